Source: an optimization exercise on an open RTL-to-GDS flow (aim: small area, a short achievable clock period and few clock cycles per item). Production flows keep margins and buffers that such runs may drop.
At most, simulation tests tie the RTL to the original design; equivalence was not proved.
Order is by start time. A run may have started before the one above it ended, and the first run may already hold edits.
Not every run is shown, and edits may drop behaviour that the tests do not exercise.
Function not checked in runs 3 to 6, 8, 13 and 18 to 20: the RTL went through the layout flow alone.
No activity file was given, so power comes from the tool's default toggle rates.

## flow/run.sh

```bash
#!/bin/bash
# synth_recipe.tcl (not shown) runs the flow's synth.tcl, then flattens the netlist and writes it again
# the make line also repeats each setting of config.mk as NAME=value (left out here)
make -C /OpenROAD-flow-scripts/flow DESIGN_CONFIG=/design/flow/config.mk WORK_HOME=/design/flow/orfs CLKGATE_MAP_FILE= SYNTH_SCRIPT=/design/flow/synth_recipe.tcl finish
```

## flow/config.mk

```make
export PLATFORM = sky130hd
export DESIGN_NAME = conv_128_8_16_1
export DESIGN_NICKNAME = conv_128_8_16_1
export VERILOG_FILES = /design/flow/design.v
export SDC_FILE = /design/flow/constraint.sdc
export NUM_CORES = 4
export LEC_CHECK = 0
export CAP_MARGIN = 20
export CORE_MARGIN = 2
export CORE_UTILIZATION = 40
export SLEW_MARGIN = 20
```

## flow/constraint.sdc

```tcl
create_clock -name core_clock -period 10.0 [get_ports {clk}]
set_input_delay 2.0000 -clock core_clock [delete_from_list [all_inputs] [get_ports {clk}]]
set_output_delay 2.0000 -clock core_clock [all_outputs]
set_load 0.01 [all_outputs]
```

## flow/design.v

```verilog
module conv_128_8_16_1(clk, reset, x_data, x_valid, x_ready, y_data, y_valid, y_ready);
  input clk, reset, x_valid, y_ready;
  input signed [15:0] x_data;
  output logic x_ready, y_valid;
  output logic signed [15:0] y_data;
  localparam int F0 = 95, F1 = 191, F2 = 158, F3 = -47, F4 = -234, F5 = -41, F6 = 10, F7 = 82;
  logic signed [15:0] xr;         
  logic               vr;
  logic [6:0]         idx;        
  logic signed [15:0] acc0, acc1, acc2, acc3, acc4, acc5, acc6;
  logic signed [15:0] y1;         
  logic               v1;
  function automatic logic signed [15:0] satmul(input logic signed [15:0] x,
                                                input logic signed [15:0] lo16,
                                                input int f);
    logic hi, lo;
    if (f > 0) begin
      hi = x > (32767 / f);
      lo = x < -(32768 / f);
    end else begin
      hi = x < -(32767 / -f);
      lo = x > (32768 / -f);
    end
    if (hi)      satmul = 16'sh7fff;
    else if (lo) satmul = 16'sh8000;
    else         satmul = lo16;
  endfunction
  function automatic logic signed [15:0] satadd(input logic signed [15:0] a,
                                                input logic signed [15:0] b);
    logic signed [16:0] s;
    s = {a[15], a} + {b[15], b};
    if (s[16] != s[15]) satadd = s[16] ? 16'sh8000 : 16'sh7fff;
    else                satadd = s[15:0];
  endfunction
  wire signed [15:0] m0 = (xr <<< 7) - (xr <<< 5) - xr;                  
  wire signed [15:0] m1 = (xr <<< 8) - (xr <<< 6) - xr;                  
  wire signed [15:0] m2 = (xr <<< 7) + (xr <<< 5) - (xr <<< 1);          
  wire signed [15:0] m3 = xr + (xr <<< 4) - (xr <<< 6);                  
  wire signed [15:0] m4 = (xr <<< 5) - (xr <<< 8) - (xr <<< 3) - (xr <<< 1);  
  wire signed [15:0] m5 = -(xr <<< 5) - (xr <<< 3) - xr;                 
  wire signed [15:0] m6 = (xr <<< 3) + (xr <<< 1);                       
  wire signed [15:0] m7 = (xr <<< 6) + (xr <<< 4) + (xr <<< 1);          
  wire signed [15:0] p0 = satmul(xr, m0, F0);
  wire signed [15:0] p1 = satmul(xr, m1, F1);
  wire signed [15:0] p2 = satmul(xr, m2, F2);
  wire signed [15:0] p3 = satmul(xr, m3, F3);
  wire signed [15:0] p4 = satmul(xr, m4, F4);
  wire signed [15:0] p5 = satmul(xr, m5, F5);
  wire signed [15:0] p6 = satmul(xr, m6, F6);
  wire signed [15:0] p7 = satmul(xr, m7, F7);
  wire signed [15:0] s7 = satadd(acc6, p7);
  wire signed [15:0] res = s7[15] ? 16'sd0 : s7;    
  wire adv  = vr & (~v1 | (idx < 7));    
  wire push = adv & (idx >= 7);          
  wire y0_free = ~y_valid | y_ready;
  always_ff @(posedge clk) begin
    if (x_ready) xr <= x_data;
    if (adv) begin
      acc0 <= p0;
      acc1 <= satadd(acc0, p1);
      acc2 <= satadd(acc1, p2);
      acc3 <= satadd(acc2, p3);
      acc4 <= satadd(acc3, p4);
      acc5 <= satadd(acc4, p5);
      acc6 <= satadd(acc5, p6);
    end
    if (~v1) y1 <= res;
    if (y0_free) y_data <= v1 ? y1 : res;
  end
  logic vr_n, v1_n;
  always_comb begin
    vr_n = x_ready ? x_valid : (vr & ~adv);
    v1_n = y0_free ? 1'b0 : (v1 | push);
  end
  always_ff @(posedge clk) begin
    if (reset) begin
      vr      <= 1'b0;
      v1      <= 1'b0;
      y_valid <= 1'b0;
      idx     <= 7'd0;
      x_ready <= 1'b1;
    end else begin
      vr      <= vr_n;
      v1      <= v1_n;
      y_valid <= y0_free ? (v1 | push) : 1'b1;
      if (adv) idx <= idx + 7'd1;
      x_ready <= ~vr_n | ~v1_n | (idx_n < 7);
    end
  end
  wire [6:0] idx_n = adv ? idx + 7'd1 : idx;
endmodule
```

==> results of run 1 <==
## worst max-delay path: cells and delay by family, from the launching register on
family,cells,cell delay (ns)
AO/OA/AOI/OAI,11,2.82
adder cells (fa/ha/maj),4,1.88
buffers and inverters,2,1.08
flip-flops,1,0.80
AND/OR/NAND/NOR,3,0.52
## final cells by class
class	instances	share of cell area, %
sequential	171	22.2
inverter	189	3.24
timing repair buffer	56	2.36
multi-input combinational	1859	65.4
tap	672	3.84
clock buffer	17	1.94
clock inverter	15	0.944
## stage by stage
step                cells  power [uW]
global route         2979        6040
floorplan            2284        3980
detailed placement   2946        4810
finish               2979        5550
global placement     2946        4730
CTS                  2978        5550
## power groups by stage
stage | Sequential, uW | Clock [uW] | Combinational [uW]
floorplan | 1220 | 0 | 2770
global placement | 1240 | 0 | 3490
detailed placement | 1240 | 0 | 3560
CTS | 1230 | 731 | 3590
global route | 1240 | 757 | 4040
finish | 1220 | 710 | 3620
## cells in the final DEF, fill, tap and decap left out, types with 37 or more instances in the layout
cell type,count
sky130_fd_sc_hd__nand3_1,43
sky130_fd_sc_hd__xnor2_1,107
sky130_fd_sc_hd__ha_1,264
sky130_fd_sc_hd__clkdlybuf4s50_1,37
sky130_fd_sc_hd__a21oi_1,221
sky130_fd_sc_hd__nand2_1,133
sky130_fd_sc_hd__nor3_1,38
sky130_fd_sc_hd__o21a_1,55
sky130_fd_sc_hd__o21ai_0,217
sky130_fd_sc_hd__nor2_1,120
sky130_fd_sc_hd__a21o_1,67
sky130_fd_sc_hd__fa_1,69
sky130_fd_sc_hd__inv_1,186
sky130_fd_sc_hd__xor2_1,66
sky130_fd_sc_hd__edfxtp_1,144
## layer usage
| layer | track usage [%] | wire length [um] | up-vias | part of all wire, % |
|---|---|---|---|---|
| met4 | 6.13 | 1070 | 0 | 1.9 |
| met1 | 28.4 | 25600 | 8261 | 46 |
| li1 | - | - | 8402 | - |
| met5 | 0 | 0 | - | 0 |
| met3 | 3.02 | 2280 | 70 | 4.1 |
| met2 | 35.7 | 26400 | 398 | 48 |
## cell families (layout without fill, tap and decap cells)
logic type	after synthesis	in the layout	share of synthesized area, %
XOR/XNOR	173	173	7.52
flip-flops	171	171	24.1
buffers and inverters	254	277	4.87
AND/OR/NAND/NOR	481	481	11.6
adder cells (fa/ha/maj)	357	357	24.4
AO/OA/AOI/OAI	832	832	26.7
multiplexers	16	16	0.807
## final timing paths
| path | from | to | cells past startpoint |
|---|---|---|---|
| max reg2reg | xr[0] | acc5[8] | 20 |
| min reg2reg | y1[11] | y1[11] | 2 |
| min | y1[11] | y1[11] | 2 |
| max | xr[0] | acc5[8] | 20 |
==> load_flow_metrics.sql, run 1 <==
INSERT INTO impl_metrics (metric_group, metric, value, unit) VALUES
('cells_and_area', 'design.final.nets', '2647', ''),
('clock_network', 'cts_tree', 'yes', ''),
('clock_network', 'cts.htree.levels', '4', ''),
('die', 'start_util', '40.3', '%'),
('routing', 'via_count', '17100', ''),
('setup_path', 'timing.critical_path.cells', 'clkinv_1 -> fa_1 -> ha_1 -> ha_1 -> inv_1 -> a21oi_1 -> o21a_1 -> or2_2 -> a21o_1 -> a2111o_1 -> o211ai_1 -> ha_1 -> nand2_1 -> o21ai_0 -> a21oi_1 -> o211ai_1 -> o221ai_1 -> nor2_1 -> a21oi_1 -> o21a_1', ''),
('routing', 'drt_first_pass_iters', '7', ''),
('timing', 'final_hold_viol_count', '0', ''),
('cells_and_area', 'fill_cells', '4903', ''),
('logic_synthesis', 'synth.top_cell.area_share', '21.4', '%'),
('die', 'boundaryPins', '38', ''),
('global_route', 'wire_length_of_the_first_global_routing_pass', '88.7', 'mm'),
('routing', 'drt_drc_violations_left', '0', ''),
('logic_synthesis', 'cell_types_with_the_highest_counts_after_synthesis', 'sky130_fd_sc_hd__ha_1 (264), sky130_fd_sc_hd__a21oi_1 (221), sky130_fd_sc_hd__o21ai_0 (217), sky130_fd_sc_hd__inv_1 (187), sky130_fd_sc_hd__edfxtp_1 (144)', ''),
('power_and_ir_drop', 'seq_power_share', '22.0', '%'),
('logic_synthesis', 'sequential_area_share_after_synthesis', '24.1', '%'),
('logic_synthesis', 'synthesis.nets', '2637', ''),
('setup_path', 'critical_path.startpoint_type', 'flip-flop', ''),
('setup_path', 'timing.critical_path.slowest_stage_cell', 'sky130_fd_sc_hd__clkinv_1', ''),
('routing', 'wl_per_cell', '18.6', 'um'),
('timing', 'timing.fmax', '0.138', 'GHz'),
('power_and_ir_drop', 'p_switching', '2580', 'uW'),
('placement', 'pre_cts_ws', '2.89', 'ns'),
('logic_synthesis', 'synth_cell_type_count', '87', ''),
('power_and_ir_drop', 'power_per_cell_area', '254', 'nW/um^2'),
('setup_path', 'critPathKind', 'reg2reg', ''),
('setup_path', 'worstPathMaxFanout', '18', ''),
('placement', 'finalWeightedCongestion', '0.946', ''),
('cells_and_area', 'area_delta_synth_final', '8.53', '%'),
('power_and_ir_drop', 'power.share.combinational', '65.2', '%'),
('power_and_ir_drop', 'static_leakage', '0.00896', 'uW'),
('timing', 'final_min_period_over_clock_period', '72.4', '%'),
('logic_synthesis', 'number_of_synthesized_register_bits', '171', ''),
('power_and_ir_drop', 'clkPwrFrac', '12.8', '%'),
('power_and_ir_drop', 'max-vdd-ir-drop', '0.124', 'mV'),
('timing', 'report.final.slew_viol_count', '0', ''),
('cells_and_area', 'antenna-diode-count', '0', ''),
('cells_and_area', 'multi_input_area', '14300', 'sq um'),
('routing', 'detail_route.vias_per_cell', '5.75', ''),
('clock_network', 'clk_transition_reported_paths', '0.08', 'ns'),
('die', 'die-height', '228', 'um'),
('timing', 'timing_worst_slew_pin_value', '1.09', 'ns'),
('outcome', 'run_status', 'no timing/DRC/antenna violations', ''),
('timing', 'finalClockSkew', '0.0195', 'ns'),
('setup_path', 'worstSetupEndpointType', 'flip-flop', ''),
('logic_synthesis', 'synthesis.area', '20200', 'sq um'),
('logic_synthesis', 'yosys-top-cells-area', 'sky130_fd_sc_hd__edfxtp_1 (21%), sky130_fd_sc_hd__ha_1 (16%), sky130_fd_sc_hd__fa_1 (6.9%)', ''),
('timing', 'timing.setup.tns', '0', 'ns'),
('timing', 'final.min_clock_period', '7.24', 'ns'),
('clock_network', 'clock_sink_count', '171', ''),
('logic_synthesis', 'synth_top_area_cell', 'sky130_fd_sc_hd__edfxtp_1', ''),
('die', 'dieArea', '52200', 'sq um'),
('logic_synthesis', 'syn-mean-instance-area', '8.83', 'sq um'),
('setup_path', 'rrSetupSlack', '2.76', 'ns'),
('global_route', 'grt-ovfl-total', '0', ''),
('logic_synthesis', 'synth.most_common_cell', 'sky130_fd_sc_hd__ha_1', ''),
('placement', 'detailedPlacementHpwl', '42.2', 'mm'),
('min_path', 'worstHoldPathType', 'reg2reg', ''),
('clock_network', 'post_cts.resized_instances', '0', ''),
('placement', 'port_buffers', '37', ''),
('cells_and_area', 'share_of_final_layout_standard_cells_stronger_than_drive_strength_1', '4.77', '%'),
('cells_and_area', 'sequential_cell_area', '4860', 'sq um'),
('routing', 'drt-initial-drc-count', '1359', ''),
('clock_network', 'cts-root-to-sink-buffers', '2', ''),
('run', 'drv_cap', '0', ''),
('cells_and_area', 'final_cell_area', '21900', 'sq um'),
('placement', 'dpl_cell_area', '21200', 'sq um'),
('timing', 'worst_hold_slack', '0.452', 'ns'),
('timing', 'layout_setup_ws', '2.76', 'ns'),
('clock_network', 'root_buffer', 'sky130_fd_sc_hd__clkbuf_16', ''),
('setup_path', 'cp_slowest_stage_delay', '0.99', 'ns');
Testbench counts, summed over its fixed seeds: cycles 8,208, items 7,744.
==> run 2, diff against run 1 <==
--- a/flow/config.mk
+++ b/flow/config.mk
@@ -6,6 +6,8 @@
 export NUM_CORES = 4
 export LEC_CHECK = 0
+export ABC_CLOCK_PERIOD_IN_PS = 3000
 export CAP_MARGIN = 20
 export CORE_MARGIN = 2
 export CORE_UTILIZATION = 40
+export SETUP_SLACK_MARGIN = 5
 export SLEW_MARGIN = 20
==> load_flow_metrics.sql, run 2 <==
INSERT INTO impl_metrics (metric_group, metric, value, unit) VALUES
('logic_synthesis', 'number_of_synthesized_register_bits', '171', ''),
('logic_synthesis', 'synthFlopType', 'sky130_fd_sc_hd__edfxtp_1', ''),
('routing', 'drt-initial-drc-count', '1417', ''),
('logic_synthesis', 'yosys-top-cells-area', 'sky130_fd_sc_hd__edfxtp_1 (21%), sky130_fd_sc_hd__ha_1 (16%), sky130_fd_sc_hd__fa_1 (6.9%)', ''),
('routing', 'drt_drc_violations_left', '0', ''),
('global_route', 'largest_net_degree_at_the_start_of_global_routing', '68', ''),
('clock_network', 'cts_made_buffers', '17', ''),
('placement', 'detailedPlacementHpwl', '42.5', 'mm'),
('global_route', 'wire_length_of_the_first_global_routing_pass', '95.7', 'mm'),
('die', 'die-height', '228', 'um'),
('logic_synthesis', 'synth_edf_count', '144', ''),
('setup_path', 'worstSetupEndpointType', 'flip-flop', ''),
('setup_path', 'critical_path.startpoint_type', 'flip-flop', ''),
('placement', 'dpl_cell_area', '21600', 'sq um'),
('global_route', 'grt-ovfl-total', '0', ''),
('clock_network', 'clk_transition_reported_paths', '0.08', 'ns'),
('logic_synthesis', 'synthesis.area', '20200', 'sq um'),
('logic_synthesis', 'synthesis.yosys.warnings', '1', ''),
('logic_synthesis', 'syn-instance-count', '2284', ''),
('setup_path', 'worstPathMaxFanout', '7', ''),
('cells_and_area', 'antenna-diode-count', '0', ''),
('timing', 'timing.fmax', '0.197', 'GHz'),
('cells_and_area', 'area_delta_synth_final', '26.7', '%'),
('outcome', 'run_status', 'no timing/DRC/antenna violations', ''),
('timing', 'report.final.slew_viol_count', '0', ''),
('timing', 'final.min_clock_period', '5.07', 'ns'),
('routing', 'drt_first_pass_iters', '5', ''),
('logic_synthesis', 'synthesis.nets', '2637', ''),
('clock_network', 'root_buffer', 'sky130_fd_sc_hd__clkbuf_16', ''),
('power_and_ir_drop', 'max-vdd-ir-drop', '0.143', 'mV'),
('logic_synthesis', 'syn-mean-instance-area', '8.83', 'sq um'),
('timing', 'worst_slew_margin_rel', '36.7', '%'),
('routing', 'antenna_violating_nets_post_route', '0', ''),
('logic_synthesis', 'sequential_area_share_after_synthesis', '24.1', '%'),
('cells_and_area', 'final_cell_area', '25500', 'sq um'),
('clock_network', 'cts.htree.levels', '4', ''),
('timing', 'finalClockSkew', '0.0211', 'ns'),
('cells_and_area', 'final_cell_mix', 'sky130_fd_sc_hd__ha_1 (214), sky130_fd_sc_hd__buf_4 (168), sky130_fd_sc_hd__inv_1 (166), sky130_fd_sc_hd__o21ai_0 (160), sky130_fd_sc_hd__a21oi_1 (160)', ''),
('routing', 'wl_per_cell', '19.7', 'um'),
('cells_and_area', 'design.final.nets', '2849', ''),
('timing', 'final_hold_viol_count', '0', ''),
('clock_network', 'cts-root-to-sink-buffers', '2', ''),
('setup_path', 'crit_arrival', '5.34', 'ns'),
('cells_and_area', 'share_of_final_layout_standard_cells_stronger_than_drive_strength_1', '23.4', '%'),
('power_and_ir_drop', 'power_per_cell_area', '259', 'nW/um^2'),
('placement', 'port_buffers', '37', ''),
('cells_and_area', 'mostFrequentLayoutCell', 'sky130_fd_sc_hd__ha_1', ''),
('timing', 'final_min_period_over_clock_period', '50.7', '%'),
('placement', 'finalWeightedCongestion', '0.938', ''),
('clock_network', 'cts-hold-fix-buffers', '0', ''),
('timing', 'timing_worst_slew_pin_value', '0.950', 'ns'),
('global_route', 'vias_in_the_first_global_route', '17800', ''),
('die', 'start_util', '40.3', '%'),
('clock_network', 'clock_sink_count', '171', ''),
('die', 'dieArea', '52200', 'sq um'),
('timing', 'timing.setup.tns', '0', 'ns'),
('die', 'boundaryPins', '38', ''),
('die', 'floorplan.die.width', '228', 'um'),
('die', 'core.rowCount', '82', ''),
('routing', 'via_count', '18500', ''),
('power_and_ir_drop', 'static_leakage', '0.0103', 'uW'),
('logic_synthesis', 'postSynth.asyncResetShare', '0', '%'),
('min_path', 'worstHoldPathType', 'reg2reg', ''),
('clock_network', 'cts_tree', 'yes', ''),
('global_route', 'track_usage', '23.1', '%'),
('logic_synthesis', 'synth.top_cell.area_share', '21.4', '%'),
('logic_synthesis', 'synth_top_area_cell', 'sky130_fd_sc_hd__edfxtp_1', ''),
('global_route', 'antenna_found_initial', '0', ''),
('setup_path', 'worst-endpoint-required', '10.26', 'ns'),
('routing', 'detail_route.vias_per_cell', '5.82', ''),
('clock_network', 'clock_insertion_delay_worst_skew', '0.51', 'ns'),
('die', 'core_area', '50000', 'sq um'),
('logic_synthesis', 'synth.most_common_cell', 'sky130_fd_sc_hd__ha_1', ''),
('run', 'drv_cap', '0', ''),
('setup_path', 'critPathKind', 'reg2reg', ''),
('logic_synthesis', 'synth_cell_type_count', '87', ''),
('routing', 'totalWireLength', '62.6', 'mm'),
('logic_synthesis', 'cell_types_with_the_highest_counts_after_synthesis', 'sky130_fd_sc_hd__ha_1 (264), sky130_fd_sc_hd__a21oi_1 (221), sky130_fd_sc_hd__o21ai_0 (217), sky130_fd_sc_hd__inv_1 (187), sky130_fd_sc_hd__edfxtp_1 (144)', ''),
('timing', 'grt_setup_unrepaired', 'yes', ''),
('setup_path', 'rrSetupSlack', '4.93', 'ns'),
('timing', 'finalSetupViolations', '0', '');
## run 2: critical path, stage by stage (launching register included)
cell,delay [ns]
sky130_fd_sc_hd__edfxtp_1,0.38
sky130_fd_sc_hd__buf_12,0.11
sky130_fd_sc_hd__clkinvlp_4,0.13
sky130_fd_sc_hd__buf_12,0.16
sky130_fd_sc_hd__fa_2,0.60
sky130_fd_sc_hd__ha_4,0.22
sky130_fd_sc_hd__ha_4,0.21
sky130_fd_sc_hd__inv_4,0.06
sky130_fd_sc_hd__a21oi_2,0.04
sky130_fd_sc_hd__o21a_1,0.20
sky130_fd_sc_hd__or2_4,0.23
sky130_fd_sc_hd__a21o_1,0.20
sky130_fd_sc_hd__a2111o_1,0.36
sky130_fd_sc_hd__o211ai_1,0.18
sky130_fd_sc_hd__ha_2,0.37
sky130_fd_sc_hd__a21oi_2,0.14
sky130_fd_sc_hd__o21bai_1,0.07
sky130_fd_sc_hd__a21o_1,0.20
sky130_fd_sc_hd__a221o_1,0.34
sky130_fd_sc_hd__o21ai_4,0.18
sky130_fd_sc_hd__buf_12,0.15
sky130_fd_sc_hd__nand3_4,0.10
sky130_fd_sc_hd__a21o_1,0.19
## run 2: path summary, 6_finish.rpt
kind,start,endpoint,cells after the start
worst max-delay path,xr[5],acc5[12],22
worst min-delay path,y1[12],y1[12],2
worst max register to register,xr[5],acc5[12],22
worst min register to register,y1[12],y1[12],2
## run 2: cell families after synthesis
family / after synthesis / share of synthesized area [%]
xor+xnor: 173 / 7.52
fa+ha+maj: 357 / 24.4
buf+inv: 254 / 4.87
flops: 171 / 24.1
compound gates: 832 / 26.7
simple gates: 481 / 11.6
mux: 16 / 0.807
## run 2: routing by layer
| layer | vias to the layer above | part of all wire [%] | GRT usage (%) | wire [um] |
|---|---|---|---|---|
| met1 | 8952 | 43 | 29.3 | 26800 |
| met5 | - | 0 | 0 | 0 |
| met2 | 558 | 48 | 38.9 | 30300 |
| met3 | 159 | 5.0 | 3.62 | 3130 |
| met4 | 0 | 3.8 | 9.76 | 2360 |
| li1 | 8831 | - | - | - |
## run 2: area by class of cell
cell class	count	area, sq um
fill	4551	24400
multi-input combinational	1866	16100
sequential	171	4860
timing repair buffer	251	2400
tap	672	841
inverter	189	743
clock buffer	17	425
clock inverter	15	196
## run 2: through the flow
stage	utilization (%)	hold WS, ns	power (uW)	std cells	worst slack, ns
finish	51.1	0.450	6620	3181	4.93
global route	51.1	0.473	7100	3181	4.75
CTS	48.2	0.454	6090	3102	4.99
detailed placement	43.3	0.433	4950	2944	3.14
global placement	43.3	0.431	4880	2944	3.42
floorplan	-	0.419	4160	2284	4.42
## run 2: where the power goes
| part | internal [uW] | switching [uW] | total (uW) |
|---|---|---|---|
| Sequential | 1130 | 98.9 | 1230 |
| Combinational | 2130 | 2570 | 4700 |
| Clock | 338 | 353 | 691 |
| Total | 3600 | 3020 | 6620 |
## run 2: what timing repair did
item	CTS	global route
gates resized for setup	156	204
gates cloned	9	3
setup buffers	117	76
endpoints found under the setup margin	126	120
pin swaps	58	112
==> run 3, diff against run 2 <==
==> flow/design.v (replaced) <==
module conv_128_8_16_1(clk, reset, x_data, x_valid, x_ready, y_data, y_valid, y_ready);
  input clk, reset, x_valid, y_ready;
  input signed [15:0] x_data;
  output logic x_ready, y_valid;
  output logic signed [15:0] y_data;
  localparam int NT = 8;
  function automatic int th(input int k);
    case (k)
      0: th = 344;  1: th = 171;  2: th = 207;  3: th = 697;
      4: th = 140;  5: th = 799;  6: th = 3276; default: th = 399;
    endcase
  endfunction
  localparam logic [NT-1:0] NEG = 8'b00111000;    
  logic signed [15:0] xr;         
  logic               vr;
  logic signed [15:0] xp;         
  logic signed [16:0] x3p, x5p;
  logic [NT-1:0]      hip, lop;   
  logic               vp;
  logic [6:0]         idx;        
  logic signed [15:0] acc0, acc1, acc2, acc3, acc4, acc5, acc6;
  logic signed [15:0] y1;         
  logic               v1;
  logic               run;        
  wire signed [16:0] x1r = {xr[15], xr};
  logic [NT-1:0] hi_n, lo_n;
  always_comb
    for (int k = 0; k < NT; k++) begin
      hi_n[k] = NEG[k] ? (xr < -th(k)) : (xr > th(k));
      lo_n[k] = NEG[k] ? (xr > th(k)) : (xr < -th(k));
    end
  always_ff @(posedge clk) begin
    if (x_ready) xr <= x_data;
    if (run) begin
      xp  <= xr;
      x3p <= x1r + (x1r <<< 1);
      x5p <= x1r + (x1r <<< 2);
      hip <= hi_n;
      lop <= lo_n;
    end
  end
  wire signed [16:0] x1 = {xp[15], xp};
  function automatic logic signed [15:0] tap(input logic signed [15:0] a,
                                             input logic signed [16:0] u,
                                             input logic signed [16:0] w,
                                             input logic signed [16:0] v,
                                             input logic hi, input logic lo);
    logic signed [16:0] ug, wg, vg, s;
    ug = hi ? 17'sh07fff : lo ? 17'sh18000 : u;
    wg = (hi | lo) ? 17'sh0 : w;
    vg = (hi | lo) ? 17'sh0 : v;
    s = {a[15], a} + ug + wg - vg;
    if (s[16] != s[15]) tap = s[16] ? 16'sh8000 : 16'sh7fff;
    else                tap = s[15:0];
  endfunction
  localparam logic signed [16:0] Z = 17'sh0;
  wire signed [15:0] n0 = tap(16'sh0, x3p <<< 5, Z,        x1,        hip[0], lop[0]);  
  wire signed [15:0] n1 = tap(acc0,  x3p <<< 6, Z,         x1,        hip[1], lop[1]);  
  wire signed [15:0] n2 = tap(acc1,  x5p <<< 5, Z,         x1 <<< 1,  hip[2], lop[2]);  
  wire signed [15:0] n3 = tap(acc2,  x1,        Z,         x3p <<< 4, hip[3], lop[3]);  
  wire signed [15:0] n4 = tap(acc3,  x3p <<< 1, x1 <<< 4,  x1 <<< 8,  hip[4], lop[4]);  
  wire signed [15:0] n5 = tap(acc4,  Z,         -x1,       x5p <<< 3, hip[5], lop[5]);  
  wire signed [15:0] n6 = tap(acc5,  x5p <<< 1, Z,         Z,         hip[6], lop[6]);  
  wire signed [15:0] n7 = tap(acc6,  x5p <<< 4, x1 <<< 1,  Z,         hip[7], lop[7]);  
  wire signed [15:0] res = n7[15] ? 16'sd0 : n7;    
  wire adv  = vp & run;                  
  wire push = adv & (idx >= 7);          
  wire y0_free = ~y_valid | y_ready;
  always_ff @(posedge clk) begin
    if (adv) begin
      acc0 <= n0;
      acc1 <= n1;
      acc2 <= n2;
      acc3 <= n3;
      acc4 <= n4;
      acc5 <= n5;
      acc6 <= n6;
    end
    if (~v1) y1 <= res;
    if (y0_free) y_data <= v1 ? y1 : res;
  end
  logic vr_n, vp_n, v1_n, run_n;
  logic [6:0] idx_n;
  always_comb begin
    vr_n  = run ? x_valid : vr;
    vp_n  = run ? vr : vp;
    v1_n  = y0_free ? 1'b0 : (v1 | push);
    idx_n = adv ? idx + 7'd1 : idx;
    run_n = ~(v1_n & vp_n & (idx_n >= 7));
  end
  always_ff @(posedge clk) begin
    if (reset) begin
      vr      <= 1'b0;
      vp      <= 1'b0;
      v1      <= 1'b0;
      y_valid <= 1'b0;
      idx     <= 7'd0;
      run     <= 1'b1;
      x_ready <= 1'b1;
    end else begin
      vr      <= vr_n;
      vp      <= vp_n;
      v1      <= v1_n;
      y_valid <= y0_free ? (v1 | push) : 1'b1;
      idx     <= idx_n;
      run     <= run_n;
      x_ready <= run_n;
    end
  end
endmodule
--- a/flow/config.mk
+++ b/flow/config.mk
@@ -6,5 +6,4 @@
 export NUM_CORES = 4
 export LEC_CHECK = 0
-export ABC_CLOCK_PERIOD_IN_PS = 3000
 export CAP_MARGIN = 20
 export CORE_MARGIN = 2
==> load_flow_metrics.sql, run 3 <==
INSERT INTO impl_metrics (metric_group, metric, value, unit) VALUES
('clock_network', 'clk_transition_reported_paths', '0.06', 'ns'),
('global_route', 'vias_in_the_first_global_route', '15400', ''),
('setup_path', 'worst-endpoint-required', '10.34', 'ns'),
('routing', 'drt_first_pass_iters', '5', ''),
('setup_path', 'worstSetupEndpointType', 'flip-flop', ''),
('placement', 'finalWeightedCongestion', '0.873', ''),
('setup_path', 'cp_common_cell', 'sky130_fd_sc_hd__and3_1', ''),
('logic_synthesis', 'synthSimpleGateAreaFrac', '11.8', '%'),
('die', 'dieArea', '53800', 'sq um'),
('power_and_ir_drop', 'max-vdd-ir-drop', '0.199', 'mV'),
('global_route', 'track_usage', '20.3', '%'),
('logic_synthesis', 'synth_top_family_by_area', 'adder cells', ''),
('min_path', 'min-delay-start', 'y1[13]', ''),
('logic_synthesis', 'synth_edf_count', '205', ''),
('cells_and_area', 'share_of_final_layout_standard_cells_stronger_than_drive_strength_1', '5.89', '%'),
('clock_network', 'clock_sink_count', '233', ''),
('logic_synthesis', 'syn-mean-instance-area', '9.35', 'sq um'),
('routing', 'drt-initial-drc-count', '1152', ''),
('min_path', 'hold_depth', '2', ''),
('cells_and_area', 'area_delta_synth_final', '10.6', '%'),
('timing', 'worst_slew_margin_rel', '35.7', '%'),
('power_and_ir_drop', 'static_leakage', '0.00979', 'uW'),
('timing', 'worst_hold_slack', '0.471', 'ns'),
('power_and_ir_drop', 'power.share.combinational', '60.1', '%'),
('timing', 'final_hold_viol_count', '0', ''),
('logic_synthesis', 'postSynth.asyncResetShare', '0', '%'),
('setup_path', 'timing.critical_path.cells', 'or2b_2 -> or4_4 -> or3_2 -> nand3_1 -> fa_1 -> inv_1 -> ha_1 -> and3_1 -> and3_1 -> a32oi_1 -> a21oi_1 -> mux2i_1 -> o2111ai_4 -> nor2_4 -> buf_12 -> o21ai_0', ''),
('cells_and_area', 'final_cell_mix', 'sky130_fd_sc_hd__inv_1 (307), sky130_fd_sc_hd__ha_1 (226), sky130_fd_sc_hd__a21oi_1 (219), sky130_fd_sc_hd__edfxtp_1 (205), sky130_fd_sc_hd__nand2_1 (148)', ''),
('min_path', 'worstHoldPathType', 'reg2reg', ''),
('placement', 'port_buffers', '37', ''),
('die', 'core_area', '51400', 'sq um'),
('logic_synthesis', 'yosys-mux-area-fraction', '0.144', '%'),
('power_and_ir_drop', 'power_per_cell_area', '308', 'nW/um^2'),
('outcome', 'run_status', 'no timing/DRC/antenna violations', ''),
('logic_synthesis', 'number_of_synthesized_register_bits', '233', ''),
('logic_synthesis', 'sequential_area_share_after_synthesis', '32.3', '%'),
('clock_network', 'clock_insertion_delay_worst_skew', '0.59', 'ns'),
('timing', 'grt_setup_unrepaired', 'no', ''),
('power_and_ir_drop', 'post_route_total_power', '7080', 'uW'),
('power_and_ir_drop', 'seq_power_share', '25.2', '%'),
('timing', 'report.final.slew_viol_count', '0', ''),
('routing', 'detail_route.vias_per_cell', '5.31', ''),
('setup_path', 'reg2reg_from', 'xp[2]', ''),
('setup_path', 'critical_path.startpoint_type', 'flip-flop', ''),
('setup_path', 'crit_arrival', '5.09', 'ns'),
('min_path', 'worstHoldEndpoint', 'y1[13]', ''),
('clock_network', 'cts_tree', 'yes', ''),
('setup_path', 'critPathKind', 'reg2reg', ''),
('power_and_ir_drop', 'clkPwrFrac', '14.7', '%'),
('timing', 'finalSetupViolations', '0', ''),
('global_route', 'antenna_found_initial', '2', ''),
('global_route', 'grt-ovfl-total', '0', ''),
('global_route', 'largest_net_degree_at_the_start_of_global_routing', '74', ''),
('cells_and_area', 'fill_cells', '4977', ''),
('logic_synthesis', 'yosys.area_share.adder', '23.6', '%'),
('setup_path', 'cp_slowest_stage_delay', '0.68', 'ns'),
('setup_path', 'worstSetupStartpoint', 'xp[2]', ''),
('logic_synthesis', 'synth.most_common_cell', 'sky130_fd_sc_hd__inv_1', ''),
('cells_and_area', 'sequential_cell_area', '6720', 'sq um'),
('timing', 'timing.setup.tns', '0', 'ns'),
('logic_synthesis', 'synthesis.nets', '2559', ''),
('timing', 'finalClockSkew', '0.0362', 'ns'),
('routing', 'totalWireLength', '54.0', 'mm'),
('run', 'drv_cap', '0', ''),
('clock_network', 'cts-root-to-sink-buffers', '3', ''),
('setup_path', 'rrSetupSlack', '5.25', 'ns'),
('logic_synthesis', 'post_synthesis_compound_gate_area_fraction', '16.3', '%'),
('die', 'core.rowCount', '83', ''),
('power_and_ir_drop', 'cell_internal_pwr', '4060', 'uW'),
('logic_synthesis', 'synth_xor_area_share', '8.50', '%'),
('setup_path', 'capture_instance_of_the_worst_register_to_register_path', 'acc5[3]', ''),
('cells_and_area', 'design.final.nets', '2589', ''),
('clock_network', 'cts_made_buffers', '29', ''),
('power_and_ir_drop', 'swShare', '42.7', '%'),
('logic_synthesis', 'synth_cell_type_count', '80', ''),
('logic_synthesis', 'cell_types_with_the_highest_counts_after_synthesis', 'sky130_fd_sc_hd__inv_1 (309), sky130_fd_sc_hd__ha_1 (226), sky130_fd_sc_hd__a21oi_1 (219), sky130_fd_sc_hd__edfxtp_1 (205), sky130_fd_sc_hd__nand2_1 (148)', ''),
('timing', 'timing_worst_slew_pin_value', '0.965', 'ns'),
('routing', 'antenna_violating_nets_post_route', '0', ''),
('logic_synthesis', 'synthesis.area', '20800', 'sq um'),
('setup_path', 'timing.critical_path.slowest_stage_cell', 'sky130_fd_sc_hd__edfxtp_1', ''),
('logic_synthesis', 'yosys-top-cells-area', 'sky130_fd_sc_hd__edfxtp_1 (30%), sky130_fd_sc_hd__ha_1 (14%), sky130_fd_sc_hd__fa_1 (8.7%)', ''),
('setup_path', 'worstPathMaxFanout', '12', ''),
('setup_path', 'cp_top_family', 'simple AND/OR/NAND/NOR gates', ''),
('routing', 'via_count', '15700', ''),
('setup_path', 'rr_worst_depth', '16', ''),
('die', 'floorplan.die.width', '232', 'um'),
('cells_and_area', 'multi_input_area', '12600', 'sq um'),
('die', 'die-height', '232', 'um'),
('power_and_ir_drop', 'p_switching', '3020', 'uW'),
('logic_synthesis', 'syn-instance-count', '2223', ''),
('logic_synthesis', 'synthFlopType', 'sky130_fd_sc_hd__edfxtp_1', ''),
('die', 'start_util', '40.5', '%'),
('global_route', 'wire_length_of_the_first_global_routing_pass', '85.5', 'mm'),
('routing', 'drt_drc_violations_left', '0', ''),
('logic_synthesis', 'synthesis.yosys.warnings', '1', ''),
('die', 'boundaryPins', '38', ''),
('routing', 'wl_per_cell', '18.3', 'um'),
('timing', 'timing.fmax', '0.210', 'GHz'),
('cells_and_area', 'mostFrequentLayoutCell', 'sky130_fd_sc_hd__inv_1', ''),
('clock_network', 'root_buffer', 'sky130_fd_sc_hd__clkbuf_16', ''),
('logic_synthesis', 'synth_top_area_cell', 'sky130_fd_sc_hd__edfxtp_1', ''),
('placement', 'detailedPlacementHpwl', '40.5', 'mm'),
('timing', 'final.min_clock_period', '4.75', 'ns'),
('logic_synthesis', 'synth.top_cell.area_share', '29.6', '%'),
('timing', 'final_min_period_over_clock_period', '47.5', '%'),
('clock_network', 'cts-hold-fix-buffers', '0', ''),
('setup_path', 'critPathBufInv', '2', ''),
('clock_network', 'cts.htree.levels', '1', '');
run 3: cell types whose count changed after synthesis, sizes merged, moves of 21 or more:
cell / before / now
ha: 264 / 226
o21ai: 234 / 131
and2: 16 / 41
a211oi: 35 / 9
xnor2: 107 / 131
fa: 69 / 90
o21a: 55 / 19
inv: 187 / 310
edfxtp: 144 / 205
run 3: logic make-up after synthesis:
family	Yosys count
simple gates	503
buf+inv	383
flops	233
fa+ha+maj	343
mux	3
xor+xnor	200
compound gates	558
run 3: cell type report:
cell class,count,area share (%)
tap,680,3.70
antenna,3,0.0327
multi-input combinational,1607,55.0
clock inverter,18,0.718
sequential,233,29.2
timing repair buffer,69,2.85
clock buffer,35,3.34
inverter,313,5.13
run 3: metrics by stage:
stage                     util [%]  cells  area (sq um)  setup slack, ns
final                         44.7   2958         23000             5.25
after global routing          44.7   2955         23000             5.02
after CTS                     44.4   2942         22800             5.01
after detailed placement      42.3   2878         21700             4.39
after global placement        42.3   2878         21700             4.49
after floorplan                  -   2223         20800             5.20
run 3: worst min-delay path: stages, from the launching register on:
cell                      delay [ns]
sky130_fd_sc_hd__dfxtp_1        0.30
sky130_fd_sc_hd__nand2_1        0.04
sky130_fd_sc_hd__o21ai_0        0.08
run 3: how the worst max path moves through the flow:
stage / end / slack (ns) / cells after the start
2_1_floorplan: x_ready / 5.20 / 5
3_3_place_gp: acc4[9] / 4.49 / 16
3_5_place_dp: acc4[9] / 4.39 / 16
4_1_cts: acc3[14] / 5.01 / 13
5_1_grt: acc3[14] / 5.02 / 13
6_report: acc5[3] / 5.25 / 16
run 3: power by group through the flow:
stage,Clock (uW),Combinational [uW],Sequential [uW]
after floorplan,0,3230,1710
after CTS,1060,4160,1790
after global routing,1100,4820,1800
final,1040,4250,1780
after global placement,0,3910,1800
after detailed placement,0,3990,1810
run 3: layer usage:
metal | global-route usage [%] | routed length [um]
met5 | 0 | 13
met4 | 6.25 | 1590
met3 | 2.85 | 3530
met2 | 33.5 | 24800
met1 | 27.6 | 24100
run 3: timing repair:
item	4_1_cts	5_1_grt
buffers inserted	11	13
gates resized for setup	9	15
setup endpoints to repair	51	97
cloned	0	0
pin swaps	2	3
==> run 4, diff against run 3 <==
--- a/flow/design.v
+++ b/flow/design.v
@@ -45,22 +45,24 @@
                                              input logic signed [16:0] w,
                                              input logic signed [16:0] v,
+                                             input logic signed [16:0] t,
                                              input logic hi, input logic lo);
-    logic signed [16:0] ug, wg, vg, s;
+    logic signed [16:0] ug, wg, vg, tg, s;
     ug = hi ? 17'sh07fff : lo ? 17'sh18000 : u;
     wg = (hi | lo) ? 17'sh0 : w;
     vg = (hi | lo) ? 17'sh0 : v;
-    s = {a[15], a} + ug + wg - vg;
+    tg = (hi | lo) ? 17'sh0 : t;
+    s = {a[15], a} + ug + wg - vg - tg;
     if (s[16] != s[15]) tap = s[16] ? 16'sh8000 : 16'sh7fff;
     else                tap = s[15:0];
   endfunction
   localparam logic signed [16:0] Z = 17'sh0;
-  wire signed [15:0] n0 = tap(16'sh0, x3p <<< 5, Z,        x1,        hip[0], lop[0]);  
-  wire signed [15:0] n1 = tap(acc0,  x3p <<< 6, Z,         x1,        hip[1], lop[1]);  
-  wire signed [15:0] n2 = tap(acc1,  x5p <<< 5, Z,         x1 <<< 1,  hip[2], lop[2]);  
-  wire signed [15:0] n3 = tap(acc2,  x1,        Z,         x3p <<< 4, hip[3], lop[3]);  
-  wire signed [15:0] n4 = tap(acc3,  x3p <<< 1, x1 <<< 4,  x1 <<< 8,  hip[4], lop[4]);  
-  wire signed [15:0] n5 = tap(acc4,  Z,         -x1,       x5p <<< 3, hip[5], lop[5]);  
-  wire signed [15:0] n6 = tap(acc5,  x5p <<< 1, Z,         Z,         hip[6], lop[6]);  
-  wire signed [15:0] n7 = tap(acc6,  x5p <<< 4, x1 <<< 1,  Z,         hip[7], lop[7]);  
+  wire signed [15:0] n0 = tap(16'sh0, x3p <<< 5, Z,        x1,        Z,  hip[0], lop[0]);  
+  wire signed [15:0] n1 = tap(acc0,  x3p <<< 6, Z,         x1,        Z,  hip[1], lop[1]);  
+  wire signed [15:0] n2 = tap(acc1,  x5p <<< 5, Z,         x1 <<< 1,  Z,  hip[2], lop[2]);  
+  wire signed [15:0] n3 = tap(acc2,  x1,        Z,         x3p <<< 4, Z,  hip[3], lop[3]);  
+  wire signed [15:0] n4 = tap(acc3,  x3p <<< 1, x1 <<< 4,  x1 <<< 8,  Z,  hip[4], lop[4]);  
+  wire signed [15:0] n5 = tap(acc4,  Z,         Z,         x5p <<< 3, x1, hip[5], lop[5]);  
+  wire signed [15:0] n6 = tap(acc5,  x5p <<< 1, Z,         Z,         Z,  hip[6], lop[6]);  
+  wire signed [15:0] n7 = tap(acc6,  x5p <<< 4, x1 <<< 1,  Z,         Z,  hip[7], lop[7]);  
   wire signed [15:0] res = n7[15] ? 16'sd0 : n7;    
   wire adv  = vp & run;                  
==> load_flow_metrics.sql, run 4 <==
INSERT INTO impl_metrics (metric_group, metric, value, unit) VALUES
('outcome', 'run_status', 'no timing/DRC/antenna violations', ''),
('timing', 'final_hold_viol_count', '0', ''),
('timing', 'finalSetupViolations', '0', ''),
('logic_synthesis', 'synth_xor_area_share', '7.46', '%'),
('logic_synthesis', 'synth.most_common_cell', 'sky130_fd_sc_hd__inv_1', ''),
('clock_network', 'clock_sink_count', '233', ''),
('routing', 'via_count', '15200', ''),
('cells_and_area', 'area_delta_synth_final', '11.0', '%'),
('logic_synthesis', 'yosys-top-cells-area', 'sky130_fd_sc_hd__edfxtp_1 (30%), sky130_fd_sc_hd__ha_1 (13%), sky130_fd_sc_hd__fa_1 (10%)', ''),
('clock_network', 'clock_insertion_delay_worst_skew', '0.60', 'ns'),
('setup_path', 'critPathKind', 'reg2reg', ''),
('min_path', 'min-delay-start', 'y1[10]', ''),
('clock_network', 'cts_tree', 'yes', ''),
('placement', 'placed_cells_incl_taps', '2817', ''),
('cells_and_area', 'mostFrequentLayoutCell', 'sky130_fd_sc_hd__inv_1', ''),
('power_and_ir_drop', 'max-vdd-ir-drop', '0.196', 'mV'),
('logic_synthesis', 'synth_edf_count', '205', ''),
('die', 'dieArea', '52600', 'sq um'),
('global_route', 'antenna_found_initial', '1', ''),
('run', 'drv_cap', '0', ''),
('power_and_ir_drop', 'cell_internal_pwr', '3760', 'uW'),
('cells_and_area', 'multi_input_area', '12300', 'sq um'),
('logic_synthesis', 'synthesis.nets', '2491', ''),
('die', 'floorplan.die.width', '229', 'um'),
('setup_path', 'worst-endpoint-required', '10.42', 'ns'),
('logic_synthesis', 'synthesis.area', '20300', 'sq um'),
('routing', 'detail_route.vias_per_cell', '5.28', ''),
('clock_network', 'root_buffer', 'sky130_fd_sc_hd__clkbuf_16', ''),
('setup_path', 'worstSetupEndpointType', 'flip-flop', ''),
('cells_and_area', 'sequential_cell_area', '6720', 'sq um'),
('global_route', 'vias_in_the_first_global_route', '14900', ''),
('routing', 'totalWireLength', '51.7', 'mm'),
('logic_synthesis', 'number_of_synthesized_register_bits', '233', ''),
('timing', 'timing.fmax', '0.214', 'GHz'),
('placement', 'detailedPlacementHpwl', '38.8', 'mm'),
('setup_path', 'critical_path.startpoint_type', 'flip-flop', ''),
('timing', 'final_min_period_over_clock_period', '46.8', '%'),
('cells_and_area', 'final_cell_mix', 'sky130_fd_sc_hd__inv_1 (309), sky130_fd_sc_hd__a21oi_1 (212), sky130_fd_sc_hd__ha_1 (212), sky130_fd_sc_hd__edfxtp_1 (205), sky130_fd_sc_hd__nand2_1 (165)', ''),
('logic_synthesis', 'syn-mean-instance-area', '9.43', 'sq um'),
('logic_synthesis', 'synth_top_area_cell', 'sky130_fd_sc_hd__edfxtp_1', ''),
('logic_synthesis', 'synthSimpleGateAreaFrac', '11.2', '%'),
('logic_synthesis', 'syn-instance-count', '2156', ''),
('die', 'die-height', '229', 'um'),
('timing', 'timing.setup.tns', '0', 'ns'),
('timing', 'report.final.slew_viol_count', '0', ''),
('logic_synthesis', 'cell_types_with_the_highest_counts_after_synthesis', 'sky130_fd_sc_hd__inv_1 (311), sky130_fd_sc_hd__a21oi_1 (212), sky130_fd_sc_hd__ha_1 (212), sky130_fd_sc_hd__edfxtp_1 (205), sky130_fd_sc_hd__nand2_1 (168)', ''),
('setup_path', 'worstPathMaxFanout', '28', ''),
('cells_and_area', 'design.final.nets', '2518', ''),
('logic_synthesis', 'synth_cell_type_count', '74', ''),
('clock_network', 'cts_made_buffers', '29', ''),
('routing', 'antenna_violating_nets_post_route', '0', ''),
('global_route', 'wire_length_of_the_first_global_routing_pass', '81.9', 'mm'),
('clock_network', 'cts.htree.levels', '1', ''),
('placement', 'port_buffers', '37', ''),
('logic_synthesis', 'yosys.area_share.adder', '23.8', '%'),
('timing', 'grt_setup_unrepaired', 'no', ''),
('power_and_ir_drop', 'swShare', '43.2', '%'),
('cells_and_area', 'share_of_final_layout_standard_cells_stronger_than_drive_strength_1', '5.35', '%'),
('die', 'start_util', '40.5', '%'),
('logic_synthesis', 'synthesis.yosys.warnings', '1', ''),
('power_and_ir_drop', 'clkPwrFrac', '16.4', '%'),
('timing', 'timing_worst_slew_pin_value', '0.927', 'ns'),
('logic_synthesis', 'synth_top_family_by_area', 'adder cells', ''),
('logic_synthesis', 'synthFlopType', 'sky130_fd_sc_hd__edfxtp_1', ''),
('timing', 'finalClockSkew', '0.0415', 'ns'),
('global_route', 'grt-ovfl-total', '0', ''),
('power_and_ir_drop', 'static_leakage', '0.00973', 'uW'),
('clock_network', 'cts-root-to-sink-buffers', '3', ''),
('global_route', 'track_usage', '19.6', '%'),
('logic_synthesis', 'yosys-mux-area-fraction', '0.197', '%'),
('die', 'boundaryPins', '38', ''),
('logic_synthesis', 'post_synthesis_compound_gate_area_fraction', '17.2', '%'),
('setup_path', 'crit_arrival', '5.10', 'ns'),
('cells_and_area', 'finalNonFillerCells', '2880', ''),
('setup_path', 'reg2reg_from', 'hip[5]', ''),
('logic_synthesis', 'sequential_area_share_after_synthesis', '33.0', '%'),
('power_and_ir_drop', 'power.share.combinational', '57.1', '%'),
('die', 'core.rowCount', '82', ''),
('routing', 'drt-initial-drc-count', '976', ''),
('min_path', 'worstHoldPathType', 'reg2reg', ''),
('clock_network', 'clk_transition_reported_paths', '0.06', 'ns'),
('logic_synthesis', 'synth.top_cell.area_share', '30.3', '%'),
('logic_synthesis', 'postSynth.asyncResetShare', '0', '%'),
('die', 'core_area', '50200', 'sq um'),
('routing', 'drt_first_pass_iters', '5', ''),
('clock_network', 'cts-hold-fix-buffers', '0', ''),
('routing', 'drt_drc_violations_left', '0', ''),
('power_and_ir_drop', 'seq_power_share', '26.6', '%'),
('power_and_ir_drop', 'p_switching', '2850', 'uW'),
('power_and_ir_drop', 'power_per_cell_area', '293', 'nW/um^2'),
('timing', 'final.min_clock_period', '4.68', 'ns'),
('setup_path', 'worstSetupStartpoint', 'hip[5]', ''),
('placement', 'finalWeightedCongestion', '0.888', ''),
('global_route', 'largest_net_degree_at_the_start_of_global_routing', '76', ''),
('cells_and_area', 'fill_cells', '4811', ''),
('timing', 'worst_slew_margin_rel', '38.2', '%'),
('routing', 'wl_per_cell', '17.9', 'um');
## run 4: changes by cell type after synthesis, sizes merged, moves of 11 or more
| cell | previous run | this run |
|---|---|---|
| clkbuf | 58 | 47 |
| nor3 | 39 | 27 |
| maj3 | 27 | 12 |
| nor2 | 114 | 102 |
| xnor2 | 131 | 105 |
| nand2 | 149 | 168 |
| fa | 90 | 103 |
| ha | 226 | 212 |
| nand3 | 41 | 27 |
## run 4: critical path, stage by stage, from the launching register on
cell                       delay [ns]
sky130_fd_sc_hd__edfxtp_1        0.45
sky130_fd_sc_hd__nor2_1          0.15
sky130_fd_sc_hd__buf_6           0.22
sky130_fd_sc_hd__and2_1          0.21
sky130_fd_sc_hd__inv_1           0.08
sky130_fd_sc_hd__fa_1            0.50
sky130_fd_sc_hd__inv_1           0.06
sky130_fd_sc_hd__fa_1            0.50
sky130_fd_sc_hd__inv_1           0.04
sky130_fd_sc_hd__ha_1            0.32
sky130_fd_sc_hd__or4_1           0.40
sky130_fd_sc_hd__o21ai_0         0.12
sky130_fd_sc_hd__nor3_1          0.11
sky130_fd_sc_hd__o31ai_2         0.30
sky130_fd_sc_hd__o21ai_0         0.21
sky130_fd_sc_hd__xor2_2          0.42
sky130_fd_sc_hd__nor2_4          0.14
sky130_fd_sc_hd__o31ai_1         0.26
## run 4: stage by stage
step	cell area, sq um	hold WS (ns)	utilization, %	setup WS (ns)	total power (uW)
3_5_place_dp	21400	0.449	42.6	4.84	5350
2_1_floorplan	20300	0.427	-	5.02	4520
5_1_grt	22500	0.506	44.9	5.00	7160
4_1_cts	22400	0.469	44.6	5.07	6480
3_3_place_gp	21400	0.444	42.6	4.99	5290
6_report	22600	0.465	45.0	5.32	6610
## run 4: metal layers
layer	share of wire, %	vias up	global-route usage, %	routed length (um)
li1	-	7460	-	-
met1	46	7278	27.1	23800
met2	46	398	32.1	23600
met3	5.9	74	2.96	3050
met4	2.3	0	5.07	1180
met5	0	-	0	0
## run 4: final cells by class
cell class / instances / area share (%)
antenna: 2 / 0.0222
clock buffer: 32 / 3.55
clock inverter: 22 / 0.888
inverter: 315 / 5.28
multi-input combinational: 1549 / 54.5
sequential: 233 / 29.8
tap: 672 / 3.73
timing repair buffer: 55 / 2.26
## run 4: power by group through the flow
stage / logic, uW / clock network [uW] / registers [uW]
2_1_floorplan: 2830 / 0 / 1680
3_3_place_gp: 3510 / 0 / 1770
3_5_place_dp: 3580 / 0 / 1770
4_1_cts: 3610 / 1110 / 1760
5_1_grt: 4240 / 1140 / 1780
6_report: 3770 / 1080 / 1760
## run 4: timing repair
action                                  4_1_cts  5_1_grt
pin swaps                                     0        2
endpoints found under the setup margin       38       93
resized for setup                             4       24
buffers inserted                              0        7
## run 4: logic make-up (layout without fill, tap and decap cells)
kind of cell    Yosys count  after routing
compound gates          566            566
simple gates            479            479
buf+inv                 374            424
fa+ha+maj               327            327
flops                   233            233
xor+xnor                173            173
mux                       4              4
other cells               0              2
## run 4: worst paths after layout
path | endpoint | slack [ns] | depth (start not counted)
setup reg to reg | acc5[3] | 5.32 | 17
hold reg to reg | y1[10] | 0.46 | 2
setup / recovery | acc5[3] | 5.32 | 17
hold / removal | y1[10] | 0.46 | 2
==> run 5, diff against run 4 <==
==> flow/design.v (replaced) <==
module conv_128_8_16_1(clk, reset, x_data, x_valid, x_ready, y_data, y_valid, y_ready);
  input clk, reset, x_valid, y_ready;
  input signed [15:0] x_data;
  output logic x_ready, y_valid;
  output logic signed [15:0] y_data;
  function automatic int th(input int k);
    case (k)
      0: th = 344;  1: th = 171;  2: th = 207;  3: th = 697;
      4: th = 140;  5: th = 799;  6: th = 3276; default: th = 399;
    endcase
  endfunction
  localparam logic [7:0] NEG = 8'b00111000;    
  logic signed [15:0] xp;         
  logic signed [16:0] x3p, x5p;
  logic [7:0]         satp;       
  logic               vp;
  logic [6:0]         idx;        
  logic signed [15:0] acc0, acc1, acc2, acc3, acc4, acc5, acc6;
  wire run = ~(y_valid & ~y_ready & vp & (idx >= 7));
  assign x_ready = run;
  wire signed [16:0] x1i = {x_data[15], x_data};
  logic [7:0] sat_n;
  always_comb
    for (int k = 0; k < 8; k++)
      sat_n[k] = (x_data > th(k)) | (x_data < -th(k));
  always_ff @(posedge clk)
    if (run) begin
      xp   <= x_data;
      x3p  <= x1i + (x1i <<< 1);
      x5p  <= x1i + (x1i <<< 2);
      satp <= sat_n;
    end
  wire signed [16:0] x1 = {xp[15], xp};
  function automatic logic signed [15:0] tap(input logic signed [15:0] a,
                                             input logic signed [16:0] u,
                                             input logic signed [16:0] w,
                                             input logic signed [16:0] v,
                                             input logic signed [16:0] t,
                                             input logic sat, input logic neg);
    logic signed [16:0] ug, wg, vg, tg, s;
    ug = !sat ? u : (xp[15] ^ neg) ? 17'sh18000 : 17'sh07fff;
    wg = sat ? 17'sh0 : w;
    vg = sat ? 17'sh0 : v;
    tg = sat ? 17'sh0 : t;
    s = {a[15], a} + ug + wg - vg - tg;
    if (s[16] != s[15]) tap = s[16] ? 16'sh8000 : 16'sh7fff;
    else                tap = s[15:0];
  endfunction
  localparam logic signed [16:0] Z = 17'sh0;
  wire signed [15:0] n0 = tap(16'sh0, x3p <<< 5, Z,        x1,        Z,  satp[0], NEG[0]);  
  wire signed [15:0] n1 = tap(acc0,  x3p <<< 6, Z,         x1,        Z,  satp[1], NEG[1]);  
  wire signed [15:0] n2 = tap(acc1,  x5p <<< 5, Z,         x1 <<< 1,  Z,  satp[2], NEG[2]);  
  wire signed [15:0] n3 = tap(acc2,  x1,        Z,         x3p <<< 4, Z,  satp[3], NEG[3]);  
  wire signed [15:0] n4 = tap(acc3,  x3p <<< 1, x1 <<< 4,  x1 <<< 8,  Z,  satp[4], NEG[4]);  
  wire signed [15:0] n5 = tap(acc4,  Z,         Z,         x5p <<< 3, x1, satp[5], NEG[5]);  
  wire signed [15:0] n6 = tap(acc5,  x5p <<< 1, Z,         Z,         Z,  satp[6], NEG[6]);  
  wire signed [15:0] n7 = tap(acc6,  x5p <<< 4, x1 <<< 1,  Z,         Z,  satp[7], NEG[7]);  
  wire adv  = vp & run;                  
  wire push = adv & (idx >= 7);          
  always_ff @(posedge clk) begin
    if (adv) begin
      acc0 <= n0;
      acc1 <= n1;
      acc2 <= n2;
      acc3 <= n3;
      acc4 <= n4;
      acc5 <= n5;
      acc6 <= n6;
    end
    if (push) y_data <= n7[15] ? 16'sd0 : n7;    
  end
  always_ff @(posedge clk) begin
    if (reset) begin
      vp      <= 1'b0;
      y_valid <= 1'b0;
      idx     <= 7'd0;
    end else begin
      if (run) vp <= x_valid;
      if (push) y_valid <= 1'b1;
      else if (y_ready) y_valid <= 1'b0;
      if (adv) idx <= idx + 7'd1;
    end
  end
endmodule
==> load_flow_metrics.sql, run 5 <==
INSERT INTO impl_metrics (metric_group, metric, value, unit) VALUES
('timing', 'worst_slew_margin_rel', '31.2', '%'),
('logic_synthesis', 'cell_types_with_the_highest_counts_after_synthesis', 'sky130_fd_sc_hd__inv_1 (353), sky130_fd_sc_hd__ha_1 (197), sky130_fd_sc_hd__edfxtp_1 (180), sky130_fd_sc_hd__a21oi_1 (177), sky130_fd_sc_hd__nor2_1 (144)', ''),
('logic_synthesis', 'synthesis.yosys.warnings', '1', ''),
('timing', 'timing_worst_slew_pin_value', '1.03', 'ns'),
('setup_path', 'critPathKind', 'reg2reg', ''),
('logic_synthesis', 'number_of_synthesized_register_bits', '189', ''),
('placement', 'finalWeightedCongestion', '0.885', ''),
('setup_path', 'worstSetupEndpointType', 'flip-flop', ''),
('global_route', 'vias_in_the_first_global_route', '14700', ''),
('routing', 'totalWireLength', '51.0', 'mm'),
('timing', 'report.final.slew_viol_count', '0', ''),
('setup_path', 'worstPathMaxFanout', '10', ''),
('clock_network', 'clock_insertion_delay_worst_skew', '0.47', 'ns'),
('timing', 'final_min_period_over_clock_period', '47.3', '%'),
('cells_and_area', 'mostFrequentLayoutCell', 'sky130_fd_sc_hd__inv_1', ''),
('cells_and_area', 'share_of_final_layout_standard_cells_stronger_than_drive_strength_1', '6.08', '%'),
('routing', 'antenna_violating_nets_post_route', '0', ''),
('logic_synthesis', 'synthFlopType', 'sky130_fd_sc_hd__edfxtp_1', ''),
('die', 'dieArea', '50900', 'sq um'),
('timing', 'grt_setup_unrepaired', 'no', ''),
('logic_synthesis', 'synth_top_area_cell', 'sky130_fd_sc_hd__edfxtp_1', ''),
('die', 'core_area', '48700', 'sq um'),
('global_route', 'largest_net_degree_at_the_start_of_global_routing', '79', ''),
('setup_path', 'crit_arrival', '5.05', 'ns'),
('power_and_ir_drop', 'max-vdd-ir-drop', '0.170', 'mV'),
('die', 'die-height', '226', 'um'),
('power_and_ir_drop', 'power_per_cell_area', '301', 'nW/um^2'),
('clock_network', 'cts_made_buffers', '17', ''),
('clock_network', 'cts_tree', 'yes', ''),
('power_and_ir_drop', 'post_route_total_power', '6450', 'uW'),
('logic_synthesis', 'synthesis.nets', '2490', ''),
('routing', 'route.met2.wl', '23.3', 'mm'),
('placement', 'port_buffers', '36', ''),
('routing', 'top_signal_layer_used', 'met4', ''),
('logic_synthesis', 'syn-instance-count', '2162', ''),
('placement', 'detailedPlacementHpwl', '39.3', 'mm'),
('run', 'drv_cap', '0', ''),
('clock_network', 'cts-hold-fix-buffers', '0', ''),
('timing', 'finalClockSkew', '0.0120', 'ns'),
('routing', 'via_count', '15200', ''),
('cells_and_area', 'area_delta_synth_final', '9.22', '%'),
('logic_synthesis', 'sequential_area_share_after_synthesis', '28.4', '%'),
('timing', 'finalSetupViolations', '0', ''),
('routing', 'drt-initial-drc-count', '1112', ''),
('logic_synthesis', 'postSynth.asyncResetShare', '0', '%'),
('clock_network', 'clk_transition_reported_paths', '0.08', 'ns'),
('routing', 'drt_drc_violations_left', '0', ''),
('logic_synthesis', 'synth_cell_type_count', '93', ''),
('clock_network', 'clock_sink_count', '189', ''),
('timing', 'final.min_clock_period', '4.73', 'ns'),
('outcome', 'run_status', 'no timing/DRC/antenna violations', ''),
('timing', 'layout_setup_ws', '5.27', 'ns'),
('cells_and_area', 'sequential_cell_area', '5590', 'sq um'),
('global_route', 'track_usage', '20.5', '%'),
('timing', 'timing.fmax', '0.211', 'GHz'),
('routing', 'met1_wl', '24.0', 'mm'),
('logic_synthesis', 'synth.top_cell.area_share', '27.5', '%'),
('setup_path', 'critical_path.startpoint_type', 'flip-flop', ''),
('cells_and_area', 'final_cell_area', '21500', 'sq um'),
('clock_network', 'cts.htree.levels', '4', ''),
('clock_network', 'root_buffer', 'sky130_fd_sc_hd__clkbuf_16', ''),
('die', 'start_util', '40.3', '%'),
('cells_and_area', 'layout.core_utilization', '44.0', '%'),
('routing', 'met3_wirelength', '2.33', 'mm'),
('timing', 'final_hold_viol_count', '0', ''),
('cells_and_area', 'final_cell_mix', 'sky130_fd_sc_hd__inv_1 (352), sky130_fd_sc_hd__ha_1 (197), sky130_fd_sc_hd__edfxtp_1 (180), sky130_fd_sc_hd__a21oi_1 (177), sky130_fd_sc_hd__nor2_1 (139)', ''),
('routing', 'detail_route.vias_per_cell', '5.31', ''),
('min_path', 'worstHoldPathType', 'reg2reg', ''),
('cells_and_area', 'antenna-diode-count', '0', ''),
('global_route', 'wire_length_of_the_first_global_routing_pass', '80.2', 'mm'),
('power_and_ir_drop', 'static_leakage', '0.00922', 'uW'),
('die', 'floorplan.die.width', '226', 'um'),
('timing', 'timing.setup.tns', '0', 'ns'),
('setup_path', 'worst-endpoint-required', '10.32', 'ns'),
('placement', 'dpl_cell_area', '20700', 'sq um'),
('cells_and_area', 'multi_input_area', '12600', 'sq um'),
('logic_synthesis', 'synth.most_common_cell', 'sky130_fd_sc_hd__inv_1', ''),
('placement', 'pre_cts_ws', '4.44', 'ns'),
('die', 'core.rowCount', '81', ''),
('routing', 'wl_per_cell', '17.8', 'um'),
('routing', 'drt_first_pass_iters', '5', ''),
('global_route', 'grt-ovfl-total', '0', ''),
('die', 'boundaryPins', '38', ''),
('logic_synthesis', 'yosys-top-cells-area', 'sky130_fd_sc_hd__edfxtp_1 (28%), sky130_fd_sc_hd__ha_1 (13%), sky130_fd_sc_hd__fa_1 (11%)', ''),
('logic_synthesis', 'syn-mean-instance-area', '9.09', 'sq um'),
('cells_and_area', 'fill_cells', '4727', ''),
('clock_network', 'cts-root-to-sink-buffers', '2', ''),
('logic_synthesis', 'synth_edf_count', '180', ''),
('logic_synthesis', 'synthesis.area', '19600', 'sq um'),
('cells_and_area', 'design.final.nets', '2518', ''),
('global_route', 'antenna_found_initial', '1', '');
## run 5: changes by cell type in the layout (fill, tap and decap cells not counted), sizes merged, moves of 22 or more
| cell | previous run | this run |
|---|---|---|
| nor2 | 102 | 145 |
| a21oi | 215 | 177 |
| inv | 318 | 358 |
| xor2 | 68 | 46 |
| edfxtp | 205 | 180 |
| nand2 | 168 | 135 |
| a21o | 76 | 51 |
| and2 | 45 | 14 |
## run 5: cell families (layout without fill, tap and decap cells)
family | Yosys count | after routing | share of synthesized area [%]
flip-flops | 189 | 189 | 28.4
AND/OR/NAND/NOR | 520 | 520 | 13.0
multiplexers | 9 | 9 | 0.484
adder cells (fa/ha/maj) | 339 | 339 | 25.5
AO/OA/AOI/OAI | 554 | 554 | 17.9
other | 1 | 1 | 0.0191
XOR/XNOR | 142 | 142 | 6.59
buffers and inverters | 408 | 449 | 8.01
## run 5: repair_timing
action,4_1_cts,5_1_grt
endpoints found under the setup margin,42,86
resized for setup,10,14
buffers inserted,0,15
## run 5: worst paths after layout
kind / slack, ns / from / endpoint / depth (start not counted)
hold reg to reg: 0.50 / y_valid / y_valid / 2
setup reg to reg: 5.27 / x5p[1] / acc5[6] / 16
hold / removal: 0.50 / y_valid / y_valid / 2
setup / recovery: 5.27 / x5p[1] / acc5[6] / 16
## run 5: report_power, final
group	leakage [uW]	switching [uW]	internal [uW]
Sequential	0.00180	154	1380
Combinational	0.00716	2480	1760
Clock	0.000269	328	346
## run 5: worst max-delay path, stage by stage, from the launching register on
cell,delay [ns]
sky130_fd_sc_hd__edfxtp_1,0.46
sky130_fd_sc_hd__inv_1,0.25
sky130_fd_sc_hd__nor2_1,0.26
sky130_fd_sc_hd__inv_1,0.09
sky130_fd_sc_hd__fa_1,0.50
sky130_fd_sc_hd__inv_1,0.05
sky130_fd_sc_hd__fa_1,0.49
sky130_fd_sc_hd__inv_1,0.04
sky130_fd_sc_hd__ha_1,0.35
sky130_fd_sc_hd__a21o_1,0.21
sky130_fd_sc_hd__a21oi_1,0.19
sky130_fd_sc_hd__a21oi_1,0.12
sky130_fd_sc_hd__o31ai_1,0.43
sky130_fd_sc_hd__a211oi_2,0.18
sky130_fd_sc_hd__nor3_4,0.40
sky130_fd_sc_hd__nand2_1,0.30
sky130_fd_sc_hd__a21oi_1,0.24
## run 5: area by class of cell
cell class	instances	share of cell area [%]
flip-flops and latches	189	26.0
clock buffers	17	1.98
well taps	664	3.87
repair buffers	62	2.64
multi-input cells	1565	58.6
clock inverters	15	0.636
inverters	355	6.24
## run 5: layer usage
| metal | GRT usage [%] | vias up |
|---|---|---|
| met5 | 0 | - |
| met4 | 7.41 | 0 |
| met3 | 2.71 | 71 |
| met2 | 32.7 | 339 |
| met1 | 28.5 | 7355 |
| li1 | - | 7473 |
## run 5: through the flow
step	hold WS, ns	cells
finish	0.501	2867
CTS	0.503	2852
floorplan	0.458	2162
detailed placement	0.487	2820
global route	0.530	2867
global placement	0.465	2820
==> run 6, diff against run 5 <==
--- a/flow/config.mk
+++ b/flow/config.mk
@@ -8,5 +8,8 @@
 export CAP_MARGIN = 20
 export CORE_MARGIN = 2
-export CORE_UTILIZATION = 40
+export CORE_UTILIZATION = 70
+export CTS_BUF_LIST = sky130_fd_sc_hd__clkbuf_8
+export CTS_CLUSTER_DIAMETER = 100
+export CTS_CLUSTER_SIZE = 30
 export SETUP_SLACK_MARGIN = 5
 export SLEW_MARGIN = 20
==> load_flow_metrics.sql, run 6 <==
INSERT INTO impl_metrics (metric_group, metric, value, unit) VALUES
('timing', 'final_min_period_over_clock_period', '49.6', '%'),
('placement', 'port_buffers', '36', ''),
('logic_synthesis', 'synth_top_family_by_area', 'adder cells', ''),
('setup_path', 'cp_slowest_stage_delay', '0.46', 'ns'),
('cells_and_area', 'share_of_final_layout_standard_cells_stronger_than_drive_strength_1', '5.95', '%'),
('routing', 'antenna_violating_nets_post_route', '0', ''),
('outcome', 'run_status', 'no timing/DRC/antenna violations', ''),
('cells_and_area', 'fill_cells', '2026', ''),
('setup_path', 'timing.critical_path.slowest_stage_cell', 'sky130_fd_sc_hd__clkdlybuf4s50_1', ''),
('setup_path', 'critPathBufInv', '2', ''),
('logic_synthesis', 'sequential_area_share_after_synthesis', '28.4', '%'),
('logic_synthesis', 'synthesis.area', '19600', 'sq um'),
('die', 'core.rowCount', '61', ''),
('power_and_ir_drop', 'static_leakage', '0.00913', 'uW'),
('power_and_ir_drop', 'power_per_cell_area', '305', 'nW/um^2'),
('logic_synthesis', 'cell_types_with_the_highest_counts_after_synthesis', 'sky130_fd_sc_hd__inv_1 (353), sky130_fd_sc_hd__ha_1 (197), sky130_fd_sc_hd__edfxtp_1 (180), sky130_fd_sc_hd__a21oi_1 (177), sky130_fd_sc_hd__nor2_1 (144)', ''),
('setup_path', 'cp_top_family', 'buffers and inverters', ''),
('die', 'start_util', '70.9', '%'),
('logic_synthesis', 'yosys-top-cells-area', 'sky130_fd_sc_hd__edfxtp_1 (28%), sky130_fd_sc_hd__ha_1 (13%), sky130_fd_sc_hd__fa_1 (11%)', ''),
('min_path', 'hold_depth', '2', ''),
('timing', 'finalClockSkew', '0.0219', 'ns'),
('cells_and_area', 'final_cell_mix', 'sky130_fd_sc_hd__inv_1 (353), sky130_fd_sc_hd__ha_1 (197), sky130_fd_sc_hd__edfxtp_1 (180), sky130_fd_sc_hd__a21oi_1 (177), sky130_fd_sc_hd__nor2_1 (138)', ''),
('clock_network', 'cts-root-to-sink-buffers', '2', ''),
('global_route', 'antenna_found_initial', '0', ''),
('setup_path', 'worstPathMaxFanout', '2', ''),
('logic_synthesis', 'syn-instance-count', '2162', ''),
('routing', 'detail_route.vias_per_cell', '6.11', ''),
('logic_synthesis', 'yosys-mux-area-fraction', '0.484', '%'),
('global_route', 'vias_in_the_first_global_route', '14600', ''),
('logic_synthesis', 'synth.most_common_cell', 'sky130_fd_sc_hd__inv_1', ''),
('logic_synthesis', 'yosys.area_share.adder', '25.5', '%'),
('routing', 'drt_first_pass_iters', '5', ''),
('timing', 'finalSetupViolations', '0', ''),
('setup_path', 'worstSetupEndpointType', 'output pin', ''),
('die', 'floorplan.die.width', '172', 'um'),
('cells_and_area', 'design.final.nets', '2517', ''),
('timing', 'worst_hold_slack', '0.491', 'ns'),
('clock_network', 'clock_insertion_delay_worst_skew', '0.51', 'ns'),
('routing', 'totalWireLength', '50.5', 'mm'),
('logic_synthesis', 'synth.top_cell.area_share', '27.5', '%'),
('placement', 'detailedPlacementHpwl', '38.2', 'mm'),
('routing', 'drt_drc_violations_left', '0', ''),
('die', 'die-height', '172', 'um'),
('placement', 'finalWeightedCongestion', '0.948', ''),
('timing', 'final.min_clock_period', '4.96', 'ns'),
('global_route', 'largest_net_degree_at_the_start_of_global_routing', '66', ''),
('timing', 'timing.fmax', '0.202', 'GHz'),
('power_and_ir_drop', 'max-vdd-ir-drop', '0.196', 'mV'),
('setup_path', 'path_depth', '4', ''),
('clock_network', 'root_buffer', 'sky130_fd_sc_hd__clkbuf_8', ''),
('routing', 'via_count', '15800', ''),
('clock_network', 'clk_transition_reported_paths', '0.10', 'ns'),
('clock_network', 'cts_tree', 'yes', ''),
('timing', 'final_hold_viol_count', '0', ''),
('setup_path', 'critical_path.startpoint_type', 'primary input', ''),
('clock_network', 'clock_sink_count', '189', ''),
('cells_and_area', 'mostFrequentLayoutCell', 'sky130_fd_sc_hd__inv_1', ''),
('logic_synthesis', 'synth_edf_count', '180', ''),
('timing', 'grt_setup_unrepaired', 'yes', ''),
('routing', 'drt-initial-drc-count', '1433', ''),
('timing', 'report.final.slew_viol_count', '0', ''),
('logic_synthesis', 'synth_cell_type_count', '93', ''),
('die', 'boundaryPins', '38', ''),
('global_route', 'wire_length_of_the_first_global_routing_pass', '77.2', 'mm'),
('logic_synthesis', 'post_synthesis_compound_gate_area_fraction', '17.9', '%'),
('global_route', 'grt-ovfl-total', '0', ''),
('setup_path', 'rrSetupSlack', '5.18', 'ns'),
('logic_synthesis', 'synthSimpleGateAreaFrac', '13.0', '%'),
('logic_synthesis', 'postSynth.asyncResetShare', '0', '%'),
('setup_path', 'critPathKind', 'in2out', ''),
('setup_path', 'timing.critical_path.cells', 'clkdlybuf4s50_1 -> nor2b_4 -> nand3_4 -> dlymetal6s2s_1', ''),
('setup_path', 'rr_worst_depth', '16', ''),
('timing', 'timing.setup.tns', '0', 'ns'),
('run', 'drv_cap', '0', ''),
('logic_synthesis', 'synthesis.yosys.warnings', '1', ''),
('logic_synthesis', 'synthesis.nets', '2490', ''),
('logic_synthesis', 'synth_xor_area_share', '6.59', '%'),
('clock_network', 'cts.htree.levels', '4', ''),
('clock_network', 'cts-hold-fix-buffers', '0', ''),
('die', 'core_area', '27700', 'sq um'),
('die', 'dieArea', '29400', 'sq um'),
('timing', 'worst_slew_margin_rel', '41.4', '%'),
('clock_network', 'cts_made_buffers', '17', ''),
('min_path', 'worstHoldPathType', 'reg2reg', ''),
('setup_path', 'crit_arrival', '2.96', 'ns'),
('timing', 'timing_worst_slew_pin_value', '0.879', 'ns'),
('logic_synthesis', 'synthFlopType', 'sky130_fd_sc_hd__edfxtp_1', ''),
('global_route', 'track_usage', '34.7', '%'),
('cells_and_area', 'area_delta_synth_final', '6.47', '%'),
('logic_synthesis', 'syn-mean-instance-area', '9.09', 'sq um'),
('setup_path', 'worst-endpoint-required', '8.00', 'ns'),
('logic_synthesis', 'synth_top_area_cell', 'sky130_fd_sc_hd__edfxtp_1', ''),
('logic_synthesis', 'number_of_synthesized_register_bits', '189', ''),
('routing', 'wl_per_cell', '19.6', 'um');
## run 6: cell type report
| class | count | area (sq um) | share of cell area, % |
|---|---|---|---|
| Tap cell | 378 | 473 | 2.26 |
| Multi-Input combinational cell | 1566 | 12600 | 60.2 |
| Antenna cell | 3 | 7.51 | 0.0359 |
| Inverter | 355 | 1340 | 6.41 |
| Sequential cell | 189 | 5590 | 26.7 |
| Timing Repair Buffer | 60 | 559 | 2.67 |
| Clock buffer | 18 | 248 | 1.18 |
| Clock inverter | 14 | 114 | 0.544 |
## run 6: through the flow
step	std cells	power [uW]	worst slack [ns]	util, %	instance area (sq um)
global placement	2532	5500	4.50	73.4	20300
finish	2583	6380	5.04	75.5	20900
CTS	2565	6170	4.66	74.8	20700
detailed placement	2532	5640	4.49	73.4	20300
floorplan	2162	4780	4.97	-	19700
global route	2580	6890	4.90	75.5	20900
## run 6: path summary, 6_finish.rpt
path              endpoint     from
setup / recovery   x_ready  y_ready
hold / removal      idx[6]   idx[6]
setup reg to reg   acc5[6]   x5p[1]
hold reg to reg     idx[6]   idx[6]
## run 6: power breakdown
part	internal, uW	switching [uW]	leakage [uW]
clock	185	307	0.000198
sequential	1380	158	0.00180
combinational	1820	2530	0.00714
## run 6: cells by family after synthesis
group	count (synthesis)
muxes	9
DFF	189
xor gates and xnor gates	142
other	1
buffers and inverters	408
AOI/OAI and AO/OA	554
adders and majority gates	339
and+or+nand+nor	520
## run 6: worst min-delay path, delay by kind of cell, from the launching register on
| kind | cells | cell delay, ns |
|---|---|---|
| flops | 1 | 0.33 |
| compound gates | 2 | 0.13 |
## run 6: layer usage
metal  GRT usage, %  part of all wire (%)  up-vias
met5              0                     0        -
met4           16.0                   4.1        0
met3           7.04                   8.5      130
met2           54.1                    45      648
met1           47.0                    42     7527
li1               -                     -     7490
## run 6: repair_timing
item / CTS / global route
endpoints found under the setup margin: 68 / 81
gates resized for setup: 7 / 14
setup buffers: 1 / 14
gates cloned: 0 / 1
pin swaps: 0 / 4
==> run 7, diff against run 6 <==
==> flow/design.v (replaced) <==
module conv_128_8_16_1(clk, reset, x_data, x_valid, x_ready, y_data, y_valid, y_ready);
  input clk, reset, x_valid, y_ready;
  input signed [15:0] x_data;
  output logic x_ready, y_valid;
  output logic signed [15:0] y_data;
  function automatic int th(input int k);
    case (k)
      0: th = 344;  1: th = 171;  2: th = 207;  3: th = 697;
      4: th = 140;  5: th = 799;  6: th = 3276; default: th = 399;
    endcase
  endfunction
  function automatic logic [16:0] add17(input logic [16:0] a, input logic [16:0] b, input logic ci);
    logic [16:0] p, g, gg, pp, c;
    p = a ^ b;
    g = a & b;
    g[0] = g[0] | (p[0] & ci);
    gg = g; pp = p;
    for (int l = 1; l <= 4; l++)
      for (int i = (1 << l) - 1; i < 17; i += (1 << l)) begin
        gg[i] = gg[i] | (pp[i] & gg[i - (1 << (l - 1))]);
        pp[i] = pp[i] & pp[i - (1 << (l - 1))];
      end
    for (int l = 3; l >= 1; l--)
      for (int i = (1 << l) + (1 << (l - 1)) - 1; i < 17; i += (1 << l)) begin
        gg[i] = gg[i] | (pp[i] & gg[i - (1 << (l - 1))]);
        pp[i] = pp[i] & pp[i - (1 << (l - 1))];
      end
    c = {gg[15:0], ci};
    add17 = p ^ c;
  endfunction
  function automatic logic [33:0] csa(input logic [16:0] a, input logic [16:0] b, input logic [16:0] c);
    csa = {(a & b) | (a & c) | (b & c), a ^ b ^ c};
  endfunction
  function automatic logic signed [15:0] sat17(input logic [16:0] s);
    if (s[16] != s[15]) sat17 = s[16] ? 16'sh8000 : 16'sh7fff;
    else                sat17 = s[15:0];
  endfunction
  logic signed [15:0] xp;         
  logic signed [16:0] x3p, x5p;
  logic [7:0]         satp;       
  logic               vp;
  logic [6:0]         idx;        
  logic signed [15:0] acc0, acc1, acc2, acc3, acc4, acc5, acc6;
  wire run = ~(y_valid & ~y_ready & vp & (idx >= 7));
  assign x_ready = run;
  wire [16:0] x1i = {x_data[15], x_data};
  logic [7:0] sat_n;
  always_comb
    for (int k = 0; k < 8; k++)
      sat_n[k] = (x_data > th(k)) | (x_data < -th(k));
  always_ff @(posedge clk)
    if (run) begin
      xp   <= x_data;
      x3p  <= add17(x1i, x1i << 1, 1'b0);
      x5p  <= add17(x1i, x1i << 2, 1'b0);
      satp <= sat_n;
    end
  wire [16:0] x1 = {xp[15], xp};
  wire        xs = xp[15];
  localparam logic [16:0] PHI = 17'h07fff, PLO = 17'h18000;
  function automatic logic [16:0] satv(input logic s, input logic neg, input logic [16:0] u);
    satv = !s ? u : (xs ^ neg) ? PLO : PHI;
  endfunction
  function automatic logic [16:0] keep(input logic s, input logic [16:0] w);
    keep = s ? 17'h0 : w;
  endfunction
  function automatic logic [16:0] keepn(input logic s, input logic [16:0] v);
    keepn = s ? 17'h1ffff : ~v;
  endfunction
  wire [16:0] a0 = {acc0[15], acc0}, a1 = {acc1[15], acc1}, a2 = {acc2[15], acc2},
              a3 = {acc3[15], acc3}, a4 = {acc4[15], acc4}, a5 = {acc5[15], acc5},
              a6 = {acc6[15], acc6};
  wire [16:0] s0 = add17(satv(satp[0], 1'b0, x3p << 5), keepn(satp[0], x1), 1'b1);
  wire [33:0] c1 = csa(a0, satv(satp[1], 1'b0, x3p << 6), keepn(satp[1], x1));
  wire [16:0] s1 = add17(c1[16:0], {c1[32:17], 1'b1}, 1'b0);
  wire [33:0] c2 = csa(a1, satv(satp[2], 1'b0, x5p << 5), keepn(satp[2], x1 << 1));
  wire [16:0] s2 = add17(c2[16:0], {c2[32:17], 1'b1}, 1'b0);
  wire [33:0] c3 = csa(a2, satv(satp[3], 1'b1, x1), keepn(satp[3], x3p << 4));
  wire [16:0] s3 = add17(c3[16:0], {c3[32:17], 1'b1}, 1'b0);
  wire [33:0] c4a = csa(a3, satv(satp[4], 1'b1, x3p << 1), keep(satp[4], x1 << 4));
  wire [33:0] c4 = csa(c4a[16:0], {c4a[32:17], 1'b1}, keepn(satp[4], x1 << 8));
  wire [16:0] s4 = add17(c4[16:0], {c4[32:17], 1'b0}, 1'b0);
  wire [33:0] c5 = csa(a4, keepn(satp[5], x5p << 3), satv(satp[5], 1'b1, ~x1));
  wire [16:0] s5 = add17(c5[16:0], {c5[32:17], 1'b1}, ~satp[5]);
  wire [16:0] s6 = add17(a5, satv(satp[6], 1'b0, x5p << 1), 1'b0);
  wire [33:0] c7 = csa(a6, satv(satp[7], 1'b0, x5p << 4), keep(satp[7], x1 << 1));
  wire [16:0] s7 = add17(c7[16:0], {c7[32:17], 1'b0}, 1'b0);
  wire signed [15:0] n7 = sat17(s7);
  wire adv  = vp & run;                  
  wire push = adv & (idx >= 7);          
  always_ff @(posedge clk) begin
    if (adv) begin
      acc0 <= sat17(s0);
      acc1 <= sat17(s1);
      acc2 <= sat17(s2);
      acc3 <= sat17(s3);
      acc4 <= sat17(s4);
      acc5 <= sat17(s5);
      acc6 <= sat17(s6);
    end
    if (push) y_data <= n7[15] ? 16'sd0 : n7;    
  end
  always_ff @(posedge clk) begin
    if (reset) begin
      vp      <= 1'b0;
      y_valid <= 1'b0;
      idx     <= 7'd0;
    end else begin
      if (run) vp <= x_valid;
      if (push) y_valid <= 1'b1;
      else if (y_ready) y_valid <= 1'b0;
      if (adv) idx <= idx + 7'd1;
    end
  end
endmodule
--- a/flow/config.mk
+++ b/flow/config.mk
@@ -8,8 +8,5 @@
 export CAP_MARGIN = 20
 export CORE_MARGIN = 2
-export CORE_UTILIZATION = 70
-export CTS_BUF_LIST = sky130_fd_sc_hd__clkbuf_8
-export CTS_CLUSTER_DIAMETER = 100
-export CTS_CLUSTER_SIZE = 30
+export CORE_UTILIZATION = 40
 export SETUP_SLACK_MARGIN = 5
 export SLEW_MARGIN = 20
==> load_flow_metrics.sql, run 7 <==
INSERT INTO impl_metrics (metric_group, metric, value, unit) VALUES
('logic_synthesis', 'synthesis.nets', '2285', ''),
('routing', 'wl_per_cell', '19.3', 'um'),
('timing', 'grt_setup_unrepaired', 'no', ''),
('die', 'dieArea', '47900', 'sq um'),
('logic_synthesis', 'yosys-top-cells-area', 'sky130_fd_sc_hd__edfxtp_1 (29%), sky130_fd_sc_hd__fa_1 (17%), sky130_fd_sc_hd__ha_1 (13%)', ''),
('cells_and_area', 'sequential_cell_area', '5590', 'sq um'),
('placement', 'finalWeightedCongestion', '0.883', ''),
('power_and_ir_drop', 'cell_internal_pwr', '3220', 'uW'),
('global_route', 'largest_net_degree_at_the_start_of_global_routing', '70', ''),
('clock_network', 'cts-hold-fix-buffers', '0', ''),
('cells_and_area', 'design.final.nets', '2335', ''),
('power_and_ir_drop', 'power_per_cell_area', '280', 'nW/um^2'),
('clock_network', 'root_buffer', 'sky130_fd_sc_hd__clkbuf_16', ''),
('global_route', 'track_usage', '21.5', '%'),
('timing', 'report.final.slew_viol_count', '0', ''),
('clock_network', 'cts-root-to-sink-buffers', '2', ''),
('routing', 'totalWireLength', '49.9', 'mm'),
('cells_and_area', 'layout.core_utilization', '45.2', '%'),
('routing', 'detail_route.vias_per_cell', '5.30', ''),
('setup_path', 'critPathKind', 'reg2reg', ''),
('clock_network', 'cts_made_buffers', '17', ''),
('logic_synthesis', 'syn-mean-instance-area', '9.65', 'sq um'),
('die', 'core.rowCount', '78', ''),
('cells_and_area', 'multi_input_area', '11600', 'sq um'),
('cells_and_area', 'final_cell_mix', 'sky130_fd_sc_hd__inv_1 (332), sky130_fd_sc_hd__a21oi_1 (195), sky130_fd_sc_hd__ha_1 (189), sky130_fd_sc_hd__edfxtp_1 (180), sky130_fd_sc_hd__fa_1 (161)', ''),
('placement', 'detailedPlacementHpwl', '37.7', 'mm'),
('timing', 'timing_worst_slew_pin_value', '0.996', 'ns'),
('setup_path', 'crit_arrival', '4.98', 'ns'),
('setup_path', 'cp_common_cell', 'sky130_fd_sc_hd__fa_1', ''),
('logic_synthesis', 'synth.top_cell.area_share', '29.3', '%'),
('power_and_ir_drop', 'seq_power_share', '25.9', '%'),
('power_and_ir_drop', 'max-vdd-ir-drop', '0.138', 'mV'),
('clock_network', 'clock_sink_count', '189', ''),
('setup_path', 'worstPathMaxFanout', '8', ''),
('die', 'start_util', '40.6', '%'),
('power_and_ir_drop', 'p_switching', '2540', 'uW'),
('cells_and_area', 'area_delta_synth_final', '11.3', '%'),
('routing', 'drt_first_pass_iters', '5', ''),
('timing', 'timing.setup.tns', '0', 'ns'),
('logic_synthesis', 'sequential_area_share_after_synthesis', '30.2', '%'),
('die', 'die-height', '219', 'um'),
('cells_and_area', 'antenna-diode-count', '0', ''),
('global_route', 'wire_length_of_the_first_global_routing_pass', '76.9', 'mm'),
('power_and_ir_drop', 'swShare', '44.1', '%'),
('cells_and_area', 'mostFrequentLayoutCell', 'sky130_fd_sc_hd__inv_1', ''),
('logic_synthesis', 'synthFlopType', 'sky130_fd_sc_hd__edfxtp_1', ''),
('clock_network', 'cts_tree', 'yes', ''),
('power_and_ir_drop', 'static_leakage', '0.00907', 'uW'),
('timing', 'worst_slew_margin_rel', '33.1', '%'),
('logic_synthesis', 'cell_types_with_the_highest_counts_after_synthesis', 'sky130_fd_sc_hd__inv_1 (337), sky130_fd_sc_hd__a21oi_1 (198), sky130_fd_sc_hd__ha_1 (190), sky130_fd_sc_hd__edfxtp_1 (180), sky130_fd_sc_hd__fa_1 (161)', ''),
('global_route', 'antenna_found_initial', '3', ''),
('power_and_ir_drop', 'clkPwrFrac', '12.6', '%'),
('routing', 'antenna_violating_nets_post_route', '0', ''),
('timing', 'timing.fmax', '0.210', 'GHz'),
('power_and_ir_drop', 'power.share.combinational', '61.5', '%'),
('logic_synthesis', 'postSynth.asyncResetShare', '0', '%'),
('clock_network', 'cts.htree.levels', '4', ''),
('global_route', 'vias_in_the_first_global_route', '13600', ''),
('clock_network', 'clk_transition_reported_paths', '0.08', 'ns'),
('logic_synthesis', 'syn-instance-count', '1914', ''),
('logic_synthesis', 'synth_edf_count', '180', ''),
('clock_network', 'clock_insertion_delay_worst_skew', '0.48', 'ns'),
('setup_path', 'rrSetupSlack', '5.23', 'ns'),
('timing', 'final.min_clock_period', '4.77', 'ns'),
('min_path', 'worstHoldPathType', 'reg2reg', ''),
('global_route', 'grt-ovfl-total', '0', ''),
('logic_synthesis', 'synth.most_common_cell', 'sky130_fd_sc_hd__inv_1', ''),
('setup_path', 'critical_path.startpoint_type', 'flip-flop', ''),
('logic_synthesis', 'synth_top_area_cell', 'sky130_fd_sc_hd__edfxtp_1', ''),
('logic_synthesis', 'synth_cell_type_count', '67', ''),
('setup_path', 'cp_slowest_stage_delay', '0.91', 'ns'),
('die', 'floorplan.die.width', '219', 'um'),
('die', 'core_area', '45500', 'sq um'),
('cells_and_area', 'fill_cells', '4385', ''),
('setup_path', 'timing.critical_path.cells', 'nand2_1 -> fa_1 -> fa_1 -> inv_1 -> ha_1 -> a21oi_2 -> o21ai_0 -> nand2b_1 -> a21o_1 -> a21o_1 -> fa_1 -> xnor2_2 -> and2_4 -> o21ai_0', ''),
('cells_and_area', 'share_of_final_layout_standard_cells_stronger_than_drive_strength_1', '7.08', '%'),
('timing', 'final_hold_viol_count', '0', ''),
('run', 'drv_cap', '0', ''),
('logic_synthesis', 'number_of_synthesized_register_bits', '189', ''),
('routing', 'via_count', '13700', ''),
('setup_path', 'worstSetupEndpointType', 'flip-flop', ''),
('setup_path', 'worst-endpoint-required', '10.21', 'ns'),
('die', 'boundaryPins', '38', ''),
('timing', 'final_min_period_over_clock_period', '47.7', '%'),
('routing', 'drt_drc_violations_left', '0', ''),
('routing', 'drt-initial-drc-count', '1082', ''),
('setup_path', 'timing.critical_path.slowest_stage_cell', 'sky130_fd_sc_hd__edfxtp_1', ''),
('timing', 'finalClockSkew', '0.0125', 'ns'),
('logic_synthesis', 'synthesis.area', '18500', 'sq um'),
('placement', 'port_buffers', '36', ''),
('power_and_ir_drop', 'post_route_total_power', '5750', 'uW'),
('logic_synthesis', 'synthesis.yosys.warnings', '1', ''),
('timing', 'finalSetupViolations', '0', ''),
('outcome', 'run_status', 'no timing/DRC/antenna violations', '');
run 7: layer usage:
metal  up-vias  GRT usage, %  wire [um]
li1       6524             -          -
met5         -             0          0
met3        69          3.48       3120
met4         0          7.91       1460
met2       364          35.3      23500
met1      6696          28.5      21800
run 7: cell families (layout without fill, tap and decap cells):
family | count (synthesis) | after routing | synth area share [%]
AOI/OAI and AO/OA | 464 | 464 | 15.0
xor gates and xnor gates | 112 | 112 | 5.31
adders and majority gates | 352 | 352 | 30.4
buffers and inverters | 393 | 454 | 8.13
DFF | 189 | 189 | 30.2
muxes | 9 | 9 | 0.528
other | 1 | 1 | 0.0203
and+or+nand+nor | 394 | 396 | 10.4
run 7: power by group through the flow:
stage / clock network, uW / logic (uW) / registers (uW)
5_1_grt: 754 / 4030 / 1510
3_3_place_gp: 0 / 3240 / 1510
2_1_floorplan: 0 / 2540 / 1430
3_5_place_dp: 0 / 3310 / 1510
4_1_cts: 731 / 3400 / 1490
6_report: 723 / 3540 / 1490
run 7: final cells by class:
type                            instances  area share (%)
Clock buffer                           21            2.29
Sequential cell                       189            27.2
Tap cell                              600            3.65
Multi-Input combinational cell       1334            56.3
Inverter                              344            6.39
Timing Repair Buffer                   77            3.52
Timing Repair inverter                  1          0.0243
Clock inverter                         11           0.639
run 7: final timing paths:
path,start,end,cells after the start
max,xp[5],acc4[7],14
min,idx[6],idx[6],2
max reg2reg,xp[5],acc4[7],14
min reg2reg,idx[6],idx[6],2
run 7: stage by stage:
step | instances | setup slack, ns | hold slack [ns] | area, sq um
2_1_floorplan | 1914 | 4.96 | 0.479 | 18500
3_3_place_gp | 2508 | 4.27 | 0.498 | 19500
3_5_place_dp | 2508 | 4.18 | 0.508 | 19500
4_1_cts | 2553 | 5.01 | 0.533 | 20200
5_1_grt | 2577 | 4.96 | 0.575 | 20600
6_report | 2577 | 5.23 | 0.521 | 20600
run 7: timing repair:
item	CTS	global route
gates resized for setup	30	30
cloned	0	3
pin swaps	2	3
endpoints found under the setup margin	105	109
setup buffers	13	21
run 7: critical path: cells and delay by family, from the launching register on:
family          cells  cell delay [ns]
compound gates      5             0.86
flops               1             0.91
buf+inv             1             0.04
xor+xnor            1             0.26
simple gates        3             0.62
fa+ha+maj           4             1.82
Testbench counts for the RTL of run 7, summed over its fixed seeds: cycles 8,208, items 7,744.
==> run 8, diff against run 7 <==
--- a/flow/design.v
+++ b/flow/design.v
@@ -42,6 +42,7 @@
   logic [6:0]         idx;        
   logic signed [15:0] acc0, acc1, acc2, acc3, acc4, acc5, acc6;
-  wire run = ~(y_valid & ~y_ready & vp & (idx >= 7));
-  assign x_ready = run;
+  logic signed [15:0] y1;         
+  logic               v1;
+  logic               run;        
   wire [16:0] x1i = {x_data[15], x_data};
   logic [7:0] sat_n;
@@ -87,6 +88,8 @@
   wire [16:0] s7 = add17(c7[16:0], {c7[32:17], 1'b0}, 1'b0);
   wire signed [15:0] n7 = sat17(s7);
+  wire signed [15:0] res = n7[15] ? 16'sd0 : n7;    
   wire adv  = vp & run;                  
   wire push = adv & (idx >= 7);          
+  wire y0_free = ~y_valid | y_ready;
   always_ff @(posedge clk) begin
     if (adv) begin
@@ -99,16 +102,30 @@
       acc6 <= sat17(s6);
     end
-    if (push) y_data <= n7[15] ? 16'sd0 : n7;    
+    if (~v1) y1 <= res;
+    if (y0_free) y_data <= v1 ? y1 : res;
+  end
+  logic vp_n, v1_n, run_n;
+  logic [6:0] idx_n;
+  always_comb begin
+    vp_n  = run ? x_valid : vp;
+    v1_n  = y0_free ? 1'b0 : (v1 | push);
+    idx_n = adv ? idx + 7'd1 : idx;
+    run_n = ~(v1_n & vp_n & (idx_n >= 7));
   end
   always_ff @(posedge clk) begin
     if (reset) begin
       vp      <= 1'b0;
+      v1      <= 1'b0;
       y_valid <= 1'b0;
       idx     <= 7'd0;
+      run     <= 1'b1;
+      x_ready <= 1'b1;
     end else begin
-      if (run) vp <= x_valid;
-      if (push) y_valid <= 1'b1;
-      else if (y_ready) y_valid <= 1'b0;
-      if (adv) idx <= idx + 7'd1;
+      vp      <= vp_n;
+      v1      <= v1_n;
+      y_valid <= y0_free ? (v1 | push) : 1'b1;
+      idx     <= idx_n;
+      run     <= run_n;
+      x_ready <= run_n;
     end
   end
==> flow/flow/run.sh (new file) <==
#!/bin/bash
set -euo pipefail
MARGIN=6
bash standard.sh SETUP_SLACK_MARGIN=$MARGIN finish > standard_flow.log 2>&1
==> flow/standard.sh (new file) <==
#!/bin/bash
# synth_recipe.tcl (not shown) runs the flow's synth.tcl, then flattens the netlist and writes it again
# the make line also repeats each setting of config.mk as NAME=value (left out here)
make -C /OpenROAD-flow-scripts/flow DESIGN_CONFIG=/design/flow/config.mk WORK_HOME=/design/flow/orfs CLKGATE_MAP_FILE= SYNTH_SCRIPT=/design/flow/synth_recipe.tcl "${@:-finish}"
--- a/flow/config.mk
+++ b/flow/config.mk
@@ -9,4 +9,3 @@
 export CORE_MARGIN = 2
 export CORE_UTILIZATION = 40
-export SETUP_SLACK_MARGIN = 5
 export SLEW_MARGIN = 20
removed: flow/run.sh
==> load_flow_metrics.sql, run 8 <==
INSERT INTO impl_metrics (metric_group, metric, value, unit) VALUES
('outcome', 'run_status', 'no timing/DRC/antenna violations', ''),
('routing', 'wl_per_cell', '19.9', 'um'),
('logic_synthesis', 'synth_top_area_cell', 'sky130_fd_sc_hd__edfxtp_1', ''),
('setup_path', 'cp_slowest_stage_delay', '0.54', 'ns'),
('cells_and_area', 'share_of_final_layout_standard_cells_stronger_than_drive_strength_1', '24.6', '%'),
('clock_network', 'cts-hold-fix-buffers', '0', ''),
('logic_synthesis', 'syn-mean-instance-area', '9.97', 'sq um'),
('cells_and_area', 'antenna-diode-count', '0', ''),
('power_and_ir_drop', 'max-vdd-ir-drop', '0.203', 'mV'),
('global_route', 'track_usage', '21.2', '%'),
('die', 'die-height', '221', 'um'),
('logic_synthesis', 'synthesis.area', '18900', 'sq um'),
('logic_synthesis', 'postSynth.asyncResetShare', '0', '%'),
('min_path', 'worstHoldPathType', 'reg2reg', ''),
('routing', 'detail_route.vias_per_cell', '5.36', ''),
('timing', 'worst_slew_margin_rel', '28.5', '%'),
('logic_synthesis', 'synth.top_cell.area_share', '28.8', '%'),
('routing', 'antenna_violating_nets_post_route', '0', ''),
('routing', 'via_count', '14500', ''),
('setup_path', 'critical_path.startpoint_type', 'flip-flop', ''),
('logic_synthesis', 'sequential_area_share_after_synthesis', '31.7', '%'),
('min_path', 'worstHoldEndpoint', 'y1[15]', ''),
('logic_synthesis', 'synth_cell_type_count', '85', ''),
('cells_and_area', 'final_cell_mix', 'sky130_fd_sc_hd__inv_1 (303), sky130_fd_sc_hd__edfxtp_1 (181), sky130_fd_sc_hd__ha_1 (157), sky130_fd_sc_hd__fa_1 (142), sky130_fd_sc_hd__buf_4 (127)', ''),
('power_and_ir_drop', 'seq_power_share', '21.3', '%'),
('timing', 'final.min_clock_period', '4.26', 'ns'),
('setup_path', 'timing.critical_path.cells', 'buf_6 -> buf_6 -> nor2_4 -> buf_6 -> a21oi_4 -> fa_1 -> inv_2 -> ha_4 -> nor3_4 -> o2111ai_4 -> a41oi_2 -> o211ai_1 -> a21o_1 -> a21o_1 -> fa_2 -> xnor2_4 -> clkbuf_16 -> nand2b_4 -> a22o_1', ''),
('die', 'boundaryPins', '38', ''),
('logic_synthesis', 'synthesis.nets', '2264', ''),
('die', 'floorplan.die.width', '221', 'um'),
('timing', 'finalClockSkew', '0.0252', 'ns'),
('routing', 'met3_wirelength', '2.67', 'mm'),
('setup_path', 'rr_worst_depth', '19', ''),
('power_and_ir_drop', 'swShare', '41.9', '%'),
('logic_synthesis', 'syn-instance-count', '1893', ''),
('timing', 'final_hold_viol_count', '0', ''),
('routing', 'drt_drc_violations_left', '0', ''),
('cells_and_area', 'design.final.nets', '2456', ''),
('logic_synthesis', 'yosys-top-cells-area', 'sky130_fd_sc_hd__edfxtp_1 (29%), sky130_fd_sc_hd__fa_1 (17%), sky130_fd_sc_hd__ha_1 (13%)', ''),
('power_and_ir_drop', 'clkPwrFrac', '12.0', '%'),
('logic_synthesis', 'cell_types_with_the_highest_counts_after_synthesis', 'sky130_fd_sc_hd__inv_1 (330), sky130_fd_sc_hd__ha_1 (189), sky130_fd_sc_hd__edfxtp_1 (181), sky130_fd_sc_hd__fa_1 (162), sky130_fd_sc_hd__a21oi_1 (138)', ''),
('routing', 'drt-initial-drc-count', '888', ''),
('timing', 'timing.fmax', '0.235', 'GHz'),
('die', 'dieArea', '48900', 'sq um'),
('power_and_ir_drop', 'power.share.combinational', '66.7', '%'),
('power_and_ir_drop', 'power_per_cell_area', '333', 'nW/um^2'),
('global_route', 'wire_length_of_the_first_global_routing_pass', '81.7', 'mm'),
('timing', 'timing.setup.tns', '0', 'ns'),
('timing', 'grt_setup_unrepaired', 'yes', ''),
('setup_path', 'worstPathMaxFanout', '7', ''),
('logic_synthesis', 'synthFlopType', 'sky130_fd_sc_hd__edfxtp_1', ''),
('die', 'core.rowCount', '79', ''),
('clock_network', 'cts-root-to-sink-buffers', '3', ''),
('routing', 'route.met2.wl', '26.8', 'mm'),
('timing', 'report.final.slew_viol_count', '0', ''),
('min_path', 'hold_depth', '1', ''),
('placement', 'finalWeightedCongestion', '0.910', ''),
('min_path', 'min-delay-start', 'y1[15]', ''),
('timing', 'final_min_period_over_clock_period', '42.6', '%'),
('clock_network', 'root_buffer', 'sky130_fd_sc_hd__clkbuf_16', ''),
('routing', 'met1_wl', '22.4', 'mm'),
('clock_network', 'clock_sink_count', '208', ''),
('timing', 'timing_worst_slew_pin_value', '1.07', 'ns'),
('setup_path', 'timing.critical_path.slowest_stage_cell', 'sky130_fd_sc_hd__fa_1', ''),
('setup_path', 'reg2reg_from', 'xp[15]', ''),
('setup_path', 'worst-endpoint-required', '10.32', 'ns'),
('global_route', 'antenna_found_initial', '2', ''),
('logic_synthesis', 'synthesis.yosys.warnings', '1', ''),
('placement', 'port_buffers', '37', ''),
('routing', 'drt_first_pass_iters', '5', ''),
('power_and_ir_drop', 'cell_internal_pwr', '4630', 'uW'),
('timing', 'finalSetupViolations', '0', ''),
('setup_path', 'capture_instance_of_the_worst_register_to_register_path', 'y_data[1]', ''),
('die', 'start_util', '40.5', '%'),
('clock_network', 'cts_made_buffers', '26', ''),
('power_and_ir_drop', 'p_switching', '3340', 'uW'),
('clock_network', 'clock_insertion_delay_worst_skew', '0.57', 'ns'),
('cells_and_area', 'area_delta_synth_final', '26.8', '%'),
('global_route', 'vias_in_the_first_global_route', '14700', ''),
('routing', 'top_signal_layer_used', 'met5', ''),
('clock_network', 'cts_tree', 'yes', ''),
('global_route', 'grt-ovfl-total', '0', ''),
('power_and_ir_drop', 'static_leakage', '0.0102', 'uW'),
('routing', 'totalWireLength', '54.0', 'mm'),
('run', 'drv_cap', '0', ''),
('logic_synthesis', 'number_of_synthesized_register_bits', '208', ''),
('cells_and_area', 'mostFrequentLayoutCell', 'sky130_fd_sc_hd__inv_1', ''),
('setup_path', 'cp_common_cell', 'sky130_fd_sc_hd__buf_6', ''),
('clock_network', 'clk_transition_reported_paths', '0.06', 'ns'),
('global_route', 'largest_net_degree_at_the_start_of_global_routing', '60', ''),
('logic_synthesis', 'synth.most_common_cell', 'sky130_fd_sc_hd__inv_1', ''),
('die', 'core_area', '46600', 'sq um'),
('setup_path', 'worstSetupEndpointType', 'flip-flop', ''),
('placement', 'detailedPlacementHpwl', '37.7', 'mm'),
('power_and_ir_drop', 'post_route_total_power', '7970', 'uW'),
('clock_network', 'cts.htree.levels', '1', ''),
('setup_path', 'rrSetupSlack', '5.74', 'ns'),
('setup_path', 'critPathKind', 'reg2reg', ''),
('setup_path', 'crit_arrival', '4.58', 'ns'),
('logic_synthesis', 'synth_edf_count', '181', '');
==> run 8: cell count changes after synthesis, moves of 10 or more <==
cell                      previous run  this run
sky130_fd_sc_hd__a21oi_1           198       138
sky130_fd_sc_hd__dfxtp_1             9        27
sky130_fd_sc_hd__a21o_1             63        47
sky130_fd_sc_hd__maj3_1              1        14
sky130_fd_sc_hd__a22o_1              3        15
sky130_fd_sc_hd__nand2_1           119       129
sky130_fd_sc_hd__nor3_2             10         0
==> run 8: cells by family (layout without fill, tap and decap cells) <==
family	Yosys count	in the layout	synth area share [%]
fa+ha+maj	366	366	30.5
xor+xnor	108	108	5.13
compound gates	442	443	14.9
mux	8	8	0.464
flops	208	208	31.7
simple gates	374	379	9.43
buf+inv	387	593	7.92
==> run 8: final cells by class <==
type                    count  area, sq um
clock buffers              34          723
clock inverters            14          145
fillers                  4113        22600
inverters                 334         1300
multi-input cells        1304        13000
flip-flops and latches    208         5980
well taps                 607          759
repair buffers            209         2030
repair inverters            2         12.5
==> run 8: what timing repair did <==
| item | CTS | global route |
|---|---|---|
| endpoints found under the setup margin | 166 | 146 |
| gates resized for setup | 206 | 216 |
| cloned | 6 | 7 |
| pin swaps | 64 | 105 |
| buffers inserted | 103 | 58 |
==> run 8: through the flow <==
step / util (%) / area [sq um] / setup WS (ns) / std cells / hold slack, ns
2_1_floorplan: - / 19100 / 5.49 / 1893 / 0.430
3_3_place_gp: 42.9 / 20000 / 4.57 / 2490 / 0.445
3_5_place_dp: 42.9 / 20000 / 4.51 / 2490 / 0.458
4_1_cts: 48.4 / 22500 / 5.71 / 2647 / 0.475
5_1_grt: 51.4 / 23900 / 5.53 / 2712 / 0.489
6_report: 51.4 / 23900 / 5.74 / 2712 / 0.465
==> run 8: worst max-delay path by stage <==
stage | from | to
final | xp[15] | y_data[1]
after global routing | xp[15] | acc4[8]
after CTS | xp[15] | y_data[7]
after detailed placement | x_data[2] | x3p[15]
after global placement | x_data[2] | x3p[15]
after floorplan | x_data[1] | x3p[15]
==> run 8: worst max-delay path: cells and delay by family (launching register included) <==
| kind | cells | cell delay [ns] |
|---|---|---|
| buf+inv | 5 | 0.66 |
| flops | 1 | 0.42 |
| fa+ha+maj | 3 | 1.10 |
| xor+xnor | 1 | 0.22 |
| simple gates | 3 | 0.41 |
| compound gates | 7 | 1.18 |
==> run 8: power groups by stage <==
stage                     clock (uW)  combinational (uW)  sequential [uW]
after floorplan                    0                2770             1640
after global placement             0                3430             1710
after detailed placement           0                3530             1710
after CTS                        977                4340             1690
after global routing            1010                5820             1720
final                            958                5320             1690
==> run 8: per-layer routing <==
| metal | vias to the layer above | global-route usage [%] |
|---|---|---|
| met5 | - | 0 |
| met3 | 112 | 2.63 |
| met2 | 387 | 36.9 |
| li1 | 6770 | - |
| met4 | 4 | 7.32 |
| met1 | 7272 | 27.4 |
==> run 9, diff against run 8 <==
--- a/flow/design.v
+++ b/flow/design.v
@@ -42,7 +42,6 @@
   logic [6:0]         idx;        
   logic signed [15:0] acc0, acc1, acc2, acc3, acc4, acc5, acc6;
-  logic signed [15:0] y1;         
-  logic               v1;
-  logic               run;        
+  wire run = ~(y_valid & ~y_ready & vp & (idx >= 7));
+  assign x_ready = run;
   wire [16:0] x1i = {x_data[15], x_data};
   logic [7:0] sat_n;
@@ -88,8 +87,6 @@
   wire [16:0] s7 = add17(c7[16:0], {c7[32:17], 1'b0}, 1'b0);
   wire signed [15:0] n7 = sat17(s7);
-  wire signed [15:0] res = n7[15] ? 16'sd0 : n7;    
   wire adv  = vp & run;                  
   wire push = adv & (idx >= 7);          
-  wire y0_free = ~y_valid | y_ready;
   always_ff @(posedge clk) begin
     if (adv) begin
@@ -102,30 +99,16 @@
       acc6 <= sat17(s6);
     end
-    if (~v1) y1 <= res;
-    if (y0_free) y_data <= v1 ? y1 : res;
-  end
-  logic vp_n, v1_n, run_n;
-  logic [6:0] idx_n;
-  always_comb begin
-    vp_n  = run ? x_valid : vp;
-    v1_n  = y0_free ? 1'b0 : (v1 | push);
-    idx_n = adv ? idx + 7'd1 : idx;
-    run_n = ~(v1_n & vp_n & (idx_n >= 7));
+    if (push) y_data <= n7[15] ? 16'sd0 : n7;    
   end
   always_ff @(posedge clk) begin
     if (reset) begin
       vp      <= 1'b0;
-      v1      <= 1'b0;
       y_valid <= 1'b0;
       idx     <= 7'd0;
-      run     <= 1'b1;
-      x_ready <= 1'b1;
     end else begin
-      vp      <= vp_n;
-      v1      <= v1_n;
-      y_valid <= y0_free ? (v1 | push) : 1'b1;
-      idx     <= idx_n;
-      run     <= run_n;
-      x_ready <= run_n;
+      if (run) vp <= x_valid;
+      if (push) y_valid <= 1'b1;
+      else if (y_ready) y_valid <= 1'b0;
+      if (adv) idx <= idx + 7'd1;
     end
   end
==> flow/run.sh (new file) <==
#!/bin/bash
# synth_recipe.tcl (not shown) runs the flow's synth.tcl, then flattens the netlist and writes it again
# the make line also repeats each setting of config.mk as NAME=value (left out here)
make -C /OpenROAD-flow-scripts/flow DESIGN_CONFIG=/design/flow/config.mk WORK_HOME=/design/flow/orfs CLKGATE_MAP_FILE= SYNTH_SCRIPT=/design/flow/synth_recipe.tcl finish
--- a/flow/config.mk
+++ b/flow/config.mk
@@ -9,3 +9,7 @@
 export CORE_MARGIN = 2
 export CORE_UTILIZATION = 40
+export CTS_BUF_LIST = sky130_fd_sc_hd__clkbuf_8
+export CTS_CLUSTER_DIAMETER = 100
+export CTS_CLUSTER_SIZE = 30
+export SETUP_SLACK_MARGIN = 5
 export SLEW_MARGIN = 20
removed: flow/flow/run.sh
removed: flow/standard.sh
==> load_flow_metrics.sql, run 9 <==
INSERT INTO impl_metrics (metric_group, metric, value, unit) VALUES
('setup_path', 'worstSetupEndpointType', 'flip-flop', ''),
('setup_path', 'critPathKind', 'reg2reg', ''),
('die', 'die-height', '219', 'um'),
('power_and_ir_drop', 'post_route_total_power', '5570', 'uW'),
('setup_path', 'timing.critical_path.slowest_stage_cell', 'sky130_fd_sc_hd__edfxtp_1', ''),
('logic_synthesis', 'synth.top_cell.area_share', '29.3', '%'),
('global_route', 'grt-ovfl-total', '0', ''),
('cells_and_area', 'sequential_cell_area', '5590', 'sq um'),
('global_route', 'wire_length_of_the_first_global_routing_pass', '76.7', 'mm'),
('clock_network', 'cts_tree', 'yes', ''),
('die', 'boundaryPins', '38', ''),
('power_and_ir_drop', 'max-vdd-ir-drop', '0.141', 'mV'),
('die', 'core.rowCount', '78', ''),
('setup_path', 'worstPathMaxFanout', '8', ''),
('clock_network', 'cts-hold-fix-buffers', '0', ''),
('logic_synthesis', 'synth_top_area_cell', 'sky130_fd_sc_hd__edfxtp_1', ''),
('clock_network', 'cts_made_buffers', '17', ''),
('logic_synthesis', 'postSynth.asyncResetShare', '0', '%'),
('placement', 'dpl_cell_area', '19500', 'sq um'),
('placement', 'finalWeightedCongestion', '0.883', ''),
('clock_network', 'cts-root-to-sink-buffers', '2', ''),
('setup_path', 'cp_common_cell', 'sky130_fd_sc_hd__fa_1', ''),
('die', 'floorplan.die.width', '219', 'um'),
('setup_path', 'critical_path.startpoint_type', 'flip-flop', ''),
('logic_synthesis', 'synthesis.nets', '2285', ''),
('clock_network', 'clk_transition_reported_paths', '0.10', 'ns'),
('timing', 'timing.fmax', '0.207', 'GHz'),
('logic_synthesis', 'sequential_area_share_after_synthesis', '30.2', '%'),
('routing', 'antenna_violating_nets_post_route', '0', ''),
('die', 'dieArea', '47900', 'sq um'),
('power_and_ir_drop', 'power_per_cell_area', '274', 'nW/um^2'),
('setup_path', 'reg2reg_from', 'xp[5]', ''),
('cells_and_area', 'mostFrequentLayoutCell', 'sky130_fd_sc_hd__inv_1', ''),
('global_route', 'met1_usage', '28.7', '%'),
('routing', 'wl_per_cell', '19.3', 'um'),
('logic_synthesis', 'syn-mean-instance-area', '9.65', 'sq um'),
('setup_path', 'endpoint', 'acc4[3]', ''),
('clock_network', 'clock_insertion_delay_worst_skew', '0.52', 'ns'),
('timing', 'final.min_clock_period', '4.82', 'ns'),
('setup_path', 'worstSetupStartpoint', 'xp[5]', ''),
('logic_synthesis', 'syn-instance-count', '1914', ''),
('cells_and_area', 'design.final.nets', '2331', ''),
('global_route', 'busiest_layer_in_global_routing', 'met2', ''),
('logic_synthesis', 'synth_edf_count', '180', ''),
('logic_synthesis', 'synthFlopType', 'sky130_fd_sc_hd__edfxtp_1', ''),
('die', 'start_util', '40.6', '%'),
('clock_network', 'clock_sink_count', '189', ''),
('cells_and_area', 'fill_cells', '4412', ''),
('routing', 'drt-initial-drc-count', '1100', ''),
('min_path', 'worstHoldPathType', 'reg2reg', ''),
('cells_and_area', 'area_delta_synth_final', '10.2', '%'),
('logic_synthesis', 'synthesis.area', '18500', 'sq um'),
('setup_path', 'critPathBufInv', '1', ''),
('timing', 'finalSetupViolations', '0', ''),
('timing', 'report.final.slew_viol_count', '0', ''),
('clock_network', 'root_buffer', 'sky130_fd_sc_hd__clkbuf_8', ''),
('logic_synthesis', 'number_of_synthesized_register_bits', '189', ''),
('placement', 'detailedPlacementHpwl', '37.7', 'mm'),
('setup_path', 'rrSetupSlack', '5.18', 'ns'),
('clock_network', 'cts.htree.levels', '4', ''),
('global_route', 'grtUsageMet3', '3.23', '%'),
('setup_path', 'rr_worst_depth', '14', ''),
('cells_and_area', 'final_cell_mix', 'sky130_fd_sc_hd__inv_1 (334), sky130_fd_sc_hd__a21oi_1 (195), sky130_fd_sc_hd__ha_1 (189), sky130_fd_sc_hd__edfxtp_1 (180), sky130_fd_sc_hd__fa_1 (161)', ''),
('global_route', 'largest_net_degree_at_the_start_of_global_routing', '70', ''),
('routing', 'drt_first_pass_iters', '5', ''),
('timing', 'final_min_period_over_clock_period', '48.2', '%'),
('global_route', 'met2_usage', '35.2', '%'),
('routing', 'totalWireLength', '49.6', 'mm'),
('setup_path', 'path_depth', '14', ''),
('placement', 'port_buffers', '36', ''),
('setup_path', 'timing.critical_path.cells', 'nand2_1 -> fa_1 -> fa_1 -> inv_1 -> ha_1 -> a21oi_2 -> o21ai_0 -> nand2b_1 -> a21o_1 -> a21o_1 -> fa_1 -> xnor2_2 -> and2_4 -> o21ai_0', ''),
('setup_path', 'cp_top_family', 'adder cells', ''),
('timing', 'worst_slew_margin_rel', '35.2', '%'),
('routing', 'detail_route.vias_per_cell', '5.29', ''),
('logic_synthesis', 'yosys-top-cells-area', 'sky130_fd_sc_hd__edfxtp_1 (29%), sky130_fd_sc_hd__fa_1 (17%), sky130_fd_sc_hd__ha_1 (13%)', ''),
('setup_path', 'cp_slowest_stage_delay', '0.95', 'ns'),
('cells_and_area', 'final_cell_area', '20400', 'sq um'),
('logic_synthesis', 'synthesis.yosys.warnings', '1', ''),
('timing', 'timing_worst_slew_pin_value', '0.965', 'ns'),
('timing', 'finalClockSkew', '0.0160', 'ns'),
('run', 'drv_cap', '0', ''),
('logic_synthesis', 'synth_cell_type_count', '67', ''),
('logic_synthesis', 'cell_types_with_the_highest_counts_after_synthesis', 'sky130_fd_sc_hd__inv_1 (337), sky130_fd_sc_hd__a21oi_1 (198), sky130_fd_sc_hd__ha_1 (190), sky130_fd_sc_hd__edfxtp_1 (180), sky130_fd_sc_hd__fa_1 (161)', ''),
('timing', 'final_hold_viol_count', '0', ''),
('global_route', 'vias_in_the_first_global_route', '13600', ''),
('routing', 'drt_drc_violations_left', '0', ''),
('cells_and_area', 'multi_input_area', '11600', 'sq um'),
('outcome', 'run_status', 'no timing/DRC/antenna violations', ''),
('global_route', 'antenna_found_initial', '4', ''),
('logic_synthesis', 'synth.most_common_cell', 'sky130_fd_sc_hd__inv_1', ''),
('setup_path', 'crit_arrival', '5.07', 'ns'),
('global_route', 'track_usage', '21.4', '%'),
('die', 'core_area', '45500', 'sq um'),
('timing', 'timing.setup.tns', '0', 'ns'),
('routing', 'via_count', '13600', ''),
('setup_path', 'worst-endpoint-required', '10.25', 'ns'),
('cells_and_area', 'share_of_final_layout_standard_cells_stronger_than_drive_strength_1', '6.84', '%'),
('power_and_ir_drop', 'static_leakage', '0.00898', 'uW'),
('timing', 'grt_setup_unrepaired', 'no', ''),
('setup_path', 'capture_instance_of_the_worst_register_to_register_path', 'acc4[3]', '');
[run 9: cell count changes after synthesis, moves of 10 or more]
cell,change
sky130_fd_sc_hd__a21o_1,+16
sky130_fd_sc_hd__a21oi_1,+60
sky130_fd_sc_hd__a22o_1,-12
sky130_fd_sc_hd__dfxtp_1,-18
sky130_fd_sc_hd__maj3_1,-13
sky130_fd_sc_hd__nand2_1,-10
sky130_fd_sc_hd__nor3_2,+10
[run 9: worst reg2reg max path: cells and delay by family, from the launching register on]
family	cells	cell delay (ns)
DFF	1	0.95
buffers and inverters	1	0.04
AOI/OAI and AO/OA	5	0.87
xor gates and xnor gates	1	0.26
and+or+nand+nor	3	0.62
adders and majority gates	4	1.82
[run 9: cells by family (layout without fill, tap and decap cells)]
kind of cell | after synthesis | count (layout) | synth area share (%)
AO/OA/AOI/OAI | 464 | 464 | 15.0
XOR/XNOR | 112 | 112 | 5.31
adder cells (fa/ha/maj) | 352 | 352 | 30.4
buffers and inverters | 393 | 450 | 8.13
flip-flops | 189 | 189 | 30.2
multiplexers | 9 | 9 | 0.528
other | 1 | 2 | 0.0203
AND/OR/NAND/NOR | 394 | 396 | 10.4
[run 9: per-layer routing]
layer | wire length (um) | share of wire (%)
met5 | 0 | 0
met4 | 1260 | 2.5
met3 | 3100 | 6.3
met2 | 23600 | 48
met1 | 21600 | 44
[run 9: how the worst min path moves through the flow]
stage	from	to	slack, ns	depth (start not counted)
finish	idx[6]	idx[6]	0.53	2
detailed placement	idx[6]	idx[6]	0.51	2
global route	idx[6]	idx[6]	0.58	2
global placement	idx[6]	idx[6]	0.50	2
floorplan	idx[6]	idx[6]	0.48	2
CTS	idx[6]	idx[6]	0.54	2
[run 9: cell type report]
type / count / share of cell area (%)
clock inverter: 12 / 0.664
timing repair inverter: 1 / 0.0246
sequential: 189 / 27.4
multi-input combinational: 1334 / 56.9
inverter: 344 / 6.45
tap: 600 / 3.69
clock buffer: 20 / 1.35
timing repair buffer: 73 / 3.48
antenna: 1 / 0.0123
[run 9: metrics by stage]
stage | util (%) | hold slack (ns) | instances | worst slack [ns]
final | 44.8 | 0.527 | 2574 | 5.18
after global routing | 44.8 | 0.582 | 2574 | 5.02
after CTS | 44.1 | 0.540 | 2553 | 5.01
after detailed placement | 42.8 | 0.508 | 2508 | 4.18
after global placement | 42.8 | 0.498 | 2508 | 4.27
after floorplan | - | 0.479 | 1914 | 4.96
[run 9: where the power goes]
part / total [uW] / switching, uW / internal [uW]
combinational: 3540 / 2060 / 1480
sequential: 1490 / 143 / 1340
clock: 551 / 307 / 244
total: 5570 / 2510 / 3070
[run 9: repair_timing]
item                                    CTS  global route
endpoints found under the hold margin     0             0
setup buffers                            13            17
gates resized for setup                  27            28
endpoints found under the setup margin  104           112
cloned                                    0             3
pin swaps                                 2             3
Testbench counts for the RTL of run 9, summed over its fixed seeds: cycles 8,208, items 7,744.
==> run 10, diff against run 9 <==
--- a/flow/config.mk
+++ b/flow/config.mk
@@ -8,8 +8,5 @@
 export CAP_MARGIN = 20
 export CORE_MARGIN = 2
-export CORE_UTILIZATION = 40
-export CTS_BUF_LIST = sky130_fd_sc_hd__clkbuf_8
-export CTS_CLUSTER_DIAMETER = 100
-export CTS_CLUSTER_SIZE = 30
+export CORE_UTILIZATION = 60
 export SETUP_SLACK_MARGIN = 5
 export SLEW_MARGIN = 20
==> load_flow_metrics.sql, run 10 <==
INSERT INTO impl_metrics (metric_group, metric, value, unit) VALUES
('setup_path', 'worstPathMaxFanout', '9', ''),
('global_route', 'grt-ovfl-total', '0', ''),
('logic_synthesis', 'postSynth.asyncResetShare', '0', '%'),
('timing', 'final.min_clock_period', '4.84', 'ns'),
('timing', 'finalClockSkew', '0.0135', 'ns'),
('cells_and_area', 'sequential_cell_area', '5590', 'sq um'),
('clock_network', 'clock_insertion_delay_worst_skew', '0.46', 'ns'),
('logic_synthesis', 'number_of_synthesized_register_bits', '189', ''),
('routing', 'drt_drc_violations_left', '0', ''),
('logic_synthesis', 'yosys-top-cells-area', 'sky130_fd_sc_hd__edfxtp_1 (29%), sky130_fd_sc_hd__fa_1 (17%), sky130_fd_sc_hd__ha_1 (13%)', ''),
('clock_network', 'cts_tree', 'yes', ''),
('logic_synthesis', 'synth.most_common_cell', 'sky130_fd_sc_hd__inv_1', ''),
('placement', 'dpl_cell_area', '19200', 'sq um'),
('global_route', 'antenna_found_initial', '0', ''),
('setup_path', 'critical_path.startpoint_type', 'primary input', ''),
('global_route', 'vias_in_the_first_global_route', '14000', ''),
('routing', 'antenna_violating_nets_post_route', '0', ''),
('clock_network', 'clk_transition_reported_paths', '0.08', 'ns'),
('logic_synthesis', 'synthFlopType', 'sky130_fd_sc_hd__edfxtp_1', ''),
('logic_synthesis', 'synth_top_area_cell', 'sky130_fd_sc_hd__edfxtp_1', ''),
('timing', 'timing_worst_slew_pin_value', '1.09', 'ns'),
('logic_synthesis', 'syn-mean-instance-area', '9.65', 'sq um'),
('logic_synthesis', 'synth.top_cell.area_share', '29.3', '%'),
('global_route', 'largest_net_degree_at_the_start_of_global_routing', '83', ''),
('clock_network', 'root_buffer', 'sky130_fd_sc_hd__clkbuf_16', ''),
('timing', 'final_min_period_over_clock_period', '48.4', '%'),
('cells_and_area', 'mostFrequentLayoutCell', 'sky130_fd_sc_hd__inv_1', ''),
('setup_path', 'critPathKind', 'in2reg', ''),
('logic_synthesis', 'syn-instance-count', '1914', ''),
('logic_synthesis', 'synthesis.yosys.warnings', '1', ''),
('clock_network', 'cts-root-to-sink-buffers', '2', ''),
('cells_and_area', 'final_cell_mix', 'sky130_fd_sc_hd__inv_1 (334), sky130_fd_sc_hd__a21oi_1 (196), sky130_fd_sc_hd__ha_1 (189), sky130_fd_sc_hd__edfxtp_1 (180), sky130_fd_sc_hd__fa_1 (161)', ''),
('die', 'core_area', '30400', 'sq um'),
('cells_and_area', 'multi_input_area', '11600', 'sq um'),
('setup_path', 'worstSetupEndpointType', 'flip-flop', ''),
('run', 'drv_cap', '0', ''),
('routing', 'via_count', '13900', ''),
('timing', 'timing.setup.tns', '0', 'ns'),
('logic_synthesis', 'synthesis.nets', '2285', ''),
('die', 'core.rowCount', '64', ''),
('cells_and_area', 'design.final.nets', '2328', ''),
('die', 'die-height', '179', 'um'),
('placement', 'port_buffers', '36', ''),
('die', 'boundaryPins', '38', ''),
('die', 'start_util', '60.7', '%'),
('cells_and_area', 'share_of_final_layout_standard_cells_stronger_than_drive_strength_1', '6.60', '%'),
('cells_and_area', 'fill_cells', '2511', ''),
('outcome', 'run_status', 'no timing/DRC/antenna violations', ''),
('die', 'dieArea', '32200', 'sq um'),
('cells_and_area', 'final_cell_area', '20300', 'sq um'),
('global_route', 'track_usage', '30.5', '%'),
('timing', 'final_hold_viol_count', '0', ''),
('min_path', 'worstHoldPathType', 'reg2reg', ''),
('logic_synthesis', 'synthesis.area', '18500', 'sq um'),
('power_and_ir_drop', 'static_leakage', '0.00910', 'uW'),
('placement', 'finalWeightedCongestion', '0.959', ''),
('logic_synthesis', 'sequential_area_share_after_synthesis', '30.2', '%'),
('routing', 'drt-initial-drc-count', '1144', ''),
('power_and_ir_drop', 'power_per_cell_area', '280', 'nW/um^2'),
('routing', 'wl_per_cell', '20.3', 'um'),
('timing', 'report.final.slew_viol_count', '0', ''),
('timing', 'timing.fmax', '0.207', 'GHz'),
('placement', 'detailedPlacementHpwl', '36.2', 'mm'),
('clock_network', 'cts.htree.levels', '4', ''),
('timing', 'grt_setup_unrepaired', 'yes', ''),
('global_route', 'wire_length_of_the_first_global_routing_pass', '75.8', 'mm'),
('timing', 'worst_slew_margin_rel', '27.5', '%'),
('routing', 'totalWireLength', '48.0', 'mm'),
('die', 'floorplan.die.width', '179', 'um'),
('logic_synthesis', 'synth_cell_type_count', '67', ''),
('routing', 'drt_first_pass_iters', '5', ''),
('timing', 'finalSetupViolations', '0', ''),
('clock_network', 'cts-hold-fix-buffers', '0', ''),
('logic_synthesis', 'cell_types_with_the_highest_counts_after_synthesis', 'sky130_fd_sc_hd__inv_1 (337), sky130_fd_sc_hd__a21oi_1 (198), sky130_fd_sc_hd__ha_1 (190), sky130_fd_sc_hd__edfxtp_1 (180), sky130_fd_sc_hd__fa_1 (161)', ''),
('clock_network', 'cts_made_buffers', '17', ''),
('power_and_ir_drop', 'max-vdd-ir-drop', '0.183', 'mV'),
('setup_path', 'worst-endpoint-required', '10.20', 'ns'),
('clock_network', 'clock_sink_count', '189', ''),
('routing', 'detail_route.vias_per_cell', '5.86', ''),
('logic_synthesis', 'synth_edf_count', '180', ''),
('setup_path', 'crit_arrival', '5.05', 'ns'),
('cells_and_area', 'area_delta_synth_final', '10.1', '%');
## run 10: changes by cell type in the layout (fill, tap and decap cells not counted), moves of 2 or more
| cell | previous run | this run |
|---|---|---|
| sky130_fd_sc_hd__clkbuf_16 | 0 | 17 |
| sky130_fd_sc_hd__o21ai_0 | 108 | 106 |
| sky130_fd_sc_hd__clkbuf_8 | 20 | 0 |
| sky130_fd_sc_hd__clkinv_8 | 0 | 4 |
| sky130_fd_sc_hd__clkinvlp_4 | 7 | 4 |
| sky130_fd_sc_hd__bufbuf_16 | 0 | 2 |
| sky130_fd_sc_hd__buf_4 | 32 | 25 |
| sky130_fd_sc_hd__inv_8 | 0 | 4 |
| sky130_fd_sc_hd__o21ai_1 | 2 | 4 |
## run 10: layout make-up
type                            instances  area share (%)
Tap cell                              396            2.44
Timing Repair Buffer                   69            3.67
Antenna cell                            1          0.0123
Timing Repair inverter                  2          0.0492
Sequential cell                       189            27.5
Multi-Input combinational cell       1334            56.9
Clock buffer                           17            2.09
Clock inverter                         15           0.948
Inverter                              344            6.45
## run 10: path summary, 6_finish.rpt
kind	from	to	slack [ns]	cells after the start
setup / recovery	x_data[9]	x3p[14]	5.16	9
hold reg to reg	idx[1]	idx[1]	0.53	2
setup reg to reg	satp[4]	acc4[10]	5.21	16
hold / removal	idx[1]	idx[1]	0.53	2
## run 10: report_power, final
part           total (uW)  internal, uW  switching (uW)  leakage, uW
logic                3470          1470            2000      0.00700
clock network         725           363             363     0.000302
registers            1500          1350             153      0.00180
total                5700          3180            2520      0.00910
## run 10: cell families after synthesis
kind of cell    Yosys count  share of synthesized area [%]
mux                       9                          0.528
simple gates            394                           10.4
buf+inv                 393                           8.13
xor+xnor                112                           5.31
other cells               1                         0.0203
flops                   189                           30.2
fa+ha+maj               352                           30.4
compound gates          464                           15.0
## run 10: metrics by stage
step | total power, uW | worst slack (ns) | util [%] | hold slack (ns) | instances
2_1_floorplan | 3970 | 4.96 | - | 0.479 | 1914
6_report | 5700 | 5.16 | 66.8 | 0.529 | 2367
3_3_place_gp | 4670 | 4.04 | 63.1 | 0.497 | 2306
3_5_place_dp | 4770 | 3.99 | 63.1 | 0.519 | 2306
4_1_cts | 5550 | 4.53 | 65.9 | 0.537 | 2348
5_1_grt | 6260 | 4.95 | 66.8 | 0.575 | 2366
## run 10: critical path, cell delays in order
cell and delay (ns):
sky130_fd_sc_hd__clkdlybuf4s50_1 0.76, sky130_fd_sc_hd__inv_1 0.20, sky130_fd_sc_hd__ha_1 0.37, sky130_fd_sc_hd__o21ai_0 0.12, sky130_fd_sc_hd__or3b_2 0.45, sky130_fd_sc_hd__a31oi_1 0.23, sky130_fd_sc_hd__nor2_1 0.08, sky130_fd_sc_hd__a221oi_1 0.35
sky130_fd_sc_hd__fa_1 0.49
## run 10: what timing repair did
item,4_1_cts,5_1_grt
gates cloned,2,4
buffers inserted,8,14
gates resized for setup,24,31
setup endpoints to repair,90,123
endpoints found under the hold margin,0,0
pin swaps,2,3
## run 10: routing by layer
metal  global-route usage [%]  routed length (um)  vias up
met5                        0                   0        -
met4                     11.2                1960        0
met3                     4.01                3090      105
met2                     52.8               23600      453
met1                     39.4               19300     6819
li1                         -                   -     6503
==> run 11, diff against run 10 <==
==> flow/flow/run.sh (new file) <==
#!/bin/bash
set -euo pipefail
bash standard.sh SETUP_SLACK_MARGIN=5.75 finish > standard_flow.log 2>&1
==> flow/standard.sh (new file) <==
#!/bin/bash
# synth_recipe.tcl (not shown) runs the flow's synth.tcl, then flattens the netlist and writes it again
# the make line also repeats each setting of config.mk as NAME=value (left out here)
make -C /OpenROAD-flow-scripts/flow DESIGN_CONFIG=/design/flow/config.mk WORK_HOME=/design/flow/orfs CLKGATE_MAP_FILE= SYNTH_SCRIPT=/design/flow/synth_recipe.tcl "${@:-finish}"
--- a/flow/config.mk
+++ b/flow/config.mk
@@ -8,5 +8,4 @@
 export CAP_MARGIN = 20
 export CORE_MARGIN = 2
-export CORE_UTILIZATION = 60
-export SETUP_SLACK_MARGIN = 5
+export CORE_UTILIZATION = 40
 export SLEW_MARGIN = 20
removed: flow/run.sh
==> load_flow_metrics.sql, run 11 <==
INSERT INTO impl_metrics (metric_group, metric, value, unit) VALUES
('clock_network', 'cts_tree', 'yes', ''),
('cells_and_area', 'sequential_cell_area', '5590', 'sq um'),
('cells_and_area', 'design.final.nets', '2437', ''),
('timing', 'finalClockSkew', '0.0126', 'ns'),
('clock_network', 'cts.htree.levels', '4', ''),
('routing', 'met3_wirelength', '3.63', 'mm'),
('logic_synthesis', 'number_of_synthesized_register_bits', '189', ''),
('power_and_ir_drop', 'power_per_cell_area', '308', 'nW/um^2'),
('timing', 'timing.setup.tns', '0', 'ns'),
('timing', 'grt_setup_unrepaired', 'yes', ''),
('cells_and_area', 'mostFrequentLayoutCell', 'sky130_fd_sc_hd__inv_1', ''),
('clock_network', 'cts-hold-fix-buffers', '0', ''),
('logic_synthesis', 'synth_cell_type_count', '67', ''),
('global_route', 'largest_net_degree_at_the_start_of_global_routing', '69', ''),
('timing', 'timing.fmax', '0.217', 'GHz'),
('cells_and_area', 'share_of_final_layout_standard_cells_stronger_than_drive_strength_1', '21.9', '%'),
('power_and_ir_drop', 'cell_internal_pwr', '3960', 'uW'),
('cells_and_area', 'fill_cells', '4224', ''),
('routing', 'top_signal_layer_used', 'met4', ''),
('logic_synthesis', 'yosys-top-cells-area', 'sky130_fd_sc_hd__edfxtp_1 (29%), sky130_fd_sc_hd__fa_1 (17%), sky130_fd_sc_hd__ha_1 (13%)', ''),
('die', 'core.rowCount', '78', ''),
('logic_synthesis', 'synth.top_cell.area_share', '29.3', '%'),
('global_route', 'track_usage', '22.1', '%'),
('min_path', 'worstHoldEndpoint', 'idx[6]', ''),
('timing', 'timing_worst_slew_pin_value', '0.966', 'ns'),
('logic_synthesis', 'syn-mean-instance-area', '9.65', 'sq um'),
('placement', 'port_buffers', '36', ''),
('outcome', 'run_status', 'no timing/DRC/antenna violations', ''),
('logic_synthesis', 'synthesis.nets', '2285', ''),
('timing', 'report.final.slew_viol_count', '0', ''),
('cells_and_area', 'multi_input_area', '12800', 'sq um'),
('die', 'core_area', '45500', 'sq um'),
('clock_network', 'cts_made_buffers', '17', ''),
('routing', 'drt_first_pass_iters', '5', ''),
('setup_path', 'reg2reg_from', 'xp[15]', ''),
('global_route', 'antenna_found_initial', '1', ''),
('setup_path', 'critPathBufInv', '2', ''),
('setup_path', 'critical_path.startpoint_type', 'primary input', ''),
('logic_synthesis', 'synthFlopType', 'sky130_fd_sc_hd__edfxtp_1', ''),
('logic_synthesis', 'synth_edf_count', '180', ''),
('clock_network', 'cts-root-to-sink-buffers', '2', ''),
('setup_path', 'cp_common_cell', 'sky130_fd_sc_hd__buf_6', ''),
('clock_network', 'clock_sink_count', '189', ''),
('setup_path', 'rrSetupSlack', '5.65', 'ns'),
('routing', 'antenna_violating_nets_post_route', '0', ''),
('logic_synthesis', 'synthesis.area', '18500', 'sq um'),
('routing', 'drt-initial-drc-count', '1073', ''),
('logic_synthesis', 'sequential_area_share_after_synthesis', '30.2', '%'),
('min_path', 'worstHoldPathType', 'reg2reg', ''),
('timing', 'worst_slew_margin_rel', '35.1', '%'),
('logic_synthesis', 'synthesis.yosys.warnings', '1', ''),
('setup_path', 'timing.critical_path.slowest_stage_cell', 'sky130_fd_sc_hd__nand3_4', ''),
('logic_synthesis', 'synth.most_common_cell', 'sky130_fd_sc_hd__inv_1', ''),
('setup_path', 'worstPathMaxFanout', '2', ''),
('placement', 'finalWeightedCongestion', '0.903', ''),
('power_and_ir_drop', 'clkPwrFrac', '10.4', '%'),
('die', 'start_util', '40.6', '%'),
('routing', 'drt_drc_violations_left', '0', ''),
('routing', 'met1_wl', '21.9', 'mm'),
('setup_path', 'rr_worst_depth', '18', ''),
('power_and_ir_drop', 'static_leakage', '0.00985', 'uW'),
('die', 'dieArea', '47900', 'sq um'),
('global_route', 'grt-ovfl-total', '0', ''),
('run', 'drv_cap', '0', ''),
('routing', 'via_count', '14400', ''),
('timing', 'final.min_clock_period', '4.60', 'ns'),
('timing', 'finalSetupViolations', '0', ''),
('power_and_ir_drop', 'power.share.combinational', '68.4', '%'),
('min_path', 'hold_depth', '2', ''),
('die', 'floorplan.die.width', '219', 'um'),
('power_and_ir_drop', 'post_route_total_power', '7050', 'uW'),
('cells_and_area', 'final_cell_mix', 'sky130_fd_sc_hd__inv_1 (317), sky130_fd_sc_hd__edfxtp_1 (180), sky130_fd_sc_hd__ha_1 (160), sky130_fd_sc_hd__fa_1 (151), sky130_fd_sc_hd__a21oi_1 (136)', ''),
('setup_path', 'worstSetupEndpointType', 'output pin', ''),
('logic_synthesis', 'syn-instance-count', '1914', ''),
('clock_network', 'root_buffer', 'sky130_fd_sc_hd__clkbuf_16', ''),
('placement', 'detailedPlacementHpwl', '37.9', 'mm'),
('cells_and_area', 'area_delta_synth_final', '23.7', '%'),
('global_route', 'vias_in_the_first_global_route', '14100', ''),
('power_and_ir_drop', 'max-vdd-ir-drop', '0.252', 'mV'),
('clock_network', 'clk_transition_reported_paths', '0.07', 'ns'),
('min_path', 'min-delay-start', 'idx[6]', ''),
('power_and_ir_drop', 'swShare', '43.9', '%'),
('setup_path', 'capture_instance_of_the_worst_register_to_register_path', 'acc4[14]', ''),
('global_route', 'wire_length_of_the_first_global_routing_pass', '79.0', 'mm'),
('setup_path', 'cp_slowest_stage_delay', '0.18', 'ns'),
('logic_synthesis', 'cell_types_with_the_highest_counts_after_synthesis', 'sky130_fd_sc_hd__inv_1 (337), sky130_fd_sc_hd__a21oi_1 (198), sky130_fd_sc_hd__ha_1 (190), sky130_fd_sc_hd__edfxtp_1 (180), sky130_fd_sc_hd__fa_1 (161)', ''),
('power_and_ir_drop', 'p_switching', '3090', 'uW'),
('routing', 'wl_per_cell', '20.0', 'um'),
('setup_path', 'critPathKind', 'in2out', ''),
('setup_path', 'timing.critical_path.cells', 'buf_6 -> nor2b_4 -> nand3_4 -> buf_6', ''),
('timing', 'final_min_period_over_clock_period', '46.0', '%'),
('setup_path', 'worst-endpoint-required', '8.00', 'ns'),
('clock_network', 'clock_insertion_delay_worst_skew', '0.47', 'ns'),
('routing', 'detail_route.vias_per_cell', '5.39', ''),
('logic_synthesis', 'synth_top_area_cell', 'sky130_fd_sc_hd__edfxtp_1', ''),
('setup_path', 'crit_arrival', '2.60', 'ns'),
('logic_synthesis', 'postSynth.asyncResetShare', '0', '%'),
('routing', 'route.met2.wl', '25.8', 'mm'),
('die', 'die-height', '219', 'um'),
('setup_path', 'cp_top_family', 'simple AND/OR/NAND/NOR gates', ''),
('routing', 'totalWireLength', '53.7', 'mm'),
('power_and_ir_drop', 'seq_power_share', '21.1', '%'),
('die', 'boundaryPins', '38', ''),
('timing', 'final_hold_viol_count', '0', ''),
('cells_and_area', 'antenna-diode-count', '0', '');
run 11: cell counts after synthesis:
No cell type changed its count.
run 11: kinds of logic after synthesis:
group,share of synthesized area [%]
multiplexers,0.528
other,0.0203
AND/OR/NAND/NOR,10.4
adder cells (fa/ha/maj),30.4
buffers and inverters,8.13
AO/OA/AOI/OAI,15.0
XOR/XNOR,5.31
flip-flops,30.2
run 11: worst reg2reg max path: stages (launching register included):
cell	delay, ns
sky130_fd_sc_hd__edfxtp_1	0.43
sky130_fd_sc_hd__buf_12	0.17
sky130_fd_sc_hd__buf_12	0.13
sky130_fd_sc_hd__nand2_8	0.09
sky130_fd_sc_hd__clkinv_8	0.09
sky130_fd_sc_hd__a21oi_4	0.13
sky130_fd_sc_hd__fa_1	0.47
sky130_fd_sc_hd__fa_1	0.56
sky130_fd_sc_hd__inv_2	0.05
sky130_fd_sc_hd__ha_4	0.25
sky130_fd_sc_hd__a21oi_2	0.15
sky130_fd_sc_hd__o21ai_2	0.08
sky130_fd_sc_hd__nand2b_4	0.14
sky130_fd_sc_hd__a21o_1	0.17
sky130_fd_sc_hd__a21o_1	0.18
sky130_fd_sc_hd__fa_2	0.38
sky130_fd_sc_hd__xnor2_4	0.25
sky130_fd_sc_hd__and2_4	0.28
sky130_fd_sc_hd__o21ai_2	0.10
run 11: stage by stage:
step                area, sq um  hold slack, ns  utilization, %  instances  setup WS, ns
finish                    22800           0.520            50.2       2679          5.40
global route              22800           0.573            50.2       2679          5.35
CTS                       21000           0.533            46.1       2596          5.39
detailed placement        19500           0.515            42.9       2508          4.55
global placement          19500           0.498            42.9       2508          4.59
floorplan                 18600           0.479               -       1914          5.03
run 11: worst max path at each step:
stage | to | cells after the start | from | slack, ns
final | x_ready | 4 | y_ready | 5.40
after global routing | x_ready | 4 | y_ready | 5.35
after CTS | x_ready | 4 | y_ready | 5.39
after detailed placement | x3p[14] | 11 | x_data[6] | 4.55
after global placement | x_ready | 4 | y_ready | 4.59
after floorplan | idx[6] | 6 | y_ready | 5.03
run 11: repair_timing:
action                                  in CTS  in global routing
buffers inserted                            52                 74
cloned                                       4                  9
endpoints found under the setup margin     140                134
pin swaps                                   14                114
resized for setup                          134                290
run 11: final cells by class:
class                      instances  share of cell area [%]
inverter                         344                    5.97
multi-input combinational       1337                    56.1
tap                              600                    3.29
clock inverter                    15                   0.805
timing repair inverter             1                  0.0219
clock buffer                      17                    1.86
timing repair buffer             176                    7.47
sequential                       189                    24.4
run 11: power by group through the flow:
| stage | Combinational, uW | Sequential (uW) | Clock, uW |
|---|---|---|---|
| 3_3_place_gp | 3240 | 1510 | 0 |
| 2_1_floorplan | 2580 | 1430 | 0 |
| 4_1_cts | 3670 | 1490 | 748 |
| 3_5_place_dp | 3320 | 1510 | 0 |
| 6_report | 4820 | 1490 | 736 |
| 5_1_grt | 5300 | 1510 | 770 |
run 11: layer usage:
metal / GRT usage (%) / vias to the layer above
li1: - / 6730
met1: 27.4 / 7126
met2: 37.4 / 462
met3: 4.30 / 122
met4: 9.19 / 0
met5: 0 / -
==> run 12, diff against run 11 <==
==> flow/flow/run.sh (replaced) <==
#!/bin/bash
set -euo pipefail
bash standard.sh SETUP_SLACK_MARGIN=5.5 finish > standard_flow.log 2>&1
==> load_flow_metrics.sql, run 12 <==
INSERT INTO impl_metrics (metric_group, metric, value, unit) VALUES
('outcome', 'run_status', 'no timing/DRC/antenna violations', ''),
('die', 'start_util', '40.6', '%'),
('setup_path', 'capture_instance_of_the_worst_register_to_register_path', 'acc5[0]', ''),
('timing', 'timing.setup.tns', '0', 'ns'),
('setup_path', 'reg2reg_from', 'xp[15]', ''),
('routing', 'antenna_violating_nets_post_route', '0', ''),
('setup_path', 'worstPathMaxFanout', '3', ''),
('power_and_ir_drop', 'power_per_cell_area', '282', 'nW/um^2'),
('power_and_ir_drop', 'max-vdd-ir-drop', '0.199', 'mV'),
('logic_synthesis', 'synthFlopType', 'sky130_fd_sc_hd__edfxtp_1', ''),
('logic_synthesis', 'cell_types_with_the_highest_counts_after_synthesis', 'sky130_fd_sc_hd__inv_1 (337), sky130_fd_sc_hd__a21oi_1 (198), sky130_fd_sc_hd__ha_1 (190), sky130_fd_sc_hd__edfxtp_1 (180), sky130_fd_sc_hd__fa_1 (161)', ''),
('min_path', 'min-delay-start', 'idx[1]', ''),
('logic_synthesis', 'synthesis.area', '18500', 'sq um'),
('die', 'dieArea', '47900', 'sq um'),
('min_path', 'hold_depth', '2', ''),
('die', 'core.rowCount', '78', ''),
('global_route', 'track_usage', '21.5', '%'),
('die', 'die-height', '219', 'um'),
('timing', 'worst_slew_margin_rel', '34.6', '%'),
('routing', 'drt-initial-drc-count', '1083', ''),
('cells_and_area', 'share_of_final_layout_standard_cells_stronger_than_drive_strength_1', '11.2', '%'),
('setup_path', 'worst-endpoint-required', '8.00', 'ns'),
('die', 'floorplan.die.width', '219', 'um'),
('logic_synthesis', 'synthesis.yosys.warnings', '1', ''),
('routing', 'totalWireLength', '50.8', 'mm'),
('timing', 'final.min_clock_period', '4.61', 'ns'),
('global_route', 'wire_length_of_the_first_global_routing_pass', '77.2', 'mm'),
('cells_and_area', 'antenna-diode-count', '0', ''),
('timing', 'final_hold_viol_count', '0', ''),
('clock_network', 'cts.htree.levels', '4', ''),
('timing', 'grt_setup_unrepaired', 'yes', ''),
('global_route', 'largest_net_degree_at_the_start_of_global_routing', '68', ''),
('clock_network', 'clock_insertion_delay_worst_skew', '0.47', 'ns'),
('timing', 'timing.fmax', '0.217', 'GHz'),
('setup_path', 'rrSetupSlack', '5.64', 'ns'),
('setup_path', 'cp_common_cell', 'sky130_fd_sc_hd__buf_6', ''),
('cells_and_area', 'fill_cells', '4374', ''),
('cells_and_area', 'sequential_cell_area', '5590', 'sq um'),
('logic_synthesis', 'number_of_synthesized_register_bits', '189', ''),
('global_route', 'vias_in_the_first_global_route', '13800', ''),
('clock_network', 'clock_sink_count', '189', ''),
('setup_path', 'critPathBufInv', '2', ''),
('logic_synthesis', 'synth_top_area_cell', 'sky130_fd_sc_hd__edfxtp_1', ''),
('global_route', 'grt-ovfl-total', '0', ''),
('die', 'core_area', '45500', 'sq um'),
('logic_synthesis', 'synth_cell_type_count', '67', ''),
('setup_path', 'critical_path.startpoint_type', 'primary input', ''),
('die', 'boundaryPins', '38', ''),
('cells_and_area', 'multi_input_area', '11800', 'sq um'),
('setup_path', 'critPathKind', 'in2out', ''),
('routing', 'detail_route.vias_per_cell', '5.32', ''),
('cells_and_area', 'mostFrequentLayoutCell', 'sky130_fd_sc_hd__inv_1', ''),
('logic_synthesis', 'synth.most_common_cell', 'sky130_fd_sc_hd__inv_1', ''),
('logic_synthesis', 'yosys-top-cells-area', 'sky130_fd_sc_hd__edfxtp_1 (29%), sky130_fd_sc_hd__fa_1 (17%), sky130_fd_sc_hd__ha_1 (13%)', ''),
('timing', 'timing_worst_slew_pin_value', '0.974', 'ns'),
('run', 'drv_cap', '0', ''),
('clock_network', 'cts_tree', 'yes', ''),
('placement', 'finalWeightedCongestion', '0.901', ''),
('timing', 'finalSetupViolations', '0', ''),
('cells_and_area', 'final_cell_mix', 'sky130_fd_sc_hd__inv_1 (327), sky130_fd_sc_hd__a21oi_1 (184), sky130_fd_sc_hd__ha_1 (184), sky130_fd_sc_hd__edfxtp_1 (180), sky130_fd_sc_hd__fa_1 (159)', ''),
('cells_and_area', 'area_delta_synth_final', '14.0', '%'),
('placement', 'placed_cells_incl_taps', '2510', ''),
('min_path', 'worstHoldEndpoint', 'idx[1]', ''),
('clock_network', 'cts-root-to-sink-buffers', '2', ''),
('timing', 'report.final.slew_viol_count', '0', ''),
('placement', 'detailedPlacementHpwl', '38.1', 'mm'),
('logic_synthesis', 'syn-mean-instance-area', '9.65', 'sq um'),
('min_path', 'worstHoldPathType', 'reg2reg', ''),
('routing', 'drt_first_pass_iters', '5', ''),
('timing', 'final_min_period_over_clock_period', '46.1', '%'),
('logic_synthesis', 'synth.top_cell.area_share', '29.3', '%'),
('placement', 'port_buffers', '36', ''),
('logic_synthesis', 'synthesis.nets', '2285', ''),
('logic_synthesis', 'postSynth.asyncResetShare', '0', '%'),
('cells_and_area', 'finalNonFillerCells', '2604', ''),
('clock_network', 'cts_made_buffers', '17', ''),
('logic_synthesis', 'sequential_area_share_after_synthesis', '30.2', '%'),
('power_and_ir_drop', 'static_leakage', '0.00926', 'uW'),
('setup_path', 'cp_slowest_stage_delay', '0.19', 'ns'),
('logic_synthesis', 'synth_edf_count', '180', ''),
('timing', 'finalClockSkew', '0.0137', 'ns'),
('setup_path', 'timing.critical_path.cells', 'buf_6 -> nor2b_4 -> nand3_4 -> buf_6', ''),
('routing', 'wl_per_cell', '19.5', 'um'),
('setup_path', 'rr_worst_depth', '19', ''),
('routing', 'via_count', '13900', ''),
('setup_path', 'timing.critical_path.slowest_stage_cell', 'sky130_fd_sc_hd__nand3_4', ''),
('setup_path', 'worstSetupEndpointType', 'output pin', ''),
('logic_synthesis', 'syn-instance-count', '1914', ''),
('cells_and_area', 'design.final.nets', '2362', ''),
('global_route', 'antenna_found_initial', '1', ''),
('clock_network', 'root_buffer', 'sky130_fd_sc_hd__clkbuf_16', ''),
('routing', 'drt_drc_violations_left', '0', ''),
('setup_path', 'cp_top_family', 'simple AND/OR/NAND/NOR gates', ''),
('setup_path', 'crit_arrival', '2.61', 'ns'),
('clock_network', 'clk_transition_reported_paths', '0.07', 'ns');
==> run 12: cell counts after synthesis <==
Identical to the previous run, type by type.
==> run 12: logic make-up after synthesis <==
group	count (synthesis)	share of synthesized area, %
AOI/OAI and AO/OA	464	15.0
and+or+nand+nor	394	10.4
buffers and inverters	393	8.13
adders and majority gates	352	30.4
DFF	189	30.2
xor gates and xnor gates	112	5.31
muxes	9	0.528
other	1	0.0203
==> run 12: what timing repair did <==
action                     4_1_cts  5_1_grt
setup endpoints to repair      136      125
resized for setup               85       69
setup buffers                   30       26
pin swaps                        7       14
gates cloned                     4        2
hold buffers                     0        0
==> run 12: worst max path at each step <==
| stage | from | end | slack [ns] | depth (start not counted) |
|---|---|---|---|---|
| after floorplan | y_ready | idx[6] | 5.03 | 6 |
| final | y_ready | x_ready | 5.39 | 4 |
| after CTS | y_ready | x_ready | 5.37 | 4 |
| after global placement | xp[15] | acc3[11] | 4.40 | 19 |
| after detailed placement | xp[15] | acc3[13] | 4.16 | 19 |
| after global routing | y_ready | x_ready | 5.36 | 4 |
==> run 12: metrics by stage <==
stage | worst slack (ns) | total power, uW | cell area (sq um) | util, % | hold slack, ns
after global placement | 4.40 | 4730 | 19500 | 42.8 | 0.498
after floorplan | 5.03 | 3970 | 18500 | - | 0.479
after detailed placement | 4.16 | 4840 | 19500 | 42.8 | 0.526
final | 5.39 | 5940 | 21100 | 46.3 | 0.533
after CTS | 5.37 | 5770 | 20600 | 45.3 | 0.542
after global routing | 5.36 | 6460 | 21100 | 46.3 | 0.582
==> run 12: worst register-to-register path, stage by stage (launching register included) <==
cell and delay, ns:
sky130_fd_sc_hd__edfxtp_1 0.43, sky130_fd_sc_hd__buf_4 0.15, sky130_fd_sc_hd__clkbuf_16 0.15, sky130_fd_sc_hd__buf_4 0.14
sky130_fd_sc_hd__nor2_4 0.04, sky130_fd_sc_hd__buf_12 0.15, sky130_fd_sc_hd__a21o_1 0.16, sky130_fd_sc_hd__fa_1 0.47
sky130_fd_sc_hd__inv_1 0.04, sky130_fd_sc_hd__ha_1 0.32, sky130_fd_sc_hd__o211ai_1 0.15, sky130_fd_sc_hd__nor3_1 0.19
sky130_fd_sc_hd__o21ai_0 0.18, sky130_fd_sc_hd__a32oi_1 0.34, sky130_fd_sc_hd__inv_1 0.10, sky130_fd_sc_hd__fa_1 0.48
sky130_fd_sc_hd__and2_1 0.20, sky130_fd_sc_hd__a22oi_2 0.20, sky130_fd_sc_hd__buf_12 0.17, sky130_fd_sc_hd__a21oi_1 0.08
==> run 12: layout make-up <==
cell class | count | share of cell area [%]
Clock inverter | 15 | 0.713
Clock buffer | 17 | 2.02
Timing Repair inverter | 2 | 0.0475
Inverter | 344 | 6.34
Tap cell | 600 | 3.56
Timing Repair Buffer | 103 | 4.66
Multi-Input combinational cell | 1334 | 56.1
Sequential cell | 189 | 26.5
==> run 12: power by group <==
group	total, uW	internal (uW)	leakage [uW]	switching (uW)
logic	3760	1610	0.00718	2150
registers	1480	1350	0.00180	139
clock network	699	352	0.000281	347
total	5940	3310	0.00926	2630
==> run 12: per-layer routing <==
metal | GRT usage (%) | part of all wire (%) | vias up
met5 | 0 | 0 | -
met4 | 9.05 | 3.7 | 0
met3 | 2.95 | 5.7 | 98
met2 | 35.4 | 48 | 423
met1 | 28.3 | 43 | 6766
li1 | - | - | 6568
==> run 13, diff against run 12 <==
==> flow/design.v: back to that of run 5 <==
==> load_flow_metrics.sql, run 13 <==
INSERT INTO impl_metrics (metric_group, metric, value, unit) VALUES
('setup_path', 'crit_arrival', '2.61', 'ns'),
('logic_synthesis', 'synthesis.nets', '2490', ''),
('min_path', 'hold_depth', '2', ''),
('logic_synthesis', 'yosys-top-cells-area', 'sky130_fd_sc_hd__edfxtp_1 (28%), sky130_fd_sc_hd__ha_1 (13%), sky130_fd_sc_hd__fa_1 (11%)', ''),
('global_route', 'wire_length_of_the_first_global_routing_pass', '83.3', 'mm'),
('routing', 'antenna_violating_nets_post_route', '0', ''),
('routing', 'via_count', '15800', ''),
('placement', 'pre_cts_ws', '4.38', 'ns'),
('setup_path', 'worstSetupEndpointType', 'output pin', ''),
('logic_synthesis', 'sequential_area_share_after_synthesis', '28.4', '%'),
('setup_path', 'worstSetupStartpoint', 'y_ready', ''),
('timing', 'timing.fmax', '0.217', 'GHz'),
('clock_network', 'root_buffer', 'sky130_fd_sc_hd__clkbuf_16', ''),
('logic_synthesis', 'number_of_synthesized_register_bits', '189', ''),
('power_and_ir_drop', 'static_leakage', '0.00951', 'uW'),
('die', 'start_util', '40.3', '%'),
('min_path', 'min-delay-start', 'y_valid', ''),
('clock_network', 'clock_sink_count', '189', ''),
('timing', 'finalClockSkew', '0.0114', 'ns'),
('setup_path', 'timing.critical_path.slowest_stage_cell', 'sky130_fd_sc_hd__buf_6', ''),
('power_and_ir_drop', 'max-vdd-ir-drop', '0.150', 'mV'),
('setup_path', 'critical_path.startpoint_type', 'primary input', ''),
('setup_path', 'worst-endpoint-required', '8.00', 'ns'),
('cells_and_area', 'finalNonFillerCells', '2913', ''),
('placement', 'placed_cells_incl_taps', '2818', ''),
('logic_synthesis', 'syn-mean-instance-area', '9.09', 'sq um'),
('clock_network', 'cts_made_buffers', '17', ''),
('placement', 'finalWeightedCongestion', '0.923', ''),
('setup_path', 'reg2reg_from', 'satp[5]', ''),
('timing', 'final_min_period_over_clock_period', '46.1', '%'),
('logic_synthesis', 'cell_types_with_the_highest_counts_after_synthesis', 'sky130_fd_sc_hd__inv_1 (353), sky130_fd_sc_hd__ha_1 (197), sky130_fd_sc_hd__edfxtp_1 (180), sky130_fd_sc_hd__a21oi_1 (177), sky130_fd_sc_hd__nor2_1 (144)', ''),
('logic_synthesis', 'synth_cell_type_count', '93', ''),
('setup_path', 'cp_common_cell', 'sky130_fd_sc_hd__buf_6', ''),
('clock_network', 'cts_tree', 'yes', ''),
('routing', 'detail_route.vias_per_cell', '5.41', ''),
('routing', 'totalWireLength', '54.6', 'mm'),
('global_route', 'grt-ovfl-total', '0', ''),
('logic_synthesis', 'syn-instance-count', '2162', ''),
('timing', 'worst_slew_margin_rel', '29.8', '%'),
('logic_synthesis', 'synthesis.area', '19600', 'sq um'),
('routing', 'drt-initial-drc-count', '1127', ''),
('cells_and_area', 'mostFrequentLayoutCell', 'sky130_fd_sc_hd__inv_1', ''),
('cells_and_area', 'share_of_final_layout_standard_cells_stronger_than_drive_strength_1', '9.83', '%'),
('timing', 'layout_setup_ws', '5.39', 'ns'),
('routing', 'wl_per_cell', '18.8', 'um'),
('logic_synthesis', 'synthFlopType', 'sky130_fd_sc_hd__edfxtp_1', ''),
('setup_path', 'cp_slowest_stage_delay', '0.22', 'ns'),
('logic_synthesis', 'synth.most_common_cell', 'sky130_fd_sc_hd__inv_1', ''),
('die', 'core_area', '48700', 'sq um'),
('timing', 'report.final.slew_viol_count', '0', ''),
('die', 'core.rowCount', '81', ''),
('placement', 'port_buffers', '36', ''),
('cells_and_area', 'area_delta_synth_final', '12.7', '%'),
('placement', 'detailedPlacementHpwl', '40.3', 'mm'),
('setup_path', 'capture_instance_of_the_worst_register_to_register_path', 'acc5[11]', ''),
('global_route', 'largest_net_degree_at_the_start_of_global_routing', '73', ''),
('cells_and_area', 'final_cell_mix', 'sky130_fd_sc_hd__inv_1 (345), sky130_fd_sc_hd__ha_1 (194), sky130_fd_sc_hd__edfxtp_1 (180), sky130_fd_sc_hd__a21oi_1 (170), sky130_fd_sc_hd__nor2_1 (135)', ''),
('clock_network', 'cts-root-to-sink-buffers', '2', ''),
('cells_and_area', 'design.final.nets', '2564', ''),
('die', 'dieArea', '50900', 'sq um'),
('global_route', 'vias_in_the_first_global_route', '14800', ''),
('outcome', 'run_status', 'no timing/DRC/antenna violations', ''),
('clock_network', 'clock_insertion_delay_worst_skew', '0.47', 'ns'),
('clock_network', 'clk_transition_reported_paths', '0.07', 'ns'),
('global_route', 'antenna_found_initial', '0', ''),
('timing', 'grt_setup_unrepaired', 'yes', ''),
('die', 'die-height', '226', 'um'),
('die', 'boundaryPins', '38', ''),
('power_and_ir_drop', 'power_per_cell_area', '306', 'nW/um^2'),
('timing', 'final_hold_viol_count', '0', ''),
('min_path', 'worstHoldEndpoint', 'y_valid', ''),
('setup_path', 'rr_worst_depth', '15', ''),
('die', 'floorplan.die.width', '226', 'um'),
('timing', 'finalSetupViolations', '0', ''),
('logic_synthesis', 'synth.top_cell.area_share', '27.5', '%'),
('setup_path', 'worstPathMaxFanout', '2', ''),
('logic_synthesis', 'synth_top_area_cell', 'sky130_fd_sc_hd__edfxtp_1', ''),
('timing', 'worst_hold_slack', '0.502', 'ns'),
('clock_network', 'cts.htree.levels', '4', ''),
('routing', 'drt_first_pass_iters', '5', ''),
('setup_path', 'critPathKind', 'in2out', ''),
('min_path', 'worstHoldPathType', 'reg2reg', ''),
('run', 'drv_cap', '0', ''),
('setup_path', 'timing.critical_path.cells', 'buf_6 -> nor2b_4 -> nand3_4 -> buf_6', ''),
('power_and_ir_drop', 'post_route_total_power', '6780', 'uW'),
('setup_path', 'rrSetupSlack', '5.63', 'ns'),
('timing', 'final.min_clock_period', '4.61', 'ns'),
('routing', 'drt_drc_violations_left', '0', ''),
('timing', 'timing_worst_slew_pin_value', '1.04', 'ns'),
('logic_synthesis', 'synthesis.yosys.warnings', '1', ''),
('global_route', 'track_usage', '21.6', '%'),
('logic_synthesis', 'synth_edf_count', '180', ''),
('logic_synthesis', 'postSynth.asyncResetShare', '0', '%'),
('timing', 'timing.setup.tns', '0', 'ns');
run 13: timing repair:
item                                    CTS  global route
hold buffers                              0             0
gates cloned                              3             2
gates resized for setup                  46            54
pin swaps                                 6            15
buffers inserted                         27            31
endpoints found under the setup margin  102           100
run 13: metal layers:
| layer | vias up | track usage, % | wire, um |
|---|---|---|---|
| met1 | 7645 | 30.1 | 24500 |
| met4 | 0 | 8.52 | 1700 |
| met2 | 467 | 33.8 | 25100 |
| li1 | 7573 | - | - |
| met3 | 73 | 3.02 | 3360 |
| met5 | - | 0 | 0 |
run 13: cells by family (layout without fill, tap and decap cells):
| kind of cell | count (synthesis) | count (layout) | share of synthesized area [%] |
|---|---|---|---|
| buffers and inverters | 408 | 493 | 8.01 |
| adders and majority gates | 339 | 339 | 25.5 |
| other | 1 | 2 | 0.0191 |
| AOI/OAI and AO/OA | 554 | 554 | 17.9 |
| xor gates and xnor gates | 142 | 142 | 6.59 |
| muxes | 9 | 9 | 0.484 |
| DFF | 189 | 189 | 28.4 |
| and+or+nand+nor | 520 | 521 | 13.0 |
run 13: power breakdown:
group | internal (uW) | total [uW] | switching, uW
Combinational | 1940 | 4570 | 2630
Sequential | 1380 | 1530 | 144
Clock | 347 | 678 | 331
Total | 3670 | 6780 | 3110
run 13: per-stage QoR:
step | cell area, sq um | utilization (%)
finish | 22100 | 45.4
floorplan | 19700 | -
global placement | 20700 | 42.5
global route | 22100 | 45.4
CTS | 21600 | 44.4
detailed placement | 20700 | 42.5
run 13: area by class of cell:
type	count	area (sq um)
tap	664	831
clock buffer	17	425
timing repair inverter	3	20.0
multi-input combinational	1566	12800
timing repair buffer	104	952
clock inverter	14	135
sequential	189	5590
antenna	1	2.50
fill	4764	26600
inverter	355	1360
run 13: critical path: cells and delay by family:
| kind | cells | cell delay [ns] |
|---|---|---|
| buffers and inverters | 2 | 0.32 |
| AND/OR/NAND/NOR | 2 | 0.28 |
run 13: worst max-delay path by stage:
stage / endpoint / slack, ns / depth (start not counted)
floorplan: idx[5] / 5.04 / 5
global placement: x_ready / 4.37 / 4
detailed placement: x_ready / 4.38 / 4
CTS: x_ready / 5.39 / 4
global route: x_ready / 5.40 / 4
finish: x_ready / 5.39 / 4
==> run 14, diff against run 13 <==
==> flow/design.v (replaced) <==
module conv_128_8_16_1(clk, reset, x_data, x_valid, x_ready, y_data, y_valid, y_ready);
  input clk, reset, x_valid, y_ready;
  input signed [15:0] x_data;
  output logic x_ready, y_valid;
  output logic signed [15:0] y_data;
  function automatic int th(input int k);
    case (k)
      0: th = 344;  1: th = 171;  2: th = 207;  3: th = 697;
      4: th = 140;  5: th = 799;  6: th = 3276; default: th = 399;
    endcase
  endfunction
  function automatic logic [16:0] add17(input logic [16:0] a, input logic [16:0] b, input logic ci);
    logic [16:0] p, g, gg, pp, c;
    p = a ^ b;
    g = a & b;
    g[0] = g[0] | (p[0] & ci);
    gg = g; pp = p;
    for (int l = 1; l <= 4; l++)
      for (int i = (1 << l) - 1; i < 17; i += (1 << l)) begin
        gg[i] = gg[i] | (pp[i] & gg[i - (1 << (l - 1))]);
        pp[i] = pp[i] & pp[i - (1 << (l - 1))];
      end
    for (int l = 3; l >= 1; l--)
      for (int i = (1 << l) + (1 << (l - 1)) - 1; i < 17; i += (1 << l)) begin
        gg[i] = gg[i] | (pp[i] & gg[i - (1 << (l - 1))]);
        pp[i] = pp[i] & pp[i - (1 << (l - 1))];
      end
    c = {gg[15:0], ci};
    add17 = p ^ c;
  endfunction
  function automatic logic [33:0] csa(input logic [16:0] a, input logic [16:0] b, input logic [16:0] c);
    csa = {(a & b) | (a & c) | (b & c), a ^ b ^ c};
  endfunction
  function automatic logic signed [15:0] sat17(input logic [16:0] s);
    if (s[16] != s[15]) sat17 = s[16] ? 16'sh8000 : 16'sh7fff;
    else                sat17 = s[15:0];
  endfunction
  logic signed [15:0] xp;         
  logic signed [16:0] x3p, x5p;
  logic [7:0]         satp;       
  logic               vp;
  logic [6:0]         idx;        
  logic signed [15:0] acc0, acc1, acc2, acc3, acc4, acc5, acc6;
  logic               sp;         
  wire run = ~(sp & ~y_ready);
  assign x_ready = run;
  wire [16:0] x1i = {x_data[15], x_data};
  logic [7:0] sat_n;
  always_comb
    for (int k = 0; k < 8; k++)
      sat_n[k] = (x_data > th(k)) | (x_data < -th(k));
  always_ff @(posedge clk)
    if (run) begin
      xp   <= x_data;
      x3p  <= add17(x1i, x1i << 1, 1'b0);
      x5p  <= add17(x1i, x1i << 2, 1'b0);
      satp <= sat_n;
    end
  wire [16:0] x1 = {xp[15], xp};
  wire        xs = xp[15];
  localparam logic [16:0] PHI = 17'h07fff, PLO = 17'h18000;
  function automatic logic [16:0] satv(input logic s, input logic neg, input logic [16:0] u);
    satv = !s ? u : (xs ^ neg) ? PLO : PHI;
  endfunction
  function automatic logic [16:0] keep(input logic s, input logic [16:0] w);
    keep = s ? 17'h0 : w;
  endfunction
  function automatic logic [16:0] keepn(input logic s, input logic [16:0] v);
    keepn = s ? 17'h1ffff : ~v;
  endfunction
  wire [16:0] a0 = {acc0[15], acc0}, a1 = {acc1[15], acc1}, a2 = {acc2[15], acc2},
              a3 = {acc3[15], acc3}, a4 = {acc4[15], acc4}, a5 = {acc5[15], acc5},
              a6 = {acc6[15], acc6};
  wire [16:0] s0 = add17(satv(satp[0], 1'b0, x3p << 5), keepn(satp[0], x1), 1'b1);
  wire [33:0] c1 = csa(a0, satv(satp[1], 1'b0, x3p << 6), keepn(satp[1], x1));
  wire [16:0] s1 = add17(c1[16:0], {c1[32:17], 1'b1}, 1'b0);
  wire [33:0] c2 = csa(a1, satv(satp[2], 1'b0, x5p << 5), keepn(satp[2], x1 << 1));
  wire [16:0] s2 = add17(c2[16:0], {c2[32:17], 1'b1}, 1'b0);
  wire [33:0] c3 = csa(a2, satv(satp[3], 1'b1, x1), keepn(satp[3], x3p << 4));
  wire [16:0] s3 = add17(c3[16:0], {c3[32:17], 1'b1}, 1'b0);
  wire [33:0] c4a = csa(a3, satv(satp[4], 1'b1, x3p << 1), keep(satp[4], x1 << 4));
  wire [33:0] c4 = csa(c4a[16:0], {c4a[32:17], 1'b1}, keepn(satp[4], x1 << 8));
  wire [16:0] s4 = add17(c4[16:0], {c4[32:17], 1'b0}, 1'b0);
  wire [33:0] c5 = csa(a4, keepn(satp[5], x5p << 3), satv(satp[5], 1'b1, ~x1));
  wire [16:0] s5 = add17(c5[16:0], {c5[32:17], 1'b1}, ~satp[5]);
  wire [16:0] s6 = add17(a5, satv(satp[6], 1'b0, x5p << 1), 1'b0);
  wire [33:0] c7 = csa(a6, satv(satp[7], 1'b0, x5p << 4), keep(satp[7], x1 << 1));
  wire [16:0] s7 = add17(c7[16:0], {c7[32:17], 1'b0}, 1'b0);
  wire signed [15:0] n7 = sat17(s7);
  wire adv  = vp & run;                  
  wire push = adv & (idx >= 7);          
  always_ff @(posedge clk) begin
    if (adv) begin
      acc0 <= sat17(s0);
      acc1 <= sat17(s1);
      acc2 <= sat17(s2);
      acc3 <= sat17(s3);
      acc4 <= sat17(s4);
      acc5 <= sat17(s5);
      acc6 <= sat17(s6);
    end
    if (push) y_data <= n7[15] ? 16'sd0 : n7;    
  end
  logic vp_n, yv_n;
  logic [6:0] idx_n;
  always_comb begin
    vp_n  = run ? x_valid : vp;
    yv_n  = push | (y_valid & ~y_ready);
    idx_n = adv ? idx + 7'd1 : idx;
  end
  always_ff @(posedge clk) begin
    if (reset) begin
      vp      <= 1'b0;
      y_valid <= 1'b0;
      idx     <= 7'd0;
      sp      <= 1'b0;
    end else begin
      vp      <= vp_n;
      y_valid <= yv_n;
      idx     <= idx_n;
      sp      <= yv_n & vp_n & (idx_n >= 7);
    end
  end
endmodule
==> flow/flow/run.sh (replaced) <==
#!/bin/bash
set -euo pipefail
bash standard.sh SETUP_SLACK_MARGIN=5.75 finish > standard_flow.log 2>&1
--- a/flow/config.mk
+++ b/flow/config.mk
@@ -6,4 +6,5 @@
 export NUM_CORES = 4
 export LEC_CHECK = 0
+export ABC_AREA = 1
 export CAP_MARGIN = 20
 export CORE_MARGIN = 2
==> load_flow_metrics.sql, run 14 <==
INSERT INTO impl_metrics (metric_group, metric, value, unit) VALUES
('outcome', 'run_status', 'no timing/DRC/antenna violations', ''),
('die', 'floorplan.die.width', '220', 'um'),
('logic_synthesis', 'synthesis.yosys.warnings', '1', ''),
('global_route', 'wire_length_of_the_first_global_routing_pass', '79.5', 'mm'),
('logic_synthesis', 'syn-instance-count', '2169', ''),
('logic_synthesis', 'syn-mean-instance-area', '8.57', 'sq um'),
('logic_synthesis', 'synthesis.area', '18600', 'sq um'),
('timing', 'final.min_clock_period', '4.38', 'ns'),
('die', 'start_util', '40.2', '%'),
('logic_synthesis', 'synth_top_area_cell', 'sky130_fd_sc_hd__edfxtp_1', ''),
('power_and_ir_drop', 'static_leakage', '0.0103', 'uW'),
('global_route', 'grt-ovfl-total', '0', ''),
('min_path', 'worstHoldEndpoint', 'y_valid', ''),
('setup_path', 'reg2reg_from', 'satp[4]', ''),
('placement', 'detailedPlacementHpwl', '38.8', 'mm'),
('logic_synthesis', 'yosys-mux-area-fraction', '0', '%'),
('global_route', 'antenna_found_initial', '1', ''),
('cells_and_area', 'fill_cells', '4450', ''),
('setup_path', 'critical_path.startpoint_type', 'primary input', ''),
('cells_and_area', 'mostFrequentLayoutCell', 'sky130_fd_sc_hd__nand2_1', ''),
('setup_path', 'worstSetupEndpointType', 'output pin', ''),
('cells_and_area', 'sequential_cell_area', '5610', 'sq um'),
('setup_path', 'capture_instance_of_the_worst_register_to_register_path', 'acc4[2]', ''),
('logic_synthesis', 'synth_top_family_by_area', 'adder cells', ''),
('setup_path', 'worstPathMaxFanout', '2', ''),
('logic_synthesis', 'sequential_area_share_after_synthesis', '30.1', '%'),
('min_path', 'min-delay-start', 'y_valid', ''),
('clock_network', 'cts_made_buffers', '17', ''),
('setup_path', 'worst-endpoint-required', '8.00', 'ns'),
('timing', 'final_hold_viol_count', '0', ''),
('die', 'boundaryPins', '38', ''),
('routing', 'detail_route.vias_per_cell', '5.08', ''),
('logic_synthesis', 'synth_edf_count', '180', ''),
('logic_synthesis', 'post_synthesis_compound_gate_area_fraction', '7.50', '%'),
('clock_network', 'cts_tree', 'yes', ''),
('clock_network', 'root_buffer', 'sky130_fd_sc_hd__clkbuf_16', ''),
('logic_synthesis', 'synth_cell_type_count', '52', ''),
('timing', 'worst_hold_slack', '0.507', 'ns'),
('logic_synthesis', 'number_of_synthesized_register_bits', '190', ''),
('routing', 'drt_drc_violations_left', '0', ''),
('min_path', 'worstHoldPathType', 'reg2reg', ''),
('timing', 'final_min_period_over_clock_period', '43.8', '%'),
('power_and_ir_drop', 'clkPwrFrac', '10.3', '%'),
('timing', 'layout_setup_ws', '5.62', 'ns'),
('cells_and_area', 'share_of_final_layout_standard_cells_stronger_than_drive_strength_1', '10.3', '%'),
('clock_network', 'clock_insertion_delay_worst_skew', '0.47', 'ns'),
('timing', 'timing_worst_slew_pin_value', '0.916', 'ns'),
('placement', 'pre_cts_ws', '4.29', 'ns'),
('timing', 'worst_slew_margin_rel', '38.9', '%'),
('clock_network', 'clk_transition_reported_paths', '0.07', 'ns'),
('setup_path', 'rr_worst_depth', '19', ''),
('clock_network', 'cts.htree.levels', '4', ''),
('cells_and_area', 'design.final.nets', '2637', ''),
('die', 'core.rowCount', '79', ''),
('logic_synthesis', 'synth.top_cell.area_share', '29.1', '%'),
('die', 'core_area', '46300', 'sq um'),
('cells_and_area', 'final_cell_area', '21300', 'sq um'),
('power_and_ir_drop', 'cell_internal_pwr', '3500', 'uW'),
('run', 'drv_cap', '0', ''),
('cells_and_area', 'antenna-diode-count', '0', ''),
('global_route', 'vias_in_the_first_global_route', '14600', ''),
('timing', 'grt_setup_unrepaired', 'yes', ''),
('timing', 'timing.fmax', '0.228', 'GHz'),
('die', 'die-height', '220', 'um'),
('logic_synthesis', 'synth.most_common_cell', 'sky130_fd_sc_hd__nand2_1', ''),
('timing', 'finalSetupViolations', '0', ''),
('placement', 'finalWeightedCongestion', '0.901', ''),
('logic_synthesis', 'postSynth.asyncResetShare', '0', '%'),
('power_and_ir_drop', 'power.share.combinational', '66.4', '%'),
('global_route', 'track_usage', '22.0', '%'),
('logic_synthesis', 'synthFlopType', 'sky130_fd_sc_hd__edfxtp_1', ''),
('power_and_ir_drop', 'swShare', '47.0', '%'),
('placement', 'dpl_cell_area', '19500', 'sq um'),
('setup_path', 'critPathKind', 'in2out', ''),
('routing', 'wl_per_cell', '18.1', 'um'),
('logic_synthesis', 'yosys-top-cells-area', 'sky130_fd_sc_hd__edfxtp_1 (29%), sky130_fd_sc_hd__fa_1 (17%), sky130_fd_sc_hd__ha_1 (13%)', ''),
('timing', 'report.final.slew_viol_count', '0', ''),
('setup_path', 'rrSetupSlack', '5.85', 'ns'),
('cells_and_area', 'final_cell_mix', 'sky130_fd_sc_hd__nand2_1 (482), sky130_fd_sc_hd__inv_1 (445), sky130_fd_sc_hd__ha_1 (181), sky130_fd_sc_hd__edfxtp_1 (180), sky130_fd_sc_hd__fa_1 (156)', ''),
('clock_network', 'clock_sink_count', '190', ''),
('timing', 'timing.setup.tns', '0', 'ns'),
('routing', 'via_count', '14600', ''),
('power_and_ir_drop', 'p_switching', '3110', 'uW'),
('logic_synthesis', 'cell_types_with_the_highest_counts_after_synthesis', 'sky130_fd_sc_hd__nand2_1 (506), sky130_fd_sc_hd__inv_1 (461), sky130_fd_sc_hd__ha_1 (190), sky130_fd_sc_hd__edfxtp_1 (180), sky130_fd_sc_hd__fa_1 (161)', ''),
('power_and_ir_drop', 'power_per_cell_area', '311', 'nW/um^2'),
('logic_synthesis', 'synth_xor_area_share', '4.27', '%'),
('cells_and_area', 'area_delta_synth_final', '14.5', '%'),
('min_path', 'hold_depth', '2', ''),
('cells_and_area', 'multi_input_area', '11600', 'sq um'),
('timing', 'finalClockSkew', '0.0147', 'ns'),
('routing', 'antenna_violating_nets_post_route', '0', ''),
('clock_network', 'cts-root-to-sink-buffers', '2', ''),
('routing', 'totalWireLength', '52.3', 'mm'),
('global_route', 'largest_net_degree_at_the_start_of_global_routing', '68', ''),
('power_and_ir_drop', 'seq_power_share', '23.3', '%'),
('logic_synthesis', 'yosys.area_share.adder', '30.1', '%'),
('logic_synthesis', 'synthSimpleGateAreaFrac', '17.2', '%'),
('routing', 'drt_first_pass_iters', '6', ''),
('routing', 'drt-initial-drc-count', '1124', ''),
('power_and_ir_drop', 'max-vdd-ir-drop', '0.190', 'mV'),
('setup_path', 'crit_arrival', '2.38', 'ns'),
('placement', 'port_buffers', '36', ''),
('logic_synthesis', 'synthesis.nets', '2540', ''),
('die', 'dieArea', '48200', 'sq um');
==> run 14: worst max path at each step <==
| stage | start | endpoint | slack [ns] | cells past startpoint |
|---|---|---|---|---|
| floorplan | y_ready | y_data[0] | 5.17 | 6 |
| global placement | y_ready | x_ready | 4.29 | 4 |
| detailed placement | y_ready | x_ready | 4.29 | 4 |
| CTS | y_ready | x_ready | 5.56 | 4 |
| global route | y_ready | x_ready | 5.60 | 4 |
| finish | y_ready | x_ready | 5.62 | 4 |
==> run 14: kinds of logic (layout without fill, tap and decap cells) <==
kind of cell / Yosys count / in the layout
AOI/OAI and AO/OA: 253 / 253
DFF: 190 / 190
other: 1 / 1
buffers and inverters: 513 / 613
adders and majority gates: 351 / 351
and+or+nand+nor: 772 / 781
xor gates and xnor gates: 89 / 89
==> run 14: area by class of cell <==
cell class | instances | share of cell area (%)
Clock inverter | 13 | 0.553
Inverter | 470 | 8.60
Multi-Input combinational cell | 1475 | 54.3
Tap cell | 607 | 3.57
Sequential cell | 190 | 26.3
Clock buffer | 18 | 2.02
Timing Repair Buffer | 112 | 4.59
==> run 14: worst max-delay path: stages <==
cell and delay (ns):
sky130_fd_sc_hd__buf_6 0.10, sky130_fd_sc_hd__clkinvlp_4 0.10, sky130_fd_sc_hd__nand2_8 0.05, sky130_fd_sc_hd__buf_6 0.13
==> run 14: repair_timing <==
action,4_1_cts,5_1_grt
pin swaps,6,32
setup buffers,35,35
cloned,4,7
hold buffers,0,0
gates resized for setup,56,114
setup endpoints to repair,154,116
==> run 14: through the flow <==
stage | total power (uW) | utilization [%] | cells
6_report | 6610 | 46.0 | 2885
2_1_floorplan | 4430 | - | 2169
5_1_grt | 7290 | 46.0 | 2885
3_3_place_gp | 5190 | 42.3 | 2773
4_1_cts | 6210 | 44.4 | 2843
3_5_place_dp | 5310 | 42.3 | 2773
==> run 14: power by group through the flow <==
stage          clock network (uW)  logic (uW)  registers (uW)
5_1_grt                       715        5020            1560
6_report                      679        4390            1540
2_1_floorplan                   0        2950            1480
3_5_place_dp                    0        3750            1560
4_1_cts                       688        3980            1540
3_3_place_gp                    0        3630            1560
==> run 14: metal layers <==
metal	routed length, um	global-route usage [%]	up-vias
met2	24400	36.0	430
met1	22700	29.0	7134
li1	-	-	6980
met3	3360	3.62	101
met4	1930	8.86	0
met5	0	0	-
Testbench counts for the RTL of run 14, summed over its fixed seeds: cycles 8,208, items 7,744.
==> run 15, diff against run 14 <==
==> flow/flow/run.sh (replaced) <==
#!/bin/bash
set -euo pipefail
bash standard.sh SETUP_SLACK_MARGIN=5.5 finish > standard_flow.log 2>&1
==> load_flow_metrics.sql, run 15 <==
INSERT INTO impl_metrics (metric_group, metric, value, unit) VALUES
('die', 'boundaryPins', '38', ''),
('timing', 'final_hold_viol_count', '0', ''),
('routing', 'detail_route.vias_per_cell', '5.05', ''),
('logic_synthesis', 'syn-mean-instance-area', '8.57', 'sq um'),
('die', 'die-height', '220', 'um'),
('clock_network', 'root_buffer', 'sky130_fd_sc_hd__clkbuf_16', ''),
('setup_path', 'timing.critical_path.cells', 'buf_2 -> clkinvlp_4 -> nand2_8 -> buf_6', ''),
('placement', 'detailedPlacementHpwl', '38.1', 'mm'),
('setup_path', 'timing.critical_path.slowest_stage_cell', 'sky130_fd_sc_hd__clkinvlp_4', ''),
('min_path', 'worstHoldPathType', 'reg2reg', ''),
('logic_synthesis', 'synthesis.nets', '2540', ''),
('timing', 'worst_hold_slack', '0.530', 'ns'),
('timing', 'finalSetupViolations', '0', ''),
('timing', 'timing.fmax', '0.226', 'GHz'),
('min_path', 'min-delay-start', 'y_valid', ''),
('timing', 'report.final.slew_viol_count', '0', ''),
('global_route', 'largest_net_degree_at_the_start_of_global_routing', '84', ''),
('clock_network', 'cts-hold-fix-buffers', '0', ''),
('clock_network', 'cts-root-to-sink-buffers', '2', ''),
('power_and_ir_drop', 'power_per_cell_area', '301', 'nW/um^2'),
('die', 'dieArea', '48200', 'sq um'),
('routing', 'antenna_violating_nets_post_route', '0', ''),
('outcome', 'run_status', 'no timing/DRC/antenna violations', ''),
('timing', 'final.min_clock_period', '4.43', 'ns'),
('cells_and_area', 'antenna-diode-count', '0', ''),
('global_route', 'grt-ovfl-total', '0', ''),
('cells_and_area', 'layout.core_utilization', '45.1', '%'),
('cells_and_area', 'final_cell_area', '20900', 'sq um'),
('logic_synthesis', 'synth_edf_count', '180', ''),
('power_and_ir_drop', 'static_leakage', '0.0102', 'uW'),
('global_route', 'track_usage', '21.6', '%'),
('cells_and_area', 'final_cell_mix', 'sky130_fd_sc_hd__nand2_1 (497), sky130_fd_sc_hd__inv_1 (452), sky130_fd_sc_hd__ha_1 (189), sky130_fd_sc_hd__edfxtp_1 (180), sky130_fd_sc_hd__fa_1 (160)', ''),
('die', 'core_area', '46300', 'sq um'),
('routing', 'drt_first_pass_iters', '6', ''),
('logic_synthesis', 'sequential_area_share_after_synthesis', '30.1', '%'),
('clock_network', 'clk_transition_reported_paths', '0.07', 'ns'),
('clock_network', 'cts.htree.levels', '4', ''),
('timing', 'finalClockSkew', '0.0151', 'ns'),
('timing', 'timing.setup.tns', '0', 'ns'),
('routing', 'totalWireLength', '50.3', 'mm'),
('setup_path', 'worst-endpoint-required', '8.00', 'ns'),
('setup_path', 'critPathKind', 'in2out', ''),
('run', 'drv_cap', '0', ''),
('cells_and_area', 'mostFrequentLayoutCell', 'sky130_fd_sc_hd__nand2_1', ''),
('logic_synthesis', 'postSynth.asyncResetShare', '0', '%'),
('clock_network', 'clock_insertion_delay_worst_skew', '0.47', 'ns'),
('die', 'start_util', '40.2', '%'),
('logic_synthesis', 'synthesis.yosys.warnings', '1', ''),
('setup_path', 'worstSetupEndpointType', 'output pin', ''),
('logic_synthesis', 'yosys-top-cells-area', 'sky130_fd_sc_hd__edfxtp_1 (29%), sky130_fd_sc_hd__fa_1 (17%), sky130_fd_sc_hd__ha_1 (13%)', ''),
('clock_network', 'cts_made_buffers', '17', ''),
('timing', 'worst_slew_margin_rel', '45.1', '%'),
('placement', 'finalWeightedCongestion', '0.899', ''),
('timing', 'final_min_period_over_clock_period', '44.3', '%'),
('logic_synthesis', 'syn-instance-count', '2169', ''),
('power_and_ir_drop', 'max-vdd-ir-drop', '0.205', 'mV'),
('logic_synthesis', 'synth.top_cell.area_share', '29.1', '%'),
('logic_synthesis', 'synth_top_area_cell', 'sky130_fd_sc_hd__edfxtp_1', ''),
('global_route', 'vias_in_the_first_global_route', '14400', ''),
('cells_and_area', 'design.final.nets', '2609', ''),
('cells_and_area', 'share_of_final_layout_standard_cells_stronger_than_drive_strength_1', '6.75', '%'),
('die', 'core.rowCount', '79', ''),
('setup_path', 'worstPathMaxFanout', '2', ''),
('logic_synthesis', 'synthFlopType', 'sky130_fd_sc_hd__edfxtp_1', ''),
('routing', 'via_count', '14400', ''),
('setup_path', 'rrSetupSlack', '5.71', 'ns'),
('timing', 'timing_worst_slew_pin_value', '0.824', 'ns'),
('logic_synthesis', 'synthesis.area', '18600', 'sq um'),
('setup_path', 'cp_slowest_stage_delay', '0.13', 'ns'),
('global_route', 'antenna_found_initial', '2', ''),
('logic_synthesis', 'number_of_synthesized_register_bits', '190', ''),
('routing', 'drt_drc_violations_left', '0', ''),
('clock_network', 'clock_sink_count', '190', ''),
('setup_path', 'crit_arrival', '2.43', 'ns'),
('routing', 'drt-initial-drc-count', '1032', ''),
('cells_and_area', 'area_delta_synth_final', '12.1', '%'),
('logic_synthesis', 'synth.most_common_cell', 'sky130_fd_sc_hd__nand2_1', ''),
('logic_synthesis', 'cell_types_with_the_highest_counts_after_synthesis', 'sky130_fd_sc_hd__nand2_1 (506), sky130_fd_sc_hd__inv_1 (461), sky130_fd_sc_hd__ha_1 (190), sky130_fd_sc_hd__edfxtp_1 (180), sky130_fd_sc_hd__fa_1 (161)', ''),
('setup_path', 'rr_worst_depth', '17', ''),
('clock_network', 'cts_tree', 'yes', ''),
('setup_path', 'capture_instance_of_the_worst_register_to_register_path', 'acc1[4]', ''),
('setup_path', 'reg2reg_from', 'xp[3]', ''),
('min_path', 'worstHoldEndpoint', 'y_valid', ''),
('min_path', 'hold_depth', '2', ''),
('logic_synthesis', 'synth_cell_type_count', '52', ''),
('global_route', 'wire_length_of_the_first_global_routing_pass', '78.3', 'mm'),
('die', 'floorplan.die.width', '220', 'um'),
('routing', 'wl_per_cell', '17.6', 'um'),
('setup_path', 'critical_path.startpoint_type', 'primary input', ''),
('timing', 'grt_setup_unrepaired', 'yes', ''),
('placement', 'port_buffers', '36', ''),
('placement', 'dpl_cell_area', '19500', 'sq um');
==> run 15: cell count changes in the layout (fill, tap and decap cells not counted), moves of 8 or more <==
cell / change
sky130_fd_sc_hd__buf_4: -17
sky130_fd_sc_hd__ha_1: +8
sky130_fd_sc_hd__nand2_1: +15
sky130_fd_sc_hd__nand2_2: -13
==> run 15: cells by family after synthesis <==
group / Yosys count / share of synthesized area (%)
compound gates: 253 / 7.50
other cells: 1 / 0.0202
flops: 190 / 30.1
simple gates: 772 / 17.2
fa+ha+maj: 351 / 30.1
xor+xnor: 89 / 4.27
buf+inv: 513 / 10.8
==> run 15: repair_timing <==
item,CTS,global route
endpoints found under the setup margin,177,105
pin swaps,3,3
cloned,3,1
endpoints found under the hold margin,0,0
gates resized for setup,24,42
buffers inserted,21,29
==> run 15: worst max-delay path by stage <==
stage                 to  depth (start not counted)     from  slack (ns)
6_report         x_ready                          4  y_ready        5.57
2_1_floorplan  y_data[0]                          6  y_ready        5.16
4_1_cts          x_ready                          4  y_ready        5.43
3_3_place_gp     x_ready                          4  y_ready        4.28
5_1_grt          acc3[0]                         20   xp[15]        5.44
3_5_place_dp     x_ready                          4  y_ready        4.30
==> run 15: critical path, delay by kind of cell <==
kind	cells	cell delay (ns)
buf+inv	3	0.34
simple gates	1	0.08
==> run 15: metal layers <==
layer / routed length, um / track usage (%)
met1: 21600 / 28.1
met2: 23300 / 35.4
met3: 3350 / 3.82
met4: 2100 / 8.95
met5: 0 / 0
==> run 15: where the power goes <==
part / leakage (uW) / internal (uW) / switching (uW) / total [uW]
combinational: 0.00811 / 1570 / 2420 / 3990
clock: 0.000302 / 419 / 326 / 746
sequential: 0.00180 / 1390 / 148 / 1540
total: 0.0102 / 3380 / 2900 / 6280
==> run 15: final cells by class <==
class | instances | area (sq um)
clock buffer | 18 | 429
timing repair buffer | 89 | 836
sequential | 190 | 5610
clock inverter | 14 | 190
inverter | 470 | 1810
fill | 4559 | 25400
tap | 607 | 759
multi-input combinational | 1470 | 11200
==> run 15: per-stage QoR <==
| stage | worst slack [ns] | power [uW] | instances |
|---|---|---|---|
| finish | 5.57 | 6280 | 2858 |
| floorplan | 5.16 | 4430 | 2169 |
| CTS | 5.43 | 6160 | 2828 |
| detailed placement | 4.30 | 5280 | 2772 |
| global placement | 4.28 | 5190 | 2772 |
| global route | 5.44 | 6960 | 2858 |
==> run 16, diff against run 15 <==
--- a/flow/config.mk
+++ b/flow/config.mk
@@ -9,4 +9,7 @@
 export CAP_MARGIN = 20
 export CORE_MARGIN = 2
-export CORE_UTILIZATION = 40
+export CORE_UTILIZATION = 55
+export CTS_BUF_LIST = sky130_fd_sc_hd__clkbuf_8
+export CTS_CLUSTER_DIAMETER = 100
+export CTS_CLUSTER_SIZE = 30
 export SLEW_MARGIN = 20
==> load_flow_metrics.sql, run 16 <==
INSERT INTO impl_metrics (metric_group, metric, value, unit) VALUES
('outcome', 'run_status', 'no timing/DRC/antenna violations', ''),
('timing', 'timing.fmax', '0.225', 'GHz'),
('logic_synthesis', 'synthFlopType', 'sky130_fd_sc_hd__edfxtp_1', ''),
('timing', 'final.min_clock_period', '4.44', 'ns'),
('routing', 'totalWireLength', '49.3', 'mm'),
('cells_and_area', 'sequential_cell_area', '5610', 'sq um'),
('setup_path', 'rr_worst_depth', '19', ''),
('setup_path', 'critPathKind', 'in2out', ''),
('die', 'floorplan.die.width', '188', 'um'),
('cells_and_area', 'design.final.nets', '2606', ''),
('clock_network', 'clock_insertion_delay_worst_skew', '0.53', 'ns'),
('setup_path', 'cp_slowest_stage_delay', '0.13', 'ns'),
('cells_and_area', 'mostFrequentLayoutCell', 'sky130_fd_sc_hd__nand2_1', ''),
('timing', 'finalClockSkew', '0.0220', 'ns'),
('min_path', 'worstHoldPathType', 'reg2reg', ''),
('logic_synthesis', 'yosys-top-cells-area', 'sky130_fd_sc_hd__edfxtp_1 (29%), sky130_fd_sc_hd__fa_1 (17%), sky130_fd_sc_hd__ha_1 (13%)', ''),
('power_and_ir_drop', 'seq_power_share', '25.2', '%'),
('power_and_ir_drop', 'p_switching', '2890', 'uW'),
('clock_network', 'clock_sink_count', '190', ''),
('run', 'drv_cap', '0', ''),
('power_and_ir_drop', 'max-vdd-ir-drop', '0.227', 'mV'),
('die', 'core.rowCount', '67', ''),
('setup_path', 'timing.critical_path.cells', 'clkbuf_2 -> clkinvlp_4 -> nand2_8 -> buf_2', ''),
('clock_network', 'cts.htree.levels', '4', ''),
('setup_path', 'capture_instance_of_the_worst_register_to_register_path', 'acc4[2]', ''),
('logic_synthesis', 'synthesis.nets', '2540', ''),
('setup_path', 'worstPathMaxFanout', '2', ''),
('routing', 'drt_first_pass_iters', '6', ''),
('routing', 'drt_drc_violations_left', '0', ''),
('setup_path', 'rrSetupSlack', '5.72', 'ns'),
('setup_path', 'path_depth', '4', ''),
('timing', 'worst_slew_margin_rel', '27.8', '%'),
('logic_synthesis', 'synth_top_area_cell', 'sky130_fd_sc_hd__edfxtp_1', ''),
('logic_synthesis', 'synth_edf_count', '180', ''),
('global_route', 'largest_net_degree_at_the_start_of_global_routing', '81', ''),
('setup_path', 'endpoint', 'x_ready', ''),
('global_route', 'track_usage', '29.0', '%'),
('setup_path', 'worstSetupStartpoint', 'y_ready', ''),
('timing', 'final_hold_viol_count', '0', ''),
('clock_network', 'cts_tree', 'yes', ''),
('die', 'dieArea', '35300', 'sq um'),
('timing', 'final_min_period_over_clock_period', '44.4', '%'),
('min_path', 'min-delay-start', 'y_valid', ''),
('setup_path', 'timing.critical_path.slowest_stage_cell', 'sky130_fd_sc_hd__buf_2', ''),
('cells_and_area', 'share_of_final_layout_standard_cells_stronger_than_drive_strength_1', '6.67', '%'),
('timing', 'timing.setup.tns', '0', 'ns'),
('logic_synthesis', 'syn-mean-instance-area', '8.57', 'sq um'),
('logic_synthesis', 'synth.most_common_cell', 'sky130_fd_sc_hd__nand2_1', ''),
('clock_network', 'cts-hold-fix-buffers', '0', ''),
('setup_path', 'worst-endpoint-required', '8.00', 'ns'),
('power_and_ir_drop', 'cell_internal_pwr', '3210', 'uW'),
('routing', 'detail_route.vias_per_cell', '5.29', ''),
('die', 'die-height', '188', 'um'),
('setup_path', 'critPathBufInv', '3', ''),
('timing', 'finalSetupViolations', '0', ''),
('power_and_ir_drop', 'power_per_cell_area', '299', 'nW/um^2'),
('logic_synthesis', 'synthesis.yosys.warnings', '1', ''),
('global_route', 'wire_length_of_the_first_global_routing_pass', '77.2', 'mm'),
('global_route', 'vias_in_the_first_global_route', '14200', ''),
('power_and_ir_drop', 'post_route_total_power', '6100', 'uW'),
('timing', 'timing_worst_slew_pin_value', '1.08', 'ns'),
('timing', 'report.final.slew_viol_count', '0', ''),
('power_and_ir_drop', 'swShare', '47.4', '%'),
('routing', 'drt-initial-drc-count', '1005', ''),
('setup_path', 'crit_arrival', '2.44', 'ns'),
('cells_and_area', 'fill_cells', '3012', ''),
('die', 'start_util', '55.6', '%'),
('global_route', 'antenna_found_initial', '1', ''),
('routing', 'wl_per_cell', '18.3', 'um'),
('placement', 'detailedPlacementHpwl', '37.8', 'mm'),
('setup_path', 'reg2reg_from', 'xp[15]', ''),
('logic_synthesis', 'synthesis.area', '18600', 'sq um'),
('clock_network', 'cts_made_buffers', '17', ''),
('clock_network', 'clk_transition_reported_paths', '0.11', 'ns'),
('logic_synthesis', 'synth_cell_type_count', '52', ''),
('power_and_ir_drop', 'power.share.combinational', '65.8', '%'),
('logic_synthesis', 'sequential_area_share_after_synthesis', '30.1', '%'),
('placement', 'port_buffers', '36', ''),
('routing', 'antenna_violating_nets_post_route', '0', ''),
('timing', 'grt_setup_unrepaired', 'yes', ''),
('logic_synthesis', 'postSynth.asyncResetShare', '0', '%'),
('setup_path', 'critical_path.startpoint_type', 'primary input', ''),
('logic_synthesis', 'syn-instance-count', '2169', ''),
('logic_synthesis', 'cell_types_with_the_highest_counts_after_synthesis', 'sky130_fd_sc_hd__nand2_1 (506), sky130_fd_sc_hd__inv_1 (461), sky130_fd_sc_hd__ha_1 (190), sky130_fd_sc_hd__edfxtp_1 (180), sky130_fd_sc_hd__fa_1 (161)', ''),
('placement', 'finalWeightedCongestion', '0.922', ''),
('logic_synthesis', 'number_of_synthesized_register_bits', '190', ''),
('die', 'core_area', '33400', 'sq um'),
('logic_synthesis', 'synth.top_cell.area_share', '29.1', '%'),
('die', 'boundaryPins', '38', ''),
('setup_path', 'cp_top_family', 'buffers and inverters', ''),
('clock_network', 'root_buffer', 'sky130_fd_sc_hd__clkbuf_8', ''),
('cells_and_area', 'multi_input_area', '11200', 'sq um'),
('cells_and_area', 'final_cell_mix', 'sky130_fd_sc_hd__nand2_1 (498), sky130_fd_sc_hd__inv_1 (453), sky130_fd_sc_hd__ha_1 (190), sky130_fd_sc_hd__edfxtp_1 (180), sky130_fd_sc_hd__fa_1 (160)', ''),
('cells_and_area', 'area_delta_synth_final', '9.89', '%'),
('routing', 'via_count', '14300', ''),
('clock_network', 'cts-root-to-sink-buffers', '2', ''),
('power_and_ir_drop', 'clkPwrFrac', '9.0', '%'),
('power_and_ir_drop', 'static_leakage', '0.0101', 'uW'),
('global_route', 'grt-ovfl-total', '0', ''),
('setup_path', 'worstSetupEndpointType', 'output pin', '');
run 16: changes by cell type in the layout (fill, tap and decap cells not counted), sizes merged:
cell,delta
buf,-4
bufinv,-2
clkdlybuf4s50,+2
clkinv,-6
clkinvlp,+4
diode,+2
dlygate4sd2,-2
inv,+5
run 16: cell type report:
type                       count  area share, %
multi-input combinational   1470           55.0
clock inverter                15          0.857
clock buffer                  17           1.14
antenna                        2         0.0245
timing repair buffer          86           4.00
sequential                   190           27.4
inverter                     470           8.82
tap                          448           2.74
run 16: cells by family (layout without fill, tap and decap cells):
logic type	count (synthesis)	count (layout)	share of synthesized area [%]
compound gates	253	253	7.50
xor+xnor	89	89	4.27
fa+ha+maj	351	351	30.1
buf+inv	513	588	10.8
flops	190	190	30.1
other cells	1	3	0.0202
simple gates	772	776	17.2
run 16: repair_timing:
item,4_1_cts,5_1_grt
resized for setup,19,41
endpoints found under the setup margin,171,100
setup buffers,16,32
gates cloned,2,2
pin swaps,1,5
run 16: worst min path at each step:
stage               cells past startpoint      end
floorplan                               2  y_valid
global placement                        2  y_valid
detailed placement                      2  y_valid
CTS                                     2  y_valid
global route                            2  y_valid
finish                                  2  y_valid
run 16: power by group through the flow:
stage,clock network (uW),logic (uW),registers (uW)
5_1_grt,586,4650,1560
4_1_cts,559,3850,1540
3_3_place_gp,0,3650,1560
3_5_place_dp,0,3730,1560
2_1_floorplan,0,2950,1480
6_report,550,4010,1540
run 16: per-layer routing:
| metal | vias to the layer above | routed length, um | track usage [%] |
|---|---|---|---|
| met3 | 76 | 2860 | 4.32 |
| met4 | 0 | 1440 | 10.8 |
| met2 | 351 | 24000 | 49.6 |
| met1 | 6918 | 20900 | 37.3 |
| li1 | 6922 | - | - |
| met5 | - | 0 | 0 |
run 16: through the flow:
stage	instances	setup slack (ns)	hold slack [ns]	util (%)	instance area [sq um]
final	2698	5.56	0.508	61.1	20400
after global routing	2696	5.45	0.556	61.1	20400
after CTS	2662	5.34	0.510	59.7	20000
after detailed placement	2612	4.35	0.491	57.8	19300
after global placement	2612	4.35	0.501	57.8	19300
after floorplan	2169	5.16	0.512	-	18600
run 16: tightest hold or removal path: stages (launching register included):
cell	delay (ns)
sky130_fd_sc_hd__dfxtp_1	0.33
sky130_fd_sc_hd__nand2_1	0.08
sky130_fd_sc_hd__a21oi_1	0.06
==> run 17, diff against run 16 <==
--- a/flow/config.mk
+++ b/flow/config.mk
@@ -9,5 +9,5 @@
 export CAP_MARGIN = 20
 export CORE_MARGIN = 2
-export CORE_UTILIZATION = 55
+export CORE_UTILIZATION = 40
 export CTS_BUF_LIST = sky130_fd_sc_hd__clkbuf_8
 export CTS_CLUSTER_DIAMETER = 100
==> load_flow_metrics.sql, run 17 <==
INSERT INTO impl_metrics (metric_group, metric, value, unit) VALUES
('power_and_ir_drop', 'power_per_cell_area', '296', 'nW/um^2'),
('routing', 'drt-initial-drc-count', '983', ''),
('cells_and_area', 'mostFrequentLayoutCell', 'sky130_fd_sc_hd__nand2_1', ''),
('routing', 'via_count', '14300', ''),
('clock_network', 'clock_sink_count', '190', ''),
('global_route', 'antenna_found_initial', '1', ''),
('clock_network', 'clk_transition_reported_paths', '0.09', 'ns'),
('clock_network', 'root_buffer', 'sky130_fd_sc_hd__clkbuf_8', ''),
('setup_path', 'worst-endpoint-required', '8.00', 'ns'),
('logic_synthesis', 'syn-mean-instance-area', '8.57', 'sq um'),
('die', 'die-height', '220', 'um'),
('timing', 'finalSetupViolations', '0', ''),
('power_and_ir_drop', 'max-vdd-ir-drop', '0.215', 'mV'),
('timing', 'report.final.slew_viol_count', '0', ''),
('timing', 'finalClockSkew', '0.0215', 'ns'),
('timing', 'timing.setup.tns', '0', 'ns'),
('timing', 'final_min_period_over_clock_period', '44.3', '%'),
('cells_and_area', 'final_cell_mix', 'sky130_fd_sc_hd__nand2_1 (497), sky130_fd_sc_hd__inv_1 (453), sky130_fd_sc_hd__ha_1 (189), sky130_fd_sc_hd__edfxtp_1 (180), sky130_fd_sc_hd__fa_1 (160)', ''),
('die', 'boundaryPins', '38', ''),
('setup_path', 'worstSetupEndpointType', 'output pin', ''),
('global_route', 'vias_in_the_first_global_route', '14300', ''),
('global_route', 'wire_length_of_the_first_global_routing_pass', '77.7', 'mm'),
('logic_synthesis', 'synthesis.area', '18600', 'sq um'),
('timing', 'timing_worst_slew_pin_value', '0.828', 'ns'),
('setup_path', 'worstPathMaxFanout', '2', ''),
('logic_synthesis', 'sequential_area_share_after_synthesis', '30.1', '%'),
('cells_and_area', 'area_delta_synth_final', '11.1', '%'),
('cells_and_area', 'finalNonFillerCells', '2855', ''),
('logic_synthesis', 'postSynth.asyncResetShare', '0', '%'),
('power_and_ir_drop', 'static_leakage', '0.0101', 'uW'),
('die', 'floorplan.die.width', '220', 'um'),
('clock_network', 'cts_tree', 'yes', ''),
('setup_path', 'critical_path.startpoint_type', 'primary input', ''),
('global_route', 'grt-ovfl-total', '0', ''),
('clock_network', 'cts-root-to-sink-buffers', '2', ''),
('routing', 'drt_drc_violations_left', '0', ''),
('routing', 'antenna_violating_nets_post_route', '0', ''),
('placement', 'finalWeightedCongestion', '0.899', ''),
('timing', 'layout_setup_ws', '5.57', 'ns'),
('clock_network', 'cts.htree.levels', '4', ''),
('placement', 'detailedPlacementHpwl', '38.1', 'mm'),
('run', 'drv_cap', '0', ''),
('die', 'dieArea', '48200', 'sq um'),
('placement', 'pre_cts_ws', '4.30', 'ns'),
('setup_path', 'crit_arrival', '2.43', 'ns'),
('cells_and_area', 'share_of_final_layout_standard_cells_stronger_than_drive_strength_1', '6.67', '%'),
('logic_synthesis', 'yosys-top-cells-area', 'sky130_fd_sc_hd__edfxtp_1 (29%), sky130_fd_sc_hd__fa_1 (17%), sky130_fd_sc_hd__ha_1 (13%)', ''),
('routing', 'drt_first_pass_iters', '8', ''),
('clock_network', 'clock_insertion_delay_worst_skew', '0.52', 'ns'),
('routing', 'detail_route.vias_per_cell', '5.02', ''),
('timing', 'final.min_clock_period', '4.43', 'ns'),
('timing', 'timing.fmax', '0.226', 'GHz'),
('outcome', 'run_status', 'no timing/DRC/antenna violations', ''),
('logic_synthesis', 'syn-instance-count', '2169', ''),
('die', 'core.rowCount', '79', ''),
('timing', 'worst_slew_margin_rel', '44.8', '%'),
('logic_synthesis', 'synthesis.nets', '2540', ''),
('logic_synthesis', 'synth_cell_type_count', '52', ''),
('timing', 'worst_hold_slack', '0.531', 'ns'),
('min_path', 'worstHoldPathType', 'reg2reg', ''),
('die', 'start_util', '40.2', '%'),
('global_route', 'track_usage', '21.3', '%'),
('global_route', 'largest_net_degree_at_the_start_of_global_routing', '84', ''),
('timing', 'grt_setup_unrepaired', 'yes', ''),
('logic_synthesis', 'cell_types_with_the_highest_counts_after_synthesis', 'sky130_fd_sc_hd__nand2_1 (506), sky130_fd_sc_hd__inv_1 (461), sky130_fd_sc_hd__ha_1 (190), sky130_fd_sc_hd__edfxtp_1 (180), sky130_fd_sc_hd__fa_1 (161)', ''),
('timing', 'final_hold_viol_count', '0', ''),
('logic_synthesis', 'synth.top_cell.area_share', '29.1', '%'),
('placement', 'placed_cells_incl_taps', '2772', ''),
('placement', 'port_buffers', '36', ''),
('logic_synthesis', 'synth_edf_count', '180', ''),
('clock_network', 'cts-hold-fix-buffers', '0', ''),
('cells_and_area', 'antenna-diode-count', '0', ''),
('setup_path', 'critPathKind', 'in2out', ''),
('logic_synthesis', 'synth_top_area_cell', 'sky130_fd_sc_hd__edfxtp_1', ''),
('die', 'core_area', '46300', 'sq um'),
('logic_synthesis', 'synthesis.yosys.warnings', '1', ''),
('logic_synthesis', 'synth.most_common_cell', 'sky130_fd_sc_hd__nand2_1', ''),
('cells_and_area', 'design.final.nets', '2606', ''),
('routing', 'wl_per_cell', '17.4', 'um'),
('logic_synthesis', 'synthFlopType', 'sky130_fd_sc_hd__edfxtp_1', ''),
('routing', 'totalWireLength', '49.7', 'mm'),
('clock_network', 'cts_made_buffers', '17', ''),
('logic_synthesis', 'number_of_synthesized_register_bits', '190', '');
run 17: cell counts after synthesis:
No cell type changed its count.
run 17: final timing paths:
kind	start	end	slack (ns)	cells past startpoint
setup / recovery	y_ready	x_ready	5.57	4
hold / removal	y_valid	y_valid	0.53	2
setup reg to reg	x5p[0]	acc2[0]	5.67	19
hold reg to reg	y_valid	y_valid	0.53	2
run 17: per-stage QoR:
| stage | power, uW | utilization, % | cell area [sq um] |
|---|---|---|---|
| 3_3_place_gp | 5190 | 42.2 | 19500 |
| 3_5_place_dp | 5280 | 42.3 | 19500 |
| 5_1_grt | 6800 | 44.7 | 20700 |
| 6_report | 6110 | 44.7 | 20700 |
| 4_1_cts | 5990 | 43.7 | 20200 |
| 2_1_floorplan | 4430 | - | 18600 |
run 17: repair_timing:
item | CTS | global route
pin swaps | 3 | 3
gates resized for setup | 21 | 45
buffers inserted | 20 | 26
setup endpoints to repair | 160 | 108
gates cloned | 3 | 2
hold endpoints to repair | 0 | 0
run 17: area by class of cell:
class / instances / area, sq um
Clock buffer: 17 / 234
Clock inverter: 15 / 194
Fill cell: 4566 / 25600
Inverter: 470 / 1810
Multi-Input combinational cell: 1471 / 11300
Sequential cell: 190 / 5610
Tap cell: 607 / 759
Timing Repair Buffer: 85 / 806
run 17: critical path, stage by stage:
cell	delay (ns)
sky130_fd_sc_hd__buf_2	0.11
sky130_fd_sc_hd__clkinvlp_4	0.13
sky130_fd_sc_hd__nand2_8	0.08
sky130_fd_sc_hd__buf_6	0.10
run 17: logic make-up (layout without fill, tap and decap cells):
kind of cell	count (synthesis)	in the layout	share of synthesized area, %
other	1	1	0.0202
DFF	190	190	30.1
xor gates and xnor gates	89	89	4.27
buffers and inverters	513	587	10.8
AOI/OAI and AO/OA	253	253	7.50
adders and majority gates	351	351	30.1
and+or+nand+nor	772	777	17.2
run 17: report_power, final:
part | leakage, uW | internal (uW) | switching (uW)
registers | 0.00180 | 1390 | 146
logic | 0.00809 | 1580 | 2420
clock network | 0.000219 | 272 | 305
run 17: per-layer routing:
metal / share of wire [%] / global-route usage [%] / vias up
li1: - / - / 6910
met4: 3.8 / 8.43 / 0
met1: 43 / 27.9 / 6958
met5: 0 / 0 / -
met3: 6.7 / 3.67 / 82
met2: 47 / 35.2 / 389
==> run 18, diff against run 17 <==
--- a/flow/design.v
+++ b/flow/design.v
@@ -42,7 +42,7 @@
   logic [6:0]         idx;        
   logic signed [15:0] acc0, acc1, acc2, acc3, acc4, acc5, acc6;
-  logic               sp;         
-  wire run = ~(sp & ~y_ready);
-  assign x_ready = run;
+  logic signed [15:0] y1;         
+  logic               v1;
+  logic               run;        
   wire [16:0] x1i = {x_data[15], x_data};
   logic [7:0] sat_n;
@@ -88,6 +88,8 @@
   wire [16:0] s7 = add17(c7[16:0], {c7[32:17], 1'b0}, 1'b0);
   wire signed [15:0] n7 = sat17(s7);
+  wire signed [15:0] res = n7[15] ? 16'sd0 : n7;    
   wire adv  = vp & run;                  
   wire push = adv & (idx >= 7);          
+  wire y0_free = ~y_valid | y_ready;
   always_ff @(posedge clk) begin
     if (adv) begin
@@ -100,24 +102,30 @@
       acc6 <= sat17(s6);
     end
-    if (push) y_data <= n7[15] ? 16'sd0 : n7;    
+    if (~v1) y1 <= res;
+    if (y0_free) y_data <= v1 ? y1 : res;
   end
-  logic vp_n, yv_n;
+  logic vp_n, v1_n, run_n;
   logic [6:0] idx_n;
   always_comb begin
     vp_n  = run ? x_valid : vp;
-    yv_n  = push | (y_valid & ~y_ready);
+    v1_n  = y0_free ? 1'b0 : (v1 | push);
     idx_n = adv ? idx + 7'd1 : idx;
+    run_n = ~(v1_n & vp_n & (idx_n >= 7));
   end
   always_ff @(posedge clk) begin
     if (reset) begin
       vp      <= 1'b0;
+      v1      <= 1'b0;
       y_valid <= 1'b0;
       idx     <= 7'd0;
-      sp      <= 1'b0;
+      run     <= 1'b1;
+      x_ready <= 1'b1;
     end else begin
       vp      <= vp_n;
-      y_valid <= yv_n;
+      v1      <= v1_n;
+      y_valid <= y0_free ? (v1 | push) : 1'b1;
       idx     <= idx_n;
-      sp      <= yv_n & vp_n & (idx_n >= 7);
+      run     <= run_n;
+      x_ready <= run_n;
     end
   end
==> flow/flow/run.sh (replaced) <==
#!/bin/bash
set -euo pipefail
bash standard.sh SETUP_SLACK_MARGIN=6.25 finish > standard_flow.log 2>&1
--- a/flow/config.mk
+++ b/flow/config.mk
@@ -10,6 +10,3 @@
 export CORE_MARGIN = 2
 export CORE_UTILIZATION = 40
-export CTS_BUF_LIST = sky130_fd_sc_hd__clkbuf_8
-export CTS_CLUSTER_DIAMETER = 100
-export CTS_CLUSTER_SIZE = 30
 export SLEW_MARGIN = 20
==> load_flow_metrics.sql, run 18 <==
INSERT INTO impl_metrics (metric_group, metric, value, unit) VALUES
('timing', 'timing_worst_slew_pin_value', '1.01', 'ns'),
('global_route', 'track_usage', '22.0', '%'),
('power_and_ir_drop', 'static_leakage', '0.0112', 'uW'),
('cells_and_area', 'share_of_final_layout_standard_cells_stronger_than_drive_strength_1', '21.0', '%'),
('logic_synthesis', 'yosys-mux-area-fraction', '0.0524', '%'),
('clock_network', 'cts_made_buffers', '27', ''),
('logic_synthesis', 'synthSimpleGateAreaFrac', '17.7', '%'),
('timing', 'layout_setup_ws', '5.93', 'ns'),
('logic_synthesis', 'synthesis.area', '19100', 'sq um'),
('clock_network', 'cts.htree.levels', '1', ''),
('clock_network', 'cts-hold-fix-buffers', '0', ''),
('logic_synthesis', 'synth_cell_type_count', '50', ''),
('placement', 'finalWeightedCongestion', '0.951', ''),
('timing', 'final_hold_viol_count', '0', ''),
('logic_synthesis', 'cell_types_with_the_highest_counts_after_synthesis', 'sky130_fd_sc_hd__nand2_1 (559), sky130_fd_sc_hd__inv_1 (439), sky130_fd_sc_hd__ha_1 (189), sky130_fd_sc_hd__edfxtp_1 (181), sky130_fd_sc_hd__fa_1 (162)', ''),
('run', 'drv_cap', '0', ''),
('cells_and_area', 'area_delta_synth_final', '24.4', '%'),
('clock_network', 'root_buffer', 'sky130_fd_sc_hd__clkbuf_16', ''),
('timing', 'finalClockSkew', '0.0144', 'ns'),
('clock_network', 'clock_sink_count', '208', ''),
('logic_synthesis', 'synth_top_family_by_area', 'adder cells', ''),
('logic_synthesis', 'synth_xor_area_share', '4.12', '%'),
('cells_and_area', 'design.final.nets', '2751', ''),
('logic_synthesis', 'synthesis.yosys.warnings', '1', ''),
('die', 'dieArea', '49500', 'sq um'),
('cells_and_area', 'antenna-diode-count', '0', ''),
('logic_synthesis', 'syn-mean-instance-area', '8.65', 'sq um'),
('die', 'core_area', '47400', 'sq um'),
('setup_path', 'worst-endpoint-required', '10.31', 'ns'),
('power_and_ir_drop', 'power_per_cell_area', '311', 'nW/um^2'),
('timing', 'report.final.slew_viol_count', '0', ''),
('routing', 'drt_first_pass_iters', '5', ''),
('logic_synthesis', 'synth.most_common_cell', 'sky130_fd_sc_hd__nand2_1', ''),
('global_route', 'grt-ovfl-total', '0', ''),
('outcome', 'run_status', 'no timing/DRC/antenna violations', ''),
('timing', 'timing.setup.tns', '0', 'ns'),
('die', 'die-height', '222', 'um'),
('setup_path', 'crit_arrival', '4.38', 'ns'),
('die', 'boundaryPins', '38', ''),
('power_and_ir_drop', 'max-vdd-ir-drop', '0.171', 'mV'),
('min_path', 'min-delay-start', 'y1[15]', ''),
('logic_synthesis', 'synthesis.nets', '2577', ''),
('die', 'start_util', '40.2', '%'),
('routing', 'via_count', '15500', ''),
('global_route', 'antenna_found_initial', '1', ''),
('setup_path', 'reg2reg_from', 'satp[7]', ''),
('timing', 'timing.fmax', '0.246', 'GHz'),
('routing', 'drt-initial-drc-count', '1234', ''),
('logic_synthesis', 'number_of_synthesized_register_bits', '208', ''),
('setup_path', 'critPathKind', 'reg2reg', ''),
('logic_synthesis', 'sequential_area_share_after_synthesis', '31.3', '%'),
('timing', 'grt_setup_unrepaired', 'yes', ''),
('setup_path', 'critical_path.startpoint_type', 'flip-flop', ''),
('placement', 'port_buffers', '37', ''),
('routing', 'drt_drc_violations_left', '0', ''),
('cells_and_area', 'final_cell_area', '23700', 'sq um'),
('cells_and_area', 'fill_cells', '4432', ''),
('routing', 'totalWireLength', '55.1', 'mm'),
('routing', 'wl_per_cell', '18.3', 'um'),
('logic_synthesis', 'synth_top_area_cell', 'sky130_fd_sc_hd__edfxtp_1', ''),
('global_route', 'wire_length_of_the_first_global_routing_pass', '84.5', 'mm'),
('setup_path', 'worstPathMaxFanout', '6', ''),
('logic_synthesis', 'yosys.area_share.adder', '29.4', '%'),
('logic_synthesis', 'synth_edf_count', '181', ''),
('routing', 'antenna_violating_nets_post_route', '0', ''),
('logic_synthesis', 'yosys-top-cells-area', 'sky130_fd_sc_hd__edfxtp_1 (28%), sky130_fd_sc_hd__fa_1 (17%), sky130_fd_sc_hd__ha_1 (12%)', ''),
('die', 'core.rowCount', '80', ''),
('clock_network', 'cts_tree', 'yes', ''),
('timing', 'final_min_period_over_clock_period', '40.7', '%'),
('logic_synthesis', 'synth.top_cell.area_share', '28.5', '%'),
('logic_synthesis', 'post_synthesis_compound_gate_area_fraction', '7.33', '%'),
('cells_and_area', 'mostFrequentLayoutCell', 'sky130_fd_sc_hd__nand2_1', ''),
('global_route', 'vias_in_the_first_global_route', '15400', ''),
('placement', 'pre_cts_ws', '5.05', 'ns'),
('routing', 'detail_route.vias_per_cell', '5.13', ''),
('logic_synthesis', 'syn-instance-count', '2206', ''),
('clock_network', 'cts-root-to-sink-buffers', '3', ''),
('die', 'floorplan.die.width', '222', 'um'),
('global_route', 'largest_net_degree_at_the_start_of_global_routing', '76', ''),
('min_path', 'worstHoldPathType', 'reg2reg', ''),
('setup_path', 'worstSetupEndpointType', 'flip-flop', ''),
('timing', 'worst_slew_margin_rel', '32.9', '%'),
('clock_network', 'clk_transition_reported_paths', '0.06', 'ns'),
('logic_synthesis', 'synthFlopType', 'sky130_fd_sc_hd__edfxtp_1', ''),
('placement', 'detailedPlacementHpwl', '38.8', 'mm'),
('timing', 'finalSetupViolations', '0', ''),
('logic_synthesis', 'postSynth.asyncResetShare', '0', '%'),
('timing', 'final.min_clock_period', '4.07', 'ns'),
('clock_network', 'clock_insertion_delay_worst_skew', '0.57', 'ns'),
('cells_and_area', 'final_cell_mix', 'sky130_fd_sc_hd__nand2_1 (470), sky130_fd_sc_hd__inv_1 (400), sky130_fd_sc_hd__edfxtp_1 (181), sky130_fd_sc_hd__ha_1 (164), sky130_fd_sc_hd__fa_1 (150)', ''),
('placement', 'dpl_cell_area', '20200', 'sq um'),
('setup_path', 'worstSetupStartpoint', 'satp[7]', '');
-- run 18: changes by cell type after synthesis, sizes merged, moves of 9 or more --
cell / delta
dfxtp: +17
inv: -23
xnor2: -12
nand3: +9
nor2: -31
xor2: +12
nand2: +53
nand3b: +11
-- run 18: power by group --
group          internal (uW)  switching, uW  total (uW)
registers               1470            165        1640
logic                   2000           2690        4690
clock network            640            414        1050
-- run 18: timing repair --
| item | 4_1_cts | 5_1_grt |
|---|---|---|
| setup endpoints to repair | 163 | 149 |
| resized for setup | 208 | 209 |
| pin swaps | 76 | 76 |
| setup buffers | 94 | 44 |
| gates cloned | 9 | 4 |
-- run 18: through the flow --
step	instances	util, %	total power, uW	hold WS [ns]
2_1_floorplan	2206	-	4300	0.405
3_3_place_gp	2815	42.5	5010	0.418
3_5_place_dp	2815	42.5	5110	0.432
4_1_cts	2968	48.0	6880	0.442
5_1_grt	3016	50.0	8020	0.467
6_report	3016	50.0	7380	0.439
-- run 18: routing by layer --
metal  vias to the layer above  wire length (um)  GRT usage, %
met5                         -                 0             0
met4                         0              2350          8.68
met3                       114              3690          3.16
met2                       492             26300          37.1
met1                      7542             22700          28.6
li1                       7318                 -             -
-- run 18: kinds of logic after synthesis --
| family | count (synthesis) |
|---|---|
| simple gates | 810 |
| buf+inv | 495 |
| fa+ha+maj | 351 |
| compound gates | 252 |
| flops | 208 |
| xor+xnor | 89 |
| mux | 1 |
-- run 18: path summary, 6_finish.rpt --
path                            slack, ns  cells after the start         to
worst max-delay path                 5.93                     21  y_data[2]
worst min register to register       0.44                      2     y1[15]
worst min-delay path                 0.44                      2     y1[15]
worst max register to register       5.93                     21  y_data[2]
-- run 18: final cells by class --
class,count,area [sq um],share of cell area (%)
timing repair buffer,181,1670,7.04
clock inverter,17,175,0.738
multi-input combinational,1512,12600,53.0
sequential,208,5980,25.2
tap,615,769,3.24
clock buffer,33,792,3.34
timing repair inverter,1,7.51,0.0316
inverter,449,1760,7.40
-- run 18: critical path: stages (launching register included) --
cell and delay [ns]:
sky130_fd_sc_hd__edfxtp_1 0.56, sky130_fd_sc_hd__clkinvlp_4 0.21, sky130_fd_sc_hd__nor2_4 0.21, sky130_fd_sc_hd__buf_6 0.15, sky130_fd_sc_hd__buf_4 0.11, sky130_fd_sc_hd__a21oi_4 0.03, sky130_fd_sc_hd__fa_1 0.51, sky130_fd_sc_hd__inv_1 0.06
sky130_fd_sc_hd__ha_4 0.26, sky130_fd_sc_hd__a21o_1 0.17, sky130_fd_sc_hd__nand2_1 0.09, sky130_fd_sc_hd__nand2_1 0.06, sky130_fd_sc_hd__o21bai_4 0.17, sky130_fd_sc_hd__nand3_2 0.06, sky130_fd_sc_hd__nand2_2 0.05, sky130_fd_sc_hd__fa_2 0.38
sky130_fd_sc_hd__xnor2_4 0.28, sky130_fd_sc_hd__buf_6 0.17, sky130_fd_sc_hd__nand2_2 0.05, sky130_fd_sc_hd__nand2_2 0.04, sky130_fd_sc_hd__nand3b_1 0.11, sky130_fd_sc_hd__nand2_1 0.08
==> run 19, diff against run 18 <==
==> flow/flow/run.sh (replaced) <==
#!/bin/bash
set -euo pipefail
bash standard.sh SETUP_SLACK_MARGIN=6 finish > standard_flow.log 2>&1
==> load_flow_metrics.sql, run 19 <==
INSERT INTO impl_metrics (metric_group, metric, value, unit) VALUES
('outcome', 'run_status', 'no timing/DRC/antenna violations', ''),
('logic_synthesis', 'syn-mean-instance-area', '8.65', 'sq um'),
('cells_and_area', 'antenna-diode-count', '0', ''),
('clock_network', 'cts.htree.levels', '1', ''),
('setup_path', 'worstPathMaxFanout', '8', ''),
('logic_synthesis', 'syn-instance-count', '2206', ''),
('global_route', 'antenna_found_initial', '2', ''),
('timing', 'grt_setup_unrepaired', 'yes', ''),
('global_route', 'track_usage', '21.6', '%'),
('run', 'drv_cap', '0', ''),
('logic_synthesis', 'synth.most_common_cell', 'sky130_fd_sc_hd__nand2_1', ''),
('global_route', 'largest_net_degree_at_the_start_of_global_routing', '69', ''),
('placement', 'detailedPlacementHpwl', '39.0', 'mm'),
('die', 'core.rowCount', '80', ''),
('placement', 'port_buffers', '37', ''),
('clock_network', 'clock_insertion_delay_worst_skew', '0.56', 'ns'),
('die', 'floorplan.die.width', '222', 'um'),
('placement', 'finalWeightedCongestion', '0.948', ''),
('setup_path', 'worst-endpoint-required', '10.30', 'ns'),
('timing', 'final_hold_viol_count', '0', ''),
('logic_synthesis', 'synth_top_area_cell', 'sky130_fd_sc_hd__edfxtp_1', ''),
('power_and_ir_drop', 'power_per_cell_area', '305', 'nW/um^2'),
('logic_synthesis', 'synth_cell_type_count', '50', ''),
('die', 'core_area', '47400', 'sq um'),
('logic_synthesis', 'postSynth.asyncResetShare', '0', '%'),
('cells_and_area', 'share_of_final_layout_standard_cells_stronger_than_drive_strength_1', '15.6', '%'),
('timing', 'timing.setup.tns', '0', 'ns'),
('cells_and_area', 'fill_cells', '4566', ''),
('routing', 'totalWireLength', '53.7', 'mm'),
('routing', 'via_count', '15200', ''),
('timing', 'timing_worst_slew_pin_value', '0.998', 'ns'),
('timing', 'final_min_period_over_clock_period', '40.2', '%'),
('timing', 'worst_slew_margin_rel', '33.4', '%'),
('timing', 'timing.fmax', '0.249', 'GHz'),
('logic_synthesis', 'synthFlopType', 'sky130_fd_sc_hd__edfxtp_1', ''),
('setup_path', 'rrSetupSlack', '5.98', 'ns'),
('power_and_ir_drop', 'max-vdd-ir-drop', '0.162', 'mV'),
('global_route', 'vias_in_the_first_global_route', '15000', ''),
('routing', 'detail_route.vias_per_cell', '5.10', ''),
('clock_network', 'clk_transition_reported_paths', '0.06', 'ns'),
('routing', 'drt-initial-drc-count', '946', ''),
('setup_path', 'crit_arrival', '4.32', 'ns'),
('logic_synthesis', 'synthesis.nets', '2577', ''),
('clock_network', 'cts_tree', 'yes', ''),
('logic_synthesis', 'sequential_area_share_after_synthesis', '31.3', '%'),
('logic_synthesis', 'cell_types_with_the_highest_counts_after_synthesis', 'sky130_fd_sc_hd__nand2_1 (559), sky130_fd_sc_hd__inv_1 (439), sky130_fd_sc_hd__ha_1 (189), sky130_fd_sc_hd__edfxtp_1 (181), sky130_fd_sc_hd__fa_1 (162)', ''),
('setup_path', 'critPathKind', 'reg2reg', ''),
('cells_and_area', 'area_delta_synth_final', '19.6', '%'),
('die', 'boundaryPins', '38', ''),
('cells_and_area', 'mostFrequentLayoutCell', 'sky130_fd_sc_hd__nand2_1', ''),
('clock_network', 'cts_made_buffers', '27', ''),
('clock_network', 'cts-root-to-sink-buffers', '3', ''),
('global_route', 'grt-ovfl-total', '0', ''),
('die', 'start_util', '40.2', '%'),
('timing', 'finalSetupViolations', '0', ''),
('setup_path', 'critical_path.startpoint_type', 'flip-flop', ''),
('cells_and_area', 'final_cell_mix', 'sky130_fd_sc_hd__nand2_1 (506), sky130_fd_sc_hd__inv_1 (415), sky130_fd_sc_hd__edfxtp_1 (181), sky130_fd_sc_hd__ha_1 (175), sky130_fd_sc_hd__fa_1 (156)', ''),
('timing', 'report.final.slew_viol_count', '0', ''),
('logic_synthesis', 'number_of_synthesized_register_bits', '208', ''),
('die', 'dieArea', '49500', 'sq um'),
('routing', 'drt_drc_violations_left', '0', ''),
('routing', 'wl_per_cell', '18.1', 'um'),
('routing', 'antenna_violating_nets_post_route', '0', ''),
('power_and_ir_drop', 'post_route_total_power', '6970', 'uW'),
('timing', 'finalClockSkew', '0.0145', 'ns'),
('logic_synthesis', 'synthesis.area', '19100', 'sq um'),
('timing', 'final.min_clock_period', '4.02', 'ns'),
('clock_network', 'root_buffer', 'sky130_fd_sc_hd__clkbuf_16', ''),
('min_path', 'worstHoldPathType', 'reg2reg', ''),
('clock_network', 'cts-hold-fix-buffers', '0', ''),
('logic_synthesis', 'synth.top_cell.area_share', '28.5', '%'),
('routing', 'drt_first_pass_iters', '5', ''),
('clock_network', 'clock_sink_count', '208', ''),
('logic_synthesis', 'synthesis.yosys.warnings', '1', ''),
('cells_and_area', 'design.final.nets', '2712', ''),
('logic_synthesis', 'yosys-top-cells-area', 'sky130_fd_sc_hd__edfxtp_1 (28%), sky130_fd_sc_hd__fa_1 (17%), sky130_fd_sc_hd__ha_1 (12%)', ''),
('setup_path', 'worstSetupEndpointType', 'flip-flop', ''),
('logic_synthesis', 'synth_edf_count', '181', ''),
('power_and_ir_drop', 'static_leakage', '0.0109', 'uW'),
('die', 'die-height', '222', 'um'),
('global_route', 'wire_length_of_the_first_global_routing_pass', '82.5', 'mm');
## run 19: per-stage QoR
step                      util [%]  cells  hold WS (ns)  worst slack [ns]  cell area, sq um
after floorplan                  -   2206         0.405              6.01             19100
after global placement        42.2   2814         0.415              4.93             20000
after detailed placement      42.2   2814         0.421              4.92             20000
after CTS                     46.2   2931         0.434              5.98             21900
after global routing          48.1   2975         0.462              5.83             22800
final                         48.1   2975         0.432              5.98             22800
## run 19: repair_timing
action                                  in CTS  in global routing
buffers inserted                            64                 38
cloned                                       5                  5
endpoints found under the setup margin     153                151
pin swaps                                   22                 86
resized for setup                           99                177
## run 19: logic make-up after synthesis
family | synth area share, %
mux | 0.0524
fa+ha+maj | 29.4
compound gates | 7.33
flops | 31.3
buf+inv | 10.1
xor+xnor | 4.12
simple gates | 17.7
## run 19: final timing paths
path / cells past startpoint / end / from
max: 20 / acc4[5] / satp[4]
min: 2 / y1[15] / y1[15]
min reg2reg: 2 / y1[15] / y1[15]
max reg2reg: 20 / acc4[5] / satp[4]
## run 19: layer usage
metal | part of all wire, % | track usage (%) | vias to the layer above
li1 | - | - | 7223
met1 | 41 | 27.6 | 7391
met2 | 47 | 35.4 | 438
met3 | 6.6 | 4.51 | 130
met4 | 4.9 | 9.33 | 4
met5 | 0.052 | 0 | -
## run 19: cell type report
cell class,instances,area (sq um),share of cell area (%)
Sequential cell,208,5980,26.2
Clock buffer,30,718,3.15
Clock inverter,18,181,0.795
Timing Repair inverter,1,7.51,0.0329
Inverter,449,1750,7.68
Tap cell,615,769,3.37
Multi-Input combinational cell,1511,12100,53.0
Timing Repair Buffer,143,1320,5.77
## run 19: critical path, stage by stage (launching register included)
cell                       delay, ns
sky130_fd_sc_hd__edfxtp_1       0.45
sky130_fd_sc_hd__buf_6          0.17
sky130_fd_sc_hd__buf_8          0.13
sky130_fd_sc_hd__inv_8          0.07
sky130_fd_sc_hd__nand2_4        0.04
sky130_fd_sc_hd__fa_1           0.50
sky130_fd_sc_hd__fa_1           0.56
sky130_fd_sc_hd__inv_2          0.05
sky130_fd_sc_hd__ha_4           0.29
sky130_fd_sc_hd__nand2_2        0.05
sky130_fd_sc_hd__nand2_2        0.08
sky130_fd_sc_hd__nand2_2        0.05
sky130_fd_sc_hd__nand2_2        0.07
sky130_fd_sc_hd__a21oi_2        0.04
sky130_fd_sc_hd__nor2_1         0.10
sky130_fd_sc_hd__nor2_1         0.06
sky130_fd_sc_hd__fa_2           0.38
sky130_fd_sc_hd__xor2_4         0.28
sky130_fd_sc_hd__nand3_4        0.21
sky130_fd_sc_hd__nand2_2        0.12
sky130_fd_sc_hd__nand2_2        0.05
## run 19: where the power goes
part	switching, uW	internal (uW)
clock network	406	594
logic	2530	1810
registers	162	1470
total	3100	3870
==> run 20, diff against run 19 <==
--- a/flow/design.v
+++ b/flow/design.v
@@ -41,8 +41,10 @@
   logic               vp;
   logic [6:0]         idx;        
-  logic signed [15:0] acc0, acc1, acc2, acc3, acc4, acc5, acc6;
-  logic signed [15:0] y1;         
-  logic               v1;
-  logic               run;        
+  logic signed [15:0] acc0;       
+  logic [16:0]        r1, r2, r3, r4, r5, r6;    
+  logic [16:0]        r7;         
+  logic               sp;         
+  wire run = ~(sp & ~y_ready);
+  assign x_ready = run;
   wire [16:0] x1i = {x_data[15], x_data};
   logic [7:0] sat_n;
@@ -69,7 +71,11 @@
     keepn = s ? 17'h1ffff : ~v;
   endfunction
-  wire [16:0] a0 = {acc0[15], acc0}, a1 = {acc1[15], acc1}, a2 = {acc2[15], acc2},
-              a3 = {acc3[15], acc3}, a4 = {acc4[15], acc4}, a5 = {acc5[15], acc5},
-              a6 = {acc6[15], acc6};
+  function automatic logic [16:0] sx(input logic [16:0] r);
+    logic [15:0] t;
+    t = sat17(r);
+    sx = {t[15], t};
+  endfunction
+  wire [16:0] a0 = {acc0[15], acc0}, a1 = sx(r1), a2 = sx(r2), a3 = sx(r3), a4 = sx(r4),
+              a5 = sx(r5), a6 = sx(r6);
   wire [16:0] s0 = add17(satv(satp[0], 1'b0, x3p << 5), keepn(satp[0], x1), 1'b1);
   wire [33:0] c1 = csa(a0, satv(satp[1], 1'b0, x3p << 6), keepn(satp[1], x1));
@@ -87,45 +93,38 @@
   wire [33:0] c7 = csa(a6, satv(satp[7], 1'b0, x5p << 4), keep(satp[7], x1 << 1));
   wire [16:0] s7 = add17(c7[16:0], {c7[32:17], 1'b0}, 1'b0);
-  wire signed [15:0] n7 = sat17(s7);
-  wire signed [15:0] res = n7[15] ? 16'sd0 : n7;    
+  wire signed [15:0] n7 = sat17(r7);
+  assign y_data = n7[15] ? 16'sd0 : n7;    
   wire adv  = vp & run;                  
   wire push = adv & (idx >= 7);          
-  wire y0_free = ~y_valid | y_ready;
   always_ff @(posedge clk) begin
     if (adv) begin
-      acc0 <= sat17(s0);
-      acc1 <= sat17(s1);
-      acc2 <= sat17(s2);
-      acc3 <= sat17(s3);
-      acc4 <= sat17(s4);
-      acc5 <= sat17(s5);
-      acc6 <= sat17(s6);
+      acc0 <= s0[15:0];
+      r1 <= s1;
+      r2 <= s2;
+      r3 <= s3;
+      r4 <= s4;
+      r5 <= s5;
+      r6 <= s6;
     end
-    if (~v1) y1 <= res;
-    if (y0_free) y_data <= v1 ? y1 : res;
+    if (push) r7 <= s7;
   end
-  logic vp_n, v1_n, run_n;
+  logic vp_n, yv_n;
   logic [6:0] idx_n;
   always_comb begin
     vp_n  = run ? x_valid : vp;
-    v1_n  = y0_free ? 1'b0 : (v1 | push);
+    yv_n  = push | (y_valid & ~y_ready);
     idx_n = adv ? idx + 7'd1 : idx;
-    run_n = ~(v1_n & vp_n & (idx_n >= 7));
   end
   always_ff @(posedge clk) begin
     if (reset) begin
       vp      <= 1'b0;
-      v1      <= 1'b0;
       y_valid <= 1'b0;
       idx     <= 7'd0;
-      run     <= 1'b1;
-      x_ready <= 1'b1;
+      sp      <= 1'b0;
     end else begin
       vp      <= vp_n;
-      v1      <= v1_n;
-      y_valid <= y0_free ? (v1 | push) : 1'b1;
+      y_valid <= yv_n;
       idx     <= idx_n;
-      run     <= run_n;
-      x_ready <= run_n;
+      sp      <= yv_n & vp_n & (idx_n >= 7);
     end
   end
==> flow/flow/run.sh (replaced) <==
#!/bin/bash
set -euo pipefail
bash standard.sh SETUP_SLACK_MARGIN=5.5 finish > standard_flow.log 2>&1
==> load_flow_metrics.sql, run 20 <==
INSERT INTO impl_metrics (metric_group, metric, value, unit) VALUES
('outcome', 'run_status', 'no timing/DRC/antenna violations', ''),
('routing', 'antenna_violating_nets_post_route', '0', ''),
('timing', 'timing.fmax', '0.225', 'GHz'),
('timing', 'finalSetupViolations', '0', ''),
('timing', 'worst_slew_margin_rel', '44.4', '%'),
('placement', 'finalWeightedCongestion', '0.876', ''),
('timing', 'timing_worst_slew_pin_value', '0.834', 'ns'),
('power_and_ir_drop', 'max-vdd-ir-drop', '0.153', 'mV'),
('power_and_ir_drop', 'power_per_cell_area', '346', 'nW/um^2'),
('logic_synthesis', 'number_of_synthesized_register_bits', '198', ''),
('die', 'floorplan.die.width', '219', 'um'),
('die', 'start_util', '40.6', '%'),
('power_and_ir_drop', 'power.share.combinational', '65.6', '%'),
('logic_synthesis', 'sequential_area_share_after_synthesis', '31.7', '%'),
('routing', 'drt_drc_violations_left', '0', ''),
('global_route', 'track_usage', '20.7', '%'),
('power_and_ir_drop', 'static_leakage', '0.00936', 'uW'),
('logic_synthesis', 'synthesis.area', '18400', 'sq um'),
('logic_synthesis', 'synth.most_common_cell', 'sky130_fd_sc_hd__nand2_1', ''),
('placement', 'dpl_cell_area', '19400', 'sq um'),
('routing', 'wl_per_cell', '17.8', 'um'),
('global_route', 'vias_in_the_first_global_route', '13700', ''),
('cells_and_area', 'finalNonFillerCells', '2656', ''),
('clock_network', 'cts_tree', 'yes', ''),
('setup_path', 'worstPathMaxFanout', '2', ''),
('clock_network', 'clock_sink_count', '198', ''),
('placement', 'placed_cells_incl_taps', '2613', ''),
('die', 'die-height', '219', 'um'),
('global_route', 'wire_length_of_the_first_global_routing_pass', '74.9', 'mm'),
('timing', 'final_min_period_over_clock_period', '44.4', '%'),
('die', 'boundaryPins', '38', ''),
('cells_and_area', 'design.final.nets', '2429', ''),
('power_and_ir_drop', 'seq_power_share', '23.6', '%'),
('routing', 'totalWireLength', '47.3', 'mm'),
('routing', 'detail_route.vias_per_cell', '5.14', ''),
('global_route', 'antenna_found_initial', '1', ''),
('routing', 'drt-initial-drc-count', '1012', ''),
('routing', 'via_count', '13700', ''),
('setup_path', 'crit_arrival', '2.44', 'ns'),
('die', 'core_area', '45400', 'sq um'),
('min_path', 'worstHoldPathType', 'reg2reg', ''),
('power_and_ir_drop', 'p_switching', '3170', 'uW'),
('setup_path', 'critPathKind', 'in2out', ''),
('logic_synthesis', 'synth_cell_type_count', '51', ''),
('run', 'drv_cap', '0', ''),
('timing', 'timing.setup.tns', '0', 'ns'),
('routing', 'route.met2.wl', '23.0', 'mm'),
('clock_network', 'clock_insertion_delay_worst_skew', '0.47', 'ns'),
('setup_path', 'worst-endpoint-required', '8.00', 'ns'),
('logic_synthesis', 'postSynth.asyncResetShare', '0', '%'),
('clock_network', 'cts-root-to-sink-buffers', '2', ''),
('logic_synthesis', 'synth_top_area_cell', 'sky130_fd_sc_hd__edfxtp_1', ''),
('clock_network', 'root_buffer', 'sky130_fd_sc_hd__clkbuf_16', ''),
('timing', 'final.min_clock_period', '4.44', 'ns'),
('logic_synthesis', 'synth_edf_count', '188', ''),
('setup_path', 'worstSetupEndpointType', 'output pin', ''),
('clock_network', 'cts-hold-fix-buffers', '0', ''),
('power_and_ir_drop', 'clkPwrFrac', '10.8', '%'),
('timing', 'grt_setup_unrepaired', 'yes', ''),
('global_route', 'largest_net_degree_at_the_start_of_global_routing', '63', ''),
('logic_synthesis', 'syn-mean-instance-area', '9.12', 'sq um'),
('cells_and_area', 'mostFrequentLayoutCell', 'sky130_fd_sc_hd__nand2_1', ''),
('power_and_ir_drop', 'cell_internal_pwr', '3820', 'uW'),
('logic_synthesis', 'syn-instance-count', '2021', ''),
('cells_and_area', 'final_cell_mix', 'sky130_fd_sc_hd__nand2_1 (384), sky130_fd_sc_hd__inv_1 (379), sky130_fd_sc_hd__ha_1 (199), sky130_fd_sc_hd__edfxtp_1 (188), sky130_fd_sc_hd__fa_1 (164)', ''),
('timing', 'finalClockSkew', '0.0101', 'ns'),
('die', 'core.rowCount', '78', ''),
('logic_synthesis', 'synthesis.nets', '2407', ''),
('global_route', 'grt-ovfl-total', '0', ''),
('clock_network', 'cts.htree.levels', '4', ''),
('logic_synthesis', 'synthesis.yosys.warnings', '1', ''),
('logic_synthesis', 'cell_types_with_the_highest_counts_after_synthesis', 'sky130_fd_sc_hd__nand2_1 (386), sky130_fd_sc_hd__inv_1 (383), sky130_fd_sc_hd__ha_1 (202), sky130_fd_sc_hd__edfxtp_1 (188), sky130_fd_sc_hd__fa_1 (164)', ''),
('timing', 'final_hold_viol_count', '0', ''),
('cells_and_area', 'final_cell_area', '20200', 'sq um'),
('timing', 'worst_hold_slack', '0.510', 'ns'),
('routing', 'met3_wirelength', '2.52', 'mm'),
('clock_network', 'cts_made_buffers', '17', ''),
('routing', 'met1_wl', '20.2', 'mm'),
('routing', 'drt_first_pass_iters', '5', ''),
('setup_path', 'critical_path.startpoint_type', 'primary input', ''),
('cells_and_area', 'area_delta_synth_final', '9.44', '%'),
('routing', 'top_signal_layer_used', 'met4', ''),
('timing', 'report.final.slew_viol_count', '0', ''),
('power_and_ir_drop', 'swShare', '45.4', '%'),
('logic_synthesis', 'synthFlopType', 'sky130_fd_sc_hd__edfxtp_1', ''),
('die', 'dieArea', '47800', 'sq um'),
('cells_and_area', 'share_of_final_layout_standard_cells_stronger_than_drive_strength_1', '4.82', '%'),
('placement', 'detailedPlacementHpwl', '36.9', 'mm'),
('placement', 'port_buffers', '36', ''),
('logic_synthesis', 'synth.top_cell.area_share', '30.6', '%'),
('logic_synthesis', 'yosys-top-cells-area', 'sky130_fd_sc_hd__edfxtp_1 (31%), sky130_fd_sc_hd__fa_1 (18%), sky130_fd_sc_hd__ha_1 (14%)', ''),
('clock_network', 'clk_transition_reported_paths', '0.07', 'ns'),
('cells_and_area', 'antenna-diode-count', '0', '');
-- run 20: worst paths after layout --
path / end / cells past startpoint / slack, ns / startpoint
max: x_ready / 4 / 5.56 / y_ready
min: y_valid / 2 / 0.51 / y_valid
max reg2reg: r4[15] / 15 / 5.64 / satp[4]
min reg2reg: y_valid / 2 / 0.51 / y_valid
-- run 20: area by class of cell --
type,count,area [sq um]
Sequential cell,198,5850
Inverter,390,1490
Clock buffer,17,425
Clock inverter,15,198
Multi-Input combinational cell,1387,11000
Timing Repair Buffer,49,479
Fill cell,4352,25200
Tap cell,600,751
-- run 20: layer usage --
layer,GRT usage (%),vias to the layer above
met1,26.6,6723
met5,0,-
met3,2.73,78
met2,35.2,352
li1,-,6510
met4,8.15,0
-- run 20: power by group through the flow --
| stage | Combinational (uW) | Clock [uW] | Sequential [uW] |
|---|---|---|---|
| floorplan | 3510 | 0 | 1590 |
| global placement | 4410 | 0 | 1660 |
| detailed placement | 4580 | 0 | 1660 |
| CTS | 4600 | 771 | 1640 |
| global route | 5350 | 799 | 1660 |
| finish | 4580 | 756 | 1650 |
-- run 20: kinds of logic (layout without fill, tap and decap cells) --
kind of cell	Yosys count	in the layout	synth area share (%)
xor+xnor	87	87	4.18
buf+inv	438	471	9.16
compound gates	301	301	9.00
flops	198	198	31.7
fa+ha+maj	366	366	31.5
other cells	1	1	0.0203
simple gates	630	632	14.4
-- run 20: what timing repair did --
action / 4_1_cts / 5_1_grt
gates cloned: 2 / 0
resized for setup: 14 / 20
pin swaps: 1 / 0
setup buffers: 2 / 7
setup endpoints to repair: 99 / 41
-- run 20: worst max-delay path, stage by stage --
cell	delay [ns]
sky130_fd_sc_hd__buf_6	0.09
sky130_fd_sc_hd__clkinvlp_4	0.10
sky130_fd_sc_hd__nand2_8	0.08
sky130_fd_sc_hd__buf_6	0.16
-- run 20: metrics by stage --
step / total power, uW / setup WS, ns / util, %
6_report: 6980 / 5.56 / 44.4
4_1_cts: 7020 / 5.42 / 44.2
5_1_grt: 7810 / 5.41 / 44.4
3_3_place_gp: 6070 / 4.27 / 42.7
3_5_place_dp: 6240 / 4.28 / 42.7
2_1_floorplan: 5090 / 5.04 / -
==> run 21, diff against run 20 <==
--- a/flow/design.v
+++ b/flow/design.v
@@ -43,8 +43,7 @@
   logic signed [15:0] acc0;       
   logic [16:0]        r1, r2, r3, r4, r5, r6;    
-  logic [16:0]        r7;         
-  logic               sp;         
-  wire run = ~(sp & ~y_ready);
-  assign x_ready = run;
+  logic [16:0]        y0, y1;     
+  logic               v1;
+  logic               run;        
   wire [16:0] x1i = {x_data[15], x_data};
   logic [7:0] sat_n;
@@ -93,8 +92,9 @@
   wire [33:0] c7 = csa(a6, satv(satp[7], 1'b0, x5p << 4), keep(satp[7], x1 << 1));
   wire [16:0] s7 = add17(c7[16:0], {c7[32:17], 1'b0}, 1'b0);
-  wire signed [15:0] n7 = sat17(r7);
-  assign y_data = n7[15] ? 16'sd0 : n7;    
+  wire signed [15:0] n7 = sat17(y0);
+  assign y_data = n7[15] ? 16'sd0 : n7;
   wire adv  = vp & run;                  
   wire push = adv & (idx >= 7);          
+  wire y0_free = ~y_valid | y_ready;
   always_ff @(posedge clk) begin
     if (adv) begin
@@ -107,24 +107,30 @@
       r6 <= s6;
     end
-    if (push) r7 <= s7;
+    if (~v1) y1 <= s7;
+    if (y0_free) y0 <= v1 ? y1 : s7;
   end
-  logic vp_n, yv_n;
+  logic vp_n, v1_n, run_n;
   logic [6:0] idx_n;
   always_comb begin
     vp_n  = run ? x_valid : vp;
-    yv_n  = push | (y_valid & ~y_ready);
+    v1_n  = y0_free ? 1'b0 : (v1 | push);
     idx_n = adv ? idx + 7'd1 : idx;
+    run_n = ~(v1_n & vp_n & (idx_n >= 7));
   end
   always_ff @(posedge clk) begin
     if (reset) begin
       vp      <= 1'b0;
+      v1      <= 1'b0;
       y_valid <= 1'b0;
       idx     <= 7'd0;
-      sp      <= 1'b0;
+      run     <= 1'b1;
+      x_ready <= 1'b1;
     end else begin
       vp      <= vp_n;
-      y_valid <= yv_n;
+      v1      <= v1_n;
+      y_valid <= y0_free ? (v1 | push) : 1'b1;
       idx     <= idx_n;
-      sp      <= yv_n & vp_n & (idx_n >= 7);
+      run     <= run_n;
+      x_ready <= run_n;
     end
   end
==> flow/flow/run.sh (replaced) <==
#!/bin/bash
set -euo pipefail
bash standard.sh SETUP_SLACK_MARGIN=6.25 finish > standard_flow.log 2>&1
==> load_flow_metrics.sql, run 21 <==
INSERT INTO impl_metrics (metric_group, metric, value, unit) VALUES
('setup_path', 'critPathKind', 'reg2out', ''),
('logic_synthesis', 'sequential_area_share_after_synthesis', '32.9', '%'),
('setup_path', 'reg2reg_from', 'r1[16]', ''),
('logic_synthesis', 'synthesis.yosys.warnings', '1', ''),
('logic_synthesis', 'synth_top_area_cell', 'sky130_fd_sc_hd__edfxtp_1', ''),
('timing', 'grt_setup_unrepaired', 'yes', ''),
('logic_synthesis', 'synth_cell_type_count', '40', ''),
('routing', 'antenna_violating_nets_post_route', '0', ''),
('clock_network', 'clock_sink_count', '216', ''),
('min_path', 'worstHoldEndpoint', 'y1[4]', ''),
('power_and_ir_drop', 'swShare', '44.4', '%'),
('clock_network', 'clock_insertion_delay_worst_skew', '0.56', 'ns'),
('clock_network', 'cts-root-to-sink-buffers', '3', ''),
('die', 'die-height', '221', 'um'),
('cells_and_area', 'area_delta_synth_final', '18.2', '%'),
('power_and_ir_drop', 'post_route_total_power', '9100', 'uW'),
('power_and_ir_drop', 'power.share.combinational', '67.4', '%'),
('global_route', 'vias_in_the_first_global_route', '14500', ''),
('cells_and_area', 'final_cell_mix', 'sky130_fd_sc_hd__nand2_1 (425), sky130_fd_sc_hd__inv_1 (376), sky130_fd_sc_hd__edfxtp_1 (188), sky130_fd_sc_hd__ha_1 (182), sky130_fd_sc_hd__fa_1 (154)', ''),
('setup_path', 'rr_worst_depth', '16', ''),
('min_path', 'hold_depth', '2', ''),
('logic_synthesis', 'synth_edf_count', '188', ''),
('global_route', 'track_usage', '20.8', '%'),
('clock_network', 'clk_transition_reported_paths', '0.06', 'ns'),
('setup_path', 'worst-endpoint-required', '8.00', 'ns'),
('timing', 'timing.setup.tns', '0', 'ns'),
('cells_and_area', 'antenna-diode-count', '0', ''),
('cells_and_area', 'share_of_final_layout_standard_cells_stronger_than_drive_strength_1', '15.0', '%'),
('logic_synthesis', 'synthesis.nets', '2498', ''),
('min_path', 'min-delay-start', 'y1[4]', ''),
('power_and_ir_drop', 'cell_internal_pwr', '5060', 'uW'),
('routing', 'drt_first_pass_iters', '5', ''),
('logic_synthesis', 'synthesis.area', '18900', 'sq um'),
('global_route', 'grt-ovfl-total', '0', ''),
('global_route', 'wire_length_of_the_first_global_routing_pass', '79.7', 'mm'),
('logic_synthesis', 'number_of_synthesized_register_bits', '216', ''),
('logic_synthesis', 'synthFlopType', 'sky130_fd_sc_hd__edfxtp_1', ''),
('cells_and_area', 'design.final.nets', '2623', ''),
('setup_path', 'critical_path.startpoint_type', 'flip-flop', ''),
('outcome', 'run_status', 'no timing/DRC/antenna violations', ''),
('setup_path', 'rrSetupSlack', '6.30', 'ns'),
('routing', 'totalWireLength', '51.8', 'mm'),
('power_and_ir_drop', 'clkPwrFrac', '11.8', '%'),
('logic_synthesis', 'synth.top_cell.area_share', '29.9', '%'),
('placement', 'finalWeightedCongestion', '0.906', ''),
('cells_and_area', 'fill_cells', '4293', ''),
('die', 'core.rowCount', '79', ''),
('power_and_ir_drop', 'static_leakage', '0.0103', 'uW'),
('logic_synthesis', 'cell_types_with_the_highest_counts_after_synthesis', 'sky130_fd_sc_hd__nand2_1 (450), sky130_fd_sc_hd__inv_1 (404), sky130_fd_sc_hd__ha_1 (202), sky130_fd_sc_hd__edfxtp_1 (188), sky130_fd_sc_hd__fa_1 (161)', ''),
('timing', 'finalClockSkew', '0.0137', 'ns'),
('logic_synthesis', 'yosys-top-cells-area', 'sky130_fd_sc_hd__edfxtp_1 (30%), sky130_fd_sc_hd__fa_1 (17%), sky130_fd_sc_hd__ha_1 (13%)', ''),
('min_path', 'worstHoldPathType', 'reg2reg', ''),
('logic_synthesis', 'syn-mean-instance-area', '8.93', 'sq um'),
('timing', 'timing.fmax', '0.260', 'GHz'),
('routing', 'via_count', '14600', ''),
('setup_path', 'critPathBufInv', '1', ''),
('timing', 'finalSetupViolations', '0', ''),
('die', 'dieArea', '49000', 'sq um'),
('setup_path', 'capture_instance_of_the_worst_register_to_register_path', 'r2[15]', ''),
('clock_network', 'cts_tree', 'yes', ''),
('timing', 'final_hold_viol_count', '0', ''),
('clock_network', 'cts.htree.levels', '1', ''),
('setup_path', 'timing.critical_path.cells', 'ha_4 -> or2_4 -> a21oi_1 -> buf_2', ''),
('die', 'start_util', '40.6', '%'),
('global_route', 'antenna_found_initial', '1', ''),
('die', 'core_area', '46600', 'sq um'),
('routing', 'drt_drc_violations_left', '0', ''),
('cells_and_area', 'mostFrequentLayoutCell', 'sky130_fd_sc_hd__nand2_1', ''),
('routing', 'drt-initial-drc-count', '1059', ''),
('logic_synthesis', 'syn-instance-count', '2115', ''),
('clock_network', 'root_buffer', 'sky130_fd_sc_hd__clkbuf_16', ''),
('setup_path', 'cp_top_family', 'flip-flops', ''),
('run', 'drv_cap', '0', ''),
('clock_network', 'cts-hold-fix-buffers', '0', ''),
('setup_path', 'cp_slowest_stage_delay', '0.45', 'ns'),
('logic_synthesis', 'synth.most_common_cell', 'sky130_fd_sc_hd__nand2_1', ''),
('power_and_ir_drop', 'power_per_cell_area', '408', 'nW/um^2'),
('power_and_ir_drop', 'max-vdd-ir-drop', '0.221', 'mV'),
('timing', 'timing_worst_slew_pin_value', '0.885', 'ns'),
('power_and_ir_drop', 'seq_power_share', '20.9', '%'),
('setup_path', 'worstPathMaxFanout', '8', ''),
('power_and_ir_drop', 'p_switching', '4040', 'uW'),
('timing', 'report.final.slew_viol_count', '0', ''),
('timing', 'final.min_clock_period', '3.85', 'ns'),
('placement', 'detailedPlacementHpwl', '38.5', 'mm'),
('die', 'floorplan.die.width', '221', 'um'),
('setup_path', 'timing.critical_path.slowest_stage_cell', 'sky130_fd_sc_hd__edfxtp_1', ''),
('routing', 'wl_per_cell', '18.1', 'um'),
('clock_network', 'cts_made_buffers', '27', ''),
('routing', 'detail_route.vias_per_cell', '5.08', ''),
('placement', 'port_buffers', '36', ''),
('timing', 'worst_slew_margin_rel', '40.9', '%'),
('timing', 'final_min_period_over_clock_period', '38.5', '%'),
('global_route', 'largest_net_degree_at_the_start_of_global_routing', '83', ''),
('setup_path', 'crit_arrival', '1.85', 'ns'),
('die', 'boundaryPins', '38', ''),
('logic_synthesis', 'postSynth.asyncResetShare', '0', '%'),
('setup_path', 'worstSetupEndpointType', 'output pin', '');
[run 21: changes by cell type in the layout (fill, tap and decap cells not counted), moves of 19 or more]
cell,delta
sky130_fd_sc_hd__nand3_1,-25
sky130_fd_sc_hd__ha_4,+19
sky130_fd_sc_hd__a21oi_1,-22
sky130_fd_sc_hd__clkdlybuf4s50_1,-20
sky130_fd_sc_hd__nand2_1,+41
sky130_fd_sc_hd__buf_4,+84
[run 21: routing by layer]
layer	vias to the layer above	GRT usage (%)	share of wire, %
li1	6983	-	-
met1	7036	26.1	40
met2	442	35.8	49
met3	115	3.39	6.5
met4	0	8.38	4.7
met5	-	0	0
[run 21: tightest hold or removal path, cell delays in order, from the launching register on]
cell and delay (ns):
sky130_fd_sc_hd__dfxtp_1 0.30, sky130_fd_sc_hd__nand2_1 0.04, sky130_fd_sc_hd__nand2_1 0.07
[run 21: worst max path at each step]
stage / from / to / cells after the start
global placement: x_data[4] / x3p[15] / 14
floorplan: x_data[0] / x5p[15] / 13
finish: y0[16] / y_data[7] / 4
global route: r2[16] / r3[15] / 16
detailed placement: x_data[3] / x5p[14] / 11
CTS: y0[16] / y_data[14] / 4
[run 21: final cells by class]
type                    instances  area [sq um]  area share (%)
well taps                     607           759            3.40
clock buffers                  31           743            3.33
multi-input cells            1441         11600            51.9
repair inverters                1          7.51          0.0336
repair buffers                144          1190            5.32
inverters                     409          1600            7.16
flip-flops and latches        216          6210            27.8
clock inverters                18           229            1.03
[run 21: logic make-up after synthesis]
| logic type | after synthesis | synth area share [%] |
|---|---|---|
| AO/OA/AOI/OAI | 316 | 9.04 |
| buffers and inverters | 461 | 9.23 |
| adder cells (fa/ha/maj) | 363 | 30.5 |
| XOR/XNOR | 91 | 4.22 |
| other | 1 | 0.0199 |
| flip-flops | 216 | 32.9 |
| AND/OR/NAND/NOR | 667 | 14.2 |
[run 21: what timing repair did]
action / in CTS / in global routing
gates resized for setup: 190 / 137
hold endpoints to repair: 0 / 0
pin swaps: 22 / 56
setup buffers: 60 / 45
cloned: 3 / 1
endpoints found under the setup margin: 126 / 56
[run 21: per-stage QoR]
step | util (%) | instance area, sq um | hold WS [ns] | std cells | worst slack, ns
floorplan | - | 18900 | 0.418 | 2115 | 6.19
global placement | 42.6 | 19800 | 0.437 | 2709 | 5.13
detailed placement | 42.6 | 19800 | 0.436 | 2709 | 4.98
CTS | 46.2 | 21500 | 0.450 | 2821 | 6.09
global route | 47.9 | 22300 | 0.475 | 2867 | 6.07
finish | 47.9 | 22300 | 0.447 | 2867 | 6.15
[run 21: power by group through the flow]
stage          sequential [uW]  combinational, uW  clock (uW)
3_3_place_gp              1900               5040           0
2_1_floorplan             1800               3990           0
4_1_cts                   1890               5530        1090
6_report                  1900               6130        1070
5_1_grt                   1920               7040        1120
3_5_place_dp              1910               5240           0
Testbench counts for the RTL of run 21, summed over its fixed seeds: cycles 8,208, items 7,744.
==> run 22, diff against run 21 <==
--- a/flow/design.v
+++ b/flow/design.v
@@ -31,8 +31,4 @@
   function automatic logic [33:0] csa(input logic [16:0] a, input logic [16:0] b, input logic [16:0] c);
     csa = {(a & b) | (a & c) | (b & c), a ^ b ^ c};
-  endfunction
-  function automatic logic signed [15:0] sat17(input logic [16:0] s);
-    if (s[16] != s[15]) sat17 = s[16] ? 16'sh8000 : 16'sh7fff;
-    else                sat17 = s[15:0];
   endfunction
   logic signed [15:0] xp;         
@@ -71,7 +67,7 @@
   endfunction
   function automatic logic [16:0] sx(input logic [16:0] r);
-    logic [15:0] t;
-    t = sat17(r);
-    sx = {t[15], t};
+    for (int i = 0; i < 15; i++)
+      sx[i] = r[16] ? (r[15] & r[i]) : (r[15] | r[i]);
+    sx[16:15] = {2{r[16]}};
   endfunction
   wire [16:0] a0 = {acc0[15], acc0}, a1 = sx(r1), a2 = sx(r2), a3 = sx(r3), a4 = sx(r4),
@@ -92,6 +88,9 @@
   wire [33:0] c7 = csa(a6, satv(satp[7], 1'b0, x5p << 4), keep(satp[7], x1 << 1));
   wire [16:0] s7 = add17(c7[16:0], {c7[32:17], 1'b0}, 1'b0);
-  wire signed [15:0] n7 = sat17(y0);
-  assign y_data = n7[15] ? 16'sd0 : n7;
+  always_comb begin
+    for (int i = 0; i < 15; i++)
+      y_data[i] = ~y0[16] & (y0[15] | y0[i]);
+    y_data[15] = 1'b0;
+  end
   wire adv  = vp & run;                  
   wire push = adv & (idx >= 7);          
==> load_flow_metrics.sql, run 22 <==
INSERT INTO impl_metrics (metric_group, metric, value, unit) VALUES
('outcome', 'run_status', 'no timing/DRC/antenna violations', ''),
('power_and_ir_drop', 'static_leakage', '0.00990', 'uW'),
('global_route', 'track_usage', '21.3', '%'),
('timing', 'finalSetupViolations', '0', ''),
('logic_synthesis', 'synth.most_common_cell', 'sky130_fd_sc_hd__inv_1', ''),
('global_route', 'wire_length_of_the_first_global_routing_pass', '78.4', 'mm'),
('logic_synthesis', 'synth_cell_type_count', '37', ''),
('timing', 'final_hold_viol_count', '0', ''),
('cells_and_area', 'design.final.nets', '2546', ''),
('logic_synthesis', 'yosys-top-cells-area', 'sky130_fd_sc_hd__edfxtp_1 (30%), sky130_fd_sc_hd__fa_1 (17%), sky130_fd_sc_hd__ha_1 (13%)', ''),
('logic_synthesis', 'syn-mean-instance-area', '8.97', 'sq um'),
('routing', 'drt-initial-drc-count', '776', ''),
('min_path', 'worstHoldPathType', 'reg2reg', ''),
('die', 'start_util', '40.8', '%'),
('logic_synthesis', 'synth_top_area_cell', 'sky130_fd_sc_hd__edfxtp_1', ''),
('die', 'die-height', '219', 'um'),
('setup_path', 'rr_worst_depth', '17', ''),
('routing', 'via_count', '14200', ''),
('min_path', 'hold_depth', '2', ''),
('global_route', 'busiest_layer_in_global_routing', 'met2', ''),
('cells_and_area', 'layout.core_utilization', '47.6', '%'),
('global_route', 'grtUsageMet3', '2.80', '%'),
('routing', 'drt_drc_violations_left', '0', ''),
('logic_synthesis', 'synthFlopType', 'sky130_fd_sc_hd__edfxtp_1', ''),
('clock_network', 'cts-hold-fix-buffers', '0', ''),
('power_and_ir_drop', 'power_per_cell_area', '294', 'nW/um^2'),
('die', 'core.rowCount', '78', ''),
('die', 'dieArea', '48200', 'sq um'),
('cells_and_area', 'final_cell_mix', 'sky130_fd_sc_hd__inv_1 (355), sky130_fd_sc_hd__nand2_1 (349), sky130_fd_sc_hd__nor2_1 (208), sky130_fd_sc_hd__edfxtp_1 (188), sky130_fd_sc_hd__ha_1 (180)', ''),
('logic_synthesis', 'number_of_synthesized_register_bits', '216', ''),
('global_route', 'largest_net_degree_at_the_start_of_global_routing', '70', ''),
('cells_and_area', 'share_of_final_layout_standard_cells_stronger_than_drive_strength_1', '11.1', '%'),
('die', 'core_area', '45600', 'sq um'),
('setup_path', 'capture_instance_of_the_worst_register_to_register_path', 'r4[15]', ''),
('setup_path', 'cp_slowest_stage_delay', '0.59', 'ns'),
('power_and_ir_drop', 'max-vdd-ir-drop', '0.183', 'mV'),
('routing', 'detail_route.vias_per_cell', '5.08', ''),
('cells_and_area', 'area_delta_synth_final', '16.8', '%'),
('timing', 'timing_worst_slew_pin_value', '0.977', 'ns'),
('routing', 'wl_per_cell', '18.1', 'um'),
('timing', 'final.min_clock_period', '3.67', 'ns'),
('timing', 'finalClockSkew', '0.0195', 'ns'),
('clock_network', 'clock_sink_count', '216', ''),
('setup_path', 'critical_path.startpoint_type', 'flip-flop', ''),
('clock_network', 'cts_tree', 'yes', ''),
('timing', 'final_min_period_over_clock_period', '36.7', '%'),
('logic_synthesis', 'syn-instance-count', '2071', ''),
('cells_and_area', 'mostFrequentLayoutCell', 'sky130_fd_sc_hd__inv_1', ''),
('clock_network', 'cts_made_buffers', '28', ''),
('setup_path', 'timing.critical_path.cells', 'nand2_2 -> clkinvlp_4 -> o21ai_2 -> fa_1 -> fa_1 -> inv_1 -> ha_1 -> nand2_1 -> inv_1 -> nand3_2 -> inv_1 -> nand2_1 -> nand3_2 -> nand3_2 -> nand2_2 -> fa_2 -> xor2_1', ''),
('setup_path', 'critPathKind', 'reg2reg', ''),
('logic_synthesis', 'cell_types_with_the_highest_counts_after_synthesis', 'sky130_fd_sc_hd__inv_1 (380), sky130_fd_sc_hd__nand2_1 (361), sky130_fd_sc_hd__nor2_1 (220), sky130_fd_sc_hd__edfxtp_1 (188), sky130_fd_sc_hd__ha_1 (188)', ''),
('placement', 'port_buffers', '36', ''),
('routing', 'totalWireLength', '50.6', 'mm'),
('timing', 'worst_slew_margin_rel', '34.8', '%'),
('setup_path', 'worst-endpoint-required', '10.30', 'ns'),
('global_route', 'vias_in_the_first_global_route', '14400', ''),
('logic_synthesis', 'synthesis.area', '18600', 'sq um'),
('timing', 'timing.fmax', '0.273', 'GHz'),
('setup_path', 'critPathBufInv', '4', ''),
('setup_path', 'reg2reg_from', 'r3[15]', ''),
('die', 'floorplan.die.width', '219', 'um'),
('routing', 'antenna_violating_nets_post_route', '0', ''),
('clock_network', 'root_buffer', 'sky130_fd_sc_hd__clkbuf_16', ''),
('global_route', 'antenna_found_initial', '0', ''),
('setup_path', 'timing.critical_path.slowest_stage_cell', 'sky130_fd_sc_hd__fa_1', ''),
('logic_synthesis', 'synthesis.yosys.warnings', '1', ''),
('run', 'drv_cap', '0', ''),
('die', 'boundaryPins', '38', ''),
('setup_path', 'crit_arrival', '3.97', 'ns'),
('setup_path', 'rrSetupSlack', '6.33', 'ns'),
('logic_synthesis', 'sequential_area_share_after_synthesis', '33.4', '%'),
('setup_path', 'worstPathMaxFanout', '6', ''),
('timing', 'grt_setup_unrepaired', 'yes', ''),
('setup_path', 'cp_top_family', 'adder cells', ''),
('min_path', 'worstHoldEndpoint', 'y1[1]', ''),
('logic_synthesis', 'postSynth.asyncResetShare', '0', '%'),
('routing', 'drt_first_pass_iters', '7', ''),
('logic_synthesis', 'synth.top_cell.area_share', '30.4', '%'),
('logic_synthesis', 'synth_edf_count', '188', ''),
('global_route', 'met1_usage', '26.7', '%'),
('clock_network', 'cts.htree.levels', '1', ''),
('timing', 'timing.setup.tns', '0', 'ns'),
('clock_network', 'clk_transition_reported_paths', '0.06', 'ns'),
('global_route', 'met2_usage', '36.8', '%'),
('placement', 'detailedPlacementHpwl', '38.4', 'mm'),
('global_route', 'grt-ovfl-total', '0', ''),
('logic_synthesis', 'synthesis.nets', '2440', ''),
('placement', 'finalWeightedCongestion', '0.897', ''),
('clock_network', 'clock_insertion_delay_worst_skew', '0.56', 'ns'),
('timing', 'report.final.slew_viol_count', '0', ''),
('setup_path', 'worstSetupEndpointType', 'flip-flop', ''),
('clock_network', 'cts-root-to-sink-buffers', '3', ''),
('cells_and_area', 'antenna-diode-count', '0', ''),
('min_path', 'min-delay-start', 'y1[1]', '');
run 22: cell count changes after synthesis, sizes merged, moves of 12 or more:
cell	delta
a21oi	-21
ha	-14
inv	-23
clkbuf	-12
nor2	+100
nand2	-91
run 22: what timing repair did:
item / in CTS / in global routing
setup buffers: 34 / 37
pin swaps: 4 / 14
endpoints found under the hold margin: 0 / 0
cloned: 4 / 2
resized for setup: 123 / 103
endpoints found under the setup margin: 113 / 49
run 22: logic make-up (layout without fill, tap and decap cells):
family                     count (synthesis)  count (layout)  share of synthesized area (%)
adders and majority gates                349             349                           30.0
buffers and inverters                    428             556                           8.73
DFF                                      216             216                           33.4
AOI/OAI and AO/OA                        307             307                           8.95
and+or+nand+nor                          677             677                           14.5
other                                      1               1                         0.0202
xor gates and xnor gates                  93              93                           4.39
run 22: worst register-to-register path, cell delays in order, from the launching register on:
cell                         delay, ns
sky130_fd_sc_hd__edfxtp_1         0.44
sky130_fd_sc_hd__nand2_2          0.12
sky130_fd_sc_hd__clkinvlp_4       0.21
sky130_fd_sc_hd__o21ai_2          0.25
sky130_fd_sc_hd__fa_1             0.46
sky130_fd_sc_hd__fa_1             0.59
sky130_fd_sc_hd__inv_1            0.05
sky130_fd_sc_hd__ha_1             0.28
sky130_fd_sc_hd__nand2_1          0.06
sky130_fd_sc_hd__inv_1            0.06
sky130_fd_sc_hd__nand3_2          0.08
sky130_fd_sc_hd__inv_1            0.04
sky130_fd_sc_hd__nand2_1          0.07
sky130_fd_sc_hd__nand3_2          0.07
sky130_fd_sc_hd__nand3_2          0.08
sky130_fd_sc_hd__nand2_2          0.06
sky130_fd_sc_hd__fa_2             0.35
sky130_fd_sc_hd__xor2_1           0.16
run 22: how the worst max path moves through the flow:
| stage | from | depth (start not counted) | end |
|---|---|---|---|
| floorplan | x_data[0] | 13 | x5p[15] |
| global placement | x_data[6] | 14 | x3p[15] |
| detailed placement | x_data[6] | 14 | x3p[15] |
| CTS | satp[7] | 19 | y0[15] |
| global route | satp[7] | 17 | y0[15] |
| finish | r3[15] | 17 | r4[15] |
run 22: power by group:
| part | internal (uW) | switching (uW) | total [uW] |
|---|---|---|---|
| logic | 1510 | 2100 | 3610 |
| clock network | 665 | 426 | 1090 |
| registers | 1540 | 147 | 1690 |
| total | 3710 | 2670 | 6380 |
run 22: area by class of cell:
type | count | area, sq um
Clock buffer | 33 | 782
Sequential cell | 216 | 6210
Timing Repair inverter | 4 | 22.5
Clock inverter | 19 | 223
Multi-Input combinational cell | 1427 | 11100
Timing Repair Buffer | 115 | 1100
Fill cell | 4263 | 23900
Tap cell | 600 | 751
Inverter | 385 | 1500
run 22: stage by stage:
stage | area [sq um] | std cells | power, uW | hold WS, ns | worst slack, ns
after global routing | 21700 | 2799 | 7040 | 0.478 | 6.15
after CTS | 21100 | 2758 | 6210 | 0.453 | 6.19
after floorplan | 18600 | 2071 | 4130 | 0.418 | 6.19
final | 21700 | 2799 | 6380 | 0.454 | 6.33
after global placement | 19500 | 2668 | 4960 | 0.435 | 5.04
after detailed placement | 19500 | 2668 | 5070 | 0.436 | 4.99
run 22: routing by layer:
layer  vias up  share of wire [%]
li1       6844                  -
met1      6871                 41
met5         -                  0
met4         0                4.9
met2       398                 49
met3       115                5.4
Testbench counts for the RTL of run 22, summed over its fixed seeds: cycles 8,208, items 7,744.
==> run 23, diff against run 22 <==
==> flow/flow/run.sh (replaced) <==
#!/bin/bash
set -euo pipefail
bash standard.sh SETUP_SLACK_MARGIN=6.5 finish > standard_flow.log 2>&1
==> load_flow_metrics.sql, run 23 <==
INSERT INTO impl_metrics (metric_group, metric, value, unit) VALUES
('logic_synthesis', 'yosys-top-cells-area', 'sky130_fd_sc_hd__edfxtp_1 (30%), sky130_fd_sc_hd__fa_1 (17%), sky130_fd_sc_hd__ha_1 (13%)', ''),
('timing', 'finalClockSkew', '0.0328', 'ns'),
('cells_and_area', 'fill_cells', '4195', ''),
('die', 'core.rowCount', '78', ''),
('setup_path', 'cp_common_cell', 'sky130_fd_sc_hd__nor2_1', ''),
('cells_and_area', 'share_of_final_layout_standard_cells_stronger_than_drive_strength_1', '18.2', '%'),
('global_route', 'antenna_found_initial', '1', ''),
('logic_synthesis', 'synthesis.nets', '2440', ''),
('timing', 'grt_setup_unrepaired', 'yes', ''),
('clock_network', 'cts_made_buffers', '27', ''),
('routing', 'totalWireLength', '52.7', 'mm'),
('cells_and_area', 'final_cell_mix', 'sky130_fd_sc_hd__inv_1 (332), sky130_fd_sc_hd__nand2_1 (320), sky130_fd_sc_hd__nor2_1 (200), sky130_fd_sc_hd__edfxtp_1 (188), sky130_fd_sc_hd__ha_1 (155)', ''),
('logic_synthesis', 'synth_edf_count', '188', ''),
('timing', 'timing_worst_slew_pin_value', '0.979', 'ns'),
('cells_and_area', 'area_delta_synth_final', '22.7', '%'),
('clock_network', 'clk_transition_reported_paths', '0.06', 'ns'),
('global_route', 'track_usage', '21.8', '%'),
('power_and_ir_drop', 'post_route_total_power', '6720', 'uW'),
('clock_network', 'clock_sink_count', '216', ''),
('setup_path', 'critPathKind', 'reg2out', ''),
('setup_path', 'critical_path.startpoint_type', 'flip-flop', ''),
('timing', 'timing.setup.tns', '0', 'ns'),
('routing', 'via_count', '14600', ''),
('timing', 'final_min_period_over_clock_period', '36.1', '%'),
('setup_path', 'cp_top_family', 'buffers and inverters', ''),
('timing', 'finalSetupViolations', '0', ''),
('global_route', 'vias_in_the_first_global_route', '14400', ''),
('setup_path', 'crit_arrival', '1.61', 'ns'),
('setup_path', 'timing.critical_path.cells', 'buf_12 -> nor2_1 -> nor2_1 -> dlygate4sd2_1', ''),
('die', 'core_area', '45600', 'sq um'),
('min_path', 'worstHoldPathType', 'reg2reg', ''),
('routing', 'drt_drc_violations_left', '0', ''),
('timing', 'final_hold_viol_count', '0', ''),
('global_route', 'wire_length_of_the_first_global_routing_pass', '79.2', 'mm'),
('timing', 'final.min_clock_period', '3.61', 'ns'),
('placement', 'placed_cells_incl_taps', '2670', ''),
('setup_path', 'cp_slowest_stage_delay', '0.41', 'ns'),
('logic_synthesis', 'synth_top_area_cell', 'sky130_fd_sc_hd__edfxtp_1', ''),
('clock_network', 'clock_insertion_delay_worst_skew', '0.57', 'ns'),
('placement', 'detailedPlacementHpwl', '38.8', 'mm'),
('outcome', 'run_status', 'no timing/DRC/antenna violations', ''),
('timing', 'timing.fmax', '0.277', 'GHz'),
('placement', 'port_buffers', '36', ''),
('logic_synthesis', 'syn-mean-instance-area', '8.97', 'sq um'),
('clock_network', 'cts_tree', 'yes', ''),
('setup_path', 'timing.critical_path.slowest_stage_cell', 'sky130_fd_sc_hd__edfxtp_1', ''),
('logic_synthesis', 'synth_cell_type_count', '37', ''),
('cells_and_area', 'design.final.nets', '2596', ''),
('routing', 'detail_route.vias_per_cell', '5.13', ''),
('die', 'die-height', '219', 'um'),
('global_route', 'grt-ovfl-total', '0', ''),
('die', 'floorplan.die.width', '219', 'um'),
('logic_synthesis', 'syn-instance-count', '2071', ''),
('logic_synthesis', 'postSynth.asyncResetShare', '0', '%'),
('power_and_ir_drop', 'max-vdd-ir-drop', '0.234', 'mV'),
('setup_path', 'worst-endpoint-required', '8.00', 'ns'),
('power_and_ir_drop', 'static_leakage', '0.0102', 'uW'),
('power_and_ir_drop', 'power_per_cell_area', '295', 'nW/um^2'),
('global_route', 'largest_net_degree_at_the_start_of_global_routing', '70', ''),
('clock_network', 'cts-hold-fix-buffers', '0', ''),
('timing', 'report.final.slew_viol_count', '0', ''),
('timing', 'worst_slew_margin_rel', '34.7', '%'),
('logic_synthesis', 'synth.most_common_cell', 'sky130_fd_sc_hd__inv_1', ''),
('logic_synthesis', 'synthesis.yosys.warnings', '1', ''),
('setup_path', 'worstSetupEndpointType', 'output pin', ''),
('cells_and_area', 'mostFrequentLayoutCell', 'sky130_fd_sc_hd__inv_1', ''),
('routing', 'antenna_violating_nets_post_route', '0', ''),
('die', 'dieArea', '48200', 'sq um'),
('logic_synthesis', 'number_of_synthesized_register_bits', '216', ''),
('routing', 'drt_first_pass_iters', '6', ''),
('logic_synthesis', 'cell_types_with_the_highest_counts_after_synthesis', 'sky130_fd_sc_hd__inv_1 (380), sky130_fd_sc_hd__nand2_1 (361), sky130_fd_sc_hd__nor2_1 (220), sky130_fd_sc_hd__edfxtp_1 (188), sky130_fd_sc_hd__ha_1 (188)', ''),
('clock_network', 'cts.htree.levels', '1', ''),
('die', 'boundaryPins', '38', ''),
('routing', 'wl_per_cell', '18.5', 'um'),
('placement', 'finalWeightedCongestion', '0.902', ''),
('run', 'drv_cap', '0', ''),
('setup_path', 'critPathBufInv', '2', ''),
('die', 'start_util', '40.8', '%'),
('logic_synthesis', 'sequential_area_share_after_synthesis', '33.4', '%'),
('logic_synthesis', 'synthesis.area', '18600', 'sq um'),
('routing', 'drt-initial-drc-count', '1087', ''),
('setup_path', 'worstPathMaxFanout', '15', ''),
('logic_synthesis', 'synthFlopType', 'sky130_fd_sc_hd__edfxtp_1', ''),
('logic_synthesis', 'synth.top_cell.area_share', '30.4', '%'),
('clock_network', 'root_buffer', 'sky130_fd_sc_hd__clkbuf_16', ''),
('clock_network', 'cts-root-to-sink-buffers', '3', ''),
('cells_and_area', 'finalNonFillerCells', '2849', '');
-- run 23: kinds of logic after synthesis --
logic type,count (synthesis),share of synthesized area [%]
and+or+nand+nor,677,14.5
buffers and inverters,428,8.73
adders and majority gates,349,30.0
AOI/OAI and AO/OA,307,8.95
DFF,216,33.4
xor gates and xnor gates,93,4.39
other,1,0.0202
-- run 23: final cells by class --
class | instances | area, sq um | area share, %
clock inverters | 22 | 304 | 1.33
repair buffers | 163 | 1590 | 6.97
multi-input cells | 1427 | 11700 | 51.1
inverters | 385 | 1530 | 6.73
repair inverters | 7 | 51.3 | 0.225
clock buffers | 28 | 701 | 3.07
well taps | 600 | 751 | 3.29
diodes | 1 | 2.50 | 0.0110
flip-flops and latches | 216 | 6210 | 27.2
-- run 23: repair_timing --
action	CTS	global route
setup endpoints to repair	128	78
cloned	4	5
pin swaps	29	68
buffers inserted	72	47
gates resized for setup	204	197
-- run 23: final timing paths --
path / end / startpoint / cells past startpoint / slack, ns
setup / recovery: y_data[5] / y0[15] / 4 / 6.39
hold / removal: y1[15] / y1[15] / 2 / 0.44
setup reg to reg: r4[14] / xp[7] / 17 / 6.44
hold reg to reg: y1[15] / y1[15] / 2 / 0.44
-- run 23: worst reg2reg max path, cell delays in order, from the launching register on --
cell	delay, ns
sky130_fd_sc_hd__edfxtp_1	0.51
sky130_fd_sc_hd__clkinvlp_4	0.18
sky130_fd_sc_hd__buf_6	0.16
sky130_fd_sc_hd__nor2_4	0.12
sky130_fd_sc_hd__inv_2	0.05
sky130_fd_sc_hd__fa_1	0.48
sky130_fd_sc_hd__fa_1	0.56
sky130_fd_sc_hd__inv_2	0.06
sky130_fd_sc_hd__ha_4	0.28
sky130_fd_sc_hd__nand2_2	0.05
sky130_fd_sc_hd__inv_2	0.05
sky130_fd_sc_hd__nand3_2	0.08
sky130_fd_sc_hd__inv_2	0.06
sky130_fd_sc_hd__nand2_2	0.05
sky130_fd_sc_hd__nand3_2	0.08
sky130_fd_sc_hd__nand3_2	0.07
sky130_fd_sc_hd__nand2_2	0.06
sky130_fd_sc_hd__fa_2	0.42
-- run 23: per-stage QoR --
step	util [%]	hold WS, ns	area, sq um	setup WS, ns
after global routing	50.0	0.481	22800	6.33
after CTS	47.7	0.450	21700	6.37
final	50.0	0.441	22800	6.39
after global placement	43.0	0.434	19600	5.08
after floorplan	-	0.418	18600	6.19
after detailed placement	43.1	0.431	19600	5.06
-- run 23: power by group --
part | internal (uW) | total (uW) | switching [uW]
Combinational | 1690 | 3930 | 2240
Sequential | 1540 | 1690 | 150
Clock | 673 | 1100 | 430
-- run 23: per-layer routing --
metal  vias up  wire [um]  global-route usage (%)
met4         0       2740                    9.05
li1       6948          -                       -
met2       458      25400                    37.5
met1      7087      21300                    26.9
met5         -          0                       0
met3       130       3300                    3.66
==> run 24, diff against run 23 <==
==> flow/flow/run.sh (replaced) <==
#!/bin/bash
set -euo pipefail
bash standard.sh SETUP_SLACK_MARGIN=6 finish > standard_flow.log 2>&1
==> load_flow_metrics.sql, run 24 <==
INSERT INTO impl_metrics (metric_group, metric, value, unit) VALUES
('outcome', 'run_status', 'no timing/DRC/antenna violations', ''),
('routing', 'antenna_violating_nets_post_route', '0', ''),
('global_route', 'track_usage', '20.6', '%'),
('logic_synthesis', 'sequential_area_share_after_synthesis', '33.4', '%'),
('timing', 'worst_slew_margin_rel', '37.4', '%'),
('timing', 'report.final.slew_viol_count', '0', ''),
('setup_path', 'timing.critical_path.slowest_stage_cell', 'sky130_fd_sc_hd__edfxtp_1', ''),
('die', 'die-height', '219', 'um'),
('logic_synthesis', 'yosys.area_share.adder', '30.0', '%'),
('min_path', 'min-delay-start', 'y1[1]', ''),
('placement', 'detailedPlacementHpwl', '38.6', 'mm'),
('clock_network', 'cts-root-to-sink-buffers', '3', ''),
('cells_and_area', 'share_of_final_layout_standard_cells_stronger_than_drive_strength_1', '6.50', '%'),
('die', 'start_util', '40.8', '%'),
('logic_synthesis', 'synthesis.area', '18600', 'sq um'),
('setup_path', 'worst-endpoint-required', '10.30', 'ns'),
('min_path', 'worstHoldEndpoint', 'y1[1]', ''),
('clock_network', 'root_buffer', 'sky130_fd_sc_hd__clkbuf_16', ''),
('setup_path', 'worstSetupEndpointType', 'flip-flop', ''),
('die', 'dieArea', '48200', 'sq um'),
('power_and_ir_drop', 'static_leakage', '0.00955', 'uW'),
('logic_synthesis', 'synth_top_area_cell', 'sky130_fd_sc_hd__edfxtp_1', ''),
('global_route', 'grt-ovfl-total', '0', ''),
('clock_network', 'cts_tree', 'yes', ''),
('setup_path', 'rr_worst_depth', '14', ''),
('logic_synthesis', 'synth_edf_count', '188', ''),
('setup_path', 'timing.critical_path.cells', 'inv_1 -> o21ai_0 -> fa_1 -> inv_1 -> ha_1 -> a21o_1 -> a21boi_0 -> o21ai_2 -> nand2_1 -> nand2_1 -> nand2_1 -> nand2_1 -> fa_1 -> xor2_1', ''),
('die', 'core.rowCount', '78', ''),
('setup_path', 'reg2reg_from', 'xp[5]', ''),
('timing', 'timing.fmax', '0.257', 'GHz'),
('die', 'floorplan.die.width', '219', 'um'),
('logic_synthesis', 'synthesis.nets', '2440', ''),
('global_route', 'antenna_found_initial', '1', ''),
('logic_synthesis', 'synth_top_family_by_area', 'adder cells', ''),
('min_path', 'hold_depth', '2', ''),
('clock_network', 'cts.htree.levels', '1', ''),
('routing', 'detail_route.vias_per_cell', '5.10', ''),
('setup_path', 'cp_top_family', 'adder cells', ''),
('routing', 'via_count', '14000', ''),
('setup_path', 'capture_instance_of_the_worst_register_to_register_path', 'r5[15]', ''),
('setup_path', 'cp_slowest_stage_delay', '0.85', 'ns'),
('timing', 'timing_worst_slew_pin_value', '0.939', 'ns'),
('cells_and_area', 'area_delta_synth_final', '12.5', '%'),
('setup_path', 'critical_path.startpoint_type', 'flip-flop', ''),
('min_path', 'worstHoldPathType', 'reg2reg', ''),
('placement', 'port_buffers', '36', ''),
('clock_network', 'clock_insertion_delay_worst_skew', '0.56', 'ns'),
('routing', 'totalWireLength', '49.2', 'mm'),
('routing', 'drt_drc_violations_left', '0', ''),
('setup_path', 'worstPathMaxFanout', '7', ''),
('die', 'boundaryPins', '38', ''),
('timing', 'finalClockSkew', '0.0108', 'ns'),
('cells_and_area', 'mostFrequentLayoutCell', 'sky130_fd_sc_hd__inv_1', ''),
('clock_network', 'clock_sink_count', '216', ''),
('logic_synthesis', 'cell_types_with_the_highest_counts_after_synthesis', 'sky130_fd_sc_hd__inv_1 (380), sky130_fd_sc_hd__nand2_1 (361), sky130_fd_sc_hd__nor2_1 (220), sky130_fd_sc_hd__edfxtp_1 (188), sky130_fd_sc_hd__ha_1 (188)', ''),
('placement', 'finalWeightedCongestion', '0.914', ''),
('logic_synthesis', 'syn-mean-instance-area', '8.97', 'sq um'),
('logic_synthesis', 'syn-instance-count', '2071', ''),
('timing', 'final_hold_viol_count', '0', ''),
('setup_path', 'critPathBufInv', '2', ''),
('timing', 'final.min_clock_period', '3.89', 'ns'),
('logic_synthesis', 'synthSimpleGateAreaFrac', '14.5', '%'),
('global_route', 'largest_net_degree_at_the_start_of_global_routing', '69', ''),
('setup_path', 'critPathKind', 'reg2reg', ''),
('clock_network', 'cts-hold-fix-buffers', '0', ''),
('power_and_ir_drop', 'max-vdd-ir-drop', '0.187', 'mV'),
('global_route', 'vias_in_the_first_global_route', '14000', ''),
('timing', 'grt_setup_unrepaired', 'yes', ''),
('clock_network', 'clk_transition_reported_paths', '0.06', 'ns'),
('die', 'core_area', '45600', 'sq um'),
('logic_synthesis', 'synthFlopType', 'sky130_fd_sc_hd__edfxtp_1', ''),
('logic_synthesis', 'yosys-mux-area-fraction', '0', '%'),
('logic_synthesis', 'postSynth.asyncResetShare', '0', '%'),
('cells_and_area', 'final_cell_mix', 'sky130_fd_sc_hd__inv_1 (370), sky130_fd_sc_hd__nand2_1 (356), sky130_fd_sc_hd__nor2_1 (213), sky130_fd_sc_hd__edfxtp_1 (188), sky130_fd_sc_hd__ha_1 (187)', ''),
('logic_synthesis', 'post_synthesis_compound_gate_area_fraction', '8.95', '%'),
('global_route', 'wire_length_of_the_first_global_routing_pass', '76.0', 'mm'),
('timing', 'final_min_period_over_clock_period', '38.9', '%'),
('timing', 'finalSetupViolations', '0', ''),
('logic_synthesis', 'number_of_synthesized_register_bits', '216', ''),
('routing', 'wl_per_cell', '17.9', 'um'),
('logic_synthesis', 'yosys-top-cells-area', 'sky130_fd_sc_hd__edfxtp_1 (30%), sky130_fd_sc_hd__fa_1 (17%), sky130_fd_sc_hd__ha_1 (13%)', ''),
('logic_synthesis', 'synth.most_common_cell', 'sky130_fd_sc_hd__inv_1', ''),
('setup_path', 'rrSetupSlack', '6.11', 'ns'),
('timing', 'worst_hold_slack', '0.452', 'ns'),
('logic_synthesis', 'synthesis.yosys.warnings', '1', ''),
('logic_synthesis', 'synth_xor_area_share', '4.39', '%'),
('logic_synthesis', 'synth_cell_type_count', '37', ''),
('power_and_ir_drop', 'power_per_cell_area', '292', 'nW/um^2'),
('routing', 'drt-initial-drc-count', '1004', ''),
('logic_synthesis', 'synth.top_cell.area_share', '30.4', '%'),
('timing', 'timing.setup.tns', '0', 'ns'),
('clock_network', 'cts_made_buffers', '27', ''),
('setup_path', 'crit_arrival', '4.19', 'ns'),
('cells_and_area', 'design.final.nets', '2503', ''),
('routing', 'drt_first_pass_iters', '6', ''),
('setup_path', 'cp_common_cell', 'sky130_fd_sc_hd__nand2_1', ''),
('run', 'drv_cap', '0', ''),
('cells_and_area', 'antenna-diode-count', '0', '');
[run 24: cells by family after synthesis]
kind of cell             count (synthesis)
XOR/XNOR                                93
other                                    1
AO/OA/AOI/OAI                          307
flip-flops                             216
buffers and inverters                  428
adder cells (fa/ha/maj)                349
AND/OR/NAND/NOR                        677
[run 24: area by class of cell]
type | count | area (sq um)
Clock inverter | 17 | 126
Timing Repair Buffer | 74 | 668
Multi-Input combinational cell | 1428 | 10900
Inverter | 385 | 1480
Fill cell | 4392 | 24700
Timing Repair inverter | 2 | 10.0
Tap cell | 600 | 751
Sequential cell | 216 | 6210
Clock buffer | 32 | 790
[run 24: worst reg2reg max path: stages, from the launching register on]
cell                       delay (ns)
sky130_fd_sc_hd__edfxtp_1        0.85
sky130_fd_sc_hd__inv_1           0.30
sky130_fd_sc_hd__o21ai_0         0.29
sky130_fd_sc_hd__fa_1            0.47
sky130_fd_sc_hd__inv_1           0.07
sky130_fd_sc_hd__ha_1            0.27
sky130_fd_sc_hd__a21o_1          0.18
sky130_fd_sc_hd__a21boi_0        0.22
sky130_fd_sc_hd__o21ai_2         0.16
sky130_fd_sc_hd__nand2_1         0.08
sky130_fd_sc_hd__nand2_1         0.08
sky130_fd_sc_hd__nand2_1         0.07
sky130_fd_sc_hd__nand2_1         0.06
sky130_fd_sc_hd__fa_1            0.37
sky130_fd_sc_hd__xor2_1          0.17
[run 24: repair_timing]
action / CTS / global route
hold endpoints to repair: 0 / 0
gates cloned: 1 / 2
setup buffers: 8 / 25
resized for setup: 40 / 50
setup endpoints to repair: 79 / 51
pin swaps: 1 / 2
[run 24: per-layer routing]
layer	track usage, %	wire, um	up-vias
li1	-	-	6731
met1	27.1	21100	6860
met2	35.1	23600	351
met3	2.39	2590	101
met4	7.45	1960	0
met5	0	0	-
[run 24: worst max-delay path by stage]
stage / from / endpoint / slack, ns / depth (start not counted)
2_1_floorplan: xp[15] / r1[15] / 6.18 / 18
3_3_place_gp: x_data[6] / x3p[15] / 5.08 / 14
3_5_place_dp: x_data[4] / x3p[15] / 5.07 / 13
4_1_cts: satp[7] / y0[15] / 6.00 / 17
5_1_grt: satp[4] / r4[15] / 5.87 / 17
6_report: xp[5] / r5[15] / 6.11 / 14
[run 24: power breakdown]
part	switching (uW)	leakage (uW)	internal [uW]
Sequential	153	0.00206	1540
Combinational	2010	0.00704	1410
Clock	408	0.000441	589
[run 24: stage by stage]
step                util [%]  power, uW  std cells  setup slack [ns]  instance area, sq um
floorplan                  -       4130       2071              6.18                 18600
global placement        42.9       4950       2669              5.08                 19600
detailed placement      42.9       5070       2669              5.07                 19600
CTS                     45.2       6110       2727              6.00                 20600
global route            45.8       6750       2754              5.87                 20900
finish                  45.8       6100       2754              6.11                 20900
==> run 25, diff against run 24 <==
==> flow/flow/run.sh (replaced) <==
#!/bin/bash
set -euo pipefail
bash standard.sh SETUP_SLACK_MARGIN=6.25 "BUFFER_PORTS_ARGS=-buffer_cell sky130_fd_sc_hd__buf_4" finish > standard_flow.log 2>&1
==> load_flow_metrics.sql, run 25 <==
INSERT INTO impl_metrics (metric_group, metric, value, unit) VALUES
('power_and_ir_drop', 'power_per_cell_area', '293', 'nW/um^2'),
('setup_path', 'rr_worst_depth', '15', ''),
('cells_and_area', 'sequential_cell_area', '6210', 'sq um'),
('cells_and_area', 'share_of_final_layout_standard_cells_stronger_than_drive_strength_1', '9.89', '%'),
('global_route', 'grt-ovfl-total', '0', ''),
('min_path', 'hold_depth', '2', ''),
('logic_synthesis', 'synthesis.yosys.warnings', '1', ''),
('setup_path', 'worstPathMaxFanout', '4', ''),
('clock_network', 'clk_transition_reported_paths', '0.06', 'ns'),
('cells_and_area', 'fill_cells', '4383', ''),
('logic_synthesis', 'syn-instance-count', '2071', ''),
('clock_network', 'clock_insertion_delay_worst_skew', '0.57', 'ns'),
('cells_and_area', 'design.final.nets', '2520', ''),
('setup_path', 'rrSetupSlack', '6.34', 'ns'),
('setup_path', 'critPathKind', 'reg2reg', ''),
('setup_path', 'crit_arrival', '3.98', 'ns'),
('logic_synthesis', 'synth_cell_type_count', '37', ''),
('routing', 'drt_drc_violations_left', '0', ''),
('timing', 'final_min_period_over_clock_period', '36.6', '%'),
('routing', 'drt-initial-drc-count', '1122', ''),
('logic_synthesis', 'cell_types_with_the_highest_counts_after_synthesis', 'sky130_fd_sc_hd__inv_1 (380), sky130_fd_sc_hd__nand2_1 (361), sky130_fd_sc_hd__nor2_1 (220), sky130_fd_sc_hd__edfxtp_1 (188), sky130_fd_sc_hd__ha_1 (188)', ''),
('setup_path', 'worst-endpoint-required', '10.32', 'ns'),
('setup_path', 'timing.critical_path.cells', 'inv_1 -> nor2_1 -> inv_1 -> fa_1 -> inv_1 -> fa_1 -> ha_1 -> nand3_1 -> inv_1 -> nand2_1 -> nand3_2 -> nand3_1 -> nand2_1 -> fa_1 -> xor2_1', ''),
('routing', 'drt_first_pass_iters', '6', ''),
('clock_network', 'clock_sink_count', '216', ''),
('setup_path', 'cp_top_family', 'adder cells', ''),
('die', 'boundaryPins', '38', ''),
('placement', 'dpl_cell_area', '19500', 'sq um'),
('logic_synthesis', 'synthesis.area', '18600', 'sq um'),
('outcome', 'run_status', 'no timing/DRC/antenna violations', ''),
('logic_synthesis', 'synth.top_cell.area_share', '30.4', '%'),
('setup_path', 'timing.critical_path.slowest_stage_cell', 'sky130_fd_sc_hd__edfxtp_1', ''),
('timing', 'worst_slew_margin_rel', '35.7', '%'),
('routing', 'via_count', '14000', ''),
('setup_path', 'capture_instance_of_the_worst_register_to_register_path', 'r4[15]', ''),
('min_path', 'min-delay-start', 'y1[0]', ''),
('routing', 'wl_per_cell', '17.9', 'um'),
('timing', 'finalClockSkew', '0.0250', 'ns'),
('timing', 'timing_worst_slew_pin_value', '0.957', 'ns'),
('min_path', 'worstHoldPathType', 'reg2reg', ''),
('routing', 'totalWireLength', '49.5', 'mm'),
('min_path', 'worstHoldEndpoint', 'y1[0]', ''),
('die', 'core.rowCount', '78', ''),
('routing', 'antenna_violating_nets_post_route', '0', ''),
('clock_network', 'cts.htree.levels', '1', ''),
('clock_network', 'root_buffer', 'sky130_fd_sc_hd__clkbuf_16', ''),
('timing', 'timing.setup.tns', '0', 'ns'),
('cells_and_area', 'multi_input_area', '11000', 'sq um'),
('global_route', 'antenna_found_initial', '0', ''),
('logic_synthesis', 'synthesis.nets', '2440', ''),
('power_and_ir_drop', 'post_route_total_power', '6200', 'uW'),
('placement', 'detailedPlacementHpwl', '38.4', 'mm'),
('timing', 'layout_setup_ws', '6.34', 'ns'),
('die', 'start_util', '40.8', '%'),
('placement', 'port_buffers', '36', ''),
('logic_synthesis', 'synth_top_area_cell', 'sky130_fd_sc_hd__edfxtp_1', ''),
('placement', 'pre_cts_ws', '5.41', 'ns'),
('clock_network', 'cts-root-to-sink-buffers', '3', ''),
('cells_and_area', 'area_delta_synth_final', '14.1', '%'),
('global_route', 'vias_in_the_first_global_route', '14100', ''),
('global_route', 'wire_length_of_the_first_global_routing_pass', '76.9', 'mm'),
('global_route', 'track_usage', '21.0', '%'),
('routing', 'detail_route.vias_per_cell', '5.06', ''),
('die', 'core_area', '45600', 'sq um'),
('cells_and_area', 'antenna-diode-count', '0', ''),
('logic_synthesis', 'syn-mean-instance-area', '8.97', 'sq um'),
('clock_network', 'cts_tree', 'yes', ''),
('logic_synthesis', 'number_of_synthesized_register_bits', '216', ''),
('die', 'die-height', '219', 'um'),
('cells_and_area', 'final_cell_area', '21200', 'sq um'),
('timing', 'timing.fmax', '0.273', 'GHz'),
('logic_synthesis', 'synth_edf_count', '188', ''),
('logic_synthesis', 'synthFlopType', 'sky130_fd_sc_hd__edfxtp_1', ''),
('setup_path', 'worstSetupEndpointType', 'flip-flop', ''),
('logic_synthesis', 'synth.most_common_cell', 'sky130_fd_sc_hd__inv_1', ''),
('timing', 'grt_setup_unrepaired', 'yes', ''),
('setup_path', 'reg2reg_from', 'xp[4]', ''),
('logic_synthesis', 'postSynth.asyncResetShare', '0', '%'),
('timing', 'final.min_clock_period', '3.66', 'ns'),
('logic_synthesis', 'yosys-top-cells-area', 'sky130_fd_sc_hd__edfxtp_1 (30%), sky130_fd_sc_hd__fa_1 (17%), sky130_fd_sc_hd__ha_1 (13%)', ''),
('cells_and_area', 'final_cell_mix', 'sky130_fd_sc_hd__inv_1 (362), sky130_fd_sc_hd__nand2_1 (352), sky130_fd_sc_hd__nor2_1 (211), sky130_fd_sc_hd__edfxtp_1 (188), sky130_fd_sc_hd__ha_1 (183)', ''),
('setup_path', 'worstSetupStartpoint', 'xp[4]', ''),
('setup_path', 'cp_common_cell', 'sky130_fd_sc_hd__inv_1', ''),
('cells_and_area', 'mostFrequentLayoutCell', 'sky130_fd_sc_hd__inv_1', ''),
('power_and_ir_drop', 'max-vdd-ir-drop', '0.196', 'mV'),
('logic_synthesis', 'sequential_area_share_after_synthesis', '33.4', '%'),
('setup_path', 'cp_slowest_stage_delay', '0.51', 'ns'),
('clock_network', 'cts_made_buffers', '28', ''),
('die', 'dieArea', '48200', 'sq um'),
('setup_path', 'critPathBufInv', '4', ''),
('run', 'drv_cap', '0', ''),
('timing', 'report.final.slew_viol_count', '0', ''),
('power_and_ir_drop', 'static_leakage', '0.00968', 'uW'),
('placement', 'finalWeightedCongestion', '0.908', ''),
('timing', 'final_hold_viol_count', '0', ''),
('timing', 'finalSetupViolations', '0', ''),
('setup_path', 'critical_path.startpoint_type', 'flip-flop', ''),
('clock_network', 'cts-hold-fix-buffers', '0', ''),
('die', 'floorplan.die.width', '219', 'um'),
('global_route', 'largest_net_degree_at_the_start_of_global_routing', '70', '');
## run 25: cell counts after synthesis
No cell type changed its count.
## run 25: power breakdown
part / internal (uW) / total, uW / switching, uW
sequential: 1540 / 1700 / 158
combinational: 1420 / 3430 / 2010
clock: 634 / 1070 / 439
## run 25: timing repair
item	CTS	global route
buffers inserted	26	23
setup endpoints to repair	70	52
endpoints found under the hold margin	0	0
resized for setup	26	75
pin swaps	3	13
gates cloned	1	1
## run 25: worst max-delay path by stage
stage              end  slack [ns]  cells after the start
2_1_floorplan  x5p[15]        6.19                     13
3_3_place_gp    y0[15]        5.49                     17
3_5_place_dp    y0[15]        5.41                     17
4_1_cts         r4[15]        6.18                     15
5_1_grt         y0[15]        6.18                     18
6_report        r4[15]        6.34                     15
## run 25: routing by layer
| metal | vias up | track usage (%) | wire length, um |
|---|---|---|---|
| met3 | 77 | 2.95 | 2800 |
| met2 | 359 | 36.7 | 24300 |
| met1 | 6824 | 26.8 | 20800 |
| met5 | - | 0 | 0 |
| li1 | 6784 | - | - |
| met4 | 0 | 6.44 | 1530 |
## run 25: cell type report
class | count | share of cell area (%)
well taps | 600 | 3.54
multi-input cells | 1427 | 51.8
repair buffers | 91 | 3.55
clock inverters | 19 | 0.880
flip-flops and latches | 216 | 29.3
repair inverters | 2 | 0.0591
clock buffers | 33 | 3.79
inverters | 385 | 7.07
## run 25: cells by family after synthesis
group / after synthesis / share of synthesized area (%)
and+or+nand+nor: 677 / 14.5
buffers and inverters: 428 / 8.73
adders and majority gates: 349 / 30.0
AOI/OAI and AO/OA: 307 / 8.95
DFF: 216 / 33.4
xor gates and xnor gates: 93 / 4.39
other: 1 / 0.0202
## run 25: worst min-delay path: stages, from the launching register on
cell	delay [ns]
sky130_fd_sc_hd__dfxtp_1	0.30
sky130_fd_sc_hd__nand2_1	0.05
sky130_fd_sc_hd__nand2_1	0.07
## run 25: metrics by stage
step / cells / hold WS (ns) / utilization, %
2_1_floorplan: 2071 / 0.418 / -
3_3_place_gp: 2669 / 0.432 / 42.7
3_5_place_dp: 2670 / 0.437 / 42.8
4_1_cts: 2749 / 0.454 / 45.5
5_1_grt: 2773 / 0.473 / 46.5
6_report: 2773 / 0.449 / 46.5
==> run 26, diff against run 25 <==
--- a/flow/design.v
+++ b/flow/design.v
@@ -80,6 +80,6 @@
   wire [33:0] c3 = csa(a2, satv(satp[3], 1'b1, x1), keepn(satp[3], x3p << 4));
   wire [16:0] s3 = add17(c3[16:0], {c3[32:17], 1'b1}, 1'b0);
-  wire [33:0] c4a = csa(a3, satv(satp[4], 1'b1, x3p << 1), keep(satp[4], x1 << 4));
-  wire [33:0] c4 = csa(c4a[16:0], {c4a[32:17], 1'b1}, keepn(satp[4], x1 << 8));
+  wire [33:0] c4a = csa(satv(satp[4], 1'b1, x3p << 1), keep(satp[4], x1 << 4), keepn(satp[4], x1 << 8));
+  wire [33:0] c4 = csa(a3, c4a[16:0], {c4a[32:17], 1'b1});
   wire [16:0] s4 = add17(c4[16:0], {c4[32:17], 1'b0}, 1'b0);
   wire [33:0] c5 = csa(a4, keepn(satp[5], x5p << 3), satv(satp[5], 1'b1, ~x1));
==> flow/flow/run.sh (replaced) <==
#!/bin/bash
set -euo pipefail
bash standard.sh SETUP_SLACK_MARGIN=6.25 finish > standard_flow.log 2>&1
==> load_flow_metrics.sql, run 26 <==
INSERT INTO impl_metrics (metric_group, metric, value, unit) VALUES
('outcome', 'run_status', 'no timing/DRC/antenna violations', ''),
('min_path', 'min-delay-start', 'y1[4]', ''),
('logic_synthesis', 'number_of_synthesized_register_bits', '216', ''),
('timing', 'grt_setup_unrepaired', 'yes', ''),
('timing', 'finalClockSkew', '0.0161', 'ns'),
('placement', 'detailedPlacementHpwl', '36.7', 'mm'),
('timing', 'worst_slew_margin_rel', '40.8', '%'),
('logic_synthesis', 'post_synthesis_compound_gate_area_fraction', '8.94', '%'),
('logic_synthesis', 'synthesis.nets', '2427', ''),
('clock_network', 'cts_made_buffers', '27', ''),
('setup_path', 'cp_slowest_stage_delay', '0.37', 'ns'),
('placement', 'port_buffers', '36', ''),
('setup_path', 'timing.critical_path.cells', 'buf_4 -> ha_1 -> nand2_1 -> inv_1 -> nand4_1 -> o211ai_1 -> buf_4 -> buf_4 -> a21o_1 -> fa_1 -> xor2_1', ''),
('logic_synthesis', 'synth_top_area_cell', 'sky130_fd_sc_hd__edfxtp_1', ''),
('logic_synthesis', 'syn-instance-count', '2060', ''),
('logic_synthesis', 'yosys.area_share.adder', '29.8', '%'),
('setup_path', 'worstPathMaxFanout', '11', ''),
('setup_path', 'rrSetupSlack', '6.34', 'ns'),
('power_and_ir_drop', 'post_route_total_power', '5520', 'uW'),
('logic_synthesis', 'postSynth.asyncResetShare', '0', '%'),
('clock_network', 'clock_sink_count', '216', ''),
('logic_synthesis', 'synthFlopType', 'sky130_fd_sc_hd__edfxtp_1', ''),
('setup_path', 'worstSetupEndpointType', 'flip-flop', ''),
('logic_synthesis', 'synthesis.yosys.warnings', '1', ''),
('clock_network', 'cts.htree.levels', '1', ''),
('die', 'core.rowCount', '79', ''),
('placement', 'placed_cells_incl_taps', '2664', ''),
('cells_and_area', 'design.final.nets', '2520', ''),
('cells_and_area', 'mostFrequentLayoutCell', 'sky130_fd_sc_hd__inv_1', ''),
('clock_network', 'clk_transition_reported_paths', '0.06', 'ns'),
('logic_synthesis', 'sequential_area_share_after_synthesis', '33.2', '%'),
('min_path', 'hold_depth', '2', ''),
('global_route', 'vias_in_the_first_global_route', '14000', ''),
('routing', 'detail_route.vias_per_cell', '4.99', ''),
('logic_synthesis', 'synth_top_family_by_area', 'adder cells', ''),
('power_and_ir_drop', 'max-vdd-ir-drop', '0.184', 'mV'),
('power_and_ir_drop', 'static_leakage', '0.00982', 'uW'),
('clock_network', 'root_buffer', 'sky130_fd_sc_hd__clkbuf_16', ''),
('setup_path', 'critPathKind', 'in2reg', ''),
('routing', 'totalWireLength', '48.6', 'mm'),
('routing', 'drt_first_pass_iters', '7', ''),
('logic_synthesis', 'yosys-top-cells-area', 'sky130_fd_sc_hd__edfxtp_1 (30%), sky130_fd_sc_hd__fa_1 (18%), sky130_fd_sc_hd__ha_1 (12%)', ''),
('cells_and_area', 'area_delta_synth_final', '14.0', '%'),
('setup_path', 'rr_worst_depth', '15', ''),
('logic_synthesis', 'synth.most_common_cell', 'sky130_fd_sc_hd__inv_1', ''),
('power_and_ir_drop', 'power_per_cell_area', '259', 'nW/um^2'),
('logic_synthesis', 'cell_types_with_the_highest_counts_after_synthesis', 'sky130_fd_sc_hd__inv_1 (376), sky130_fd_sc_hd__nand2_1 (355), sky130_fd_sc_hd__nor2_1 (208), sky130_fd_sc_hd__edfxtp_1 (188), sky130_fd_sc_hd__ha_1 (183)', ''),
('routing', 'wl_per_cell', '17.5', 'um'),
('timing', 'final_hold_viol_count', '0', ''),
('routing', 'drt-initial-drc-count', '948', ''),
('timing', 'final.min_clock_period', '3.71', 'ns'),
('logic_synthesis', 'syn-mean-instance-area', '9.07', 'sq um'),
('setup_path', 'reg2reg_from', 'xp[3]', ''),
('die', 'floorplan.die.width', '220', 'um'),
('setup_path', 'timing.critical_path.slowest_stage_cell', 'sky130_fd_sc_hd__fa_1', ''),
('run', 'drv_cap', '0', ''),
('global_route', 'track_usage', '20.4', '%'),
('timing', 'timing.fmax', '0.269', 'GHz'),
('setup_path', 'capture_instance_of_the_worst_register_to_register_path', 'r4[15]', ''),
('min_path', 'worstHoldPathType', 'reg2reg', ''),
('clock_network', 'cts-root-to-sink-buffers', '3', ''),
('timing', 'finalSetupViolations', '0', ''),
('setup_path', 'cp_common_cell', 'sky130_fd_sc_hd__buf_4', ''),
('clock_network', 'cts_tree', 'yes', ''),
('routing', 'via_count', '13900', ''),
('logic_synthesis', 'synthesis.area', '18700', 'sq um'),
('timing', 'timing_worst_slew_pin_value', '0.888', 'ns'),
('cells_and_area', 'layout.core_utilization', '46.0', '%'),
('timing', 'worst_hold_slack', '0.450', 'ns'),
('timing', 'timing.setup.tns', '0', 'ns'),
('cells_and_area', 'share_of_final_layout_standard_cells_stronger_than_drive_strength_1', '10.1', '%'),
('die', 'start_util', '40.3', '%'),
('global_route', 'antenna_found_initial', '0', ''),
('logic_synthesis', 'synth_edf_count', '188', ''),
('min_path', 'worstHoldEndpoint', 'y1[4]', ''),
('logic_synthesis', 'yosys-mux-area-fraction', '0', '%'),
('die', 'boundaryPins', '38', ''),
('timing', 'final_min_period_over_clock_period', '37.1', '%'),
('global_route', 'wire_length_of_the_first_global_routing_pass', '75.6', 'mm'),
('timing', 'report.final.slew_viol_count', '0', ''),
('die', 'core_area', '46400', 'sq um'),
('global_route', 'grt-ovfl-total', '0', ''),
('cells_and_area', 'final_cell_mix', 'sky130_fd_sc_hd__inv_1 (355), sky130_fd_sc_hd__nand2_1 (347), sky130_fd_sc_hd__nor2_1 (202), sky130_fd_sc_hd__edfxtp_1 (188), sky130_fd_sc_hd__ha_1 (180)', ''),
('die', 'dieArea', '48500', 'sq um'),
('placement', 'finalWeightedCongestion', '0.914', ''),
('global_route', 'largest_net_degree_at_the_start_of_global_routing', '68', ''),
('cells_and_area', 'finalNonFillerCells', '2781', ''),
('logic_synthesis', 'synth_xor_area_share', '4.35', '%'),
('logic_synthesis', 'synth_cell_type_count', '45', ''),
('clock_network', 'clock_insertion_delay_worst_skew', '0.55', 'ns'),
('setup_path', 'critical_path.startpoint_type', 'primary input', ''),
('die', 'die-height', '220', 'um'),
('setup_path', 'crit_arrival', '4.00', 'ns'),
('routing', 'drt_drc_violations_left', '0', ''),
('routing', 'antenna_violating_nets_post_route', '0', ''),
('logic_synthesis', 'synthSimpleGateAreaFrac', '14.7', '%'),
('logic_synthesis', 'synth.top_cell.area_share', '30.2', '%'),
('setup_path', 'worst-endpoint-required', '10.29', 'ns');
-- run 26: cell count changes in the layout (fill, tap and decap cells not counted), sizes merged, moves of 4 or more --
cell           previous run  this run
nor3                     10        14
xnor2                    38        42
clkdlybuf4s50             0         4
xor2                     55        50
buf                      91        76
dlygate4sd2               0        16
clkinv                    8        14
a21oi                    79        62
nor2                    221       214
ha                      188       183
inv                     380       376
o21ai                   172       177
-- run 26: routing by layer --
| layer | global-route usage, % | vias to the layer above | wire length [um] |
|---|---|---|---|
| met2 | 35.5 | 290 | 23700 |
| li1 | - | 6757 | - |
| met5 | 0 | - | 0 |
| met4 | 5.62 | 0 | 1220 |
| met1 | 26.8 | 6782 | 20800 |
| met3 | 2.76 | 62 | 2860 |
-- run 26: power breakdown --
group          total (uW)  switching (uW)  internal [uW]
Clock                 979             401            578
Sequential           1620             125           1490
Combinational        2920            1700           1220
Total                5520            2230           3290
-- run 26: worst max-delay path by stage --
stage	start	endpoint	slack (ns)
finish	x_data[7]	x5p[11]	6.29
global route	r6[15]	y0[15]	6.18
floorplan	x_data[1]	x5p[14]	6.19
CTS	x_data[11]	x5p[15]	6.20
global placement	x_data[6]	x5p[15]	4.97
detailed placement	x_data[6]	x5p[15]	4.95
-- run 26: layout make-up --
cell class	instances	area [sq um]
multi-input combinational	1412	10900
clock inverter	19	180
sequential	216	6210
timing repair inverter	2	10.0
inverter	387	1510
fill	4380	25100
antenna	1	2.50
tap	607	759
timing repair buffer	107	1020
clock buffer	30	697
-- run 26: critical path: cells and delay by family --
| kind | cells | cell delay, ns |
|---|---|---|
| fa+ha+maj | 2 | 0.70 |
| xor+xnor | 1 | 0.17 |
| compound gates | 2 | 0.37 |
| simple gates | 2 | 0.17 |
| buf+inv | 4 | 0.57 |
-- run 26: kinds of logic after synthesis --
| logic type | after synthesis |
|---|---|
| adders and majority gates | 347 |
| buffers and inverters | 432 |
| and+or+nand+nor | 673 |
| other | 1 |
| DFF | 216 |
| xor gates and xnor gates | 92 |
| AOI/OAI and AO/OA | 299 |
-- run 26: repair_timing --
action / in CTS / in global routing
endpoints found under the setup margin: 80 / 38
gates resized for setup: 92 / 65
pin swaps: 3 / 8
hold buffers: 0 / 0
buffers inserted: 36 / 27
gates cloned: 2 / 2
-- run 26: metrics by stage --
step                      cell area [sq um]  setup slack (ns)
after floorplan                       18700              6.19
after global routing                  21300              6.18
after CTS                             21000              6.20
after detailed placement              19700              4.95
final                                 21300              6.29
after global placement                19700              4.97
Testbench counts for the RTL of run 26, summed over its fixed seeds: cycles 8,208, items 7,744.
==> run 27, diff against run 26 <==
==> flow/flow/run.sh (replaced) <==
#!/bin/bash
set -euo pipefail
bash standard.sh SETUP_SLACK_MARGIN=6.5 "BUFFER_PORTS_ARGS=-buffer_cell sky130_fd_sc_hd__buf_4" finish > standard_flow.log 2>&1
==> load_flow_metrics.sql, run 27 <==
INSERT INTO impl_metrics (metric_group, metric, value, unit) VALUES
('outcome', 'run_status', 'no timing/DRC/antenna violations', ''),
('clock_network', 'root_buffer', 'sky130_fd_sc_hd__clkbuf_16', ''),
('cells_and_area', 'finalNonFillerCells', '2840', ''),
('die', 'core.rowCount', '79', ''),
('die', 'core_area', '46400', 'sq um'),
('die', 'die-height', '220', 'um'),
('power_and_ir_drop', 'max-vdd-ir-drop', '0.157', 'mV'),
('min_path', 'worstHoldPathType', 'reg2reg', ''),
('setup_path', 'worstSetupEndpointType', 'flip-flop', ''),
('logic_synthesis', 'synthFlopType', 'sky130_fd_sc_hd__edfxtp_1', ''),
('clock_network', 'cts_made_buffers', '27', ''),
('cells_and_area', 'sequential_cell_area', '6210', 'sq um'),
('logic_synthesis', 'synth.top_cell.area_share', '30.2', '%'),
('logic_synthesis', 'synthesis.nets', '2427', ''),
('placement', 'placed_cells_incl_taps', '2663', ''),
('routing', 'totalWireLength', '51.0', 'mm'),
('timing', 'final.min_clock_period', '3.53', 'ns'),
('clock_network', 'cts_tree', 'yes', ''),
('setup_path', 'timing.critical_path.slowest_stage_cell', 'sky130_fd_sc_hd__fa_2', ''),
('routing', 'drt_drc_violations_left', '0', ''),
('logic_synthesis', 'synth_edf_count', '188', ''),
('global_route', 'track_usage', '20.8', '%'),
('timing', 'finalClockSkew', '0.0210', 'ns'),
('clock_network', 'clk_transition_reported_paths', '0.06', 'ns'),
('setup_path', 'worstPathMaxFanout', '5', ''),
('timing', 'worst_slew_margin_rel', '33.0', '%'),
('timing', 'finalSetupViolations', '0', ''),
('setup_path', 'critical_path.startpoint_type', 'flip-flop', ''),
('cells_and_area', 'share_of_final_layout_standard_cells_stronger_than_drive_strength_1', '18.6', '%'),
('timing', 'final_min_period_over_clock_period', '35.3', '%'),
('setup_path', 'reg2reg_from', 'satp[4]', ''),
('logic_synthesis', 'synth.most_common_cell', 'sky130_fd_sc_hd__inv_1', ''),
('setup_path', 'critPathKind', 'reg2reg', ''),
('global_route', 'wire_length_of_the_first_global_routing_pass', '77.0', 'mm'),
('routing', 'detail_route.vias_per_cell', '5.09', ''),
('logic_synthesis', 'synthesis.area', '18700', 'sq um'),
('timing', 'grt_setup_unrepaired', 'yes', ''),
('timing', 'report.final.slew_viol_count', '0', ''),
('timing', 'timing_worst_slew_pin_value', '1.00', 'ns'),
('die', 'floorplan.die.width', '220', 'um'),
('setup_path', 'worst-endpoint-required', '10.32', 'ns'),
('placement', 'detailedPlacementHpwl', '37.4', 'mm'),
('cells_and_area', 'area_delta_synth_final', '20.0', '%'),
('logic_synthesis', 'syn-mean-instance-area', '9.07', 'sq um'),
('cells_and_area', 'design.final.nets', '2578', ''),
('placement', 'finalWeightedCongestion', '0.923', ''),
('global_route', 'largest_net_degree_at_the_start_of_global_routing', '68', ''),
('clock_network', 'clock_insertion_delay_worst_skew', '0.56', 'ns'),
('timing', 'timing.fmax', '0.284', 'GHz'),
('global_route', 'antenna_found_initial', '2', ''),
('clock_network', 'cts-root-to-sink-buffers', '3', ''),
('clock_network', 'clock_sink_count', '216', ''),
('logic_synthesis', 'postSynth.asyncResetShare', '0', '%'),
('min_path', 'min-delay-start', 'y1[12]', ''),
('die', 'dieArea', '48500', 'sq um'),
('logic_synthesis', 'syn-instance-count', '2060', ''),
('cells_and_area', 'final_cell_mix', 'sky130_fd_sc_hd__inv_1 (337), sky130_fd_sc_hd__nand2_1 (326), sky130_fd_sc_hd__edfxtp_1 (188), sky130_fd_sc_hd__nor2_1 (184), sky130_fd_sc_hd__ha_1 (162)', ''),
('logic_synthesis', 'sequential_area_share_after_synthesis', '33.2', '%'),
('timing', 'timing.setup.tns', '0', 'ns'),
('routing', 'drt-initial-drc-count', '897', ''),
('power_and_ir_drop', 'post_route_total_power', '5990', 'uW'),
('clock_network', 'cts.htree.levels', '1', ''),
('logic_synthesis', 'number_of_synthesized_register_bits', '216', ''),
('power_and_ir_drop', 'power_per_cell_area', '267', 'nW/um^2'),
('global_route', 'grt-ovfl-total', '0', ''),
('setup_path', 'worstSetupStartpoint', 'satp[4]', ''),
('logic_synthesis', 'cell_types_with_the_highest_counts_after_synthesis', 'sky130_fd_sc_hd__inv_1 (376), sky130_fd_sc_hd__nand2_1 (355), sky130_fd_sc_hd__nor2_1 (208), sky130_fd_sc_hd__edfxtp_1 (188), sky130_fd_sc_hd__ha_1 (183)', ''),
('logic_synthesis', 'synthesis.yosys.warnings', '1', ''),
('logic_synthesis', 'yosys-top-cells-area', 'sky130_fd_sc_hd__edfxtp_1 (30%), sky130_fd_sc_hd__fa_1 (18%), sky130_fd_sc_hd__ha_1 (12%)', ''),
('die', 'start_util', '40.3', '%'),
('die', 'boundaryPins', '38', ''),
('logic_synthesis', 'synth_cell_type_count', '45', ''),
('timing', 'final_hold_viol_count', '0', ''),
('setup_path', 'cp_slowest_stage_delay', '0.58', 'ns'),
('cells_and_area', 'multi_input_area', '11500', 'sq um'),
('routing', 'via_count', '14400', ''),
('cells_and_area', 'mostFrequentLayoutCell', 'sky130_fd_sc_hd__inv_1', ''),
('global_route', 'vias_in_the_first_global_route', '14200', ''),
('placement', 'port_buffers', '36', ''),
('routing', 'antenna_violating_nets_post_route', '0', ''),
('run', 'drv_cap', '0', ''),
('power_and_ir_drop', 'static_leakage', '0.0101', 'uW'),
('setup_path', 'crit_arrival', '3.85', 'ns'),
('setup_path', 'timing.critical_path.cells', 'buf_6 -> buf_4 -> nand2_8 -> nand2_4 -> fa_1 -> inv_1 -> fa_2 -> inv_2 -> ha_4 -> nand4_1 -> inv_2 -> a21oi_4 -> buf_4 -> fa_2 -> inv_1', ''),
('cells_and_area', 'fill_cells', '4262', ''),
('routing', 'drt_first_pass_iters', '5', ''),
('logic_synthesis', 'synth_top_area_cell', 'sky130_fd_sc_hd__edfxtp_1', ''),
('routing', 'wl_per_cell', '18.0', 'um');
-- run 27: cell counts after synthesis --
No cell type changed its count.
-- run 27: kinds of logic (layout without fill, tap and decap cells) --
kind of cell / after synthesis / after routing / share of synthesized area (%)
AOI/OAI and AO/OA: 299 / 299 / 8.94
adders and majority gates: 347 / 347 / 29.8
DFF: 216 / 216 / 33.2
buffers and inverters: 432 / 604 / 9.02
xor gates and xnor gates: 92 / 92 / 4.35
and+or+nand+nor: 673 / 673 / 14.7
other: 1 / 2 / 0.0201
-- run 27: worst paths after layout --
check / slack, ns / endpoint / depth (start not counted)
max: 6.47 / r4[12] / 15
min reg2reg: 0.45 / y1[12] / 2
max reg2reg: 6.47 / r4[12] / 15
min: 0.45 / y1[12] / 2
-- run 27: critical path, delay by kind of cell (launching register included) --
kind                       cells  cell delay, ns
DFF                            1            0.37
AOI/OAI and AO/OA              1            0.07
and+or+nand+nor                3            0.28
adders and majority gates      4            1.85
buffers and inverters          7            0.73
-- run 27: power by group --
group | internal (uW) | switching (uW)
registers | 1490 | 138
clock network | 627 | 408
logic | 1450 | 1870
-- run 27: layout make-up --
class | count | area share [%]
inverters | 387 | 6.82
flip-flops and latches | 216 | 27.7
well taps | 607 | 3.39
clock inverters | 18 | 1.05
repair buffers | 163 | 6.42
repair inverters | 4 | 0.123
clock buffers | 32 | 3.10
diodes | 1 | 0.0112
multi-input cells | 1412 | 51.4
-- run 27: metal layers --
metal / track usage [%] / wire (um)
met5: 0 / 0
met1: 26.4 / 20700
met4: 7.29 / 1860
met3: 2.60 / 2790
met2: 36.6 / 25600
-- run 27: through the flow --
step	utilization, %	hold slack (ns)	worst slack [ns]	area, sq um
after floorplan	-	0.418	6.20	18800
after global placement	42.2	0.432	5.50	19600
after detailed placement	42.3	0.443	5.77	19600
after CTS	45.9	0.459	6.42	21300
after global routing	48.4	0.469	6.40	22400
final	48.4	0.451	6.47	22400
-- run 27: repair_timing --
| item | in CTS | in global routing |
|---|---|---|
| hold buffers | 0 | 0 |
| cloned | 2 | 2 |
| buffers inserted | 64 | 58 |
| resized for setup | 73 | 178 |
| setup endpoints to repair | 87 | 59 |
| pin swaps | 11 | 54 |
==> run 28, diff against run 27 <==
==> flow/flow/run.sh (replaced) <==
#!/bin/bash
set -euo pipefail
bash standard.sh SETUP_SLACK_MARGIN=6.25 "BUFFER_PORTS_ARGS=-buffer_cell sky130_fd_sc_hd__buf_4" finish > standard_flow.log 2>&1
--- a/flow/config.mk
+++ b/flow/config.mk
@@ -10,3 +10,4 @@
 export CORE_MARGIN = 2
 export CORE_UTILIZATION = 40
+export CTS_BUF_LIST = sky130_fd_sc_hd__clkbuf_8
 export SLEW_MARGIN = 20
==> load_flow_metrics.sql, run 28 <==
INSERT INTO impl_metrics (metric_group, metric, value, unit) VALUES
('logic_synthesis', 'cell_types_with_the_highest_counts_after_synthesis', 'sky130_fd_sc_hd__inv_1 (376), sky130_fd_sc_hd__nand2_1 (355), sky130_fd_sc_hd__nor2_1 (208), sky130_fd_sc_hd__edfxtp_1 (188), sky130_fd_sc_hd__ha_1 (183)', ''),
('logic_synthesis', 'sequential_area_share_after_synthesis', '33.2', '%'),
('cells_and_area', 'share_of_final_layout_standard_cells_stronger_than_drive_strength_1', '10.9', '%'),
('die', 'core_area', '46400', 'sq um'),
('clock_network', 'clock_insertion_delay_worst_skew', '0.61', 'ns'),
('routing', 'drt-initial-drc-count', '873', ''),
('power_and_ir_drop', 'seq_power_share', '30.0', '%'),
('timing', 'timing_worst_slew_pin_value', '1.08', 'ns'),
('cells_and_area', 'final_cell_mix', 'sky130_fd_sc_hd__inv_1 (366), sky130_fd_sc_hd__nand2_1 (349), sky130_fd_sc_hd__nor2_1 (201), sky130_fd_sc_hd__edfxtp_1 (188), sky130_fd_sc_hd__ha_1 (179)', ''),
('logic_synthesis', 'number_of_synthesized_register_bits', '216', ''),
('timing', 'report.final.slew_viol_count', '0', ''),
('routing', 'wl_per_cell', '17.7', 'um'),
('setup_path', 'worst-endpoint-required', '10.35', 'ns'),
('clock_network', 'root_buffer', 'sky130_fd_sc_hd__clkbuf_8', ''),
('placement', 'detailedPlacementHpwl', '37.6', 'mm'),
('timing', 'final.min_clock_period', '3.67', 'ns'),
('die', 'core.rowCount', '79', ''),
('placement', 'pre_cts_ws', '5.59', 'ns'),
('routing', 'detail_route.vias_per_cell', '5.05', ''),
('power_and_ir_drop', 'clkPwrFrac', '15.8', '%'),
('power_and_ir_drop', 'static_leakage', '0.00969', 'uW'),
('global_route', 'vias_in_the_first_global_route', '13800', ''),
('logic_synthesis', 'synth.most_common_cell', 'sky130_fd_sc_hd__inv_1', ''),
('global_route', 'grt-ovfl-total', '0', ''),
('power_and_ir_drop', 'power.share.combinational', '54.2', '%'),
('timing', 'timing.fmax', '0.272', 'GHz'),
('die', 'die-height', '220', 'um'),
('cells_and_area', 'area_delta_synth_final', '12.3', '%'),
('clock_network', 'cts-hold-fix-buffers', '0', ''),
('outcome', 'run_status', 'no timing/DRC/antenna violations', ''),
('setup_path', 'worstPathMaxFanout', '7', ''),
('run', 'drv_cap', '0', ''),
('logic_synthesis', 'synth_top_area_cell', 'sky130_fd_sc_hd__edfxtp_1', ''),
('logic_synthesis', 'synth_edf_count', '188', ''),
('setup_path', 'critical_path.startpoint_type', 'flip-flop', ''),
('routing', 'totalWireLength', '49.3', 'mm'),
('timing', 'grt_setup_unrepaired', 'yes', ''),
('timing', 'finalClockSkew', '0.0331', 'ns'),
('power_and_ir_drop', 'cell_internal_pwr', '3160', 'uW'),
('logic_synthesis', 'synthesis.nets', '2427', ''),
('routing', 'met3_wirelength', '2.86', 'mm'),
('clock_network', 'cts_made_buffers', '41', ''),
('cells_and_area', 'finalNonFillerCells', '2788', ''),
('setup_path', 'cp_slowest_stage_delay', '0.55', 'ns'),
('cells_and_area', 'design.final.nets', '2520', ''),
('placement', 'placed_cells_incl_taps', '2661', ''),
('routing', 'antenna_violating_nets_post_route', '0', ''),
('die', 'floorplan.die.width', '220', 'um'),
('min_path', 'worstHoldPathType', 'reg2reg', ''),
('logic_synthesis', 'yosys-top-cells-area', 'sky130_fd_sc_hd__edfxtp_1 (30%), sky130_fd_sc_hd__fa_1 (18%), sky130_fd_sc_hd__ha_1 (12%)', ''),
('setup_path', 'rr_worst_depth', '15', ''),
('placement', 'finalWeightedCongestion', '0.953', ''),
('min_path', 'hold_depth', '2', ''),
('routing', 'route.met2.wl', '23.3', 'mm'),
('routing', 'drt_drc_violations_left', '0', ''),
('routing', 'met1_wl', '21.3', 'mm'),
('power_and_ir_drop', 'power_per_cell_area', '259', 'nW/um^2'),
('setup_path', 'cp_top_family', 'adder cells', ''),
('setup_path', 'rrSetupSlack', '6.33', 'ns'),
('cells_and_area', 'mostFrequentLayoutCell', 'sky130_fd_sc_hd__inv_1', ''),
('placement', 'port_buffers', '36', ''),
('die', 'boundaryPins', '38', ''),
('timing', 'worst_slew_margin_rel', '27.7', '%'),
('timing', 'finalSetupViolations', '0', ''),
('logic_synthesis', 'syn-instance-count', '2060', ''),
('setup_path', 'timing.critical_path.cells', 'buf_6 -> clkinvlp_4 -> buf_6 -> nand2_1 -> fa_1 -> inv_1 -> fa_2 -> inv_1 -> ha_1 -> nand3_1 -> nand2_1 -> a21oi_2 -> o21bai_1 -> fa_2 -> xor2_1', ''),
('global_route', 'track_usage', '20.7', '%'),
('routing', 'drt_first_pass_iters', '7', ''),
('global_route', 'antenna_found_initial', '0', ''),
('logic_synthesis', 'synth_cell_type_count', '45', ''),
('global_route', 'largest_net_degree_at_the_start_of_global_routing', '76', ''),
('die', 'dieArea', '48500', 'sq um'),
('logic_synthesis', 'synthesis.area', '18700', 'sq um'),
('die', 'start_util', '40.3', '%'),
('logic_synthesis', 'postSynth.asyncResetShare', '0', '%'),
('power_and_ir_drop', 'swShare', '41.8', '%'),
('setup_path', 'critPathKind', 'reg2reg', ''),
('logic_synthesis', 'synthFlopType', 'sky130_fd_sc_hd__edfxtp_1', ''),
('clock_network', 'cts_tree', 'yes', ''),
('timing', 'final_min_period_over_clock_period', '36.7', '%'),
('timing', 'final_hold_viol_count', '0', ''),
('clock_network', 'cts.htree.levels', '2', ''),
('logic_synthesis', 'synth.top_cell.area_share', '30.2', '%'),
('routing', 'via_count', '14100', ''),
('global_route', 'wire_length_of_the_first_global_routing_pass', '75.6', 'mm'),
('setup_path', 'critPathBufInv', '5', ''),
('setup_path', 'crit_arrival', '4.02', 'ns'),
('timing', 'timing.setup.tns', '0', 'ns'),
('timing', 'layout_setup_ws', '6.33', 'ns'),
('logic_synthesis', 'syn-mean-instance-area', '9.07', 'sq um'),
('setup_path', 'timing.critical_path.slowest_stage_cell', 'sky130_fd_sc_hd__edfxtp_1', ''),
('routing', 'top_signal_layer_used', 'met4', ''),
('cells_and_area', 'antenna-diode-count', '0', ''),
('power_and_ir_drop', 'max-vdd-ir-drop', '0.159', 'mV'),
('clock_network', 'cts-root-to-sink-buffers', '3', ''),
('clock_network', 'clk_transition_reported_paths', '0.06', 'ns'),
('clock_network', 'clock_sink_count', '216', ''),
('setup_path', 'path_depth', '15', ''),
('power_and_ir_drop', 'p_switching', '2270', 'uW'),
('logic_synthesis', 'synthesis.yosys.warnings', '1', ''),
('setup_path', 'worstSetupEndpointType', 'flip-flop', '');
[run 28: changes by cell type in the layout (fill, tap and decap cells not counted), sizes merged, moves of 4 or more]
cell	delta
clkbuf	+13
inv	+14
bufinv	-4
buf	-69
clkinvlp	-14
clkinv	+9
[run 28: path summary, 6_finish.rpt]
check,end,start
max reg2reg,r4[15],satp[4]
min,y1[14],y1[14]
min reg2reg,y1[14],y1[14]
max,r4[15],satp[4]
[run 28: cell families (layout without fill, tap and decap cells)]
group,count (synthesis),after routing,share of synthesized area (%)
compound gates,299,299,8.94
xor+xnor,92,92,4.35
fa+ha+maj,347,347,29.8
buf+inv,432,553,9.02
flops,216,216,33.2
other cells,1,1,0.0201
simple gates,673,673,14.7
[run 28: metal layers]
| metal | vias up | global-route usage [%] |
|---|---|---|
| met5 | - | 0 |
| met4 | 0 | 8.10 |
| met3 | 109 | 3.55 |
| met2 | 390 | 34.6 |
| met1 | 6814 | 26.9 |
| li1 | 6767 | - |
[run 28: area by class of cell]
class / count / area [sq um]
Tap cell: 607 / 759
Multi-Input combinational cell: 1412 / 10900
Fill cell: 4446 / 25400
Inverter: 387 / 1510
Clock inverter: 26 / 151
Clock buffer: 45 / 619
Sequential cell: 216 / 6210
Timing Repair Buffer: 94 / 803
Timing Repair inverter: 1 / 5.00
[run 28: per-stage QoR]
step	total power (uW)	instance area (sq um)	hold slack [ns]	utilization, %
2_1_floorplan	3750	18700	0.418	-
3_3_place_gp	4380	19500	0.436	42.1
3_5_place_dp	4510	19500	0.435	42.1
4_1_cts	5400	20600	0.450	44.4
5_1_grt	5980	21000	0.489	45.3
6_report	5430	21000	0.446	45.3
[run 28: worst reg2reg max path, cell delays in order (launching register included)]
cell and delay, ns:
sky130_fd_sc_hd__edfxtp_1 0.55, sky130_fd_sc_hd__buf_6 0.20, sky130_fd_sc_hd__clkinvlp_4 0.07, sky130_fd_sc_hd__buf_6 0.13, sky130_fd_sc_hd__nand2_1 0.07, sky130_fd_sc_hd__fa_1 0.48, sky130_fd_sc_hd__inv_1 0.06, sky130_fd_sc_hd__fa_2 0.54
sky130_fd_sc_hd__inv_1 0.05, sky130_fd_sc_hd__ha_1 0.32, sky130_fd_sc_hd__nand3_1 0.11, sky130_fd_sc_hd__nand2_1 0.09, sky130_fd_sc_hd__a21oi_2 0.15, sky130_fd_sc_hd__o21bai_1 0.10, sky130_fd_sc_hd__fa_2 0.34, sky130_fd_sc_hd__xor2_1 0.16
[run 28: power groups by stage]
stage / clock [uW] / combinational (uW) / sequential, uW
finish: 857 / 2950 / 1630
global route: 914 / 3420 / 1650
CTS: 877 / 2880 / 1640
detailed placement: 0 / 2850 / 1660
global placement: 0 / 2730 / 1650
floorplan: 0 / 2180 / 1570
[run 28: repair_timing]
item / 4_1_cts / 5_1_grt
pin swaps: 2 / 14
gates cloned: 0 / 1
buffers inserted: 27 / 28
endpoints found under the setup margin: 46 / 34
gates resized for setup: 25 / 44
endpoints found under the hold margin: 0 / 0
==> run 29, diff against run 28 <==
--- a/flow/config.mk
+++ b/flow/config.mk
@@ -9,5 +9,4 @@
 export CAP_MARGIN = 20
 export CORE_MARGIN = 2
-export CORE_UTILIZATION = 40
-export CTS_BUF_LIST = sky130_fd_sc_hd__clkbuf_8
+export CORE_UTILIZATION = 55
 export SLEW_MARGIN = 20
==> load_flow_metrics.sql, run 29 <==
INSERT INTO impl_metrics (metric_group, metric, value, unit) VALUES
('power_and_ir_drop', 'power_per_cell_area', '265', 'nW/um^2'),
('logic_synthesis', 'yosys-top-cells-area', 'sky130_fd_sc_hd__edfxtp_1 (30%), sky130_fd_sc_hd__fa_1 (18%), sky130_fd_sc_hd__ha_1 (12%)', ''),
('setup_path', 'worstPathMaxFanout', '12', ''),
('logic_synthesis', 'sequential_area_share_after_synthesis', '33.2', '%'),
('setup_path', 'cp_common_cell', 'sky130_fd_sc_hd__fa_1', ''),
('timing', 'finalClockSkew', '0.0250', 'ns'),
('die', 'core_area', '33500', 'sq um'),
('power_and_ir_drop', 'static_leakage', '0.00971', 'uW'),
('global_route', 'wire_length_of_the_first_global_routing_pass', '75.3', 'mm'),
('setup_path', 'cp_top_family', 'adder cells', ''),
('clock_network', 'cts_tree', 'yes', ''),
('logic_synthesis', 'synth_edf_count', '188', ''),
('clock_network', 'root_buffer', 'sky130_fd_sc_hd__clkbuf_16', ''),
('clock_network', 'clock_sink_count', '216', ''),
('timing', 'report.final.slew_viol_count', '0', ''),
('setup_path', 'crit_arrival', '3.98', 'ns'),
('timing', 'finalSetupViolations', '0', ''),
('logic_synthesis', 'synthesis.nets', '2427', ''),
('logic_synthesis', 'cell_types_with_the_highest_counts_after_synthesis', 'sky130_fd_sc_hd__inv_1 (376), sky130_fd_sc_hd__nand2_1 (355), sky130_fd_sc_hd__nor2_1 (208), sky130_fd_sc_hd__edfxtp_1 (188), sky130_fd_sc_hd__ha_1 (183)', ''),
('cells_and_area', 'finalNonFillerCells', '2613', ''),
('cells_and_area', 'final_cell_mix', 'sky130_fd_sc_hd__inv_1 (357), sky130_fd_sc_hd__nand2_1 (345), sky130_fd_sc_hd__nor2_1 (200), sky130_fd_sc_hd__edfxtp_1 (188), sky130_fd_sc_hd__ha_1 (179)', ''),
('clock_network', 'cts_made_buffers', '26', ''),
('clock_network', 'cts-hold-fix-buffers', '0', ''),
('logic_synthesis', 'postSynth.asyncResetShare', '0', '%'),
('setup_path', 'critPathBufInv', '3', ''),
('placement', 'detailedPlacementHpwl', '36.3', 'mm'),
('routing', 'drt-initial-drc-count', '934', ''),
('logic_synthesis', 'synth_top_area_cell', 'sky130_fd_sc_hd__edfxtp_1', ''),
('global_route', 'antenna_found_initial', '1', ''),
('logic_synthesis', 'number_of_synthesized_register_bits', '216', ''),
('timing', 'timing.setup.tns', '0', 'ns'),
('run', 'drv_cap', '0', ''),
('logic_synthesis', 'synth_cell_type_count', '45', ''),
('clock_network', 'clock_insertion_delay_worst_skew', '0.56', 'ns'),
('logic_synthesis', 'synthesis.area', '18700', 'sq um'),
('routing', 'detail_route.vias_per_cell', '5.30', ''),
('die', 'floorplan.die.width', '188', 'um'),
('cells_and_area', 'area_delta_synth_final', '12.1', '%'),
('timing', 'worst_slew_margin_rel', '38.2', '%'),
('timing', 'final_min_period_over_clock_period', '36.7', '%'),
('global_route', 'vias_in_the_first_global_route', '13800', ''),
('routing', 'wl_per_cell', '18.2', 'um'),
('placement', 'placed_cells_incl_taps', '2504', ''),
('cells_and_area', 'share_of_final_layout_standard_cells_stronger_than_drive_strength_1', '10.7', '%'),
('placement', 'port_buffers', '36', ''),
('setup_path', 'critical_path.startpoint_type', 'flip-flop', ''),
('die', 'dieArea', '35500', 'sq um'),
('routing', 'via_count', '13800', ''),
('logic_synthesis', 'synth.top_cell.area_share', '30.2', '%'),
('logic_synthesis', 'synthesis.yosys.warnings', '1', ''),
('cells_and_area', 'mostFrequentLayoutCell', 'sky130_fd_sc_hd__inv_1', ''),
('cells_and_area', 'design.final.nets', '2512', ''),
('routing', 'drt_drc_violations_left', '0', ''),
('timing', 'final.min_clock_period', '3.67', 'ns'),
('routing', 'totalWireLength', '47.6', 'mm'),
('global_route', 'grt-ovfl-total', '0', ''),
('min_path', 'worstHoldPathType', 'reg2reg', ''),
('clock_network', 'cts.htree.levels', '1', ''),
('routing', 'antenna_violating_nets_post_route', '0', ''),
('clock_network', 'cts-root-to-sink-buffers', '3', ''),
('setup_path', 'critPathKind', 'reg2reg', ''),
('setup_path', 'cp_slowest_stage_delay', '0.56', 'ns'),
('die', 'boundaryPins', '38', ''),
('placement', 'finalWeightedCongestion', '0.918', ''),
('logic_synthesis', 'synthFlopType', 'sky130_fd_sc_hd__edfxtp_1', ''),
('power_and_ir_drop', 'max-vdd-ir-drop', '0.220', 'mV'),
('global_route', 'largest_net_degree_at_the_start_of_global_routing', '69', ''),
('outcome', 'run_status', 'no timing/DRC/antenna violations', ''),
('die', 'start_util', '55.7', '%'),
('setup_path', 'worst-endpoint-required', '10.31', 'ns'),
('clock_network', 'clk_transition_reported_paths', '0.07', 'ns'),
('setup_path', 'timing.critical_path.slowest_stage_cell', 'sky130_fd_sc_hd__fa_1', ''),
('cells_and_area', 'antenna-diode-count', '0', ''),
('logic_synthesis', 'syn-instance-count', '2060', ''),
('timing', 'grt_setup_unrepaired', 'yes', ''),
('global_route', 'track_usage', '27.8', '%'),
('die', 'core.rowCount', '67', ''),
('logic_synthesis', 'syn-mean-instance-area', '9.07', 'sq um'),
('routing', 'drt_first_pass_iters', '5', ''),
('logic_synthesis', 'synth.most_common_cell', 'sky130_fd_sc_hd__inv_1', ''),
('die', 'die-height', '188', 'um'),
('timing', 'final_hold_viol_count', '0', ''),
('setup_path', 'timing.critical_path.cells', 'buf_12 -> clkinv_8 -> nand2_4 -> o21ai_0 -> ha_1 -> inv_1 -> fa_1 -> ha_4 -> a21o_1 -> a21oi_1 -> nand2_2 -> a21oi_2 -> o21bai_1 -> fa_1 -> xor2_1', ''),
('timing', 'timing_worst_slew_pin_value', '0.927', 'ns'),
('setup_path', 'worstSetupEndpointType', 'flip-flop', ''),
('timing', 'timing.fmax', '0.272', 'GHz');
==> run 29: layout make-up <==
type	instances	area [sq um]
clock inverter	14	134
clock buffer	34	754
sequential	216	6210
fill	2917	12600
timing repair inverter	1	5.00
multi-input combinational	1412	11000
tap	448	561
inverter	387	1520
timing repair buffer	101	817
==> run 29: report_power, final <==
part,internal (uW),switching (uW),total (uW)
clock,584,394,977
combinational,1220,1720,2940
sequential,1490,146,1640
==> run 29: metrics by stage <==
stage | cell area (sq um) | worst slack, ns | power (uW) | utilization, % | hold slack, ns
floorplan | 18700 | 6.19 | 3750 | - | 0.418
global placement | 19400 | 5.63 | 4420 | 57.7 | 0.433
detailed placement | 19400 | 5.60 | 4510 | 57.7 | 0.437
CTS | 20500 | 6.25 | 5520 | 61.1 | 0.454
global route | 21000 | 6.20 | 6110 | 62.5 | 0.481
finish | 21000 | 6.33 | 5550 | 62.5 | 0.448
==> run 29: what timing repair did <==
| action | 4_1_cts | 5_1_grt |
|---|---|---|
| cloned | 0 | 1 |
| hold endpoints to repair | 0 | 0 |
| pin swaps | 2 | 11 |
| setup endpoints to repair | 41 | 33 |
| setup buffers | 22 | 38 |
| resized for setup | 18 | 58 |
==> run 29: worst paths after layout <==
check | startpoint | to | slack [ns] | cells after the start
max | xp[15] | r4[15] | 6.33 | 15
min | y1[1] | y1[1] | 0.45 | 2
max reg2reg | xp[15] | r4[15] | 6.33 | 15
min reg2reg | y1[1] | y1[1] | 0.45 | 2
==> run 29: logic make-up after synthesis <==
family                     count (synthesis)  share of synthesized area [%]
adders and majority gates                347                           29.8
xor gates and xnor gates                  92                           4.35
and+or+nand+nor                          673                           14.7
DFF                                      216                           33.2
AOI/OAI and AO/OA                        299                           8.94
buffers and inverters                    432                           9.02
other                                      1                         0.0201
==> run 29: routing by layer <==
| metal | wire (um) | up-vias | part of all wire, % | global-route usage, % |
|---|---|---|---|---|
| met5 | 12 | - | 0.025 | 0 |
| met4 | 1840 | 2 | 3.9 | 9.50 |
| met3 | 3340 | 82 | 7.0 | 4.77 |
| met2 | 21900 | 368 | 46 | 44.9 |
| met1 | 20500 | 6635 | 43 | 38.2 |
| li1 | - | 6757 | - | - |
==> run 29: worst min-delay path, delay by kind of cell (launching register included) <==
family	cells	cell delay [ns]
flip-flops	1	0.31
AND/OR/NAND/NOR	2	0.11
==> run 30, diff against run 29 <==
--- a/flow/config.mk
+++ b/flow/config.mk
@@ -9,4 +9,4 @@
 export CAP_MARGIN = 20
 export CORE_MARGIN = 2
-export CORE_UTILIZATION = 55
+export CORE_UTILIZATION = 40
 export SLEW_MARGIN = 20
==> load_flow_metrics.sql, run 30 <==
INSERT INTO impl_metrics (metric_group, metric, value, unit) VALUES
('outcome', 'run_status', 'no timing/DRC/antenna violations', ''),
('global_route', 'antenna_found_initial', '0', ''),
('power_and_ir_drop', 'seq_power_share', '29.8', '%'),
('routing', 'via_count', '13900', ''),
('timing', 'finalSetupViolations', '0', ''),
('die', 'boundaryPins', '38', ''),
('logic_synthesis', 'syn-mean-instance-area', '9.07', 'sq um'),
('cells_and_area', 'design.final.nets', '2508', ''),
('timing', 'report.final.slew_viol_count', '0', ''),
('cells_and_area', 'share_of_final_layout_standard_cells_stronger_than_drive_strength_1', '10.3', '%'),
('global_route', 'vias_in_the_first_global_route', '13600', ''),
('timing', 'timing.fmax', '0.273', 'GHz'),
('global_route', 'grt-ovfl-total', '0', ''),
('setup_path', 'reg2reg_from', 'satp[4]', ''),
('logic_synthesis', 'synth.top_cell.area_share', '30.2', '%'),
('clock_network', 'cts_made_buffers', '26', ''),
('die', 'start_util', '40.3', '%'),
('setup_path', 'crit_arrival', '3.96', 'ns'),
('power_and_ir_drop', 'power.share.combinational', '53.6', '%'),
('die', 'dieArea', '48500', 'sq um'),
('setup_path', 'critical_path.startpoint_type', 'flip-flop', ''),
('clock_network', 'cts_tree', 'yes', ''),
('power_and_ir_drop', 'static_leakage', '0.00968', 'uW'),
('logic_synthesis', 'synth_cell_type_count', '45', ''),
('setup_path', 'rr_worst_depth', '17', ''),
('logic_synthesis', 'synth.most_common_cell', 'sky130_fd_sc_hd__inv_1', ''),
('power_and_ir_drop', 'post_route_total_power', '5490', 'uW'),
('timing', 'final_min_period_over_clock_period', '36.6', '%'),
('logic_synthesis', 'synth_top_area_cell', 'sky130_fd_sc_hd__edfxtp_1', ''),
('routing', 'drt_drc_violations_left', '0', ''),
('clock_network', 'clock_sink_count', '216', ''),
('setup_path', 'rrSetupSlack', '6.34', 'ns'),
('placement', 'detailedPlacementHpwl', '37.6', 'mm'),
('power_and_ir_drop', 'cell_internal_pwr', '3240', 'uW'),
('run', 'drv_cap', '0', ''),
('power_and_ir_drop', 'power_per_cell_area', '261', 'nW/um^2'),
('routing', 'drt-initial-drc-count', '887', ''),
('timing', 'finalClockSkew', '0.0192', 'ns'),
('logic_synthesis', 'synthFlopType', 'sky130_fd_sc_hd__edfxtp_1', ''),
('die', 'core_area', '46400', 'sq um'),
('cells_and_area', 'multi_input_area', '11000', 'sq um'),
('global_route', 'wire_length_of_the_first_global_routing_pass', '74.9', 'mm'),
('cells_and_area', 'fill_cells', '4442', ''),
('cells_and_area', 'finalNonFillerCells', '2766', ''),
('logic_synthesis', 'synthesis.yosys.warnings', '1', ''),
('setup_path', 'worst-endpoint-required', '10.30', 'ns'),
('routing', 'detail_route.vias_per_cell', '5.04', ''),
('clock_network', 'clock_insertion_delay_worst_skew', '0.54', 'ns'),
('global_route', 'track_usage', '20.4', '%'),
('min_path', 'min-delay-start', 'y1[14]', ''),
('min_path', 'worstHoldEndpoint', 'y1[14]', ''),
('logic_synthesis', 'postSynth.asyncResetShare', '0', '%'),
('min_path', 'hold_depth', '2', ''),
('timing', 'grt_setup_unrepaired', 'yes', ''),
('logic_synthesis', 'number_of_synthesized_register_bits', '216', ''),
('cells_and_area', 'sequential_cell_area', '6210', 'sq um'),
('power_and_ir_drop', 'swShare', '40.9', '%'),
('timing', 'timing.setup.tns', '0', 'ns'),
('cells_and_area', 'mostFrequentLayoutCell', 'sky130_fd_sc_hd__inv_1', ''),
('power_and_ir_drop', 'max-vdd-ir-drop', '0.150', 'mV'),
('logic_synthesis', 'syn-instance-count', '2060', ''),
('clock_network', 'clk_transition_reported_paths', '0.06', 'ns'),
('logic_synthesis', 'synthesis.area', '18700', 'sq um'),
('die', 'floorplan.die.width', '220', 'um'),
('timing', 'final.min_clock_period', '3.66', 'ns'),
('cells_and_area', 'area_delta_synth_final', '12.7', '%'),
('routing', 'wl_per_cell', '17.7', 'um'),
('die', 'die-height', '220', 'um'),
('clock_network', 'root_buffer', 'sky130_fd_sc_hd__clkbuf_16', ''),
('die', 'core.rowCount', '79', ''),
('setup_path', 'worstPathMaxFanout', '7', ''),
('timing', 'final_hold_viol_count', '0', ''),
('routing', 'drt_first_pass_iters', '5', ''),
('power_and_ir_drop', 'p_switching', '2250', 'uW'),
('placement', 'placed_cells_incl_taps', '2661', ''),
('setup_path', 'critPathKind', 'reg2reg', ''),
('logic_synthesis', 'synthesis.nets', '2427', ''),
('setup_path', 'capture_instance_of_the_worst_register_to_register_path', 'r4[15]', ''),
('timing', 'timing_worst_slew_pin_value', '1.08', 'ns'),
('clock_network', 'cts.htree.levels', '1', ''),
('placement', 'finalWeightedCongestion', '0.953', ''),
('logic_synthesis', 'synth_edf_count', '188', ''),
('power_and_ir_drop', 'clkPwrFrac', '16.6', '%'),
('setup_path', 'worstSetupEndpointType', 'flip-flop', ''),
('clock_network', 'cts-root-to-sink-buffers', '3', ''),
('timing', 'worst_slew_margin_rel', '28.2', '%'),
('cells_and_area', 'final_cell_mix', 'sky130_fd_sc_hd__inv_1 (359), sky130_fd_sc_hd__nand2_1 (348), sky130_fd_sc_hd__nor2_1 (201), sky130_fd_sc_hd__edfxtp_1 (188), sky130_fd_sc_hd__ha_1 (177)', ''),
('routing', 'totalWireLength', '49.1', 'mm'),
('placement', 'port_buffers', '36', ''),
('routing', 'antenna_violating_nets_post_route', '0', ''),
('cells_and_area', 'antenna-diode-count', '0', ''),
('logic_synthesis', 'yosys-top-cells-area', 'sky130_fd_sc_hd__edfxtp_1 (30%), sky130_fd_sc_hd__fa_1 (18%), sky130_fd_sc_hd__ha_1 (12%)', ''),
('min_path', 'worstHoldPathType', 'reg2reg', ''),
('global_route', 'largest_net_degree_at_the_start_of_global_routing', '76', ''),
('logic_synthesis', 'sequential_area_share_after_synthesis', '33.2', '%'),
('logic_synthesis', 'cell_types_with_the_highest_counts_after_synthesis', 'sky130_fd_sc_hd__inv_1 (376), sky130_fd_sc_hd__nand2_1 (355), sky130_fd_sc_hd__nor2_1 (208), sky130_fd_sc_hd__edfxtp_1 (188), sky130_fd_sc_hd__ha_1 (183)', '');
-- run 30: cell counts after synthesis --
Identical to the previous run, type by type.
-- run 30: stage by stage --
stage | worst slack, ns | cell area [sq um] | utilization (%) | hold WS, ns
3_3_place_gp | 5.74 | 19500 | 42.1 | 0.436
2_1_floorplan | 6.19 | 18700 | - | 0.418
3_5_place_dp | 5.59 | 19500 | 42.1 | 0.435
5_1_grt | 6.20 | 21100 | 45.4 | 0.488
4_1_cts | 6.08 | 20600 | 44.5 | 0.449
6_report | 6.34 | 21100 | 45.4 | 0.447
-- run 30: worst max-delay path by stage --
stage	from	end	slack [ns]
after floorplan	x_data[1]	x5p[14]	6.19
after global placement	satp[2]	r2[15]	5.74
after detailed placement	satp[2]	r2[15]	5.59
after CTS	satp[2]	r2[15]	6.08
after global routing	r1[16]	r2[15]	6.20
final	satp[4]	r4[15]	6.34
-- run 30: area by class of cell --
type | instances | share of cell area (%)
repair buffers | 97 | 3.80
clock inverters | 12 | 0.279
well taps | 607 | 3.61
multi-input cells | 1412 | 52.1
clock buffers | 34 | 3.58
repair inverters | 1 | 0.0238
flip-flops and latches | 216 | 29.5
inverters | 387 | 7.15
-- run 30: metal layers --
metal  track usage, %  vias up  routed length (um)
met5                0        -                   0
met4             5.91        0                1500
met3             2.74       74                2600
met2             34.6      353               23500
met1             27.2     6790               21500
li1                 -     6732                   -
-- run 30: power groups by stage --
| stage | combinational [uW] | sequential, uW | clock [uW] |
|---|---|---|---|
| finish | 2940 | 1640 | 911 |
| global route | 3410 | 1660 | 966 |
| CTS | 2880 | 1640 | 930 |
| detailed placement | 2850 | 1660 | 0 |
| global placement | 2730 | 1650 | 0 |
| floorplan | 2180 | 1570 | 0 |
-- run 30: logic make-up (layout without fill, tap and decap cells) --
logic type | after synthesis | after routing | synth area share, %
simple gates | 673 | 673 | 14.7
buf+inv | 432 | 531 | 9.02
fa+ha+maj | 347 | 347 | 29.8
compound gates | 299 | 299 | 8.94
flops | 216 | 216 | 33.2
xor+xnor | 92 | 92 | 4.35
other cells | 1 | 1 | 0.0201
-- run 30: repair_timing --
action | CTS | global route
hold buffers | 0 | 0
pin swaps | 1 | 14
endpoints found under the hold margin | 0 | 0
setup endpoints to repair | 41 | 38
buffers inserted | 28 | 30
resized for setup | 20 | 51
gates cloned | 0 | 1
-- run 30: worst max-delay path, cell delays in order (launching register included) --
cell	delay, ns
sky130_fd_sc_hd__edfxtp_1	0.53
sky130_fd_sc_hd__buf_6	0.19
sky130_fd_sc_hd__clkinvlp_4	0.07
sky130_fd_sc_hd__buf_6	0.13
sky130_fd_sc_hd__nand2_1	0.07
sky130_fd_sc_hd__fa_1	0.47
sky130_fd_sc_hd__inv_1	0.05
sky130_fd_sc_hd__fa_1	0.50
sky130_fd_sc_hd__inv_1	0.06
sky130_fd_sc_hd__ha_4	0.25
sky130_fd_sc_hd__nand2_1	0.06
sky130_fd_sc_hd__nand2_1	0.07
sky130_fd_sc_hd__nand3_1	0.09
sky130_fd_sc_hd__nand2_1	0.09
sky130_fd_sc_hd__a21oi_2	0.14
sky130_fd_sc_hd__o21bai_1	0.10
sky130_fd_sc_hd__fa_1	0.38
sky130_fd_sc_hd__xor2_1	0.16
==> run 31, diff against run 30 <==
--- a/flow/config.mk
+++ b/flow/config.mk
@@ -10,3 +10,5 @@
 export CORE_MARGIN = 2
 export CORE_UTILIZATION = 40
+export CTS_CLUSTER_DIAMETER = 50
+export CTS_CLUSTER_SIZE = 40
 export SLEW_MARGIN = 20
==> load_flow_metrics.sql, run 31 <==
INSERT INTO impl_metrics (metric_group, metric, value, unit) VALUES
('clock_network', 'clk_transition_reported_paths', '0.07', 'ns'),
('run', 'drv_cap', '0', ''),
('logic_synthesis', 'postSynth.asyncResetShare', '0', '%'),
('min_path', 'worstHoldEndpoint', 'y1[14]', ''),
('global_route', 'vias_in_the_first_global_route', '13700', ''),
('setup_path', 'rr_worst_depth', '15', ''),
('routing', 'drt_first_pass_iters', '5', ''),
('placement', 'dpl_cell_area', '19500', 'sq um'),
('setup_path', 'reg2reg_from', 'xp[5]', ''),
('logic_synthesis', 'synth_top_area_cell', 'sky130_fd_sc_hd__edfxtp_1', ''),
('placement', 'finalWeightedCongestion', '0.953', ''),
('cells_and_area', 'design.final.nets', '2500', ''),
('global_route', 'largest_net_degree_at_the_start_of_global_routing', '76', ''),
('logic_synthesis', 'synth_edf_count', '188', ''),
('power_and_ir_drop', 'seq_power_share', '28.4', '%'),
('clock_network', 'cts-root-to-sink-buffers', '3', ''),
('clock_network', 'cts_tree', 'yes', ''),
('cells_and_area', 'antenna-diode-count', '0', ''),
('die', 'start_util', '40.3', '%'),
('timing', 'final_hold_viol_count', '0', ''),
('setup_path', 'worstSetupEndpointType', 'flip-flop', ''),
('cells_and_area', 'final_cell_area', '21300', 'sq um'),
('power_and_ir_drop', 'p_switching', '2360', 'uW'),
('routing', 'detail_route.vias_per_cell', '5.04', ''),
('setup_path', 'critical_path.startpoint_type', 'flip-flop', ''),
('logic_synthesis', 'sequential_area_share_after_synthesis', '33.2', '%'),
('routing', 'wl_per_cell', '17.7', 'um'),
('timing', 'timing.fmax', '0.274', 'GHz'),
('routing', 'antenna_violating_nets_post_route', '0', ''),
('setup_path', 'worst-endpoint-required', '10.33', 'ns'),
('power_and_ir_drop', 'cell_internal_pwr', '3390', 'uW'),
('timing', 'report.final.slew_viol_count', '0', ''),
('clock_network', 'cts_made_buffers', '30', ''),
('power_and_ir_drop', 'swShare', '41.1', '%'),
('clock_network', 'cts.htree.levels', '1', ''),
('timing', 'final_min_period_over_clock_period', '36.5', '%'),
('logic_synthesis', 'synthesis.yosys.warnings', '1', ''),
('placement', 'detailedPlacementHpwl', '37.6', 'mm'),
('clock_network', 'clock_sink_count', '216', ''),
('timing', 'grt_setup_unrepaired', 'yes', ''),
('setup_path', 'crit_arrival', '3.99', 'ns'),
('clock_network', 'root_buffer', 'sky130_fd_sc_hd__clkbuf_16', ''),
('logic_synthesis', 'number_of_synthesized_register_bits', '216', ''),
('power_and_ir_drop', 'max-vdd-ir-drop', '0.166', 'mV'),
('logic_synthesis', 'yosys-top-cells-area', 'sky130_fd_sc_hd__edfxtp_1 (30%), sky130_fd_sc_hd__fa_1 (18%), sky130_fd_sc_hd__ha_1 (12%)', ''),
('timing', 'final.min_clock_period', '3.65', 'ns'),
('cells_and_area', 'mostFrequentLayoutCell', 'sky130_fd_sc_hd__inv_1', ''),
('global_route', 'track_usage', '20.4', '%'),
('logic_synthesis', 'synthFlopType', 'sky130_fd_sc_hd__edfxtp_1', ''),
('global_route', 'antenna_found_initial', '0', ''),
('timing', 'timing.setup.tns', '0', 'ns'),
('global_route', 'grt-ovfl-total', '0', ''),
('die', 'core_area', '46400', 'sq um'),
('cells_and_area', 'fill_cells', '4412', ''),
('clock_network', 'cts-hold-fix-buffers', '0', ''),
('cells_and_area', 'share_of_final_layout_standard_cells_stronger_than_drive_strength_1', '10.5', '%'),
('die', 'dieArea', '48500', 'sq um'),
('timing', 'finalSetupViolations', '0', ''),
('setup_path', 'capture_instance_of_the_worst_register_to_register_path', 'r4[15]', ''),
('setup_path', 'worstPathMaxFanout', '5', ''),
('setup_path', 'rrSetupSlack', '6.35', 'ns'),
('logic_synthesis', 'syn-mean-instance-area', '9.07', 'sq um'),
('power_and_ir_drop', 'static_leakage', '0.00976', 'uW'),
('logic_synthesis', 'synthesis.nets', '2427', ''),
('power_and_ir_drop', 'power_per_cell_area', '271', 'nW/um^2'),
('timing', 'finalClockSkew', '0.0250', 'ns'),
('global_route', 'wire_length_of_the_first_global_routing_pass', '75.1', 'mm'),
('clock_network', 'clock_insertion_delay_worst_skew', '0.58', 'ns'),
('logic_synthesis', 'synthesis.area', '18700', 'sq um'),
('min_path', 'min-delay-start', 'y1[14]', ''),
('outcome', 'run_status', 'no timing/DRC/antenna violations', '');
## run 31: cell counts after synthesis
No cell type changed its count.
## run 31: how the worst max path moves through the flow
stage,from,endpoint,cells after the start
2_1_floorplan,x_data[1],x5p[14],10
3_3_place_gp,satp[2],r2[15],15
3_5_place_dp,satp[2],r2[15],15
4_1_cts,r1[16],r2[15],16
5_1_grt,r1[16],r2[15],18
6_report,xp[5],r4[15],15
## run 31: cell type report
class | count | area [sq um] | area share (%)
clock inverters | 24 | 354 | 1.67
clock buffers | 32 | 779 | 3.67
well taps | 607 | 759 | 3.57
flip-flops and latches | 216 | 6210 | 29.2
repair buffers | 85 | 694 | 3.27
repair inverters | 1 | 5.00 | 0.0235
inverters | 387 | 1500 | 7.05
multi-input cells | 1412 | 11000 | 51.5
## run 31: kinds of logic after synthesis
| logic type | synth area share (%) |
|---|---|
| AO/OA/AOI/OAI | 8.94 |
| XOR/XNOR | 4.35 |
| adder cells (fa/ha/maj) | 29.8 |
| buffers and inverters | 9.02 |
| flip-flops | 33.2 |
| other | 0.0201 |
| AND/OR/NAND/NOR | 14.7 |
## run 31: what timing repair did
action,CTS,global route
pin swaps,1,15
endpoints found under the setup margin,43,33
cloned,0,1
resized for setup,22,43
buffers inserted,27,19
## run 31: routing by layer
metal / global-route usage (%) / vias up / routed length [um]
met1: 27.1 / 6792 / 21500
li1: - / 6735 / -
met3: 3.00 / 84 / 2530
met5: 0 / - / 0
met2: 34.5 / 329 / 23300
met4: 6.42 / 0 / 1680
## run 31: through the flow
stage | std cells | total power, uW | setup WS [ns] | hold WS, ns | util [%]
2_1_floorplan | 2060 | 3750 | 6.19 | 0.418 | -
3_3_place_gp | 2661 | 4380 | 5.74 | 0.436 | 42.1
3_5_place_dp | 2661 | 4510 | 5.59 | 0.435 | 42.1
4_1_cts | 2744 | 5720 | 6.18 | 0.452 | 45.2
5_1_grt | 2764 | 6300 | 6.20 | 0.490 | 45.8
6_report | 2764 | 5760 | 6.35 | 0.449 | 45.8
## run 31: critical path, cell delays in order, from the launching register on
cell	delay, ns
sky130_fd_sc_hd__edfxtp_1	0.57
sky130_fd_sc_hd__inv_1	0.23
sky130_fd_sc_hd__nor2_1	0.12
sky130_fd_sc_hd__fa_1	0.54
sky130_fd_sc_hd__inv_1	0.05
sky130_fd_sc_hd__fa_1	0.50
sky130_fd_sc_hd__inv_1	0.06
sky130_fd_sc_hd__ha_4	0.26
sky130_fd_sc_hd__nand2_1	0.06
sky130_fd_sc_hd__nand2_1	0.07
sky130_fd_sc_hd__nand3_1	0.09
sky130_fd_sc_hd__nand2_1	0.09
sky130_fd_sc_hd__a21oi_2	0.14
sky130_fd_sc_hd__o21bai_1	0.10
sky130_fd_sc_hd__fa_1	0.38
sky130_fd_sc_hd__xor2_1	0.16
## run 31: power by group through the flow
stage                     logic [uW]  registers, uW  clock network [uW]
final                           2930           1640                1190
after CTS                       2880           1640                1210
after global routing            3400           1660                1240
after global placement          2730           1650                   0
after floorplan                 2180           1570                   0
after detailed placement        2850           1660                   0

[what the ideal ports hide]
How much do the figures lean on ideal ports? The routed layouts below were timed once more, with nothing changed but the port constraints.
Step 1: set_driving_cell puts a clkbuf_16 on clk and a buf_2 on each other input, an assumption about the parent block.
Step 2 also shifts input and output timing later by t, the mid clock arrival at the registers, as if the neighbouring blocks saw the same clock.
Slacks: no drivers / after step 1 / after step 2; pairs: no drivers / after step 1.
run	t, ns	setup slack, ns	hold WS [ns]
run 1	0.556	2.757 / 2.757 / 2.757	0.452 / 0.452 / 0.452
run 2	0.565	4.926 / 4.926 / 4.926	0.450 / 0.450 / 0.450
run 3	0.627	5.246 / 5.246 / 5.246	0.471 / 0.471 / 0.471
run 4	0.629	5.319 / 5.319 / 5.319	0.465 / 0.465 / 0.465
run 5	0.522	5.267 / 5.267 / 4.834	0.501 / 0.501 / 0.501
run 6	0.544	5.040 / 5.019 / 4.792	0.491 / 0.491 / 0.491
run 7	0.528	5.231 / 5.231 / 4.762	0.521 / 0.521 / 0.521
run 8	0.611	5.739 / 5.739 / 5.305	0.465 / 0.465 / 0.465
run 9	0.565	5.180 / 5.180 / 4.675	0.527 / 0.526 / 0.526
run 10	0.511	5.159 / 5.188 / 4.677	0.529 / 0.529 / 0.529
run 11	0.522	5.401 / 5.365 / 5.365	0.520 / 0.520 / 0.520
run 12	0.516	5.390 / 5.355 / 5.199	0.533 / 0.533 / 0.533
run 13	0.518	5.387 / 5.352 / 5.161	0.502 / 0.502 / 0.502
run 14	0.518	5.617 / 5.583 / 5.433	0.507 / 0.507 / 0.507
run 15	0.518	5.573 / 5.548 / 5.186	0.530 / 0.530 / 0.530
run 16	0.566	5.557 / 5.533 / 5.149	0.508 / 0.508 / 0.508
run 17	0.564	5.573 / 5.548 / 5.148	0.531 / 0.531 / 0.531
run 18	0.615	5.931 / 5.931 / 5.840	0.439 / 0.439 / 0.439
run 19	0.611	5.982 / 5.982 / 5.623	0.432 / 0.432 / 0.432
run 20	0.518	5.561 / 5.529 / 5.260	0.510 / 0.510 / 0.510
run 21	0.611	6.149 / 6.092 / 5.786	0.447 / 0.447 / 0.447
run 22	0.613	6.334 / 6.312 / 5.768	0.454 / 0.454 / 0.454
run 23	0.612	6.392 / 6.335 / 5.918	0.441 / 0.441 / 0.441
run 24	0.609	6.109 / 6.109 / 5.594	0.452 / 0.452 / 0.452
run 25	0.619	6.337 / 6.337 / 5.827	0.449 / 0.449 / 0.449
run 26	0.605	6.286 / 6.322 / 5.717	0.450 / 0.450 / 0.450
run 27	0.605	6.475 / 6.475 / 5.909	0.451 / 0.451 / 0.451
run 28	0.649	6.326 / 6.326 / 5.743	0.446 / 0.446 / 0.446
run 29	0.599	6.329 / 6.329 / 5.839	0.448 / 0.448 / 0.448
run 30	0.591	6.336 / 6.336 / 5.782	0.447 / 0.447 / 0.447
run 31	0.627	6.347 / 6.345 / 5.785	0.449 / 0.449 / 0.449
After both steps setup and hold are still met in every run listed. The setup slack of run 28, which loses most, moves by 0.000 ns with the drivers and by -0.583 ns with both steps.
